This design comes from an exercise in tuning for small area, a short achievable clock period and few clock cycles per item on the open sky130 flow, not from production work.
At most, simulation tests tie the RTL to the original design; equivalence was not proved.
Order is by start time. A run may have started before the one above it ended, and the first run may already hold edits.
Some runs may be left out. An edit can pass the tests and still lose a function that they never use.
No functional check of the RTL was part of runs 3 to 10, 16, 19, 20, 22, 24, 25 and 27 to 31.

## flow/design.v

```verilog
module n_delay #(
    parameter  int unsigned Latency    = 1,
    parameter  int unsigned Width      = 8,
    localparam int unsigned LatencyMin = Latency == 0 ? 1 : Latency
) (
    input  logic                        clk_i,
    input  logic                        en_i,
    input  logic                        rst_ni,
    input  logic [           Width-1:0] data_i,
    output logic [           Width-1:0] data_o,
    output logic [LatencyMin*Width-1:0] buffer_o
);
  logic [(Latency+1)-1:0][Width-1:0] buffer_temp;
  assign buffer_temp[0] = data_i;
  assign data_o = buffer_temp[(Latency+1)-1];
  for (genvar n = 0; n < Latency; n++) begin : gen_buffer
    always_ff @(posedge clk_i)
      if (!rst_ni) buffer_temp[n+1] <= '0;
      else if (en_i) buffer_temp[n+1] <= buffer_temp[n];
  end
  if (Latency == 0) assign buffer_o = data_i;
  else if (Latency == 1) assign buffer_o = buffer_temp[0];
  else assign buffer_o = buffer_temp[Latency-1:0];
endmodule
(* use_dsp = "yes" *)
module integer_multiplier #(
    parameter  int unsigned WidthX  = 4,
    parameter  int unsigned WidthK  = 8,
    parameter  int unsigned Latency = 1,
    localparam int unsigned WidthY  = WidthX + WidthK
) (
    input  logic                     clk_i,
    input  logic                     rst_ni,
    input  logic                     en_i,
    input  logic signed [WidthX-1:0] x_i,
    input  logic signed [WidthK-1:0] k_i,
    output logic signed [WidthY-1:0] y_o
);
  logic signed [WidthY-1:0] temp_mul;
  always_ff @(posedge clk_i)
    if (!rst_ni) temp_mul <= '0;
    else if (en_i) temp_mul <= $signed(x_i) * $signed(k_i);
  n_delay #(
      .Latency(Latency - 1),
      .Width  (WidthY)
  ) i_mac_delay (
      .clk_i   (clk_i),
      .en_i    (en_i),
      .rst_ni  (rst_ni),
      .data_i  (temp_mul),
      .data_o  (y_o),
      .buffer_o()
  );
endmodule
(* use_dsp = "yes" *)
module minifloat_multiplier #(
    parameter  int unsigned ExpWidthX   = 4,
    parameter  int unsigned ExpWidthK   = 4,
    parameter  int unsigned ManWidthX   = 3,
    parameter  int unsigned ManWidthK   = 3,
    parameter  int unsigned Latency     = 1,
    localparam int unsigned WidthX      = 1 + ExpWidthX + ManWidthX,
    localparam int unsigned WidthK      = 1 + ExpWidthK + ManWidthK,
    localparam int unsigned ManWidthMax = ((ManWidthX > ManWidthK) ? ManWidthX : ManWidthK),
    localparam int unsigned ExpWidthMax = ((ExpWidthX > ExpWidthK) ? ExpWidthX : ExpWidthK),
    localparam int unsigned WidthY      = 2 * (ManWidthMax + (2 ** ExpWidthMax))
) (
    input  logic                     clk_i,
    input  logic                     rst_ni,
    input  logic                     en_i,
    input  logic        [WidthX-1:0] x_i,
    input  logic        [WidthK-1:0] k_i,
    output logic signed [WidthY-1:0] y_o
);
  logic sign_x, sign_k;
  logic [ExpWidthX-1:0] exp_x;
  logic [ExpWidthK-1:0] exp_k;
  logic [ManWidthX-1:0] man_x;
  logic [ManWidthK-1:0] man_k;
  logic norm_x, norm_k;
  logic [(ManWidthX+1)-1:0] ext_man_x;   
  logic [(ManWidthK+1)-1:0] ext_man_k;   
  logic signed [(ManWidthX-1)+2:0] signed_man_x;   
  logic signed [(ManWidthK-1)+2:0] signed_man_k;   
  logic signed [WidthY-1:0] fixed_product;
  always_comb begin
    {sign_x, exp_x, man_x} = x_i;
    {sign_k, exp_k, man_k} = k_i;
    {norm_x, norm_k} = {|exp_x, |exp_k};
    ext_man_x = {norm_x, man_x};   
    ext_man_k = {norm_k, man_k};   
    signed_man_x = sign_x ? -ext_man_x : ext_man_x;   
    signed_man_k = sign_k ? -ext_man_k : ext_man_k;   
    fixed_product = ($signed(signed_man_x) * $signed(signed_man_k)) <<
        ($unsigned({1'b0, exp_x} + {1'b0, exp_k}) - $unsigned(norm_x) - $unsigned(norm_k));
  end
  logic signed [WidthY-1:0] temp_mul;
  always_ff @(posedge clk_i) begin
    if (!rst_ni) temp_mul <= '0;
    else if (en_i) temp_mul <= fixed_product;
  end
  n_delay #(
      .Latency(Latency - 1),
      .Width  (WidthY)
  ) i_mac_delay (
      .clk_i   (clk_i),
      .en_i    (en_i),
      .rst_ni  (rst_ni),
      .data_i  (temp_mul),
      .data_o  (y_o),
      .buffer_o()
  );
endmodule
module acc #(
    parameter int unsigned WidthX  = 4,
    parameter int unsigned WidthY  = 16,
    parameter int unsigned Latency = 1
) (
    input  logic                     clk_i,
    input  logic                     rst_ni,
    input  logic                     en_i,
    input  logic                     x_valid_i,
    input  logic                     first_i,
    input  logic signed [WidthX-1:0] x_i,
    output logic signed [WidthY-1:0] y_o
);
  logic signed [WidthY-1:0] temp_acc;
  always_ff @(posedge clk_i)
    if (!rst_ni) temp_acc <= '0;
    else if (en_i && x_valid_i) begin
      temp_acc <= WidthY'($signed(x_i)) + $signed(first_i ? WidthY'(0) : temp_acc);
    end
  n_delay #(
      .Latency(Latency - 1),
      .Width  (WidthY)
  ) i_mac_delay (
      .clk_i   (clk_i),
      .en_i    (en_i),
      .rst_ni  (rst_ni),
      .data_i  (temp_acc),
      .data_o  (y_o),
      .buffer_o()
  );
endmodule
module tri_buffer #(
    parameter int unsigned Width = 8,
    parameter int unsigned Size  = 4
) (
    input  logic                       clk_i,
    input  logic                       rst_ni,
    input  logic                       en_i,
    input  logic [Size-1:0][Width-1:0] x_i,
    output logic [Size-1:0][Width-1:0] y_o
);
  logic signed [Size-1:0][Size-1:0][Width-1:0] buffer;  
  assign buffer[0] = x_i;   
  for (genvar row = 1; row < Size; row++) begin : gen_row   
    for (genvar col = row; col < Size; col++) begin : gen_col   
      always_ff @(posedge clk_i)
        if (!rst_ni) buffer[row][col] <= 0;
        else if (en_i) buffer[row][col] <= buffer[row-1][col];
    end
  end
  for (genvar col = 0; col < Size; col++) begin : gen_output   
    assign y_o[col] = buffer[col][col];   
  end
endmodule
module axis_sa #(
    parameter int unsigned LatencyMul = 1,
    parameter int unsigned LatencyAcc = 1,
    parameter int unsigned Rows = 4,
    parameter int unsigned Cols = 8,
    parameter int unsigned WidthY = 16,   
    parameter int unsigned MacType = 0,   
    parameter int unsigned WidthX = 4,
    parameter int unsigned WidthK = 8,
    parameter int unsigned ExpWidthX = 4,
    parameter int unsigned ExpWidthK = 4,
    parameter int unsigned ManWidthX = 3,
    parameter int unsigned ManWidthK = 3,
    parameter int unsigned WidthM = WidthX + WidthK,   
    localparam int unsigned FpWidthX = 1 + ExpWidthX + ManWidthX,
    localparam int unsigned FpWidthK = 1 + ExpWidthK + ManWidthK,
    localparam int unsigned ManWidthMax = ((ManWidthX > ManWidthK) ? ManWidthX : ManWidthK),
    localparam int unsigned ExpWidthMax = ((ExpWidthX > ExpWidthK) ? ExpWidthX : ExpWidthK),
    localparam int unsigned FpWidthM = 2 * (ManWidthMax + (2 ** ExpWidthMax)),
    localparam int unsigned DiagLen = (Rows + Cols) - 1,
    localparam int unsigned ActualWidthX = (MacType == 0) ? WidthX : FpWidthX,
    localparam int unsigned ActualWidthK = (MacType == 0) ? WidthK : FpWidthK,
    localparam int unsigned ActualWidthM = (MacType == 0) ? WidthY : FpWidthM
) (
    input  logic                              clk_i,
    input  logic                              rst_ni,
    input  logic                              s_valid_i,
    input  logic                              s_last_i,
    input  logic                              m_ready_i,
    output logic                              s_ready_o,
    output logic                              m_valid_o,
    output logic                              m_last_o,
    input  logic [Rows-1:0][ActualWidthX-1:0] sx_data_i,
    input  logic [Cols-1:0][ActualWidthK-1:0] sk_data_i,
    output logic [Rows-1:0][      WidthY-1:0] m_data_o
);
  logic en_mac, en_shift;
  logic [Rows-1:0][ActualWidthX-1:0] xi_delayed;
  logic [Cols-1:0][ActualWidthK-1:0] ki_delayed, sk_reversed;
  logic [Rows-1:0][Cols-1:0][ActualWidthX-1:0] xi;
  logic [Rows-1:0][Cols-1:0][ActualWidthK-1:0] ki;
  logic [Rows-1:0][Cols-1:0][ActualWidthM-1:0] mo;
  logic [Rows-1:0][Cols-1:0][WidthY-1:0] ao, ro;
  logic [DiagLen-1:0] r_valid, r_last, r_copy, r_clear, conflict, a_valid, m_first;
  logic [LatencyMul+LatencyAcc+DiagLen-1:0] valid, vlast;
  assign en_mac   = !(|conflict);  
  assign en_shift = r_valid[DiagLen-1] && m_ready_i;   
  logic busy, s_fire;
  assign s_ready_o = en_mac && !busy;
  assign s_fire = s_valid_i && s_ready_o;
  always_ff @(posedge clk_i)
    if (!rst_ni) busy <= 1'b0;
    else if (s_fire && s_last_i) busy <= 1'b1;
    else if (m_valid_o && m_ready_i && m_last_o) busy <= 1'b0;
  for (genvar c = 0; c < Cols; c++) assign sk_reversed[c] = sk_data_i[Cols-1-c];
  tri_buffer #(
      .Width(ActualWidthX),
      .Size (Rows)
  ) i_tri_x (
      .clk_i (clk_i),
      .rst_ni(rst_ni),
      .en_i  (en_mac),
      .x_i   (sx_data_i),
      .y_o   (xi_delayed)
  );
  tri_buffer #(
      .Width(ActualWidthK),
      .Size (Cols)
  ) i_tri_k (
      .clk_i (clk_i),
      .rst_ni(rst_ni),
      .en_i  (en_mac),
      .x_i   (sk_reversed),
      .y_o   (ki_delayed)
  );
  n_delay #(
      .Latency(LatencyMul + LatencyAcc + DiagLen),
      .Width  (1)
  ) i_valid (
      .clk_i   (clk_i),
      .en_i    (en_mac),
      .rst_ni  (rst_ni),
      .data_i  (s_valid_i && !busy),
      .data_o  (),
      .buffer_o(valid)
  );
  n_delay #(
      .Latency(LatencyMul + LatencyAcc + DiagLen),
      .Width  (1)
  ) i_vlast (
      .clk_i   (clk_i),
      .en_i    (en_mac),
      .rst_ni  (rst_ni),
      .data_i  (s_valid_i && !busy && s_last_i),
      .data_o  (),
      .buffer_o(vlast)
  );
  for (genvar r = 0; r < Rows; r++) begin
    for (genvar c = 0; c < Cols; c++) begin
      if (c == 0) assign xi[r][c] = xi_delayed[r];
      else   
        always_ff @(posedge clk_i)
          if (!rst_ni) xi[r][c] <= '0;
          else if (en_mac) xi[r][c] <= xi[r][c-1];
      if (r == 0) assign ki[r][c] = ki_delayed[c];
      else   
        always_ff @(posedge clk_i)
          if (!rst_ni) ki[r][c] <= '0;
          else if (en_mac) ki[r][c] <= ki[r-1][c];
    end
  end
  for (genvar r = 0; r < Rows; r++) begin : MR
    for (genvar c = 0; c < Cols; c++) begin : MC
      if (MacType == 0) begin
        logic signed [WidthM-1:0] mul_y;
        assign mo[r][c] = ActualWidthM'(mul_y);
        integer_multiplier #(
            .WidthX (WidthX),
            .WidthK (WidthK),
            .Latency(LatencyMul)
        ) MUL (
            .clk_i (clk_i),
            .rst_ni(rst_ni),
            .en_i  (en_mac),
            .x_i   (xi[r][c]),
            .k_i   (ki[r][c]),
            .y_o   (mul_y)
        );
      end else begin
        minifloat_multiplier #(
            .ExpWidthX(ExpWidthX),
            .ExpWidthK(ExpWidthK),
            .ManWidthX(ManWidthX),
            .ManWidthK(ManWidthK),
            .Latency  (LatencyMul)
        ) MUL (
            .clk_i (clk_i),
            .rst_ni(rst_ni),
            .en_i  (en_mac),
            .x_i   (xi[r][c]),
            .k_i   (ki[r][c]),
            .y_o   (mo[r][c])
        );
      end
    end
  end
  for (genvar d = 0; d < DiagLen; d++) begin
    always_ff @(posedge clk_i)
      if (!rst_ni) m_first[d] <= 1'b1;
      else if (valid[LatencyMul+d]) m_first[d] <= vlast[LatencyMul+d];
  end
  for (genvar r = 0; r < Rows; r++) begin : AR
    for (genvar c = 0; c < Cols; c++) begin : AC
      localparam d = (r + c);
      acc #(
          .WidthX (ActualWidthM),
          .WidthY (WidthY),
          .Latency(LatencyAcc)
      ) ACC (
          .clk_i    (clk_i),
          .rst_ni   (rst_ni),
          .en_i     (en_mac),
          .x_valid_i(valid[LatencyMul+d]),
          .first_i  (m_first[d]),
          .x_i      (mo[r][c]),
          .y_o      (ao[r][c])
      );
    end
  end
  for (genvar d = 0; d < DiagLen; d++) begin
    if (d == 0) assign r_last[0] = r_valid[0];
    else
      always_ff @(posedge clk_i)
        if (!rst_ni) r_last[d] <= 0;
        else if (en_shift)
          if ((d >= (Cols - 1)) && m_last_o)
            r_last[d] <= 0;   
          else r_last[d] <= r_last[d-1];   
    always_ff @(posedge clk_i)
      if (!rst_ni) a_valid[d] <= 0;
      else if (en_mac) a_valid[d] <= vlast[LatencyMul+LatencyAcc+d-1];
    assign conflict [d] = a_valid[d]  &&  r_valid[d];  
    assign r_copy   [d] = a_valid[d]  && !r_valid[d];  
    assign r_clear[d] = en_shift && r_last[d];   
    always_ff @(posedge clk_i)
      if (!rst_ni) r_valid[d] <= 0;
      else if ((d >= (Cols - 1)) && en_shift && m_last_o)
        r_valid[d] <= 0;   
      else if (r_copy[d]) r_valid[d] <= 1;
      else if (r_clear[d]) r_valid[d] <= 0;
  end
  for (genvar r = 0; r < Rows; r++) begin
    for (genvar c = 0; c < Cols; c++) begin
      if (c == 0) begin
        always_ff @(posedge clk_i)
          if (!rst_ni) ro[r][0] <= '0;
          else if (r_copy[(r + 0)]) ro[r][0] <= ao[r][0];
      end else begin
        always_ff @(posedge clk_i)
          if (!rst_ni) ro[r][c] <= '0;
          else if (r_copy[(r + c)]) ro[r][c] <= ao[r][c];
          else if (en_shift) ro[r][c] <= ro[r][c-1];
      end
    end
  end
  assign m_valid_o = r_valid[DiagLen-1];
  assign m_last_o  = r_last[Cols-1];
  for (genvar r = 0; r < Rows; r++) assign m_data_o[r] = ro[r][Cols-1];
endmodule
module sa_top (
    input  logic          clk_i,
    input  logic          rst_ni,
    input  logic          s_valid_i,
    input  logic          s_last_i,
    input  logic          m_ready_i,
    output logic          s_ready_o,
    output logic          m_valid_o,
    output logic          m_last_o,
    input  logic [ 15:0]  sx_data_i,
    input  logic [ 63:0]  sk_data_i,
    output logic [ 63:0]  m_data_o
);
  axis_sa #(
      .LatencyMul(1),
      .LatencyAcc(1),
      .Rows      (4),
      .Cols      (8),
      .WidthY    (16),
      .MacType   (0),
      .WidthX    (4),
      .WidthK    (8)
  ) i_sa (
      .clk_i    (clk_i),
      .rst_ni   (rst_ni),
      .s_valid_i(s_valid_i),
      .s_last_i (s_last_i),
      .m_ready_i(m_ready_i),
      .s_ready_o(s_ready_o),
      .m_valid_o(m_valid_o),
      .m_last_o (m_last_o),
      .sx_data_i(sx_data_i),
      .sk_data_i(sk_data_i),
      .m_data_o (m_data_o)
  );
endmodule
```

## flow/run.sh

```bash
#!/bin/bash
# synth_recipe.tcl (not shown) runs the flow's synth.tcl, then flattens the netlist and writes it again
# the make line also repeats each setting of config.mk as NAME=value (left out here)
make -C /OpenROAD-flow-scripts/flow DESIGN_CONFIG=/design/flow/config.mk WORK_HOME=/design/flow/orfs CLKGATE_MAP_FILE= SYNTH_SCRIPT=/design/flow/synth_recipe.tcl finish
```

## flow/config.mk

```make
export PLATFORM = sky130hd
export DESIGN_NAME = sa_top
export DESIGN_NICKNAME = sa_top
export VERILOG_FILES = /design/flow/design.v
export SDC_FILE = /design/flow/constraint.sdc
export NUM_CORES = 4
export LEC_CHECK = 0
export CAP_MARGIN = 20
export CORE_MARGIN = 2
export CORE_UTILIZATION = 40
export PLACE_DENSITY = 0.6
export SLEW_MARGIN = 20
```

## flow/constraint.sdc

```tcl
create_clock -name core_clock -period 4.2 [get_ports {clk_i}]
set_input_delay 0.8400 -clock core_clock [delete_from_list [all_inputs] [get_ports {clk_i}]]
set_output_delay 0.8400 -clock core_clock [all_outputs]
set_load 0.01 [all_outputs]
```

==> load_flow_metrics.sql, run 1 <==
INSERT INTO impl_metrics (metric_group, metric, value, unit) VALUES
('placed_design', 'dp_hpwl', '266000', 'um'),
('critical_path', 'end_kind', 'primary output', ''),
('sta', 'achievable-frequency', '247', 'MHz'),
('placed_design', 'globalplace.congestion', '0.873', ''),
('cells_and_area', 'syn_to_final_growth', '11.4', '%'),
('drt', 'drt-initial-drc-count', '6873', ''),
('sta', 'period_share', '0.965', ''),
('yosys', 'yosys.cell_types.count', '84', ''),
('global_route', 'grt_start_max_net_pins', '155', ''),
('clock_network', 'cts_inserted_buffers', '231', ''),
('sta', 'period_needed', '4.05', 'ns'),
('yosys', 'yosys_register_bits', '2013', ''),
('cells_and_area', 'layout.cells.non_filler', '20653', ''),
('yosys', 'async_reset_ff_frac', '0', ''),
('cells_and_area', 'mostFrequentLayoutCell', 'nand2_1', ''),
('sta', 'worst_slack', '0.149', 'ns'),
('critical_path', 'worstPathArrival', '3.21', 'ns'),
('die', 'core', '327000', 'um2'),
('global_route', 'number_of_global_route_vias_before_repair', '103480', ''),
('drt', 'num_vias', '108528', ''),
('yosys', 'netlist_area', '131000', 'um2'),
('yosys', 'synth.yosys.warnings', '9', ''),
('critical_path', 'crit_required', '3.36', 'ns'),
('placed_design', 'port_buffers', '151', ''),
('global_route', 'antenna_found_initial', '8', ''),
('clock_network', 'clkSlewWorstSetupHoldPaths', '0.06', 'ns'),
('clock_network', 'htreeDepth', '4', ''),
('drt', 'drt_drc_violations_left', '0', ''),
('sta', 'timing.clock.skew', '0.101', 'ns'),
('cells_and_area', 'final_cell_area', '146000', 'um2'),
('cells_and_area', 'num-nets-final', '17895', ''),
('global_route', 'global_route.overflow_total', '0', ''),
('clock_network', 'tritoncts', 'done', ''),
('clock_network', 'cts.path.max_buffers', '4', ''),
('yosys', 'synthCells', '16260', ''),
('sta', 'tightest_slew', '1.03', 'ns'),
('sta', 'grt_setup_unrepaired', 'true', ''),
('yosys', 'synth_enable_flop_cells', '0', ''),
('clock_network', 'clock_latency', '0.95', 'ns'),
('yosys', 'synthFlopType', 'dfxtp_1', ''),
('critical_path', 'crit_path_start_kind', 'flop', ''),
('critical_path', 'crit_slowest_cell', 'clkdlybuf4s50_1', ''),
('cells_and_area', 'final_layout_size_suffix_gt1_frac', '0.0638', ''),
('yosys', 'synth_seq_area_share', '0.307', ''),
('cells_and_area', 'final_util', '0.447', ''),
('status', 'status', 'no timing/DRC/antenna violations', ''),
('sta', 'finalMaxSlewViolations', '0', ''),
('die', 'row_count', '210', ''),
('drt', 'ant_nets', '0', ''),
('placed_design', 'place.detailed.instances', '20227', ''),
('yosys', 'per_instance_average_area_after_synthesis', '8.06', 'um2'),
('cells_and_area', 'fillCellCount', '32684', ''),
('die', 'dieArea', '332000', 'um2'),
('global_route', 'grt_pass1_wl', '575000', 'um'),
('clock_network', 'cts_root_buffer', 'clkbuf_16', ''),
('yosys', 'synthesis.nets', '18041', ''),
('placed_design', 'place_ws', '-0.677', 'ns'),
('critical_path', 'worst-path-max-fanout', '6', ''),
('drt', 'avgRoutedWirePerCell', '17.5', 'um'),
('sta', 'report.final.setup_viol', '0', ''),
('die', 'initial_cell_density_of_the_core', '0.401', ''),
('clock_network', 'cts_sinks', '2013', ''),
('die', 'fp.dieH', '576', 'um'),
('flow_run', 'max_capacitance_violation_total', '0', ''),
('die', 'design.portCount', '152', ''),
('die', 'die_w', '576', 'um'),
('sta', 'relSlewSlack', '0.311', ''),
('critical_path', 'stage_delay_of_the_slowest_cell_on_the_critical_path', '0.56', 'ns'),
('drt', 'routed_via_density', '5.25', ''),
('clock_network', 'cts_setup_buffers', '0', ''),
('clock_network', 'hold_buffers', '0', ''),
('critical_path', 'worstSetupPathType', 'reg -> out', ''),
('critical_path', 'critical_path.cell_chain', 'a22oi_1 -> nand2_1 -> or3_4 -> nor2_1 -> clkdlybuf4s50_1', ''),
('drt', 'detailedRoute.firstPassIterationCount', '5', ''),
('drt', 'wl', '360000', 'um'),
('sta', 'final_hold_viol_count', '0', ''),
('worst_hold_path', 'worstHoldPathType', 'in -> reg', ''),
('cells_and_area', 'layout.cells.most_common_list', 'nand2_1 (3,711), dfxtp_1 (1,990), a21oi_1 (1,663), ha_1 (1,119), nor2_1 (817)', ''),
('global_route', 'grt.total_usage', '0.212', ''),
('placed_design', 'dpl-instance-area', '138000', 'um2');
## registers in the layout (all words and copies together) (netlist names)
name	flops
i_sa.AR.AC.ACC.temp_acc	512
i_sa.xi	112
i_sa.r_last	7
i_sa.ro	512
i_sa.i_valid.buffer_temp	11
i_sa.i_vlast.buffer_temp	3
i_sa.r_valid	11
i_sa.ki	192
i_sa.m_first	11
i_sa.i_tri_x.buffer	24
i_sa.i_tri_k.buffer	224
i_sa.busy	1
i_sa.a_valid	9
i_sa.MR.MC.genblk1.MUL.temp_mul	384
## cells in the mapped netlist (146+ instances only)
master    count  area, um2
fa_1        576      11500
o21ai_0     204       1020
buf_2       232       1160
clkbuf_1    652       2450
nor2_1      817       3070
a311oi_1    459       4020
or3_1       146        913
xnor2_1     515       4510
nor2b_1     687       4300
dfxtp_1    2013      40300
a21oi_1    1690       8460
nand3_1     209       1050
nor3_1      189        946
and2_1      623       3900
ha_1       1120      14000
inv_1       781       2930
nand2_1    3719      14000
## final cells by class
class,count,area [um2],area share
multi-input combinational,12474,83800,0.573
sequential,2013,40300,0.276
clock buffer,327,6670,0.0457
timing repair buffer,612,5680,0.0389
tap,4346,5440,0.0372
inverter,782,2940,0.0201
clock inverter,95,1250,0.00855
antenna,4,10.0,0.0000685
## critical path, delay by kind of cell (launching register included)
| kind | cells | cell delay [ns] |
|---|---|---|
| AOI/OAI and AO/OA | 1 | 0.42 |
| buffers and inverters | 1 | 0.56 |
| DFF | 1 | 0.39 |
| and+or+nand+nor | 3 | 0.87 |
## kinds of logic after synthesis
group	share of synthesized area
xor gates and xnor gates	0.0418
adders and majority gates	0.195
and+or+nand+nor	0.234
buffers and inverters	0.0551
muxes	0.00469
DFF	0.307
AOI/OAI and AO/OA	0.162
## per-stage QoR
step | hold WS (ns) | TNS [ns]
floorplan | 0.432 | 0
global placement | 0.438 | -2.29
detailed placement | 0.442 | -2.13
CTS | 0.240 | 0
global route | 0.276 | -0.0821
finish | 0.302 | 0
## metal layers
layer	up-vias	share of wire	GRT usage
met5	-	0	0
met4	0	0.023	0.0483
met3	406	0.044	0.0207
met2	1918	0.44	0.340
met1	51733	0.49	0.307
li1	54471	-	-
## repair_timing
item                       CTS  global route
hold endpoints to repair     0             0
setup endpoints to repair    0            25
gates resized for setup      0            47
## worst paths after layout
path	start	cells past startpoint	end	slack [ns]
max reg2reg	i_sa.i_tri_k.buffer[144]$_SDFFE_PN0N_	15	i_sa.MR[0].MC[2].genblk1.MUL.temp_mul[11]$_SDFFE_PN0N_	0.20
min reg2reg	i_sa.AR[2].AC[2].ACC.temp_acc[8]$_SDFFE_PN0P_	2	i_sa.ro[296]$_SDFFE_PN0P_	0.42
min	rst_ni	2	i_sa.m_first[9]$_SDFFE_PN1P_	0.30
max	i_sa.a_valid[3]$_SDFFE_PN0N_	5	s_ready_o	0.15
Testbench counts, summed over its fixed seeds: cycles 12,893, items 384.
Power of run 1 is not shown: the default activity estimate is doubtful for this run.
==> run 2: changes to the inputs <==
==> flow/design.v (replaced) <==
module sa_top (
    input  logic          clk_i,
    input  logic          rst_ni,
    input  logic          s_valid_i,
    input  logic          s_last_i,
    input  logic          m_ready_i,
    output logic          s_ready_o,
    output logic          m_valid_o,
    output logic          m_last_o,
    input  logic [ 15:0]  sx_data_i,
    input  logic [ 63:0]  sk_data_i,
    output logic [ 63:0]  m_data_o
);
  localparam int R = 4;
  localparam int C = 8;
  logic        m_valid_q, m_last_q;
  logic [63:0] m_data_q;
  wire en = !m_valid_q || m_ready_i;
  logic [15:0] x0;
  logic [63:0] w0;
  logic        v0, l0;
  logic [2:0]  cnt;   
  wire hold = l0 && (cnt != 3'd7);
  wire go0  = v0 && !hold;             
  assign s_ready_o = en && !(v0 && hold);
  always_ff @(posedge clk_i)
    if (s_valid_i && s_ready_o) begin
      x0 <= sx_data_i;
      w0 <= sk_data_i;
      l0 <= s_last_i;
    end
  always_ff @(posedge clk_i)
    if (!rst_ni) v0 <= 1'b0;
    else if (s_ready_o) v0 <= s_valid_i;
  always_ff @(posedge clk_i)
    if (!rst_ni) cnt <= 3'd7;
    else if (en) begin
      if (go0 && l0) cnt <= 3'd0;
      else if (cnt != 3'd7) cnt <= cnt + 3'd1;
    end
  logic [C:1]        vs, ls;
  logic [15:0]       xs [1:C-1];
  logic [7:0]        ws [1:C-1][1:C-1];   
  always_ff @(posedge clk_i)
    if (!rst_ni) vs <= '0;
    else if (en) vs <= {vs[C-1:1], go0};
  always_ff @(posedge clk_i)
    if (en) ls <= {ls[C-1:1], l0};
  for (genvar j = 1; j < C; j++) begin : g_stage
    always_ff @(posedge clk_i)
      if (en) xs[j] <= (j == 1) ? x0 : xs[j-1];
    for (genvar c = j; c < C; c++) begin : g_w
      always_ff @(posedge clk_i)
        if (en) ws[j][c] <= (j == 1) ? w0[8*c +: 8] : ws[j-1][c];
    end
  end
  logic [15:0] acc [C][R];
  logic [C-1:0] fc;   
  for (genvar c = 0; c < C; c++) begin : g_col
    wire        vc = (c == 0) ? go0 : vs[c];
    wire        lc = (c == 0) ? l0 : ls[c];
    wire [15:0] xc = (c == 0) ? x0 : xs[c];
    wire [7:0]  wc = (c == 0) ? w0[7:0] : ws[c][c];
    always_ff @(posedge clk_i)
      if (!rst_ni) fc[c] <= 1'b1;
      else if (en && vc) fc[c] <= lc;
    for (genvar r = 0; r < R; r++) begin : g_row
      wire signed [11:0] p = $signed(xc[4*r +: 4]) * $signed(wc);
      always_ff @(posedge clk_i)
        if (en && vc) acc[c][r] <= (fc[c] ? 16'd0 : acc[c][r]) + {{4{p[11]}}, p};
    end
  end
  wire [C-1:0] sel = vs[C:1] & ls[C:1];
  logic [63:0] omux;
  always_comb begin
    omux = '0;
    for (int c = 0; c < C; c++)
      for (int r = 0; r < R; r++)
        omux[16*r +: 16] = omux[16*r +: 16] | ({16{sel[c]}} & acc[c][r]);
  end
  always_ff @(posedge clk_i)
    if (!rst_ni) m_valid_q <= 1'b0;
    else if (en) m_valid_q <= |sel;
  always_ff @(posedge clk_i)
    if (en) begin
      m_last_q <= sel[C-1];
      m_data_q <= omux;
    end
  assign m_valid_o = m_valid_q;
  assign m_last_o  = m_last_q;
  assign m_data_o  = m_data_q;
endmodule
==> run 2 against run 1 <==
  * Now fails the layout checks on negative setup slack
  * Critical path depth increased by 18
  * Via count down 32%
  * Die area fell by 29%
  * Worst setup slack got worse by 1.4 ns
  * Fmax fell by 25%
  * Sequential share of layout area fell by 3.7 points
  * Cell count decreased by 33%
  * Non-clock buffer count rose by 1735
  * Clock-buffer cell count down 163
  * Cell area is 13% lower
  * First-iteration DRC count down 26%
  * Sequential cell count is 990 lower
  * Largest cell class unchanged
==> load_flow_metrics.sql, run 2 <==
INSERT INTO impl_metrics (metric_group, metric, value, unit) VALUES
('yosys', 'synthesis.nets', '10227', ''),
('sta', 'timing.clock.skew', '0.0387', 'ns'),
('placed_design', 'dpl-instance-area', '114000', 'um2'),
('sta', 'tightest_slew', '1.04', 'ns'),
('sta', 'worst_slack', '-1.22', 'ns'),
('die', 'row_count', '176', ''),
('clock_network', 'tritoncts', 'done', ''),
('critical_path', 'worstPathArrival', '5.97', 'ns'),
('yosys', 'synth_top_cell_area_share', '0.325', ''),
('die', 'initial_cell_density_of_the_core', '0.402', ''),
('global_route', 'grt_pass1_wl', '455000', 'um'),
('global_route', 'number_of_global_route_vias_before_repair', '75816', ''),
('sta', 'relSlewSlack', '0.303', ''),
('clock_network', 'cts.path.max_buffers', '3', ''),
('sta', 'finalMaxSlewViolations', '0', ''),
('die', 'design.portCount', '152', ''),
('critical_path', 'reg2reg_setup_slack', '-1.22', 'ns'),
('die', 'dieArea', '235000', 'um2'),
('clock_network', 'cts_root_buffer', 'clkbuf_16', ''),
('clock_network', 'cts_inserted_buffers', '135', ''),
('yosys', 'synth_top_cell_by_area', 'edfxtp_1', ''),
('cells_and_area', 'largest_reg_by_ff_count', 'acc', ''),
('sta', 'report.final.setup_viol', '300', ''),
('yosys', 'async_reset_ff_frac', '0', ''),
('cells_and_area', 'syn_to_final_growth', '38.1', '%'),
('status', 'check-failures', 'negative setup slack', ''),
('global_route', 'grt.total_usage', '0.255', ''),
('placed_design', 'globalplace.congestion', '0.969', ''),
('die', 'fp.dieH', '485', 'um'),
('sta', 'period_needed', '5.42', 'ns'),
('yosys', 'netlist_area', '92400', 'um2'),
('yosys', 'yosys.cell_types.count', '92', ''),
('drt', 'avgRoutedWirePerCell', '22.3', 'um'),
('drt', 'wl', '311000', 'um'),
('global_route', 'global_route.overflow_total', '0', ''),
('sta', 'grt_setup_unrepaired', 'true', ''),
('sta', 'final_hold_viol_count', '0', ''),
('cells_and_area', 'largest_register_ff_count', '512', ''),
('yosys', 'biggest_area_contributors_in_the_synthesized_netlist', 'edfxtp_1 (33%), ha_1 (15%), fa_1 (12%)', ''),
('clock_network', 'htreeDepth', '4', ''),
('drt', 'drt_drc_violations_left', '0', ''),
('cells_and_area', 'largest_registers', 'acc x512, ws x224, xs x112', ''),
('critical_path', 'worst-path-max-fanout', '5', ''),
('sta', 'achievable-frequency', '185', 'MHz'),
('status', 'status', 'complete, but fails checks', ''),
('drt', 'routed_via_density', '5.34', ''),
('yosys', 'synthCells', '8445', ''),
('cells_and_area', 'layout.cells.most_common_list', 'buf_4 (1,964), edfxtp_1 (1,002), ha_1 (908), nor2b_1 (686), and2_1 (635)', ''),
('yosys', 'synthFlopType', 'edfxtp_1', ''),
('die', 'die_w', '485', 'um'),
('drt', 'drt-initial-drc-count', '5091', ''),
('drt', 'num_vias', '74298', ''),
('clock_network', 'cts_sinks', '1023', ''),
('cells_and_area', 'final_cell_area', '128000', 'um2'),
('yosys', 'synth_seq_area_share', '0.330', ''),
('worst_hold_path', 'worstHoldPathType', 'reg -> reg', ''),
('global_route', 'grt_start_max_net_pins', '111', ''),
('critical_path', 'crit_path_start_kind', 'flop', ''),
('flow_run', 'max_capacitance_violation_total', '0', ''),
('placed_design', 'port_buffers', '151', ''),
('clock_network', 'clkSlewWorstSetupHoldPaths', '0.06', 'ns'),
('cells_and_area', 'final_layout_size_suffix_gt1_frac', '0.349', ''),
('critical_path', 'crit_required', '4.75', 'ns'),
('critical_path', 'worstSetupPathType', 'reg -> reg', ''),
('yosys', 'per_instance_average_area_after_synthesis', '10.9', 'um2'),
('placed_design', 'dp_hpwl', '244000', 'um'),
('clock_network', 'clock_latency', '0.82', 'ns'),
('cells_and_area', 'mostFrequentLayoutCell', 'buf_4', ''),
('yosys', 'netlist_top_cells_count', 'ha_1 (1,121), edfxtp_1 (1,002), nor2b_1 (707), and2_1 (663), xnor2_1 (613)', ''),
('sta', 'period_share', '1.29', ''),
('die', 'core', '230000', 'um2'),
('yosys', 'yosys_register_bits', '1023', ''),
('yosys', 'synth.yosys.warnings', '4', ''),
('cells_and_area', 'fillCellCount', '19442', ''),
('drt', 'ant_nets', '0', ''),
('drt', 'detailedRoute.firstPassIterationCount', '7', ''),
('yosys', 'synth_most_common_cell', 'ha_1', ''),
('global_route', 'antenna_found_initial', '32', ''),
('cells_and_area', 'num-nets-final', '12523', ''),
('yosys', 'synth_enable_flop_cells', '1002', ''),
('critical_path', 'end_kind', 'flop', '');
-- run 2: cells by family after synthesis --
logic type | share of synthesized area
DFF | 0.330
xor gates and xnor gates | 0.0850
muxes | 0.00631
adders and majority gates | 0.276
buffers and inverters | 0.0284
and+or+nand+nor | 0.149
AOI/OAI and AO/OA | 0.125
-- run 2: path summary, 6_finish.rpt --
check                                         start                     to  cells after the start
worst max-delay path            ws[24][0]$_DFFE_PN_  acc[17][15]$_DFFE_PP_                     23
worst min-delay path               w0[26]$_DFFE_PP_     ws[2][2]$_DFFE_PN_                      0
worst max register to register  ws[24][0]$_DFFE_PN_  acc[17][15]$_DFFE_PP_                     23
worst min register to register     w0[26]$_DFFE_PP_     ws[2][2]$_DFFE_PN_                      0
-- run 2: per-layer routing --
layer  up-vias  track usage  part of all wire
met5         -            0                 0
met4         0        0.107             0.049
met2      1919        0.407              0.46
li1      34722            -                 -
met1     37163        0.346              0.43
met3       494       0.0375             0.059
-- run 2: stage by stage --
stage	setup TNS, ns	hold slack [ns]	setup WS, ns	std cells	util
final	-185.08	0.412	-1.22	13906	0.555
after CTS	-197.84	0.414	-1.18	13727	0.526
after floorplan	-98.08	0.400	-0.961	8445	-
after detailed placement	-225.14	0.405	-1.32	13358	0.494
after global routing	-234.88	0.421	-1.40	13890	0.555
after global placement	-211.54	0.401	-1.30	13358	0.494
-- run 2: layout make-up --
type	count	area (um2)	area share
Tap cell	3026	3790	0.0297
Antenna cell	33	82.6	0.000647
Inverter	498	1900	0.0149
Multi-Input combinational cell	6736	67700	0.530
Sequential cell	1023	30500	0.239
Clock inverter	79	749	0.00587
Clock buffer	164	3650	0.0286
Timing Repair Buffer	2347	19300	0.151
-- run 2: worst max-delay path: stages (launching register included) --
cell,delay (ns)
edfxtp_1,0.37
buf_6,0.15
buf_12,0.13
buf_6,0.11
nand2b_4,0.13
fa_1,0.53
fa_1,0.42
inv_1,0.09
fa_2,0.45
ha_4,0.18
fa_2,0.36
a21o_1,0.22
a211oi_2,0.24
nor2_2,0.08
nor2_2,0.12
xnor2_2,0.15
ha_4,0.33
and3_4,0.21
nand2_4,0.06
nor3_4,0.20
o21ai_4,0.10
o211a_1,0.23
o31ai_2,0.20
xnor2_1,0.11
-- run 2: repair_timing --
item / in CTS / in global routing
cloned: 1 / 1
pin swaps: 411 / 706
hold buffers: 0 / 0
setup buffers: 127 / 188
gates resized for setup: 370 / 1065
endpoints found under the setup margin: 306 / 314
Testbench counts for the RTL of run 2, summed over its fixed seeds: cycles 5,480, items 384.
Power of run 2 is not shown: the default activity estimate is doubtful for this run.
==> run 3: changes to the inputs <==
==> flow/design.v (replaced) <==
module mac_cell #(
    parameter int CW = 4,                
    localparam int NC = 16 / CW          
) (
    input  logic              clk_i,
    input  logic              v_i,       
    input  logic              clr_i,     
    input  logic [3:0]        x_i,
    input  logic [7:0]        w_i,
    output logic [15:0]       acc_o,     
    output logic [NC-1:0]     cy_o       
);
  wire one0 = v_i & x_i[0];
  wire two0 = v_i & x_i[1] & ~x_i[0];
  wire neg0 = v_i & x_i[1];
  wire one1 = v_i & (x_i[2] ^ x_i[1]);
  wire two1 = v_i & ((x_i[3] & ~x_i[2] & ~x_i[1]) | (~x_i[3] & x_i[2] & x_i[1]));
  wire neg1 = v_i & x_i[3];
  wire [8:0] ws = {w_i[7], w_i};
  wire [8:0] m0 = ({9{one0}} & ws) | ({9{two0}} & {w_i, 1'b0});
  wire [8:0] m1 = ({9{one1}} & ws) | ({9{two1}} & {w_i, 1'b0});
  wire [9:0] p0 = {m0[8], m0} ^ {10{neg0}};   
  wire [9:0] p1 = {m1[8], m1} ^ {10{neg1}};   
  wire [15:0] xa = {{6{p0[9]}}, p0};
  wire [15:0] ya = {{4{p1[9]}}, p1, 2'b00};
  logic [15:0]   acc_q;
  logic [NC-1:0] cy_q;
  wire  [15:0]   a  = clr_i ? 16'd0 : acc_q;
  wire  [NC-1:0] ci = clr_i ? '0 : cy_q;
  logic [15:0] s, c;
  always_comb begin
    s = '0;
    c = '0;
    s[0] = a[0]; c[0] = xa[0];
    s[1] = a[1]; c[1] = xa[1];
    c[2] = neg1;
    for (int i = 2; i < 16; i++) begin
      s[i] = a[i] ^ xa[i] ^ ya[i];
      if (i < 15) c[i+1] = (a[i] & xa[i]) | (a[i] & ya[i]) | (xa[i] & ya[i]);
    end
  end
  logic [15:0]   sum;
  logic [NC-1:0] co;
  always_comb begin
    for (int k = 0; k < NC; k++) begin
      logic cc;
      cc = (k == 0) ? neg0 : ci[k];
      for (int i = k * CW; i < (k + 1) * CW; i++) begin
        sum[i] = s[i] ^ c[i] ^ cc;
        cc     = (s[i] & c[i]) | (s[i] & cc) | (c[i] & cc);
      end
      co[k] = cc;
    end
  end
  always_ff @(posedge clk_i) begin
    acc_q <= sum;
    cy_q  <= {co[NC-2:0], 1'b0};
  end
  assign acc_o = acc_q;
  assign cy_o  = cy_q;
endmodule
module mac_resolve #(
    parameter int CW = 4,
    localparam int NC = 16 / CW
) (
    input  logic [15:0]   acc_i,
    input  logic [NC-1:0] cy_i,
    output logic [15:0]   y_o
);
  logic [15:0] cv;
  always_comb begin
    cv = '0;
    for (int k = 1; k < NC; k++) cv[k*CW] = cy_i[k];
  end
  assign y_o = acc_i + cv;
endmodule
module sa_top (
    input  logic          clk_i,
    input  logic          rst_ni,
    input  logic          s_valid_i,
    input  logic          s_last_i,
    input  logic          m_ready_i,
    output logic          s_ready_o,
    output logic          m_valid_o,
    output logic          m_last_o,
    input  logic [ 15:0]  sx_data_i,
    input  logic [ 63:0]  sk_data_i,
    output logic [ 63:0]  m_data_o
);
  localparam int R  = 4;
  localparam int C  = 8;
  localparam int CW = 2;   
  localparam int NC = 16 / CW;
  logic adv_q;   
  wire  adv_n;
  logic [15:0] x0;
  logic [63:0] w0;
  logic        v0, l0;
  logic [2:0]  cnt;   
  wire hold = l0 && (cnt != 3'd7);
  wire go0  = v0 && !hold;   
  assign s_ready_o = adv_q && !(v0 && hold);
  always_ff @(posedge clk_i)
    if (s_ready_o) begin
      x0 <= sx_data_i;
      w0 <= sk_data_i;
      l0 <= s_last_i;
    end
  always_ff @(posedge clk_i)
    if (!rst_ni) v0 <= 1'b0;
    else if (s_ready_o) v0 <= s_valid_i;
  always_ff @(posedge clk_i)
    if (!rst_ni) cnt <= 3'd7;
    else if (adv_q) begin
      if (go0 && l0) cnt <= 3'd0;
      else if (cnt != 3'd7) cnt <= cnt + 3'd1;
    end
  logic [C:1]  vs, ls;
  logic [15:0] xs [1:C-1];
  logic [7:0]  ws [1:C-1][1:C-1];   
  always_ff @(posedge clk_i)
    if (!rst_ni) vs <= '0;
    else if (adv_q) vs <= {vs[C-1:1], go0};
  always_ff @(posedge clk_i)
    if (adv_q) ls <= {ls[C-1:1], l0};
  for (genvar j = 1; j < C; j++) begin : g_stage
    always_ff @(posedge clk_i)
      if (adv_q) xs[j] <= (j == 1) ? x0 : xs[j-1];
    for (genvar c = j; c < C; c++) begin : g_w
      always_ff @(posedge clk_i)
        if (adv_q) ws[j][c] <= (j == 1) ? w0[8*c +: 8] : ws[j-1][c];
    end
  end
  logic [15:0]   acc [C][R];
  logic [NC-1:0] cy  [C][R];
  logic [C-1:0]  fc;   
  logic [C-1:0] act_q;
  wire       v0_n   = s_ready_o ? s_valid_i : v0;
  wire       l0_n   = s_ready_o ? s_last_i : l0;
  wire [2:0] cnt_n  = !adv_q ? cnt : (go0 && l0) ? 3'd0 : (cnt != 3'd7) ? cnt + 3'd1 : cnt;
  wire       go0_n  = v0_n && !(l0_n && (cnt_n != 3'd7));
  wire [C-1:1] vs_n = adv_q ? {vs[C-2:1], go0} : vs[C-1:1];
  always_ff @(posedge clk_i)
    if (!rst_ni) act_q <= '0;
    else act_q <= {C{adv_n}} & {vs_n, go0_n};
  for (genvar c = 0; c < C; c++) begin : g_col
    wire        vc = act_q[c];
    wire        lc = (c == 0) ? l0 : ls[c];
    wire [15:0] xc = (c == 0) ? x0 : xs[c];
    wire [7:0]  wc = (c == 0) ? w0[7:0] : ws[c][c];
    always_ff @(posedge clk_i)
      if (!rst_ni) fc[c] <= 1'b1;
      else if (vc) fc[c] <= lc;
    for (genvar r = 0; r < R; r++) begin : g_row
      mac_cell #(.CW(CW)) u_mac (
          .clk_i(clk_i),
          .v_i  (vc),
          .clr_i(vc && fc[c]),
          .x_i  (xc[4*r +: 4]),
          .w_i  (wc),
          .acc_o(acc[c][r]),
          .cy_o (cy[c][r])
      );
    end
  end
  wire [C-1:0] sel = vs[C:1] & ls[C:1];
  logic [15:0]   macc [R];
  logic [NC-1:0] mcy  [R];
  logic [63:0]   pd;
  always_comb begin
    for (int r = 0; r < R; r++) begin
      macc[r] = '0;
      mcy[r]  = '0;
      for (int c = 0; c < C; c++) begin
        macc[r] = macc[r] | ({16{sel[c]}} & acc[c][r]);
        mcy[r]  = mcy[r]  | ({NC{sel[c]}} & cy[c][r]);
      end
    end
  end
  for (genvar r = 0; r < R; r++) begin : g_res
    mac_resolve #(.CW(CW)) u_res (.acc_i(macc[r]), .cy_i(mcy[r]), .y_o(pd[16*r +: 16]));
  end
  wire push = adv_q && |sel;
  wire pl   = sel[C-1];
  wire pop  = m_valid_o && m_ready_i;
  logic        hv, sv, hl, sl;
  logic [63:0] hd, sd;
  wire take = !hv || pop;   
  always_ff @(posedge clk_i)
    if (!rst_ni) begin
      hv <= 1'b0;
      sv <= 1'b0;
    end else if (take) begin
      hv <= sv || push;
      sv <= sv && push;
    end else begin
      sv <= sv || push;
    end
  always_ff @(posedge clk_i)
    if (take) begin
      hd <= sv ? sd : pd;
      hl <= sv ? sl : pl;
    end
  always_ff @(posedge clk_i)
    if (push && !(take && !sv)) begin
      sd <= pd;
      sl <= pl;
    end
  wire hv_n = take ? (sv || push) : hv;
  wire sv_n = take ? (sv && push) : (sv || push);
  assign adv_n = !(hv_n && sv_n);
  always_ff @(posedge clk_i)
    if (!rst_ni) adv_q <= 1'b1;
    else adv_q <= adv_n;
  assign m_valid_o = hv;
  assign m_last_o  = hl;
  assign m_data_o  = hd;
endmodule
==> run 3 against run 2 <==
  * Clock-buffer cell count increased by 54
  * Sequential cell count increased by 299
  * Now clean on timing, DRC and antenna
  * Synthesized cell count decreased by 4.6%
  * Highest routed layer is now met5
  * Via count decreased by 16%
  * Cell count decreased by 21%
==> load_flow_metrics.sql, run 3 <==
INSERT INTO impl_metrics (metric_group, metric, value, unit) VALUES
('sta', 'final_hold_viol_count', '0', ''),
('yosys', 'synth_most_common_cell', 'fa_1', ''),
('global_route', 'gr-usage-met1', '0.415', ''),
('global_route', 'antenna_found_initial', '37', ''),
('critical_path', 'r2r-start', 'ls[5]$_DFFE_PP_', ''),
('cells_and_area', 'mostFrequentLayoutCell', 'fa_1', ''),
('worst_hold_path', 'worstHoldPathType', 'reg -> reg', ''),
('clock_network', 'clock_latency', '0.87', 'ns'),
('clock_network', 'clkSlewWorstSetupHoldPaths', '0.06', 'ns'),
('critical_path', 'reg2reg_setup_slack', '0.26', 'ns'),
('cells_and_area', 'largest_register_ff_count', '512', ''),
('yosys', 'synth_enable_flop_cells', '554', ''),
('worst_hold_path', 'worst_hold_path.num_cells', '0', ''),
('sta', 'achievable-frequency', '254', 'MHz'),
('clock_network', 'cts.path.max_buffers', '3', ''),
('cells_and_area', 'largest_reg_by_ff_count', 'g_col.g_row.u_mac.acc_q', ''),
('clock_network', 'htreeDepth', '4', ''),
('die', 'fp.dieH', '457', 'um'),
('cells_and_area', 'layout.area.seq', '32000', 'um2'),
('status', 'status', 'no timing/DRC/antenna violations', ''),
('yosys', 'synth_top_cell_area_share', '0.211', ''),
('cells_and_area', 'layout.cells.most_common_list', 'fa_1 (864), nand2_1 (829), dfxtp_1 (759), inv_1 (651), o21ai_0 (602)', ''),
('drt', 'routed_via_density', '5.70', ''),
('global_route', 'grt_start_max_net_pins', '152', ''),
('sta', 'period_needed', '3.94', 'ns'),
('clock_network', 'cts_setup_buffers', '0', ''),
('die', 'dieArea', '209000', 'um2'),
('global_route', 'grt_use_met3', '0.0763', ''),
('clock_network', 'cts_root_buffer', 'clkbuf_16', ''),
('yosys', 'synthFlopType', 'dfxtp_1', ''),
('drt', 'drt_drc_violations_left', '0', ''),
('drt', 'wl', '321000', 'um'),
('yosys', 'synth_seq_area_share', '0.390', ''),
('die', 'initial_cell_density_of_the_core', '0.402', ''),
('sta', 'grt_setup_unrepaired', 'false', ''),
('cells_and_area', 'fillCellCount', '18966', ''),
('sta', 'period_share', '0.938', ''),
('cells_and_area', 'multi_input_area', '45300', 'um2'),
('yosys', 'synthesis.nets', '9042', ''),
('yosys', 'per_instance_average_area_after_synthesis', '10.2', 'um2'),
('clock_network', 'cts_sinks', '1322', ''),
('yosys', 'netlist_top_cells_count', 'fa_1 (864), nand2_1 (837), dfxtp_1 (768), inv_1 (652), o21ai_0 (609)', ''),
('sta', 'timing.clock.skew', '0.0635', 'ns'),
('yosys', 'yosys_register_bits', '1322', ''),
('placed_design', 'place.detailed.instances', '10678', ''),
('critical_path', 'crit_required', '4.75', 'ns'),
('clock_network', 'tritoncts', 'done', ''),
('die', 'design.portCount', '152', ''),
('die', 'die_w', '457', 'um'),
('sta', 'finalMaxSlewViolations', '0', ''),
('yosys', 'netlist_area', '82100', 'um2'),
('yosys', 'synthCells', '8060', ''),
('critical_path', 'ff_to_ff_end', 'hd[63]$_DFFE_PN_', ''),
('die', 'core', '204000', 'um2'),
('drt', 'drt-initial-drc-count', '8344', ''),
('cells_and_area', 'layout.cells.non_filler', '10997', ''),
('sta', 'report.final.setup_viol', '0', ''),
('global_route', 'grt_most_used_layer', 'met2', ''),
('sta', 'tightest_slew', '1.20', 'ns'),
('drt', 'num_vias', '62702', ''),
('yosys', 'async_reset_ff_frac', '0', ''),
('placed_design', 'dp_hpwl', '254000', 'um'),
('cells_and_area', 'syn_to_final_growth', '13.7', '%'),
('critical_path', 'worstSetupPathType', 'reg -> reg', ''),
('global_route', 'number_of_global_route_vias_before_repair', '61113', ''),
('critical_path', 'worst-path-max-fanout', '30', ''),
('sta', 'relSlewSlack', '0.201', ''),
('die', 'row_count', '166', ''),
('critical_path', 'worst_r2r_path_depth', '10', ''),
('worst_hold_path', 'worst_hold_startpoint', 'ws[41][6]$_DFFE_PP_', ''),
('critical_path', 'end_kind', 'flop', ''),
('flow_run', 'max_capacitance_violation_total', '0', ''),
('global_route', 'grt.total_usage', '0.305', ''),
('clock_network', 'cts_inserted_buffers', '159', ''),
('placed_design', 'port_buffers', '151', ''),
('global_route', 'global_route.overflow_total', '0', ''),
('clock_network', 'hold_buffers', '0', ''),
('yosys', 'biggest_area_contributors_in_the_synthesized_netlist', 'fa_1 (21%), edfxtp_1 (20%), dfxtp_1 (19%)', ''),
('critical_path', 'crit_path_start_kind', 'flop', ''),
('global_route', 'globalRouteMet2Util', '0.446', ''),
('drt', 'avgRoutedWirePerCell', '29.2', 'um'),
('drt', 'ant_nets', '0', ''),
('yosys', 'yosys.cell_types.count', '76', ''),
('placed_design', 'globalplace.congestion', '1.04', ''),
('clock_network', 'cts_resized', '0', ''),
('drt', 'detailedRoute.firstPassIterationCount', '10', ''),
('critical_path', 'worstPathArrival', '4.49', 'ns'),
('global_route', 'grt_pass1_wl', '455000', 'um'),
('cells_and_area', 'num-nets-final', '9135', ''),
('yosys', 'synth_top_cell_by_area', 'fa_1', ''),
('yosys', 'synth.yosys.warnings', '13', ''),
('cells_and_area', 'final_layout_size_suffix_gt1_frac', '0.0923', ''),
('cells_and_area', 'largest_registers', 'g_col.g_row.u_mac.acc_q x512, g_col.g_row.u_mac.cy_q x224, ws x224', ''),
('worst_hold_path', 'holdPathEnd', 'ws[48][6]$_DFFE_PP_', '');
==> run 3: cell types whose count changed in the layout (fill, tap and decap cells not counted), moves of 437 or more <==
cell,change
nand2_1,+616
ha_1,-875
edfxtp_1,-448
dfxtp_1,+746
buf_4,-1603
nor2b_1,-437
o21ai_0,+539
==> run 3: worst max-delay path, stage by stage, from the launching register on <==
cell and delay [ns]:
edfxtp_1 0.38, and2_4 0.31, a22oi_1 0.56, nand4_1 0.23
ha_1 0.41, a21o_1 0.14, nand2_1 0.08, o31ai_1 0.39
nand2_1 0.22, nor3b_1 0.21, o41ai_1 0.70
==> run 3: per-stage QoR <==
| stage | utilization | setup slack, ns | hold WS (ns) | setup TNS [ns] | area, um2 |
|---|---|---|---|---|---|
| after floorplan | - | -0.888 | 0.400 | -74.25 | 82100 |
| after global placement | 0.430 | 0.443 | 0.400 | 0 | 87800 |
| after detailed placement | 0.430 | 0.417 | 0.405 | 0 | 87800 |
| after CTS | 0.456 | 0.0802 | 0.387 | 0 | 93200 |
| after global routing | 0.457 | 0.139 | 0.410 | 0 | 93200 |
| final | 0.457 | 0.261 | 0.378 | 0 | 93300 |
==> run 3: layout make-up <==
cell class | count | area share
Multi-Input combinational cell | 5484 | 0.486
Sequential cell | 1322 | 0.343
Timing Repair Buffer | 533 | 0.0497
Clock buffer | 218 | 0.0480
Tap cell | 2688 | 0.0361
Inverter | 653 | 0.0263
Clock inverter | 80 | 0.0101
Antenna cell | 19 | 0.000510
==> run 3: routing by layer <==
layer	up-vias	wire, um
li1	27239	-
met1	31674	133000
met2	3152	136000
met3	625	31900
met4	12	20200
met5	-	72
==> run 3: how the worst max path moves through the flow <==
stage | slack, ns | to | cells after the start | start
2_1_floorplan | -0.89 | s_ready_o | 3 | adv_q$_SDFF_PN1_
3_3_place_gp | 0.44 | hd[47]$_DFFE_PN_ | 12 | ls[3]$_DFFE_PP_
3_5_place_dp | 0.42 | hd[63]$_DFFE_PN_ | 11 | ls[2]$_DFFE_PP_
4_1_cts | 0.08 | s_ready_o | 4 | l0$_DFF_P_
5_1_grt | 0.14 | hd[63]$_DFFE_PN_ | 11 | ls[2]$_DFFE_PP_
6_report | 0.26 | hd[63]$_DFFE_PN_ | 10 | ls[5]$_DFFE_PP_
==> run 3: kinds of logic after synthesis <==
logic type,after synthesis,share of synthesized area
AOI/OAI and AO/OA,1786,0.138
buffers and inverters,1254,0.0583
xor gates and xnor gates,408,0.0435
adders and majority gates,899,0.216
DFF,1322,0.390
and+or+nand+nor,2271,0.138
muxes,120,0.0156
Power of run 3 is not shown: the default activity estimate is doubtful for this run.
==> run 4: changes to the inputs <==
--- a/flow/design.v
+++ b/flow/design.v
@@ -91,3 +91,3 @@
   localparam int C  = 8;
-  localparam int CW = 2;   
+  localparam int CW = 1;   
   localparam int NC = 16 / CW;
==> run 4 against run 3 <==
  * Still clean on timing, DRC and antenna
  * Synthesized cell count is 15% higher
  * Clock-buffer cell count up 22
  * Clock skew fell by 0.0090 ns
  * Register-to-register slack got worse by 0.06 ns
  * Wire length increased by 9.1%
  * Cell area up 12%
  * Critical path type unchanged
  * Critical endpoint is now hd[31]$_DFFE_PN_
==> load_flow_metrics.sql, run 4 <==
INSERT INTO impl_metrics (metric_group, metric, value, unit) VALUES
('critical_path', 'worstPathArrival', '4.62', 'ns'),
('sta', 'period_share', '0.952', ''),
('clock_network', 'cts.path.max_buffers', '3', ''),
('drt', 'routed.top_layer', 'met5', ''),
('die', 'design.portCount', '152', ''),
('sta', 'finalMaxSlewViolations', '0', ''),
('sta', 'timing.clock.skew', '0.0545', 'ns'),
('critical_path', 'worstSetupPathType', 'reg -> reg', ''),
('yosys', 'synthesis.nets', '10264', ''),
('clock_network', 'htreeDepth', '4', ''),
('drt', 'num_vias', '70696', ''),
('clock_network', 'cts_resized', '0', ''),
('yosys', 'synth_seq_area_share', '0.401', ''),
('clock_network', 'cts_sinks', '1578', ''),
('yosys', 'synth-compound-area-share', '0.151', ''),
('critical_path', 'ff_to_ff_end', 'hd[31]$_DFFE_PN_', ''),
('status', 'status', 'no timing/DRC/antenna violations', ''),
('global_route', 'grt_pass1_wl', '496000', 'um'),
('sta', 'relSlewSlack', '0.189', ''),
('yosys', 'netlist_top_cells_count', 'nand2_1 (1,096), dfxtp_1 (1,024), fa_1 (868), inv_1 (805), a22oi_1 (662)', ''),
('yosys', 'async_reset_ff_frac', '0', ''),
('global_route', 'number_of_global_route_vias_before_repair', '67212', ''),
('drt', 'avgRoutedWirePerCell', '28.3', 'um'),
('critical_path', 'end_kind', 'flop', ''),
('placed_design', 'dp_hpwl', '276000', 'um'),
('cells_and_area', 'layout.cells.most_common_list', 'nand2_1 (1,088), dfxtp_1 (1,014), fa_1 (868), inv_1 (803), a22oi_1 (662)', ''),
('yosys', 'synth_xor_xnor_area_share', '0.0283', ''),
('cells_and_area', 'syn_to_final_growth', '12.5', '%'),
('drt', 'drt-initial-drc-count', '8704', ''),
('drt', 'met2_wirelength', '142000', 'um'),
('drt', 'drt_drc_violations_left', '0', ''),
('drt', 'routed_via_density', '5.71', ''),
('yosys', 'yosys-mux-area-fraction', '0.0104', ''),
('critical_path', 'worst-path-max-fanout', '30', ''),
('global_route', 'grt.total_usage', '0.294', ''),
('cells_and_area', 'final_layout_size_suffix_gt1_frac', '0.0786', ''),
('critical_path', 'crit_required', '4.82', 'ns'),
('drt', 'detailedRoute.firstPassIterationCount', '9', ''),
('sta', 'tightest_slew', '1.20', 'ns'),
('yosys', 'synthCells', '9254', ''),
('sta', 'tns', '0', 'ns'),
('worst_hold_path', 'worst_hold_startpoint', 'ws[27][1]$_DFFE_PP_', ''),
('drt', 'wl', '350000', 'um'),
('placed_design', 'globalplace.congestion', '0.999', ''),
('clock_network', 'clkSlewWorstSetupHoldPaths', '0.06', 'ns'),
('critical_path', 'reg2reg_setup_slack', '0.20', 'ns'),
('global_route', 'antenna_found_initial', '34', ''),
('yosys', 'synth_adder_area_share', '0.213', ''),
('flow_run', 'max_capacitance_violation_total', '0', ''),
('global_route', 'grt_start_max_net_pins', '144', ''),
('yosys', 'yosys_register_bits', '1578', ''),
('die', 'core', '230000', 'um2'),
('critical_path', 'crit_path_start_kind', 'flop', ''),
('cells_and_area', 'largest_register_ff_count', '512', ''),
('critical_path', 'worst_r2r_path_depth', '13', ''),
('die', 'dieArea', '235000', 'um2'),
('clock_network', 'cts_setup_buffers', '0', ''),
('critical_path', 'crit_slowest_cell', 'buf_4', ''),
('cells_and_area', 'largest_reg_by_ff_count', 'g_col.g_row.u_mac.acc_q', ''),
('cells_and_area', 'num-nets-final', '10196', ''),
('yosys', 'synth_simple_gate_area_share', '0.134', ''),
('yosys', 'netlist_area', '92600', 'um2'),
('cells_and_area', 'largest_registers', 'g_col.g_row.u_mac.acc_q x512, g_col.g_row.u_mac.cy_q x480, ws x224', ''),
('yosys', 'synth_most_common_cell', 'nand2_1', ''),
('critical_path', 'stage_delay_of_the_slowest_cell_on_the_critical_path', '0.40', 'ns'),
('yosys', 'yosys.cell_types.count', '68', ''),
('yosys', 'synth.yosys.warnings', '13', ''),
('sta', 'grt_setup_unrepaired', 'false', ''),
('global_route', 'global_route.overflow_total', '0', ''),
('yosys', 'synth_top_cell_area_share', '0.221', ''),
('yosys', 'synth_enable_flop_cells', '554', ''),
('die', 'die_w', '485', 'um'),
('die', 'initial_cell_density_of_the_core', '0.403', ''),
('clock_network', 'hold_buffers', '0', ''),
('sta', 'period_needed', '4.00', 'ns'),
('die', 'row_count', '176', ''),
('yosys', 'per_instance_average_area_after_synthesis', '10.0', 'um2'),
('critical_path', 'cp-endpoint', 'hd[31]$_DFFE_PN_', ''),
('worst_hold_path', 'worstHoldPathType', 'reg -> reg', ''),
('clock_network', 'tritoncts', 'done', ''),
('drt', 'dr_wl_met3', '40000', 'um'),
('clock_network', 'cts_root_buffer', 'clkbuf_16', ''),
('critical_path', 'critical_path.cell_chain', 'and2_4 -> buf_6 -> buf_4 -> a22oi_1 -> nand4_1 -> ha_1 -> o21a_1 -> o31a_1 -> o31ai_2 -> nand3b_1 -> a221oi_2 -> xnor2_1 -> mux2_2', ''),
('clock_network', 'cts_inserted_buffers', '180', ''),
('clock_network', 'clock_latency', '0.89', 'ns'),
('sta', 'achievable-frequency', '250', 'MHz'),
('critical_path', 'r2r-start', 'vs[5]$_SDFFE_PN0P_', ''),
('drt', 'ant_nets', '0', ''),
('cells_and_area', 'fillCellCount', '21450', ''),
('drt', 'post_route_met1_wirelength', '154000', 'um'),
('yosys', 'synth_top_cell_by_area', 'dfxtp_1', ''),
('critical_path', 'startpoint', 'vs[5]$_SDFFE_PN0P_', ''),
('die', 'fp.dieH', '485', 'um'),
('placed_design', 'port_buffers', '151', ''),
('sta', 'final_hold_viol_count', '0', ''),
('cells_and_area', 'mostFrequentLayoutCell', 'nand2_1', ''),
('yosys', 'biggest_area_contributors_in_the_synthesized_netlist', 'dfxtp_1 (22%), fa_1 (19%), edfxtp_1 (18%)', ''),
('yosys', 'main_combinational_cell_family_by_area_after_synthesis', 'adder cells', ''),
('yosys', 'synthFlopType', 'dfxtp_1', ''),
('sta', 'report.final.setup_viol', '0', '');
## run 4: cell types whose count changed after synthesis, sizes merged, moves of 90 or more
cell    delta
nand2    +259
nor2b     -99
clkbuf   +143
a22oi    +144
a21oi    +106
maj3     +160
a22o     +149
and2     +142
o21ai     -90
inv      +154
dfxtp    +256
xnor2    -179
o211ai    +95
## run 4: through the flow
stage,hold WS (ns),worst slack (ns),area (um2),cells,utilization
after floorplan,0.400,-0.894,92700,9254,-
after global placement,0.401,0.299,97800,12024,0.425
after global routing,0.379,0.0231,104000,12374,0.453
after detailed placement,0.405,0.190,97900,12025,0.425
final,0.370,0.201,104000,12386,0.453
after CTS,0.367,0.182,104000,12367,0.453
## run 4: cells by family (layout without fill, tap and decap cells)
kind of cell,after synthesis,count (layout)
simple gates,2547,2547
compound gates,2111,2111
flops,1578,1578
buf+inv,1544,1636
fa+ha+maj,1087,1087
xor+xnor,299,299
mux,88,88
other cells,0,14
## run 4: per-layer routing
metal	track usage	vias to the layer above
li1	-	31066
met1	0.426	35696
met2	0.407	3384
met3	0.0911	532
met4	0.110	18
met5	0	-
## run 4: worst min-delay path by stage
| stage | cells past startpoint | to | slack, ns |
|---|---|---|---|
| after floorplan | 0 | ws[0][0]$_DFFE_PP_ | 0.40 |
| after global placement | 0 | ws[18][4]$_DFFE_PP_ | 0.40 |
| after detailed placement | 0 | ws[10][0]$_DFFE_PP_ | 0.40 |
| after CTS | 0 | ws[34][1]$_DFFE_PP_ | 0.37 |
| after global routing | 0 | ws[34][1]$_DFFE_PP_ | 0.38 |
| final | 0 | ws[34][1]$_DFFE_PP_ | 0.37 |
## run 4: area by class of cell
cell class	instances	area, um2	area share
inverter	823	3090	0.0297
multi-input combinational	6132	49800	0.478
clock buffer	240	4960	0.0476
clock inverter	102	1300	0.0125
sequential	1578	37200	0.356
antenna	14	35.0	0.000336
tap	3026	3790	0.0363
timing repair buffer	471	4120	0.0395
## run 4: critical path: cells and delay by family, from the launching register on
family,cells,cell delay (ns)
AOI/OAI and AO/OA,5,1.14
buffers and inverters,2,0.77
and+or+nand+nor,3,0.73
DFF,1,0.36
adders and majority gates,1,0.28
muxes,1,0.28
xor gates and xnor gates,1,0.13
Power of run 4 is not shown: the default activity estimate is doubtful for this run.
==> run 5: changes to the inputs <==
--- a/flow/design.v
+++ b/flow/design.v
@@ -91,3 +91,3 @@
   localparam int C  = 8;
-  localparam int CW = 1;   
+  localparam int CW = 2;   
   localparam int NC = 16 / CW;
--- a/flow/config.mk
+++ b/flow/config.mk
@@ -7,2 +7,3 @@
 export LEC_CHECK = 0
+export ABC_CLOCK_PERIOD_IN_PS = 2200
 export CAP_MARGIN = 20
@@ -11,2 +12,3 @@
 export PLACE_DENSITY = 0.6
+export SETUP_SLACK_MARGIN = 1.9
 export SLEW_MARGIN = 20
==> run 5 against run 4 <==
  * Still clean on timing, DRC and antenna
  * Sequential cell count down 256
  * Critical path depth is the same
  * Fmax increased by 14%
  * First-iteration DRC count increased by 2.3%
  * Synthesized area fell by 11%
  * Cell area grew 11%
  * Clock skew fell by 0.0094 ns
  * Critical endpoint is now hd[62]$_DFFE_PN_
==> load_flow_metrics.sql, run 5 <==
INSERT INTO impl_metrics (metric_group, metric, value, unit) VALUES
('cells_and_area', 'num-nets-final', '10421', ''),
('yosys', 'synthFlopType', 'dfxtp_1', ''),
('sta', 'finalMaxSlewViolations', '0', ''),
('yosys', 'netlist_area', '82100', 'um2'),
('sta', 'grt_setup_unrepaired', 'true', ''),
('cells_and_area', 'final_layout_size_suffix_gt1_frac', '0.422', ''),
('worst_hold_path', 'worstHoldPathType', 'in -> reg', ''),
('yosys', 'biggest_area_contributors_in_the_synthesized_netlist', 'fa_1 (21%), edfxtp_1 (20%), dfxtp_1 (19%)', ''),
('critical_path', 'buffers_and_inverters_on_the_worst_path', '3', ''),
('drt', 'num_vias', '71547', ''),
('clock_network', 'cts_root_buffer', 'clkbuf_16', ''),
('critical_path', 'crit_path_start_kind', 'flop', ''),
('cells_and_area', 'largest_reg_by_ff_count', 'g_col.g_row.u_mac.acc_q', ''),
('drt', 'wl', '359000', 'um'),
('sta', 'relSlewSlack', '0.243', ''),
('drt', 'ant_nets', '0', ''),
('sta', 'period_needed', '3.50', 'ns'),
('critical_path', 'stage_delay_of_the_slowest_cell_on_the_critical_path', '0.43', 'ns'),
('placed_design', 'dp_hpwl', '241000', 'um'),
('critical_path', 'worst-path-max-fanout', '4', ''),
('yosys', 'yosys.cell_types.count', '76', ''),
('worst_hold_path', 'worst_hold_path.num_cells', '2', ''),
('die', 'row_count', '166', ''),
('status', 'status', 'no timing/DRC/antenna violations', ''),
('sta', 'worst_slack', '0.704', 'ns'),
('yosys', 'synthesis.nets', '9042', ''),
('cells_and_area', 'fillCellCount', '16577', ''),
('clock_network', 'cts_sinks', '1322', ''),
('die', 'die_w', '457', 'um'),
('critical_path', 'worstSetupPathType', 'reg -> reg', ''),
('die', 'design.portCount', '152', ''),
('die', 'fp.dieH', '457', 'um'),
('clock_network', 'hold_buffers', '0', ''),
('yosys', 'yosys_register_bits', '1322', ''),
('placed_design', 'place_ws', '0.325', 'ns'),
('drt', 'drt-initial-drc-count', '8900', ''),
('yosys', 'netlist_top_cells_count', 'fa_1 (864), nand2_1 (837), dfxtp_1 (768), inv_1 (652), o21ai_0 (609)', ''),
('sta', 'period_share', '0.832', ''),
('critical_path', 'critical_path.cell_chain', 'buf_6 -> and2_4 -> buf_4 -> a22oi_2 -> nand4_1 -> ha_4 -> ha_4 -> a21oi_4 -> o311ai_4 -> buf_6 -> a22oi_2 -> xnor2_2 -> mux2_2', ''),
('cells_and_area', 'final_util', '0.567', ''),
('cells_and_area', 'syn_to_final_growth', '41.2', '%'),
('yosys', 'synth_seq_area_share', '0.390', ''),
('sta', 'tightest_slew', '1.14', 'ns'),
('global_route', 'grt_pass1_wl', '497000', 'um'),
('yosys', 'synth_top_cell_area_share', '0.211', ''),
('yosys', 'synth_top_cell_by_area', 'fa_1', ''),
('clock_network', 'cts.path.max_buffers', '3', ''),
('global_route', 'global_route.overflow_total', '0', ''),
('yosys', 'async_reset_ff_frac', '0', ''),
('global_route', 'number_of_global_route_vias_before_repair', '68881', ''),
('critical_path', 'crit_required', '4.78', 'ns'),
('die', 'dieArea', '209000', 'um2'),
('sta', 'achievable-frequency', '286', 'MHz'),
('die', 'core', '204000', 'um2'),
('global_route', 'grt_most_used_layer', 'met2', ''),
('critical_path', 'crit_slowest_cell', 'a22oi_2', ''),
('drt', 'routed_via_density', '5.83', ''),
('critical_path', 'end_kind', 'flop', ''),
('placed_design', 'port_buffers', '151', ''),
('drt', 'drt_drc_violations_left', '0', ''),
('global_route', 'antenna_found_initial', '30', ''),
('global_route', 'globalRouteMet2Util', '0.483', ''),
('critical_path', 'cp_top_delay_family', 'compound AO/OA/AOI/OAI gates', ''),
('yosys', 'synth_enable_flop_cells', '554', ''),
('cells_and_area', 'multi_input_area', '53800', 'um2'),
('clock_network', 'tritoncts', 'done', ''),
('flow_run', 'max_capacitance_violation_total', '0', ''),
('sta', 'final_hold_viol_count', '0', ''),
('global_route', 'grt_start_max_net_pins', '130', ''),
('placed_design', 'globalplace.congestion', '1.02', ''),
('yosys', 'synth.yosys.warnings', '13', ''),
('clock_network', 'cts_inserted_buffers', '157', ''),
('yosys', 'synth_most_common_cell', 'fa_1', ''),
('cells_and_area', 'mostFrequentLayoutCell', 'buf_4', ''),
('die', 'initial_cell_density_of_the_core', '0.402', ''),
('drt', 'avgRoutedWirePerCell', '29.3', 'um'),
('sta', 'tns', '0', 'ns'),
('placed_design', 'dpl-instance-area', '88200', 'um2'),
('clock_network', 'htreeDepth', '4', ''),
('critical_path', 'worstPathArrival', '4.07', 'ns'),
('cells_and_area', 'layout.area.seq', '32100', 'um2'),
('critical_path', 'cp.depth', '13', ''),
('cells_and_area', 'layout.cells.most_common_list', 'buf_4 (881), dfxtp_1 (743), nand2_1 (719), buf_6 (584), edfxtp_1 (554)', ''),
('sta', 'timing.clock.skew', '0.0451', 'ns'),
('drt', 'detailedRoute.firstPassIterationCount', '9', ''),
('global_route', 'grt_use_met3', '0.0969', ''),
('clock_network', 'clock_latency', '0.86', 'ns'),
('cells_and_area', 'final_cell_area', '116000', 'um2'),
('sta', 'report.final.setup_viol', '0', ''),
('cells_and_area', 'largest_register_ff_count', '512', ''),
('global_route', 'gr-usage-met1', '0.428', ''),
('clock_network', 'clkSlewWorstSetupHoldPaths', '0.06', 'ns'),
('critical_path', 'worst_r2r_path_depth', '13', ''),
('global_route', 'grt.total_usage', '0.330', ''),
('cells_and_area', 'largest_registers', 'g_col.g_row.u_mac.acc_q x512, g_col.g_row.u_mac.cy_q x224, ws x224', ''),
('yosys', 'synthCells', '8060', ''),
('yosys', 'per_instance_average_area_after_synthesis', '10.2', 'um2');
-- run 5: cell count changes in the layout (fill, tap and decap cells not counted), sizes merged, moves of 86 or more --
cell,delta
and2,-128
nand2,-257
buf,+1374
inv,-183
o21ai,+90
o211ai,-95
a21oi,-106
xnor2,+179
a22o,-149
nor2b,+99
maj3,-160
dfxtp,-256
a22oi,-144
a21boi,+86
-- run 5: layout make-up --
class / count / area share
multi-input combinational: 5500 / 0.465
sequential: 1322 / 0.277
timing repair buffer: 1805 / 0.161
clock buffer: 230 / 0.0388
tap: 2688 / 0.0290
inverter: 653 / 0.0231
clock inverter: 62 / 0.00619
antenna: 14 / 0.000302
-- run 5: final timing paths --
path / start / to / slack (ns)
worst max-delay path: ls[4]$_DFFE_PP_ / hd[62]$_DFFE_PN_ / 0.70
worst min-delay path: rst_ni / vs[1]$_SDFFE_PN0P_ / 0.34
worst max register to register: ls[4]$_DFFE_PP_ / hd[62]$_DFFE_PN_ / 0.70
worst min register to register: ws[25][6]$_DFFE_PP_ / ws[32][6]$_DFFE_PP_ / 0.39
-- run 5: repair_timing --
item,in CTS,in global routing
buffers inserted,977,281
gates resized for setup,2737,967
gates cloned,56,7
endpoints found under the setup margin,1112,920
hold endpoints to repair,0,0
pin swaps,1036,918
-- run 5: cell families after synthesis --
| kind of cell | Yosys count | share of synthesized area |
|---|---|---|
| AO/OA/AOI/OAI | 1786 | 0.138 |
| multiplexers | 120 | 0.0156 |
| AND/OR/NAND/NOR | 2271 | 0.138 |
| flip-flops | 1322 | 0.390 |
| XOR/XNOR | 408 | 0.0435 |
| adder cells (fa/ha/maj) | 899 | 0.216 |
| buffers and inverters | 1254 | 0.0583 |
-- run 5: layer usage --
metal | vias up | wire length, um
li1 | 29947 | -
met1 | 35832 | 134000
met2 | 4544 | 151000
met3 | 1210 | 43100
met4 | 14 | 30900
met5 | - | 138
-- run 5: stage by stage --
stage | std cells | hold slack [ns]
after global placement | 10647 | 0.402
after global routing | 12261 | 0.318
final | 12274 | 0.344
after CTS | 11972 | 0.283
after detailed placement | 10647 | 0.405
after floorplan | 8060 | 0.400
Power of run 5 is not shown: the default activity estimate is doubtful for this run.
==> run 6: changes to the inputs <==
--- a/flow/design.v
+++ b/flow/design.v
@@ -91,3 +91,3 @@
   localparam int C  = 8;
-  localparam int CW = 2;   
+  localparam int CW = 1;   
   localparam int NC = 16 / CW;
==> run 6 against run 5 <==
  * Critical path depth increased by 3
  * Synthesized area grew 13%
  * Synthesized cell count up 15%
  * Register-to-register slack got worse by 0.16 ns
  * Via count grew 13%
  * First-iteration DRC count increased by 19%
  * Sequential share of layout area up 1.3 points
  * Fmax is 4.5% lower
  * Cell count up 12%
  * Critical path type unchanged
==> load_flow_metrics.sql, run 6 <==
INSERT INTO impl_metrics (metric_group, metric, value, unit) VALUES
('status', 'status', 'no timing/DRC/antenna violations', ''),
('clock_network', 'clkSlewWorstSetupHoldPaths', '0.06', 'ns'),
('drt', 'avgRoutedWirePerCell', '30.4', 'um'),
('global_route', 'global_route.overflow_total', '0', ''),
('critical_path', 'crit_required', '4.86', 'ns'),
('critical_path', 'crit_slowest_cell', 'edfxtp_1', ''),
('global_route', 'grt_most_used_layer', 'met2', ''),
('drt', 'num_vias', '80657', ''),
('yosys', 'async_reset_ff_frac', '0', ''),
('sta', 'tightest_slew', '1.07', 'ns'),
('yosys', 'synth_most_common_cell', 'nand2_1', ''),
('yosys', 'netlist_area', '92600', 'um2'),
('critical_path', 'ff_to_ff_end', 'hd[47]$_DFFE_PN_', ''),
('yosys', 'synthFlopType', 'dfxtp_1', ''),
('yosys', 'per_instance_average_area_after_synthesis', '10.0', 'um2'),
('clock_network', 'cts.path.max_buffers', '3', ''),
('yosys', 'netlist_top_cells_count', 'nand2_1 (1,096), dfxtp_1 (1,024), fa_1 (868), inv_1 (805), a22oi_1 (662)', ''),
('drt', 'routed_via_density', '5.89', ''),
('clock_network', 'clock_latency', '0.91', 'ns'),
('cells_and_area', 'final_layout_size_suffix_gt1_frac', '0.392', ''),
('worst_hold_path', 'worst_hold_path.num_cells', '0', ''),
('critical_path', 'critical_path.cell_chain', 'buf_6 -> and2_4 -> buf_12 -> buf_12 -> buf_12 -> a22oi_2 -> nand4_1 -> ha_4 -> buf_6 -> o211a_1 -> o31ai_4 -> a311oi_2 -> o31ai_2 -> a31oi_1 -> xnor2_1 -> mux2_4', ''),
('die', 'row_count', '176', ''),
('drt', 'ant_nets', '0', ''),
('yosys', 'yosys_register_bits', '1578', ''),
('drt', 'detailedRoute.firstPassIterationCount', '7', ''),
('global_route', 'grt_start_max_net_pins', '132', ''),
('worst_hold_path', 'worst_hold_startpoint', 'w0[63]$_DFFE_PP_', ''),
('critical_path', 'cp_top_delay_family', 'compound AO/OA/AOI/OAI gates', ''),
('worst_hold_path', 'worstHoldPathType', 'reg -> reg', ''),
('yosys', 'yosys.cell_types.count', '68', ''),
('drt', 'wl', '417000', 'um'),
('critical_path', 'worstSetupPathType', 'reg -> reg', ''),
('global_route', 'grt_pass1_wl', '569000', 'um'),
('clock_network', 'cts_root_buffer', 'clkbuf_16', ''),
('sta', 'finalMaxSlewViolations', '0', ''),
('yosys', 'synth.yosys.warnings', '13', ''),
('yosys', 'synth_enable_flop_cells', '554', ''),
('global_route', 'grt_use_met3', '0.108', ''),
('cells_and_area', 'mostFrequentLayoutCell', 'dfxtp_1', ''),
('placed_design', 'dp_hpwl', '284000', 'um'),
('clock_network', 'tritoncts', 'done', ''),
('cells_and_area', 'largest_reg_by_ff_count', 'g_col.g_row.u_mac.acc_q', ''),
('global_route', 'antenna_found_initial', '46', ''),
('placed_design', 'port_buffers', '151', ''),
('sta', 'tns', '0', 'ns'),
('cells_and_area', 'layout.cells.most_common_list', 'dfxtp_1 (1,002), nand2_1 (933), buf_4 (755), and2_1 (610), buf_6 (565)', ''),
('critical_path', 'worst-path-max-fanout', '6', ''),
('yosys', 'synthesis.nets', '10264', ''),
('global_route', 'grt.total_usage', '0.339', ''),
('placed_design', 'globalplace.congestion', '1.03', ''),
('yosys', 'synth_top_cell_by_area', 'dfxtp_1', ''),
('drt', 'drt_drc_violations_left', '0', ''),
('sta', 'final_hold_viol_count', '0', ''),
('die', 'initial_cell_density_of_the_core', '0.403', ''),
('worst_hold_path', 'holdPathEnd', 'ws[6][7]$_DFFE_PP_', ''),
('critical_path', 'reg2reg_setup_slack', '0.54', 'ns'),
('global_route', 'globalRouteMet2Util', '0.479', ''),
('yosys', 'synth_seq_area_share', '0.401', ''),
('critical_path', 'stage_delay_of_the_slowest_cell_on_the_critical_path', '0.45', 'ns'),
('sta', 'fin_hold_ws', '0.397', 'ns'),
('critical_path', 'crit_path_start_kind', 'flop', ''),
('yosys', 'synthCells', '9254', ''),
('sta', 'report.final.setup_viol', '0', ''),
('clock_network', 'cts_inserted_buffers', '183', ''),
('critical_path', 'crit_path_frequent_cell', 'buf_12', ''),
('placed_design', 'place.detailed.instances', '12017', ''),
('cells_and_area', 'syn_to_final_growth', '38.6', '%'),
('sta', 'period_share', '0.872', ''),
('critical_path', 'worst_r2r_path_depth', '16', ''),
('cells_and_area', 'fillCellCount', '19023', ''),
('yosys', 'biggest_area_contributors_in_the_synthesized_netlist', 'dfxtp_1 (22%), fa_1 (19%), edfxtp_1 (18%)', ''),
('sta', 'relSlewSlack', '0.289', ''),
('die', 'dieArea', '235000', 'um2'),
('die', 'fp.dieH', '485', 'um'),
('sta', 'grt_setup_unrepaired', 'true', ''),
('flow_run', 'max_capacitance_violation_total', '0', ''),
('critical_path', 'end_kind', 'flop', ''),
('sta', 'period_needed', '3.66', 'ns'),
('sta', 'achievable-frequency', '273', 'MHz'),
('cells_and_area', 'largest_register_ff_count', '512', ''),
('cells_and_area', 'layout.cells.non_filler', '13703', ''),
('sta', 'timing.clock.skew', '0.0634', 'ns'),
('die', 'core', '230000', 'um2'),
('die', 'die_w', '485', 'um'),
('yosys', 'synth_top_cell_area_share', '0.221', ''),
('cells_and_area', 'num-nets-final', '11514', ''),
('global_route', 'gr-usage-met1', '0.473', ''),
('global_route', 'number_of_global_route_vias_before_repair', '76370', ''),
('clock_network', 'htreeDepth', '4', ''),
('critical_path', 'worstPathArrival', '4.32', 'ns'),
('critical_path', 'r2r-start', 'ls[4]$_DFFE_PP_', ''),
('critical_path', 'buffers_and_inverters_on_the_worst_path', '5', ''),
('clock_network', 'cts_sinks', '1578', ''),
('drt', 'drt-initial-drc-count', '10557', ''),
('die', 'design.portCount', '152', ''),
('cells_and_area', 'largest_registers', 'g_col.g_row.u_mac.acc_q x512, g_col.g_row.u_mac.cy_q x480, ws x224', '');
## run 6: changes by cell type after synthesis, sizes merged, moves of 86 or more
cell / change
and2: +142
o21ai: -90
maj3: +160
a21boi: -86
a22oi: +144
clkbuf: +143
a22o: +149
inv: +154
o211ai: +95
a21oi: +106
nand2: +259
xnor2: -179
nor2b: -99
dfxtp: +256
## run 6: layer usage
metal / share of wire / wire length [um]
met1: 0.41 / 169000
met2: 0.41 / 170000
met3: 0.13 / 52300
met4: 0.060 / 25000
met5: 0.00043 / 179
## run 6: cells by family (layout without fill, tap and decap cells)
logic type | Yosys count | in the layout | share of synthesized area
muxes | 88 | 88 | 0.0104
and+or+nand+nor | 2547 | 2563 | 0.134
adders and majority gates | 1087 | 1087 | 0.213
DFF | 1578 | 1578 | 0.401
xor gates and xnor gates | 299 | 299 | 0.0283
AOI/OAI and AO/OA | 2111 | 2112 | 0.151
other | 0 | 11 | 0
buffers and inverters | 1544 | 2939 | 0.0630
## run 6: cell type report
type	instances	area, um2	share of cell area
timing repair buffer	1769	19800	0.155
tap	3026	3790	0.0295
antenna	11	27.5	0.000214
inverter	823	3280	0.0255
sequential	1578	37200	0.290
clock inverter	106	1160	0.00906
clock buffer	241	5060	0.0394
multi-input combinational	6149	58100	0.452
## run 6: what timing repair did
action / in CTS / in global routing
buffers inserted: 919 / 309
gates resized for setup: 2764 / 1234
pin swaps: 1116 / 873
cloned: 83 / 17
hold buffers: 0 / 0
endpoints found under the setup margin: 1261 / 1191
## run 6: worst max-delay path by stage
stage	slack (ns)	end	cells past startpoint	from
after floorplan	-0.89	s_ready_o	3	adv_q$_SDFF_PN1_
after global placement	0.40	hd[59]$_DFFE_PN_	14	ls[4]$_DFFE_PP_
after detailed placement	0.35	hd[59]$_DFFE_PN_	14	ls[4]$_DFFE_PP_
after CTS	0.63	hd[59]$_DFFE_PN_	12	ls[2]$_DFFE_PP_
after global routing	0.48	hd[31]$_DFFE_PN_	12	ls[2]$_DFFE_PP_
final	0.54	hd[47]$_DFFE_PN_	16	ls[4]$_DFFE_PP_
## run 6: through the flow
step | setup WS, ns | instance area [um2] | utilization
floorplan | -0.891 | 93400 | -
global placement | 0.405 | 98100 | 0.426
detailed placement | 0.349 | 98100 | 0.426
CTS | 0.631 | 121000 | 0.526
global route | 0.485 | 128000 | 0.558
finish | 0.539 | 128000 | 0.558
## run 6: worst reg2reg max path: stages, from the launching register on
cell	delay (ns)
edfxtp_1	0.45
buf_6	0.16
and2_4	0.20
buf_12	0.16
buf_12	0.13
buf_12	0.13
a22oi_2	0.12
nand4_1	0.25
ha_4	0.37
buf_6	0.10
o211a_1	0.17
o31ai_4	0.10
a311oi_2	0.38
o31ai_2	0.12
a31oi_1	0.21
xnor2_1	0.12
mux2_4	0.29
Power of run 6 is not shown: the default activity estimate is doubtful for this run.
==> run 7: changes to the inputs <==
--- a/flow/design.v
+++ b/flow/design.v
@@ -1 +1,12 @@
+module booth_enc (
+    input  logic [3:0] x_i,
+    output logic [5:0] xe_o
+);
+  assign xe_o[0] = x_i[1];
+  assign xe_o[1] = x_i[0];
+  assign xe_o[2] = x_i[1] & ~x_i[0];
+  assign xe_o[3] = x_i[3];
+  assign xe_o[4] = x_i[2] ^ x_i[1];
+  assign xe_o[5] = (x_i[3] & ~x_i[2] & ~x_i[1]) | (~x_i[3] & x_i[2] & x_i[1]);
+endmodule
 module mac_cell #(
@@ -7,3 +18,3 @@
     input  logic              clr_i,     
-    input  logic [3:0]        x_i,
+    input  logic [5:0]        xe_i,      
     input  logic [7:0]        w_i,
@@ -12,8 +23,8 @@
 );
-  wire one0 = v_i & x_i[0];
-  wire two0 = v_i & x_i[1] & ~x_i[0];
-  wire neg0 = v_i & x_i[1];
-  wire one1 = v_i & (x_i[2] ^ x_i[1]);
-  wire two1 = v_i & ((x_i[3] & ~x_i[2] & ~x_i[1]) | (~x_i[3] & x_i[2] & x_i[1]));
-  wire neg1 = v_i & x_i[3];
+  wire neg0 = xe_i[0];
+  wire one0 = v_i & xe_i[1];
+  wire two0 = v_i & xe_i[2];
+  wire neg1 = xe_i[3];
+  wire one1 = v_i & xe_i[4];
+  wire two1 = v_i & xe_i[5];
   wire [8:0] ws = {w_i[7], w_i};
@@ -91,3 +102,3 @@
   localparam int C  = 8;
-  localparam int CW = 1;   
+  localparam int CW = 2;   
   localparam int NC = 16 / CW;
@@ -95,3 +106,3 @@
   wire  adv_n;
-  logic [15:0] x0;
+  logic [23:0] x0;   
   logic [63:0] w0;
@@ -101,6 +112,11 @@
   wire go0  = v0 && !hold;   
-  assign s_ready_o = adv_q && !(v0 && hold);
+  logic rdy_q;   
+  assign s_ready_o = rdy_q;
+  logic [23:0] xenc;
+  for (genvar r = 0; r < R; r++) begin : g_enc
+    booth_enc u_enc (.x_i(sx_data_i[4*r +: 4]), .xe_o(xenc[6*r +: 6]));
+  end
   always_ff @(posedge clk_i)
     if (s_ready_o) begin
-      x0 <= sx_data_i;
+      x0 <= xenc;
       w0 <= sk_data_i;
@@ -118,3 +134,3 @@
   logic [C:1]  vs, ls;
-  logic [15:0] xs [1:C-1];
+  logic [23:0] xs [1:C-1];
   logic [7:0]  ws [1:C-1][1:C-1];   
@@ -140,7 +156,10 @@
   wire [2:0] cnt_n  = !adv_q ? cnt : (go0 && l0) ? 3'd0 : (cnt != 3'd7) ? cnt + 3'd1 : cnt;
-  wire       go0_n  = v0_n && !(l0_n && (cnt_n != 3'd7));
+  wire       hold_n = l0_n && (cnt_n != 3'd7);
+  wire       go0_n  = v0_n && !hold_n;
   wire [C-1:1] vs_n = adv_q ? {vs[C-2:1], go0} : vs[C-1:1];
+  wire [C-1:0] act_n = {C{adv_n}} & {vs_n, go0_n};
+  logic [C-1:0] clr_q;
   always_ff @(posedge clk_i)
     if (!rst_ni) act_q <= '0;
-    else act_q <= {C{adv_n}} & {vs_n, go0_n};
+    else act_q <= act_n;
   for (genvar c = 0; c < C; c++) begin : g_col
@@ -148,3 +167,3 @@
     wire        lc = (c == 0) ? l0 : ls[c];
-    wire [15:0] xc = (c == 0) ? x0 : xs[c];
+    wire [23:0] xc = (c == 0) ? x0 : xs[c];
     wire [7:0]  wc = (c == 0) ? w0[7:0] : ws[c][c];
@@ -153,2 +172,6 @@
       else if (vc) fc[c] <= lc;
+    wire fc_n = vc ? lc : fc[c];
+    always_ff @(posedge clk_i)
+      if (!rst_ni) clr_q[c] <= 1'b0;
+      else clr_q[c] <= act_n[c] && fc_n;
     for (genvar r = 0; r < R; r++) begin : g_row
@@ -157,4 +180,4 @@
           .v_i  (vc),
-          .clr_i(vc && fc[c]),
-          .x_i  (xc[4*r +: 4]),
+          .clr_i(clr_q[c]),
+          .xe_i (xc[6*r +: 6]),
           .w_i  (wc),
@@ -168,3 +191,2 @@
   logic [NC-1:0] mcy  [R];
-  logic [63:0]   pd;
   always_comb begin
@@ -179,34 +201,46 @@
   end
+  wire push = adv_q && |sel;
+  logic          pv, pl;
+  logic [15:0]   pacc [R];
+  logic [NC-1:0] pcy  [R];
+  logic [63:0]   pres;
   for (genvar r = 0; r < R; r++) begin : g_res
-    mac_resolve #(.CW(CW)) u_res (.acc_i(macc[r]), .cy_i(mcy[r]), .y_o(pd[16*r +: 16]));
-  end
-  wire push = adv_q && |sel;
-  wire pl   = sel[C-1];
-  wire pop  = m_valid_o && m_ready_i;
+    mac_resolve #(.CW(CW)) u_res (.acc_i(pacc[r]), .cy_i(pcy[r]), .y_o(pres[16*r +: 16]));
+  end
+  always_ff @(posedge clk_i)
+    if (push)
+      for (int r = 0; r < R; r++) begin
+        pacc[r] <= macc[r];
+        pcy[r]  <= mcy[r];
+      end
+  always_ff @(posedge clk_i)
+    if (push) pl <= sel[C-1];
   logic        hv, sv, hl, sl;
   logic [63:0] hd, sd;
-  wire take = !hv || pop;   
+  wire take  = !hv || m_ready_i;     
+  wire pmove = pv && (take || !sv);  
+  always_ff @(posedge clk_i)
+    if (take) begin
+      hd <= sv ? sd : pres;
+      hl <= sv ? sl : pl;
+    end
+  always_ff @(posedge clk_i)
+    if (pmove && !(take && !sv)) begin
+      sd <= pres;
+      sl <= pl;
+    end
+  wire pv_n = push || (pv && !pmove);
+  wire hv_n = take ? (sv || pv) : hv;
+  wire sv_n = take ? (sv && pv) : (sv || pv);
   always_ff @(posedge clk_i)
     if (!rst_ni) begin
+      pv <= 1'b0;
       hv <= 1'b0;
       sv <= 1'b0;
-    end else if (take) begin
-      hv <= sv || push;
-      sv <= sv && push;
     end else begin
-      sv <= sv || push;
-    end
-  always_ff @(posedge clk_i)
-    if (take) begin
-      hd <= sv ? sd : pd;
-      hl <= sv ? sl : pl;
-    end
-  always_ff @(posedge clk_i)
-    if (push && !(take && !sv)) begin
-      sd <= pd;
-      sl <= pl;
-    end
-  wire hv_n = take ? (sv || push) : hv;
-  wire sv_n = take ? (sv && push) : (sv || push);
-  assign adv_n = !(hv_n && sv_n);
+      pv <= pv_n;
+      hv <= hv_n;
+      sv <= sv_n;
+    end
+  assign adv_n = !(pv_n && sv_n);
   always_ff @(posedge clk_i)
@@ -217,2 +251,5 @@
   assign m_data_o  = hd;
-endmodule
+  always_ff @(posedge clk_i)
+    if (!rst_ni) rdy_q <= 1'b1;
+    else rdy_q <= adv_n && !(v0_n && hold_n);
+endmodule
--- a/flow/config.mk
+++ b/flow/config.mk
@@ -7,3 +7,2 @@
 export LEC_CHECK = 0
-export ABC_CLOCK_PERIOD_IN_PS = 2200
 export CAP_MARGIN = 20
@@ -12,3 +11,3 @@
 export PLACE_DENSITY = 0.6
-export SETUP_SLACK_MARGIN = 1.9
+export SETUP_SLACK_MARGIN = 1.4
 export SLEW_MARGIN = 20
==> run 7 against run 6 <==
  * Sequential share of layout area up 9.2 points
  * Sequential cell count is 89 lower
  * Cell area down 25%
  * Worst setup slack better by 0.84 ns
  * Critical path depth down 11
  * Cell count down 24%
  * Die area decreased by 9.6%
  * Clock skew is 0.020 ns lower
  * Utilization down 9.1 points
  * Synthesized cell count fell by 21%
  * Register-to-register slack gained 0.84 ns
  * Via count decreased by 30%
  * Highest routed layer unchanged
==> load_flow_metrics.sql, run 7 <==
INSERT INTO impl_metrics (metric_group, metric, value, unit) VALUES
('status', 'status', 'no timing/DRC/antenna violations', ''),
('critical_path', 'buffers_and_inverters_on_the_worst_path', '2', ''),
('cells_and_area', 'syn_to_final_growth', '15.8', '%'),
('yosys', 'netlist_top_cells_count', 'nand2_1 (953), dfxtp_1 (778), xnor2_1 (756), edfxtp_1 (711), fa_1 (640)', ''),
('yosys', 'synthesis.nets', '8102', ''),
('global_route', 'global_route.overflow_total', '0', ''),
('drt', 'ant_nets', '0', ''),
('clock_network', 'cts.path.max_buffers', '3', ''),
('critical_path', 'worstPathArrival', '3.26', 'ns'),
('critical_path', 'stage_delay_of_the_slowest_cell_on_the_critical_path', '0.59', 'ns'),
('cells_and_area', 'layout.area.seq', '37000', 'um2'),
('yosys', 'synth-compound-area-share', '0.122', ''),
('yosys', 'synth.yosys.warnings', '17', ''),
('clock_network', 'clock_latency', '0.86', 'ns'),
('yosys', 'synth_xor_xnor_area_share', '0.108', ''),
('yosys', 'synth_adder_area_share', '0.169', ''),
('clock_network', 'htreeDepth', '4', ''),
('yosys', 'synth_simple_gate_area_share', '0.0966', ''),
('sta', 'period_share', '0.671', ''),
('yosys', 'netlist_area', '83700', 'um2'),
('global_route', 'grt_start_max_net_pins', '112', ''),
('yosys', 'biggest_area_contributors_in_the_synthesized_netlist', 'edfxtp_1 (26%), dfxtp_1 (19%), fa_1 (15%)', ''),
('clock_network', 'cts_root_buffer', 'clkbuf_16', ''),
('cells_and_area', 'largest_reg_by_ff_count', 'g_col.g_row.u_mac.acc_q', ''),
('cells_and_area', 'final_util', '0.467', ''),
('die', 'core', '207000', 'um2'),
('placed_design', 'globalplace.congestion', '0.933', ''),
('sta', 'report.final.setup_viol', '0', ''),
('yosys', 'synthCells', '7280', ''),
('yosys', 'synth_most_common_cell', 'nand2_1', ''),
('critical_path', 'critical_path.cell_chain', 'and2_4 -> or4_1 -> o21ai_2 -> clkinvlp_4 -> buf_12', ''),
('sta', 'period_needed', '2.82', 'ns'),
('drt', 'num_vias', '56628', ''),
('cells_and_area', 'mostFrequentLayoutCell', 'nand2_1', ''),
('critical_path', 'crit_path_start_kind', 'flop', ''),
('critical_path', 'crit_required', '4.64', 'ns'),
('drt', 'avgRoutedWirePerCell', '25.8', 'um'),
('cells_and_area', 'num-nets-final', '8303', ''),
('global_route', 'grt_most_used_layer', 'met2', ''),
('global_route', 'grt.total_usage', '0.250', ''),
('die', 'design.portCount', '152', ''),
('critical_path', 'worstSetupPathType', 'reg -> reg', ''),
('cells_and_area', 'multi_input_area', '43400', 'um2'),
('clock_network', 'cts_sinks', '1489', ''),
('placed_design', 'place_ws', '0.952', 'ns'),
('placed_design', 'port_buffers', '151', ''),
('critical_path', 'worst-path-max-fanout', '93', ''),
('critical_path', 'end_kind', 'flop', ''),
('sta', 'finalMaxSlewViolations', '0', ''),
('placed_design', 'dp_hpwl', '194000', 'um'),
('yosys', 'per_instance_average_area_after_synthesis', '11.5', 'um2'),
('cells_and_area', 'largest_registers', 'g_col.g_row.u_mac.acc_q x512, g_col.g_row.u_mac.cy_q x224, ws x224', ''),
('worst_hold_path', 'worstHoldPathType', 'reg -> reg', ''),
('drt', 'routed_via_density', '5.43', ''),
('drt', 'drt_drc_violations_left', '0', ''),
('yosys', 'yosys-mux-area-fraction', '0.0139', ''),
('flow_run', 'max_capacitance_violation_total', '0', ''),
('critical_path', 'cp_top_delay_family', 'simple AND/OR/NAND/NOR gates', ''),
('cells_and_area', 'largest_register_ff_count', '512', ''),
('yosys', 'synth_top_cell_by_area', 'edfxtp_1', ''),
('clock_network', 'tritoncts', 'done', ''),
('sta', 'grt_setup_unrepaired', 'true', ''),
('global_route', 'grt_pass1_wl', '386000', 'um'),
('yosys', 'yosys_register_bits', '1489', ''),
('yosys', 'main_combinational_cell_family_by_area_after_synthesis', 'adder cells', ''),
('global_route', 'gr-usage-met1', '0.325', ''),
('global_route', 'globalRouteMet2Util', '0.387', ''),
('sta', 'relSlewSlack', '0.314', ''),
('clock_network', 'cts_inserted_buffers', '171', ''),
('sta', 'achievable-frequency', '355', 'MHz'),
('yosys', 'synth_enable_flop_cells', '711', ''),
('sta', 'tightest_slew', '1.03', 'ns'),
('critical_path', 'crit_slowest_cell', 'or4_1', ''),
('die', 'initial_cell_density_of_the_core', '0.403', ''),
('placed_design', 'place.detailed.instances', '9890', ''),
('global_route', 'number_of_global_route_vias_before_repair', '56633', ''),
('yosys', 'yosys.cell_types.count', '67', ''),
('sta', 'timing.clock.skew', '0.0434', 'ns'),
('sta', 'worst_slack', '1.38', 'ns'),
('die', 'row_count', '167', ''),
('yosys', 'async_reset_ff_frac', '0', ''),
('cells_and_area', 'layout.cells.most_common_list', 'nand2_1 (953), dfxtp_1 (759), xnor2_1 (718), edfxtp_1 (711), fa_1 (635)', ''),
('global_route', 'grt_use_met3', '0.0560', ''),
('drt', 'drt-initial-drc-count', '5479', ''),
('yosys', 'synthFlopType', 'dfxtp_1', ''),
('yosys', 'synth_top_cell_area_share', '0.255', ''),
('drt', 'detailedRoute.firstPassIterationCount', '6', ''),
('die', 'fp.dieH', '461', 'um'),
('sta', 'final_hold_viol_count', '0', ''),
('cells_and_area', 'layout.cells.non_filler', '10425', ''),
('die', 'dieArea', '213000', 'um2'),
('clock_network', 'clkSlewWorstSetupHoldPaths', '0.06', 'ns'),
('cells_and_area', 'final_layout_size_suffix_gt1_frac', '0.139', ''),
('cells_and_area', 'fillCellCount', '18621', ''),
('drt', 'wl', '269000', 'um'),
('die', 'die_w', '461', 'um'),
('global_route', 'antenna_found_initial', '29', ''),
('yosys', 'synth_seq_area_share', '0.441', '');
## run 7: changes by cell type in the layout (fill, tap and decap cells not counted), moves of 264 or more
cell     change
fa_1       +268
xnor2_1    +576
and2_1     -571
buf_6      -534
nor2b_1    +331
buf_4      -435
a22o_1     +264
fa_2       -496
## run 7: logic make-up after synthesis
logic type	count (synthesis)
adder cells (fa/ha/maj)	751
flip-flops	1489
AND/OR/NAND/NOR	1725
XOR/XNOR	983
AO/OA/AOI/OAI	1235
buffers and inverters	993
multiplexers	104
## run 7: path summary, 6_finish.rpt
path	cells after the start	slack (ns)	startpoint	to
hold / removal	0	0.41	w0[46]$_DFFE_PP_	ws[4][6]$_DFFE_PP_
setup / recovery	5	1.38	ls[2]$_DFFE_PP_	pacc[3][14]$_DFFE_PP_
setup reg to reg	5	1.38	ls[2]$_DFFE_PP_	pacc[3][14]$_DFFE_PP_
hold reg to reg	0	0.41	w0[46]$_DFFE_PP_	ws[4][6]$_DFFE_PP_
## run 7: cell type report
type / instances / share of cell area
clock buffers: 240 / 0.0502
inverters: 465 / 0.0181
diodes: 8 / 0.000207
well taps: 2788 / 0.0360
multi-input cells: 4798 / 0.448
repair buffers: 556 / 0.0552
flip-flops and latches: 1489 / 0.382
clock inverters: 81 / 0.0103
## run 7: timing repair
action / in CTS / in global routing
setup buffers: 83 / 118
endpoints found under the setup margin: 281 / 141
endpoints found under the hold margin: 0 / 0
hold buffers: 0 / 0
gates resized for setup: 70 / 96
pin swaps: 4 / 9
cloned: 3 / 2
## run 7: through the flow
| stage | hold WS, ns | TNS (ns) | instance area (um2) |
|---|---|---|---|
| floorplan | 0.400 | -63.87 | 83800 |
| global placement | 0.401 | 0 | 88100 |
| detailed placement | 0.405 | 0 | 88100 |
| CTS | 0.412 | 0 | 95300 |
| global route | 0.416 | 0 | 96900 |
| finish | 0.414 | 0 | 96900 |
## run 7: worst register-to-register path, stage by stage, from the launching register on
cell and delay (ns):
edfxtp_1 0.46, and2_4 0.37, or4_1 0.60, o21ai_2 0.40
clkinvlp_4 0.20, buf_12 0.21
## run 7: per-layer routing
layer  vias to the layer above  wire length [um]
met1                     28350            107000
met2                      2603            120000
li1                      25052                 -
met3                       617             25100
met5                         -                31
met4                         6             17200
Power of run 7 is not shown: the default activity estimate is doubtful for this run.
==> run 8: changes to the inputs <==
--- a/flow/design.v
+++ b/flow/design.v
@@ -102,3 +102,3 @@
   localparam int C  = 8;
-  localparam int CW = 2;   
+  localparam int CW = 1;   
   localparam int NC = 16 / CW;
--- a/flow/config.mk
+++ b/flow/config.mk
@@ -11,3 +11,3 @@
 export PLACE_DENSITY = 0.6
-export SETUP_SLACK_MARGIN = 1.4
+export SETUP_SLACK_MARGIN = 1.6
 export SLEW_MARGIN = 20
==> run 8 against run 7 <==
  * Sequential share of layout area grew 2.3 points
  * First-iteration DRC count grew 15%
  * Global-route usage shrank 1.4 points
  * Via count grew 5.7%
  * Critical path depth grew 3
  * Register-to-register slack gained 0.14 ns
  * Critical endpoint is now hd[29]$_DFFE_PN_
  * Largest cell class unchanged
==> load_flow_metrics.sql, run 8 <==
INSERT INTO impl_metrics (metric_group, metric, value, unit) VALUES
('cells_and_area', 'final_layout_size_suffix_gt1_frac', '0.0993', ''),
('placed_design', 'dpl-instance-area', '97900', 'um2'),
('global_route', 'grt_most_used_layer', 'met2', ''),
('die', 'die_w', '485', 'um'),
('cells_and_area', 'final_cell_area', '106000', 'um2'),
('global_route', 'gr-usage-met1', '0.336', ''),
('critical_path', 'end_kind', 'flop', ''),
('die', 'initial_cell_density_of_the_core', '0.403', ''),
('clock_network', 'cts_sinks', '1777', ''),
('global_route', 'grt_use_met3', '0.0612', ''),
('yosys', 'synth_enable_flop_cells', '743', ''),
('sta', 'relSlewSlack', '0.294', ''),
('yosys', 'synth_top_cell_area_share', '0.241', ''),
('yosys', 'synth.yosys.warnings', '17', ''),
('sta', 'final_hold_viol_count', '0', ''),
('critical_path', 'worstSetupPathType', 'reg -> reg', ''),
('placed_design', 'place.detailed.instances', '10709', ''),
('critical_path', 'worst_r2r_path_depth', '8', ''),
('critical_path', 'stage_delay_of_the_slowest_cell_on_the_critical_path', '0.40', 'ns'),
('global_route', 'grt.total_usage', '0.237', ''),
('drt', 'detailedRoute.firstPassIterationCount', '8', ''),
('die', 'fp.dieH', '485', 'um'),
('clock_network', 'hold_buffers', '0', ''),
('sta', 'timing.clock.skew', '0.0451', 'ns'),
('yosys', 'synth_most_common_cell', 'dfxtp_1', ''),
('drt', 'wl', '282000', 'um'),
('critical_path', 'r2r-start', 'pcy[1][1]$_DFFE_PP_', ''),
('worst_hold_path', 'worstHoldPathType', 'reg -> reg', ''),
('worst_hold_path', 'worst_hold_path.num_cells', '0', ''),
('yosys', 'netlist_top_cells_count', 'dfxtp_1 (1,034), fa_1 (868), inv_1 (797), edfxtp_1 (743), nand2_1 (588)', ''),
('sta', 'worst_slack', '1.53', 'ns'),
('drt', 'ant_nets', '0', ''),
('yosys', 'yosys.cell_types.count', '59', ''),
('sta', 'finalMaxSlewViolations', '0', ''),
('yosys', 'synth_top_cell_by_area', 'edfxtp_1', ''),
('placed_design', 'place_ws', '1.03', 'ns'),
('sta', 'achievable-frequency', '374', 'MHz'),
('clock_network', 'cts_root_buffer', 'clkbuf_16', ''),
('yosys', 'synth_seq_area_share', '0.464', ''),
('die', 'row_count', '176', ''),
('critical_path', 'reg2reg_setup_slack', '1.53', 'ns'),
('critical_path', 'worstPathArrival', '3.25', 'ns'),
('critical_path', 'critical_path.cell_chain', 'ha_2 -> fa_2 -> a21o_1 -> a311oi_4 -> nor3_2 -> or3b_1 -> xor2_1 -> mux2_2', ''),
('critical_path', 'ff_to_ff_end', 'hd[29]$_DFFE_PN_', ''),
('cells_and_area', 'largest_registers', 'g_col.g_row.u_mac.acc_q x512, g_col.g_row.u_mac.cy_q x480, ws x224', ''),
('critical_path', 'crit_required', '4.77', 'ns'),
('sta', 'grt_setup_unrepaired', 'true', ''),
('cells_and_area', 'syn_to_final_growth', '14.8', '%'),
('clock_network', 'cts_inserted_buffers', '197', ''),
('drt', 'num_vias', '59851', ''),
('global_route', 'grt_start_max_net_pins', '162', ''),
('critical_path', 'crit_slowest_cell', 'a311oi_4', ''),
('die', 'design.portCount', '152', ''),
('cells_and_area', 'largest_reg_by_ff_count', 'g_col.g_row.u_mac.acc_q', ''),
('yosys', 'synthFlopType', 'dfxtp_1', ''),
('yosys', 'synthesis.nets', '8959', ''),
('cells_and_area', 'largest_register_ff_count', '512', ''),
('cells_and_area', 'mostFrequentLayoutCell', 'dfxtp_1', ''),
('clock_network', 'tritoncts', 'done', ''),
('yosys', 'yosys_register_bits', '1777', ''),
('global_route', 'antenna_found_initial', '21', ''),
('cells_and_area', 'layout.cells.non_filler', '11190', ''),
('critical_path', 'crit_path_start_kind', 'flop', ''),
('global_route', 'global_route.overflow_total', '0', ''),
('yosys', 'biggest_area_contributors_in_the_synthesized_netlist', 'edfxtp_1 (24%), dfxtp_1 (22%), fa_1 (19%)', ''),
('cells_and_area', 'fillCellCount', '20644', ''),
('drt', 'avgRoutedWirePerCell', '25.2', 'um'),
('global_route', 'grt_pass1_wl', '411000', 'um'),
('worst_hold_path', 'worst_hold_startpoint', 'ws[12][5]$_DFFE_PP_', ''),
('placed_design', 'port_buffers', '151', ''),
('sta', 'report.final.setup_viol', '0', ''),
('drt', 'drt-initial-drc-count', '6290', ''),
('placed_design', 'globalplace.congestion', '0.919', ''),
('yosys', 'async_reset_ff_frac', '0', ''),
('clock_network', 'clock_latency', '0.85', 'ns'),
('global_route', 'number_of_global_route_vias_before_repair', '61602', ''),
('cells_and_area', 'layout.cells.most_common_list', 'dfxtp_1 (1,015), fa_1 (864), inv_1 (793), edfxtp_1 (743), nand2_1 (587)', ''),
('yosys', 'synthCells', '7949', ''),
('critical_path', 'worst-path-max-fanout', '3', ''),
('yosys', 'netlist_area', '92700', 'um2'),
('status', 'status', 'no timing/DRC/antenna violations', ''),
('sta', 'period_share', '0.636', ''),
('placed_design', 'dp_hpwl', '201000', 'um'),
('sta', 'period_needed', '2.67', 'ns'),
('global_route', 'globalRouteMet2Util', '0.350', ''),
('clock_network', 'cts.path.max_buffers', '3', ''),
('clock_network', 'htreeDepth', '4', ''),
('flow_run', 'max_capacitance_violation_total', '0', ''),
('die', 'dieArea', '236000', 'um2'),
('sta', 'tightest_slew', '1.06', 'ns'),
('drt', 'drt_drc_violations_left', '0', ''),
('die', 'core', '230000', 'um2'),
('yosys', 'per_instance_average_area_after_synthesis', '11.7', 'um2'),
('cells_and_area', 'num-nets-final', '8997', ''),
('drt', 'routed_via_density', '5.35', ''),
('clock_network', 'clkSlewWorstSetupHoldPaths', '0.06', 'ns'),
('worst_hold_path', 'holdPathEnd', 'ws[19][5]$_DFFE_PP_', '');
==> run 8: cell types whose count changed in the layout (fill, tap and decap cells not counted), moves of 136 or more <==
cell | before | now
buf_4 | 320 | 184
dfxtp_1 | 759 | 1015
fa_1 | 635 | 864
inv_1 | 411 | 793
nand2_1 | 953 | 587
nand2b_1 | 14 | 390
nor2b_1 | 422 | 563
xnor2_1 | 718 | 226
xor2_1 | 169 | 464
==> run 8: metrics by stage <==
stage	TNS, ns	hold slack (ns)	utilization
after global routing	0	0.419	0.462
after floorplan	-81.54	0.400	-
after global placement	0	0.402	0.426
after detailed placement	0	0.405	0.426
after CTS	0	0.409	0.460
final	0	0.409	0.463
==> run 8: layer usage <==
layer,part of all wire,vias up
met4,0.039,8
li1,-,26230
met2,0.43,2618
met5,0.00017,-
met3,0.10,525
met1,0.43,30470
==> run 8: layout make-up <==
class / instances / area [um2] / area share
antenna: 4 / 10.0 / 0.0000940
clock buffer: 276 / 5650 / 0.0531
clock inverter: 96 / 986 / 0.00926
inverter: 797 / 2990 / 0.0281
multi-input combinational: 4776 / 45200 / 0.425
sequential: 1777 / 43100 / 0.405
tap: 3026 / 3790 / 0.0356
timing repair buffer: 438 / 4720 / 0.0444
==> run 8: worst max-delay path, delay by kind of cell (launching register included) <==
kind / cells / cell delay (ns)
compound gates: 2 / 0.60
simple gates: 2 / 0.46
fa+ha+maj: 2 / 0.54
xor+xnor: 1 / 0.17
flops: 1 / 0.38
mux: 1 / 0.26
==> run 8: worst max path at each step <==
stage | from | to | cells past startpoint | slack [ns]
2_1_floorplan | adv_q$_SDFF_PN1_ | pacc[0][0]$_DFFE_PP_ | 3 | -0.65
3_3_place_gp | ws[8][7]$_DFFE_PP_ | g_col[2].g_row[0].u_mac.acc_q[14]$_DFF_P_ | 8 | 1.10
3_5_place_dp | ws[8][7]$_DFFE_PP_ | g_col[2].g_row[0].u_mac.acc_q[14]$_DFF_P_ | 8 | 1.03
4_1_cts | pcy[1][1]$_DFFE_PP_ | hd[29]$_DFFE_PN_ | 8 | 1.56
5_1_grt | pcy[1][1]$_DFFE_PP_ | hd[29]$_DFFE_PN_ | 8 | 1.45
6_report | pcy[1][1]$_DFFE_PP_ | hd[29]$_DFFE_PN_ | 8 | 1.53
==> run 8: logic make-up (layout without fill, tap and decap cells) <==
kind of cell / Yosys count / count (layout) / synth area share
buffers and inverters: 1398 / 1607 / 0.0566
AOI/OAI and AO/OA: 1201 / 1201 / 0.0991
other: 0 / 4 / 0
adders and majority gates: 925 / 925 / 0.195
muxes: 74 / 74 / 0.00879
and+or+nand+nor: 1814 / 1816 / 0.105
xor gates and xnor gates: 760 / 760 / 0.0718
DFF: 1777 / 1777 / 0.464
==> run 8: what timing repair did <==
action                                  in CTS  in global routing
cloned                                       1                  2
pin swaps                                   20                 18
setup buffers                               81                 20
resized for setup                          107                 63
endpoints found under the setup margin     614                120
Power of run 8 is not shown: the default activity estimate is doubtful for this run.
==> run 9: changes to the inputs <==
--- a/flow/design.v
+++ b/flow/design.v
@@ -102,3 +102,3 @@
   localparam int C  = 8;
-  localparam int CW = 1;   
+  localparam int CW = 2;   
   localparam int NC = 16 / CW;
--- a/flow/config.mk
+++ b/flow/config.mk
@@ -11,3 +11,3 @@
 export PLACE_DENSITY = 0.6
-export SETUP_SLACK_MARGIN = 1.6
+export SETUP_SLACK_MARGIN = 1.7
 export SLEW_MARGIN = 20
==> run 9 against run 8 <==
  * Wire length increased by 3.9%
  * Register-to-register slack worse by 0.15 ns
  * Critical path type unchanged
  * Fmax decreased by 5.4%
  * Critical endpoint is now g_col[3].g_row[3].u_mac.acc_q[13]$_DFF_P_
==> load_flow_metrics.sql, run 9 <==
INSERT INTO impl_metrics (metric_group, metric, value, unit) VALUES
('critical_path', 'worst_r2r_path_depth', '13', ''),
('cells_and_area', 'layout.area.seq', '37000', 'um2'),
('critical_path', 'crit_required', '4.92', 'ns'),
('yosys', 'netlist_top_cells_count', 'nand2_1 (953), dfxtp_1 (778), xnor2_1 (756), edfxtp_1 (711), fa_1 (640)', ''),
('critical_path', 'worst-path-max-fanout', '5', ''),
('drt', 'detailedRoute.firstPassIterationCount', '6', ''),
('critical_path', 'worstSetupPathType', 'reg -> reg', ''),
('sta', 'period_needed', '2.82', 'ns'),
('yosys', 'synth_seq_area_share', '0.441', ''),
('drt', 'wl', '293000', 'um'),
('yosys', 'synth_top_cell_by_area', 'edfxtp_1', ''),
('sta', 'timing.clock.skew', '0.0550', 'ns'),
('die', 'core', '207000', 'um2'),
('worst_hold_path', 'worst_hold_path.num_cells', '0', ''),
('drt', 'ant_nets', '0', ''),
('clock_network', 'clkSlewWorstSetupHoldPaths', '0.06', 'ns'),
('die', 'dieArea', '213000', 'um2'),
('sta', 'relSlewSlack', '0.362', ''),
('global_route', 'grt_pass1_wl', '406000', 'um'),
('cells_and_area', 'multi_input_area', '49400', 'um2'),
('clock_network', 'hold_buffers', '0', ''),
('yosys', 'netlist_area', '83700', 'um2'),
('clock_network', 'htreeDepth', '4', ''),
('yosys', 'async_reset_ff_frac', '0', ''),
('cells_and_area', 'largest_reg_by_ff_count', 'g_col.g_row.u_mac.acc_q', ''),
('sta', 'tightest_slew', '0.957', 'ns'),
('sta', 'grt_setup_unrepaired', 'true', ''),
('cells_and_area', 'largest_registers', 'g_col.g_row.u_mac.acc_q x512, g_col.g_row.u_mac.cy_q x224, ws x224', ''),
('critical_path', 'worstPathArrival', '3.55', 'ns'),
('die', 'die_w', '461', 'um'),
('worst_hold_path', 'holdPathEnd', 'ws[26][1]$_DFFE_PP_', ''),
('global_route', 'grt.total_usage', '0.263', ''),
('critical_path', 'ff_to_ff_end', 'g_col[3].g_row[3].u_mac.acc_q[13]$_DFF_P_', ''),
('critical_path', 'crit_path_start_kind', 'flop', ''),
('yosys', 'yosys_register_bits', '1489', ''),
('clock_network', 'tritoncts', 'done', ''),
('cells_and_area', 'layout.cells.most_common_list', 'nand2_1 (771), dfxtp_1 (758), edfxtp_1 (711), buf_4 (643), a22o_1 (448)', ''),
('cells_and_area', 'largest_register_ff_count', '512', ''),
('global_route', 'antenna_found_initial', '30', ''),
('yosys', 'synthCells', '7280', ''),
('placed_design', 'port_buffers', '151', ''),
('worst_hold_path', 'worst_hold_startpoint', 'ws[19][1]$_DFFE_PP_', ''),
('die', 'initial_cell_density_of_the_core', '0.403', ''),
('global_route', 'number_of_global_route_vias_before_repair', '59536', ''),
('cells_and_area', 'num-nets-final', '8964', ''),
('global_route', 'grt_start_max_net_pins', '150', ''),
('yosys', 'biggest_area_contributors_in_the_synthesized_netlist', 'edfxtp_1 (26%), dfxtp_1 (19%), fa_1 (15%)', ''),
('drt', 'drt-initial-drc-count', '6806', ''),
('yosys', 'yosys.cell_types.count', '67', ''),
('yosys', 'synth_top_cell_area_share', '0.255', ''),
('critical_path', 'reg2reg_setup_slack', '1.38', 'ns'),
('cells_and_area', 'fillCellCount', '17079', ''),
('critical_path', 'end_kind', 'flop', ''),
('drt', 'drt_drc_violations_left', '0', ''),
('placed_design', 'dp_hpwl', '197000', 'um'),
('yosys', 'per_instance_average_area_after_synthesis', '11.5', 'um2'),
('clock_network', 'clock_latency', '0.88', 'ns'),
('sta', 'final_hold_viol_count', '0', ''),
('cells_and_area', 'final_layout_size_suffix_gt1_frac', '0.336', ''),
('placed_design', 'globalplace.congestion', '0.955', ''),
('sta', 'tns', '0', 'ns'),
('cells_and_area', 'final_util', '0.530', ''),
('worst_hold_path', 'worstHoldPathType', 'reg -> reg', ''),
('clock_network', 'cts_inserted_buffers', '166', ''),
('die', 'design.portCount', '152', ''),
('sta', 'finalMaxSlewViolations', '0', ''),
('die', 'row_count', '167', ''),
('yosys', 'synth_enable_flop_cells', '711', ''),
('sta', 'report.final.setup_viol', '0', ''),
('yosys', 'synth_most_common_cell', 'nand2_1', ''),
('drt', 'num_vias', '61317', ''),
('clock_network', 'cts_root_buffer', 'clkbuf_16', ''),
('flow_run', 'max_capacitance_violation_total', '0', ''),
('yosys', 'synthesis.nets', '8102', ''),
('die', 'fp.dieH', '461', 'um'),
('clock_network', 'cts.path.max_buffers', '3', ''),
('yosys', 'synthFlopType', 'dfxtp_1', ''),
('drt', 'avgRoutedWirePerCell', '26.4', 'um'),
('sta', 'achievable-frequency', '354', 'MHz'),
('critical_path', 'r2r-start', 'ws[16][7]$_DFFE_PP_', ''),
('cells_and_area', 'syn_to_final_growth', '31.4', '%'),
('yosys', 'synth.yosys.warnings', '17', ''),
('drt', 'routed_via_density', '5.53', ''),
('clock_network', 'cts_sinks', '1489', ''),
('status', 'status', 'no timing/DRC/antenna violations', ''),
('critical_path', 'startpoint', 'ws[16][7]$_DFFE_PP_', ''),
('global_route', 'global_route.overflow_total', '0', ''),
('sta', 'period_share', '0.673', ''),
('cells_and_area', 'mostFrequentLayoutCell', 'nand2_1', '');
[run 9: changes by cell type after synthesis, moves of 228 or more]
cell / previous run / this run
xor2_1: 532 / 178
inv_1: 797 / 423
nand2_1: 588 / 953
fa_1: 868 / 640
dfxtp_1: 1034 / 778
nand2b_1: 392 / 14
xnor2_1: 228 / 756
[run 9: worst max-delay path by stage]
| stage | endpoint | slack [ns] | cells after the start |
|---|---|---|---|
| after floorplan | pacc[0][0]$_DFFE_PP_ | -0.68 | 2 |
| after global placement | g_col[4].g_row[2].u_mac.acc_q[11]$_DFF_P_ | 0.75 | 8 |
| after detailed placement | g_col[4].g_row[2].u_mac.acc_q[11]$_DFF_P_ | 0.71 | 8 |
| after CTS | g_col[3].g_row[3].u_mac.acc_q[9]$_DFF_P_ | 1.46 | 10 |
| after global routing | g_col[3].g_row[3].u_mac.acc_q[13]$_DFF_P_ | 1.29 | 13 |
| final | g_col[3].g_row[3].u_mac.acc_q[13]$_DFF_P_ | 1.38 | 13 |
[run 9: cell families after synthesis]
group,share of synthesized area
buffers and inverters,0.0493
DFF,0.441
muxes,0.0139
adders and majority gates,0.169
and+or+nand+nor,0.0966
xor gates and xnor gates,0.108
AOI/OAI and AO/OA,0.122
[run 9: cell type report]
type                            count  share of cell area
Multi-Input combinational cell   4805               0.449
Sequential cell                  1489               0.336
Timing Repair Buffer             1214               0.114
Clock buffer                      210              0.0410
Tap cell                         2788              0.0317
Inverter                          465              0.0171
Clock inverter                    101              0.0103
Antenna cell                       11            0.000250
Timing Repair inverter              1           0.0000683
[run 9: per-layer routing]
metal / up-vias / global-route usage / wire (um) / share of wire
met3: 718 / 0.0735 / 31800 / 0.11
met1: 30934 / 0.359 / 117000 / 0.40
met2: 3262 / 0.385 / 126000 / 0.43
met4: 4 / 0.126 / 17800 / 0.061
li1: 26399 / - / - / -
met5: - / 0 / 28 / 0.000096
[run 9: worst max-delay path: stages (launching register included)]
cell	delay, ns
edfxtp_1	0.42
buf_12	0.17
buf_12	0.12
buf_4	0.13
buf_8	0.12
o211ai_4	0.08
xor2_4	0.10
buf_12	0.16
buf_12	0.13
buf_12	0.12
buf_4	0.13
and2_2	0.23
o21ai_0	0.30
fa_2	0.49
[run 9: repair_timing]
item | in CTS | in global routing
buffers inserted | 599 | 235
resized for setup | 986 | 792
gates cloned | 11 | 16
endpoints found under the setup margin | 834 | 460
pin swaps | 490 | 583
[run 9: through the flow]
step / cells / cell area [um2] / worst slack, ns / hold slack, ns
final: 11084 / 110000 / 1.38 / 0.384
after global routing: 11074 / 110000 / 1.29 / 0.402
after CTS: 10822 / 104000 / 1.46 / 0.389
after detailed placement: 9901 / 88600 / 0.713 / 0.405
after global placement: 9901 / 88600 / 0.749 / 0.401
after floorplan: 7280 / 84700 / -0.684 / 0.400
Power of run 9 is not shown: the default activity estimate is doubtful for this run.
==> run 10: changes to the inputs <==
--- a/flow/design.v
+++ b/flow/design.v
@@ -201,22 +201,11 @@
   end
+  logic [63:0] pres;
+  for (genvar r = 0; r < R; r++) begin : g_res
+    mac_resolve #(.CW(CW)) u_res (.acc_i(macc[r]), .cy_i(mcy[r]), .y_o(pres[16*r +: 16]));
+  end
   wire push = adv_q && |sel;
-  logic          pv, pl;
-  logic [15:0]   pacc [R];
-  logic [NC-1:0] pcy  [R];
-  logic [63:0]   pres;
-  for (genvar r = 0; r < R; r++) begin : g_res
-    mac_resolve #(.CW(CW)) u_res (.acc_i(pacc[r]), .cy_i(pcy[r]), .y_o(pres[16*r +: 16]));
-  end
-  always_ff @(posedge clk_i)
-    if (push)
-      for (int r = 0; r < R; r++) begin
-        pacc[r] <= macc[r];
-        pcy[r]  <= mcy[r];
-      end
-  always_ff @(posedge clk_i)
-    if (push) pl <= sel[C-1];
+  wire pl   = sel[C-1];
   logic        hv, sv, hl, sl;
   logic [63:0] hd, sd;
-  wire take  = !hv || m_ready_i;     
-  wire pmove = pv && (take || !sv);  
+  wire take = !hv || m_ready_i;   
   always_ff @(posedge clk_i)
@@ -227,3 +216,3 @@
   always_ff @(posedge clk_i)
-    if (pmove && !(take && !sv)) begin
+    if (push && !(take && !sv)) begin
       sd <= pres;
@@ -231,8 +220,6 @@
     end
-  wire pv_n = push || (pv && !pmove);
-  wire hv_n = take ? (sv || pv) : hv;
-  wire sv_n = take ? (sv && pv) : (sv || pv);
+  wire hv_n = take ? (sv || push) : hv;
+  wire sv_n = take ? (sv && push) : (sv || push);
   always_ff @(posedge clk_i)
     if (!rst_ni) begin
-      pv <= 1'b0;
       hv <= 1'b0;
@@ -240,3 +227,2 @@
     end else begin
-      pv <= pv_n;
       hv <= hv_n;
@@ -244,3 +230,3 @@
     end
-  assign adv_n = !(pv_n && sv_n);
+  assign adv_n = !(hv_n && sv_n);
   always_ff @(posedge clk_i)
==> run 10 against run 9 <==
  * Synthesized cell count decreased by 5.0%
  * Wire length is 9.1% higher
  * Register-to-register slack got worse by 0.49 ns
  * Sequential share of layout area is 1.8 points lower
  * Worst setup slack worse by 0.49 ns
  * Synthesized area is 4.1% lower
  * Worst hold slack improved by 0.011 ns
  * Sequential cell count decreased by 94
  * Non-clock buffer count is 55 higher
  * Critical path depth down 1
  * Fmax shrank 15%
  * Global-route usage rose by 4.3 points
==> load_flow_metrics.sql, run 10 <==
INSERT INTO impl_metrics (metric_group, metric, value, unit) VALUES
('cells_and_area', 'final_cell_area', '107000', 'um2'),
('global_route', 'number_of_global_route_vias_before_repair', '60393', ''),
('yosys', 'biggest_area_contributors_in_the_synthesized_netlist', 'edfxtp_1 (23%), fa_1 (22%), dfxtp_1 (19%)', ''),
('sta', 'worst_slack', '0.890', 'ns'),
('placed_design', 'dp_hpwl', '212000', 'um'),
('die', 'initial_cell_density_of_the_core', '0.402', ''),
('drt', 'drt-initial-drc-count', '7022', ''),
('global_route', 'grt_pass1_wl', '443000', 'um'),
('yosys', 'synth_most_common_cell', 'fa_1', ''),
('clock_network', 'tritoncts', 'done', ''),
('clock_network', 'htreeDepth', '4', ''),
('yosys', 'yosys.cell_types.count', '70', ''),
('yosys', 'per_instance_average_area_after_synthesis', '11.6', 'um2'),
('yosys', 'synthesis.nets', '7898', ''),
('sta', 'report.final.setup_viol', '0', ''),
('drt', 'wl', '319000', 'um'),
('cells_and_area', 'final_layout_size_suffix_gt1_frac', '0.360', ''),
('cells_and_area', 'largest_reg_by_ff_count', 'g_col.g_row.u_mac.acc_q', ''),
('critical_path', 'crit_slowest_cell', 'or4b_1', ''),
('yosys', 'netlist_area', '80300', 'um2'),
('die', 'fp.dieH', '452', 'um'),
('cells_and_area', 'num-nets-final', '8794', ''),
('sta', 'fin_hold_ws', '0.395', 'ns'),
('placed_design', 'place_ws', '0.401', 'ns'),
('yosys', 'synthCells', '6916', ''),
('critical_path', 'worst-path-max-fanout', '5', ''),
('clock_network', 'cts_root_buffer', 'clkbuf_16', ''),
('critical_path', 'end_kind', 'flop', ''),
('yosys', 'yosys_register_bits', '1395', ''),
('sta', 'period_share', '0.788', ''),
('yosys', 'synth_seq_area_share', '0.425', ''),
('critical_path', 'crit_required', '4.89', 'ns'),
('sta', 'relSlewSlack', '0.376', ''),
('cells_and_area', 'largest_registers', 'g_col.g_row.u_mac.acc_q x512, g_col.g_row.u_mac.cy_q x224, ws x224', ''),
('critical_path', 'critical_path.cell_chain', 'and2_4 -> buf_12 -> a22oi_2 -> nand4_1 -> ha_4 -> a21oi_4 -> nor2_2 -> o31ai_4 -> a21oi_4 -> o2111a_1 -> or4b_1 -> nand3_1', ''),
('critical_path', 'worstSetupPathType', 'reg -> reg', ''),
('global_route', 'antenna_found_initial', '24', ''),
('drt', 'ant_nets', '0', ''),
('sta', 'grt_setup_unrepaired', 'true', ''),
('global_route', 'global_route.overflow_total', '0', ''),
('yosys', 'synth_enable_flop_cells', '618', ''),
('sta', 'final_hold_viol_count', '0', ''),
('drt', 'routed_via_density', '5.61', ''),
('sta', 'timing.clock.skew', '0.0429', 'ns'),
('yosys', 'async_reset_ff_frac', '0', ''),
('yosys', 'synth_top_cell_by_area', 'edfxtp_1', ''),
('yosys', 'netlist_top_cells_count', 'fa_1 (864), dfxtp_1 (777), edfxtp_1 (618), inv_1 (596), xnor2_1 (591)', ''),
('clock_network', 'cts_inserted_buffers', '163', ''),
('clock_network', 'hold_buffers', '0', ''),
('worst_hold_path', 'worstHoldPathType', 'reg -> reg', ''),
('critical_path', 'crit_path_frequent_cell', 'a21oi_4', ''),
('die', 'core', '200000', 'um2'),
('cells_and_area', 'syn_to_final_growth', '33.6', '%'),
('cells_and_area', 'final_util', '0.537', ''),
('die', 'design.portCount', '152', ''),
('global_route', 'grt_start_max_net_pins', '101', ''),
('drt', 'drt_drc_violations_left', '0', ''),
('critical_path', 'cp_top_delay_family', 'simple AND/OR/NAND/NOR gates', ''),
('critical_path', 'buffers_and_inverters_on_the_worst_path', '1', ''),
('yosys', 'synthFlopType', 'dfxtp_1', ''),
('clock_network', 'cts.path.max_buffers', '3', ''),
('die', 'dieArea', '204000', 'um2'),
('placed_design', 'port_buffers', '151', ''),
('sta', 'achievable-frequency', '302', 'MHz'),
('die', 'die_w', '452', 'um'),
('status', 'status', 'no timing/DRC/antenna violations', ''),
('sta', 'tightest_slew', '0.936', 'ns'),
('flow_run', 'max_capacitance_violation_total', '0', ''),
('clock_network', 'clkSlewWorstSetupHoldPaths', '0.07', 'ns'),
('cells_and_area', 'largest_register_ff_count', '512', ''),
('yosys', 'synth_top_cell_area_share', '0.231', ''),
('clock_network', 'cts_sinks', '1395', ''),
('yosys', 'synth.yosys.warnings', '13', ''),
('drt', 'avgRoutedWirePerCell', '30.1', 'um'),
('global_route', 'grt.total_usage', '0.306', ''),
('cells_and_area', 'mostFrequentLayoutCell', 'dfxtp_1', ''),
('clock_network', 'clock_latency', '0.84', 'ns'),
('sta', 'finalMaxSlewViolations', '0', ''),
('sta', 'period_needed', '3.31', 'ns'),
('placed_design', 'dpl-instance-area', '86300', 'um2'),
('critical_path', 'crit_path_start_kind', 'flop', ''),
('die', 'row_count', '164', ''),
('drt', 'detailedRoute.firstPassIterationCount', '10', ''),
('critical_path', 'stage_delay_of_the_slowest_cell_on_the_critical_path', '0.47', 'ns'),
('critical_path', 'worstPathArrival', '4.00', 'ns'),
('placed_design', 'globalplace.congestion', '1.02', ''),
('drt', 'num_vias', '59550', ''),
('cells_and_area', 'layout.cells.most_common_list', 'dfxtp_1 (753), buf_4 (661), edfxtp_1 (618), nor2b_1 (491), a22o_1 (473)', '');
## run 10: cell types whose count changed after synthesis, sizes merged, moves of 125 or more
| cell | change |
|---|---|
| nand2 | -388 |
| nand2b | +263 |
| fa | +224 |
| xnor2 | -197 |
| inv | +168 |
| clkbuf | +125 |
## run 10: per-stage QoR
step,cells,TNS (ns)
2_1_floorplan,6916,-37.46
3_3_place_gp,9470,0
4_1_cts,10451,0
5_1_grt,10616,0
3_5_place_dp,9470,0
6_report,10621,0
## run 10: path summary, 6_finish.rpt
| path | end | depth (start not counted) | slack [ns] | from |
|---|---|---|---|---|
| max reg2reg | hd[14]$_DFFE_PN_ | 12 | 0.89 | ls[8]$_DFFE_PP_ |
| min | ws[24][0]$_DFFE_PP_ | 0 | 0.39 | ws[17][0]$_DFFE_PP_ |
| min reg2reg | ws[24][0]$_DFFE_PP_ | 0 | 0.39 | ws[17][0]$_DFFE_PP_ |
| max | hd[14]$_DFFE_PN_ | 12 | 0.89 | ls[8]$_DFFE_PP_ |
## run 10: cell type report
cell class                      instances  area (um2)
Antenna cell                           13        32.5
Multi-Input combinational cell       4354       48600
Timing Repair Buffer                 1269       13300
Clock buffer                          223        4600
Sequential cell                      1395       34200
Tap cell                             2656        3320
Clock inverter                         82         898
Fill cell                           16450       92400
Inverter                              629        2390
## run 10: cell families (layout without fill, tap and decap cells)
logic type,Yosys count,in the layout,synth area share
XOR/XNOR,752,752,0.0821
flip-flops,1395,1395,0.425
buffers and inverters,1180,2203,0.0561
AND/OR/NAND/NOR,1633,1646,0.108
other,0,13,0
AO/OA/AOI/OAI,965,965,0.0953
multiplexers,94,94,0.0130
adder cells (fa/ha/maj),897,897,0.221
## run 10: layer usage
layer	up-vias	global-route usage	share of wire
met3	1022	0.101	0.12
met5	-	0	0.00082
met2	3579	0.446	0.42
met4	18	0.207	0.086
li1	24611	-	-
met1	30320	0.386	0.37
## run 10: timing repair
action | CTS | global route
pin swaps | 719 | 584
resized for setup | 1534 | 504
cloned | 34 | 11
setup buffers | 642 | 146
setup endpoints to repair | 846 | 634
## run 10: worst register-to-register path, cell delays in order (launching register included)
cell and delay (ns):
edfxtp_1 0.41, and2_4 0.23, buf_12 0.14, a22oi_2 0.34, nand4_1 0.34, ha_4 0.37
a21oi_4 0.20, nor2_2 0.07, o31ai_4 0.08, a21oi_4 0.13, o2111a_1 0.30, or4b_1 0.47
nand3_1 0.08
Power of run 10 is not shown: the default activity estimate is doubtful for this run.
==> run 11: changes to the inputs <==
--- a/flow/design.v
+++ b/flow/design.v
@@ -133,3 +133,3 @@
     end
-  logic [C:1]  vs, ls;
+  logic [C-1:1] vs, ls;
   logic [23:0] xs [1:C-1];
@@ -138,5 +138,5 @@
     if (!rst_ni) vs <= '0;
-    else if (adv_q) vs <= {vs[C-1:1], go0};
-  always_ff @(posedge clk_i)
-    if (adv_q) ls <= {ls[C-1:1], l0};
+    else if (adv_q) vs <= {vs[C-2:1], go0};
+  always_ff @(posedge clk_i)
+    if (adv_q) ls <= {ls[C-2:1], l0};
   for (genvar j = 1; j < C; j++) begin : g_stage
@@ -188,3 +188,13 @@
   end
-  wire [C-1:0] sel = vs[C:1] & ls[C:1];
+  logic [C-1:0] sel;
+  logic         push;
+  wire [C-1:0] sel_n = adv_q ? ({vs[C-1:1], go0} & {ls[C-1:1], l0}) : sel;
+  always_ff @(posedge clk_i)
+    if (!rst_ni) begin
+      sel  <= '0;
+      push <= 1'b0;
+    end else begin
+      sel  <= sel_n;
+      push <= adv_n && |sel_n;
+    end
   logic [15:0]   macc [R];
@@ -201,11 +211,21 @@
   end
-  logic [63:0] pres;
+  logic          pv, pl;
+  logic [15:0]   pacc [R];
+  logic [NC-1:0] pcy  [R];
+  logic [63:0]   pres;
   for (genvar r = 0; r < R; r++) begin : g_res
-    mac_resolve #(.CW(CW)) u_res (.acc_i(macc[r]), .cy_i(mcy[r]), .y_o(pres[16*r +: 16]));
-  end
-  wire push = adv_q && |sel;
-  wire pl   = sel[C-1];
+    mac_resolve #(.CW(CW)) u_res (.acc_i(pacc[r]), .cy_i(pcy[r]), .y_o(pres[16*r +: 16]));
+  end
+  always_ff @(posedge clk_i)
+    if (push)
+      for (int r = 0; r < R; r++) begin
+        pacc[r] <= macc[r];
+        pcy[r]  <= mcy[r];
+      end
+  always_ff @(posedge clk_i)
+    if (push) pl <= sel[C-1];
   logic        hv, sv, hl, sl;
   logic [63:0] hd, sd;
-  wire take = !hv || m_ready_i;   
+  wire take  = !hv || m_ready_i;     
+  wire pmove = pv && (take || !sv);  
   always_ff @(posedge clk_i)
@@ -216,3 +236,3 @@
   always_ff @(posedge clk_i)
-    if (push && !(take && !sv)) begin
+    if (pmove && !(take && !sv)) begin
       sd <= pres;
@@ -220,6 +240,8 @@
     end
-  wire hv_n = take ? (sv || push) : hv;
-  wire sv_n = take ? (sv && push) : (sv || push);
+  wire pv_n = push || (pv && !pmove);
+  wire hv_n = take ? (sv || pv) : hv;
+  wire sv_n = take ? (sv && pv) : (sv || pv);
   always_ff @(posedge clk_i)
     if (!rst_ni) begin
+      pv <= 1'b0;
       hv <= 1'b0;
@@ -227,2 +249,3 @@
     end else begin
+      pv <= pv_n;
       hv <= hv_n;
@@ -230,3 +253,3 @@
     end
-  assign adv_n = !(hv_n && sv_n);
+  assign adv_n = !(pv_n && sv_n);
   always_ff @(posedge clk_i)
--- a/flow/config.mk
+++ b/flow/config.mk
@@ -10,4 +10,7 @@
 export CORE_UTILIZATION = 40
+export CTS_BUF_LIST = sky130_fd_sc_hd__clkbuf_8
+export CTS_CLUSTER_DIAMETER = 60
+export CTS_CLUSTER_SIZE = 20
 export PLACE_DENSITY = 0.6
-export SETUP_SLACK_MARGIN = 1.7
+export SETUP_SLACK_MARGIN = 1.45
 export SLEW_MARGIN = 20
==> run 11 against run 10 <==
  * Largest cell class unchanged
  * Cell count down 0.58%
  * Critical path type unchanged
  * Worst setup slack improved by 0.53 ns
  * Sequential cell count rose by 101
  * Highest routed layer unchanged
  * Still clean on timing, DRC and antenna
  * Critical path depth down 4
==> load_flow_metrics.sql, run 11 <==
INSERT INTO impl_metrics (metric_group, metric, value, unit) VALUES
('global_route', 'grt.total_usage', '0.244', ''),
('die', 'dieArea', '213000', 'um2'),
('global_route', 'gr-usage-met1', '0.351', ''),
('drt', 'routed_via_density', '5.39', ''),
('drt', 'num_vias', '56887', ''),
('drt', 'avgRoutedWirePerCell', '24.8', 'um'),
('drt', 'drt_drc_violations_left', '0', ''),
('critical_path', 'crit_path_start_kind', 'flop', ''),
('worst_hold_path', 'worst_hold_startpoint', 'w0[51]$_DFFE_PP_', ''),
('critical_path', 'crit_slowest_cell', 'xnor2_2', ''),
('sta', 'grt_setup_unrepaired', 'true', ''),
('global_route', 'global_route.overflow_total', '0', ''),
('yosys', 'yosys_register_bits', '1496', ''),
('clock_network', 'clock_latency', '1.02', 'ns'),
('cells_and_area', 'final_layout_size_suffix_gt1_frac', '0.170', ''),
('cells_and_area', 'largest_reg_by_ff_count', 'g_col.g_row.u_mac.acc_q', ''),
('sta', 'finalMaxSlewViolations', '0', ''),
('global_route', 'grt_use_met3', '0.0643', ''),
('die', 'core', '207000', 'um2'),
('critical_path', 'cp_top_delay_family', 'adder cells', ''),
('clock_network', 'tritoncts', 'done', ''),
('yosys', 'yosys.cell_types.count', '61', ''),
('yosys', 'netlist_area', '83600', 'um2'),
('clock_network', 'clkSlewWorstSetupHoldPaths', '0.10', 'ns'),
('global_route', 'grt_start_max_net_pins', '118', ''),
('yosys', 'synth_most_common_cell', 'nand2_1', ''),
('sta', 'final_hold_viol_count', '0', ''),
('cells_and_area', 'final_util', '0.465', ''),
('die', 'fp.dieH', '461', 'um'),
('placed_design', 'place.detailed.instances', '9901', ''),
('worst_hold_path', 'worstHoldPathType', 'reg -> reg', ''),
('drt', 'detailedRoute.firstPassIterationCount', '6', ''),
('sta', 'worst_slack', '1.42', 'ns'),
('yosys', 'synth_top_cell_area_share', '0.255', ''),
('cells_and_area', 'largest_registers', 'g_col.g_row.u_mac.acc_q x512, g_col.g_row.u_mac.cy_q x224, ws x224', ''),
('die', 'initial_cell_density_of_the_core', '0.403', ''),
('yosys', 'async_reset_ff_frac', '0', ''),
('yosys', 'synthFlopType', 'dfxtp_1', ''),
('sta', 'tightest_slew', '1.07', 'ns'),
('critical_path', 'cp.depth', '8', ''),
('drt', 'drt-initial-drc-count', '6466', ''),
('yosys', 'synth_enable_flop_cells', '710', ''),
('critical_path', 'r2r-start', 'ws[24][7]$_DFFE_PP_', ''),
('critical_path', 'worst-path-max-fanout', '7', ''),
('die', 'design.portCount', '152', ''),
('critical_path', 'critical_path.cell_chain', 'buf_12 -> buf_4 -> o211ai_2 -> xnor2_2 -> buf_4 -> xnor2_2 -> fa_2 -> fa_1', ''),
('drt', 'ant_nets', '0', ''),
('status', 'status', 'no timing/DRC/antenna violations', ''),
('die', 'die_w', '461', 'um'),
('yosys', 'netlist_top_cells_count', 'nand2_1 (951), dfxtp_1 (786), xnor2_1 (760), edfxtp_1 (710), fa_1 (640)', ''),
('cells_and_area', 'num-nets-final', '8459', ''),
('critical_path', 'worst_r2r_path_depth', '8', ''),
('global_route', 'globalRouteMet2Util', '0.354', ''),
('cells_and_area', 'fillCellCount', '18846', ''),
('critical_path', 'worstPathArrival', '3.73', 'ns'),
('critical_path', 'end_kind', 'flop', ''),
('yosys', 'synthCells', '7301', ''),
('clock_network', 'cts_root_buffer', 'clkbuf_8', ''),
('placed_design', 'dp_hpwl', '197000', 'um'),
('yosys', 'synth.yosys.warnings', '17', ''),
('critical_path', 'worstSetupPathType', 'reg -> reg', ''),
('clock_network', 'cts.path.max_buffers', '3', ''),
('critical_path', 'buffers_and_inverters_on_the_worst_path', '3', ''),
('yosys', 'biggest_area_contributors_in_the_synthesized_netlist', 'edfxtp_1 (25%), dfxtp_1 (19%), fa_1 (15%)', ''),
('sta', 'timing.clock.skew', '0.0791', 'ns'),
('clock_network', 'cts_sinks', '1496', ''),
('clock_network', 'htreeDepth', '4', ''),
('cells_and_area', 'mostFrequentLayoutCell', 'nand2_1', ''),
('flow_run', 'max_capacitance_violation_total', '0', ''),
('clock_network', 'cts_inserted_buffers', '144', ''),
('sta', 'period_share', '0.662', ''),
('cells_and_area', 'layout.cells.most_common_list', 'nand2_1 (944), dfxtp_1 (758), edfxtp_1 (710), xnor2_1 (703), fa_1 (581)', ''),
('cells_and_area', 'layout.cells.non_filler', '10559', ''),
('cells_and_area', 'largest_register_ff_count', '512', ''),
('worst_hold_path', 'worst_hold_path.num_cells', '0', ''),
('cells_and_area', 'syn_to_final_growth', '15.3', '%'),
('global_route', 'number_of_global_route_vias_before_repair', '55526', ''),
('placed_design', 'globalplace.congestion', '0.951', ''),
('placed_design', 'place_ws', '0.879', 'ns'),
('yosys', 'per_instance_average_area_after_synthesis', '11.5', 'um2'),
('sta', 'achievable-frequency', '360', 'MHz'),
('sta', 'relSlewSlack', '0.286', ''),
('critical_path', 'stage_delay_of_the_slowest_cell_on_the_critical_path', '0.53', 'ns'),
('sta', 'period_needed', '2.78', 'ns'),
('placed_design', 'port_buffers', '151', ''),
('sta', 'report.final.setup_viol', '0', ''),
('critical_path', 'startpoint', 'ws[24][7]$_DFFE_PP_', ''),
('critical_path', 'crit_required', '5.15', 'ns'),
('yosys', 'synthesis.nets', '8123', ''),
('yosys', 'synth_top_cell_by_area', 'edfxtp_1', ''),
('global_route', 'grt_most_used_layer', 'met2', ''),
('drt', 'wl', '262000', 'um'),
('yosys', 'synth_seq_area_share', '0.443', ''),
('die', 'row_count', '167', ''),
('global_route', 'antenna_found_initial', '24', ''),
('global_route', 'grt_pass1_wl', '377000', 'um');
==> run 11: cell families (layout without fill, tap and decap cells) <==
kind of cell,after synthesis,in the layout,share of synthesized area
AND/OR/NAND/NOR,1726,1726,0.0966
flip-flops,1496,1496,0.443
AO/OA/AOI/OAI,1246,1246,0.122
buffers and inverters,997,1456,0.0488
XOR/XNOR,983,983,0.107
adder cells (fa/ha/maj),750,750,0.169
multiplexers,103,103,0.0136
other,0,11,0
==> run 11: through the flow <==
step           area, um2  setup TNS, ns  hold WS, ns
2_1_floorplan      83700         -0.516        0.400
3_3_place_gp       87900              0        0.402
3_5_place_dp       87900              0        0.405
4_1_cts            94200              0        0.297
5_1_grt            96400              0        0.302
6_report           96400              0        0.371
==> run 11: worst paths after layout <==
path         slack (ns)                                         to
min reg2reg        0.37                         ws[5][3]$_DFFE_PP_
min                0.37                         ws[5][3]$_DFFE_PP_
max reg2reg        1.42  g_col[4].g_row[0].u_mac.acc_q[11]$_DFF_P_
max                1.42  g_col[4].g_row[0].u_mac.acc_q[11]$_DFF_P_
==> run 11: worst reg2reg max path: cells and delay by family, from the launching register on <==
kind | cells | cell delay [ns]
fa+ha+maj | 2 | 0.91
xor+xnor | 2 | 0.61
flops | 1 | 0.50
buf+inv | 3 | 0.59
compound gates | 1 | 0.10
==> run 11: timing repair <==
| item | CTS | global route |
|---|---|---|
| endpoints found under the setup margin | 534 | 195 |
| resized for setup | 166 | 213 |
| pin swaps | 11 | 69 |
| hold buffers | 0 | 0 |
| buffers inserted | 239 | 137 |
| cloned | 0 | 2 |
==> run 11: area by class of cell <==
type	instances	area (um2)	share of cell area
diodes	11	27.5	0.000285
clock buffers	154	2120	0.0220
clock inverters	115	1230	0.0128
inverters	464	1770	0.0183
multi-input cells	4808	43900	0.456
flip-flops and latches	1496	37100	0.385
well taps	2788	3490	0.0362
repair buffers	723	6690	0.0694
==> run 11: routing by layer <==
metal	vias up	routed length (um)
met1	28608	114000
met3	406	27600
met4	2	8510
met5	-	13
li1	25360	-
met2	2511	112000
Testbench counts for the RTL of run 11, summed over its fixed seeds: cycles 5,488, items 384.
Power of run 11 is not shown: the default activity estimate is doubtful for this run.
==> run 12: changes to the inputs <==
--- a/flow/config.mk
+++ b/flow/config.mk
@@ -10,5 +10,2 @@
 export CORE_UTILIZATION = 40
-export CTS_BUF_LIST = sky130_fd_sc_hd__clkbuf_8
-export CTS_CLUSTER_DIAMETER = 60
-export CTS_CLUSTER_SIZE = 20
 export PLACE_DENSITY = 0.6
==> run 12 against run 11 <==
  * Still clean on timing, DRC and antenna
  * Clock-buffer cell count is 84 higher
  * Sequential share of layout area is 0.77 points lower
  * Cell count grew 0.16%
  * Critical path depth rose by 1
  * Die area did not move
  * First-iteration DRC count grew 1.0%
  * Fmax is 1.4% higher
  * Critical endpoint is now g_col[4].g_row[3].u_mac.acc_q[13]$_DFF_P_
  * Highest routed layer unchanged
==> load_flow_metrics.sql, run 12 <==
INSERT INTO impl_metrics (metric_group, metric, value, unit) VALUES
('drt', 'detailedRoute.firstPassIterationCount', '7', ''),
('critical_path', 'worstPathArrival', '3.44', 'ns'),
('critical_path', 'end_kind', 'flop', ''),
('worst_hold_path', 'holdPathEnd', 'ws[32][1]$_DFFE_PP_', ''),
('critical_path', 'worst-path-max-fanout', '6', ''),
('placed_design', 'dp_hpwl', '197000', 'um'),
('critical_path', 'reg2reg_setup_slack', '1.46', 'ns'),
('cells_and_area', 'layout.cells.most_common_list', 'nand2_1 (945), dfxtp_1 (758), edfxtp_1 (710), xnor2_1 (707), fa_1 (597)', ''),
('cells_and_area', 'num-nets-final', '8455', ''),
('placed_design', 'port_buffers', '151', ''),
('worst_hold_path', 'worst_hold_path.num_cells', '0', ''),
('sta', 'finalMaxSlewViolations', '0', ''),
('cells_and_area', 'largest_register_ff_count', '512', ''),
('die', 'dieArea', '213000', 'um2'),
('die', 'design.portCount', '152', ''),
('yosys', 'synth.yosys.warnings', '17', ''),
('yosys', 'netlist_area', '83600', 'um2'),
('clock_network', 'cts_inserted_buffers', '173', ''),
('clock_network', 'clkSlewWorstSetupHoldPaths', '0.06', 'ns'),
('global_route', 'grt_use_met3', '0.0610', ''),
('critical_path', 'ff_to_ff_end', 'g_col[4].g_row[3].u_mac.acc_q[13]$_DFF_P_', ''),
('drt', 'drt_drc_violations_left', '0', ''),
('drt', 'ant_nets', '0', ''),
('yosys', 'synthesis.nets', '8123', ''),
('yosys', 'yosys_register_bits', '1496', ''),
('critical_path', 'crit_required', '4.90', 'ns'),
('cells_and_area', 'largest_registers', 'g_col.g_row.u_mac.acc_q x512, g_col.g_row.u_mac.cy_q x224, ws x224', ''),
('yosys', 'per_instance_average_area_after_synthesis', '11.5', 'um2'),
('sta', 'final_hold_viol_count', '0', ''),
('drt', 'avgRoutedWirePerCell', '24.8', 'um'),
('critical_path', 'crit_path_start_kind', 'flop', ''),
('sta', 'report.final.setup_viol', '0', ''),
('clock_network', 'clock_latency', '0.85', 'ns'),
('sta', 'relSlewSlack', '0.266', ''),
('critical_path', 'worst_r2r_path_depth', '9', ''),
('yosys', 'synthFlopType', 'dfxtp_1', ''),
('sta', 'grt_setup_unrepaired', 'true', ''),
('clock_network', 'cts_root_buffer', 'clkbuf_16', ''),
('die', 'die_w', '461', 'um'),
('cells_and_area', 'largest_reg_by_ff_count', 'g_col.g_row.u_mac.acc_q', ''),
('clock_network', 'cts.path.max_buffers', '3', ''),
('yosys', 'synth_top_cell_by_area', 'edfxtp_1', ''),
('global_route', 'gr-usage-met1', '0.356', ''),
('yosys', 'synth_enable_flop_cells', '710', ''),
('global_route', 'global_route.overflow_total', '0', ''),
('drt', 'drt-initial-drc-count', '6531', ''),
('global_route', 'grt.total_usage', '0.245', ''),
('sta', 'achievable-frequency', '365', 'MHz'),
('cells_and_area', 'final_layout_size_suffix_gt1_frac', '0.162', ''),
('die', 'fp.dieH', '461', 'um'),
('global_route', 'grt_most_used_layer', 'met2', ''),
('yosys', 'synth_top_cell_area_share', '0.255', ''),
('drt', 'wl', '263000', 'um'),
('die', 'row_count', '167', ''),
('global_route', 'number_of_global_route_vias_before_repair', '55901', ''),
('drt', 'routed_via_density', '5.41', ''),
('die', 'core', '207000', 'um2'),
('placed_design', 'globalplace.congestion', '0.951', ''),
('status', 'status', 'no timing/DRC/antenna violations', ''),
('yosys', 'yosys.cell_types.count', '61', ''),
('worst_hold_path', 'worstHoldPathType', 'reg -> reg', ''),
('clock_network', 'tritoncts', 'done', ''),
('sta', 'tightest_slew', '1.10', 'ns'),
('die', 'initial_cell_density_of_the_core', '0.403', ''),
('clock_network', 'hold_buffers', '0', ''),
('sta', 'period_needed', '2.74', 'ns'),
('clock_network', 'htreeDepth', '4', ''),
('drt', 'num_vias', '57207', ''),
('worst_hold_path', 'worst_hold_startpoint', 'ws[25][1]$_DFFE_PP_', ''),
('global_route', 'grt_start_max_net_pins', '118', ''),
('global_route', 'globalRouteMet2Util', '0.356', ''),
('global_route', 'grt_pass1_wl', '380000', 'um'),
('critical_path', 'worstSetupPathType', 'reg -> reg', ''),
('yosys', 'synthCells', '7301', ''),
('clock_network', 'cts_sinks', '1496', ''),
('sta', 'tns', '0', 'ns'),
('critical_path', 'r2r-start', 'ws[24][7]$_DFFE_PP_', ''),
('yosys', 'netlist_top_cells_count', 'nand2_1 (951), dfxtp_1 (786), xnor2_1 (760), edfxtp_1 (710), fa_1 (640)', ''),
('flow_run', 'max_capacitance_violation_total', '0', ''),
('yosys', 'synth_most_common_cell', 'nand2_1', ''),
('cells_and_area', 'mostFrequentLayoutCell', 'nand2_1', ''),
('yosys', 'async_reset_ff_frac', '0', ''),
('yosys', 'biggest_area_contributors_in_the_synthesized_netlist', 'edfxtp_1 (25%), dfxtp_1 (19%), fa_1 (15%)', ''),
('global_route', 'antenna_found_initial', '26', ''),
('sta', 'period_share', '0.653', ''),
('yosys', 'synth_seq_area_share', '0.443', ''),
('sta', 'timing.clock.skew', '0.0603', 'ns'),
('cells_and_area', 'syn_to_final_growth', '17.6', '%');
## run 12: cell type report
| type | instances | area [um2] |
|---|---|---|
| fillers | 18623 | 109000 |
| multi-input cells | 4808 | 43800 |
| flip-flops and latches | 1496 | 37100 |
| repair buffers | 690 | 6460 |
| clock buffers | 238 | 4880 |
| well taps | 2788 | 3490 |
| inverters | 464 | 1770 |
| clock inverters | 84 | 838 |
| diodes | 8 | 20.0 |
## run 12: critical path, cell delays in order (launching register included)
cell and delay (ns):
edfxtp_1 0.48, buf_12 0.18, o211ai_2 0.14, xor2_4 0.22
buf_4 0.16, xnor2_1 0.35, xnor2_1 0.16, fa_1 0.38
inv_1 0.09, fa_1 0.42
## run 12: how the worst max path moves through the flow
stage                             start                                         to  slack, ns  cells after the start
floorplan              adv_q$_SDFF_PN1_                        clr_q[0]$_SDFF_PN0_      -0.24                      6
detailed placement  act_q[6]$_SDFF_PN0_  g_col[6].g_row[1].u_mac.acc_q[11]$_DFF_P_       0.88                      8
global placement    ws[16][7]$_DFFE_PP_  g_col[3].g_row[1].u_mac.acc_q[11]$_DFF_P_       0.93                      7
CTS                 ws[16][7]$_DFFE_PP_  g_col[3].g_row[1].u_mac.acc_q[11]$_DFF_P_       1.37                      9
finish              ws[24][7]$_DFFE_PP_  g_col[4].g_row[3].u_mac.acc_q[13]$_DFF_P_       1.46                      9
global route        ws[24][7]$_DFFE_PP_  g_col[4].g_row[0].u_mac.acc_q[11]$_DFF_P_       1.38                      9
## run 12: timing repair
| action | CTS | global route |
|---|---|---|
| gates resized for setup | 103 | 167 |
| setup buffers | 222 | 122 |
| gates cloned | 0 | 1 |
| pin swaps | 9 | 49 |
| setup endpoints to repair | 468 | 170 |
## run 12: layer usage
layer | part of all wire | vias to the layer above | routed length (um)
met5 | 0.00013 | - | 34
met4 | 0.034 | 4 | 8900
met3 | 0.10 | 434 | 27300
met2 | 0.43 | 2585 | 112000
met1 | 0.44 | 28796 | 115000
li1 | - | 25388 | -
## run 12: cells by family after synthesis
logic type                 after synthesis  synth area share
and+or+nand+nor                       1726            0.0966
DFF                                   1496             0.443
AOI/OAI and AO/OA                     1246             0.122
buffers and inverters                  997            0.0488
xor gates and xnor gates               983             0.107
adders and majority gates              750             0.169
muxes                                  103            0.0136
## run 12: through the flow
stage / hold WS, ns / area [um2] / util / cells / setup slack, ns
global route: 0.398 / 98400 / 0.474 / 10570 / 1.38
finish: 0.391 / 98400 / 0.474 / 10576 / 1.46
detailed placement: 0.405 / 87900 / 0.424 / 9901 / 0.879
floorplan: 0.400 / 83700 / - / 7301 / -0.236
global placement: 0.402 / 87900 / 0.424 / 9901 / 0.930
CTS: 0.384 / 96600 / 0.465 / 10445 / 1.37
Power of run 12 is not shown: the default activity estimate is doubtful for this run.
==> run 13: changes to the inputs <==
--- a/flow/config.mk
+++ b/flow/config.mk
@@ -7,2 +7,3 @@
 export LEC_CHECK = 0
+export ABC_AREA = 1
 export CAP_MARGIN = 20
==> run 13 against run 12 <==
  * Critical endpoint is now pacc[0][2]$_DFFE_PP_
  * Register-to-register slack lost 0.06 ns
  * Highest routed layer unchanged
  * Still clean on timing, DRC and antenna
  * Critical path type unchanged
  * Wire length grew 7.2%
  * Clock skew shrank 0.022 ns
==> load_flow_metrics.sql, run 13 <==
INSERT INTO impl_metrics (metric_group, metric, value, unit) VALUES
('critical_path', 'worst-path-max-fanout', '35', ''),
('placed_design', 'dp_hpwl', '209000', 'um'),
('cells_and_area', 'fillCellCount', '19008', ''),
('yosys', 'synth_top_cell_by_area', 'edfxtp_1', ''),
('drt', 'ant_nets', '0', ''),
('worst_hold_path', 'worst_hold_path.num_cells', '0', ''),
('clock_network', 'cts.path.max_buffers', '3', ''),
('sta', 'tightest_slew', '1.11', 'ns'),
('yosys', 'async_reset_ff_frac', '0', ''),
('yosys', 'yosys.cell_types.count', '51', ''),
('sta', 'period_share', '0.666', ''),
('sta', 'grt_setup_unrepaired', 'true', ''),
('clock_network', 'tritoncts', 'done', ''),
('global_route', 'global_route.overflow_total', '0', ''),
('critical_path', 'end_kind', 'flop', ''),
('drt', 'detailedRoute.firstPassIterationCount', '6', ''),
('cells_and_area', 'largest_registers', 'g_col.g_row.u_mac.acc_q x512, g_col.g_row.u_mac.cy_q x224, ws x224', ''),
('drt', 'wl', '281000', 'um'),
('sta', 'final_hold_viol_count', '0', ''),
('die', 'row_count', '167', ''),
('cells_and_area', 'layout.area.seq', '37100', 'um2'),
('drt', 'drt_drc_violations_left', '0', ''),
('cells_and_area', 'final_layout_size_suffix_gt1_frac', '0.155', ''),
('cells_and_area', 'largest_reg_by_ff_count', 'g_col.g_row.u_mac.acc_q', ''),
('clock_network', 'htreeDepth', '4', ''),
('clock_network', 'cts_root_buffer', 'clkbuf_16', ''),
('status', 'status', 'no timing/DRC/antenna violations', ''),
('global_route', 'antenna_found_initial', '17', ''),
('yosys', 'netlist_top_cells_count', 'nand2_1 (1,592), inv_1 (1,019), dfxtp_1 (786), edfxtp_1 (710), xor2_1 (698)', ''),
('worst_hold_path', 'worstHoldPathType', 'reg -> reg', ''),
('global_route', 'grt_start_max_net_pins', '161', ''),
('sta', 'achievable-frequency', '357', 'MHz'),
('yosys', 'yosys_register_bits', '1496', ''),
('global_route', 'number_of_global_route_vias_before_repair', '60329', ''),
('worst_hold_path', 'worst_hold_startpoint', 'w0[42]$_DFFE_PP_', ''),
('placed_design', 'port_buffers', '151', ''),
('sta', 'relSlewSlack', '0.259', ''),
('cells_and_area', 'multi_input_area', '42300', 'um2'),
('critical_path', 'crit_path_start_kind', 'flop', ''),
('critical_path', 'r2r-start', 'sel[1]$_SDFF_PN0_', ''),
('cells_and_area', 'largest_register_ff_count', '512', ''),
('yosys', 'synth_seq_area_share', '0.446', ''),
('yosys', 'synth_most_common_cell', 'nand2_1', ''),
('global_route', 'grt_pass1_wl', '398000', 'um'),
('yosys', 'synth_top_cell_area_share', '0.256', ''),
('cells_and_area', 'num-nets-final', '9631', ''),
('placed_design', 'dpl-instance-area', '87700', 'um2'),
('critical_path', 'reg2reg_setup_slack', '1.40', 'ns'),
('clock_network', 'clock_latency', '0.86', 'ns'),
('clock_network', 'cts_sinks', '1496', ''),
('die', 'initial_cell_density_of_the_core', '0.402', ''),
('critical_path', 'ff_to_ff_end', 'pacc[0][2]$_DFFE_PP_', ''),
('sta', 'report.final.setup_viol', '0', ''),
('sta', 'tns', '0', 'ns'),
('die', 'dieArea', '212000', 'um2'),
('sta', 'finalMaxSlewViolations', '0', ''),
('die', 'design.portCount', '152', ''),
('cells_and_area', 'layout.cells.most_common_list', 'nand2_1 (1,482), inv_1 (947), dfxtp_1 (759), edfxtp_1 (710), xor2_1 (655)', ''),
('placed_design', 'globalplace.congestion', '0.984', ''),
('sta', 'period_needed', '2.80', 'ns'),
('yosys', 'synthFlopType', 'dfxtp_1', ''),
('cells_and_area', 'final_cell_area', '99100', 'um2'),
('drt', 'drt-initial-drc-count', '6058', ''),
('yosys', 'synth_enable_flop_cells', '710', ''),
('die', 'die_w', '460', 'um'),
('clock_network', 'clkSlewWorstSetupHoldPaths', '0.06', 'ns'),
('cells_and_area', 'syn_to_final_growth', '19.2', '%'),
('drt', 'routed_via_density', '5.35', ''),
('drt', 'avgRoutedWirePerCell', '24.1', 'um'),
('flow_run', 'max_capacitance_violation_total', '0', ''),
('yosys', 'synth.yosys.warnings', '17', ''),
('critical_path', 'worst_r2r_path_depth', '5', ''),
('clock_network', 'cts_inserted_buffers', '173', ''),
('critical_path', 'worstSetupPathType', 'reg -> reg', ''),
('die', 'core', '207000', 'um2'),
('yosys', 'biggest_area_contributors_in_the_synthesized_netlist', 'edfxtp_1 (26%), dfxtp_1 (19%), fa_1 (15%)', ''),
('global_route', 'grt.total_usage', '0.256', ''),
('cells_and_area', 'mostFrequentLayoutCell', 'nand2_1', ''),
('yosys', 'netlist_area', '83200', 'um2'),
('worst_hold_path', 'holdPathEnd', 'ws[4][2]$_DFFE_PP_', ''),
('yosys', 'per_instance_average_area_after_synthesis', '9.85', 'um2'),
('drt', 'num_vias', '62382', ''),
('die', 'fp.dieH', '460', 'um'),
('yosys', 'synthCells', '8441', ''),
('critical_path', 'crit_required', '4.59', 'ns'),
('sta', 'timing.clock.skew', '0.0380', 'ns'),
('critical_path', 'worstPathArrival', '3.19', 'ns'),
('yosys', 'synthesis.nets', '9263', '');
==> run 13: worst max-delay path, cell delays in order, from the launching register on <==
cell	delay (ns)
dfxtp_2	0.33
buf_4	0.31
nand2_1	0.18
nand3_1	0.19
a221oi_1	0.64
nand4_1	0.66
==> run 13: repair_timing <==
item | in CTS | in global routing
setup endpoints to repair | 374 | 328
hold buffers | 0 | 0
pin swaps | 2 | 99
gates cloned | 0 | 14
buffers inserted | 127 | 115
gates resized for setup | 179 | 408
==> run 13: layer usage <==
| layer | global-route usage | vias to the layer above | wire length [um] | part of all wire |
|---|---|---|---|---|
| met2 | 0.405 | 2757 | 127000 | 0.45 |
| met5 | 0 | - | 81 | 0.00029 |
| met4 | 0.114 | 12 | 14400 | 0.051 |
| met1 | 0.339 | 30758 | 115000 | 0.41 |
| li1 | - | 28276 | - | - |
| met3 | 0.0533 | 579 | 24900 | 0.088 |
==> run 13: kinds of logic after synthesis <==
group / after synthesis / synth area share
AOI/OAI and AO/OA: 1063 / 0.0828
xor gates and xnor gates: 794 / 0.0839
adders and majority gates: 737 / 0.169
buffers and inverters: 1483 / 0.0698
DFF: 1496 / 0.446
muxes: 11 / 0.00147
and+or+nand+nor: 2857 / 0.148
==> run 13: area by class of cell <==
| type | instances | area share |
|---|---|---|
| Multi-Input combinational cell | 5462 | 0.427 |
| Sequential cell | 1496 | 0.374 |
| Timing Repair Buffer | 533 | 0.0572 |
| Clock buffer | 241 | 0.0495 |
| Inverter | 1143 | 0.0463 |
| Tap cell | 2704 | 0.0341 |
| Clock inverter | 86 | 0.0110 |
| Antenna cell | 4 | 0.000101 |
==> run 13: how the worst max path moves through the flow <==
stage	startpoint	to	slack, ns
6_report	sel[1]$_SDFF_PN0_	pacc[0][2]$_DFFE_PP_	1.40
3_5_place_dp	act_q[5]$_SDFF_PN0_	g_col[5].g_row[0].u_mac.acc_q[15]$_DFF_P_	1.14
3_3_place_gp	act_q[4]$_SDFF_PN0_	g_col[4].g_row[0].u_mac.acc_q[15]$_DFF_P_	1.16
2_1_floorplan	adv_q$_SDFF_PN1_	act_q[0]$_SDFF_PN0_	0.12
4_1_cts	rdy_q$_SDFF_PN1_	s_ready_o	1.20
5_1_grt	act_q[7]$_SDFF_PN0_	g_col[7].g_row[0].u_mac.acc_q[15]$_DFF_P_	1.33
==> run 13: metrics by stage <==
| stage | hold WS [ns] | setup WS (ns) | util | cells |
|---|---|---|---|---|
| after global routing | 0.410 | 1.33 | 0.479 | 11666 |
| after detailed placement | 0.405 | 1.14 | 0.424 | 11082 |
| final | 0.401 | 1.40 | 0.479 | 11669 |
| after CTS | 0.396 | 1.20 | 0.463 | 11536 |
| after floorplan | 0.400 | 0.123 | - | 8441 |
| after global placement | 0.401 | 1.16 | 0.424 | 11081 |
Power of run 13 is not shown: the default activity estimate is doubtful for this run.
==> run 14: changes to the inputs <==
--- a/flow/design.v
+++ b/flow/design.v
@@ -106,28 +106,20 @@
   wire  adv_n;
+  logic [2:0] cnt;    
+  logic       lt7_q;  
+  assign s_ready_o = adv_q && !(s_last_i && lt7_q);
+  wire go0 = s_valid_i && s_ready_o;   
   logic [23:0] x0;   
-  logic [63:0] w0;
-  logic        v0, l0;
-  logic [2:0]  cnt;   
-  wire hold = l0 && (cnt != 3'd7);
-  wire go0  = v0 && !hold;   
-  logic rdy_q;   
-  assign s_ready_o = rdy_q;
-  logic [23:0] xenc;
+  wire  [63:0] w0 = sk_data_i;
+  wire         l0 = s_last_i;
   for (genvar r = 0; r < R; r++) begin : g_enc
-    booth_enc u_enc (.x_i(sx_data_i[4*r +: 4]), .xe_o(xenc[6*r +: 6]));
-  end
-  always_ff @(posedge clk_i)
-    if (s_ready_o) begin
-      x0 <= xenc;
-      w0 <= sk_data_i;
-      l0 <= s_last_i;
-    end
-  always_ff @(posedge clk_i)
-    if (!rst_ni) v0 <= 1'b0;
-    else if (s_ready_o) v0 <= s_valid_i;
-  always_ff @(posedge clk_i)
-    if (!rst_ni) cnt <= 3'd7;
-    else if (adv_q) begin
-      if (go0 && l0) cnt <= 3'd0;
-      else if (cnt != 3'd7) cnt <= cnt + 3'd1;
+    booth_enc u_enc (.x_i(sx_data_i[4*r +: 4]), .xe_o(x0[6*r +: 6]));
+  end
+  wire [2:0] cnt_n = !adv_q ? cnt : (go0 && l0) ? 3'd0 : (cnt != 3'd7) ? cnt + 3'd1 : cnt;
+  always_ff @(posedge clk_i)
+    if (!rst_ni) begin
+      cnt   <= 3'd7;
+      lt7_q <= 1'b0;
+    end else begin
+      cnt   <= cnt_n;
+      lt7_q <= (cnt_n != 3'd7);
     end
@@ -152,11 +144,6 @@
   logic [C-1:0]  fc;   
-  logic [C-1:0] act_q;
-  wire       v0_n   = s_ready_o ? s_valid_i : v0;
-  wire       l0_n   = s_ready_o ? s_last_i : l0;
-  wire [2:0] cnt_n  = !adv_q ? cnt : (go0 && l0) ? 3'd0 : (cnt != 3'd7) ? cnt + 3'd1 : cnt;
-  wire       hold_n = l0_n && (cnt_n != 3'd7);
-  wire       go0_n  = v0_n && !hold_n;
-  wire [C-1:1] vs_n = adv_q ? {vs[C-2:1], go0} : vs[C-1:1];
-  wire [C-1:0] act_n = {C{adv_n}} & {vs_n, go0_n};
-  logic [C-1:0] clr_q;
+  logic [C-1:1] act_q;
+  wire [C-1:1] vs_n  = adv_q ? {vs[C-2:1], go0} : vs[C-1:1];
+  wire [C-1:1] act_n = {(C-1){adv_n}} & vs_n;
+  wire [C-1:0] act   = {act_q, go0};
   always_ff @(posedge clk_i)
@@ -165,3 +152,3 @@
   for (genvar c = 0; c < C; c++) begin : g_col
-    wire        vc = act_q[c];
+    wire        vc = act[c];
     wire        lc = (c == 0) ? l0 : ls[c];
@@ -172,6 +159,13 @@
       else if (vc) fc[c] <= lc;
-    wire fc_n = vc ? lc : fc[c];
-    always_ff @(posedge clk_i)
-      if (!rst_ni) clr_q[c] <= 1'b0;
-      else clr_q[c] <= act_n[c] && fc_n;
+    wire clr;
+    if (c == 0) begin : g_clr0
+      assign clr = go0 && fc[0];
+    end else begin : g_clrq
+      wire fc_n = vc ? lc : fc[c];
+      logic clr_q;
+      always_ff @(posedge clk_i)
+        if (!rst_ni) clr_q <= 1'b0;
+        else clr_q <= act_n[c] && fc_n;
+      assign clr = clr_q;
+    end
     for (genvar r = 0; r < R; r++) begin : g_row
@@ -180,3 +174,3 @@
           .v_i  (vc),
-          .clr_i(clr_q[c]),
+          .clr_i(clr),
           .xe_i (xc[6*r +: 6]),
@@ -260,5 +254,2 @@
   assign m_data_o  = hd;
-  always_ff @(posedge clk_i)
-    if (!rst_ni) rdy_q <= 1'b1;
-    else rdy_q <= adv_n && !(v0_n && hold_n);
-endmodule
+endmodule
--- a/flow/config.mk
+++ b/flow/config.mk
@@ -7,3 +7,2 @@
 export LEC_CHECK = 0
-export ABC_AREA = 1
 export CAP_MARGIN = 20
==> run 14 against run 13 <==
  * Still clean
  * Via count is 6.7% lower
  * Fmax is 4.8% lower
  * Worst hold slack worse by 0.10 ns
  * Clock-buffer cell count is 28 lower
==> load_flow_metrics.sql, run 14 <==
INSERT INTO impl_metrics (metric_group, metric, value, unit) VALUES
('placed_design', 'port_buffers', '151', ''),
('flow_run', 'max_capacitance_violation_total', '0', ''),
('die', 'initial_cell_density_of_the_core', '0.403', ''),
('drt', 'wl', '298000', 'um'),
('critical_path', 'worstPathArrival', '3.70', 'ns'),
('die', 'dieArea', '208000', 'um2'),
('sta', 'period_share', '0.700', ''),
('die', 'design.portCount', '152', ''),
('sta', 'grt_setup_unrepaired', 'true', ''),
('sta', 'relSlewSlack', '0.331', ''),
('cells_and_area', 'largest_register_ff_count', '512', ''),
('sta', 'tightest_slew', '1.00', 'ns'),
('status', 'status', 'no timing/DRC/antenna violations', ''),
('drt', 'detailedRoute.firstPassIterationCount', '6', ''),
('yosys', 'synth_seq_area_share', '0.421', ''),
('critical_path', 'reg2reg_setup_slack', '1.26', 'ns'),
('drt', 'drt-initial-drc-count', '7037', ''),
('die', 'die_w', '456', 'um'),
('placed_design', 'dp_hpwl', '209000', 'um'),
('yosys', 'synth_top_cell_area_share', '0.229', ''),
('yosys', 'synth-compound-area-share', '0.110', ''),
('drt', 'avgRoutedWirePerCell', '28.7', 'um'),
('clock_network', 'clkSlewWorstSetupHoldPaths', '0.06', 'ns'),
('global_route', 'number_of_global_route_vias_before_repair', '57486', ''),
('yosys', 'synth_most_common_cell', 'fa_1', ''),
('cells_and_area', 'fillCellCount', '17745', ''),
('yosys', 'yosys.cell_types.count', '93', ''),
('cells_and_area', 'final_util', '0.495', ''),
('cells_and_area', 'num-nets-final', '8546', ''),
('die', 'row_count', '165', ''),
('drt', 'ant_nets', '0', ''),
('yosys', 'synth_simple_gate_area_share', '0.104', ''),
('yosys', 'netlist_area', '81600', 'um2'),
('yosys', 'yosys_register_bits', '1404', ''),
('clock_network', 'cts_sinks', '1404', ''),
('sta', 'worst_slack', '1.26', 'ns'),
('sta', 'report.final.setup_viol', '0', ''),
('cells_and_area', 'syn_to_final_growth', '22.8', '%'),
('critical_path', 'end_kind', 'flop', ''),
('yosys', 'netlist_top_cells_count', 'fa_1 (840), dfxtp_1 (782), inv_1 (648), edfxtp_1 (622), nand2_1 (596)', ''),
('clock_network', 'cts.path.max_buffers', '3', ''),
('sta', 'finalMaxSlewViolations', '0', ''),
('placed_design', 'globalplace.congestion', '0.963', ''),
('sta', 'final_hold_viol_count', '0', ''),
('yosys', 'synthCells', '7162', ''),
('critical_path', 'worst-path-max-fanout', '8', ''),
('critical_path', 'r2r-start', 'ws[24][7]$_DFFE_PP_', ''),
('yosys', 'async_reset_ff_frac', '0', ''),
('die', 'core', '203000', 'um2'),
('critical_path', 'crit_required', '4.96', 'ns'),
('sta', 'timing.clock.skew', '0.0493', 'ns'),
('global_route', 'global_route.overflow_total', '0', ''),
('cells_and_area', 'layout.cells.most_common_list', 'dfxtp_1 (756), edfxtp_1 (622), nand2_1 (576), fa_1 (569), inv_1 (541)', ''),
('worst_hold_path', 'worstHoldPathType', 'in -> reg', ''),
('yosys', 'synthFlopType', 'dfxtp_1', ''),
('sta', 'achievable-frequency', '340', 'MHz'),
('critical_path', 'startpoint', 'ws[24][7]$_DFFE_PP_', ''),
('global_route', 'grt_pass1_wl', '417000', 'um'),
('yosys', 'yosys-mux-area-fraction', '0.0156', ''),
('yosys', 'synthesis.nets', '8128', ''),
('die', 'fp.dieH', '456', 'um'),
('clock_network', 'htreeDepth', '4', ''),
('cells_and_area', 'largest_reg_by_ff_count', 'g_col.g_row.u_mac.acc_q', ''),
('yosys', 'synth_enable_flop_cells', '622', ''),
('drt', 'routed_via_density', '5.59', ''),
('cells_and_area', 'final_layout_size_suffix_gt1_frac', '0.232', ''),
('drt', 'num_vias', '58175', ''),
('clock_network', 'hold_buffers', '0', ''),
('yosys', 'synth.yosys.warnings', '17', ''),
('cells_and_area', 'mostFrequentLayoutCell', 'dfxtp_1', ''),
('clock_network', 'clock_latency', '0.86', 'ns'),
('sta', 'period_needed', '2.94', 'ns'),
('critical_path', 'worstSetupPathType', 'reg -> reg', ''),
('cells_and_area', 'multi_input_area', '45300', 'um2'),
('global_route', 'grt_start_max_net_pins', '103', ''),
('yosys', 'biggest_area_contributors_in_the_synthesized_netlist', 'edfxtp_1 (23%), fa_1 (21%), dfxtp_1 (19%)', ''),
('yosys', 'synth_xor_xnor_area_share', '0.0768', ''),
('clock_network', 'cts_root_buffer', 'clkbuf_16', ''),
('drt', 'drt_drc_violations_left', '0', ''),
('clock_network', 'tritoncts', 'done', ''),
('yosys', 'synth_top_cell_by_area', 'edfxtp_1', ''),
('cells_and_area', 'largest_registers', 'g_col.g_row.u_mac.acc_q x512, g_col.g_row.u_mac.cy_q x224, ws x224', ''),
('cells_and_area', 'layout.area.seq', '34400', 'um2'),
('yosys', 'synth_adder_area_share', '0.214', ''),
('global_route', 'antenna_found_initial', '41', ''),
('placed_design', 'place_ws', '0.161', 'ns'),
('clock_network', 'cts_inserted_buffers', '161', ''),
('yosys', 'per_instance_average_area_after_synthesis', '11.4', 'um2'),
('yosys', 'main_combinational_cell_family_by_area_after_synthesis', 'adder cells', ''),
('worst_hold_path', 'worst_hold_startpoint', 's_last_i', ''),
('critical_path', 'crit_path_start_kind', 'flop', ''),
('global_route', 'grt.total_usage', '0.278', '');
run 14: cell count changes after synthesis, sizes merged, moves of 370 or more:
cell and delta:
nand3 -458, nand2 -1161, xnor2 +490, inv -454, a22o +370, xor2 -572, nor2b +380, nor2 -437
o22ai -452, a22oi +410
run 14: worst paths after layout:
path | to | cells past startpoint
min | ls[1]$_DFFE_PP_ | 1
max reg2reg | g_col[4].g_row[2].u_mac.acc_q[15]$_DFF_P_ | 14
max | g_col[4].g_row[2].u_mac.acc_q[15]$_DFF_P_ | 14
min reg2reg | ws[32][1]$_DFFE_PP_ | 0
run 14: per-layer routing:
layer,global-route usage,routed length [um],up-vias
li1,-,-,24728
met1,0.370,117000,29672
met2,0.419,130000,3082
met3,0.0679,31400,667
met4,0.151,19400,26
met5,0,153,-
run 14: logic make-up (layout without fill, tap and decap cells):
| kind of cell | after synthesis | after routing |
|---|---|---|
| and+or+nand+nor | 1605 | 1605 |
| AOI/OAI and AO/OA | 1170 | 1170 |
| DFF | 1404 | 1404 |
| buffers and inverters | 1264 | 1820 |
| other | 0 | 8 |
| muxes | 116 | 117 |
| xor gates and xnor gates | 712 | 712 |
| adders and majority gates | 891 | 891 |
run 14: cell type report:
class                           count  share of cell area
Clock inverter                     89              0.0114
Inverter                          682              0.0261
Clock buffer                      213              0.0445
Timing Repair Buffer              836              0.0888
Tap cell                         2672              0.0334
Multi-Input combinational cell   4495               0.452
Antenna cell                        8            0.000200
Sequential cell                  1404               0.344
run 14: critical path, cell delays in order, from the launching register on:
cell and delay, ns:
edfxtp_1 0.43, and2_4 0.18, buf_12 0.17, o21ai_4 0.08
xor2_2 0.16, buf_6 0.16, inv_1 0.04, buf_4 0.15
fa_1 0.48, inv_1 0.05, fa_2 0.33, xnor2_1 0.17
xnor2_1 0.16, xnor2_1 0.16, xnor2_1 0.15
run 14: stage by stage:
stage	hold slack, ns	TNS [ns]	std cells	instance area [um2]
floorplan	0.400	-115.81	7162	82100
global placement	0.401	0	9702	87100
detailed placement	0.405	0	9702	87100
CTS	0.403	0	10244	96900
global route	0.283	0	10392	100000
finish	0.301	0	10399	100000
run 14: repair_timing:
item	CTS	global route
setup endpoints to repair	700	401
cloned	16	9
resized for setup	613	511
pin swaps	216	280
buffers inserted	224	138
Testbench counts for the RTL of run 14, summed over its fixed seeds: cycles 5,480, items 384.
Power of run 14 is not shown: the default activity estimate is doubtful for this run.
==> run 15: changes to the inputs <==
--- a/flow/config.mk
+++ b/flow/config.mk
@@ -9,4 +9,4 @@
 export CORE_MARGIN = 2
-export CORE_UTILIZATION = 40
-export PLACE_DENSITY = 0.6
+export CORE_UTILIZATION = 55
+export PLACE_DENSITY = 0.7
 export SETUP_SLACK_MARGIN = 1.45
==> run 15 against run 14 <==
  * Cell area down 0.24%
  * Critical path type unchanged
  * Die area down 27%
  * Cell count shrank 7.0%
  * Synthesized cell count is the same
  * Via count increased by 1.5%
  * Still clean on timing, DRC and antenna
  * Critical endpoint is now g_col[3].g_row[2].u_mac.acc_q[9]$_DFF_P_
  * Global-route usage grew 9.4 points
  * First-iteration DRC count up 2.3%
  * Critical path depth down 2
==> load_flow_metrics.sql, run 15 <==
INSERT INTO impl_metrics (metric_group, metric, value, unit) VALUES
('sta', 'report.final.setup_viol', '0', ''),
('sta', 'period_needed', '3.07', 'ns'),
('critical_path', 'worstPathArrival', '3.82', 'ns'),
('global_route', 'number_of_global_route_vias_before_repair', '58113', ''),
('yosys', 'synth_most_common_cell', 'fa_1', ''),
('yosys', 'biggest_area_contributors_in_the_synthesized_netlist', 'edfxtp_1 (23%), fa_1 (21%), dfxtp_1 (19%)', ''),
('clock_network', 'hold_buffers', '0', ''),
('die', 'row_count', '141', ''),
('die', 'initial_cell_density_of_the_core', '0.553', ''),
('drt', 'avgRoutedWirePerCell', '29.9', 'um'),
('yosys', 'synth_top_cell_by_area', 'edfxtp_1', ''),
('sta', 'tns', '0', 'ns'),
('sta', 'relSlewSlack', '0.267', ''),
('critical_path', 'crit_path_start_kind', 'flop', ''),
('yosys', 'synth_adder_area_share', '0.214', ''),
('sta', 'period_share', '0.731', ''),
('critical_path', 'worst_r2r_path_depth', '12', ''),
('cells_and_area', 'multi_input_area', '45700', 'um2'),
('critical_path', 'crit_required', '4.95', 'ns'),
('yosys', 'synth-compound-area-share', '0.110', ''),
('sta', 'timing.clock.skew', '0.0304', 'ns'),
('cells_and_area', 'syn_to_final_growth', '22.5', '%'),
('die', 'die_w', '389', 'um'),
('cells_and_area', 'largest_register_ff_count', '512', ''),
('global_route', 'grt.total_usage', '0.373', ''),
('critical_path', 'cp-endpoint', 'g_col[3].g_row[2].u_mac.acc_q[9]$_DFF_P_', ''),
('cells_and_area', 'largest_reg_by_ff_count', 'g_col.g_row.u_mac.acc_q', ''),
('critical_path', 'worstSetupPathType', 'reg -> reg', ''),
('sta', 'tightest_slew', '1.10', 'ns'),
('placed_design', 'globalplace.congestion', '0.991', ''),
('yosys', 'synth_seq_area_share', '0.421', ''),
('yosys', 'synth_simple_gate_area_share', '0.104', ''),
('global_route', 'global_route.overflow_total', '0', ''),
('cells_and_area', 'num-nets-final', '8570', ''),
('cells_and_area', 'fillCellCount', '10628', ''),
('critical_path', 'ff_to_ff_end', 'g_col[3].g_row[2].u_mac.acc_q[9]$_DFF_P_', ''),
('clock_network', 'cts_root_buffer', 'clkbuf_16', ''),
('clock_network', 'tritoncts', 'done', ''),
('status', 'status', 'no timing/DRC/antenna violations', ''),
('critical_path', 'r2r-start', 'act_q[3]$_SDFF_PN0_', ''),
('worst_hold_path', 'worst_hold_startpoint', 's_last_i', ''),
('clock_network', 'clock_latency', '0.83', 'ns'),
('die', 'core', '147000', 'um2'),
('die', 'dieArea', '151000', 'um2'),
('worst_hold_path', 'worstHoldPathType', 'in -> reg', ''),
('die', 'design.portCount', '152', ''),
('clock_network', 'htreeDepth', '4', ''),
('drt', 'routed_via_density', '6.10', ''),
('critical_path', 'end_kind', 'flop', ''),
('clock_network', 'clkSlewWorstSetupHoldPaths', '0.06', 'ns'),
('sta', 'final_hold_viol_count', '0', ''),
('critical_path', 'reg2reg_setup_slack', '1.13', 'ns'),
('yosys', 'synth_enable_flop_cells', '622', ''),
('clock_network', 'cts.path.max_buffers', '3', ''),
('cells_and_area', 'layout.cells.most_common_list', 'dfxtp_1 (756), edfxtp_1 (622), nand2_1 (562), fa_1 (545), inv_1 (497)', ''),
('drt', 'num_vias', '59022', ''),
('yosys', 'netlist_top_cells_count', 'fa_1 (840), dfxtp_1 (782), inv_1 (648), edfxtp_1 (622), nand2_1 (596)', ''),
('yosys', 'synthesis.nets', '8128', ''),
('drt', 'drt_drc_violations_left', '0', ''),
('yosys', 'yosys-mux-area-fraction', '0.0156', ''),
('cells_and_area', 'mostFrequentLayoutCell', 'dfxtp_1', ''),
('drt', 'wl', '289000', 'um'),
('drt', 'detailedRoute.firstPassIterationCount', '8', ''),
('sta', 'finalMaxSlewViolations', '0', ''),
('global_route', 'grt_pass1_wl', '404000', 'um'),
('sta', 'achievable-frequency', '326', 'MHz'),
('cells_and_area', 'largest_registers', 'g_col.g_row.u_mac.acc_q x512, g_col.g_row.u_mac.cy_q x224, ws x224', ''),
('yosys', 'synth_xor_xnor_area_share', '0.0768', ''),
('global_route', 'grt_start_max_net_pins', '167', ''),
('yosys', 'yosys_register_bits', '1404', ''),
('yosys', 'synth.yosys.warnings', '17', ''),
('yosys', 'synth_top_cell_area_share', '0.229', ''),
('yosys', 'synthFlopType', 'dfxtp_1', ''),
('critical_path', 'worst-path-max-fanout', '5', ''),
('drt', 'ant_nets', '0', ''),
('placed_design', 'dp_hpwl', '198000', 'um'),
('yosys', 'async_reset_ff_frac', '0', ''),
('sta', 'grt_setup_unrepaired', 'true', ''),
('sta', 'fin_hold_ws', '0.335', 'ns'),
('yosys', 'yosys.cell_types.count', '93', ''),
('global_route', 'antenna_found_initial', '27', ''),
('yosys', 'per_instance_average_area_after_synthesis', '11.4', 'um2'),
('placed_design', 'port_buffers', '151', ''),
('clock_network', 'cts_inserted_buffers', '158', ''),
('clock_network', 'cts_sinks', '1404', ''),
('die', 'fp.dieH', '389', 'um'),
('yosys', 'synthCells', '7162', ''),
('drt', 'drt-initial-drc-count', '7197', ''),
('cells_and_area', 'layout.area.seq', '34400', 'um2'),
('yosys', 'netlist_area', '81600', 'um2'),
('critical_path', 'startpoint', 'act_q[3]$_SDFF_PN0_', ''),
('flow_run', 'max_capacitance_violation_total', '0', ''),
('cells_and_area', 'final_layout_size_suffix_gt1_frac', '0.248', ''),
('yosys', 'main_combinational_cell_family_by_area_after_synthesis', 'adder cells', '');
run 15: routing by layer:
layer / routed length (um) / up-vias / track usage / share of wire
li1: - / 24752 / - / -
met1: 106000 / 29828 / 0.491 / 0.37
met2: 126000 / 3596 / 0.556 / 0.44
met3: 33600 / 828 / 0.0896 / 0.12
met4: 23400 / 18 / 0.236 / 0.081
met5: 126 / - / 0 / 0.00044
run 15: worst max-delay path, stage by stage, from the launching register on:
cell	delay (ns)
dfxtp_4	0.40
and2_4	0.18
buf_12	0.14
buf_6	0.12
o21ai_2	0.05
xor2_1	0.15
buf_4	0.19
buf_6	0.12
buf_8	0.13
fa_1	0.51
inv_2	0.05
fa_2	0.39
fa_2	0.56
run 15: per-stage QoR:
stage / cell area [um2] / cells / setup WS, ns / util
after detailed placement: 86100 / 8939 / 0.141 / 0.583
after global placement: 86100 / 8939 / 0.219 / 0.583
after CTS: 96200 / 9483 / 1.16 / 0.652
final: 100000 / 9676 / 1.13 / 0.678
after global routing: 99900 / 9672 / 1.06 / 0.678
after floorplan: 82100 / 7162 / -1.59 / -
run 15: timing repair:
| action | 4_1_cts | 5_1_grt |
|---|---|---|
| endpoints found under the setup margin | 504 | 525 |
| gates cloned | 20 | 10 |
| pin swaps | 269 | 365 |
| gates resized for setup | 691 | 556 |
| setup buffers | 227 | 178 |
run 15: final cells by class:
class	count	area share
tap	1930	0.0242
inverter	682	0.0265
timing repair buffer	861	0.0938
sequential	1404	0.344
clock buffer	213	0.0434
clock inverter	84	0.0100
antenna	5	0.000125
multi-input combinational	4497	0.457
run 15: kinds of logic (layout without fill, tap and decap cells):
group,after synthesis,after routing
AOI/OAI and AO/OA,1170,1170
xor gates and xnor gates,712,712
adders and majority gates,891,891
buffers and inverters,1264,1840
DFF,1404,1404
muxes,116,117
other,0,5
and+or+nand+nor,1605,1607
run 15: worst min path at each step:
stage | to | slack, ns | depth (start not counted)
detailed placement | ws[16][2]$_DFFE_PP_ | 0.40 | 0
finish | ls[1]$_DFFE_PP_ | 0.34 | 1
global placement | ws[24][1]$_DFFE_PP_ | 0.40 | 0
floorplan | ws[10][0]$_DFFE_PP_ | 0.40 | 0
CTS | ls[1]$_DFFE_PP_ | 0.36 | 1
global route | ls[1]$_DFFE_PP_ | 0.32 | 1
Power of run 15 is not shown: the default activity estimate is doubtful for this run.
==> run 16: changes to the inputs <==
--- a/flow/design.v
+++ b/flow/design.v
@@ -161,3 +161,7 @@
     if (c == 0) begin : g_clr0
-      assign clr = go0 && fc[0];
+      logic clr_q;
+      always_ff @(posedge clk_i)
+        if (!rst_ni) clr_q <= 1'b1;
+        else clr_q <= adv_n && (go0 ? l0 : fc[0]);
+      assign clr = clr_q;
     end else begin : g_clrq
--- a/flow/config.mk
+++ b/flow/config.mk
@@ -9,4 +9,4 @@
 export CORE_MARGIN = 2
-export CORE_UTILIZATION = 55
-export PLACE_DENSITY = 0.7
+export CORE_UTILIZATION = 40
+export PLACE_DENSITY = 0.6
 export SETUP_SLACK_MARGIN = 1.45
==> run 16 against run 15 <==
  * Fmax rose by 1.6%
  * Cell area fell by 0.47%
  * Via count fell by 3.4%
  * Highest routed layer unchanged
  * Critical endpoint is now g_col[6].g_row[0].u_mac.acc_q[9]$_DFF_P_
  * Critical path type unchanged
  * Clock skew rose by 0.016 ns
  * Global-route usage fell by 9.9 points
==> load_flow_metrics.sql, run 16 <==
INSERT INTO impl_metrics (metric_group, metric, value, unit) VALUES
('status', 'status', 'no timing/DRC/antenna violations', ''),
('sta', 'achievable-frequency', '331', 'MHz'),
('sta', 'timing.clock.skew', '0.0461', 'ns'),
('placed_design', 'dp_hpwl', '200000', 'um'),
('worst_hold_path', 'worst_hold_path.num_cells', '1', ''),
('cells_and_area', 'final_layout_size_suffix_gt1_frac', '0.237', ''),
('yosys', 'synthFlopType', 'dfxtp_1', ''),
('drt', 'drt-initial-drc-count', '6619', ''),
('yosys', 'synth_top_cell_area_share', '0.232', ''),
('critical_path', 'crit_path_start_kind', 'flop', ''),
('critical_path', 'crit_required', '4.97', 'ns'),
('die', 'core', '200000', 'um2'),
('yosys', 'synth_most_common_cell', 'fa_1', ''),
('critical_path', 'worstSetupPathType', 'reg -> reg', ''),
('yosys', 'async_reset_ff_frac', '0', ''),
('drt', 'avgRoutedWirePerCell', '27.8', 'um'),
('drt', 'wl', '287000', 'um'),
('yosys', 'synth_adder_area_share', '0.215', ''),
('cells_and_area', 'mostFrequentLayoutCell', 'dfxtp_1', ''),
('yosys', 'biggest_area_contributors_in_the_synthesized_netlist', 'edfxtp_1 (23%), fa_1 (21%), dfxtp_1 (19%)', ''),
('yosys', 'synth-compound-area-share', '0.107', ''),
('drt', 'drt_drc_violations_left', '0', ''),
('yosys', 'synth_simple_gate_area_share', '0.102', ''),
('die', 'design.portCount', '152', ''),
('sta', 'period_needed', '3.02', 'ns'),
('global_route', 'number_of_global_route_vias_before_repair', '56628', ''),
('sta', 'final_hold_viol_count', '0', ''),
('yosys', 'synthCells', '7070', ''),
('yosys', 'yosys_register_bits', '1405', ''),
('die', 'initial_cell_density_of_the_core', '0.403', ''),
('clock_network', 'htreeDepth', '4', ''),
('die', 'die_w', '453', 'um'),
('yosys', 'main_combinational_cell_family_by_area_after_synthesis', 'adder cells', ''),
('global_route', 'grt_start_max_net_pins', '133', ''),
('cells_and_area', 'largest_register_ff_count', '512', ''),
('global_route', 'global_route.overflow_total', '0', ''),
('cells_and_area', 'layout.cells.most_common_list', 'dfxtp_1 (756), edfxtp_1 (622), fa_1 (580), nand2_1 (570), inv_1 (514)', ''),
('global_route', 'grt.total_usage', '0.274', ''),
('drt', 'ant_nets', '0', ''),
('clock_network', 'cts_root_buffer', 'clkbuf_16', ''),
('sta', 'finalMaxSlewViolations', '0', ''),
('drt', 'detailedRoute.firstPassIterationCount', '6', ''),
('critical_path', 'worst-path-max-fanout', '6', ''),
('placed_design', 'port_buffers', '151', ''),
('sta', 'tightest_slew', '1.00', 'ns'),
('cells_and_area', 'syn_to_final_growth', '23.3', '%'),
('yosys', 'synthesis.nets', '8032', ''),
('cells_and_area', 'largest_reg_by_ff_count', 'g_col.g_row.u_mac.acc_q', ''),
('global_route', 'antenna_found_initial', '23', ''),
('drt', 'routed_via_density', '5.53', ''),
('clock_network', 'cts_sinks', '1405', ''),
('yosys', 'synth_enable_flop_cells', '622', ''),
('sta', 'period_share', '0.720', ''),
('yosys', 'synth_xor_xnor_area_share', '0.0784', ''),
('cells_and_area', 'largest_registers', 'g_col.g_row.u_mac.acc_q x512, g_col.g_row.u_mac.cy_q x224, ws x224', ''),
('yosys', 'netlist_top_cells_count', 'fa_1 (836), dfxtp_1 (783), inv_1 (629), edfxtp_1 (622), nand2_1 (608)', ''),
('cells_and_area', 'num-nets-final', '8473', ''),
('die', 'dieArea', '205000', 'um2'),
('clock_network', 'clock_latency', '0.84', 'ns'),
('worst_hold_path', 'worstHoldPathType', 'in -> reg', ''),
('sta', 'report.final.setup_viol', '0', ''),
('clock_network', 'tritoncts', 'done', ''),
('yosys', 'synth_seq_area_share', '0.426', ''),
('critical_path', 'end_kind', 'flop', ''),
('yosys', 'yosys.cell_types.count', '69', ''),
('clock_network', 'clkSlewWorstSetupHoldPaths', '0.07', 'ns'),
('flow_run', 'max_capacitance_violation_total', '0', ''),
('placed_design', 'dpl-instance-area', '86300', 'um2'),
('yosys', 'netlist_area', '80700', 'um2'),
('sta', 'relSlewSlack', '0.333', ''),
('drt', 'num_vias', '57012', ''),
('placed_design', 'globalplace.congestion', '0.978', ''),
('clock_network', 'cts.path.max_buffers', '3', ''),
('yosys', 'synth.yosys.warnings', '17', ''),
('global_route', 'grt_pass1_wl', '404000', 'um'),
('die', 'fp.dieH', '453', 'um'),
('cells_and_area', 'final_cell_area', '99500', 'um2'),
('sta', 'grt_setup_unrepaired', 'true', ''),
('yosys', 'synth_top_cell_by_area', 'edfxtp_1', ''),
('clock_network', 'cts_inserted_buffers', '163', ''),
('yosys', 'yosys-mux-area-fraction', '0.0144', ''),
('yosys', 'per_instance_average_area_after_synthesis', '11.4', 'um2'),
('die', 'row_count', '164', ''),
('critical_path', 'worstPathArrival', '3.80', 'ns'),
('critical_path', 'worst_r2r_path_depth', '12', '');
[run 16: cell types whose count changed after synthesis, sizes merged, moves of 8 or more]
| cell | delta |
|---|---|
| buf | -51 |
| nor2b | +47 |
| and2 | -39 |
| clkbuf | +36 |
| xnor2 | +19 |
| inv | -17 |
| mux2i | -15 |
| nand2b | -10 |
| a22oi | +9 |
| nand2 | +9 |
| nand4 | -9 |
| xor2 | -9 |
| o22ai | +8 |
[run 16: through the flow]
step	hold WS, ns	worst slack, ns	TNS [ns]	utilization	cells
after global routing	0.366	1.09	0	0.497	10310
after floorplan	0.400	-1.46	-93.07	-	7070
after CTS	0.334	1.27	0	0.483	10161
after global placement	0.403	0.143	0	0.431	9591
final	0.376	1.18	0	0.497	10314
after detailed placement	0.405	0.123	0	0.431	9592
[run 16: final timing paths]
path                                                                  to  slack [ns]           startpoint
worst min register to register                       ws[11][0]$_DFFE_PP_        0.40   ws[4][0]$_DFFE_PP_
worst max-delay path            g_col[6].g_row[0].u_mac.acc_q[9]$_DFF_P_        1.18  act_q[6]$_SDFF_PN0_
worst max register to register  g_col[6].g_row[0].u_mac.acc_q[9]$_DFF_P_        1.18  act_q[6]$_SDFF_PN0_
worst min-delay path                                     ls[1]$_DFFE_PP_        0.38             s_last_i
[run 16: final cells by class]
class                   count  area, um2
fillers                 17484     101000
diodes                      5       12.5
inverters                 663       2580
flip-flops and latches   1405      34400
well taps                2656       3320
clock inverters            77        967
repair buffers            843       8740
clock buffers             230       4690
multi-input cells        4435      44700
[run 16: cells by family after synthesis]
| kind of cell | count (synthesis) |
|---|---|
| compound gates | 1134 |
| xor+xnor | 722 |
| fa+ha+maj | 890 |
| buf+inv | 1230 |
| flops | 1405 |
| mux | 105 |
| simple gates | 1584 |
[run 16: repair_timing]
action / in CTS / in global routing
cloned: 14 / 6
hold buffers: 0 / 0
endpoints found under the hold margin: 0 / 0
gates resized for setup: 632 / 467
pin swaps: 235 / 285
buffers inserted: 248 / 142
setup endpoints to repair: 544 / 309
[run 16: critical path, cell delays in order, from the launching register on]
cell     delay (ns)
dfxtp_4        0.40
and2_4         0.16
buf_8          0.13
buf_12         0.17
o21ai_4        0.07
xor2_1         0.15
buf_4          0.17
buf_6          0.12
buf_12         0.13
fa_1           0.49
inv_1          0.05
fa_2           0.36
fa_2           0.56
[run 16: layer usage]
metal / up-vias / wire length [um] / GRT usage / part of all wire
met5: - / 13 / 0 / 0.000045
met4: 2 / 19900 / 0.159 / 0.069
met3: 583 / 28700 / 0.0618 / 0.10
met2: 2918 / 125000 / 0.409 / 0.44
met1: 29144 / 113000 / 0.365 / 0.39
li1: 24365 / - / - / -
Power of run 16 is not shown: the default activity estimate is doubtful for this run.
==> run 17: changes to the inputs <==
==> flow/design.v: back to that of run 11 <==
--- a/flow/config.mk
+++ b/flow/config.mk
@@ -9,4 +9,4 @@
 export CORE_MARGIN = 2
-export CORE_UTILIZATION = 40
-export PLACE_DENSITY = 0.6
+export CORE_UTILIZATION = 35
+export PLACE_DENSITY = 0.5
 export SETUP_SLACK_MARGIN = 1.45
==> run 17 against run 16 <==
  * Largest cell class unchanged
  * Non-clock buffer count shrank 201
  * Critical path type unchanged
  * Worst hold slack improved by 0.014 ns
  * Cell area down 0.49%
  * Sequential cell count increased by 91
  * Synthesized area increased by 3.7%
  * Still clean
  * Wire length is 1.2% higher
==> load_flow_metrics.sql, run 17 <==
INSERT INTO impl_metrics (metric_group, metric, value, unit) VALUES
('cells_and_area', 'largest_reg_by_ff_count', 'g_col.g_row.u_mac.acc_q', ''),
('worst_hold_path', 'holdPathEnd', 'ws[5][5]$_DFFE_PP_', ''),
('cells_and_area', 'largest_registers', 'g_col.g_row.u_mac.acc_q x512, g_col.g_row.u_mac.cy_q x224, ws x224', ''),
('sta', 'finalMaxSlewViolations', '0', ''),
('flow_run', 'max_capacitance_violation_total', '0', ''),
('cells_and_area', 'num-nets-final', '8413', ''),
('sta', 'grt_setup_unrepaired', 'true', ''),
('worst_hold_path', 'worst_hold_startpoint', 'w0[53]$_DFFE_PP_', ''),
('yosys', 'netlist_area', '83600', 'um2'),
('yosys', 'biggest_area_contributors_in_the_synthesized_netlist', 'edfxtp_1 (25%), dfxtp_1 (19%), fa_1 (15%)', ''),
('cells_and_area', 'final_cell_area', '99000', 'um2'),
('clock_network', 'clkSlewWorstSetupHoldPaths', '0.06', 'ns'),
('yosys', 'per_instance_average_area_after_synthesis', '11.5', 'um2'),
('die', 'fp.dieH', '493', 'um'),
('clock_network', 'htreeDepth', '4', ''),
('critical_path', 'buffers_and_inverters_on_the_worst_path', '3', ''),
('cells_and_area', 'multi_input_area', '43900', 'um2'),
('critical_path', 'stage_delay_of_the_slowest_cell_on_the_critical_path', '0.48', 'ns'),
('die', 'dieArea', '243000', 'um2'),
('drt', 'drt_drc_violations_left', '0', ''),
('critical_path', 'cp_top_delay_family', 'adder cells', ''),
('cells_and_area', 'layout.area.seq', '37100', 'um2'),
('clock_network', 'hold_buffers', '0', ''),
('placed_design', 'dp_hpwl', '208000', 'um'),
('critical_path', 'worst-path-max-fanout', '10', ''),
('global_route', 'number_of_global_route_vias_before_repair', '56730', ''),
('sta', 'fin_hold_ws', '0.391', 'ns'),
('critical_path', 'crit_slowest_cell', 'fa_1', ''),
('clock_network', 'cts_sinks', '1496', ''),
('global_route', 'grt_pass1_wl', '411000', 'um'),
('die', 'core', '238000', 'um2'),
('sta', 'final_hold_viol_count', '0', ''),
('critical_path', 'ff_to_ff_end', 'g_col[5].g_row[0].u_mac.acc_q[11]$_DFF_P_', ''),
('yosys', 'synthFlopType', 'dfxtp_1', ''),
('global_route', 'antenna_found_initial', '40', ''),
('worst_hold_path', 'worstHoldPathType', 'reg -> reg', ''),
('placed_design', 'globalplace.congestion', '0.891', ''),
('sta', 'achievable-frequency', '362', 'MHz'),
('critical_path', 'crit_required', '4.93', 'ns'),
('clock_network', 'tritoncts', 'done', ''),
('drt', 'num_vias', '57171', ''),
('sta', 'period_share', '0.657', ''),
('cells_and_area', 'final_layout_size_suffix_gt1_frac', '0.157', ''),
('yosys', 'synth_top_cell_by_area', 'edfxtp_1', ''),
('yosys', 'synth_top_cell_area_share', '0.255', ''),
('yosys', 'synth_enable_flop_cells', '710', ''),
('drt', 'ant_nets', '0', ''),
('yosys', 'synthesis.nets', '8123', ''),
('critical_path', 'worstSetupPathType', 'reg -> reg', ''),
('global_route', 'grt.total_usage', '0.236', ''),
('die', 'die_w', '493', 'um'),
('sta', 'timing.clock.skew', '0.0489', 'ns'),
('yosys', 'async_reset_ff_frac', '0', ''),
('cells_and_area', 'layout.cells.non_filler', '10921', ''),
('die', 'design.portCount', '152', ''),
('sta', 'tns', '0', 'ns'),
('critical_path', 'worstPathArrival', '3.49', 'ns'),
('yosys', 'yosys_register_bits', '1496', ''),
('critical_path', 'reg2reg_setup_slack', '1.44', 'ns'),
('sta', 'tightest_slew', '1.16', 'ns'),
('placed_design', 'dpl-instance-area', '88800', 'um2'),
('global_route', 'global_route.overflow_total', '0', ''),
('die', 'row_count', '179', ''),
('sta', 'relSlewSlack', '0.225', ''),
('cells_and_area', 'syn_to_final_growth', '18.3', '%'),
('drt', 'routed_via_density', '5.23', ''),
('yosys', 'synthCells', '7301', ''),
('yosys', 'yosys.cell_types.count', '61', ''),
('critical_path', 'crit_path_frequent_cell', 'fa_1', ''),
('yosys', 'synth_most_common_cell', 'nand2_1', ''),
('cells_and_area', 'fillCellCount', '22414', ''),
('critical_path', 'end_kind', 'flop', ''),
('global_route', 'grt_start_max_net_pins', '161', ''),
('placed_design', 'place.detailed.instances', '10306', ''),
('worst_hold_path', 'worst_hold_path.num_cells', '0', ''),
('drt', 'detailedRoute.firstPassIterationCount', '27', ''),
('critical_path', 'r2r-start', 'ws[32][7]$_DFFE_PP_', ''),
('clock_network', 'cts_root_buffer', 'clkbuf_16', ''),
('critical_path', 'critical_path.cell_chain', 'buf_12 -> clkbuf_16 -> o211ai_1 -> xor2_2 -> buf_4 -> nand2_1 -> a21o_1 -> fa_1 -> fa_1', ''),
('sta', 'report.final.setup_viol', '0', ''),
('clock_network', 'cts_inserted_buffers', '179', ''),
('drt', 'drt-initial-drc-count', '5914', ''),
('die', 'initial_cell_density_of_the_core', '0.352', ''),
('sta', 'period_needed', '2.76', 'ns'),
('yosys', 'synth.yosys.warnings', '17', ''),
('cells_and_area', 'layout.cells.most_common_list', 'nand2_1 (948), dfxtp_1 (758), edfxtp_1 (710), xnor2_1 (690), fa_1 (608)', ''),
('placed_design', 'port_buffers', '151', ''),
('yosys', 'netlist_top_cells_count', 'nand2_1 (951), dfxtp_1 (786), xnor2_1 (760), edfxtp_1 (710), fa_1 (640)', ''),
('drt', 'avgRoutedWirePerCell', '26.6', 'um'),
('cells_and_area', 'mostFrequentLayoutCell', 'nand2_1', ''),
('clock_network', 'clock_latency', '0.86', 'ns'),
('yosys', 'synth_seq_area_share', '0.443', ''),
('cells_and_area', 'largest_register_ff_count', '512', ''),
('drt', 'wl', '291000', 'um'),
('status', 'status', 'no timing/DRC/antenna violations', ''),
('critical_path', 'worst_r2r_path_depth', '9', ''),
('clock_network', 'cts.path.max_buffers', '3', ''),
('critical_path', 'crit_path_start_kind', 'flop', '');
## run 17: timing repair
item | in CTS | in global routing
gates resized for setup | 151 | 212
endpoints found under the setup margin | 412 | 203
buffers inserted | 156 | 109
pin swaps | 20 | 42
gates cloned | 4 | 2
## run 17: worst max-delay path by stage
stage,endpoint,cells after the start,start
final,g_col[5].g_row[0].u_mac.acc_q[11]$_DFF_P_,9,ws[32][7]$_DFFE_PP_
after global routing,g_col[4].g_row[0].u_mac.acc_q[11]$_DFF_P_,7,xs[4][4]$_DFFE_PP_
after CTS,g_col[6].g_row[2].u_mac.acc_q[13]$_DFF_P_,10,act_q[6]$_SDFF_PN0_
after detailed placement,g_col[0].g_row[1].u_mac.acc_q[5]$_DFF_P_,7,clr_q[0]$_SDFF_PN0_
after global placement,g_col[0].g_row[1].u_mac.acc_q[5]$_DFF_P_,7,clr_q[0]$_SDFF_PN0_
after floorplan,clr_q[0]$_SDFF_PN0_,6,adv_q$_SDFF_PN1_
## run 17: cell type report
type                       instances  share of cell area
multi-input combinational       4808               0.443
inverter                         464              0.0179
antenna                            8            0.000202
clock buffer                     243              0.0499
tap                             3167              0.0400
clock inverter                    93             0.00919
sequential                      1496               0.375
timing repair buffer             642              0.0644
## run 17: kinds of logic after synthesis
family                     Yosys count  synth area share
adders and majority gates          750             0.169
and+or+nand+nor                   1726            0.0966
muxes                              103            0.0136
xor gates and xnor gates           983             0.107
AOI/OAI and AO/OA                 1246             0.122
DFF                               1496             0.443
buffers and inverters              997            0.0488
## run 17: stage by stage
step                 util  setup WS (ns)
floorplan               -         -0.236
global placement    0.373          0.813
detailed placement  0.373          0.768
CTS                 0.408           1.42
global route        0.416           1.36
finish              0.416           1.44
## run 17: metal layers
| metal | up-vias | wire [um] | GRT usage | part of all wire |
|---|---|---|---|---|
| met3 | 510 | 23600 | 0.0494 | 0.081 |
| li1 | 25324 | - | - | - |
| met1 | 29040 | 125000 | 0.323 | 0.43 |
| met4 | 16 | 14200 | 0.101 | 0.049 |
| met5 | - | 104 | 0 | 0.00036 |
| met2 | 2281 | 128000 | 0.359 | 0.44 |
Testbench counts for the RTL of run 17, summed over its fixed seeds: cycles 5,488, items 384.
Power of run 17 is not shown: the default activity estimate is doubtful for this run.
==> run 18: changes to the inputs <==
--- a/flow/config.mk
+++ b/flow/config.mk
@@ -9,4 +9,7 @@
 export CORE_MARGIN = 2
-export CORE_UTILIZATION = 35
-export PLACE_DENSITY = 0.5
+export CORE_UTILIZATION = 40
+export CTS_BUF_LIST = sky130_fd_sc_hd__clkbuf_8
+export CTS_CLUSTER_DIAMETER = 50
+export CTS_CLUSTER_SIZE = 12
+export PLACE_DENSITY = 0.6
 export SETUP_SLACK_MARGIN = 1.45
==> run 18 against run 17 <==
  * Die area shrank 12%
  * Wire length is 9.6% lower
  * Non-clock buffer count up 72
  * Sequential cell count unchanged
  * Sequential share of layout area rose by 0.78 points
  * First-iteration DRC count grew 8.2%
  * Worst hold slack better by 0.0015 ns
  * Cell area fell by 2.0%
  * Worst setup slack got worse by 0.076 ns
  * Via count about the same
  * Register-to-register slack worse by 0.08 ns
  * Critical path type unchanged
==> load_flow_metrics.sql, run 18 <==
INSERT INTO impl_metrics (metric_group, metric, value, unit) VALUES
('status', 'status', 'no timing/DRC/antenna violations', ''),
('clock_network', 'hold_buffers', '0', ''),
('critical_path', 'crit_path_start_kind', 'flop', ''),
('critical_path', 'crit_required', '5.07', 'ns'),
('clock_network', 'htreeDepth', '4', ''),
('drt', 'avgRoutedWirePerCell', '24.7', 'um'),
('yosys', 'synthFlopType', 'dfxtp_1', ''),
('clock_network', 'clock_latency', '1.01', 'ns'),
('yosys', 'synthesis.nets', '8123', ''),
('drt', 'drt_drc_violations_left', '0', ''),
('placed_design', 'globalplace.congestion', '0.951', ''),
('die', 'die_w', '461', 'um'),
('clock_network', 'cts_inserted_buffers', '184', ''),
('yosys', 'synth_top_cell_area_share', '0.255', ''),
('sta', 'worst_slack', '1.36', 'ns'),
('yosys', 'netlist_area', '83600', 'um2'),
('cells_and_area', 'largest_reg_by_ff_count', 'g_col.g_row.u_mac.acc_q', ''),
('sta', 'finalMaxSlewViolations', '0', ''),
('yosys', 'per_instance_average_area_after_synthesis', '11.5', 'um2'),
('global_route', 'grt_pass1_wl', '379000', 'um'),
('yosys', 'synth_enable_flop_cells', '710', ''),
('cells_and_area', 'layout.cells.most_common_list', 'nand2_1 (944), dfxtp_1 (758), edfxtp_1 (710), xnor2_1 (701), fa_1 (589)', ''),
('yosys', 'synth_seq_area_share', '0.443', ''),
('critical_path', 'worstSetupPathType', 'reg -> reg', ''),
('drt', 'wl', '263000', 'um'),
('critical_path', 'end_kind', 'flop', ''),
('clock_network', 'cts_sinks', '1496', ''),
('cells_and_area', 'syn_to_final_growth', '15.9', '%'),
('yosys', 'biggest_area_contributors_in_the_synthesized_netlist', 'edfxtp_1 (25%), dfxtp_1 (19%), fa_1 (15%)', ''),
('cells_and_area', 'fillCellCount', '18857', ''),
('sta', 'relSlewSlack', '0.253', ''),
('die', 'design.portCount', '152', ''),
('worst_hold_path', 'worst_hold_path.num_cells', '1', ''),
('sta', 'report.final.setup_viol', '0', ''),
('clock_network', 'clkSlewWorstSetupHoldPaths', '0.08', 'ns'),
('yosys', 'yosys.cell_types.count', '61', ''),
('die', 'initial_cell_density_of_the_core', '0.403', ''),
('sta', 'timing.clock.skew', '0.0599', 'ns'),
('clock_network', 'cts.path.max_buffers', '3', ''),
('placed_design', 'place_ws', '0.879', 'ns'),
('critical_path', 'worst_r2r_path_depth', '8', ''),
('die', 'dieArea', '213000', 'um2'),
('global_route', 'number_of_global_route_vias_before_repair', '56086', ''),
('critical_path', 'worst-path-max-fanout', '15', ''),
('yosys', 'synth.yosys.warnings', '17', ''),
('yosys', 'yosys_register_bits', '1496', ''),
('sta', 'period_needed', '2.84', 'ns'),
('drt', 'drt-initial-drc-count', '6400', ''),
('cells_and_area', 'largest_registers', 'g_col.g_row.u_mac.acc_q x512, g_col.g_row.u_mac.cy_q x224, ws x224', ''),
('yosys', 'synthCells', '7301', ''),
('die', 'core', '207000', 'um2'),
('cells_and_area', 'largest_register_ff_count', '512', ''),
('cells_and_area', 'layout.area.seq', '37100', 'um2'),
('global_route', 'grt_start_max_net_pins', '118', ''),
('global_route', 'global_route.overflow_total', '0', ''),
('drt', 'routed_via_density', '5.39', ''),
('global_route', 'grt.total_usage', '0.244', ''),
('worst_hold_path', 'worstHoldPathType', 'in -> reg', ''),
('sta', 'period_share', '0.675', ''),
('sta', 'fin_hold_ws', '0.392', 'ns'),
('sta', 'grt_setup_unrepaired', 'true', ''),
('global_route', 'antenna_found_initial', '22', ''),
('clock_network', 'tritoncts', 'done', ''),
('flow_run', 'max_capacitance_violation_total', '0', ''),
('yosys', 'netlist_top_cells_count', 'nand2_1 (951), dfxtp_1 (786), xnor2_1 (760), edfxtp_1 (710), fa_1 (640)', ''),
('yosys', 'async_reset_ff_frac', '0', ''),
('sta', 'final_hold_viol_count', '0', ''),
('die', 'fp.dieH', '461', 'um'),
('placed_design', 'port_buffers', '151', ''),
('drt', 'num_vias', '57217', ''),
('placed_design', 'dp_hpwl', '197000', 'um'),
('die', 'row_count', '167', ''),
('yosys', 'synth_most_common_cell', 'nand2_1', ''),
('cells_and_area', 'mostFrequentLayoutCell', 'nand2_1', ''),
('yosys', 'synth_top_cell_by_area', 'edfxtp_1', ''),
('cells_and_area', 'final_layout_size_suffix_gt1_frac', '0.170', ''),
('critical_path', 'worstPathArrival', '3.71', 'ns'),
('drt', 'ant_nets', '0', ''),
('cells_and_area', 'num-nets-final', '8490', ''),
('clock_network', 'cts_root_buffer', 'clkbuf_8', ''),
('drt', 'detailedRoute.firstPassIterationCount', '8', ''),
('sta', 'tightest_slew', '1.12', 'ns'),
('cells_and_area', 'multi_input_area', '43900', 'um2'),
('sta', 'achievable-frequency', '353', 'MHz');
## run 18: cells by family after synthesis
group,share of synthesized area
mux,0.0136
simple gates,0.0966
buf+inv,0.0488
compound gates,0.122
fa+ha+maj,0.169
flops,0.443
xor+xnor,0.107
## run 18: metrics by stage
step | instance area, um2 | std cells | utilization | setup TNS (ns)
after floorplan | 83700 | 7301 | - | -0.516
after global placement | 87900 | 9901 | 0.424 | 0
after detailed placement | 87900 | 9901 | 0.424 | 0
after CTS | 95000 | 10483 | 0.458 | 0
after global routing | 97000 | 10616 | 0.467 | 0
final | 97000 | 10619 | 0.467 | 0
## run 18: final timing paths
path / start / slack, ns / to
hold reg to reg: ws[17][2]$_DFFE_PP_ / 0.40 / ws[24][2]$_DFFE_PP_
hold / removal: sk_data_i[57] / 0.39 / w0[57]$_DFFE_PP_
setup / recovery: ws[8][6]$_DFFE_PP_ / 1.36 / g_col[2].g_row[1].u_mac.acc_q[9]$_DFF_P_
setup reg to reg: ws[8][6]$_DFFE_PP_ / 1.36 / g_col[2].g_row[1].u_mac.acc_q[9]$_DFF_P_
## run 18: what timing repair did
action,4_1_cts,5_1_grt
endpoints found under the setup margin,544,174
setup buffers,239,127
pin swaps,13,60
gates cloned,0,3
resized for setup,181,175
## run 18: layout make-up
| class | count | area share |
|---|---|---|
| Timing Repair Buffer | 714 | 0.0681 |
| Sequential cell | 1496 | 0.383 |
| Inverter | 464 | 0.0183 |
| Clock inverter | 150 | 0.0149 |
| Clock buffer | 193 | 0.0274 |
| Antenna cell | 6 | 0.000155 |
| Tap cell | 2788 | 0.0360 |
| Multi-Input combinational cell | 4808 | 0.452 |
## run 18: routing by layer
layer  wire [um]  track usage  up-vias
li1            -            -    25447
met1      114000        0.351    28845
met2      111000        0.354     2471
met3       27500       0.0637      446
met4        9710       0.0858        8
met5          55            0        -
## run 18: critical path, cell delays in order (launching register included)
cell      delay (ns)
edfxtp_1        0.48
buf_6           0.23
a22o_1          0.21
nand2_1         0.08
xor2_1          0.30
fa_2            0.40
inv_1           0.10
fa_1            0.44
fa_1            0.48
Power of run 18 is not shown: the default activity estimate is doubtful for this run.
==> run 19: changes to the inputs <==
--- a/flow/design.v
+++ b/flow/design.v
@@ -23,6 +23,6 @@
 );
-  wire neg0 = xe_i[0];
+  wire neg0 = v_i & xe_i[0];
   wire one0 = v_i & xe_i[1];
   wire two0 = v_i & xe_i[2];
-  wire neg1 = xe_i[3];
+  wire neg1 = v_i & xe_i[3];
   wire one1 = v_i & xe_i[4];
@@ -34,4 +34,4 @@
   wire [9:0] p1 = {m1[8], m1} ^ {10{neg1}};   
-  wire [15:0] xa = {{6{p0[9]}}, p0};
-  wire [15:0] ya = {{4{p1[9]}}, p1, 2'b00};
+  wire [15:0] xa = {4'b0000, v_i & ~p0[9], p0[9], p0[9], p0[8:0]};
+  wire [15:0] ya = {4'b0000, v_i & ~p1[9], p1[8:0], 2'b00};
   logic [15:0]   acc_q;
@@ -78,2 +78,3 @@
     input  logic [NC-1:0] cy_i,
+    input  logic [3:0]    n_i,    
     output logic [15:0]   y_o
@@ -85,3 +86,3 @@
   end
-  assign y_o = acc_i + cv;
+  assign y_o = acc_i + cv - {n_i, 12'd0};
 endmodule
@@ -127,2 +128,8 @@
     else if (s_ready_o) v0 <= s_valid_i;
+  logic [3:0] nbeat, kmod;
+  always_ff @(posedge clk_i)
+    if (!rst_ni) nbeat <= 4'd0;
+    else if (adv_q && go0) nbeat <= l0 ? 4'd0 : nbeat + 4'd1;
+  always_ff @(posedge clk_i)
+    if (adv_q && go0 && l0) kmod <= nbeat + 4'd1;
   always_ff @(posedge clk_i)
@@ -212,16 +219,11 @@
   logic          pv, pl;
-  logic [15:0]   pacc [R];
-  logic [NC-1:0] pcy  [R];
-  logic [63:0]   pres;
+  logic [63:0]   mres, pres;
   for (genvar r = 0; r < R; r++) begin : g_res
-    mac_resolve #(.CW(CW)) u_res (.acc_i(pacc[r]), .cy_i(pcy[r]), .y_o(pres[16*r +: 16]));
-  end
-  always_ff @(posedge clk_i)
-    if (push)
-      for (int r = 0; r < R; r++) begin
-        pacc[r] <= macc[r];
-        pcy[r]  <= mcy[r];
-      end
-  always_ff @(posedge clk_i)
-    if (push) pl <= sel[C-1];
+    mac_resolve #(.CW(CW)) u_res (.acc_i(macc[r]), .cy_i(mcy[r]), .n_i(kmod), .y_o(mres[16*r +: 16]));
+  end
+  always_ff @(posedge clk_i)
+    if (push) begin
+      pres <= mres;
+      pl   <= sel[C-1];
+    end
   logic        hv, sv, hl, sl;
--- a/flow/config.mk
+++ b/flow/config.mk
@@ -10,7 +10,4 @@
 export CORE_UTILIZATION = 40
-export CTS_BUF_LIST = sky130_fd_sc_hd__clkbuf_8
-export CTS_CLUSTER_DIAMETER = 50
-export CTS_CLUSTER_SIZE = 12
 export PLACE_DENSITY = 0.6
-export SETUP_SLACK_MARGIN = 1.45
+export SETUP_SLACK_MARGIN = 1.3
 export SLEW_MARGIN = 20
==> run 19 against run 18 <==
  * Highest routed layer unchanged
  * Die area is 2.4% lower
  * Critical path type unchanged
  * Worst hold slack better by 0.0076 ns
  * Clock skew decreased by 0.019 ns
  * Sequential share of layout area is 1.2 points lower
  * Worst setup slack worse by 0.49 ns
  * Cell count is 2.7% lower
  * Still clean
==> load_flow_metrics.sql, run 19 <==
INSERT INTO impl_metrics (metric_group, metric, value, unit) VALUES
('cells_and_area', 'fillCellCount', '18035', ''),
('critical_path', 'crit_required', '4.84', 'ns'),
('die', 'design.portCount', '152', ''),
('cells_and_area', 'final_cell_area', '98400', 'um2'),
('worst_hold_path', 'worstHoldPathType', 'reg -> reg', ''),
('critical_path', 'worst-path-max-fanout', '12', ''),
('sta', 'tightest_slew', '0.986', 'ns'),
('critical_path', 'ff_to_ff_end', 'pres[15]$_DFFE_PP_', ''),
('die', 'fp.dieH', '456', 'um'),
('cells_and_area', 'largest_registers', 'g_col.g_row.u_mac.acc_q x512, g_col.g_row.u_mac.cy_q x224, ws x224', ''),
('critical_path', 'startpoint', 'sel[5]$_SDFF_PN0_', ''),
('clock_network', 'cts_inserted_buffers', '170', ''),
('sta', 'timing.clock.skew', '0.0414', 'ns'),
('yosys', 'synth_seq_area_share', '0.446', ''),
('drt', 'avgRoutedWirePerCell', '27.5', 'um'),
('yosys', 'async_reset_ff_frac', '0', ''),
('status', 'status', 'no timing/DRC/antenna violations', ''),
('clock_network', 'clkSlewWorstSetupHoldPaths', '0.06', 'ns'),
('die', 'initial_cell_density_of_the_core', '0.403', ''),
('critical_path', 'cp-endpoint', 'pres[15]$_DFFE_PP_', ''),
('placed_design', 'port_buffers', '151', ''),
('yosys', 'synthCells', '7115', ''),
('yosys', 'synth.yosys.warnings', '13', ''),
('drt', 'wl', '284000', 'um'),
('yosys', 'yosys_register_bits', '1476', ''),
('drt', 'detailedRoute.firstPassIterationCount', '6', ''),
('critical_path', 'reg2reg_setup_slack', '0.87', 'ns'),
('yosys', 'synthesis.nets', '8057', ''),
('cells_and_area', 'mostFrequentLayoutCell', 'dfxtp_1', ''),
('drt', 'routed_via_density', '5.47', ''),
('placed_design', 'dpl-instance-area', '86200', 'um2'),
('yosys', 'netlist_area', '81600', 'um2'),
('cells_and_area', 'largest_register_ff_count', '512', ''),
('yosys', 'yosys.cell_types.count', '66', ''),
('clock_network', 'cts.path.max_buffers', '3', ''),
('placed_design', 'place.detailed.instances', '9554', ''),
('sta', 'report.final.setup_viol', '0', ''),
('global_route', 'grt_start_max_net_pins', '141', ''),
('yosys', 'synthFlopType', 'dfxtp_1', ''),
('cells_and_area', 'layout.cells.non_filler', '10329', ''),
('sta', 'achievable-frequency', '300', 'MHz'),
('clock_network', 'hold_buffers', '0', ''),
('yosys', 'biggest_area_contributors_in_the_synthesized_netlist', 'edfxtp_1 (25%), dfxtp_1 (19%), fa_1 (17%)', ''),
('die', 'row_count', '165', ''),
('critical_path', 'worst_r2r_path_depth', '13', ''),
('clock_network', 'tritoncts', 'done', ''),
('drt', 'drt_drc_violations_left', '0', ''),
('critical_path', 'worstSetupPathType', 'reg -> reg', ''),
('cells_and_area', 'syn_to_final_growth', '20.6', '%'),
('clock_network', 'cts_root_buffer', 'clkbuf_16', ''),
('yosys', 'synth_enable_flop_cells', '686', ''),
('cells_and_area', 'layout.cells.most_common_list', 'dfxtp_1 (762), a22oi_1 (758), fa_1 (707), edfxtp_1 (686), xnor2_1 (608)', ''),
('sta', 'grt_setup_unrepaired', 'true', ''),
('sta', 'period_needed', '3.33', 'ns'),
('global_route', 'global_route.overflow_total', '0', ''),
('yosys', 'per_instance_average_area_after_synthesis', '11.5', 'um2'),
('sta', 'relSlewSlack', '0.343', ''),
('critical_path', 'worstPathArrival', '3.97', 'ns'),
('sta', 'period_share', '0.793', ''),
('global_route', 'grt.total_usage', '0.269', ''),
('drt', 'ant_nets', '0', ''),
('worst_hold_path', 'worst_hold_startpoint', 'ws[10][5]$_DFFE_PP_', ''),
('sta', 'finalMaxSlewViolations', '0', ''),
('cells_and_area', 'final_layout_size_suffix_gt1_frac', '0.167', ''),
('placed_design', 'globalplace.congestion', '1.00', ''),
('yosys', 'synth_most_common_cell', 'a22oi_1', ''),
('die', 'core', '203000', 'um2'),
('critical_path', 'r2r-start', 'sel[5]$_SDFF_PN0_', ''),
('yosys', 'synth_top_cell_by_area', 'edfxtp_1', ''),
('yosys', 'netlist_top_cells_count', 'a22oi_1 (815), dfxtp_1 (790), fa_1 (712), edfxtp_1 (686), xnor2_1 (618)', ''),
('drt', 'drt-initial-drc-count', '6609', ''),
('cells_and_area', 'final_util', '0.486', ''),
('placed_design', 'dp_hpwl', '204000', 'um'),
('yosys', 'synth_top_cell_area_share', '0.252', ''),
('global_route', 'number_of_global_route_vias_before_repair', '55511', ''),
('cells_and_area', 'num-nets-final', '8440', ''),
('die', 'dieArea', '208000', 'um2'),
('cells_and_area', 'largest_reg_by_ff_count', 'g_col.g_row.u_mac.acc_q', ''),
('drt', 'num_vias', '56475', ''),
('die', 'die_w', '456', 'um'),
('sta', 'final_hold_viol_count', '0', ''),
('global_route', 'grt_pass1_wl', '403000', 'um'),
('flow_run', 'max_capacitance_violation_total', '0', ''),
('sta', 'fin_hold_ws', '0.400', 'ns'),
('clock_network', 'cts_sinks', '1476', ''),
('global_route', 'antenna_found_initial', '28', ''),
('critical_path', 'crit_path_start_kind', 'flop', ''),
('critical_path', 'end_kind', 'flop', ''),
('clock_network', 'htreeDepth', '4', ''),
('clock_network', 'clock_latency', '0.86', 'ns');
-- run 19: stage by stage --
stage,setup WS (ns),setup TNS (ns)
after CTS,1.03,0
final,0.871,0
after detailed placement,0.505,0
after floorplan,-0.148,-0.388
after global placement,0.580,0
after global routing,0.819,0
-- run 19: how the worst min path moves through the flow --
stage                                     end  depth (start not counted)  slack, ns
after floorplan            ws[0][0]$_DFFE_PP_                          0       0.40
final                     ws[17][5]$_DFFE_PP_                          0       0.40
after global placement    ws[12][0]$_DFFE_PP_                          0       0.40
after detailed placement  ws[10][7]$_DFFE_PP_                          0       0.40
after global routing      ws[48][2]$_DFFE_PP_                          0       0.41
after CTS                 ws[17][5]$_DFFE_PP_                          0       0.41
-- run 19: cell type report --
class / instances / area (um2) / area share
multi-input combinational: 4500 / 42400 / 0.431
sequential: 1476 / 36500 / 0.371
timing repair buffer: 780 / 8090 / 0.0823
clock buffer: 246 / 4990 / 0.0507
tap: 2672 / 3340 / 0.0340
inverter: 570 / 2150 / 0.0218
clock inverter: 76 / 858 / 0.00872
antenna: 9 / 22.5 / 0.000229
-- run 19: what timing repair did --
action	in CTS	in global routing
cloned	10	1
endpoints found under the setup margin	304	157
buffers inserted	239	194
resized for setup	234	179
pin swaps	104	82
-- run 19: layer usage --
metal	vias to the layer above	part of all wire	track usage	routed length, um
li1	24500	-	-	-
met5	-	0.00020	0	57
met3	507	0.10	0.0689	29700
met2	2694	0.42	0.394	121000
met4	8	0.043	0.103	12200
met1	28766	0.43	0.381	122000
-- run 19: cell families after synthesis --
| kind of cell | share of synthesized area |
|---|---|
| AND/OR/NAND/NOR | 0.126 |
| flip-flops | 0.446 |
| buffers and inverters | 0.0526 |
| AO/OA/AOI/OAI | 0.0952 |
| adder cells (fa/ha/maj) | 0.197 |
| XOR/XNOR | 0.0711 |
| multiplexers | 0.0117 |
-- run 19: critical path: stages (launching register included) --
cell and delay (ns):
dfxtp_4 0.43, buf_6 0.20, a22oi_1 0.10, and4_1 0.22
ha_1 0.28, inv_2 0.06, ha_4 0.17, o21a_1 0.21
o211ai_2 0.21, a21o_1 0.24, a21oi_4 0.10, o41ai_4 0.40
mux2i_1 0.15, a2111oi_2 0.34
Power of run 19 is not shown: the default activity estimate is doubtful for this run.
==> run 20: changes to the inputs <==
--- a/flow/design.v
+++ b/flow/design.v
@@ -123,2 +123,3 @@
       w0 <= sk_data_i;
+      wsn[0] <= ~sk_data_i[7:0];
       l0 <= s_last_i;
@@ -143,2 +144,3 @@
   logic [7:0]  ws [1:C-1][1:C-1];   
+  logic [7:0]  wsn [0:C-1];
   always_ff @(posedge clk_i)
@@ -155,2 +157,4 @@
     end
+    always_ff @(posedge clk_i)
+      if (adv_q) wsn[j] <= ~((j == 1) ? w0[8*j +: 8] : ws[j-1][j]);
   end
@@ -176,2 +180,3 @@
     wire [7:0]  wc = (c == 0) ? w0[7:0] : ws[c][c];
+    wire [7:0]  wcb = ~wsn[c];   
     always_ff @(posedge clk_i)
@@ -189,3 +194,3 @@
           .xe_i (xc[6*r +: 6]),
-          .w_i  (wc),
+          .w_i  ((r < 2) ? wc : wcb),
           .acc_o(acc[c][r]),
@@ -219,10 +224,19 @@
   logic          pv, pl;
-  logic [63:0]   mres, pres;
+  logic [3:0]    pnb;
+  logic [15:0]   pacc [R];
+  logic [NC-1:0] pcy  [R];
+  logic [63:0]   pres;
   for (genvar r = 0; r < R; r++) begin : g_res
-    mac_resolve #(.CW(CW)) u_res (.acc_i(macc[r]), .cy_i(mcy[r]), .n_i(kmod), .y_o(mres[16*r +: 16]));
-  end
+    mac_resolve #(.CW(CW)) u_res (.acc_i(pacc[r]), .cy_i(pcy[r]), .n_i(pnb), .y_o(pres[16*r +: 16]));
+  end
+  always_ff @(posedge clk_i)
+    if (push)
+      for (int r = 0; r < R; r++) begin
+        pacc[r] <= macc[r];
+        pcy[r]  <= mcy[r];
+      end
   always_ff @(posedge clk_i)
     if (push) begin
-      pres <= mres;
-      pl   <= sel[C-1];
+      pl  <= sel[C-1];
+      pnb <= kmod;
     end
--- a/flow/config.mk
+++ b/flow/config.mk
@@ -11,3 +11,3 @@
 export PLACE_DENSITY = 0.6
-export SETUP_SLACK_MARGIN = 1.3
+export SETUP_SLACK_MARGIN = 1.6
 export SLEW_MARGIN = 20
==> run 20 against run 19 <==
  * Utilization increased by 1.2 points
  * Fmax grew 23%
  * Synthesized area up 3.8%
  * Clock skew down 0.0082 ns
  * Cell count up 6.4%
  * Critical path depth fell by 3
  * Wire length is 1.5% lower
  * Sequential cell count grew 96
  * Register-to-register slack improved by 0.63 ns
  * Sequential share of layout area grew 0.57 points
  * Clock-buffer cell count fell by 13
  * Via count increased by 4.9%
  * Critical path type unchanged
  * Critical endpoint is now hd[47]$_DFFE_PN_
==> load_flow_metrics.sql, run 20 <==
INSERT INTO impl_metrics (metric_group, metric, value, unit) VALUES
('die', 'dieArea', '216000', 'um2'),
('cells_and_area', 'largest_reg_by_ff_count', 'g_col.g_row.u_mac.acc_q', ''),
('yosys', 'synthFlopType', 'dfxtp_1', ''),
('yosys', 'synth_enable_flop_cells', '782', ''),
('clock_network', 'cts_sinks', '1572', ''),
('yosys', 'biggest_area_contributors_in_the_synthesized_netlist', 'edfxtp_1 (28%), dfxtp_1 (19%), fa_1 (15%)', ''),
('status', 'status', 'no timing/DRC/antenna violations', ''),
('yosys', 'synthesis.nets', '8271', ''),
('yosys', 'per_instance_average_area_after_synthesis', '11.4', 'um2'),
('global_route', 'number_of_global_route_vias_before_repair', '57153', ''),
('global_route', 'grt_start_max_net_pins', '123', ''),
('cells_and_area', 'mostFrequentLayoutCell', 'edfxtp_1', ''),
('clock_network', 'cts_inserted_buffers', '174', ''),
('die', 'fp.dieH', '464', 'um'),
('flow_run', 'max_capacitance_violation_total', '0', ''),
('critical_path', 'cp_top_delay_family', 'adder cells', ''),
('critical_path', 'critical_path.cell_chain', 'buf_12 -> fa_1 -> inv_2 -> ha_4 -> a21o_1 -> a211oi_2 -> o2bb2ai_1 -> a31oi_1 -> xor2_1 -> mux2_4', ''),
('sta', 'report.final.setup_viol', '0', ''),
('yosys', 'async_reset_ff_frac', '0', ''),
('yosys', 'netlist_top_cells_count', 'dfxtp_1 (790), edfxtp_1 (782), nor2b_1 (629), fa_1 (616), a22oi_1 (596)', ''),
('clock_network', 'clock_latency', '0.85', 'ns'),
('placed_design', 'port_buffers', '151', ''),
('critical_path', 'worst-path-max-fanout', '4', ''),
('critical_path', 'stage_delay_of_the_slowest_cell_on_the_critical_path', '0.49', 'ns'),
('yosys', 'yosys_register_bits', '1572', ''),
('yosys', 'synth_top_cell_by_area', 'edfxtp_1', ''),
('drt', 'ant_nets', '0', ''),
('sta', 'period_needed', '2.70', 'ns'),
('sta', 'finalMaxSlewViolations', '0', ''),
('critical_path', 'worstPathArrival', '3.28', 'ns'),
('critical_path', 'worstSetupPathType', 'reg -> reg', ''),
('cells_and_area', 'syn_to_final_growth', '23.4', '%'),
('worst_hold_path', 'worstHoldPathType', 'reg -> reg', ''),
('drt', 'routed.top_layer', 'met5', ''),
('die', 'die_w', '464', 'um'),
('yosys', 'netlist_area', '84700', 'um2'),
('drt', 'dr_wl_met3', '28600', 'um'),
('global_route', 'antenna_found_initial', '43', ''),
('cells_and_area', 'fillCellCount', '18211', ''),
('drt', 'num_vias', '59217', ''),
('placed_design', 'dp_hpwl', '194000', 'um'),
('drt', 'wl', '280000', 'um'),
('sta', 'timing.clock.skew', '0.0332', 'ns'),
('die', 'core', '210000', 'um2'),
('drt', 'post_route_met1_wirelength', '119000', 'um'),
('critical_path', 'crit_required', '4.78', 'ns'),
('yosys', 'yosys.cell_types.count', '59', ''),
('drt', 'drt-initial-drc-count', '6600', ''),
('global_route', 'grt.total_usage', '0.249', ''),
('yosys', 'synth_most_common_cell', 'dfxtp_1', ''),
('cells_and_area', 'largest_register_ff_count', '512', ''),
('global_route', 'global_route.overflow_total', '0', ''),
('critical_path', 'buffers_and_inverters_on_the_worst_path', '2', ''),
('yosys', 'synth.yosys.warnings', '19', ''),
('critical_path', 'crit_slowest_cell', 'fa_1', ''),
('critical_path', 'end_kind', 'flop', ''),
('clock_network', 'cts_root_buffer', 'clkbuf_16', ''),
('drt', 'drt_drc_violations_left', '0', ''),
('yosys', 'synthCells', '7425', ''),
('drt', 'routed_via_density', '5.39', ''),
('yosys', 'synth_seq_area_share', '0.464', ''),
('sta', 'grt_setup_unrepaired', 'true', ''),
('sta', 'relSlewSlack', '0.338', ''),
('critical_path', 'crit_path_start_kind', 'flop', ''),
('die', 'initial_cell_density_of_the_core', '0.403', ''),
('clock_network', 'tritoncts', 'done', ''),
('drt', 'avgRoutedWirePerCell', '25.5', 'um'),
('die', 'design.portCount', '152', ''),
('drt', 'met2_wirelength', '116000', 'um'),
('clock_network', 'htreeDepth', '4', ''),
('yosys', 'synth_top_cell_area_share', '0.277', ''),
('sta', 'achievable-frequency', '371', 'MHz'),
('global_route', 'grt_pass1_wl', '393000', 'um'),
('cells_and_area', 'largest_registers', 'g_col.g_row.u_mac.acc_q x512, g_col.g_row.u_mac.cy_q x224, ws x224', ''),
('placed_design', 'globalplace.congestion', '0.963', ''),
('die', 'row_count', '168', ''),
('cells_and_area', 'final_layout_size_suffix_gt1_frac', '0.229', ''),
('sta', 'period_share', '0.642', ''),
('cells_and_area', 'layout.cells.most_common_list', 'edfxtp_1 (782), dfxtp_1 (762), buf_4 (666), nor2b_1 (584), xnor2_1 (535)', ''),
('clock_network', 'cts.path.max_buffers', '3', ''),
('cells_and_area', 'num-nets-final', '8876', ''),
('sta', 'tightest_slew', '0.994', 'ns'),
('sta', 'final_hold_viol_count', '0', ''),
('sta', 'tns', '0', 'ns'),
('clock_network', 'clkSlewWorstSetupHoldPaths', '0.06', 'ns'),
('drt', 'detailedRoute.firstPassIterationCount', '8', '');
[run 20: cell types whose count changed in the layout (fill, tap and decap cells not counted), moves of 52 or more]
cell / change
xnor2_1: -73
fa_2: +136
xor2_1: +219
inv_1: -67
o22ai_1: +151
maj3_1: +88
nand4_1: +55
nand2b_1: -52
edfxtp_1: +96
o22ai_2: +63
fa_1: -232
and2_1: -85
buf_4: +212
a22oi_1: -257
[run 20: logic make-up after synthesis]
kind of cell | after synthesis | share of synthesized area
buf+inv | 1098 | 0.0499
simple gates | 1873 | 0.121
compound gates | 1102 | 0.0898
xor+xnor | 865 | 0.0894
flops | 1572 | 0.464
mux | 57 | 0.00735
fa+ha+maj | 858 | 0.178
[run 20: final timing paths]
kind,start,end,slack (ns),cells past startpoint
worst min-delay path,ws[18][6]$_DFFE_PP_,ws[25][6]$_DFFE_PP_,0.41,0
worst min register to register,ws[18][6]$_DFFE_PP_,ws[25][6]$_DFFE_PP_,0.41,0
worst max-delay path,pnb[0]$_DFFE_PP_,hd[47]$_DFFE_PN_,1.50,10
worst max register to register,pnb[0]$_DFFE_PP_,hd[47]$_DFFE_PN_,1.50,10
[run 20: cell type report]
type                    count  area (um2)  area share
flip-flops and latches   1572       39400       0.377
clock inverters            96        1110      0.0106
inverters                 562        2250      0.0215
repair buffers            962        8820      0.0843
multi-input cells        4755       44500       0.426
repair inverters            3        20.0    0.000192
diodes                      7        17.5    0.000168
clock buffers             233        4890      0.0468
well taps                2805        3510      0.0336
[run 20: repair_timing]
action | CTS | global route
gates resized for setup | 342 | 603
pin swaps | 55 | 267
hold buffers | 0 | 0
endpoints found under the setup margin | 430 | 330
setup buffers | 401 | 331
cloned | 0 | 4
[run 20: per-stage QoR]
step	cell area (um2)	util	hold slack, ns	std cells	worst slack, ns
6_report	105000	0.498	0.412	10995	1.50
5_1_grt	105000	0.498	0.420	10991	1.39
4_1_cts	99400	0.473	0.411	10653	1.49
3_5_place_dp	88600	0.422	0.405	9923	0.902
3_3_place_gp	88600	0.422	0.402	9923	1.05
2_1_floorplan	84800	-	0.400	7425	-0.320
[run 20: layer usage]
| layer | global-route usage | up-vias |
|---|---|---|
| met5 | 0 | - |
| met4 | 0.126 | 12 |
| met3 | 0.0614 | 547 |
| met2 | 0.353 | 2804 |
| met1 | 0.352 | 29737 |
| li1 | - | 26117 |
Power of run 20 is not shown: the default activity estimate is doubtful for this run.
==> run 21: changes to the inputs <==
--- a/flow/design.v
+++ b/flow/design.v
@@ -123,3 +123,2 @@
       w0 <= sk_data_i;
-      wsn[0] <= ~sk_data_i[7:0];
       l0 <= s_last_i;
@@ -144,3 +143,2 @@
   logic [7:0]  ws [1:C-1][1:C-1];   
-  logic [7:0]  wsn [0:C-1];
   always_ff @(posedge clk_i)
@@ -157,4 +155,2 @@
     end
-    always_ff @(posedge clk_i)
-      if (adv_q) wsn[j] <= ~((j == 1) ? w0[8*j +: 8] : ws[j-1][j]);
   end
@@ -180,3 +176,2 @@
     wire [7:0]  wc = (c == 0) ? w0[7:0] : ws[c][c];
-    wire [7:0]  wcb = ~wsn[c];   
     always_ff @(posedge clk_i)
@@ -194,3 +189,3 @@
           .xe_i (xc[6*r +: 6]),
-          .w_i  ((r < 2) ? wc : wcb),
+          .w_i  (wc),
           .acc_o(acc[c][r]),
--- a/flow/config.mk
+++ b/flow/config.mk
@@ -11,3 +11,3 @@
 export PLACE_DENSITY = 0.6
-export SETUP_SLACK_MARGIN = 1.6
+export SETUP_SLACK_MARGIN = 1.45
 export SLEW_MARGIN = 20
==> run 21 against run 20 <==
  * Wire length fell by 9.0%
  * Via count fell by 5.4%
  * Die area down 2.0%
  * Fmax fell by 2.0%
  * Cell count decreased by 6.1%
  * Worst hold slack got worse by 0.013 ns
  * Cell area fell by 7.5%
  * Clock skew grew 0.027 ns
  * Critical path type unchanged
==> load_flow_metrics.sql, run 21 <==
INSERT INTO impl_metrics (metric_group, metric, value, unit) VALUES
('critical_path', 'end_kind', 'flop', ''),
('critical_path', 'worst_r2r_path_depth', '6', ''),
('cells_and_area', 'layout.cells.most_common_list', 'a22oi_1 (784), xnor2_1 (769), dfxtp_1 (762), edfxtp_1 (718), nor2b_1 (604)', ''),
('drt', 'drt_drc_violations_left', '0', ''),
('yosys', 'netlist_top_cells_count', 'a22oi_1 (819), dfxtp_1 (790), xnor2_1 (774), edfxtp_1 (718), nor2b_1 (633)', ''),
('yosys', 'synthesis.nets', '8146', ''),
('yosys', 'synth_seq_area_share', '0.450', ''),
('critical_path', 'cp_top_delay_family', 'adder cells', ''),
('clock_network', 'htreeDepth', '4', ''),
('die', 'row_count', '167', ''),
('drt', 'drt-initial-drc-count', '6212', ''),
('yosys', 'synth.yosys.warnings', '17', ''),
('worst_hold_path', 'worstHoldPathType', 'reg -> reg', ''),
('sta', 'period_needed', '2.75', 'ns'),
('global_route', 'grt_pass1_wl', '366000', 'um'),
('yosys', 'async_reset_ff_frac', '0', ''),
('placed_design', 'port_buffers', '151', ''),
('sta', 'tightest_slew', '0.966', 'ns'),
('yosys', 'biggest_area_contributors_in_the_synthesized_netlist', 'edfxtp_1 (26%), dfxtp_1 (19%), fa_1 (15%)', ''),
('cells_and_area', 'largest_reg_by_ff_count', 'g_col.g_row.u_mac.acc_q', ''),
('critical_path', 'buffers_and_inverters_on_the_worst_path', '2', ''),
('sta', 'report.final.setup_viol', '0', ''),
('global_route', 'grt_most_used_layer', 'met2', ''),
('yosys', 'synthCells', '7301', ''),
('clock_network', 'cts_inserted_buffers', '169', ''),
('drt', 'avgRoutedWirePerCell', '24.7', 'um'),
('critical_path', 'crit_slowest_cell', 'dfxtp_4', ''),
('sta', 'final_hold_viol_count', '0', ''),
('global_route', 'global_route.overflow_total', '0', ''),
('sta', 'achievable-frequency', '364', 'MHz'),
('sta', 'period_share', '0.655', ''),
('cells_and_area', 'final_cell_area', '96700', 'um2'),
('cells_and_area', 'largest_register_ff_count', '512', ''),
('cells_and_area', 'largest_registers', 'g_col.g_row.u_mac.acc_q x512, g_col.g_row.u_mac.cy_q x224, ws x224', ''),
('yosys', 'synth_top_cell_by_area', 'edfxtp_1', ''),
('global_route', 'globalRouteMet2Util', '0.346', ''),
('clock_network', 'tritoncts', 'done', ''),
('drt', 'wl', '255000', 'um'),
('critical_path', 'reg2reg_setup_slack', '1.45', 'ns'),
('clock_network', 'cts.path.max_buffers', '3', ''),
('die', 'initial_cell_density_of_the_core', '0.402', ''),
('clock_network', 'cts_root_buffer', 'clkbuf_16', ''),
('critical_path', 'crit_path_frequent_cell', 'fa_1', ''),
('clock_network', 'cts_sinks', '1508', ''),
('yosys', 'yosys_register_bits', '1508', ''),
('placed_design', 'dpl-instance-area', '87000', 'um2'),
('sta', 'finalMaxSlewViolations', '0', ''),
('die', 'design.portCount', '152', ''),
('critical_path', 'ff_to_ff_end', 'g_col[2].g_row[0].u_mac.acc_q[3]$_DFF_P_', ''),
('global_route', 'grt.total_usage', '0.234', ''),
('clock_network', 'clkSlewWorstSetupHoldPaths', '0.06', 'ns'),
('global_route', 'number_of_global_route_vias_before_repair', '55295', ''),
('cells_and_area', 'fillCellCount', '18655', ''),
('drt', 'detailedRoute.firstPassIterationCount', '6', ''),
('flow_run', 'max_capacitance_violation_total', '0', ''),
('clock_network', 'hold_buffers', '0', ''),
('global_route', 'grt_use_met3', '0.0637', ''),
('status', 'status', 'no timing/DRC/antenna violations', ''),
('global_route', 'grt_start_max_net_pins', '141', ''),
('die', 'core', '207000', 'um2'),
('die', 'fp.dieH', '460', 'um'),
('sta', 'grt_setup_unrepaired', 'true', ''),
('cells_and_area', 'syn_to_final_growth', '16.4', '%'),
('cells_and_area', 'final_layout_size_suffix_gt1_frac', '0.127', ''),
('drt', 'ant_nets', '0', ''),
('yosys', 'synth_enable_flop_cells', '718', ''),
('yosys', 'main_combinational_cell_family_by_area_after_synthesis', 'adder cells', ''),
('cells_and_area', 'mostFrequentLayoutCell', 'a22oi_1', ''),
('global_route', 'gr-usage-met1', '0.331', ''),
('critical_path', 'worstPathArrival', '3.46', 'ns'),
('placed_design', 'dp_hpwl', '182000', 'um'),
('worst_hold_path', 'worst_hold_startpoint', 'ws[3][0]$_DFFE_PP_', ''),
('critical_path', 'worstSetupPathType', 'reg -> reg', ''),
('yosys', 'yosys-mux-area-fraction', '0.00734', ''),
('yosys', 'synth_adder_area_share', '0.182', ''),
('global_route', 'antenna_found_initial', '45', ''),
('worst_hold_path', 'holdPathEnd', 'ws[10][0]$_DFFE_PP_', ''),
('critical_path', 'crit_required', '4.91', 'ns'),
('worst_hold_path', 'worst_hold_path.num_cells', '0', ''),
('critical_path', 'r2r-start', 'clr_q[2]$_SDFF_PN0_', ''),
('yosys', 'synth_simple_gate_area_share', '0.125', ''),
('yosys', 'netlist_area', '83000', 'um2'),
('drt', 'routed_via_density', '5.43', ''),
('yosys', 'synthFlopType', 'dfxtp_1', ''),
('clock_network', 'clock_latency', '0.86', 'ns'),
('yosys', 'per_instance_average_area_after_synthesis', '11.4', 'um2'),
('critical_path', 'stage_delay_of_the_slowest_cell_on_the_critical_path', '0.66', 'ns'),
('critical_path', 'worst-path-max-fanout', '38', ''),
('critical_path', 'crit_path_start_kind', 'flop', ''),
('cells_and_area', 'num-nets-final', '8309', ''),
('sta', 'relSlewSlack', '0.356', ''),
('yosys', 'synth_top_cell_area_share', '0.260', ''),
('yosys', 'synth_xor_xnor_area_share', '0.0905', ''),
('sta', 'timing.clock.skew', '0.0600', 'ns'),
('die', 'dieArea', '211000', 'um2'),
('die', 'die_w', '460', 'um'),
('placed_design', 'globalplace.congestion', '0.935', ''),
('yosys', 'synth-compound-area-share', '0.0971', ''),
('critical_path', 'critical_path.cell_chain', 'buf_12 -> nand2b_1 -> fa_1 -> fa_1 -> inv_1 -> fa_1', ''),
('yosys', 'yosys.cell_types.count', '64', ''),
('yosys', 'synth_most_common_cell', 'a22oi_1', ''),
('drt', 'num_vias', '56029', '');
## run 21: cell types whose count changed after synthesis, moves of 76 or more
cell      before  now
o22ai_1      224    4
clkbuf_1     444  520
xnor2_1      575  774
inv_1        528  429
xor2_1       290   84
a22oi_1      596  819
## run 21: final cells by class
| cell class | instances | area, um2 | share of cell area |
|---|---|---|---|
| repair buffers | 600 | 5940 | 0.0614 |
| multi-input cells | 4755 | 42400 | 0.439 |
| clock buffers | 229 | 4730 | 0.0489 |
| well taps | 2704 | 3380 | 0.0350 |
| inverters | 430 | 1620 | 0.0168 |
| clock inverters | 89 | 1110 | 0.0115 |
| flip-flops and latches | 1508 | 37500 | 0.388 |
| diodes | 8 | 20.0 | 0.000207 |
## run 21: through the flow
stage          std cells  TNS, ns  hold WS [ns]   util  setup WS, ns
2_1_floorplan       7301   -0.304         0.400      -        -0.124
3_3_place_gp        9695        0         0.400  0.421          1.00
3_5_place_dp        9695        0         0.405  0.421         0.973
4_1_cts            10153        0         0.403  0.458          1.41
5_1_grt            10318        0         0.416  0.468          1.41
6_report           10323        0         0.398  0.468          1.45
## run 21: cell families after synthesis
| kind of cell | Yosys count |
|---|---|
| xor gates and xnor gates | 858 |
| muxes | 56 |
| AOI/OAI and AO/OA | 1104 |
| buffers and inverters | 1038 |
| DFF | 1508 |
| and+or+nand+nor | 1880 |
| adders and majority gates | 857 |
## run 21: worst max-delay path by stage
stage / cells after the start / end / startpoint / slack (ns)
3_5_place_dp: 6 / clr_q[6]$_SDFF_PN0_ / m_ready_i / 0.97
2_1_floorplan: 6 / clr_q[0]$_SDFF_PN0_ / adv_q$_SDFF_PN1_ / -0.12
4_1_cts: 8 / g_col[3].g_row[2].u_mac.cy_q[6]$_DFF_P_ / ws[16][7]$_DFFE_PP_ / 1.41
6_report: 6 / g_col[2].g_row[0].u_mac.acc_q[3]$_DFF_P_ / clr_q[2]$_SDFF_PN0_ / 1.45
3_3_place_gp: 6 / act_q[6]$_SDFF_PN0_ / m_ready_i / 1.00
5_1_grt: 6 / g_col[6].g_row[3].u_mac.acc_q[11]$_DFF_P_ / xs[6][19]$_DFFE_PP_ / 1.41
## run 21: metal layers
layer  routed length [um]  share of wire
met5                   86        0.00034
met4                 9930          0.039
met3                27200           0.11
met2               109000           0.43
met1               109000           0.43
## run 21: repair_timing
| action | in CTS | in global routing |
|---|---|---|
| setup buffers | 138 | 162 |
| gates resized for setup | 62 | 144 |
| pin swaps | 5 | 32 |
| endpoints found under the setup margin | 348 | 204 |
| gates cloned | 2 | 0 |
Testbench counts for the RTL of run 21, summed over its fixed seeds: cycles 5,488, items 384.
Power of run 21 is not shown: the default activity estimate is doubtful for this run.
==> run 22: changes to the inputs <==
--- a/flow/design.v
+++ b/flow/design.v
@@ -120,5 +120,6 @@
   always_ff @(posedge clk_i)
-    if (s_ready_o) begin
+    if (s_ready_o || !v0) begin
       x0 <= xenc;
       w0 <= sk_data_i;
+      wsn[0] <= ~sk_data_i[7:0];
       l0 <= s_last_i;
@@ -143,2 +144,3 @@
   logic [7:0]  ws [1:C-1][1:C-1];   
+  logic [7:0]  wsn [0:C-1];
   always_ff @(posedge clk_i)
@@ -155,2 +157,4 @@
     end
+    always_ff @(posedge clk_i)
+      if (adv_q) wsn[j] <= ~((j == 1) ? w0[8*j +: 8] : ws[j-1][j]);
   end
@@ -176,2 +180,3 @@
     wire [7:0]  wc = (c == 0) ? w0[7:0] : ws[c][c];
+    wire [7:0]  wcb = ~wsn[c];   
     always_ff @(posedge clk_i)
@@ -189,3 +194,3 @@
           .xe_i (xc[6*r +: 6]),
-          .w_i  (wc),
+          .w_i  ((r < 2) ? wc : wcb),
           .acc_o(acc[c][r]),
--- a/flow/config.mk
+++ b/flow/config.mk
@@ -11,3 +11,3 @@
 export PLACE_DENSITY = 0.6
-export SETUP_SLACK_MARGIN = 1.45
+export SETUP_SLACK_MARGIN = 1.5
 export SLEW_MARGIN = 20
==> run 22 against run 21 <==
  * Die area is 2.0% higher
  * Wire length grew 5.1%
  * Largest cell class unchanged
  * Utilization grew 0.85 points
  * Sequential share of layout area rose by 0.63 points
  * Still clean
  * Sequential cell count increased by 64
  * Register-to-register slack improved by 0.04 ns
  * Highest routed layer unchanged
  * Critical endpoint is now g_col[1].g_row[2].u_mac.acc_q[9]$_DFF_P_
  * Critical path type unchanged
  * Global-route usage increased by 0.54 points
  * Synthesized area up 2.1%
==> load_flow_metrics.sql, run 22 <==
INSERT INTO impl_metrics (metric_group, metric, value, unit) VALUES
('sta', 'fin_hold_ws', '0.392', 'ns'),
('drt', 'ant_nets', '0', ''),
('critical_path', 'worstSetupPathType', 'reg -> reg', ''),
('critical_path', 'end_kind', 'flop', ''),
('yosys', 'biggest_area_contributors_in_the_synthesized_netlist', 'edfxtp_1 (28%), dfxtp_1 (19%), fa_1 (15%)', ''),
('yosys', 'synth_top_cell_area_share', '0.277', ''),
('die', 'initial_cell_density_of_the_core', '0.404', ''),
('yosys', 'synthesis.nets', '8274', ''),
('yosys', 'synth.yosys.warnings', '19', ''),
('cells_and_area', 'syn_to_final_growth', '18.0', '%'),
('die', 'die_w', '464', 'um'),
('sta', 'period_share', '0.645', ''),
('drt', 'detailedRoute.firstPassIterationCount', '8', ''),
('clock_network', 'cts.path.max_buffers', '3', ''),
('critical_path', 'worst-path-max-fanout', '7', ''),
('drt', 'wl', '268000', 'um'),
('sta', 'finalMaxSlewViolations', '0', ''),
('flow_run', 'max_capacitance_violation_total', '0', ''),
('global_route', 'grt_pass1_wl', '380000', 'um'),
('drt', 'num_vias', '57782', ''),
('global_route', 'number_of_global_route_vias_before_repair', '55638', ''),
('sta', 'final_hold_viol_count', '0', ''),
('global_route', 'global_route.overflow_total', '0', ''),
('die', 'core', '210000', 'um2'),
('die', 'fp.dieH', '464', 'um'),
('critical_path', 'reg2reg_setup_slack', '1.49', 'ns'),
('placed_design', 'dp_hpwl', '193000', 'um'),
('critical_path', 'worstPathArrival', '3.44', 'ns'),
('global_route', 'grt.total_usage', '0.240', ''),
('yosys', 'synthCells', '7428', ''),
('sta', 'report.final.setup_viol', '0', ''),
('cells_and_area', 'largest_registers', 'g_col.g_row.u_mac.acc_q x512, g_col.g_row.u_mac.cy_q x224, ws x224', ''),
('yosys', 'per_instance_average_area_after_synthesis', '11.4', 'um2'),
('critical_path', 'crit_path_start_kind', 'flop', ''),
('sta', 'timing.clock.skew', '0.0410', 'ns'),
('yosys', 'async_reset_ff_frac', '0', ''),
('drt', 'avgRoutedWirePerCell', '25.0', 'um'),
('cells_and_area', 'largest_register_ff_count', '512', ''),
('cells_and_area', 'mostFrequentLayoutCell', 'edfxtp_1', ''),
('status', 'status', 'no timing/DRC/antenna violations', ''),
('cells_and_area', 'largest_reg_by_ff_count', 'g_col.g_row.u_mac.acc_q', ''),
('cells_and_area', 'layout.cells.most_common_list', 'edfxtp_1 (783), dfxtp_1 (761), nor2b_1 (596), fa_1 (595), a22oi_1 (558)', ''),
('global_route', 'antenna_found_initial', '34', ''),
('yosys', 'synthFlopType', 'dfxtp_1', ''),
('sta', 'period_needed', '2.71', 'ns'),
('clock_network', 'clkSlewWorstSetupHoldPaths', '0.06', 'ns'),
('sta', 'tightest_slew', '0.997', 'ns'),
('drt', 'drt-initial-drc-count', '6566', ''),
('clock_network', 'cts_root_buffer', 'clkbuf_16', ''),
('clock_network', 'cts_inserted_buffers', '176', ''),
('sta', 'grt_setup_unrepaired', 'true', ''),
('cells_and_area', 'num-nets-final', '8564', ''),
('drt', 'routed_via_density', '5.40', ''),
('yosys', 'yosys_register_bits', '1572', ''),
('sta', 'relSlewSlack', '0.335', ''),
('placed_design', 'globalplace.congestion', '0.983', ''),
('die', 'dieArea', '216000', 'um2'),
('yosys', 'synth_seq_area_share', '0.464', ''),
('worst_hold_path', 'worstHoldPathType', 'reg -> reg', ''),
('drt', 'drt_drc_violations_left', '0', ''),
('cells_and_area', 'final_layout_size_suffix_gt1_frac', '0.151', ''),
('clock_network', 'clock_latency', '0.86', 'ns'),
('placed_design', 'port_buffers', '151', ''),
('die', 'row_count', '168', ''),
('die', 'design.portCount', '152', ''),
('yosys', 'synth_most_common_cell', 'dfxtp_1', ''),
('yosys', 'synth_enable_flop_cells', '783', ''),
('clock_network', 'cts_sinks', '1572', ''),
('clock_network', 'tritoncts', 'done', ''),
('global_route', 'grt_start_max_net_pins', '128', ''),
('yosys', 'netlist_top_cells_count', 'dfxtp_1 (789), edfxtp_1 (783), nor2b_1 (629), fa_1 (616), a22oi_1 (597)', ''),
('clock_network', 'hold_buffers', '0', ''),
('cells_and_area', 'fillCellCount', '18793', ''),
('yosys', 'netlist_area', '84700', 'um2'),
('critical_path', 'crit_required', '4.93', 'ns'),
('sta', 'achievable-frequency', '369', 'MHz'),
('yosys', 'yosys.cell_types.count', '58', ''),
('yosys', 'synth_top_cell_by_area', 'edfxtp_1', ''),
('clock_network', 'htreeDepth', '4', '');
## run 22: cell count changes after synthesis, sizes merged, moves of 25 or more
cell	change
nor2	+28
clkbuf	-73
xor2	+207
edfxtp	+65
inv	+117
nand3	-25
xnor2	-199
a21oi	+38
a22oi	-222
o22ai	+220
## run 22: stage by stage
stage	instances	setup WS [ns]	TNS (ns)	util	area, um2
2_1_floorplan	7428	-1.10	-20.65	-	84800
3_3_place_gp	9931	1.03	0	0.422	88600
3_5_place_dp	9931	1.00	0	0.422	88600
4_1_cts	10419	1.49	0	0.460	96700
5_1_grt	10679	1.41	0	0.476	100000
6_report	10694	1.49	0	0.476	100000
## run 22: layout make-up
type,instances,area [um2],share of cell area
multi-input combinational,4757,42700,0.427
inverter,563,2180,0.0218
tap,2805,3510,0.0351
clock buffer,218,4690,0.0469
sequential,1572,39400,0.394
clock inverter,114,1350,0.0135
timing repair inverter,2,10.0,0.000100
antenna,17,42.5,0.000425
timing repair buffer,646,6110,0.0611
## run 22: cells by family after synthesis
family | synth area share
mux | 0.00709
fa+ha+maj | 0.178
xor+xnor | 0.0895
buf+inv | 0.0499
flops | 0.464
compound gates | 0.0897
simple gates | 0.122
## run 22: timing repair
item | 4_1_cts | 5_1_grt
gates cloned | 0 | 2
buffers inserted | 156 | 256
setup endpoints to repair | 314 | 274
resized for setup | 133 | 259
pin swaps | 11 | 64
## run 22: worst paths after layout
path / startpoint / end / cells after the start
hold reg to reg: ws[4][6]$_DFFE_PP_ / ws[11][6]$_DFFE_PP_ / 0
setup reg to reg: wsn[1][5]$_DFFE_PP_ / g_col[1].g_row[2].u_mac.acc_q[9]$_DFF_P_ / 7
setup / recovery: wsn[1][5]$_DFFE_PP_ / g_col[1].g_row[2].u_mac.acc_q[9]$_DFF_P_ / 7
hold / removal: ws[4][6]$_DFFE_PP_ / ws[11][6]$_DFFE_PP_ / 0
## run 22: routing by layer
| layer | track usage | vias up | part of all wire |
|---|---|---|---|
| li1 | - | 25510 | - |
| met1 | 0.331 | 28995 | 0.42 |
| met2 | 0.351 | 2746 | 0.42 |
| met3 | 0.0679 | 523 | 0.11 |
| met4 | 0.101 | 8 | 0.050 |
| met5 | 0 | - | 0.00017 |
## run 22: worst max-delay path, stage by stage (launching register included)
cell and delay, ns:
edfxtp_1 0.56, o22ai_2 0.26, xor2_2 0.36, and2_1 0.24
xnor2_1 0.15, xnor2_1 0.11, fa_1 0.42, fa_1 0.49
Power of run 22 is not shown: the default activity estimate is doubtful for this run.
==> run 23: changes to the inputs <==
--- a/flow/design.v
+++ b/flow/design.v
@@ -78,3 +78,2 @@
     input  logic [NC-1:0] cy_i,
-    input  logic [3:0]    n_i,    
     output logic [15:0]   y_o
@@ -86,3 +85,3 @@
   end
-  assign y_o = acc_i + cv - {n_i, 12'd0};
+  assign y_o = acc_i + cv;
 endmodule
@@ -123,3 +122,2 @@
       w0 <= sk_data_i;
-      wsn[0] <= ~sk_data_i[7:0];
       l0 <= s_last_i;
@@ -144,3 +142,2 @@
   logic [7:0]  ws [1:C-1][1:C-1];   
-  logic [7:0]  wsn [0:C-1];
   always_ff @(posedge clk_i)
@@ -157,4 +154,2 @@
     end
-    always_ff @(posedge clk_i)
-      if (adv_q) wsn[j] <= ~((j == 1) ? w0[8*j +: 8] : ws[j-1][j]);
   end
@@ -180,3 +175,2 @@
     wire [7:0]  wc = (c == 0) ? w0[7:0] : ws[c][c];
-    wire [7:0]  wcb = ~wsn[c];   
     always_ff @(posedge clk_i)
@@ -194,3 +188,3 @@
           .xe_i (xc[6*r +: 6]),
-          .w_i  ((r < 2) ? wc : wcb),
+          .w_i  (wc),
           .acc_o(acc[c][r]),
@@ -224,3 +218,2 @@
   logic          pv, pl;
-  logic [3:0]    pnb;
   logic [15:0]   pacc [R];
@@ -229,3 +222,3 @@
   for (genvar r = 0; r < R; r++) begin : g_res
-    mac_resolve #(.CW(CW)) u_res (.acc_i(pacc[r]), .cy_i(pcy[r]), .n_i(pnb), .y_o(pres[16*r +: 16]));
+    mac_resolve #(.CW(CW)) u_res (.acc_i(pacc[r]), .cy_i(pcy[r]), .y_o(pres[16*r +: 16]));
   end
@@ -234,3 +227,3 @@
       for (int r = 0; r < R; r++) begin
-        pacc[r] <= macc[r];
+        pacc[r] <= {macc[r][15:12] - kmod, macc[r][11:0]};
         pcy[r]  <= mcy[r];
@@ -240,3 +233,2 @@
       pl  <= sel[C-1];
-      pnb <= kmod;
     end
--- a/flow/config.mk
+++ b/flow/config.mk
@@ -11,3 +11,3 @@
 export PLACE_DENSITY = 0.6
-export SETUP_SLACK_MARGIN = 1.5
+export SETUP_SLACK_MARGIN = 1.55
 export SLEW_MARGIN = 20
==> run 23 against run 22 <==
  * Die area down 3.5%
  * Worst hold slack better by 0.022 ns
  * Worst setup slack worse by 0.0057 ns
  * Global-route usage down 0.18 points
  * Utilization up 0.17 points
  * Cell count down 4.6%
  * Non-clock buffer count up 104
  * Sequential share of layout area down 0.84 points
==> load_flow_metrics.sql, run 23 <==
INSERT INTO impl_metrics (metric_group, metric, value, unit) VALUES
('status', 'status', 'no timing/DRC/antenna violations', ''),
('yosys', 'synth_adder_area_share', '0.179', ''),
('drt', 'detailedRoute.firstPassIterationCount', '6', ''),
('worst_hold_path', 'worst_hold_startpoint', 'ws[5][2]$_DFFE_PP_', ''),
('yosys', 'synth_seq_area_share', '0.456', ''),
('die', 'fp.dieH', '456', 'um'),
('global_route', 'antenna_found_initial', '24', ''),
('yosys', 'synth_top_cell_area_share', '0.263', ''),
('drt', 'drt_drc_violations_left', '0', ''),
('die', 'core', '203000', 'um2'),
('clock_network', 'cts_sinks', '1504', ''),
('critical_path', 'r2r-start', 'sel[0]$_SDFF_PN0_', ''),
('yosys', 'synth.yosys.warnings', '17', ''),
('cells_and_area', 'largest_reg_by_ff_count', 'g_col.g_row.u_mac.acc_q', ''),
('die', 'die_w', '456', 'um'),
('drt', 'drt-initial-drc-count', '5894', ''),
('drt', 'post_route_met1_wirelength', '112000', 'um'),
('yosys', 'synth_most_common_cell', 'a22oi_1', ''),
('die', 'row_count', '165', ''),
('cells_and_area', 'syn_to_final_growth', '18.5', '%'),
('cells_and_area', 'mostFrequentLayoutCell', 'xnor2_1', ''),
('clock_network', 'clock_latency', '0.88', 'ns'),
('critical_path', 'crit_required', '4.61', 'ns'),
('yosys', 'synth_xor_xnor_area_share', '0.0925', ''),
('cells_and_area', 'largest_registers', 'g_col.g_row.u_mac.acc_q x512, g_col.g_row.u_mac.cy_q x224, ws x224', ''),
('cells_and_area', 'num-nets-final', '8179', ''),
('yosys', 'netlist_area', '81800', 'um2'),
('global_route', 'grt_start_max_net_pins', '129', ''),
('die', 'dieArea', '208000', 'um2'),
('yosys', 'synth_top_cell_by_area', 'edfxtp_1', ''),
('drt', 'routed.top_layer', 'met5', ''),
('global_route', 'global_route.overflow_total', '0', ''),
('clock_network', 'hold_buffers', '0', ''),
('critical_path', 'crit_path_start_kind', 'flop', ''),
('drt', 'avgRoutedWirePerCell', '25.2', 'um'),
('yosys', 'per_instance_average_area_after_synthesis', '11.6', 'um2'),
('yosys', 'synthesis.nets', '7873', ''),
('clock_network', 'cts.path.max_buffers', '3', ''),
('clock_network', 'cts_root_buffer', 'clkbuf_16', ''),
('critical_path', 'worstPathArrival', '3.12', 'ns'),
('placed_design', 'globalplace.congestion', '0.916', ''),
('sta', 'period_needed', '2.71', 'ns'),
('yosys', 'synth_enable_flop_cells', '715', ''),
('yosys', 'synthCells', '7066', ''),
('clock_network', 'clkSlewWorstSetupHoldPaths', '0.06', 'ns'),
('yosys', 'yosys-mux-area-fraction', '0.00858', ''),
('drt', 'routed_via_density', '5.46', ''),
('critical_path', 'startpoint', 'sel[0]$_SDFF_PN0_', ''),
('flow_run', 'max_capacitance_violation_total', '0', ''),
('critical_path', 'crit_slowest_cell', 'a22oi_1', ''),
('clock_network', 'htreeDepth', '4', ''),
('sta', 'report.final.setup_viol', '0', ''),
('sta', 'relSlewSlack', '0.391', ''),
('global_route', 'grt.total_usage', '0.238', ''),
('critical_path', 'worst-path-max-fanout', '31', ''),
('yosys', 'synth-compound-area-share', '0.0947', ''),
('critical_path', 'critical_path.cell_chain', 'buf_4 -> a22oi_1 -> nand4_1', ''),
('sta', 'timing.clock.skew', '0.0765', 'ns'),
('critical_path', 'stage_delay_of_the_slowest_cell_on_the_critical_path', '0.62', 'ns'),
('yosys', 'synth_simple_gate_area_share', '0.124', ''),
('yosys', 'async_reset_ff_frac', '0', ''),
('drt', 'dr_wl_met3', '27300', 'um'),
('yosys', 'synthFlopType', 'dfxtp_1', ''),
('global_route', 'grt_pass1_wl', '364000', 'um'),
('clock_network', 'cts_inserted_buffers', '170', ''),
('drt', 'num_vias', '55660', ''),
('cells_and_area', 'largest_register_ff_count', '512', ''),
('yosys', 'yosys.cell_types.count', '54', ''),
('yosys', 'yosys_register_bits', '1504', ''),
('sta', 'tightest_slew', '0.913', 'ns'),
('yosys', 'main_combinational_cell_family_by_area_after_synthesis', 'adder cells', ''),
('cells_and_area', 'final_layout_size_suffix_gt1_frac', '0.171', ''),
('cells_and_area', 'layout.cells.most_common_list', 'xnor2_1 (779), dfxtp_1 (762), edfxtp_1 (715), a22oi_1 (697), nor2b_1 (578)', ''),
('die', 'initial_cell_density_of_the_core', '0.403', ''),
('sta', 'tns', '0', 'ns'),
('die', 'design.portCount', '152', ''),
('sta', 'grt_setup_unrepaired', 'true', ''),
('placed_design', 'port_buffers', '151', ''),
('sta', 'final_hold_viol_count', '0', ''),
('drt', 'wl', '257000', 'um'),
('worst_hold_path', 'worstHoldPathType', 'reg -> reg', ''),
('drt', 'met2_wirelength', '108000', 'um'),
('drt', 'ant_nets', '0', ''),
('critical_path', 'worstSetupPathType', 'reg -> reg', ''),
('sta', 'period_share', '0.646', ''),
('cells_and_area', 'fillCellCount', '18063', ''),
('yosys', 'netlist_top_cells_count', 'a22oi_1 (812), dfxtp_1 (789), xnor2_1 (786), edfxtp_1 (715)', ''),
('sta', 'achievable-frequency', '368', 'MHz'),
('placed_design', 'dp_hpwl', '180000', 'um'),
('sta', 'finalMaxSlewViolations', '0', ''),
('yosys', 'biggest_area_contributors_in_the_synthesized_netlist', 'edfxtp_1 (26%), dfxtp_1 (19%), fa_1 (15%)', ''),
('critical_path', 'end_kind', 'flop', ''),
('clock_network', 'tritoncts', 'done', ''),
('global_route', 'number_of_global_route_vias_before_repair', '53770', '');
run 23: logic make-up (layout without fill, tap and decap cells):
group,Yosys count,in the layout
other,0,9
adders and majority gates,819,819
muxes,64,64
buffers and inverters,938,1394
DFF,1504,1504
AOI/OAI and AO/OA,1050,1050
xor gates and xnor gates,864,864
and+or+nand+nor,1827,1827
run 23: layout make-up:
class	count	area (um2)	area share
Multi-Input combinational cell	4624	42000	0.433
Clock buffer	217	4590	0.0474
Inverter	322	1210	0.0125
Sequential cell	1504	37400	0.386
Timing Repair Buffer	750	7240	0.0747
Clock inverter	105	1180	0.0122
Antenna cell	9	22.5	0.000232
Tap cell	2672	3340	0.0345
run 23: critical path: cells and delay by family (launching register included):
kind | cells | cell delay (ns)
AOI/OAI and AO/OA | 1 | 0.62
and+or+nand+nor | 1 | 0.57
DFF | 1 | 0.55
buffers and inverters | 1 | 0.41
run 23: worst paths after layout:
check / endpoint / slack [ns] / cells past startpoint
worst max-delay path: pacc[0][0]$_DFFE_PP_ / 1.49 / 3
worst min register to register: ws[12][2]$_DFFE_PP_ / 0.41 / 0
worst max register to register: pacc[0][0]$_DFFE_PP_ / 1.49 / 3
worst min-delay path: ws[12][2]$_DFFE_PP_ / 0.41 / 0
run 23: metrics by stage:
step | hold slack (ns) | instance area [um2] | utilization | std cells | setup slack, ns
2_1_floorplan | 0.400 | 81900 | - | 7066 | 0.00682
3_3_place_gp | 0.403 | 85400 | 0.421 | 9415 | 1.09
3_5_place_dp | 0.405 | 85400 | 0.421 | 9415 | 1.06
4_1_cts | 0.414 | 94100 | 0.464 | 9988 | 1.52
5_1_grt | 0.421 | 96900 | 0.478 | 10197 | 1.46
6_report | 0.414 | 96900 | 0.478 | 10203 | 1.49
run 23: repair_timing:
action / CTS / global route
resized for setup: 107 / 284
pin swaps: 8 / 64
cloned: 2 / 0
endpoints found under the hold margin: 0 / 0
setup buffers: 249 / 206
setup endpoints to repair: 412 / 269
run 23: routing by layer:
metal | GRT usage | vias to the layer above
met1 | 0.346 | 28136
met4 | 0.0784 | 8
li1 | - | 24500
met5 | 0 | -
met3 | 0.0592 | 470
met2 | 0.345 | 2546
Testbench counts for the RTL of run 23, summed over its fixed seeds: cycles 5,488, items 384.
Power of run 23 is not shown: the default activity estimate is doubtful for this run.
==> run 24: changes to the inputs <==
--- a/flow/design.v
+++ b/flow/design.v
@@ -56,9 +56,6 @@
     for (int k = 0; k < NC; k++) begin
-      logic cc;
-      cc = (k == 0) ? neg0 : ci[k];
-      for (int i = k * CW; i < (k + 1) * CW; i++) begin
-        sum[i] = s[i] ^ c[i] ^ cc;
-        cc     = (s[i] & c[i]) | (s[i] & cc) | (c[i] & cc);
-      end
-      co[k] = cc;
+      logic [CW:0] t;
+      t = {1'b0, s[k*CW +: CW]} + {1'b0, c[k*CW +: CW]} + ((k == 0) ? {{CW{1'b0}}, neg0} : {{CW{1'b0}}, ci[k]});
+      sum[k*CW +: CW] = t[CW-1:0];
+      co[k] = t[CW];
     end
--- a/flow/config.mk
+++ b/flow/config.mk
@@ -11,3 +11,3 @@
 export PLACE_DENSITY = 0.6
-export SETUP_SLACK_MARGIN = 1.55
+export SETUP_SLACK_MARGIN = 1.45
 export SLEW_MARGIN = 20
==> run 24 against run 23 <==
  * Non-clock buffer count rose by 28
  * Sequential share of layout area shrank 0.10 points
  * Cell area rose by 0.24%
  * Fmax decreased by 4.1%
  * Cell count is 2.1% higher
  * First-iteration DRC count up 17%
  * Sequential cell count unchanged
  * Utilization rose by 0.21 points
  * Critical path depth unchanged
==> load_flow_metrics.sql, run 24 <==
INSERT INTO impl_metrics (metric_group, metric, value, unit) VALUES
('clock_network', 'cts_sinks', '1504', ''),
('worst_hold_path', 'worstHoldPathType', 'reg -> reg', ''),
('yosys', 'per_instance_average_area_after_synthesis', '11.3', 'um2'),
('placed_design', 'globalplace.congestion', '0.959', ''),
('critical_path', 'worstSetupPathType', 'reg -> reg', ''),
('placed_design', 'place.detailed.instances', '9567', ''),
('clock_network', 'cts.path.max_buffers', '3', ''),
('die', 'core', '202000', 'um2'),
('sta', 'relSlewSlack', '0.232', ''),
('sta', 'final_hold_viol_count', '0', ''),
('placed_design', 'dp_hpwl', '193000', 'um'),
('critical_path', 'buffers_and_inverters_on_the_worst_path', '1', ''),
('drt', 'ant_nets', '0', ''),
('sta', 'achievable-frequency', '353', 'MHz'),
('yosys', 'biggest_area_contributors_in_the_synthesized_netlist', 'edfxtp_1 (26%), dfxtp_1 (19%), fa_1 (17%)', ''),
('drt', 'wl', '274000', 'um'),
('clock_network', 'tritoncts', 'done', ''),
('yosys', 'netlist_area', '81500', 'um2'),
('drt', 'routed_via_density', '5.39', ''),
('yosys', 'yosys.cell_types.count', '63', ''),
('yosys', 'yosys_register_bits', '1504', ''),
('cells_and_area', 'final_layout_size_suffix_gt1_frac', '0.159', ''),
('global_route', 'number_of_global_route_vias_before_repair', '54754', ''),
('cells_and_area', 'num-nets-final', '8491', ''),
('sta', 'timing.clock.skew', '0.0476', 'ns'),
('cells_and_area', 'mostFrequentLayoutCell', 'dfxtp_1', ''),
('cells_and_area', 'layout.cells.most_common_list', 'dfxtp_1 (762), a22oi_1 (743), inv_1 (724), edfxtp_1 (715), fa_1 (644)', ''),
('clock_network', 'clock_latency', '0.87', 'ns'),
('sta', 'tightest_slew', '1.15', 'ns'),
('cells_and_area', 'largest_registers', 'g_col.g_row.u_mac.acc_q x512, g_col.g_row.u_mac.cy_q x224, ws x224', ''),
('status', 'status', 'no timing/DRC/antenna violations', ''),
('drt', 'avgRoutedWirePerCell', '26.3', 'um'),
('yosys', 'synth_top_cell_area_share', '0.263', ''),
('global_route', 'grt.total_usage', '0.256', ''),
('sta', 'report.final.setup_viol', '0', ''),
('clock_network', 'cts_inserted_buffers', '171', ''),
('yosys', 'synthesis.nets', '8113', ''),
('critical_path', 'critical_path.cell_chain', 'buf_4 -> a22oi_1 -> nand4_1', ''),
('yosys', 'synth_most_common_cell', 'a22oi_1', ''),
('critical_path', 'crit_required', '4.52', 'ns'),
('yosys', 'synthCells', '7210', ''),
('global_route', 'grt_pass1_wl', '387000', 'um'),
('critical_path', 'worstPathArrival', '3.15', 'ns'),
('sta', 'fin_hold_ws', '0.409', 'ns'),
('cells_and_area', 'largest_register_ff_count', '512', ''),
('global_route', 'global_route.overflow_total', '0', ''),
('drt', 'detailedRoute.firstPassIterationCount', '6', ''),
('sta', 'grt_setup_unrepaired', 'true', ''),
('sta', 'period_needed', '2.83', 'ns'),
('sta', 'finalMaxSlewViolations', '0', ''),
('sta', 'period_share', '0.674', ''),
('die', 'die_w', '455', 'um'),
('clock_network', 'hold_buffers', '0', ''),
('critical_path', 'end_kind', 'flop', ''),
('yosys', 'synthFlopType', 'dfxtp_1', ''),
('clock_network', 'htreeDepth', '4', ''),
('die', 'row_count', '165', ''),
('die', 'design.portCount', '152', ''),
('critical_path', 'worst-path-max-fanout', '41', ''),
('global_route', 'antenna_found_initial', '22', ''),
('yosys', 'synth.yosys.warnings', '17', ''),
('yosys', 'async_reset_ff_frac', '0', ''),
('yosys', 'netlist_top_cells_count', 'a22oi_1 (822), dfxtp_1 (789), inv_1 (741), edfxtp_1 (715), fa_1 (708)', ''),
('die', 'dieArea', '207000', 'um2'),
('cells_and_area', 'layout.cells.non_filler', '10416', ''),
('global_route', 'grt_start_max_net_pins', '127', ''),
('yosys', 'synth_seq_area_share', '0.457', ''),
('drt', 'drt-initial-drc-count', '6878', ''),
('drt', 'num_vias', '56130', ''),
('critical_path', 'crit_slowest_cell', 'nand4_1', ''),
('yosys', 'synth_top_cell_by_area', 'edfxtp_1', ''),
('clock_network', 'cts_root_buffer', 'clkbuf_16', ''),
('die', 'initial_cell_density_of_the_core', '0.403', ''),
('yosys', 'synth_enable_flop_cells', '715', ''),
('critical_path', 'stage_delay_of_the_slowest_cell_on_the_critical_path', '0.79', 'ns'),
('drt', 'drt_drc_violations_left', '0', ''),
('die', 'fp.dieH', '455', 'um'),
('cells_and_area', 'syn_to_final_growth', '19.2', '%'),
('clock_network', 'clkSlewWorstSetupHoldPaths', '0.06', 'ns'),
('cells_and_area', 'largest_reg_by_ff_count', 'g_col.g_row.u_mac.acc_q', ''),
('critical_path', 'crit_path_start_kind', 'flop', ''),
('flow_run', 'max_capacitance_violation_total', '0', ''),
('critical_path', 'cp_top_delay_family', 'simple AND/OR/NAND/NOR gates', ''),
('placed_design', 'port_buffers', '151', '');
-- run 24: changes by cell type in the layout (fill, tap and decap cells not counted), moves of 23 or more --
cell	previous run	this run
inv_1	315	724
nor2b_1	578	339
nand2b_1	201	428
nand2_1	445	620
xnor2_1	779	617
and2_1	270	124
fa_1	528	644
maj3_1	86	0
a22oi_2	131	79
a22oi_1	697	743
xor2_1	67	32
nand2_2	0	25
buf_4	463	487
nor2b_2	23	0
-- run 24: layer usage --
| layer | GRT usage | up-vias | wire (um) |
|---|---|---|---|
| met4 | 0.144 | 2 | 18400 |
| li1 | - | 24534 | - |
| met3 | 0.0775 | 488 | 31100 |
| met1 | 0.355 | 28321 | 113000 |
| met5 | 0 | - | 13 |
| met2 | 0.354 | 2785 | 111000 |
-- run 24: cell families after synthesis --
| kind of cell | after synthesis | share of synthesized area |
|---|---|---|
| AOI/OAI and AO/OA | 1042 | 0.0937 |
| xor gates and xnor gates | 670 | 0.0720 |
| adders and majority gates | 819 | 0.191 |
| buffers and inverters | 1315 | 0.0611 |
| DFF | 1504 | 0.457 |
| muxes | 71 | 0.00956 |
| and+or+nand+nor | 1789 | 0.116 |
-- run 24: final cells by class --
class,instances,area [um2]
clock inverter,79,903
inverter,742,2790
antenna,8,20.0
tap,2672,3340
clock buffer,242,4880
fill,18130,105000
timing repair buffer,778,7660
multi-input combinational,4391,40200
sequential,1504,37400
-- run 24: repair_timing --
action	CTS	global route
setup endpoints to repair	302	140
gates resized for setup	31	268
setup buffers	299	217
pin swaps	1	75
gates cloned	0	4
hold endpoints to repair	0	0
-- run 24: final timing paths --
check / start / end / slack [ns] / cells after the start
worst min register to register: w0[41]$_DFFE_PP_ / ws[4][1]$_DFFE_PP_ / 0.41 / 0
worst max-delay path: sel[1]$_SDFF_PN0_ / pacc[3][0]$_DFFE_PP_ / 1.37 / 3
worst max register to register: sel[1]$_SDFF_PN0_ / pacc[3][0]$_DFFE_PP_ / 1.37 / 3
worst min-delay path: w0[41]$_DFFE_PP_ / ws[4][1]$_DFFE_PP_ / 0.41 / 0
-- run 24: per-stage QoR --
stage / setup TNS, ns / util / area [um2] / setup WS, ns
finish: 0 / 0.480 / 97100 / 1.37
global route: 0 / 0.480 / 97100 / 1.39
CTS: 0 / 0.466 / 94300 / 1.24
detailed placement: 0 / 0.422 / 85300 / 0.961
global placement: 0 / 0.422 / 85300 / 0.943
floorplan: -4.91 / - / 81600 / -0.619
Power of run 24 is not shown: the default activity estimate is doubtful for this run.
==> run 25: changes to the inputs <==
--- a/flow/design.v
+++ b/flow/design.v
@@ -56,6 +56,9 @@
     for (int k = 0; k < NC; k++) begin
-      logic [CW:0] t;
-      t = {1'b0, s[k*CW +: CW]} + {1'b0, c[k*CW +: CW]} + ((k == 0) ? {{CW{1'b0}}, neg0} : {{CW{1'b0}}, ci[k]});
-      sum[k*CW +: CW] = t[CW-1:0];
-      co[k] = t[CW];
+      logic cc;
+      cc = (k == 0) ? neg0 : ci[k];
+      for (int i = k * CW; i < (k + 1) * CW; i++) begin
+        sum[i] = s[i] ^ c[i] ^ cc;
+        cc     = (s[i] & c[i]) | (s[i] & cc) | (c[i] & cc);
+      end
+      co[k] = cc;
     end
@@ -103,23 +106,12 @@
   wire  adv_n;
+  logic [2:0] cnt;    
+  logic       lt7_q;  
+  assign s_ready_o = adv_q && !(s_last_i && lt7_q);
+  wire go0 = s_valid_i && s_ready_o;   
   logic [23:0] x0;   
-  logic [63:0] w0;
-  logic        v0, l0;
-  logic [2:0]  cnt;   
-  wire hold = l0 && (cnt != 3'd7);
-  wire go0  = v0 && !hold;   
-  logic rdy_q;   
-  assign s_ready_o = rdy_q;
-  logic [23:0] xenc;
+  wire  [63:0] w0 = sk_data_i;
+  wire         l0 = s_last_i;
   for (genvar r = 0; r < R; r++) begin : g_enc
-    booth_enc u_enc (.x_i(sx_data_i[4*r +: 4]), .xe_o(xenc[6*r +: 6]));
-  end
-  always_ff @(posedge clk_i)
-    if (s_ready_o || !v0) begin
-      x0 <= xenc;
-      w0 <= sk_data_i;
-      l0 <= s_last_i;
-    end
-  always_ff @(posedge clk_i)
-    if (!rst_ni) v0 <= 1'b0;
-    else if (s_ready_o) v0 <= s_valid_i;
+    booth_enc u_enc (.x_i(sx_data_i[4*r +: 4]), .xe_o(x0[6*r +: 6]));
+  end
   logic [3:0] nbeat, kmod;
@@ -127,10 +119,13 @@
     if (!rst_ni) nbeat <= 4'd0;
-    else if (adv_q && go0) nbeat <= l0 ? 4'd0 : nbeat + 4'd1;
-  always_ff @(posedge clk_i)
-    if (adv_q && go0 && l0) kmod <= nbeat + 4'd1;
-  always_ff @(posedge clk_i)
-    if (!rst_ni) cnt <= 3'd7;
-    else if (adv_q) begin
-      if (go0 && l0) cnt <= 3'd0;
-      else if (cnt != 3'd7) cnt <= cnt + 3'd1;
+    else if (go0) nbeat <= l0 ? 4'd0 : nbeat + 4'd1;
+  always_ff @(posedge clk_i)
+    if (go0 && l0) kmod <= nbeat + 4'd1;
+  wire [2:0] cnt_n = !adv_q ? cnt : (go0 && l0) ? 3'd0 : (cnt != 3'd7) ? cnt + 3'd1 : cnt;
+  always_ff @(posedge clk_i)
+    if (!rst_ni) begin
+      cnt   <= 3'd7;
+      lt7_q <= 1'b0;
+    end else begin
+      cnt   <= cnt_n;
+      lt7_q <= (cnt_n != 3'd7);
     end
@@ -155,10 +150,6 @@
   logic [C-1:0]  fc;   
-  logic [C-1:0] act_q;
-  wire       v0_n   = s_ready_o ? s_valid_i : v0;
-  wire       l0_n   = s_ready_o ? s_last_i : l0;
-  wire [2:0] cnt_n  = !adv_q ? cnt : (go0 && l0) ? 3'd0 : (cnt != 3'd7) ? cnt + 3'd1 : cnt;
-  wire       hold_n = l0_n && (cnt_n != 3'd7);
-  wire       go0_n  = v0_n && !hold_n;
-  wire [C-1:1] vs_n = adv_q ? {vs[C-2:1], go0} : vs[C-1:1];
-  wire [C-1:0] act_n = {C{adv_n}} & {vs_n, go0_n};
+  logic [C-1:1] act_q;
+  wire [C-1:1] vs_n  = adv_q ? {vs[C-2:1], go0} : vs[C-1:1];
+  wire [C-1:1] act_n = {(C-1){adv_n}} & vs_n;
+  wire [C-1:0] act   = {act_q, go0};
   logic [C-1:0] clr_q;
@@ -168,3 +159,3 @@
   for (genvar c = 0; c < C; c++) begin : g_col
-    wire        vc = act_q[c];
+    wire        vc = act[c];
     wire        lc = (c == 0) ? l0 : ls[c];
@@ -176,5 +167,11 @@
     wire fc_n = vc ? lc : fc[c];
-    always_ff @(posedge clk_i)
-      if (!rst_ni) clr_q[c] <= 1'b0;
-      else clr_q[c] <= act_n[c] && fc_n;
+    if (c == 0) begin : g_clr0
+      always_ff @(posedge clk_i)
+        if (!rst_ni) clr_q[0] <= 1'b1;
+        else clr_q[0] <= adv_n && fc_n;
+    end else begin : g_clrq
+      always_ff @(posedge clk_i)
+        if (!rst_ni) clr_q[c] <= 1'b0;
+        else clr_q[c] <= act_n[c] && fc_n;
+    end
     for (genvar r = 0; r < R; r++) begin : g_row
@@ -265,5 +262,2 @@
   assign m_data_o  = hd;
-  always_ff @(posedge clk_i)
-    if (!rst_ni) rdy_q <= 1'b1;
-    else rdy_q <= adv_n && !(v0_n && hold_n);
-endmodule
+endmodule
==> run 25 against run 24 <==
  * Sequential share of layout area is 2.4 points lower
  * Cell area is 1.2% lower
  * Largest cell class unchanged
  * Register-to-register slack worse by 0.04 ns
  * Critical path depth is 6 higher
  * Fmax is 1.6% lower
  * Clock-buffer cell count is 23 lower
  * Worst hold slack worse by 0.031 ns
  * Non-clock buffer count is 76 higher
  * Highest routed layer unchanged
  * Utilization is 1.2 points higher
  * Still clean on timing, DRC and antenna
==> load_flow_metrics.sql, run 25 <==
INSERT INTO impl_metrics (metric_group, metric, value, unit) VALUES
('sta', 'relSlewSlack', '0.265', ''),
('cells_and_area', 'syn_to_final_growth', '21.9', '%'),
('critical_path', 'crit_path_start_kind', 'flop', ''),
('yosys', 'synth_simple_gate_area_share', '0.131', ''),
('yosys', 'synth.yosys.warnings', '17', ''),
('clock_network', 'htreeDepth', '4', ''),
('critical_path', 'reg2reg_setup_slack', '1.32', 'ns'),
('global_route', 'grt_use_met3', '0.0797', ''),
('yosys', 'synth_seq_area_share', '0.439', ''),
('cells_and_area', 'largest_registers', 'g_col.g_row.u_mac.acc_q x512, g_col.g_row.u_mac.cy_q x224, ws x224', ''),
('die', 'dieArea', '200000', 'um2'),
('global_route', 'grt_pass1_wl', '387000', 'um'),
('worst_hold_path', 'holdPathEnd', 'ws[32][0]$_DFFE_PP_', ''),
('critical_path', 'cp_top_delay_family', 'adder cells', ''),
('yosys', 'synth_adder_area_share', '0.196', ''),
('yosys', 'async_reset_ff_frac', '0', ''),
('clock_network', 'cts.path.max_buffers', '3', ''),
('critical_path', 'cp.depth', '9', ''),
('drt', 'avgRoutedWirePerCell', '27.5', 'um'),
('sta', 'grt_setup_unrepaired', 'true', ''),
('sta', 'report.final.setup_viol', '0', ''),
('sta', 'period_share', '0.685', ''),
('yosys', 'netlist_top_cells_count', 'a22oi_1 (787), dfxtp_1 (787), fa_1 (696), edfxtp_1 (626), xnor2_1 (586)', ''),
('sta', 'timing.clock.skew', '0.0709', 'ns'),
('cells_and_area', 'largest_reg_by_ff_count', 'g_col.g_row.u_mac.acc_q', ''),
('cells_and_area', 'num-nets-final', '8286', ''),
('yosys', 'yosys.cell_types.count', '64', ''),
('critical_path', 'buffers_and_inverters_on_the_worst_path', '3', ''),
('placed_design', 'dp_hpwl', '194000', 'um'),
('sta', 'period_needed', '2.88', 'ns'),
('global_route', 'globalRouteMet2Util', '0.392', ''),
('die', 'fp.dieH', '448', 'um'),
('yosys', 'synth_top_cell_area_share', '0.239', ''),
('cells_and_area', 'final_layout_size_suffix_gt1_frac', '0.216', ''),
('global_route', 'number_of_global_route_vias_before_repair', '54048', ''),
('critical_path', 'crit_slowest_cell', 'fa_1', ''),
('yosys', 'synth_enable_flop_cells', '626', ''),
('critical_path', 'worst_r2r_path_depth', '9', ''),
('drt', 'wl', '280000', 'um'),
('flow_run', 'max_capacitance_violation_total', '0', ''),
('clock_network', 'clkSlewWorstSetupHoldPaths', '0.06', 'ns'),
('clock_network', 'cts_sinks', '1413', ''),
('clock_network', 'hold_buffers', '0', ''),
('critical_path', 'worstPathArrival', '3.65', 'ns'),
('drt', 'drt_drc_violations_left', '0', ''),
('placed_design', 'globalplace.congestion', '0.985', ''),
('drt', 'num_vias', '56093', ''),
('worst_hold_path', 'worst_hold_path.num_cells', '0', ''),
('die', 'row_count', '162', ''),
('drt', 'ant_nets', '0', ''),
('placed_design', 'port_buffers', '151', ''),
('global_route', 'grt_most_used_layer', 'met2', ''),
('critical_path', 'crit_required', '4.98', 'ns'),
('critical_path', 'end_kind', 'flop', ''),
('die', 'design.portCount', '152', ''),
('critical_path', 'ff_to_ff_end', 'g_col[1].g_row[2].u_mac.acc_q[9]$_DFF_P_', ''),
('cells_and_area', 'mostFrequentLayoutCell', 'dfxtp_1', ''),
('worst_hold_path', 'worstHoldPathType', 'reg -> reg', ''),
('sta', 'achievable-frequency', '348', 'MHz'),
('critical_path', 'stage_delay_of_the_slowest_cell_on_the_critical_path', '0.58', 'ns'),
('cells_and_area', 'largest_register_ff_count', '512', ''),
('yosys', 'main_combinational_cell_family_by_area_after_synthesis', 'adder cells', ''),
('sta', 'final_hold_viol_count', '0', ''),
('critical_path', 'crit_path_frequent_cell', 'fa_2', ''),
('worst_hold_path', 'worst_hold_startpoint', 'ws[25][0]$_DFFE_PP_', ''),
('status', 'status', 'no timing/DRC/antenna violations', ''),
('global_route', 'antenna_found_initial', '17', ''),
('sta', 'fin_hold_ws', '0.378', 'ns'),
('clock_network', 'cts_inserted_buffers', '162', ''),
('yosys', 'netlist_area', '78700', 'um2'),
('yosys', 'yosys_register_bits', '1413', ''),
('yosys', 'yosys-mux-area-fraction', '0.0120', ''),
('clock_network', 'cts_root_buffer', 'clkbuf_16', ''),
('die', 'die_w', '448', 'um'),
('drt', 'routed_via_density', '5.52', ''),
('yosys', 'biggest_area_contributors_in_the_synthesized_netlist', 'edfxtp_1 (24%), dfxtp_1 (20%), fa_1 (18%)', ''),
('global_route', 'gr-usage-met1', '0.367', ''),
('drt', 'detailedRoute.firstPassIterationCount', '6', ''),
('clock_network', 'clock_latency', '0.87', 'ns'),
('global_route', 'grt.total_usage', '0.270', ''),
('yosys', 'synth_top_cell_by_area', 'edfxtp_1', ''),
('die', 'core', '195000', 'um2'),
('yosys', 'per_instance_average_area_after_synthesis', '11.3', 'um2'),
('global_route', 'global_route.overflow_total', '0', ''),
('yosys', 'synth-compound-area-share', '0.101', ''),
('yosys', 'synthesis.nets', '7864', ''),
('critical_path', 'critical_path.cell_chain', 'buf_12 -> buf_6 -> a22oi_2 -> xnor2_1 -> nand2_2 -> fa_1 -> inv_2 -> fa_2 -> fa_2', ''),
('critical_path', 'r2r-start', 'ws[0][6]$_DFFE_PP_', ''),
('cells_and_area', 'layout.cells.most_common_list', 'dfxtp_1 (760), a22oi_1 (634), edfxtp_1 (626), xnor2_1 (568), nor2b_1 (527)', ''),
('clock_network', 'tritoncts', 'done', ''),
('sta', 'finalMaxSlewViolations', '0', ''),
('die', 'initial_cell_density_of_the_core', '0.403', ''),
('yosys', 'synthCells', '6973', ''),
('yosys', 'synth_xor_xnor_area_share', '0.0711', ''),
('drt', 'drt-initial-drc-count', '6335', ''),
('global_route', 'grt_start_max_net_pins', '161', ''),
('critical_path', 'worstSetupPathType', 'reg -> reg', ''),
('sta', 'tightest_slew', '1.10', 'ns'),
('critical_path', 'worst-path-max-fanout', '4', ''),
('yosys', 'synthFlopType', 'dfxtp_1', '');
==> run 25: changes by cell type in the layout (fill, tap and decap cells not counted), moves of 31 or more <==
cell / delta
buf_6: +31
a22oi_1: -109
inv_1: -344
o21ai_0: +42
nand2b_1: -155
nand2_1: -192
nor2b_1: +188
edfxtp_1: -89
a22oi_2: +74
fa_1: -144
xnor2_1: -49
and2_1: +142
inv_2: +37
fa_2: +132
==> run 25: area by class of cell <==
class / count / area [um2]
antenna: 1 / 2.50
clock buffer: 219 / 4490
clock inverter: 85 / 1070
fill: 17313 / 99200
inverter: 435 / 1640
multi-input combinational: 4529 / 42200
sequential: 1413 / 34700
tap: 2624 / 3280
timing repair buffer: 854 / 8650
==> run 25: through the flow <==
step	worst slack [ns]	instance area [um2]	utilization	cells	TNS (ns)
5_1_grt	1.29	96000	0.492	10159	0
3_3_place_gp	0.220	83200	0.426	9346	0
2_1_floorplan	-1.66	79000	-	6973	-108.07
3_5_place_dp	0.171	83200	0.426	9346	0
4_1_cts	1.29	92500	0.474	9925	0
6_report	1.32	96000	0.492	10160	0
==> run 25: cells by family (layout without fill, tap and decap cells) <==
| logic type | after synthesis | count (layout) |
|---|---|---|
| buf+inv | 1031 | 1593 |
| fa+ha+maj | 820 | 820 |
| compound gates | 1108 | 1108 |
| other cells | 0 | 1 |
| mux | 87 | 87 |
| xor+xnor | 639 | 639 |
| flops | 1413 | 1413 |
| simple gates | 1875 | 1875 |
==> run 25: routing by layer <==
metal,up-vias,part of all wire
met5,-,0.00039
met4,16,0.062
met3,582,0.11
met2,2936,0.42
met1,28320,0.41
li1,24239,-
==> run 25: worst max-delay path by stage <==
stage | startpoint | to
floorplan | adv_q$_SDFF_PN1_ | g_col[0].g_row[0].u_mac.acc_q[5]$_DFF_P_
CTS | lt7_q$_SDFF_PN0_ | s_ready_o
global placement | sx_data_i[9] | g_col[0].g_row[2].u_mac.acc_q[5]$_DFF_P_
detailed placement | sx_data_i[9] | g_col[0].g_row[2].u_mac.acc_q[5]$_DFF_P_
global route | ws[0][6]$_DFFE_PP_ | g_col[1].g_row[2].u_mac.acc_q[9]$_DFF_P_
finish | ws[0][6]$_DFFE_PP_ | g_col[1].g_row[2].u_mac.acc_q[9]$_DFF_P_
==> run 25: what timing repair did <==
action | in CTS | in global routing
pin swaps | 70 | 257
endpoints found under the setup margin | 418 | 278
gates cloned | 6 | 5
resized for setup | 286 | 427
setup buffers | 269 | 229
Power of run 25 is not shown: the default activity estimate is doubtful for this run.
==> run 26: changes to the inputs <==
==> flow/design.v: back to that of run 23 <==
==> run 26 against run 25 <==
  * Still clean
  * Cell count down 1.1%
  * Utilization down 2.4 points
  * Synthesized cell count up 1.3%
  * Register-to-register slack better by 0.09 ns
  * Worst hold slack better by 0.028 ns
  * Cell area down 1.1%
  * Critical path depth down 2
  * Wire length down 11%
  * Clock skew up 0.0022 ns
  * First-iteration DRC count up 0.43%
  * Die area up 3.8%
  * Worst setup slack better by 0.087 ns
  * Largest cell class unchanged
==> load_flow_metrics.sql, run 26 <==
INSERT INTO impl_metrics (metric_group, metric, value, unit) VALUES
('cells_and_area', 'num-nets-final', '8017', ''),
('critical_path', 'worstPathArrival', '3.54', 'ns'),
('sta', 'relSlewSlack', '0.309', ''),
('die', 'row_count', '165', ''),
('yosys', 'biggest_area_contributors_in_the_synthesized_netlist', 'edfxtp_1 (26%), dfxtp_1 (19%), fa_1 (15%)', ''),
('yosys', 'synthCells', '7066', ''),
('critical_path', 'stage_delay_of_the_slowest_cell_on_the_critical_path', '0.51', 'ns'),
('clock_network', 'hold_buffers', '0', ''),
('drt', 'routed_via_density', '5.45', ''),
('die', 'die_w', '456', 'um'),
('cells_and_area', 'layout.cells.non_filler', '10045', ''),
('sta', 'period_share', '0.664', ''),
('yosys', 'yosys_register_bits', '1504', ''),
('critical_path', 'worst_r2r_path_depth', '7', ''),
('critical_path', 'crit_path_frequent_cell', 'fa_1', ''),
('sta', 'achievable-frequency', '359', 'MHz'),
('drt', 'drt_drc_violations_left', '0', ''),
('yosys', 'netlist_area', '81800', 'um2'),
('sta', 'grt_setup_unrepaired', 'true', ''),
('yosys', 'synth_most_common_cell', 'a22oi_1', ''),
('cells_and_area', 'syn_to_final_growth', '16.1', '%'),
('drt', 'avgRoutedWirePerCell', '24.8', 'um'),
('yosys', 'synthesis.nets', '7873', ''),
('cells_and_area', 'layout.cells.most_common_list', 'a22oi_1 (790), xnor2_1 (786), dfxtp_1 (762), edfxtp_1 (715), fa_1 (596)', ''),
('sta', 'tightest_slew', '1.04', 'ns'),
('global_route', 'global_route.overflow_total', '0', ''),
('clock_network', 'htreeDepth', '4', ''),
('die', 'fp.dieH', '456', 'um'),
('die', 'dieArea', '208000', 'um2'),
('worst_hold_path', 'holdPathEnd', 'ws[11][4]$_DFFE_PP_', ''),
('critical_path', 'crit_required', '4.95', 'ns'),
('die', 'core', '203000', 'um2'),
('yosys', 'netlist_top_cells_count', 'a22oi_1 (812), dfxtp_1 (789), xnor2_1 (786), edfxtp_1 (715)', ''),
('clock_network', 'cts_sinks', '1504', ''),
('clock_network', 'cts_root_buffer', 'clkbuf_16', ''),
('yosys', 'synth_seq_area_share', '0.456', ''),
('critical_path', 'crit_slowest_cell', 'fa_1', ''),
('yosys', 'synth_enable_flop_cells', '715', ''),
('critical_path', 'r2r-start', 'xs[3][7]$_DFFE_PP_', ''),
('clock_network', 'cts.path.max_buffers', '3', ''),
('global_route', 'grt.total_usage', '0.234', ''),
('critical_path', 'critical_path.cell_chain', 'o21ai_0 -> xor2_2 -> buf_4 -> and2_1 -> fa_1 -> fa_1 -> ha_1', ''),
('critical_path', 'end_kind', 'flop', ''),
('placed_design', 'place_ws', '0.843', 'ns'),
('global_route', 'gr-usage-met1', '0.340', ''),
('placed_design', 'dp_hpwl', '181000', 'um'),
('clock_network', 'cts_inserted_buffers', '175', ''),
('worst_hold_path', 'worstHoldPathType', 'reg -> reg', ''),
('placed_design', 'place.detailed.instances', '9410', ''),
('drt', 'num_vias', '54701', ''),
('flow_run', 'max_capacitance_violation_total', '0', ''),
('drt', 'detailedRoute.firstPassIterationCount', '6', ''),
('yosys', 'yosys.cell_types.count', '54', ''),
('global_route', 'antenna_found_initial', '34', ''),
('clock_network', 'tritoncts', 'done', ''),
('clock_network', 'clock_latency', '0.86', 'ns'),
('placed_design', 'globalplace.congestion', '0.907', ''),
('sta', 'worst_slack', '1.41', 'ns'),
('cells_and_area', 'layout.area.seq', '37400', 'um2'),
('yosys', 'synth.yosys.warnings', '17', ''),
('yosys', 'per_instance_average_area_after_synthesis', '11.6', 'um2'),
('cells_and_area', 'largest_register_ff_count', '512', ''),
('global_route', 'grt_most_used_layer', 'met2', ''),
('global_route', 'grt_pass1_wl', '361000', 'um'),
('sta', 'final_hold_viol_count', '0', ''),
('sta', 'tns', '0', 'ns'),
('drt', 'ant_nets', '0', ''),
('drt', 'wl', '249000', 'um'),
('global_route', 'grt_start_max_net_pins', '83', ''),
('die', 'design.portCount', '152', ''),
('critical_path', 'worstSetupPathType', 'reg -> reg', ''),
('critical_path', 'buffers_and_inverters_on_the_worst_path', '1', ''),
('cells_and_area', 'mostFrequentLayoutCell', 'a22oi_1', ''),
('yosys', 'async_reset_ff_frac', '0', ''),
('die', 'initial_cell_density_of_the_core', '0.403', ''),
('cells_and_area', 'final_util', '0.468', ''),
('cells_and_area', 'largest_registers', 'g_col.g_row.u_mac.acc_q x512, g_col.g_row.u_mac.cy_q x224, ws x224', ''),
('critical_path', 'worst-path-max-fanout', '3', ''),
('sta', 'period_needed', '2.79', 'ns'),
('yosys', 'synth_top_cell_area_share', '0.263', ''),
('critical_path', 'crit_path_start_kind', 'flop', ''),
('cells_and_area', 'multi_input_area', '41100', 'um2'),
('cells_and_area', 'fillCellCount', '18250', ''),
('global_route', 'globalRouteMet2Util', '0.342', ''),
('yosys', 'synth_top_cell_by_area', 'edfxtp_1', ''),
('sta', 'finalMaxSlewViolations', '0', ''),
('worst_hold_path', 'worst_hold_path.num_cells', '0', ''),
('global_route', 'number_of_global_route_vias_before_repair', '53588', ''),
('critical_path', 'ff_to_ff_end', 'g_col[3].g_row[1].u_mac.acc_q[13]$_DFF_P_', ''),
('critical_path', 'reg2reg_setup_slack', '1.41', 'ns'),
('critical_path', 'cp_top_delay_family', 'adder cells', ''),
('global_route', 'grt_use_met3', '0.0575', ''),
('sta', 'report.final.setup_viol', '0', ''),
('sta', 'timing.clock.skew', '0.0731', 'ns'),
('cells_and_area', 'largest_reg_by_ff_count', 'g_col.g_row.u_mac.acc_q', ''),
('status', 'status', 'no timing/DRC/antenna violations', ''),
('worst_hold_path', 'worst_hold_startpoint', 'ws[4][4]$_DFFE_PP_', ''),
('placed_design', 'port_buffers', '151', ''),
('clock_network', 'clkSlewWorstSetupHoldPaths', '0.06', 'ns'),
('cells_and_area', 'final_layout_size_suffix_gt1_frac', '0.125', ''),
('drt', 'drt-initial-drc-count', '6362', ''),
('yosys', 'synthFlopType', 'dfxtp_1', '');
-- run 26: what timing repair did --
action	in CTS	in global routing
gates cloned	1	1
hold endpoints to repair	0	0
pin swaps	0	6
endpoints found under the setup margin	336	155
buffers inserted	139	154
gates resized for setup	43	90
-- run 26: worst max path at each step --
stage,startpoint,end,cells after the start
global route,xs[3][7]$_DFFE_PP_,g_col[3].g_row[1].u_mac.acc_q[13]$_DFF_P_,7
global placement,rst_ni,act_q[0]$_SDFF_PN0_,6
finish,xs[3][7]$_DFFE_PP_,g_col[3].g_row[1].u_mac.acc_q[13]$_DFF_P_,7
CTS,clr_q[2]$_SDFF_PN0_,g_col[2].g_row[3].u_mac.acc_q[5]$_DFF_P_,5
detailed placement,rst_ni,act_q[0]$_SDFF_PN0_,6
floorplan,adv_q$_SDFF_PN1_,clr_q[1]$_SDFF_PN0_,4
-- run 26: kinds of logic after synthesis --
logic type / share of synthesized area
AND/OR/NAND/NOR: 0.124
flip-flops: 0.456
AO/OA/AOI/OAI: 0.0947
buffers and inverters: 0.0460
XOR/XNOR: 0.0925
adder cells (fa/ha/maj): 0.179
multiplexers: 0.00858
-- run 26: through the flow --
step                      hold slack [ns]  cell area (um2)
after floorplan                     0.400            81800
after global placement              0.402            85400
after detailed placement            0.405            85400
after CTS                           0.400            93300
after global routing                0.418            94900
final                               0.406            94900
-- run 26: layer usage --
layer | wire [um] | vias up
met5 | 57 | -
met4 | 8260 | 10
met3 | 25500 | 431
met2 | 106000 | 2496
met1 | 109000 | 27623
li1 | - | 24141
-- run 26: layout make-up --
class | instances | share of cell area
sequential | 1504 | 0.394
timing repair buffer | 583 | 0.0600
multi-input combinational | 4624 | 0.433
clock buffer | 232 | 0.0515
antenna | 10 | 0.000264
tap | 2672 | 0.0352
inverter | 322 | 0.0127
clock inverter | 98 | 0.0134
Testbench counts for the RTL of run 26, summed over its fixed seeds: cycles 5,488, items 384.
Power of run 26 is not shown: the default activity estimate is doubtful for this run.
==> run 27: changes to the inputs <==
--- a/flow/design.v
+++ b/flow/design.v
@@ -19,3 +19,3 @@
     input  logic [5:0]        xe_i,      
-    input  logic [7:0]        w_i,
+    input  logic [7:0]        w_i,       
     output logic [15:0]       acc_o,     
@@ -24,7 +24,7 @@
   wire neg0 = v_i & xe_i[0];
-  wire one0 = v_i & xe_i[1];
-  wire two0 = v_i & xe_i[2];
+  wire one0 = xe_i[1];
+  wire two0 = xe_i[2];
   wire neg1 = v_i & xe_i[3];
-  wire one1 = v_i & xe_i[4];
-  wire two1 = v_i & xe_i[5];
+  wire one1 = xe_i[4];
+  wire two1 = xe_i[5];
   wire [8:0] ws = {w_i[7], w_i};
@@ -175,2 +175,3 @@
     wire [7:0]  wc = (c == 0) ? w0[7:0] : ws[c][c];
+    wire [7:0]  wcg = {8{vc}} & wc;   
     always_ff @(posedge clk_i)
@@ -188,3 +189,3 @@
           .xe_i (xc[6*r +: 6]),
-          .w_i  (wc),
+          .w_i  (wcg),
           .acc_o(acc[c][r]),
==> run 27 against run 26 <==
  * Cell area rose by 0.35%
  * Sequential share of layout area fell by 0.14 points
  * Cell count rose by 1.5%
  * Clock-buffer cell count rose by 1
  * Largest cell class unchanged
==> load_flow_metrics.sql, run 27 <==
INSERT INTO impl_metrics (metric_group, metric, value, unit) VALUES
('drt', 'drt-initial-drc-count', '6207', ''),
('critical_path', 'crit_path_start_kind', 'flop', ''),
('sta', 'timing.clock.skew', '0.0538', 'ns'),
('flow_run', 'max_capacitance_violation_total', '0', ''),
('global_route', 'global_route.overflow_total', '0', ''),
('critical_path', 'reg2reg_setup_slack', '1.47', 'ns'),
('global_route', 'grt_start_max_net_pins', '121', ''),
('yosys', 'synthCells', '7222', ''),
('yosys', 'synth_simple_gate_area_share', '0.130', ''),
('yosys', 'synth_top_cell_by_area', 'edfxtp_1', ''),
('die', 'initial_cell_density_of_the_core', '0.402', ''),
('worst_hold_path', 'worst_hold_startpoint', 'w0[23]$_DFFE_PP_', ''),
('clock_network', 'cts_inserted_buffers', '172', ''),
('yosys', 'main_combinational_cell_family_by_area_after_synthesis', 'adder cells', ''),
('clock_network', 'htreeDepth', '4', ''),
('cells_and_area', 'largest_register_ff_count', '512', ''),
('worst_hold_path', 'worstHoldPathType', 'reg -> reg', ''),
('placed_design', 'dp_hpwl', '188000', 'um'),
('clock_network', 'tritoncts', 'done', ''),
('yosys', 'yosys_register_bits', '1504', ''),
('cells_and_area', 'multi_input_area', '41700', 'um2'),
('critical_path', 'end_kind', 'flop', ''),
('critical_path', 'worstPathArrival', '3.46', 'ns'),
('cells_and_area', 'layout.cells.non_filler', '10200', ''),
('die', 'row_count', '166', ''),
('placed_design', 'globalplace.congestion', '0.958', ''),
('global_route', 'grt.total_usage', '0.242', ''),
('clock_network', 'cts_root_buffer', 'clkbuf_16', ''),
('cells_and_area', 'mostFrequentLayoutCell', 'dfxtp_1', ''),
('drt', 'ant_nets', '0', ''),
('critical_path', 'ff_to_ff_end', 'g_col[4].g_row[0].u_mac.acc_q[13]$_DFF_P_', ''),
('cells_and_area', 'layout.cells.most_common_list', 'dfxtp_1 (762), a22oi_1 (753), edfxtp_1 (715), xnor2_1 (654), fa_1 (595)', ''),
('cells_and_area', 'syn_to_final_growth', '15.5', '%'),
('drt', 'detailedRoute.firstPassIterationCount', '6', ''),
('die', 'fp.dieH', '458', 'um'),
('clock_network', 'hold_buffers', '0', ''),
('yosys', 'synthesis.nets', '8029', ''),
('drt', 'num_vias', '55797', ''),
('global_route', 'antenna_found_initial', '38', ''),
('die', 'die_w', '458', 'um'),
('sta', 'grt_setup_unrepaired', 'true', ''),
('sta', 'tns', '0', 'ns'),
('clock_network', 'clock_latency', '0.86', 'ns'),
('yosys', 'yosys.cell_types.count', '56', ''),
('worst_hold_path', 'worst_hold_path.num_cells', '0', ''),
('critical_path', 'r2r-start', 'xs[4][5]$_DFFE_PP_', ''),
('yosys', 'per_instance_average_area_after_synthesis', '11.4', 'um2'),
('yosys', 'synth_xor_xnor_area_share', '0.0917', ''),
('die', 'core', '205000', 'um2'),
('global_route', 'grt_pass1_wl', '372000', 'um'),
('yosys', 'async_reset_ff_frac', '0', ''),
('yosys', 'synth.yosys.warnings', '17', ''),
('die', 'design.portCount', '152', ''),
('sta', 'tightest_slew', '1.05', 'ns'),
('yosys', 'synth_enable_flop_cells', '715', ''),
('cells_and_area', 'layout.area.seq', '37400', 'um2'),
('sta', 'relSlewSlack', '0.301', ''),
('clock_network', 'cts_sinks', '1504', ''),
('sta', 'period_needed', '2.73', 'ns'),
('placed_design', 'place_ws', '0.913', 'ns'),
('worst_hold_path', 'holdPathEnd', 'ws[1][7]$_DFFE_PP_', ''),
('sta', 'report.final.setup_viol', '0', ''),
('placed_design', 'place.detailed.instances', '9585', ''),
('clock_network', 'clkSlewWorstSetupHoldPaths', '0.06', 'ns'),
('critical_path', 'worstSetupPathType', 'reg -> reg', ''),
('critical_path', 'worst_r2r_path_depth', '6', ''),
('placed_design', 'port_buffers', '151', ''),
('cells_and_area', 'largest_reg_by_ff_count', 'g_col.g_row.u_mac.acc_q', ''),
('yosys', 'synth-compound-area-share', '0.0952', ''),
('sta', 'period_share', '0.651', ''),
('cells_and_area', 'final_util', '0.465', ''),
('yosys', 'synth_adder_area_share', '0.176', ''),
('die', 'dieArea', '210000', 'um2'),
('sta', 'achievable-frequency', '366', 'MHz'),
('drt', 'routed_via_density', '5.47', ''),
('sta', 'worst_slack', '1.47', 'ns'),
('drt', 'wl', '259000', 'um'),
('yosys', 'synth_most_common_cell', 'dfxtp_1', ''),
('critical_path', 'crit_required', '4.93', 'ns'),
('critical_path', 'worst-path-max-fanout', '9', ''),
('sta', 'finalMaxSlewViolations', '0', ''),
('cells_and_area', 'final_layout_size_suffix_gt1_frac', '0.124', ''),
('cells_and_area', 'largest_registers', 'g_col.g_row.u_mac.acc_q x512, g_col.g_row.u_mac.cy_q x224, ws x224', ''),
('yosys', 'netlist_area', '82400', 'um2'),
('cells_and_area', 'fillCellCount', '18585', ''),
('yosys', 'synthFlopType', 'dfxtp_1', ''),
('clock_network', 'cts.path.max_buffers', '3', ''),
('drt', 'drt_drc_violations_left', '0', ''),
('yosys', 'netlist_top_cells_count', 'dfxtp_1 (789), a22oi_1 (765), edfxtp_1 (715), xnor2_1 (654), fa_1 (612)', ''),
('yosys', 'biggest_area_contributors_in_the_synthesized_netlist', 'edfxtp_1 (26%), dfxtp_1 (19%), fa_1 (15%)', ''),
('status', 'status', 'no timing/DRC/antenna violations', ''),
('cells_and_area', 'num-nets-final', '8163', ''),
('global_route', 'number_of_global_route_vias_before_repair', '54345', ''),
('yosys', 'synth_top_cell_area_share', '0.260', ''),
('drt', 'avgRoutedWirePerCell', '25.4', 'um'),
('yosys', 'yosys-mux-area-fraction', '0.00852', ''),
('yosys', 'synth_seq_area_share', '0.452', ''),
('sta', 'final_hold_viol_count', '0', '');
-- run 27: cell types whose count changed in the layout (fill, tap and decap cells not counted), sizes merged, moves of 16 or more --
cell / change
or2: +54
a22oi: -63
xor2: +86
nor2: +36
nand2: +117
xnor2: -108
nor2b: -16
and3: +46
a22o: +64
and2: -92
-- run 27: cell type report --
type / count / area share
Antenna cell: 7 / 0.000184
Clock buffer: 233 / 0.0498
Clock inverter: 90 / 0.0116
Inverter: 324 / 0.0128
Multi-Input combinational cell: 4771 / 0.437
Sequential cell: 1504 / 0.392
Tap cell: 2688 / 0.0353
Timing Repair Buffer: 583 / 0.0605
-- run 27: critical path: stages (launching register included) --
cell      delay [ns]
edfxtp_1        0.58
o21ai_0         0.30
xor2_1          0.16
and2_1          0.21
fa_1            0.59
fa_1            0.49
ha_1            0.31
-- run 27: per-layer routing --
metal  GRT usage  share of wire  vias to the layer above
li1            -              -                    24679
met1       0.345           0.43                    28080
met2       0.357           0.42                     2573
met3      0.0641           0.11                      459
met4      0.0743          0.037                        6
met5           0        0.00016                        -
-- run 27: stage by stage --
stage,hold slack (ns),cell area (um2)
after detailed placement,0.405,86100
final,0.398,95200
after global routing,0.406,95200
after floorplan,0.400,82500
after CTS,0.399,93700
after global placement,0.401,86100
-- run 27: kinds of logic (layout without fill, tap and decap cells) --
logic type	after synthesis	after routing
fa+ha+maj	811	811
compound gates	1066	1066
buf+inv	947	1230
mux	64	64
simple gates	1988	1988
flops	1504	1504
xor+xnor	842	842
other cells	0	7
-- run 27: worst max-delay path by stage --
stage | from | endpoint | cells after the start | slack [ns]
2_1_floorplan | adv_q$_SDFF_PN1_ | rdy_q$_SDFF_PN1_ | 5 | 0.008
3_3_place_gp | rst_ni | clr_q[0]$_SDFF_PN0_ | 5 | 0.88
3_5_place_dp | rst_ni | clr_q[0]$_SDFF_PN0_ | 5 | 0.91
4_1_cts | xs[5][19]$_DFFE_PP_ | g_col[5].g_row[3].u_mac.acc_q[9]$_DFF_P_ | 7 | 1.45
5_1_grt | w0[7]$_DFFE_PP_ | g_col[0].g_row[1].u_mac.acc_q[11]$_DFF_P_ | 8 | 1.37
6_report | xs[4][5]$_DFFE_PP_ | g_col[4].g_row[0].u_mac.acc_q[13]$_DFF_P_ | 6 | 1.47
-- run 27: timing repair --
action                     in CTS  in global routing
pin swaps                       0                  5
setup buffers                 132                153
resized for setup              37                 60
setup endpoints to repair     349                159
Power of run 27 is not shown: the default activity estimate is doubtful for this run.
==> run 28: changes to the inputs <==
--- a/flow/config.mk
+++ b/flow/config.mk
@@ -11,3 +11,3 @@
 export PLACE_DENSITY = 0.6
-export SETUP_SLACK_MARGIN = 1.45
+export SETUP_SLACK_MARGIN = 1.3
 export SLEW_MARGIN = 20
==> run 28 against run 27 <==
  * Sequential cell count unchanged
  * Highest routed layer unchanged
  * Still clean on timing, DRC and antenna
  * Die area unchanged
  * Via count down 2.2%
  * Synthesized area unchanged
==> load_flow_metrics.sql, run 28 <==
INSERT INTO impl_metrics (metric_group, metric, value, unit) VALUES
('status', 'status', 'no timing/DRC/antenna violations', ''),
('placed_design', 'port_buffers', '151', ''),
('critical_path', 'crit_required', '4.90', 'ns'),
('drt', 'drt_drc_violations_left', '0', ''),
('sta', 'fin_hold_ws', '0.388', 'ns'),
('drt', 'avgRoutedWirePerCell', '25.3', 'um'),
('die', 'core', '205000', 'um2'),
('clock_network', 'cts_sinks', '1504', ''),
('yosys', 'synth_enable_flop_cells', '715', ''),
('die', 'die_w', '458', 'um'),
('sta', 'tightest_slew', '0.956', 'ns'),
('global_route', 'grt.total_usage', '0.241', ''),
('drt', 'num_vias', '54549', ''),
('sta', 'tns', '0', 'ns'),
('sta', 'finalMaxSlewViolations', '0', ''),
('critical_path', 'critical_path.cell_chain', 'buf_6 -> a22o_1 -> or2_0 -> and3_1 -> maj3_1 -> fa_1 -> fa_1', ''),
('clock_network', 'clkSlewWorstSetupHoldPaths', '0.06', 'ns'),
('worst_hold_path', 'worst_hold_path.num_cells', '0', ''),
('global_route', 'grt_pass1_wl', '371000', 'um'),
('yosys', 'netlist_top_cells_count', 'dfxtp_1 (789), a22oi_1 (765), edfxtp_1 (715), xnor2_1 (654), fa_1 (612)', ''),
('drt', 'met2_wirelength', '106000', 'um'),
('yosys', 'synth_top_cell_area_share', '0.260', ''),
('drt', 'ant_nets', '0', ''),
('critical_path', 'worstSetupPathType', 'reg -> reg', ''),
('yosys', 'per_instance_average_area_after_synthesis', '11.4', 'um2'),
('drt', 'dr_wl_met3', '28200', 'um'),
('die', 'row_count', '166', ''),
('clock_network', 'clock_latency', '0.85', 'ns'),
('sta', 'period_share', '0.674', ''),
('critical_path', 'crit_path_frequent_cell', 'fa_1', ''),
('global_route', 'global_route.overflow_total', '0', ''),
('sta', 'achievable-frequency', '353', 'MHz'),
('drt', 'drt-initial-drc-count', '5776', ''),
('sta', 'timing.clock.skew', '0.0530', 'ns'),
('drt', 'wl', '254000', 'um'),
('cells_and_area', 'final_layout_size_suffix_gt1_frac', '0.0954', ''),
('yosys', 'biggest_area_contributors_in_the_synthesized_netlist', 'edfxtp_1 (26%), dfxtp_1 (19%), fa_1 (15%)', ''),
('die', 'design.portCount', '152', ''),
('yosys', 'synth_seq_area_share', '0.452', ''),
('die', 'dieArea', '210000', 'um2'),
('cells_and_area', 'syn_to_final_growth', '13.4', '%'),
('critical_path', 'end_kind', 'flop', ''),
('yosys', 'netlist_area', '82400', 'um2'),
('cells_and_area', 'mostFrequentLayoutCell', 'a22oi_1', ''),
('clock_network', 'cts_root_buffer', 'clkbuf_16', ''),
('yosys', 'synth.yosys.warnings', '17', ''),
('yosys', 'yosys_register_bits', '1504', ''),
('global_route', 'number_of_global_route_vias_before_repair', '53740', ''),
('critical_path', 'crit_slowest_cell', 'edfxtp_1', ''),
('yosys', 'yosys.cell_types.count', '56', ''),
('critical_path', 'stage_delay_of_the_slowest_cell_on_the_critical_path', '0.52', 'ns'),
('clock_network', 'htreeDepth', '4', ''),
('cells_and_area', 'layout.cells.non_filler', '10009', ''),
('yosys', 'synthFlopType', 'dfxtp_1', ''),
('sta', 'period_needed', '2.83', 'ns'),
('yosys', 'synth_top_cell_by_area', 'edfxtp_1', ''),
('drt', 'detailedRoute.firstPassIterationCount', '8', ''),
('placed_design', 'place_ws', '0.786', 'ns'),
('flow_run', 'max_capacitance_violation_total', '0', ''),
('yosys', 'synthesis.nets', '8029', ''),
('cells_and_area', 'num-nets-final', '7978', ''),
('drt', 'routed.top_layer', 'met5', ''),
('cells_and_area', 'layout.cells.most_common_list', 'a22oi_1 (764), dfxtp_1 (762), edfxtp_1 (715), xnor2_1 (654), fa_1 (609)', ''),
('clock_network', 'cts_inserted_buffers', '169', ''),
('cells_and_area', 'largest_registers', 'g_col.g_row.u_mac.acc_q x512, g_col.g_row.u_mac.cy_q x224, ws x224', ''),
('sta', 'final_hold_viol_count', '0', ''),
('cells_and_area', 'largest_register_ff_count', '512', ''),
('die', 'initial_cell_density_of_the_core', '0.402', ''),
('yosys', 'synthCells', '7222', ''),
('critical_path', 'worst-path-max-fanout', '12', ''),
('sta', 'relSlewSlack', '0.363', ''),
('critical_path', 'crit_path_start_kind', 'flop', ''),
('clock_network', 'tritoncts', 'done', ''),
('cells_and_area', 'largest_reg_by_ff_count', 'g_col.g_row.u_mac.acc_q', ''),
('yosys', 'synth_most_common_cell', 'dfxtp_1', ''),
('drt', 'routed_via_density', '5.45', ''),
('sta', 'grt_setup_unrepaired', 'false', ''),
('worst_hold_path', 'worstHoldPathType', 'reg -> reg', ''),
('yosys', 'async_reset_ff_frac', '0', ''),
('global_route', 'antenna_found_initial', '26', ''),
('placed_design', 'dp_hpwl', '190000', 'um'),
('sta', 'worst_slack', '1.37', 'ns'),
('placed_design', 'place.detailed.instances', '9575', ''),
('clock_network', 'cts.path.max_buffers', '3', ''),
('global_route', 'grt_start_max_net_pins', '116', ''),
('sta', 'report.final.setup_viol', '0', ''),
('critical_path', 'worstPathArrival', '3.53', 'ns'),
('placed_design', 'globalplace.congestion', '0.978', ''),
('critical_path', 'worst_r2r_path_depth', '7', ''),
('drt', 'post_route_met1_wirelength', '110000', 'um'),
('die', 'fp.dieH', '458', 'um');
==> run 28: kinds of logic (layout without fill, tap and decap cells) <==
| family | count (synthesis) | after routing | synth area share |
|---|---|---|---|
| flip-flops | 1504 | 1504 | 0.452 |
| multiplexers | 64 | 64 | 0.00852 |
| buffers and inverters | 947 | 1042 | 0.0458 |
| XOR/XNOR | 842 | 842 | 0.0917 |
| AND/OR/NAND/NOR | 1988 | 1988 | 0.130 |
| other | 0 | 4 | 0 |
| AO/OA/AOI/OAI | 1066 | 1066 | 0.0952 |
| adder cells (fa/ha/maj) | 811 | 811 | 0.176 |
==> run 28: stage by stage <==
| step | utilization | cell area, um2 |
|---|---|---|
| final | 0.457 | 93500 |
| after global routing | 0.457 | 93500 |
| after CTS | 0.455 | 93100 |
| after detailed placement | 0.420 | 86000 |
| after global placement | 0.420 | 86000 |
| after floorplan | - | 82500 |
==> run 28: repair_timing <==
item	4_1_cts	5_1_grt
setup buffers	94	19
hold buffers	0	0
setup endpoints to repair	222	84
resized for setup	14	19
==> run 28: worst paths after layout <==
kind	startpoint	to	slack [ns]
min reg2reg	ws[4][0]$_DFFE_PP_	ws[11][0]$_DFFE_PP_	0.39
min	ws[4][0]$_DFFE_PP_	ws[11][0]$_DFFE_PP_	0.39
max	ws[24][7]$_DFFE_PP_	g_col[4].g_row[3].u_mac.acc_q[11]$_DFF_P_	1.37
max reg2reg	ws[24][7]$_DFFE_PP_	g_col[4].g_row[3].u_mac.acc_q[11]$_DFF_P_	1.37
==> run 28: critical path: cells and delay by family, from the launching register on <==
| family | cells | cell delay [ns] |
|---|---|---|
| DFF | 1 | 0.52 |
| buffers and inverters | 1 | 0.23 |
| adders and majority gates | 3 | 1.31 |
| AOI/OAI and AO/OA | 1 | 0.26 |
| and+or+nand+nor | 2 | 0.37 |
==> run 28: layer usage <==
layer  global-route usage  vias up
met3               0.0738      429
li1                     -    24307
met1                0.341    27389
met2                0.345     2418
met4               0.0880        6
met5                    0        -
==> run 28: final cells by class <==
type | count | area [um2]
clock buffers | 222 | 4640
flip-flops and latches | 1504 | 37400
multi-input cells | 4771 | 41500
well taps | 2688 | 3360
repair buffers | 401 | 4150
clock inverters | 95 | 1290
inverters | 324 | 1220
diodes | 4 | 10.0
fillers | 18653 | 111000
Power of run 28 is not shown: the default activity estimate is doubtful for this run.
==> run 29: changes to the inputs <==
--- a/flow/config.mk
+++ b/flow/config.mk
@@ -11,3 +11,3 @@
 export PLACE_DENSITY = 0.6
-export SETUP_SLACK_MARGIN = 1.3
+export SETUP_SLACK_MARGIN = 1.38
 export SLEW_MARGIN = 20
==> run 29 against run 28 <==
  * Register-to-register slack gained 0.05 ns
  * Wire length grew 1.3%
  * Clock skew shrank 0.00058 ns
  * Cell count grew 0.71%
  * Worst hold slack is essentially flat
==> load_flow_metrics.sql, run 29 <==
INSERT INTO impl_metrics (metric_group, metric, value, unit) VALUES
('clock_network', 'cts_inserted_buffers', '169', ''),
('clock_network', 'hold_buffers', '0', ''),
('global_route', 'antenna_found_initial', '25', ''),
('sta', 'fin_hold_ws', '0.388', 'ns'),
('status', 'status', 'no timing/DRC/antenna violations', ''),
('global_route', 'grt_pass1_wl', '372000', 'um'),
('critical_path', 'worstPathArrival', '3.48', 'ns'),
('critical_path', 'crit_required', '4.90', 'ns'),
('sta', 'finalMaxSlewViolations', '0', ''),
('yosys', 'per_instance_average_area_after_synthesis', '11.4', 'um2'),
('clock_network', 'clock_latency', '0.85', 'ns'),
('drt', 'avgRoutedWirePerCell', '25.5', 'um'),
('placed_design', 'globalplace.congestion', '0.978', ''),
('cells_and_area', 'layout.cells.most_common_list', 'a22oi_1 (764), dfxtp_1 (762), edfxtp_1 (715), xnor2_1 (654), fa_1 (606)', ''),
('global_route', 'grt.total_usage', '0.242', ''),
('critical_path', 'cp_top_delay_family', 'adder cells', ''),
('critical_path', 'buffers_and_inverters_on_the_worst_path', '1', ''),
('yosys', 'biggest_area_contributors_in_the_synthesized_netlist', 'edfxtp_1 (26%), dfxtp_1 (19%), fa_1 (15%)', ''),
('worst_hold_path', 'worstHoldPathType', 'reg -> reg', ''),
('global_route', 'number_of_global_route_vias_before_repair', '53962', ''),
('yosys', 'synth_top_cell_by_area', 'edfxtp_1', ''),
('clock_network', 'cts.path.max_buffers', '3', ''),
('yosys', 'netlist_top_cells_count', 'dfxtp_1 (789), a22oi_1 (765), edfxtp_1 (715), xnor2_1 (654), fa_1 (612)', ''),
('yosys', 'yosys.cell_types.count', '56', ''),
('cells_and_area', 'mostFrequentLayoutCell', 'a22oi_1', ''),
('critical_path', 'crit_path_start_kind', 'flop', ''),
('cells_and_area', 'largest_register_ff_count', '512', ''),
('clock_network', 'cts_sinks', '1504', ''),
('yosys', 'synth_enable_flop_cells', '715', ''),
('drt', 'ant_nets', '0', ''),
('yosys', 'synth_seq_area_share', '0.452', ''),
('yosys', 'yosys_register_bits', '1504', ''),
('drt', 'routed_via_density', '5.46', ''),
('drt', 'num_vias', '55087', ''),
('global_route', 'grt_start_max_net_pins', '116', ''),
('sta', 'period_share', '0.663', ''),
('critical_path', 'end_kind', 'flop', ''),
('yosys', 'synth.yosys.warnings', '17', ''),
('die', 'initial_cell_density_of_the_core', '0.402', ''),
('sta', 'timing.clock.skew', '0.0524', 'ns'),
('sta', 'tightest_slew', '0.957', 'ns'),
('sta', 'relSlewSlack', '0.362', ''),
('placed_design', 'port_buffers', '151', ''),
('global_route', 'global_route.overflow_total', '0', ''),
('critical_path', 'crit_path_frequent_cell', 'fa_1', ''),
('yosys', 'synthCells', '7222', ''),
('clock_network', 'clkSlewWorstSetupHoldPaths', '0.06', 'ns'),
('yosys', 'synthesis.nets', '8029', ''),
('sta', 'final_hold_viol_count', '0', ''),
('die', 'row_count', '166', ''),
('yosys', 'netlist_area', '82400', 'um2'),
('critical_path', 'worstSetupPathType', 'reg -> reg', ''),
('drt', 'detailedRoute.firstPassIterationCount', '9', ''),
('drt', 'drt-initial-drc-count', '5961', ''),
('sta', 'report.final.setup_viol', '0', ''),
('critical_path', 'stage_delay_of_the_slowest_cell_on_the_critical_path', '0.51', 'ns'),
('critical_path', 'crit_slowest_cell', 'fa_1', ''),
('sta', 'achievable-frequency', '359', 'MHz'),
('clock_network', 'cts_root_buffer', 'clkbuf_16', ''),
('cells_and_area', 'largest_registers', 'g_col.g_row.u_mac.acc_q x512, g_col.g_row.u_mac.cy_q x224, ws x224', ''),
('die', 'dieArea', '210000', 'um2'),
('cells_and_area', 'num-nets-final', '8049', ''),
('yosys', 'synthFlopType', 'dfxtp_1', ''),
('drt', 'drt_drc_violations_left', '0', ''),
('critical_path', 'critical_path.cell_chain', 'buf_6 -> a22o_1 -> or2_0 -> and3_1 -> maj3_1 -> fa_1 -> fa_1', ''),
('cells_and_area', 'final_layout_size_suffix_gt1_frac', '0.106', ''),
('sta', 'period_needed', '2.79', 'ns'),
('die', 'die_w', '458', 'um'),
('die', 'fp.dieH', '458', 'um'),
('flow_run', 'max_capacitance_violation_total', '0', ''),
('clock_network', 'tritoncts', 'done', ''),
('drt', 'wl', '257000', 'um'),
('sta', 'grt_setup_unrepaired', 'true', ''),
('cells_and_area', 'syn_to_final_growth', '14.3', '%'),
('yosys', 'synth_top_cell_area_share', '0.260', ''),
('yosys', 'async_reset_ff_frac', '0', ''),
('clock_network', 'htreeDepth', '4', ''),
('sta', 'tns', '0', 'ns'),
('yosys', 'synth_most_common_cell', 'dfxtp_1', ''),
('placed_design', 'dp_hpwl', '190000', 'um'),
('cells_and_area', 'largest_reg_by_ff_count', 'g_col.g_row.u_mac.acc_q', ''),
('die', 'core', '205000', 'um2'),
('critical_path', 'worst-path-max-fanout', '12', ''),
('die', 'design.portCount', '152', '');
[run 29: cell counts after synthesis]
No cell type changed its count.
[run 29: metal layers]
metal,global-route usage,up-vias,part of all wire
met5,0,-,0.00012
met4,0.0901,6,0.041
met1,0.343,27610,0.43
met2,0.346,2612,0.42
met3,0.0725,414,0.11
li1,-,24445,-
[run 29: metrics by stage]
step	setup WS, ns	instance area [um2]	std cells	util
after CTS	1.37	93600	10018	0.457
final	1.41	94200	10080	0.460
after detailed placement	0.786	86000	9575	0.420
after global placement	0.718	86000	9575	0.420
after floorplan	0.00838	82500	7222	-
after global routing	1.36	94200	10077	0.460
[run 29: worst paths after layout]
path                            start                                        end  slack [ns]  cells after the start
hold / removal    ws[41][2]$_DFFE_PP_                        ws[48][2]$_DFFE_PP_        0.39                      0
hold reg to reg   ws[41][2]$_DFFE_PP_                        ws[48][2]$_DFFE_PP_        0.39                      0
setup reg to reg  ws[24][7]$_DFFE_PP_  g_col[4].g_row[3].u_mac.acc_q[11]$_DFF_P_        1.41                      7
setup / recovery  ws[24][7]$_DFFE_PP_  g_col[4].g_row[3].u_mac.acc_q[11]$_DFF_P_        1.41                      7
[run 29: area by class of cell]
cell class	count	area (um2)
Antenna cell	4	10.0
Tap cell	2688	3360
Inverter	324	1220
Clock buffer	222	4640
Fill cell	18610	111000
Timing Repair Buffer	472	4780
Clock inverter	95	1290
Sequential cell	1504	37400
Multi-Input combinational cell	4771	41500
[run 29: kinds of logic after synthesis]
family                     after synthesis  share of synthesized area
AOI/OAI and AO/OA                     1066                     0.0952
and+or+nand+nor                       1988                      0.130
adders and majority gates              811                      0.176
buffers and inverters                  947                     0.0458
DFF                                   1504                      0.452
xor gates and xnor gates               842                     0.0917
muxes                                   64                    0.00852
[run 29: worst reg2reg max path, delay by kind of cell (launching register included)]
kind,cells,cell delay [ns]
fa+ha+maj,3,1.31
flops,1,0.49
simple gates,2,0.37
compound gates,1,0.28
buf+inv,1,0.22
[run 29: timing repair]
item / CTS / global route
buffers inserted: 126 / 58
resized for setup: 22 / 28
pin swaps: 0 / 1
cloned: 0 / 0
setup endpoints to repair: 307 / 86
Power of run 29 is not shown: the default activity estimate is doubtful for this run.
==> run 30: changes to the inputs <==
--- a/flow/design.v
+++ b/flow/design.v
@@ -2,10 +2,6 @@
     input  logic [3:0] x_i,
-    output logic [5:0] xe_o
-);
-  assign xe_o[0] = x_i[1];
-  assign xe_o[1] = x_i[0];
-  assign xe_o[2] = x_i[1] & ~x_i[0];
-  assign xe_o[3] = x_i[3];
-  assign xe_o[4] = x_i[2] ^ x_i[1];
-  assign xe_o[5] = (x_i[3] & ~x_i[2] & ~x_i[1]) | (~x_i[3] & x_i[2] & x_i[1]);
+    output logic [4:0] xe_o
+);
+  assign xe_o[3:0] = x_i;
+  assign xe_o[4]   = (x_i[3] & ~x_i[2] & ~x_i[1]) | (~x_i[3] & x_i[2] & x_i[1]);
 endmodule
@@ -18,3 +14,3 @@
     input  logic              clr_i,     
-    input  logic [5:0]        xe_i,      
+    input  logic [4:0]        xe_i,      
     input  logic [7:0]        w_i,       
@@ -23,8 +19,8 @@
 );
-  wire neg0 = v_i & xe_i[0];
-  wire one0 = xe_i[1];
-  wire two0 = xe_i[2];
+  wire neg0 = v_i & xe_i[1];
+  wire one0 = xe_i[0];
+  wire two0 = xe_i[1] & ~xe_i[0];
   wire neg1 = v_i & xe_i[3];
-  wire one1 = xe_i[4];
-  wire two1 = xe_i[5];
+  wire one1 = xe_i[2] ^ xe_i[1];
+  wire two1 = xe_i[4];
   wire [8:0] ws = {w_i[7], w_i};
@@ -106,3 +102,3 @@
   wire  adv_n;
-  logic [23:0] x0;   
+  logic [19:0] x0;   
   logic [63:0] w0;
@@ -114,5 +110,5 @@
   assign s_ready_o = rdy_q;
-  logic [23:0] xenc;
+  logic [19:0] xenc;
   for (genvar r = 0; r < R; r++) begin : g_enc
-    booth_enc u_enc (.x_i(sx_data_i[4*r +: 4]), .xe_o(xenc[6*r +: 6]));
+    booth_enc u_enc (.x_i(sx_data_i[4*r +: 4]), .xe_o(xenc[5*r +: 5]));
   end
@@ -140,3 +136,3 @@
   logic [C-1:1] vs, ls;
-  logic [23:0] xs [1:C-1];
+  logic [19:0] xs [1:C-1];
   logic [7:0]  ws [1:C-1][1:C-1];   
@@ -173,3 +169,3 @@
     wire        lc = (c == 0) ? l0 : ls[c];
-    wire [23:0] xc = (c == 0) ? x0 : xs[c];
+    wire [19:0] xc = (c == 0) ? x0 : xs[c];
     wire [7:0]  wc = (c == 0) ? w0[7:0] : ws[c][c];
@@ -188,3 +184,3 @@
           .clr_i(clr_q[c]),
-          .xe_i (xc[6*r +: 6]),
+          .xe_i (xc[5*r +: 5]),
           .w_i  (wcg),
--- a/flow/config.mk
+++ b/flow/config.mk
@@ -11,3 +11,3 @@
 export PLACE_DENSITY = 0.6
-export SETUP_SLACK_MARGIN = 1.38
+export SETUP_SLACK_MARGIN = 1.42
 export SLEW_MARGIN = 20
==> run 30 against run 29 <==
  * Critical endpoint is now g_col[3].g_row[1].u_mac.acc_q[7]$_DFF_P_
  * Still clean
  * Cell area up 2.7%
  * Fmax down 2.3%
  * Global-route usage rose by 0.25 points
  * Die area decreased by 1.1%
  * Critical path depth grew 1
  * Sequential share of layout area shrank 2.0 points
==> load_flow_metrics.sql, run 30 <==
INSERT INTO impl_metrics (metric_group, metric, value, unit) VALUES
('cells_and_area', 'multi_input_area', '43300', 'um2'),
('cells_and_area', 'largest_reg_by_ff_count', 'g_col.g_row.u_mac.acc_q', ''),
('critical_path', 'worst_r2r_path_depth', '8', ''),
('sta', 'achievable-frequency', '351', 'MHz'),
('die', 'core', '202000', 'um2'),
('sta', 'timing.clock.skew', '0.0407', 'ns'),
('drt', 'avgRoutedWirePerCell', '24.6', 'um'),
('clock_network', 'cts_inserted_buffers', '169', ''),
('die', 'row_count', '165', ''),
('drt', 'routed_via_density', '5.45', ''),
('die', 'dieArea', '208000', 'um2'),
('yosys', 'netlist_area', '81600', 'um2'),
('cells_and_area', 'largest_registers', 'g_col.g_row.u_mac.acc_q x512, g_col.g_row.u_mac.cy_q x224, ws x224', ''),
('clock_network', 'tritoncts', 'done', ''),
('status', 'status', 'no timing/DRC/antenna violations', ''),
('yosys', 'synthesis.nets', '8234', ''),
('yosys', 'synth_enable_flop_cells', '683', ''),
('yosys', 'synth_top_cell_area_share', '0.251', ''),
('critical_path', 'r2r-start', 'xs[3][6]$_DFFE_PP_', ''),
('clock_network', 'clkSlewWorstSetupHoldPaths', '0.06', 'ns'),
('sta', 'relSlewSlack', '0.363', ''),
('cells_and_area', 'layout.cells.most_common_list', 'dfxtp_1 (762), nand2_1 (683), edfxtp_1 (683), nor2b_1 (631), xnor2_1 (554)', ''),
('critical_path', 'crit_path_start_kind', 'flop', ''),
('critical_path', 'ff_to_ff_end', 'g_col[3].g_row[1].u_mac.acc_q[7]$_DFF_P_', ''),
('yosys', 'synthCells', '7427', ''),
('cells_and_area', 'syn_to_final_growth', '18.6', '%'),
('placed_design', 'globalplace.congestion', '0.966', ''),
('critical_path', 'critical_path.cell_chain', 'xor2_4 -> buf_6 -> a22oi_2 -> xnor2_1 -> and2_1 -> fa_1 -> fa_2 -> fa_2', ''),
('critical_path', 'worst-path-max-fanout', '5', ''),
('drt', 'drt_drc_violations_left', '0', ''),
('clock_network', 'cts_sinks', '1472', ''),
('yosys', 'yosys.cell_types.count', '57', ''),
('flow_run', 'max_capacitance_violation_total', '0', ''),
('cells_and_area', 'layout.area.seq', '36400', 'um2'),
('sta', 'final_hold_viol_count', '0', ''),
('yosys', 'synthFlopType', 'dfxtp_1', ''),
('critical_path', 'end_kind', 'flop', ''),
('die', 'die_w', '456', 'um'),
('worst_hold_path', 'holdPathEnd', 'ws[1][4]$_DFFE_PP_', ''),
('cells_and_area', 'fillCellCount', '18370', ''),
('placed_design', 'place.detailed.instances', '9914', ''),
('cells_and_area', 'mostFrequentLayoutCell', 'dfxtp_1', ''),
('clock_network', 'clock_latency', '0.85', 'ns'),
('critical_path', 'worstSetupPathType', 'reg -> reg', ''),
('critical_path', 'stage_delay_of_the_slowest_cell_on_the_critical_path', '0.54', 'ns'),
('cells_and_area', 'largest_register_ff_count', '512', ''),
('yosys', 'synth.yosys.warnings', '17', ''),
('yosys', 'async_reset_ff_frac', '0', ''),
('yosys', 'synth_most_common_cell', 'dfxtp_1', ''),
('global_route', 'antenna_found_initial', '39', ''),
('global_route', 'grt.total_usage', '0.244', ''),
('yosys', 'yosys_register_bits', '1472', ''),
('yosys', 'synth_top_cell_by_area', 'edfxtp_1', ''),
('drt', 'ant_nets', '0', ''),
('clock_network', 'cts.path.max_buffers', '3', ''),
('clock_network', 'htreeDepth', '4', ''),
('sta', 'period_share', '0.679', ''),
('die', 'design.portCount', '152', ''),
('worst_hold_path', 'worstHoldPathType', 'reg -> reg', ''),
('sta', 'report.final.setup_viol', '0', ''),
('yosys', 'netlist_top_cells_count', 'dfxtp_1 (789), nand2_1 (688), edfxtp_1 (683), nor2b_1 (632), fa_1 (612)', ''),
('critical_path', 'crit_required', '4.97', 'ns'),
('sta', 'period_needed', '2.85', 'ns'),
('yosys', 'per_instance_average_area_after_synthesis', '11.0', 'um2'),
('worst_hold_path', 'worst_hold_path.num_cells', '0', ''),
('drt', 'num_vias', '57842', ''),
('drt', 'drt-initial-drc-count', '6130', ''),
('global_route', 'grt_start_max_net_pins', '126', ''),
('die', 'initial_cell_density_of_the_core', '0.403', ''),
('sta', 'finalMaxSlewViolations', '0', ''),
('worst_hold_path', 'worst_hold_startpoint', 'w0[20]$_DFFE_PP_', ''),
('clock_network', 'hold_buffers', '0', ''),
('critical_path', 'crit_slowest_cell', 'fa_2', ''),
('sta', 'grt_setup_unrepaired', 'true', ''),
('cells_and_area', 'layout.cells.non_filler', '10618', ''),
('clock_network', 'cts_root_buffer', 'clkbuf_16', ''),
('placed_design', 'dp_hpwl', '189000', 'um'),
('drt', 'wl', '261000', 'um'),
('cells_and_area', 'num-nets-final', '8602', ''),
('yosys', 'synth_seq_area_share', '0.445', ''),
('critical_path', 'reg2reg_setup_slack', '1.35', 'ns'),
('die', 'fp.dieH', '456', 'um'),
('sta', 'tightest_slew', '0.955', 'ns'),
('critical_path', 'crit_path_frequent_cell', 'fa_2', ''),
('drt', 'detailedRoute.firstPassIterationCount', '6', ''),
('yosys', 'biggest_area_contributors_in_the_synthesized_netlist', 'edfxtp_1 (25%), dfxtp_1 (19%), fa_1 (15%)', ''),
('critical_path', 'worstPathArrival', '3.62', 'ns'),
('placed_design', 'port_buffers', '151', ''),
('global_route', 'grt_pass1_wl', '376000', 'um'),
('global_route', 'number_of_global_route_vias_before_repair', '56082', ''),
('global_route', 'global_route.overflow_total', '0', ''),
('cells_and_area', 'final_layout_size_suffix_gt1_frac', '0.155', '');
==> run 30: worst max path at each step <==
| stage | slack, ns | start | end | cells past startpoint |
|---|---|---|---|---|
| 5_1_grt | 1.28 | xs[3][6]$_DFFE_PP_ | g_col[3].g_row[1].u_mac.acc_q[7]$_DFF_P_ | 8 |
| 6_report | 1.35 | xs[3][6]$_DFFE_PP_ | g_col[3].g_row[1].u_mac.acc_q[7]$_DFF_P_ | 8 |
| 3_3_place_gp | 0.96 | xs[3][6]$_DFFE_PP_ | g_col[3].g_row[1].u_mac.acc_q[7]$_DFF_P_ | 7 |
| 2_1_floorplan | -0.17 | adv_q$_SDFF_PN1_ | clr_q[0]$_SDFF_PN0_ | 5 |
| 4_1_cts | 1.39 | xs[5][2]$_DFFE_PP_ | g_col[5].g_row[0].u_mac.acc_q[13]$_DFF_P_ | 9 |
| 3_5_place_dp | 0.92 | xs[3][1]$_DFFE_PP_ | g_col[3].g_row[0].u_mac.acc_q[7]$_DFF_P_ | 7 |
==> run 30: logic make-up (layout without fill, tap and decap cells) <==
group / Yosys count / count (layout) / synth area share
simple gates: 2400 / 2400 / 0.158
flops: 1472 / 1472 / 0.445
compound gates: 1193 / 1193 / 0.0970
buf+inv: 841 / 1350 / 0.0407
fa+ha+maj: 762 / 762 / 0.172
xor+xnor: 689 / 694 / 0.0771
mux: 70 / 70 / 0.00936
other cells: 0 / 5 / 0
==> run 30: final cells by class <==
class | instances | share of cell area
Tap cell | 2672 | 0.0346
Multi-Input combinational cell | 5119 | 0.448
Clock inverter | 73 | 0.00859
Inverter | 327 | 0.0127
Timing Repair Buffer | 706 | 0.0696
Clock buffer | 244 | 0.0502
Sequential cell | 1472 | 0.376
Antenna cell | 5 | 0.000129
==> run 30: through the flow <==
step / cell area, um2 / util / hold WS (ns) / TNS [ns] / setup slack [ns]
2_1_floorplan: 81600 / - / 0.400 / -0.255 / -0.173
4_1_cts: 94700 / 0.468 / 0.406 / 0 / 1.39
3_3_place_gp: 85900 / 0.425 / 0.401 / 0 / 0.962
5_1_grt: 96700 / 0.478 / 0.412 / 0 / 1.28
6_report: 96700 / 0.478 / 0.394 / 0 / 1.35
3_5_place_dp: 85900 / 0.425 / 0.405 / 0 / 0.923
==> run 30: repair_timing <==
item	4_1_cts	5_1_grt
setup buffers	251	125
setup endpoints to repair	423	262
cloned	4	2
resized for setup	82	287
pin swaps	42	159
==> run 30: layer usage <==
layer,track usage,part of all wire,up-vias
met2,0.350,0.42,2665
met4,0.0879,0.040,16
met5,0,0.00039,-
met3,0.0663,0.11,442
li1,-,-,25832
met1,0.352,0.44,28887
==> run 30: critical path, delay by kind of cell, from the launching register on <==
family	cells	cell delay [ns]
xor+xnor	2	0.46
fa+ha+maj	3	1.46
buf+inv	1	0.14
simple gates	1	0.20
compound gates	1	0.05
flops	1	0.49
Power of run 30 is not shown: the default activity estimate is doubtful for this run.
==> run 31: changes to the inputs <==
--- a/flow/config.mk
+++ b/flow/config.mk
@@ -11,3 +11,3 @@
 export PLACE_DENSITY = 0.6
-export SETUP_SLACK_MARGIN = 1.42
+export SETUP_SLACK_MARGIN = 1.38
 export SLEW_MARGIN = 20
==> run 31 against run 30 <==
  * Cell count down 0.39%
  * Worst setup slack better by 0.019 ns
  * Fmax up 0.68%
  * First-iteration DRC count down 2.0%
  * Global-route usage down 0.096 points
  * Utilization down 0.31 points
  * Non-clock buffer count down 41
  * Sequential share of layout area up 0.24 points
  * Worst hold slack better by 0.0034 ns
  * Critical path type unchanged
==> load_flow_metrics.sql, run 31 <==
INSERT INTO impl_metrics (metric_group, metric, value, unit) VALUES
('placed_design', 'globalplace.congestion', '0.934', ''),
('clock_network', 'clock_latency', '0.84', 'ns'),
('placed_design', 'dpl-instance-area', '85900', 'um2'),
('sta', 'period_needed', '2.83', 'ns'),
('drt', 'drt_drc_violations_left', '0', ''),
('die', 'initial_cell_density_of_the_core', '0.403', ''),
('sta', 'tns', '0', 'ns'),
('yosys', 'yosys-mux-area-fraction', '0.00936', ''),
('sta', 'grt_setup_unrepaired', 'true', ''),
('clock_network', 'clkSlewWorstSetupHoldPaths', '0.06', 'ns'),
('clock_network', 'tritoncts', 'done', ''),
('yosys', 'synth_top_cell_by_area', 'edfxtp_1', ''),
('yosys', 'async_reset_ff_frac', '0', ''),
('drt', 'drt-initial-drc-count', '6009', ''),
('yosys', 'synth_adder_area_share', '0.172', ''),
('cells_and_area', 'largest_registers', 'g_col.g_row.u_mac.acc_q x512, g_col.g_row.u_mac.cy_q x224, ws x224', ''),
('yosys', 'synth_seq_area_share', '0.445', ''),
('die', 'design.portCount', '152', ''),
('critical_path', 'end_kind', 'flop', ''),
('yosys', 'synth_most_common_cell', 'dfxtp_1', ''),
('yosys', 'synth-compound-area-share', '0.0970', ''),
('clock_network', 'cts_inserted_buffers', '167', ''),
('cells_and_area', 'syn_to_final_growth', '17.8', '%'),
('critical_path', 'reg2reg_setup_slack', '1.37', 'ns'),
('yosys', 'synth_enable_flop_cells', '683', ''),
('critical_path', 'worstSetupPathType', 'reg -> reg', ''),
('yosys', 'per_instance_average_area_after_synthesis', '11.0', 'um2'),
('critical_path', 'r2r-start', 'xs[5][1]$_DFFE_PP_', ''),
('sta', 'achievable-frequency', '353', 'MHz'),
('clock_network', 'cts_root_buffer', 'clkbuf_16', ''),
('sta', 'tightest_slew', '1.13', 'ns'),
('worst_hold_path', 'worst_hold_path.num_cells', '0', ''),
('clock_network', 'cts_sinks', '1472', ''),
('yosys', 'synth_top_cell_area_share', '0.251', ''),
('yosys', 'yosys.cell_types.count', '57', ''),
('global_route', 'grt_pass1_wl', '374000', 'um'),
('cells_and_area', 'largest_reg_by_ff_count', 'g_col.g_row.u_mac.acc_q', ''),
('yosys', 'synth.yosys.warnings', '17', ''),
('yosys', 'synth_simple_gate_area_share', '0.158', ''),
('flow_run', 'max_capacitance_violation_total', '0', ''),
('drt', 'detailedRoute.firstPassIterationCount', '6', ''),
('yosys', 'main_combinational_cell_family_by_area_after_synthesis', 'adder cells', ''),
('critical_path', 'crit_required', '4.93', 'ns'),
('worst_hold_path', 'worstHoldPathType', 'reg -> reg', ''),
('die', 'dieArea', '208000', 'um2'),
('yosys', 'netlist_area', '81600', 'um2'),
('die', 'row_count', '165', ''),
('die', 'die_w', '456', 'um'),
('global_route', 'grt.total_usage', '0.243', ''),
('sta', 'relSlewSlack', '0.246', ''),
('cells_and_area', 'num-nets-final', '8558', ''),
('worst_hold_path', 'holdPathEnd', 'ws[4][4]$_DFFE_PP_', ''),
('yosys', 'synthCells', '7427', ''),
('global_route', 'global_route.overflow_total', '0', ''),
('critical_path', 'worst_r2r_path_depth', '9', ''),
('drt', 'ant_nets', '0', ''),
('die', 'fp.dieH', '456', 'um'),
('yosys', 'yosys_register_bits', '1472', ''),
('drt', 'avgRoutedWirePerCell', '24.3', 'um'),
('cells_and_area', 'final_layout_size_suffix_gt1_frac', '0.140', ''),
('sta', 'finalMaxSlewViolations', '0', ''),
('yosys', 'synthFlopType', 'dfxtp_1', ''),
('critical_path', 'crit_path_start_kind', 'flop', ''),
('global_route', 'antenna_found_initial', '26', ''),
('clock_network', 'cts.path.max_buffers', '3', ''),
('status', 'status', 'no timing/DRC/antenna violations', ''),
('yosys', 'synth_xor_xnor_area_share', '0.0771', ''),
('cells_and_area', 'layout.cells.most_common_list', 'dfxtp_1 (762), nand2_1 (685), edfxtp_1 (683), nor2b_1 (631), a22oi_1 (563)', ''),
('sta', 'fin_hold_ws', '0.397', 'ns'),
('cells_and_area', 'final_cell_area', '96100', 'um2'),
('yosys', 'synthesis.nets', '8234', ''),
('yosys', 'netlist_top_cells_count', 'dfxtp_1 (789), nand2_1 (688), edfxtp_1 (683), nor2b_1 (632), fa_1 (612)', ''),
('global_route', 'number_of_global_route_vias_before_repair', '55740', ''),
('sta', 'final_hold_viol_count', '0', ''),
('clock_network', 'hold_buffers', '0', ''),
('die', 'core', '202000', 'um2'),
('drt', 'num_vias', '57269', ''),
('critical_path', 'ff_to_ff_end', 'g_col[5].g_row[0].u_mac.acc_q[13]$_DFF_P_', ''),
('drt', 'routed_via_density', '5.41', ''),
('placed_design', 'place.detailed.instances', '9901', ''),
('clock_network', 'htreeDepth', '4', ''),
('critical_path', 'worst-path-max-fanout', '4', ''),
('cells_and_area', 'largest_register_ff_count', '512', ''),
('yosys', 'biggest_area_contributors_in_the_synthesized_netlist', 'edfxtp_1 (25%), dfxtp_1 (19%), fa_1 (15%)', ''),
('sta', 'timing.clock.skew', '0.0334', 'ns'),
('placed_design', 'dp_hpwl', '190000', 'um'),
('global_route', 'grt_start_max_net_pins', '150', ''),
('sta', 'report.final.setup_viol', '0', ''),
('sta', 'period_share', '0.674', ''),
('drt', 'wl', '257000', 'um'),
('worst_hold_path', 'worst_hold_startpoint', 'w0[44]$_DFFE_PP_', ''),
('cells_and_area', 'layout.cells.non_filler', '10577', ''),
('cells_and_area', 'mostFrequentLayoutCell', 'dfxtp_1', ''),
('placed_design', 'port_buffers', '151', ''),
('critical_path', 'worstPathArrival', '3.56', 'ns');
[run 31: cell counts after synthesis]
Identical to the previous run, type by type.
[run 31: through the flow]
stage               setup slack, ns   util
finish                         1.37  0.475
detailed placement            0.845  0.425
global route                   1.28  0.475
global placement              0.886  0.425
floorplan                    -0.173      -
CTS                            1.38  0.466
[run 31: worst max-delay path, stage by stage, from the launching register on]
cell and delay (ns):
edfxtp_1 0.53, xor2_4 0.26, buf_4 0.17, o21ai_2 0.14, xnor2_2 0.14, nand2_1 0.13
and2_1 0.20, fa_2 0.44, fa_1 0.41, ha_1 0.29
[run 31: kinds of logic (layout without fill, tap and decap cells)]
| family | after synthesis | in the layout |
|---|---|---|
| other cells | 0 | 9 |
| fa+ha+maj | 762 | 762 |
| mux | 70 | 70 |
| flops | 1472 | 1472 |
| xor+xnor | 689 | 693 |
| simple gates | 2400 | 2400 |
| buf+inv | 841 | 1306 |
| compound gates | 1193 | 1193 |
[run 31: how the worst max path moves through the flow]
stage / start / to / slack (ns) / cells after the start
floorplan: adv_q$_SDFF_PN1_ / clr_q[0]$_SDFF_PN0_ / -0.17 / 5
global placement: xs[3][6]$_DFFE_PP_ / g_col[3].g_row[1].u_mac.acc_q[7]$_DFF_P_ / 0.89 / 7
detailed placement: xs[3][6]$_DFFE_PP_ / g_col[3].g_row[1].u_mac.acc_q[5]$_DFF_P_ / 0.84 / 7
CTS: x0[16]$_DFFE_PP_ / g_col[0].g_row[3].u_mac.acc_q[7]$_DFF_P_ / 1.38 / 7
global route: xs[1][12]$_DFFE_PP_ / g_col[1].g_row[2].u_mac.acc_q[9]$_DFF_P_ / 1.28 / 9
finish: xs[5][1]$_DFFE_PP_ / g_col[5].g_row[0].u_mac.acc_q[13]$_DFF_P_ / 1.37 / 9
[run 31: metal layers]
layer	vias up	global-route usage	routed length, um
li1	25731	-	-
met1	28676	0.348	114000
met2	2424	0.352	108000
met3	434	0.0687	25800
met4	4	0.0847	9530
met5	-	0	26
[run 31: cell type report]
type	instances	area (um2)
fillers	18311	106000
multi-input cells	5118	43000
flip-flops and latches	1472	36400
repair buffers	665	6470
clock buffers	233	4720
well taps	2672	3340
inverters	327	1230
clock inverters	81	902
diodes	9	22.5
[run 31: what timing repair did]
| item | in CTS | in global routing |
|---|---|---|
| endpoints found under the setup margin | 372 | 237 |
| gates resized for setup | 45 | 213 |
| cloned | 2 | 3 |
| setup buffers | 219 | 129 |
| pin swaps | 23 | 95 |
Power of run 31 is not shown: the default activity estimate is doubtful for this run.
--- run 32: outline of the changes from run 31 ---
flow/design.v: 269 -> 272 lines; modules unchanged: 1
  booth_enc: edited, 7 -> 11 lines
  mac_cell: edited, 61 -> 61 lines, not shown
  sa_top: edited, 186 -> 185 lines, not shown
==> module booth_enc as of run 32 <==
module booth_enc (
    input  logic [3:0] x_i,
    output logic [5:0] xe_o
);
  assign xe_o[0] = x_i[1];
  assign xe_o[1] = x_i[0];
  assign xe_o[2] = x_i[1] & ~x_i[0];
  assign xe_o[3] = x_i[3];
  assign xe_o[4] = x_i[2] ^ x_i[1];
  assign xe_o[5] = (x_i[3] & ~x_i[2] & ~x_i[1]) | (~x_i[3] & x_i[2] & x_i[1]);
endmodule
--- a/flow/config.mk
+++ b/flow/config.mk
@@ -10,4 +10,7 @@
 export CORE_UTILIZATION = 40
+export CTS_BUF_LIST = sky130_fd_sc_hd__clkbuf_16
+export CTS_CLUSTER_DIAMETER = 80
+export CTS_CLUSTER_SIZE = 20
 export PLACE_DENSITY = 0.6
-export SETUP_SLACK_MARGIN = 1.38
+export SETUP_SLACK_MARGIN = 1.3
 export SLEW_MARGIN = 20
==> run 32 against run 31 <==
  * Critical path depth shrank 2
  * Die area grew 0.26%
  * Via count shrank 6.9%
  * Critical path type unchanged
  * First-iteration DRC count grew 5.3%
  * Fmax about the same
  * Global-route usage fell by 1.6 points
  * Cell count is 7.9% lower
==> load_flow_metrics.sql, run 32 <==
INSERT INTO impl_metrics (metric_group, metric, value, unit) VALUES
('status', 'status', 'no timing/DRC/antenna violations', ''),
('critical_path', 'crit_path_start_kind', 'flop', ''),
('placed_design', 'globalplace.congestion', '0.897', ''),
('sta', 'fin_hold_ws', '0.413', 'ns'),
('yosys', 'synth.yosys.warnings', '17', ''),
('critical_path', 'worstPathArrival', '3.58', 'ns'),
('worst_hold_path', 'holdPathEnd', 'ws[18][7]$_DFFE_PP_', ''),
('die', 'core', '203000', 'um2'),
('flow_run', 'max_capacitance_violation_total', '0', ''),
('die', 'initial_cell_density_of_the_core', '0.403', ''),
('critical_path', 'stage_delay_of_the_slowest_cell_on_the_critical_path', '0.54', 'ns'),
('clock_network', 'cts_sinks', '1504', ''),
('cells_and_area', 'mostFrequentLayoutCell', 'a22oi_1', ''),
('sta', 'worst_slack', '1.37', 'ns'),
('critical_path', 'end_kind', 'flop', ''),
('yosys', 'yosys_register_bits', '1504', ''),
('drt', 'met2_wirelength', '102000', 'um'),
('yosys', 'yosys.cell_types.count', '54', ''),
('placed_design', 'place_ws', '0.990', 'ns'),
('drt', 'num_vias', '53335', ''),
('cells_and_area', 'layout.cells.non_filler', '9744', ''),
('critical_path', 'worstSetupPathType', 'reg -> reg', ''),
('critical_path', 'r2r-start', 'w0[7]$_DFFE_PP_', '');
[run 32: changes by cell type in the layout (fill, tap and decap cells not counted), sizes merged, moves of 49 or more]
cell | before | now
nand2b | 383 | 202
xor2 | 127 | 78
clkbuf | 235 | 110
maj3 | 40 | 97
nand2 | 688 | 446
xnor2 | 566 | 786
buf | 512 | 266
and2 | 228 | 294
nand3 | 207 | 75
a22oi | 605 | 828
a21oi | 154 | 28
o21ai | 285 | 85
inv | 337 | 386
[run 32: cells by family after synthesis]
group | synth area share
flops | 0.456
mux | 0.00858
fa+ha+maj | 0.179
buf+inv | 0.0460
simple gates | 0.124
xor+xnor | 0.0925
compound gates | 0.0947
[run 32: area by class of cell]
class | count | area (um2)
timing repair buffer | 418 | 4280
antenna | 5 | 12.5
fill | 18668 | 112000
tap | 2672 | 3340
multi-input combinational | 4624 | 40800
clock buffer | 109 | 2730
sequential | 1504 | 37400
clock inverter | 90 | 805
inverter | 322 | 1210
Testbench counts for the RTL of run 32, summed over its fixed seeds: cycles 5,488, items 384.
Power of run 32 is not shown: the default activity estimate is doubtful for this run.

==> static timing again, ports no longer ideal <==
No port has a modelled driver above. Below, the same layouts with a new extraction and two added sets of constraints. Step 1 sets driving cells, clkbuf_16 on the clock port and buf_2 on the other inputs (assumed; they add their load-dependent delay and slew). Step 2 also shifts input and output timing later by t, the mid clock arrival at the registers, as if the neighbouring blocks saw the same clock. Three values: no drivers, after step 1, after step 2; two values: the first two.
run | shift t [ns] | setup WS [ns] | worst setup path at the end | slew at the worst register clock pin (ns)
run 1 | 1.000 | 0.149 / 0.046 / -0.640 | input to register | 0.07 / 0.07
run 2 | 0.889 | -1.217 / -1.217 / -1.217 | register to register | 0.07 / 0.07
run 3 | 0.923 | 0.261 / 0.242 / 0.261 | register to register | 0.07 / 0.07
run 4 | 0.962 | 0.201 / 0.201 / 0.201 | register to register | 0.07 / 0.07
run 5 | 0.924 | 0.704 / 0.704 / 0.704 | register to register | 0.07 / 0.07
run 6 | 0.983 | 0.539 / 0.539 / 0.539 | register to register | 0.07 / 0.07
run 7 | 0.916 | 1.383 / 1.383 / 1.043 | input to register | 0.07 / 0.07
run 8 | 0.909 | 1.527 / 1.527 / 1.355 | input to register | 0.07 / 0.07
run 9 | 0.930 | 1.375 / 1.375 / 1.375 | register to register | 0.07 / 0.07
run 10 | 0.907 | 0.890 / 0.890 / 0.890 | register to register | 0.07 / 0.07
run 11 | 1.075 | 1.420 / 1.420 / 1.067 | input to register | 0.12 / 0.12
run 12 | 0.910 | 1.459 / 1.459 / 1.070 | input to register | 0.07 / 0.07
run 13 | 0.929 | 1.403 / 1.403 / 1.230 | input to register | 0.07 / 0.07
run 14 | 0.930 | 1.260 / 1.260 / 0.517 | input to register | 0.07 / 0.07
run 15 | 0.893 | 1.128 / 1.128 / 0.522 | input to register | 0.07 / 0.07
run 16 | 0.903 | 1.178 / 1.178 / 0.612 | input to register | 0.07 / 0.07
run 17 | 0.918 | 1.440 / 1.440 / 1.350 | input to register | 0.06 / 0.06
run 18 | 1.059 | 1.364 / 1.364 / 1.075 | input to register | 0.09 / 0.09
run 19 | 0.926 | 0.871 / 0.871 / 0.871 | register to register | 0.07 / 0.07
run 20 | 0.923 | 1.504 / 1.504 / 1.118 | input to register | 0.07 / 0.07
run 21 | 0.916 | 1.449 / 1.449 / 1.175 | input to register | 0.07 / 0.07
run 22 | 0.915 | 1.491 / 1.491 / 1.057 | input to register | 0.07 / 0.07
run 23 | 0.926 | 1.485 / 1.485 / 1.262 | input to register | 0.07 / 0.07
run 24 | 0.926 | 1.369 / 1.369 / 1.369 | register to register | 0.07 / 0.07
run 25 | 0.919 | 1.324 / 1.324 / 0.644 | input to register | 0.07 / 0.07
run 26 | 0.916 | 1.411 / 1.411 / 0.874 | input to register | 0.07 / 0.07
run 27 | 0.929 | 1.467 / 1.460 / 0.843 | input to register | 0.06 / 0.06
run 28 | 0.913 | 1.368 / 1.368 / 0.771 | input to register | 0.07 / 0.07
run 29 | 0.913 | 1.414 / 1.414 / 0.802 | input to register | 0.07 / 0.07
run 30 | 0.925 | 1.349 / 1.349 / 1.220 | input to register | 0.07 / 0.07
run 31 | 0.916 | 1.368 / 1.368 / 1.099 | input to register | 0.07 / 0.07
run 32 | 0.846 | 1.367 / 1.367 / 0.995 | input to register | 0.09 / 0.09
With both steps, setup timing fails in run 1, where it was met with ideal ports. For run 1, which loses most, drivers alone change the setup slack by -0.103 ns; drivers and shift together by -0.789 ns.
